This is an optimization exercise on Yosys and OpenROAD, whose aim is small area and a short achievable clock period, not a production implementation.
Where RTL was checked, it was by simulation tests only, not by an equivalence proof against the original.
Runs are listed by start time; runs that overlapped did not see each other's results, and the first one shown may already differ from the original design.
Not every run is shown, and edits may drop behaviour that the tests do not exercise.
The RTL of runs 2 to 19, 21, 23, 25 to 29, 31 to 36, 38 to 41, 44, 47 and 52 was laid out without a check of its function.
Power and IR drop assume default switching activity.

File: run.sh
#!/bin/bash
# synth_recipe.tcl (not shown) runs the flow's synth.tcl, then flattens the netlist and writes it again
# the make line also repeats each setting of config.mk as NAME=value (left out here)
make -C /OpenROAD-flow-scripts/flow DESIGN_CONFIG=/design/flow/config.mk WORK_HOME=/design/flow/orfs CLKGATE_MAP_FILE= SYNTH_SCRIPT=/design/flow/synth_recipe.tcl finish
File: design.v
module lzsv(
	input wire clk,
	input wire [24:0] v,
	output wire [7:0] num,
	output wire [23:0] res
);
 reg [31:0] cnum;
 assign num = cnum[31:24];
 assign res = cnum[23:0];
always @(posedge clk) begin
	if (v[24]) cnum <= {8'hFF, v[24:1]};
	else if (v[23]) cnum <= {8'd0, v[23:0]};
	else if (v[22]) cnum <= {8'd1, v[22:0],  1'b0};
	else if (v[21]) cnum <= {8'd2, v[21:0],  2'b0};
	else if (v[20]) cnum <= {8'd3, v[20:0],  3'b0};
	else if (v[19]) cnum <= {8'd4, v[19:0],  4'b0};
	else if (v[18]) cnum <= {8'd5, v[18:0],  5'b0};
	else if (v[17]) cnum <= {8'd6, v[17:0],  6'b0};
	else if (v[16]) cnum <= {8'd7, v[16:0],  7'b0};
	else if (v[15]) cnum <= {8'd8, v[15:0],  8'b0};
	else if (v[14]) cnum <= {8'd9, v[14:0],  9'b0};
	else if (v[13]) cnum <= {8'd10, v[13:0], 10'b0};
	else if (v[12]) cnum <= {8'd11, v[12:0], 11'b0};
	else if (v[11]) cnum <= {8'd12, v[11:0], 12'b0};
	else if (v[10]) cnum <= {8'd13, v[10:0], 13'b0};
	else if (v[ 9]) cnum <= {8'd14, v[ 9:0], 14'b0};
	else if (v[ 8]) cnum <= {8'd15, v[ 8:0], 15'b0};
	else if (v[ 7]) cnum <= {8'd16, v[ 7:0], 16'b0};
	else if (v[ 6]) cnum <= {8'd17, v[ 6:0], 17'b0};
	else if (v[ 5]) cnum <= {8'd18, v[ 5:0], 18'b0};
	else if (v[ 4]) cnum <= {8'd19, v[ 4:0], 19'b0};
	else if (v[ 3]) cnum <= {8'd20, v[ 3:0], 20'b0};
	else if (v[ 2]) cnum <= {8'd21, v[ 2:0], 21'b0};
	else if (v[ 1]) cnum <= {8'd22, v[ 1:0], 22'b0};
	else if (v[ 0]) cnum <= {8'd23, 24'h800_000};
	else cnum <= {8'd0, 24'd0};
end
endmodule
module float_addsub(
	input wire clk,
	input wire [31:0] v1,
	input wire [31:0] v2,
	input wire op,
	output wire [31:0] vres
);
	assign vres = res;
	reg [31:0] vb;
	reg [31:0] vs;
	reg [7:0] dexp;
	reg [7:0] eb;
	reg [7:0] es;
	reg [22:0] vb2;
	reg [22:0] vs2;
	reg opb;
	reg ops;
	reg [7:0] eb2;
	reg [7:0] es2;
	reg [24:0] vb3;
	reg [24:0] vs3;
	reg opb2;
	reg ops2;
	reg [7:0] vexp3;
	reg [24:0] r;
	reg op3;
	reg [7:0] vexp4;
	reg [7:0] vexp5;
	reg [23:0] lzr;
	reg op4;
	reg op5;
	wire [7:0] lznum;
	wire [23:0] lzres;
	lzsv lzm(
		.clk(clk),
		.v(r),
		.num(lznum),
		.res(lzres)
	);
	reg [31:0] res;
	always @(posedge clk) begin
		if (v2[30:23] < v1[30:23]) begin
			vb <= v1;
			vs <= {v2[31] ^ op, v2[30:0]};
		end else if (v1[30:23] < v2[30:23]) begin
			vb <= {v2[31] ^ op, v2[30:0]};
			vs <= v1;
		end else if (v2[22:0] < v1[22:0]) begin
			vb <= v1;
			vs <= {v2[31] ^ op, v2[30:0]};
		end else begin
			vb <= {v2[31] ^ op, v2[30:0]};
			vs <= v1;
		end
		opb <= vb[31];
		ops <= vs[31];
		dexp <= vb[30:23] - vs[30:23];
		eb <= vb[30:23];
		es <= vs[30:23];
		vb2 <= vb;
		vs2 <= vs;
		opb2 <= opb;
		ops2 <= ops;
		eb2 <= eb;
		es2 <= es;
		vb3 <= {2'b1, vb2};
		vs3 <= {1'b0, vssf({1'b1, vs2}, dexp)};
		if ((eb2 == es2) && (vb3 == vs3) && (opb2 ^ ops2)) begin
			op3 <= 1'b0;
			vexp3 <= 8'b0;
		end else begin
			op3 <= opb2;
			vexp3 <= eb2;
		end
		if (eb2 == 8'b0) begin
			r <= 25'b0;
		end else if (es2 == 8'b0) begin
			r <= vb3;
		end else if (opb2 ^ ops2) begin
			r <= vb3 - vs3;
		end else begin
			r <= vb3 + vs3;
		end
		op4 <= op3;
		op5 <= op4;
		vexp4 <= vexp3;
		vexp5 <= vexp4 - lznum;
		lzr <= lzres;
		res[31] <= op5;
		res[30:23] <= vexp5;
		res[22:0] <= lzr[22:0];
	end
function [23:0] vssf(input [23:0] v, input [7:0] num);
begin
  case(num)
  8'd0: vssf = v;
  8'd1: vssf = {1'b0, v[23:1]};
  8'd2: vssf = {2'b0, v[23:2]};
  8'd3: vssf = {3'b0, v[23:3]};
  8'd4: vssf = {4'b0, v[23:4]};
  8'd5: vssf = {5'b0, v[23:5]};
  8'd6: vssf = {6'b0, v[23:6]};
  8'd7: vssf = {7'b0, v[23:7]};
  8'd8: vssf = {8'b0, v[23:8]};
  8'd9: vssf = {9'b0, v[23:9]};
  8'd10: vssf = {10'b0, v[23:10]};
  8'd11: vssf = {11'b0, v[23:11]};
  8'd12: vssf = {12'b0, v[23:12]};
  8'd13: vssf = {13'b0, v[23:13]};
  8'd14: vssf = {14'b0, v[23:14]};
  8'd15: vssf = {15'b0, v[23:15]};
  8'd16: vssf = {16'b0, v[23:16]};
  8'd17: vssf = {17'b0, v[23:17]};
  8'd18: vssf = {18'b0, v[23:18]};
  8'd19: vssf = {19'b0, v[23:19]};
  8'd20: vssf = {20'b0, v[23:20]};
  8'd21: vssf = {21'b0, v[23:21]};
  8'd22: vssf = {22'b0, v[23:22]};
  8'd23: vssf = {23'b0, v[23]};
  default: vssf = 24'b0;
  endcase
end
endfunction
endmodule
File: constraint.sdc
create_clock -name core_clock -period 4.0 [get_ports {clk}]
set_input_delay 0.8000 -clock core_clock [delete_from_list [all_inputs] [get_ports {clk}]]
set_output_delay 0.8000 -clock core_clock [all_outputs]
set_load 0.01 [all_outputs]
File: config.mk
export PLATFORM = sky130hd
export DESIGN_NAME = float_addsub
export DESIGN_NICKNAME = float_addsub
export VERILOG_FILES = /design/flow/design.v
export SDC_FILE = /design/flow/constraint.sdc
export NUM_CORES = 4
export LEC_CHECK = 0
export CAP_MARGIN = 20
export CORE_MARGIN = 2
export CORE_UTILIZATION = 40
export SLEW_MARGIN = 20
==> results of run 1 <==
worst max-delay path: stages:
cell and delay, ns:
clkdlybuf4s50_1 0.49, inv_1 0.06, ha_1 0.30, a21o_1 0.16, a21oi_1 0.17, nor2_1 0.08
a2111oi_2 0.31, nor2_1 0.08, o2111ai_1 0.19, o211ai_1 0.22, o21ai_4 0.27, buf_12 0.25
mux2_2 0.38
stage by stage:
step,area (µm²),power (mW)
final,19200,14.6
after global routing,19200,15.5
after CTS,19200,14.6
after detailed placement,17800,10.6
after global placement,17800,10.6
after floorplan,16400,8.83
cell families (layout without fill, tap and decap cells):
| kind of cell | after synthesis | count (layout) |
|---|---|---|
| adder cells (fa/ha/maj) | 94 | 94 |
| XOR/XNOR | 43 | 43 |
| multiplexers | 84 | 84 |
| AND/OR/NAND/NOR | 443 | 443 |
| buffers and inverters | 257 | 313 |
| flip-flops | 337 | 337 |
| AO/OA/AOI/OAI | 605 | 605 |
routing by layer:
| metal | global-route usage, % | vias up | wire, µm |
|---|---|---|---|
| met1 | 27.6 | 6709 | 19600 |
| li1 | - | 6790 | - |
| met2 | 35.8 | 666 | 21900 |
| met5 | 0 | - | 0 |
| met3 | 3.70 | 171 | 3210 |
| met4 | 10.8 | 0 | 2170 |
power groups by stage:
stage                     combinational, mW  sequential (mW)  clock [mW]
after global placement                 5.31             5.27           0
final                                  5.45             5.23        3.91
after detailed placement               5.34             5.29           0
after CTS                              5.37             5.22        4.01
after floorplan                        4.07             4.76           0
after global routing                   5.98             5.34        4.16
layout by cell type (no fill, tap or decap), types with 32 or more instances in the layout:
cell,n
dfxtp_1,337
a21oi_1,161
nor2_1,134
nand2_1,114
inv_1,107
o21ai_0,104
clkdlybuf4s50_1,97
ha_1,90
a22oi_1,49
mux2_2,49
a211oi_1,46
nor2b_1,41
clkbuf_16,39
a221oi_1,35
nand3_1,33
buf_4,32
how the worst max path moves through the flow:
stage | from | slack (ns) | cells past startpoint | endpoint
floorplan | v1[8] | 0.94 | 12 | vs[11]$_DFF_P_
global placement | v1[8] | 0.09 | 13 | vs[3]$_DFF_P_
detailed placement | v1[8] | 0.09 | 13 | vb[2]$_DFF_P_
CTS | v1[8] | 0.67 | 13 | vb[2]$_DFF_P_
global route | v1[8] | 0.51 | 13 | vb[2]$_DFF_P_
finish | v1[8] | 0.67 | 13 | vb[2]$_DFF_P_
final cells by class:
| type | count | area, µm² |
|---|---|---|
| flip-flops and latches | 337 | 6750 |
| clock inverters | 25 | 404 |
| repair buffers | 131 | 1250 |
| inverters | 112 | 420 |
| multi-input cells | 1269 | 8690 |
| clock buffers | 45 | 1050 |
| well taps | 532 | 666 |
| fillers | 3830 | 21400 |
flip-flops by register name, summed over array words and instances, names as in the netlist, 8 cells and up:
register  count
es2           8
dexp          8
vs           32
es            8
r            25
vexp5         8
vexp3         8
vexp4         8
vb3          23
vb2          23
lzr          23
eb2           8
eb            8
vb           32
vs3          24
lzm.cnum     29
res          32
vs2          23
==> results.yml, run 1 <==
floorplanning:
  die_h_um: 207
  die_area_mm2: 0.0427
  die_w_um: 207
  core_region_area_mm2: 0.0406
  io_pins: 98
  floorplan.initialDensity_pct: 40.4
  row_count: 74
setup_path:
  critPathArrivalTime_ns: 3.77
  reg2reg_to: "r[24]$_SDFF_PP0_"
  crit_type: "in -> reg"
  start_kind: "primary input"
  required_ns: 4.44
  endpoint_kind: "register"
  reg2reg_from: "vs3[8]$_DFF_P_"
  cp_max_fo: 38
  r2r_slack_ns: 0.81
  r2r_cells: 11
synth:
  synth.largest_area_cell: "dfxtp_1"
  synth_mux_area_share_pct: 5.70
  synth_cell_type_count: 72
  synth_xor_area_share_pct: 2.29
  synth-async-reset-ratio_pct: 0
  synthTopCellsByCount: "dfxtp_1 (337), a21oi_1 (161), nor2_1 (134)"
  yosys.area.top_type_share_pct: 41.1
  yosysSeqAreaShare_pct: 41.1
  avgSynthCellArea_um2: 8.82
  synth_top_family_by_area: "compound AO/OA/AOI/OAI gates"
  synthAdderAreaFrac_pct: 7.34
  syn_inst: 1863
  synth_fp_nets: 2023
  synthTopCellsByArea: "dfxtp_1 (41%), ha_1 (6.9%), a21oi_1 (4.9%), mux2_2 (3.4%), o21ai_0 (3.2%)"
  synth_area_mm2: 0.0164
  ys_seq_elements: 337
  synth_edf_count: 0
  synth_flop_cell: "dfxtp_1"
  synth-compound-area-share_pct: 24.6
  synthSimpleGateAreaFrac_pct: 12.8
  synth_most_common_cell: "dfxtp_1"
  ys.warnings.count: 2
timing:
  hold-worst-slack_ns: 0.321
  setup_viol_count_final: 0
  timing.final.ws_setup_ns: 0.674
  fin_setup_tns_ns: 0
  period_minus_slack_ns: 3.33
  slew_viol_final: 0
  clock_skew_ns: 0.0156
  slew_headroom_pct: 28.1
  finalCritPeriodShare_pct: 83.2
  hold_viol: 0
  max_freq_mhz: 301
  tightestPinTransition_ns: 1.08
  rsz0062_at_grt: "false"
detailed_routing:
  vias_per_cell: 5.85
  drtPass1Iterations: 7
  wire_per_inst_um: 19.1
  num_vias: 14300
  ant_nets: 0
  drt_iter0_drc: 1775
  finalWirelength_mm: 46.9
  route.detailed.drc: 0
clocking:
  cts_tree: "done"
  clk_pin_slew_ns: 0.06
  clk_latency_ns: 0.56
  cts.htree.levels: 2
  clockBufferDepth: 3
  clockRootBuffer: "clkbuf_16"
  numCtsBuffers: 38
  holdBufCountCts: 0
  post_cts_buffers: 0
  cts-resized-gates: 0
  clock-sinks: 337
finish:
  drive_gt1_share_pct: 8.91
  fin_util_pct: 47.3
  fin_nets: 2049
  fin_cells: 2451
  num_antenna_cells: 0
  areaGrowthSynthToFinish_pct: 17.0
power:
  p_leak_nw: 7.71
  peakVddDrop_mv: 0.334
  p_int_mw: 9.04
  power-per-cell-area_mw_per_mm2: 759
  p_sw_share_pct: 38.0
  clockPowerShare_pct: 26.8
  p_comb_share_pct: 37.3
  p_switching_mw: 5.55
  seqPwrFrac_pct: 35.8
hold_path:
  whs_path_depth: 0
  whs_endpoint: "vb3[10]$_DFF_P_"
  hold_class: "reg -> reg"
  hold_start: "vb2[10]$_DFF_P_"
run_status:
  status: "timing/DRC/antenna clean"
global_route:
  globalRouteTotalUtil_pct: 21.8
  grt_pass1_vias: 13500
  grt_pass1_wl_mm: 74.0
  grt_antenna_before_repair: 1
  grt.overflow.total: 0
  grt_max_degree: 39
placed_design:
  post-dp-hpwl_mm: 33.0
  dpl.cell_count: 2381
  place_ws_ns: 0.0861
  gp_congestion: 0.973
  portBuffers: 97
flow_run:
  drv_cap: 0
==> run 2: changes to the inputs <==
==> design.v (replaced) <==
module lzc25(
	input wire [24:0] v,
	output reg [4:0] n
);
	integer i;
	always @(*) begin
		n = 5'd0;
		for (i = 0; i < 25; i = i + 1)
			if (v[i]) n = 5'd24 - i[4:0];
	end
endmodule
module float_addsub(
	input wire clk,
	input wire [31:0] v1,
	input wire [31:0] v2,
	input wire op,
	output wire [31:0] vres
);
	wire        s1 = v1[31];
	wire        s2 = v2[31] ^ op;
	wire [7:0]  e1 = v1[30:23];
	wire [7:0]  e2 = v2[30:23];
	wire        gt = v1[30:0] > v2[30:0];     
	wire        eq = v1[30:0] == v2[30:0];
	wire        sub = s1 ^ s2;
	wire [8:0]  d12 = {1'b0, e1} - {1'b0, e2};
	wire [7:0]  d21 = e2 - e1;
	wire [7:0]  d = d12[8] ? d21 : d12[7:0];
	wire        ez = (e1 == 8'd0) | (e2 == 8'd0);      
	wire        bz = (e1 == 8'd0) & (e2 == 8'd0);      
	wire        far = ez | (d[7:5] != 3'd0) | (d[4:3] == 2'b11);
	reg         r1_s, r1_sub, r1_kill;
	reg  [7:0]  r1_e;
	reg  [22:0] r1_fb, r1_fs;
	reg  [4:0]  r1_sh;
	always @(posedge clk) begin
		r1_s    <= (gt ? s1 : s2) & ~(eq & sub);
		r1_sub  <= sub;
		r1_kill <= bz | (eq & sub);
		r1_e    <= gt ? e1 : e2;
		r1_fb   <= gt ? v1[22:0] : v2[22:0];
		r1_fs   <= gt ? v2[22:0] : v1[22:0];
		r1_sh   <= far ? 5'd31 : d[4:0];
	end
	wire [23:0] sm = {1'b1, r1_fs} >> r1_sh;
	wire [24:0] sum = r1_sub ? ({2'b01, r1_fb} - {1'b0, sm}) : ({2'b01, r1_fb} + {1'b0, sm});
	reg         r2_s, r2_kill;
	reg  [7:0]  r2_e;
	reg  [24:0] r2_r;
	always @(posedge clk) begin
		r2_s    <= r1_s;
		r2_kill <= r1_kill;
		r2_e    <= r1_e + 8'd1;
		r2_r    <= sum;
	end
	wire [4:0] lz;
	lzc25 lzm(.v(r2_r), .n(lz));
	reg         r3_s, r3_kill;
	reg  [7:0]  r3_e;
	reg  [24:0] r3_r;
	reg  [4:0]  r3_lz;
	always @(posedge clk) begin
		r3_s    <= r2_s;
		r3_kill <= r2_kill;
		r3_e    <= r2_e;
		r3_r    <= r2_r;
		r3_lz   <= lz;
	end
	wire [24:0] nr = r3_r << r3_lz;
	wire [7:0]  ne = r3_e - {3'b0, r3_lz};
	reg  [31:0] r4, r5, r6, r7;
	always @(posedge clk) begin
		r4 <= {r3_s, r3_kill ? 8'd0 : ne, r3_kill ? 23'd0 : nr[23:1]};
		r5 <= r4;
		r6 <= r5;
		r7 <= r6;
	end
	assign vres = r7;
endmodule
==> run 2 against run 1 <==
Now fails the layout checks on negative setup slack. Register-to-register slack worse by 1.4 ns. Core utilization up 6.5 points. First-iteration DRC count down 64%. Synthesized cell count down 21%. Count of clock-buffer cells in the layout down 13. Sequential cell count down 73. Critical path type is now reg -> reg. Largest cell class unchanged.
==> results.yml, run 2 <==
finish:
  drive_gt1_share_pct: 23.0
  seqAreaFraction_pct: 30.2
  ff_latch_area_mm2: 0.00529
  n_all_inverters: 76
  num_antenna_cells: 0
  mostFrequentLayoutCell: "dfxtp_1"
  final_cell_area_mm2: 0.0175
  clockNetworkAreaShare_pct: 4.70
  areaGrowthSynthToFinish_pct: 32.4
  clkbuf_count: 32
  fin_nets: 1886
  mostFrequentLayoutCells: "dfxtp_1 (262), buf_4 (217), nand2_1 (187)"
  multi_input_area_mm2: 0.00764
  n_all_buffers: 331
  fin_cells: 2207
  fillers: 2995
  nFlopsAndLatches: 264
  nonClkBufAreaFrac_pct: 16.6
  multi_input_gates: 1050
  dominant-cell-class: "multi-input combinational cells"
  multi_input_area_share_pct: 43.7
setup_path:
  cp_max_fo: 7
  critPathMaxStageDelay_ns: 0.50
  crit_type: "reg -> reg"
  crit_top_cell: "buf_4"
  path_depth: 21
  crit_end: "r2_r[24]$_DFF_P_"
  start_kind: "register"
  r2r_slack_ns: -0.56
  slowest_stage: "mux4_2"
  required_ns: 4.46
  crit_family: "simple AND/OR/NAND/NOR gates"
  worstPathCellList: "buf_8 -> buf_6 -> mux4_2 -> a22oi_2 -> a31o_2 -> nor4b_4 -> buf_4 -> nand3_4 -> nor3_4 -> and3b_2 -> buf_4 -> a31oi_1 -> xnor2_1 -> ha_1 -> a21o_1 -> or3_4 -> o21ai_4 -> o311ai_2 -> or3_1 -> o221ai_2 -> xor2_1"
  reg2reg_to: "r2_r[24]$_DFF_P_"
  r2r_cells: 21
  critPathBufInv: 4
  critPathArrivalTime_ns: 5.01
  crit_start: "r1_sh[0]$_SDFF_PP1_"
  endpoint_kind: "register"
  reg2reg_from: "r1_sh[0]$_SDFF_PP1_"
floorplanning:
  die_h_um: 186
  core_region_area_mm2: 0.0325
  floorplan.initialDensity_pct: 40.6
  die_area_mm2: 0.0345
  tap_cells: 442
  row_count: 66
  die_w_um: 186
  io_pins: 98
timing:
  slew_headroom_pct: 44.4
  timing.final.ws_setup_ns: -0.558
  clock_skew_ns: 0.00652
  rsz0062_at_grt: "true"
  slew_viol_final: 0
  tightestPinTransition_ns: 0.832
  finalCritPeriodShare_pct: 114
  setup_viol_count_final: 10
  max_freq_mhz: 219
  period_minus_slack_ns: 4.56
  hold_viol: 0
power:
  p_comb_share_pct: 43.3
  clockPowerShare_pct: 20.0
  peakVddDrop_mv: 0.306
  powerSeq_mw: 4.20
  p_switching_mw: 3.83
  clock_power_mw: 2.28
  p_leak_nw: 7.55
  seqPwrFrac_pct: 36.7
  p_sw_share_pct: 33.5
  combinationalPower_mw: 4.95
  power-per-cell-area_mw_per_mm2: 653
  power.group.top: "combinational logic"
  p_int_mw: 7.61
placed_design:
  post-dp-hpwl_mm: 27.4
  place_ws_ns: -0.821
  gp_congestion: 0.912
  portBuffers: 97
  dpl_cell_area_mm2: 0.0163
  dpl.cell_count: 2150
synth:
  synth.largest_area_cell: "dfxtp_1"
  synth_area_mm2: 0.0132
  synth_flop_cell: "dfxtp_1"
  synth_most_common_cell: "dfxtp_1"
  synth_edf_count: 0
  yosysSeqAreaShare_pct: 40.0
  synth-async-reset-ratio_pct: 0
  synth_cell_type_count: 73
  ys_seq_elements: 264
  synthTopCellsByCount: "dfxtp_1 (264), nand2_1 (191), nor2_1 (106)"
  synth_fp_nets: 1610
  syn_inst: 1472
  ys.warnings.count: 2
  avgSynthCellArea_um2: 8.98
  synthTopCellsByArea: "dfxtp_1 (40%), ha_1 (6.4%), nand2_1 (5.4%), mux4_2 (4.4%), a2bb2oi_1 (3.6%)"
  yosys.area.top_type_share_pct: 40.0
clocking:
  cts.htree.levels: 1
  clockRootBuffer: "clkbuf_16"
  clk_latency_ns: 0.53
  numCtsBuffers: 25
  clk_pin_slew_ns: 0.06
  clock-sinks: 264
  cts_tree: "done"
  holdBufCountCts: 0
  clockBufferDepth: 3
global_route:
  grt.overflow.total: 0
  grt_antenna_before_repair: 0
  globalRouteTotalUtil_pct: 20.3
  grt_pass1_vias: 11200
  grt_pass1_wl_mm: 56.4
  grt_max_degree: 69
detailed_routing:
  drt_iter0_drc: 644
  vias_per_cell: 5.29
  ant_nets: 0
  finalWirelength_mm: 34.9
  wire_per_inst_um: 15.8
  num_vias: 11700
  route.detailed.drc: 0
  drtPass1Iterations: 6
flow_run:
  drv_cap: 0
run_status:
  status: "finished with violations"
  so_faults: "negative setup slack"
hold_path:
  hold_class: "reg -> reg"
  hold_start: "r4[2]$_SDFF_PP0_"
## run 2: cell types whose count changed after synthesis, sizes merged, moves of 48 or more
| cell | before | now |
|---|---|---|
| a21oi | 161 | 76 |
| nand2 | 114 | 191 |
| o21ai | 109 | 35 |
| dfxtp | 337 | 264 |
| a2bb2oi | 3 | 54 |
| clkbuf | 112 | 64 |
## run 2: timing repair
| action | CTS | global route |
|---|---|---|
| pin swaps | 19 | 13 |
| gates resized for setup | 38 | 29 |
| hold endpoints to repair | 0 | 0 |
| setup endpoints to repair | 15 | 20 |
| setup buffers | 8 | 5 |
## run 2: how the worst min path moves through the flow
stage / to / slack (ns) / cells after the start
6_report: r5[2]$_DFF_P_ / 0.32 / 0
5_1_grt: r7[23]$_DFF_P_ / 0.33 / 0
4_1_cts: r6[4]$_DFF_P_ / 0.32 / 0
3_5_place_dp: r3_s$_DFF_P_ / 0.31 / 0
3_3_place_gp: r7[11]$_DFF_P_ / 0.31 / 0
2_1_floorplan: r2_kill$_DFF_P_ / 0.31 / 0
## run 2: worst register-to-register path: cells and delay by family (launching register included)
kind / cells / cell delay [ns]
buffers and inverters: 4 / 0.52
xor gates and xnor gates: 2 / 0.32
AOI/OAI and AO/OA: 7 / 1.12
and+or+nand+nor: 6 / 1.31
DFF: 1 / 0.41
adders and majority gates: 1 / 0.32
muxes: 1 / 0.50
## run 2: metal layers
metal | global-route usage (%) | routed length [µm]
met3 | 2.29 | 1680
met2 | 36.6 | 17100
met4 | 5.32 | 852
met5 | 0 | 0
met1 | 25.6 | 15200
## run 2: cells by family after synthesis
group | Yosys count | share of synthesized area (%)
AND/OR/NAND/NOR | 489 | 17.1
multiplexers | 71 | 8.07
adder cells (fa/ha/maj) | 72 | 7.04
flip-flops | 264 | 40.0
AO/OA/AOI/OAI | 365 | 19.5
buffers and inverters | 158 | 4.81
XOR/XNOR | 53 | 3.51
## run 2: through the flow
stage	util, %	power, mW	hold slack (ns)	setup TNS [ns]
4_1_cts	53.3	11.4	0.323	-3.04
5_1_grt	53.8	12.2	0.326	-5.89
3_5_place_dp	50.2	8.95	0.312	-6.39
3_3_place_gp	50.2	8.87	0.310	-5.71
6_report	53.8	11.4	0.324	-2.95
2_1_floorplan	-	6.97	0.310	-1.55
==> run 3: changes to the inputs <==
--- a/design.v
+++ b/design.v
@@ -44,4 +44,15 @@
 	end
-	wire [23:0] sm = {1'b1, r1_fs} >> r1_sh;
-	wire [24:0] sum = r1_sub ? ({2'b01, r1_fb} - {1'b0, sm}) : ({2'b01, r1_fb} + {1'b0, sm});
+	reg         q_s, q_sub, q_kill;
+	reg  [7:0]  q_e;
+	reg  [22:0] q_fb;
+	reg  [23:0] q_sm;
+	always @(posedge clk) begin
+		q_s    <= r1_s;
+		q_sub  <= r1_sub;
+		q_kill <= r1_kill;
+		q_e    <= r1_e + 8'd1;
+		q_fb   <= r1_fb;
+		q_sm   <= {1'b1, r1_fs} >> r1_sh;
+	end
+	wire [24:0] sum = q_sub ? ({2'b01, q_fb} - {1'b0, q_sm}) : ({2'b01, q_fb} + {1'b0, q_sm});
 	reg         r2_s, r2_kill;
@@ -50,5 +61,5 @@
 	always @(posedge clk) begin
-		r2_s    <= r1_s;
-		r2_kill <= r1_kill;
-		r2_e    <= r1_e + 8'd1;
+		r2_s    <= q_s;
+		r2_kill <= q_kill;
+		r2_e    <= q_e;
 		r2_r    <= sum;
@@ -70,3 +81,3 @@
 	wire [7:0]  ne = r3_e - {3'b0, r3_lz};
-	reg  [31:0] r4, r5, r6, r7;
+	reg  [31:0] r4, r5, r6;
 	always @(posedge clk) begin
@@ -75,5 +86,4 @@
 		r6 <= r5;
-		r7 <= r6;
 	end
-	assign vres = r7;
+	assign vres = r6;
 endmodule
==> run 3 against run 2 <==
The run now finishes clean. Hold slack got worse by 0.0062 ns. Critical path depth decreased by 9. Sequential cell count increased by 26. Non-clock buffer count decreased by 221. Clock skew increased by 0.0046 ns. Critical path type unchanged.
==> results.yml, run 3 <==
run_status:
  status: "timing/DRC/antenna clean"
synth:
  synthTopCellsByArea: "dfxtp_1 (47%), ha_1 (6.9%), mux2i_1 (4.5%), mux2_2 (4.2%), nor2_1 (3.1%)"
  synth_flop_cell: "dfxtp_1"
  synth.largest_area_cell: "dfxtp_1"
  synth_mux_area_share_pct: 12.7
  synth_cell_type_count: 69
  synth_xor_area_share_pct: 4.11
  synth-compound-area-share_pct: 13.1
  synth_top_family_by_area: "compound AO/OA/AOI/OAI gates"
  synth-async-reset-ratio_pct: 0
  synthAdderAreaFrac_pct: 7.55
  synth_most_common_cell: "dfxtp_1"
  synth_fp_nets: 1349
  yosys.area.top_type_share_pct: 47.1
  yosysSeqAreaShare_pct: 47.1
  synthTopCellsByCount: "dfxtp_1 (290), nor2_1 (103), inv_1 (74)"
  synth_edf_count: 0
  avgSynthCellArea_um2: 10.2
  ys.warnings.count: 2
  synth_area_mm2: 0.0123
  syn_inst: 1211
  ys_seq_elements: 290
  synthSimpleGateAreaFrac_pct: 11.4
clocking:
  clk_pin_slew_ns: 0.06
  holdBufCountCts: 0
  clk_latency_ns: 0.55
  cts.htree.levels: 1
  cts_tree: "done"
  numCtsBuffers: 29
  post_cts_buffers: 0
  clock-sinks: 290
  cts-resized-gates: 0
  clockBufferDepth: 3
  clockRootBuffer: "clkbuf_16"
finish:
  mostFrequentLayoutCell: "dfxtp_1"
  drive_gt1_share_pct: 10.6
  areaGrowthSynthToFinish_pct: 20.2
  fin_cells: 1723
  final_cell_area_mm2: 0.0148
  mostFrequentLayoutCells: "dfxtp_1 (290), nor2_1 (103), clkdlybuf4s50_1 (97)"
  largest_registers: "r4: 32 flops, r5: 32 flops, r6: 32 flops"
  fin_nets: 1443
  fin_util_pct: 48.6
  num_antenna_cells: 0
  fillers: 2816
detailed_routing:
  ant_nets: 0
  finalWirelength_mm: 24.9
  drtPass1Iterations: 7
  route.detailed.drc: 0
  drt_iter0_drc: 534
  vias_per_cell: 5.01
  wire_per_inst_um: 14.4
  num_vias: 8626
timing:
  max_freq_mhz: 271
  slew_headroom_pct: 39.8
  finalCritPeriodShare_pct: 92.3
  period_minus_slack_ns: 3.69
  fin_setup_tns_ns: 0
  slew_viol_final: 0
  rsz0062_at_grt: "false"
  setup_viol_count_final: 0
  clock_skew_ns: 0.0111
  tightestPinTransition_ns: 0.902
  hold_viol: 0
floorplanning:
  core_region_area_mm2: 0.0305
  die_h_um: 180
  floorplan.initialDensity_pct: 40.4
  io_pins: 98
  die_w_um: 180
  row_count: 64
  die_area_mm2: 0.0323
global_route:
  grt_max_degree: 43
  grt_pass1_vias: 8547
  grt_pass1_wl_mm: 41.0
  grt_antenna_before_repair: 0
  grt.overflow.total: 0
  globalRouteTotalUtil_pct: 15.1
power:
  peakVddDrop_mv: 0.391
  seqPwrFrac_pct: 38.2
  p_int_mw: 7.71
  power-per-cell-area_mw_per_mm2: 759
  p_switching_mw: 3.54
  p_sw_share_pct: 31.5
  p_leak_nw: 6.21
  p_comb_share_pct: 34.3
  clockPowerShare_pct: 27.5
setup_path:
  critPathMaxStageDelay_ns: 0.66
  start_kind: "register"
  worstPathCellList: "or4_1 -> nor3b_4 -> a21oi_1 -> xnor2_1 -> ha_1 -> and4_1 -> nand2_1 -> o211ai_1 -> a31o_2 -> a2111oi_0 -> o21bai_1 -> xor2_1"
  endpoint_kind: "register"
  slowest_stage: "a2111oi_0"
  critPathArrivalTime_ns: 4.13
  cp_max_fo: 5
  crit_type: "reg -> reg"
  required_ns: 4.43
placed_design:
  post-dp-hpwl_mm: 19.5
  gp_congestion: 0.912
  dpl.cell_count: 1670
  dpl_cell_area_mm2: 0.0137
  portBuffers: 97
hold_path:
  hold_class: "reg -> reg"
flow_run:
  drv_cap: 0
==> run 3: worst max-delay path: cells and delay by family (launching register included) <==
kind / cells / cell delay [ns]
xor+xnor: 2 / 0.30
fa+ha+maj: 1 / 0.34
simple gates: 4 / 1.23
compound gates: 5 / 1.37
flops: 1 / 0.34
==> run 3: cell type report <==
| cell class | count | area (µm²) | area share (%) |
|---|---|---|---|
| multi-input cells | 798 | 6020 | 40.6 |
| flip-flops and latches | 290 | 5810 | 39.2 |
| repair buffers | 110 | 1080 | 7.29 |
| clock buffers | 33 | 771 | 5.20 |
| well taps | 396 | 495 | 3.34 |
| clock inverters | 20 | 360 | 2.43 |
| inverters | 76 | 285 | 1.92 |
==> run 3: worst paths after layout <==
kind | startpoint | to | slack (ns) | depth (start not counted)
setup / recovery | q_sm[0]$_DFF_P_ | r2_r[17]$_DFF_P_ | 0.31 | 12
hold / removal | q_e[7]$_DFF_P_ | r2_e[7]$_DFF_P_ | 0.32 | 0
setup reg to reg | q_sm[0]$_DFF_P_ | r2_r[17]$_DFF_P_ | 0.31 | 12
hold reg to reg | q_e[7]$_DFF_P_ | r2_e[7]$_DFF_P_ | 0.32 | 0
==> run 3: logic make-up after synthesis <==
kind of cell	after synthesis
AND/OR/NAND/NOR	292
flip-flops	290
AO/OA/AOI/OAI	246
multiplexers	131
buffers and inverters	123
adder cells (fa/ha/maj)	72
XOR/XNOR	57
==> run 3: metal layers <==
metal	track usage (%)	wire length (µm)
met5	0	0
met1	18.9	11400
met3	2.23	934
met2	26.5	11700
met4	5.01	745
==> run 3: power by group through the flow <==
stage,Combinational [mW],Clock [mW],Sequential [mW]
CTS,3.88,3.17,4.31
finish,3.86,3.09,4.30
floorplan,2.78,0,4.28
global route,4.31,3.29,4.41
detailed placement,3.87,0,4.37
global placement,3.84,0,4.34
==> run 3: per-stage QoR <==
stage	power, mW	setup slack, ns	hold WS [ns]
floorplan	7.06	0.711	0.310
CTS	11.4	0.332	0.307
global placement	8.18	0.279	0.311
detailed placement	8.23	0.202	0.312
global route	12.0	0.155	0.325
finish	11.3	0.306	0.318
==> run 4: changes to the inputs <==
--- a/config.mk
+++ b/config.mk
@@ -10,2 +10,3 @@
 export CORE_UTILIZATION = 40
+export SETUP_SLACK_MARGIN = 1.6
 export SLEW_MARGIN = 20
==> run 4 against run 3 <==
Count of clock-buffer cells in the layout up 3. Clock skew about the same. Final area up 14%. Sequential cell count unchanged. Critical path depth up 3. Critical endpoint is now r2_r[23]$_DFF_P_. Combinational power up 25%. Global-route usage up 1.6 points. Area after synthesis unchanged. Sequential power about the same. Wire length up 13%. Highest routed layer unchanged. Final cell count up 6.3%. Total power up 6.7%.
==> results.yml, run 4 <==
synth:
  synth_cell_type_count: 69
  ys.warnings.count: 2
  synth-async-reset-ratio_pct: 0
  avgSynthCellArea_um2: 10.2
  yosysSeqAreaShare_pct: 47.1
  ys_seq_elements: 290
  synth_flop_cell: "dfxtp_1"
  synth_edf_count: 0
  synthTopCellsByArea: "dfxtp_1 (47%), ha_1 (6.9%), mux2i_1 (4.5%), mux2_2 (4.2%), nor2_1 (3.1%)"
  synth_most_common_cell: "dfxtp_1"
  syn_inst: 1211
  synthTopCellsByCount: "dfxtp_1 (290), nor2_1 (103), inv_1 (74)"
  synth_fp_nets: 1349
  yosys.area.top_type_share_pct: 47.1
  synth_area_mm2: 0.0123
  synth.largest_area_cell: "dfxtp_1"
power:
  clockPowerShare_pct: 24.1
  p_comb_share_pct: 40.1
  p_switching_mw: 3.89
  fin_total_pwr_mw: 12.0
  p_int_mw: 8.12
  power.group.top: "combinational logic"
  peakVddDrop_mv: 0.344
  powerSeq_mw: 4.30
  power-per-cell-area_mw_per_mm2: 709
  combinationalPower_mw: 4.82
  p_sw_share_pct: 32.4
  p_leak_nw: 7.22
  seqPwrFrac_pct: 35.8
  clock_power_mw: 2.90
detailed_routing:
  finalWirelength_mm: 28.1
  num_vias: 9293
  drtPass1Iterations: 5
  wire_per_inst_um: 15.3
  drt_iter0_drc: 507
  vias_per_cell: 5.08
  route.detailed.drc: 0
  ant_nets: 0
clocking:
  cts.htree.levels: 1
  clk_latency_ns: 0.54
  cts_tree: "done"
  clock-sinks: 290
  holdBufCountCts: 0
  clockBufferDepth: 3
  clockRootBuffer: "clkbuf_16"
  clk_pin_slew_ns: 0.06
  numCtsBuffers: 29
timing:
  period_minus_slack_ns: 3.31
  max_freq_mhz: 302
  rsz0062_at_grt: "true"
  clock_skew_ns: 0.0107
  slew_viol_final: 0
  finalCritPeriodShare_pct: 82.8
  fin_setup_tns_ns: 0
  tightestPinTransition_ns: 0.762
  setup_viol_count_final: 0
  slew_headroom_pct: 49.1
  hold_viol: 0
setup_path:
  endpoint_kind: "register"
  reg2reg_from: "q_sm[0]$_DFF_P_"
  cp_max_fo: 4
  r2r_slack_ns: 0.69
  worstPathCellList: "or4_4 -> nor3b_4 -> buf_6 -> and2_4 -> a21oi_2 -> xnor2_1 -> ha_1 -> buf_4 -> buf_4 -> a21o_1 -> a21o_1 -> a21oi_1 -> nand3b_1 -> a21oi_1 -> nor4_2"
  crit_type: "reg -> reg"
  critPathMaxStageDelay_ns: 0.57
  required_ns: 4.42
  crit_family: "simple AND/OR/NAND/NOR gates"
  critPathArrivalTime_ns: 3.73
  reg2reg_to: "r2_r[23]$_DFF_P_"
  r2r_cells: 15
  slowest_stage: "or4_4"
  critPathBufInv: 3
  start_kind: "register"
finish:
  fillers: 2602
  mostFrequentLayoutCell: "dfxtp_1"
  largest_registers: "r4: 32 flops, r5: 32 flops, r6: 32 flops"
  mostFrequentLayoutCells: "dfxtp_1 (286), nor2_1 (93), buf_4 (75)"
  areaGrowthSynthToFinish_pct: 37.4
  fin_nets: 1550
  drive_gt1_share_pct: 30.0
  num_antenna_cells: 0
hold_path:
  whs_path_depth: 0
  hold_start: "r5[25]$_DFF_P_"
  whs_endpoint: "r6[25]$_DFF_P_"
  hold_class: "reg -> reg"
placed_design:
  gp_congestion: 0.898
  portBuffers: 97
  post-dp-hpwl_mm: 19.5
floorplanning:
  floorplan.initialDensity_pct: 40.4
  io_pins: 98
  die_h_um: 180
  row_count: 64
  die_w_um: 180
  die_area_mm2: 0.0323
  core_region_area_mm2: 0.0305
flow_run:
  drv_cap: 0
global_route:
  grt_pass1_wl_mm: 45.4
  grt_pass1_vias: 9208
  grt_max_degree: 31
  globalRouteTotalUtil_pct: 16.7
  grt.overflow.total: 0
  grt_antenna_before_repair: 0
run_status:
  status: "timing/DRC/antenna clean"
-- run 4: cell types whose count changed in the layout (fill, tap and decap cells not counted), moves of 17 or more --
cell | before | now
buf_4 | 12 | 75
clkdlybuf4s50_1 | 97 | 35
mux2_4 | 0 | 48
buf_6 | 0 | 34
mux2_2 | 46 | 13
ha_1 | 68 | 43
ha_4 | 0 | 21
buf_2 | 0 | 17
inv_1 | 74 | 57
-- run 4: how the worst max path moves through the flow --
stage	startpoint	end	slack, ns	cells after the start
global placement	v2[1]	r1_e[7]$_DFF_P_	0.10	11
CTS	q_sm[1]$_DFF_P_	r2_r[24]$_DFF_P_	0.76	14
global route	q_sm[0]$_DFF_P_	r2_r[24]$_DFF_P_	0.55	14
floorplan	v2[1]	r1_fs[10]$_DFF_P_	0.89	10
finish	q_sm[0]$_DFF_P_	r2_r[23]$_DFF_P_	0.69	15
detailed placement	v2[1]	r1_e[7]$_DFF_P_	0.06	11
-- run 4: what timing repair did --
item,4_1_cts,5_1_grt
setup buffers,61,35
setup endpoints to repair,78,91
endpoints found under the hold margin,0,0
cloned,9,0
gates resized for setup,324,101
pin swaps,87,54
-- run 4: stage by stage --
stage / std cells / worst slack, ns / utilization [%] / area, µm² / hold WS (ns)
2_1_floorplan: 1211 / 0.893 / - / 12600 / 0.310
3_3_place_gp: 1672 / 0.101 / 45.9 / 14000 / 0.310
3_5_place_dp: 1672 / 0.0627 / 45.9 / 14000 / 0.312
4_1_cts: 1796 / 0.758 / 53.4 / 16300 / 0.325
5_1_grt: 1831 / 0.547 / 55.5 / 16900 / 0.328
6_report: 1831 / 0.689 / 55.5 / 16900 / 0.324
-- run 4: layer usage --
metal  vias up  track usage [%]  part of all wire [%]
li1       4697                -                     -
met1      4315             20.6                    43
met2       219             30.0                    49
met3        62             2.43                   4.0
met4         0             5.30                   3.1
met5         -                0                     0
-- run 4: final cells by class --
cell class	instances	area, µm²	area share (%)
Clock buffer	36	792	4.67
Inverter	76	320	1.89
Sequential cell	290	5810	34.3
Clock inverter	18	265	1.57
Timing Repair Buffer	215	2180	12.9
Tap cell	396	495	2.92
Timing Repair inverter	1	5.00	0.0295
Multi-Input combinational cell	799	7070	41.7
-- run 4: cell families (layout without fill, tap and decap cells) --
group	Yosys count	count (layout)	synth area share [%]
compound gates	246	247	13.1
mux	131	131	12.7
buf+inv	123	346	4.10
xor+xnor	57	57	4.11
fa+ha+maj	72	72	7.55
flops	290	290	47.1
simple gates	292	292	11.4
==> run 5: changes to the inputs <==
--- a/design.v
+++ b/design.v
@@ -1,11 +1,70 @@
+module ks_add #(parameter N = 25) (
+	input  wire [N-1:0] a,
+	input  wire [N-1:0] b,
+	input  wire         cin,
+	output wire [N-1:0] s,
+	output wire         cout
+);
+	localparam L = $clog2(N);
+	wire [N-1:0] p = a ^ b;
+	wire [N-1:0] g [0:L];
+	wire [N-1:0] q [0:L];
+	assign g[0] = {(a[N-1:1] & b[N-1:1]), (a[0] & b[0]) | (p[0] & cin)};
+	assign q[0] = p;
+	genvar k, i;
+	generate
+		for (k = 0; k < L; k = k + 1) begin : lvl
+			for (i = 0; i < N; i = i + 1) begin : bit_
+				if (i >= (1 << k)) begin : comb
+					assign g[k+1][i] = g[k][i] | (q[k][i] & g[k][i - (1 << k)]);
+					assign q[k+1][i] = q[k][i] & q[k][i - (1 << k)];
+				end else begin : pass
+					assign g[k+1][i] = g[k][i];
+					assign q[k+1][i] = q[k][i];
+				end
+			end
+		end
+	endgenerate
+	assign s = p ^ {g[L][N-2:0], cin};
+	assign cout = g[L][N-1];
+endmodule
 module lzc25(
-	input wire [24:0] v,
-	output reg [4:0] n
+	input  wire [24:0] v,
+	output wire [4:0]  n
 );
-	integer i;
-	always @(*) begin
-		n = 5'd0;
-		for (i = 0; i < 25; i = i + 1)
-			if (v[i]) n = 5'd24 - i[4:0];
-	end
+	wire [31:0] x = {v, 7'h7f};
+	wire [15:0] z1;             
+	wire [15:0] c1;             
+	genvar i;
+	generate
+		for (i = 0; i < 16; i = i + 1) begin : l1
+			assign z1[i] = ~(x[2*i+1] | x[2*i]);
+			assign c1[i] = ~x[2*i+1];
+		end
+	endgenerate
+	wire [7:0] z2;
+	wire [1:0] c2 [0:7];
+	generate
+		for (i = 0; i < 8; i = i + 1) begin : l2
+			assign z2[i] = z1[2*i+1] & z1[2*i];
+			assign c2[i] = z1[2*i+1] ? {1'b1, c1[2*i]} : {1'b0, c1[2*i+1]};
+		end
+	endgenerate
+	wire [3:0] z3;
+	wire [2:0] c3 [0:3];
+	generate
+		for (i = 0; i < 4; i = i + 1) begin : l3
+			assign z3[i] = z2[2*i+1] & z2[2*i];
+			assign c3[i] = z2[2*i+1] ? {1'b1, c2[2*i]} : {1'b0, c2[2*i+1]};
+		end
+	endgenerate
+	wire [1:0] z4;
+	wire [3:0] c4 [0:1];
+	generate
+		for (i = 0; i < 2; i = i + 1) begin : l4
+			assign z4[i] = z3[2*i+1] & z3[2*i];
+			assign c4[i] = z3[2*i+1] ? {1'b1, c3[2*i]} : {1'b0, c3[2*i+1]};
+		end
+	endgenerate
+	assign n = z4[1] ? {1'b1, c4[0]} : {1'b0, c4[1]};
 endmodule
@@ -22,8 +81,32 @@
 	wire [7:0]  e2 = v2[30:23];
-	wire        gt = v1[30:0] > v2[30:0];     
-	wire        eq = v1[30:0] == v2[30:0];
 	wire        sub = s1 ^ s2;
-	wire [8:0]  d12 = {1'b0, e1} - {1'b0, e2};
-	wire [7:0]  d21 = e2 - e1;
-	wire [7:0]  d = d12[8] ? d21 : d12[7:0];
+	wire [30:0] bg = v1[30:0] & ~v2[30:0];
+	wire [30:0] be = ~(v1[30:0] ^ v2[30:0]);
+	function automatic [1:0] cmpc(input [1:0] hi, input [1:0] lo);  
+		cmpc = {hi[1] | (hi[0] & lo[1]), hi[0] & lo[0]};
+	endfunction
+	function automatic [1:0] cmp8(input [7:0] g, input [7:0] e);
+		reg [1:0] a0, a1, a2, a3, b0, b1;
+		begin
+			a0 = cmpc({g[1], e[1]}, {g[0], e[0]});
+			a1 = cmpc({g[3], e[3]}, {g[2], e[2]});
+			a2 = cmpc({g[5], e[5]}, {g[4], e[4]});
+			a3 = cmpc({g[7], e[7]}, {g[6], e[6]});
+			b0 = cmpc(a1, a0);
+			b1 = cmpc(a3, a2);
+			cmp8 = cmpc(b1, b0);
+		end
+	endfunction
+	wire [1:0] ce  = cmp8(bg[30:23], be[30:23]);
+	wire [1:0] cf2 = cmp8(bg[22:15], be[22:15]);
+	wire [1:0] cf1 = cmp8(bg[14:7], be[14:7]);
+	wire [1:0] cf0 = cmp8({bg[6:0], 1'b0}, {be[6:0], 1'b1});
+	wire [1:0] cf  = cmpc(cf2, cmpc(cf1, cf0));
+	wire        gt = ce[1] | (ce[0] & cf[1]);    
+	wire        eq = ce[0] & cf[0];
+	wire [7:0]  d12, d21;
+	wire        c12, c21;
+	ks_add #(8) ad12(.a(e1), .b(~e2), .cin(1'b1), .s(d12), .cout(c12));
+	ks_add #(8) ad21(.a(e2), .b(~e1), .cin(1'b1), .s(d21), .cout(c21));
+	wire [7:0]  d = c12 ? d12 : d21;         
 	wire        ez = (e1 == 8'd0) | (e2 == 8'd0);      
@@ -44,2 +127,7 @@
 	end
+	wire [23:0] t0 = r1_sh[0] ? {1'b0, 1'b1, r1_fs[22:1]} : {1'b1, r1_fs};
+	wire [23:0] t1 = r1_sh[1] ? {2'b0, t0[23:2]} : t0;
+	wire [23:0] t2 = r1_sh[2] ? {4'b0, t1[23:4]} : t1;
+	wire [23:0] t3 = r1_sh[3] ? {8'b0, t2[23:8]} : t2;
+	wire [23:0] t4 = r1_sh[4] ? {16'b0, t3[23:16]} : t3;
 	reg         q_s, q_sub, q_kill;
@@ -54,5 +142,7 @@
 		q_fb   <= r1_fb;
-		q_sm   <= {1'b1, r1_fs} >> r1_sh;
+		q_sm   <= t4 ^ {24{r1_sub}};
 	end
-	wire [24:0] sum = q_sub ? ({2'b01, q_fb} - {1'b0, q_sm}) : ({2'b01, q_fb} + {1'b0, q_sm});
+	wire [24:0] sum;
+	wire        cout_unused;
+	ks_add #(25) addm(.a({2'b01, q_fb}), .b({q_sub, q_sm}), .cin(q_sub), .s(sum), .cout(cout_unused));
 	reg         r2_s, r2_kill;
@@ -79,3 +169,7 @@
 	end
-	wire [24:0] nr = r3_r << r3_lz;
+	wire [24:0] n0 = r3_lz[4] ? {r3_r[8:0], 16'b0} : r3_r;
+	wire [24:0] n1 = r3_lz[3] ? {n0[16:0], 8'b0} : n0;
+	wire [24:0] n2 = r3_lz[2] ? {n1[20:0], 4'b0} : n1;
+	wire [24:0] n3 = r3_lz[1] ? {n2[22:0], 2'b0} : n2;
+	wire [24:0] n4 = r3_lz[0] ? {n3[23:0], 1'b0} : n3;
 	wire [7:0]  ne = r3_e - {3'b0, r3_lz};
@@ -83,3 +177,3 @@
 	always @(posedge clk) begin
-		r4 <= {r3_s, r3_kill ? 8'd0 : ne, r3_kill ? 23'd0 : nr[23:1]};
+		r4 <= {r3_s, r3_kill ? 8'd0 : ne, r3_kill ? 23'd0 : n4[23:1]};
 		r5 <= r4;
--- a/config.mk
+++ b/config.mk
@@ -10,3 +10,3 @@
 export CORE_UTILIZATION = 40
-export SETUP_SLACK_MARGIN = 1.6
+export SETUP_SLACK_MARGIN = 1.5
 export SLEW_MARGIN = 20
==> run 5 against run 4 <==
Still clean. Wire length decreased by 10%. Die area decreased by 2.7%. Worst setup slack improved by 0.62 ns.
==> results.yml, run 5 <==
setup_path:
  reg2reg_from: "q_sub$_DFF_P_"
  required_ns: 4.43
  start_kind: "primary input"
  cp_max_fo: 5
  reg2reg_to: "r2_r[10]$_DFF_P_"
  r2r_cells: 12
  crit_type: "in -> reg"
  critPathArrivalTime_ns: 3.12
  endpoint_kind: "register"
  r2r_slack_ns: 1.61
finish:
  fin_cells: 1743
  largest_registers: "r4: 32 flops, r5: 32 flops, r6: 32 flops"
  num_antenna_cells: 0
  fin_nets: 1468
  final_cell_area_mm2: 0.0157
  mostFrequentLayoutCells: "dfxtp_1 (287), nor2_1 (84), nand2_1 (80)"
  drive_gt1_share_pct: 23.9
  areaGrowthSynthToFinish_pct: 30.7
  fillers: 2634
  mostFrequentLayoutCell: "dfxtp_1"
power:
  powerSeq_mw: 4.38
  combinationalPower_mw: 3.23
  p_switching_mw: 3.19
  p_sw_share_pct: 30.3
  p_int_mw: 7.33
  power.group.top: "sequential cells"
  seqPwrFrac_pct: 41.6
  p_leak_nw: 6.79
  clock_power_mw: 2.91
  p_comb_share_pct: 30.7
  peakVddDrop_mv: 0.433
  clockPowerShare_pct: 27.7
  power-per-cell-area_mw_per_mm2: 671
global_route:
  globalRouteTotalUtil_pct: 15.6
  grt_antenna_before_repair: 1
  grt.overflow.total: 0
  grt_pass1_wl_mm: 40.3
  grt_max_degree: 40
  grt_pass1_vias: 8476
clocking:
  clockRootBuffer: "clkbuf_16"
  clockBufferDepth: 3
  post_cts_buffers: 26
  clk_latency_ns: 0.54
  cts-resized-gates: 202
  holdBufCountCts: 0
  cts_tree: "done"
  cts.htree.levels: 1
  clock-sinks: 290
  clk_pin_slew_ns: 0.06
  numCtsBuffers: 29
timing:
  period_minus_slack_ns: 2.69
  rsz0062_at_grt: "true"
  clock_skew_ns: 0.0139
  slew_viol_final: 0
  tightestPinTransition_ns: 0.880
  setup_viol_count_final: 0
  finalCritPeriodShare_pct: 67.2
  slew_headroom_pct: 41.2
  max_freq_mhz: 372
  timing.final.ws_setup_ns: 1.31
  hold_viol: 0
synth:
  synth_flop_cell: "dfxtp_1"
  ys.warnings.count: 4
  syn_inst: 1194
  synth-async-reset-ratio_pct: 0
  avgSynthCellArea_um2: 10.0
  synthTopCellsByArea: "dfxtp_1 (48%), ha_1 (7.0%), mux2i_1 (4.3%), mux2_2 (3.5%), a21oi_1 (2.9%)"
  synth_edf_count: 0
  yosys.area.top_type_share_pct: 48.4
  synth.largest_area_cell: "dfxtp_1"
  synth_area_mm2: 0.0120
  synth_fp_nets: 1332
  synthTopCellsByCount: "dfxtp_1 (290), nand2_1 (91), nor2_1 (85)"
  yosysSeqAreaShare_pct: 48.4
  ys_seq_elements: 290
  synth_most_common_cell: "dfxtp_1"
  synth_cell_type_count: 58
detailed_routing:
  wire_per_inst_um: 14.5
  num_vias: 8595
  route.detailed.drc: 0
  wl_met3_um: 998
  drt_iter0_drc: 244
  finalWirelength_mm: 25.3
  met2_length_mm: 12.1
  top_layer_used: "met5"
  ant_nets: 0
  drtPass1Iterations: 5
  vias_per_cell: 4.93
  wl_met1_mm: 11.0
placed_design:
  portBuffers: 97
  dpl_cell_area_mm2: 0.0136
  gp_congestion: 0.866
  place_ws_ns: 0.0359
  post-dp-hpwl_mm: 17.9
  dpl.cell_count: 1647
hold_path:
  whs_endpoint: "r5[12]$_DFF_P_"
  hold_class: "reg -> reg"
  hold_start: "r4[12]$_SDFF_PP0_"
  whs_path_depth: 0
floorplanning:
  die_w_um: 177
  floorplan.initialDensity_pct: 40.6
  core_region_area_mm2: 0.0296
  die_h_um: 177
  row_count: 63
  die_area_mm2: 0.0314
  io_pins: 98
run_status:
  status: "timing/DRC/antenna clean"
flow_run:
  drv_cap: 0
==> run 5: changes by cell type after synthesis, moves of 12 or more <==
cell | before | now
xor2_1 | 15 | 33
nand3_1 | 6 | 18
o21ai_0 | 39 | 59
nand2_1 | 72 | 91
mux2_1 | 15 | 0
nor2_1 | 103 | 85
==> run 5: cells by family (layout without fill, tap and decap cells) <==
| group | Yosys count | in the layout | share of synthesized area (%) |
|---|---|---|---|
| adders and majority gates | 72 | 72 | 7.83 |
| buffers and inverters | 124 | 283 | 4.28 |
| and+or+nand+nor | 282 | 282 | 10.8 |
| muxes | 103 | 103 | 10.4 |
| DFF | 290 | 290 | 48.4 |
| xor gates and xnor gates | 64 | 64 | 4.68 |
| AOI/OAI and AO/OA | 259 | 259 | 13.5 |
==> run 5: critical path, stage by stage <==
cell             delay [ns]
clkdlybuf4s50_1        0.50
inv_1                  0.11
ha_4                   0.24
a21oi_4                0.16
a2bb2oi_4              0.19
a21oi_4                0.09
a211oi_4               0.24
buf_4                  0.16
buf_6                  0.11
buf_16                 0.12
buf_8                  0.11
mux2_4                 0.29
==> run 5: final cells by class <==
| class | instances | area, µm² | area share (%) |
|---|---|---|---|
| flip-flops and latches | 290 | 5810 | 37.1 |
| clock inverters | 17 | 246 | 1.57 |
| multi-input cells | 780 | 6450 | 41.2 |
| repair buffers | 161 | 1580 | 10.1 |
| inverters | 68 | 277 | 1.76 |
| clock buffers | 37 | 826 | 5.27 |
| well taps | 390 | 488 | 3.11 |
==> run 5: metal layers <==
metal / GRT usage [%] / vias to the layer above
met4: 8.40 / 2
met3: 2.41 / 69
met1: 18.5 / 3886
li1: - / 4441
met5: 0 / -
met2: 27.2 / 197
==> run 5: worst max-delay path by stage <==
stage	start	to	slack [ns]
2_1_floorplan	v1[8]	r1_e[7]$_DFF_P_	1.35
5_1_grt	v2[2]	r1_fb[13]$_DFF_P_	1.25
4_1_cts	v2[8]	r1_fb[13]$_DFF_P_	1.40
6_report	v2[2]	r1_fb[18]$_DFF_P_	1.31
3_3_place_gp	v1[25]	r1_s$_DFF_P_	-0.14
3_5_place_dp	v1[25]	r1_fb[0]$_DFF_P_	0.04
==> run 5: through the flow <==
step	total power, mW	util [%]	setup TNS [ns]	hold WS, ns
after floorplan	6.44	-	0	0.310
after global placement	7.39	46.0	-0.221	0.310
after detailed placement	7.43	46.0	0	0.312
after CTS	10.5	52.0	0	0.313
after global routing	11.2	53.0	0	0.311
final	10.5	53.0	0	0.311
==> run 6: changes to the inputs <==
--- a/config.mk
+++ b/config.mk
@@ -10,3 +10,2 @@
 export CORE_UTILIZATION = 40
-export SETUP_SLACK_MARGIN = 1.5
 export SLEW_MARGIN = 20
==> run 6 against run 5 <==
Non-clock buffer count is 34 lower. Sequential power is essentially flat. Core utilization down 4.2 points. Clock skew is 0.00097 ns higher. Die area unchanged. Clock power is 5% lower. Register-to-register slack worse by 0.44 ns. Combinational power decreased by 9.0%. Wire length fell by 7.6%. Hold slack gained 0.011 ns. Via count fell by 3.3%. Largest power group unchanged. Highest routed layer is now met4.
==> results.yml, run 6 <==
clocking:
  post_cts_buffers: 0
  clock-sinks: 290
  clk_pin_slew_ns: 0.06
  cts_tree: "done"
  cts-resized-gates: 0
  clk_latency_ns: 0.55
  clockBufferDepth: 3
  holdBufCountCts: 0
  numCtsBuffers: 29
  cts.htree.levels: 1
  clockRootBuffer: "clkbuf_16"
synth:
  synth_area_mm2: 0.0120
  ys.warnings.count: 4
  synth.largest_area_cell: "dfxtp_1"
  syn_inst: 1194
  yosysSeqAreaShare_pct: 48.4
  ys_seq_elements: 290
  synth_edf_count: 0
  yosys.area.top_type_share_pct: 48.4
  synth_cell_type_count: 58
  synth_mux_area_share_pct: 10.4
  synthSimpleGateAreaFrac_pct: 10.8
  synth-async-reset-ratio_pct: 0
  synthTopCellsByArea: "dfxtp_1 (48%), ha_1 (7.0%), mux2i_1 (4.3%), mux2_2 (3.5%), a21oi_1 (2.9%)"
  synth_flop_cell: "dfxtp_1"
  synth_fp_nets: 1332
  synthAdderAreaFrac_pct: 7.83
  synth_top_family_by_area: "compound AO/OA/AOI/OAI gates"
  synthTopCellsByCount: "dfxtp_1 (290), nand2_1 (91), nor2_1 (85)"
  synth_xor_area_share_pct: 4.68
  synth_most_common_cell: "dfxtp_1"
  synth-compound-area-share_pct: 13.5
  avgSynthCellArea_um2: 10.0
detailed_routing:
  vias_per_cell: 4.86
  drt_iter0_drc: 346
  drtPass1Iterations: 4
  num_vias: 8311
  wire_per_inst_um: 13.7
  ant_nets: 0
  route.detailed.drc: 0
  finalWirelength_mm: 23.4
placed_design:
  gp_congestion: 0.863
  post-dp-hpwl_mm: 18.1
  dpl.cell_count: 1655
  portBuffers: 97
setup_path:
  worstPathCellList: "clkdlybuf4s50_1 -> inv_1 -> ha_1 -> a211oi_1 -> o21bai_1 -> a2111oi_0 -> buf_4 -> o21ai_1 -> a211oi_4 -> buf_12 -> mux2_2"
  r2r_slack_ns: 1.17
  endpoint_kind: "register"
  critPathMaxStageDelay_ns: 0.47
  slowest_stage: "clkdlybuf4s50_1"
  crit_family: "compound AO/OA/AOI/OAI gates"
  required_ns: 4.42
  critPathBufInv: 4
  start_kind: "primary input"
  cp_max_fo: 51
  critPathArrivalTime_ns: 3.66
  crit_type: "in -> reg"
finish:
  areaGrowthSynthToFinish_pct: 20.5
  fin_cells: 1709
  fin_nets: 1434
  largest_registers: "r4: 32 flops, r5: 32 flops, r6: 32 flops"
  fillers: 2781
  drive_gt1_share_pct: 10.3
  mostFrequentLayoutCell: "dfxtp_1"
  mostFrequentLayoutCells: "dfxtp_1 (290), clkdlybuf4s50_1 (97), nand2_1 (91)"
  num_antenna_cells: 0
global_route:
  grt_pass1_wl_mm: 38.4
  grt_max_degree: 52
  globalRouteTotalUtil_pct: 14.9
  grt_pass1_vias: 7913
  grt.overflow.total: 0
  grt_antenna_before_repair: 0
floorplanning:
  die_w_um: 177
  row_count: 63
  io_pins: 98
  die_area_mm2: 0.0314
  core_region_area_mm2: 0.0296
  floorplan.initialDensity_pct: 40.6
  die_h_um: 177
timing:
  tightestPinTransition_ns: 0.992
  slew_viol_final: 0
  setup_viol_count_final: 0
  clock_skew_ns: 0.0149
  period_minus_slack_ns: 3.24
  hold_viol: 0
  fin_setup_tns_ns: 0
  rsz0062_at_grt: "false"
  max_freq_mhz: 309
  hold-worst-slack_ns: 0.321
  slew_headroom_pct: 33.8
  finalCritPeriodShare_pct: 81.0
power:
  power-per-cell-area_mw_per_mm2: 698
  peakVddDrop_mv: 0.356
  p_leak_nw: 6.24
flow_run:
  drv_cap: 0
hold_path:
  hold_class: "reg -> reg"
run_status:
  status: "timing/DRC/antenna clean"
==> run 6: cell counts after synthesis <==
No cell type changed its count.
==> run 6: worst register-to-register path, stage by stage, from the launching register on <==
cell and delay, ns:
dfxtp_1 0.29, inv_1 0.12, fa_1 0.22, inv_1 0.07, fa_1 0.48, a211oi_1 0.23
o21bai_1 0.11, a21oi_1 0.30, o31ai_1 0.11, buf_4 0.16, a21oi_1 0.28, o21bai_1 0.19
xnor2_1 0.16
==> run 6: cell families (layout without fill, tap and decap cells) <==
| group | Yosys count | after routing |
|---|---|---|
| flip-flops | 290 | 290 |
| AND/OR/NAND/NOR | 282 | 282 |
| AO/OA/AOI/OAI | 259 | 259 |
| buffers and inverters | 124 | 249 |
| multiplexers | 103 | 103 |
| adder cells (fa/ha/maj) | 72 | 72 |
| XOR/XNOR | 64 | 64 |
==> run 6: power breakdown <==
group,internal (mW),total [mW],switching (mW)
combinational,1.46,2.94,1.47
sequential,3.89,4.38,0.489
clock,1.67,2.77,1.10
==> run 6: layer usage <==
metal,GRT usage (%),part of all wire [%],vias up
li1,-,-,4381
met5,0,0,-
met2,26.1,48,157
met3,2.60,4.3,41
met4,4.61,2.4,0
met1,18.6,46,3732
==> run 6: path summary, 6_finish.rpt <==
check                    start          endpoint  depth (start not counted)
max reg2reg      q_sub$_DFF_P_  r2_r[24]$_DFF_P_                         12
min          r4[12]$_SDFF_PP0_    r5[12]$_DFF_P_                          0
min reg2reg  r4[12]$_SDFF_PP0_    r5[12]$_DFF_P_                          0
max                      v2[8]  r1_fb[1]$_DFF_P_                         11
==> run 6: final cells by class <==
cell class	instances	area (µm²)	share of cell area [%]
clock buffers	36	792	5.48
well taps	390	488	3.38
repair buffers	127	1210	8.37
clock inverters	18	216	1.50
inverters	68	255	1.77
flip-flops and latches	290	5810	40.2
multi-input cells	780	5680	39.3
==> run 6: stage by stage <==
step	utilization [%]	area, µm²	total power [mW]	setup WS (ns)
4_1_cts	48.9	14400	10.2	0.759
5_1_grt	48.9	14400	10.8	0.616
3_3_place_gp	45.5	13400	7.36	0.230
6_report	48.9	14400	10.1	0.760
2_1_floorplan	-	12000	6.40	1.11
3_5_place_dp	45.5	13400	7.40	0.201
==> run 7: changes to the inputs <==
==> flow/run.sh (new file) <==
#!/bin/bash
set -euo pipefail
export BUFFER_PORTS_ARGS="-buffer_cell sky130_fd_sc_hd__buf_2"
bash standard.sh > standard_flow.log 2>&1
==> standard.sh (new file) <==
#!/bin/bash
# synth_recipe.tcl (not shown) runs the flow's synth.tcl, then flattens the netlist and writes it again
# the make line also repeats each setting of config.mk as NAME=value (left out here)
make -C /OpenROAD-flow-scripts/flow DESIGN_CONFIG=/design/flow/config.mk WORK_HOME=/design/flow/orfs CLKGATE_MAP_FILE= SYNTH_SCRIPT=/design/flow/synth_recipe.tcl "${@:-finish}"
--- a/config.mk
+++ b/config.mk
@@ -10,2 +10,3 @@
 export CORE_UTILIZATION = 40
+export SETUP_SLACK_MARGIN = 1.5
 export SLEW_MARGIN = 20
removed: run.sh
==> run 7 against run 6 <==
Register-to-register slack improved by 0.42 ns. Synthesized cell count unchanged. Sequential power barely moved. Global-route usage increased by 0.61 points. Sequential cell count did not move. Hold slack gained 0.0022 ns. Sequential share of layout area shrank 0.73 points. Die area did not move.
==> results.yml, run 7 <==
synth:
  yosysSeqAreaShare_pct: 48.4
  synth_flop_cell: "dfxtp_1"
  avgSynthCellArea_um2: 10.0
  synth_cell_type_count: 58
  synth-async-reset-ratio_pct: 0
  synth_most_common_cell: "dfxtp_1"
  ys.warnings.count: 4
  syn_inst: 1194
  synth.largest_area_cell: "dfxtp_1"
  synth_edf_count: 0
  synthTopCellsByCount: "dfxtp_1 (290), nand2_1 (91), nor2_1 (85)"
  synth_fp_nets: 1332
  synthTopCellsByArea: "dfxtp_1 (48%), ha_1 (7.0%), mux2i_1 (4.3%), mux2_2 (3.5%), a21oi_1 (2.9%)"
  yosys.area.top_type_share_pct: 48.4
  synth_area_mm2: 0.0120
  ys_seq_elements: 290
placed_design:
  gp_congestion: 0.866
  post-dp-hpwl_mm: 18.0
  portBuffers: 97
  dpl.cell_count: 1638
hold_path:
  whs_path_depth: 0
  hold_class: "reg -> reg"
  hold_start: "r5[9]$_DFF_P_"
power:
  peakVddDrop_mv: 0.345
  power-per-cell-area_mw_per_mm2: 688
  p_sw_share_pct: 31.3
  p_comb_share_pct: 29.4
  p_int_mw: 6.96
  p_leak_nw: 6.49
  seqPwrFrac_pct: 43.2
  p_switching_mw: 3.17
  clockPowerShare_pct: 27.4
detailed_routing:
  route.detailed.drc: 0
  finalWirelength_mm: 25.1
  vias_per_cell: 4.91
  num_vias: 8447
  ant_nets: 0
  drt_iter0_drc: 346
  drtPass1Iterations: 5
  wire_per_inst_um: 14.6
clocking:
  holdBufCountCts: 0
  clockRootBuffer: "clkbuf_16"
  clockBufferDepth: 3
  cts_tree: "done"
  clk_latency_ns: 0.55
  cts.htree.levels: 1
  numCtsBuffers: 30
  clock-sinks: 290
  clk_pin_slew_ns: 0.06
setup_path:
  slowest_stage: "a2111oi_2"
  crit_start: "v1[8]"
  critPathArrivalTime_ns: 2.95
  start_kind: "primary input"
  reg2reg_from: "q_fb[0]$_DFF_P_"
  critPathMaxStageDelay_ns: 0.33
  crit_top_cell: "buf_6"
  cp_max_fo: 5
  crit_type: "in -> reg"
  endpoint_kind: "register"
  required_ns: 4.43
  path_depth: 11
  r2r_cells: 12
  critPathBufInv: 4
  crit_family: "compound AO/OA/AOI/OAI gates"
  worstPathCellList: "buf_8 -> ha_4 -> a211oi_2 -> o21bai_1 -> a2111oi_2 -> o21ai_1 -> a211oi_4 -> buf_6 -> buf_6 -> buf_16 -> mux2_4"
timing:
  slew_viol_final: 0
  rsz0062_at_grt: "true"
  tightestPinTransition_ns: 0.891
  max_freq_mhz: 397
  slew_headroom_pct: 40.5
  period_minus_slack_ns: 2.52
  fin_setup_tns_ns: 0
  finalCritPeriodShare_pct: 63.0
  clock_skew_ns: 0.00997
  hold_viol: 0
  setup_viol_count_final: 0
finish:
  drive_gt1_share_pct: 22.6
  ff_latch_area_mm2: 0.00581
  fillers: 2663
  fin_nets: 1446
  multi_input_area_mm2: 0.00613
  num_antenna_cells: 0
  areaGrowthSynthToFinish_pct: 22.8
  largest_registers: "r4: 32 flops, r5: 32 flops, r6: 32 flops"
  mostFrequentLayoutCell: "dfxtp_1"
  mostFrequentLayoutCells: "dfxtp_1 (287), buf_2 (93), nand2_1 (91)"
  fin_cells: 1721
floorplanning:
  io_pins: 98
  die_w_um: 177
  floorplan.initialDensity_pct: 40.6
  die_area_mm2: 0.0314
  core_region_area_mm2: 0.0296
  row_count: 63
  die_h_um: 177
global_route:
  globalRouteTotalUtil_pct: 15.5
  grt_pass1_vias: 8133
  grt.overflow.total: 0
  grt_max_degree: 40
  grt_antenna_before_repair: 0
  grt_pass1_wl_mm: 39.9
flow_run:
  drv_cap: 0
run_status:
  status: "timing/DRC/antenna clean"
-- run 7: cell types whose count changed in the layout (fill, tap and decap cells not counted), sizes merged --
cell | previous run | this run
buf | 30 | 132
clkinvlp | 2 | 9
clkinv | 11 | 9
clkbuf | 36 | 42
bufbuf | 0 | 1
clkdlybuf4s50 | 97 | 0
inv | 69 | 65
bufinv | 4 | 3
-- run 7: repair_timing --
item                                   CTS  global route
buffers inserted                         8            12
pin swaps                                9            17
resized for setup                       27            46
endpoints found under the hold margin    0             0
gates cloned                             3             5
setup endpoints to repair               75            71
-- run 7: cells by family after synthesis --
family | after synthesis | share of synthesized area (%)
buffers and inverters | 124 | 4.28
adder cells (fa/ha/maj) | 72 | 7.83
flip-flops | 290 | 48.4
AO/OA/AOI/OAI | 259 | 13.5
XOR/XNOR | 64 | 4.68
AND/OR/NAND/NOR | 282 | 10.8
multiplexers | 103 | 10.4
-- run 7: worst paths after layout --
kind | endpoint | slack [ns]
max | r1_fb[13]$_DFF_P_ | 1.48
min | r6[9]$_DFF_P_ | 0.32
min reg2reg | r6[9]$_DFF_P_ | 0.32
max reg2reg | r2_r[20]$_DFF_P_ | 1.59
-- run 7: power by group through the flow --
stage | combinational (mW) | sequential [mW] | clock (mW)
after floorplan | 2.11 | 4.33 | 0
after global placement | 2.77 | 4.42 | 0
after detailed placement | 2.79 | 4.44 | 0
after CTS | 2.89 | 4.38 | 2.85
after global routing | 3.36 | 4.49 | 2.97
final | 2.98 | 4.37 | 2.77
-- run 7: stage by stage --
step,instance area (µm²),hold WS (ns),utilization [%],power [mW],worst slack (ns)
after floorplan,12200,0.310,-,6.44,1.35
after global placement,13000,0.310,44.1,7.19,0.320
after detailed placement,13000,0.312,44.1,7.23,0.345
after CTS,14300,0.325,48.4,10.1,1.50
after global routing,14700,0.329,49.8,10.8,1.39
final,14700,0.324,49.8,10.1,1.48
-- run 7: layer usage --
layer  part of all wire (%)  routed length, µm  vias to the layer above  track usage (%)
met4                    2.8                699                        0             4.92
li1                       -                  -                     4397                -
met1                     44              11100                     3857             19.2
met5                      0                  0                        -                0
met2                     50              12500                      143             27.6
met3                    3.2                808                       50             2.17
-- run 7: layout make-up --
type | count | area share, %
inverters | 68 | 1.87
clock inverters | 18 | 1.41
well taps | 390 | 3.31
repair buffers | 138 | 6.74
clock buffers | 37 | 5.55
flip-flops and latches | 290 | 39.5
multi-input cells | 780 | 41.6
==> run 8: changes to the inputs <==
==> run.sh (new file) <==
#!/bin/bash
# synth_recipe.tcl (not shown) runs the flow's synth.tcl, then flattens the netlist and writes it again
# the make line also repeats each setting of config.mk as NAME=value (left out here)
make -C /OpenROAD-flow-scripts/flow DESIGN_CONFIG=/design/flow/config.mk WORK_HOME=/design/flow/orfs CLKGATE_MAP_FILE= SYNTH_SCRIPT=/design/flow/synth_recipe.tcl finish
--- a/config.mk
+++ b/config.mk
@@ -10,3 +10,3 @@
 export CORE_UTILIZATION = 40
-export SETUP_SLACK_MARGIN = 1.5
+export SETUP_SLACK_MARGIN = 2.0
 export SLEW_MARGIN = 20
removed: flow/run.sh
removed: standard.sh
==> run 8 against run 7 <==
Sequential power about the same. Worst setup slack worse by 0.015 ns. Clock power down 3%. Clock skew up 0.0011 ns. Combinational power up 16%. First-iteration DRC count down 2.0%. Final cell count up 3.5%. Critical path type unchanged. Highest routed layer unchanged.
==> results.yml, run 8 <==
run_status:
  status: "timing/DRC/antenna clean"
synth:
  synth_flop_cell: "dfxtp_1"
  synthTopCellsByArea: "dfxtp_1 (48%), ha_1 (7.0%), mux2i_1 (4.3%), mux2_2 (3.5%), a21oi_1 (2.9%)"
  synth_edf_count: 0
  synth_top_family_by_area: "compound AO/OA/AOI/OAI gates"
  syn_inst: 1194
  synth_area_mm2: 0.0120
  synth_mux_area_share_pct: 10.4
  yosysSeqAreaShare_pct: 48.4
  synth_cell_type_count: 58
  synth_most_common_cell: "dfxtp_1"
  synthSimpleGateAreaFrac_pct: 10.8
  synth_fp_nets: 1332
  synthTopCellsByCount: "dfxtp_1 (290), nand2_1 (91), nor2_1 (85)"
  synth-compound-area-share_pct: 13.5
  synth_xor_area_share_pct: 4.68
  synth-async-reset-ratio_pct: 0
  synth.largest_area_cell: "dfxtp_1"
  ys_seq_elements: 290
  yosys.area.top_type_share_pct: 48.4
  avgSynthCellArea_um2: 10.0
  ys.warnings.count: 4
  synthAdderAreaFrac_pct: 7.83
timing:
  tightestPinTransition_ns: 0.860
  hold_viol: 0
  rsz0062_at_grt: "true"
  finalCritPeriodShare_pct: 63.4
  slew_viol_final: 0
  max_freq_mhz: 394
  period_minus_slack_ns: 2.54
  slew_headroom_pct: 42.6
  clock_skew_ns: 0.0111
  fin_setup_tns_ns: 0
  setup_viol_count_final: 0
power:
  p_int_mw: 7.17
  clockPowerShare_pct: 25.5
  p_comb_share_pct: 32.8
  peakVddDrop_mv: 0.331
  fin_total_pwr_mw: 10.5
  p_sw_share_pct: 31.8
  seqPwrFrac_pct: 41.7
  p_switching_mw: 3.34
  power-per-cell-area_mw_per_mm2: 648
  p_leak_nw: 6.99
hold_path:
  hold_class: "reg -> reg"
flow_run:
  drv_cap: 0
floorplanning:
  floorplan.initialDensity_pct: 40.6
  die_w_um: 177
  die_h_um: 177
  core_region_area_mm2: 0.0296
  die_area_mm2: 0.0314
  row_count: 63
  io_pins: 98
global_route:
  globalRouteTotalUtil_pct: 16.3
  grt_antenna_before_repair: 0
  grt_pass1_vias: 8717
  grt_pass1_wl_mm: 42.1
  grt.overflow.total: 0
  grt_max_degree: 40
setup_path:
  r2r_slack_ns: 1.63
  crit_family: "compound AO/OA/AOI/OAI gates"
  crit_type: "in -> reg"
  cp_max_fo: 5
  endpoint_kind: "register"
  critPathArrivalTime_ns: 2.96
  required_ns: 4.43
  critPathMaxStageDelay_ns: 0.32
  start_kind: "primary input"
  critPathBufInv: 5
  slowest_stage: "a211oi_4"
  worstPathCellList: "dlygate4sd2_1 -> inv_2 -> ha_4 -> a21o_1 -> a21o_1 -> a2bb2oi_2 -> a21oi_4 -> a211oi_4 -> buf_6 -> buf_16 -> buf_6 -> mux2_4"
detailed_routing:
  wire_per_inst_um: 14.8
  finalWirelength_mm: 26.4
  route.detailed.drc: 0
  num_vias: 8848
  vias_per_cell: 4.97
  ant_nets: 0
  drtPass1Iterations: 4
  drt_iter0_drc: 339
clocking:
  clk_pin_slew_ns: 0.07
  clockBufferDepth: 3
  clk_latency_ns: 0.54
  cts_tree: "done"
  numCtsBuffers: 29
  cts.htree.levels: 1
  clock-sinks: 290
  clockRootBuffer: "clkbuf_16"
finish:
  areaGrowthSynthToFinish_pct: 35.4
  mostFrequentLayoutCell: "dfxtp_1"
  num_antenna_cells: 0
  largest_registers: "r4: 32 flops, r5: 32 flops, r6: 32 flops"
  mostFrequentLayoutCells: "dfxtp_1 (284), nor2_1 (83), nand2_1 (72)"
  fillers: 2585
  drive_gt1_share_pct: 30.6
  fin_nets: 1508
placed_design:
  portBuffers: 97
  gp_congestion: 0.893
  post-dp-hpwl_mm: 18.3
run 8: cell counts after synthesis:
No cell type changed its count.
run 8: area by class of cell:
class / instances / area [µm²] / share of cell area (%)
Tap cell: 390 / 488 / 3.01
Multi-Input combinational cell: 780 / 6700 / 41.2
Sequential cell: 290 / 5820 / 35.8
Timing Repair Buffer: 201 / 1970 / 12.1
Clock buffer: 36 / 782 / 4.82
Inverter: 68 / 292 / 1.80
Clock inverter: 17 / 190 / 1.17
run 8: kinds of logic after synthesis:
kind of cell / count (synthesis)
AOI/OAI and AO/OA: 259
buffers and inverters: 124
and+or+nand+nor: 282
DFF: 290
xor gates and xnor gates: 64
adders and majority gates: 72
muxes: 103
run 8: timing repair:
item                       4_1_cts  5_1_grt
setup endpoints to repair      144       95
cloned                           3        4
buffers inserted                40       38
hold buffers                     0        0
gates resized for setup        287      190
pin swaps                       57       68
run 8: per-stage QoR:
stage          hold WS (ns)  setup WS [ns]  utilization, %  cells  area (µm²)
2_1_floorplan         0.310           1.35               -   1194       12300
3_3_place_gp          0.310          0.112            46.2   1644       13700
3_5_place_dp          0.312         0.0799            46.2   1644       13700
4_1_cts               0.325           1.42            52.4   1740       15500
5_1_grt               0.326           1.44            54.9   1782       16200
6_report              0.325           1.46            54.9   1782       16200
run 8: layer usage:
layer	global-route usage [%]	vias to the layer above	part of all wire, %
met1	19.5	4061	43
met5	0	-	0
met2	28.8	192	49
li1	-	4529	-
met4	6.65	0	4.0
met3	2.64	66	3.8
run 8: final timing paths:
path | end | start | cells after the start
hold / removal | r6[12]$_DFF_P_ | r5[12]$_DFF_P_ | 0
setup / recovery | r1_fb[22]$_DFF_P_ | v2[4] | 12
setup reg to reg | r2_r[20]$_DFF_P_ | q_sub$_DFF_P_ | 11
hold reg to reg | r6[12]$_DFF_P_ | r5[12]$_DFF_P_ | 0
run 8: worst reg2reg max path: stages (launching register included):
cell	delay, ns
dfxtp_2	0.32
inv_2	0.04
fa_2	0.41
inv_2	0.07
fa_2	0.21
a211oi_2	0.07
o21bai_1	0.20
a21oi_2	0.12
o31ai_4	0.31
a21oi_2	0.14
o31ai_2	0.24
xor2_1	0.16
run 8: power by group through the flow:
stage               clock network [mW]  registers [mW]  logic [mW]
detailed placement                   0            4.46        3.02
floorplan                            0            4.33        2.15
global route                      2.89            4.49        3.84
global placement                     0            4.44        3.00
finish                            2.68            4.38        3.45
CTS                               2.76            4.40        3.18
==> run 9: changes to the inputs <==
==> flow/run.sh (new file) <==
#!/bin/bash
set -euo pipefail
export BUFFER_PORTS_ARGS="-buffer_cell sky130_fd_sc_hd__buf_2"
bash standard.sh > standard_flow.log 2>&1
==> standard.sh (new file) <==
#!/bin/bash
# synth_recipe.tcl (not shown) runs the flow's synth.tcl, then flattens the netlist and writes it again
# the make line also repeats each setting of config.mk as NAME=value (left out here)
make -C /OpenROAD-flow-scripts/flow DESIGN_CONFIG=/design/flow/config.mk WORK_HOME=/design/flow/orfs CLKGATE_MAP_FILE= SYNTH_SCRIPT=/design/flow/synth_recipe.tcl "${@:-finish}"
--- a/config.mk
+++ b/config.mk
@@ -10,3 +10,6 @@
 export CORE_UTILIZATION = 40
-export SETUP_SLACK_MARGIN = 2.0
+export CTS_BUF_LIST = sky130_fd_sc_hd__clkbuf_8
+export CTS_CLUSTER_DIAMETER = 50
+export CTS_CLUSTER_SIZE = 20
+export SETUP_SLACK_MARGIN = 1.5
 export SLEW_MARGIN = 20
removed: run.sh
==> run 9 against run 8 <==
Wire length down 9.5%. Critical path type unchanged. Worst setup slack improved by 0.024 ns. Combinational power decreased by 16%. Sequential cell count unchanged. Final cell count is 4.9% lower. Via count is 7.1% lower.
==> results.yml, run 9 <==
synth:
  synthTopCellsByArea: "dfxtp_1 (48%), ha_1 (7.0%), mux2i_1 (4.3%), mux2_2 (3.5%), a21oi_1 (2.9%)"
  yosys.area.top_type_share_pct: 48.4
  syn_inst: 1194
  ys_seq_elements: 290
  yosysSeqAreaShare_pct: 48.4
  synth_cell_type_count: 58
  synth_most_common_cell: "dfxtp_1"
  synth-async-reset-ratio_pct: 0
  synth.largest_area_cell: "dfxtp_1"
  synth_edf_count: 0
  synth_area_mm2: 0.0120
  avgSynthCellArea_um2: 10.0
  synth_fp_nets: 1332
  ys.warnings.count: 4
  synth_flop_cell: "dfxtp_1"
  synthTopCellsByCount: "dfxtp_1 (290), nand2_1 (91), nor2_1 (85)"
finish:
  drive_gt1_share_pct: 20.9
  num_antenna_cells: 0
  fin_nets: 1426
  areaGrowthSynthToFinish_pct: 17.2
  largest_registers: "r4: 32 flops, r5: 32 flops, r6: 32 flops"
  final_cell_area_mm2: 0.0141
  fin_util_pct: 47.5
  mostFrequentLayoutCell: "dfxtp_1"
  fillers: 2752
  mostFrequentLayoutCells: "dfxtp_1 (287), buf_2 (95), nand2_1 (91)"
floorplanning:
  core_region_area_mm2: 0.0296
  io_pins: 98
  die_h_um: 177
  floorplan.initialDensity_pct: 40.6
  die_w_um: 177
  row_count: 63
  die_area_mm2: 0.0314
timing:
  clock_skew_ns: 0.0264
  rsz0062_at_grt: "true"
  tightestPinTransition_ns: 0.892
  max_freq_mhz: 398
  slew_viol_final: 0
  fin_setup_tns_ns: 0
  slew_headroom_pct: 40.4
  period_minus_slack_ns: 2.51
  finalCritPeriodShare_pct: 62.8
  hold-worst-slack_ns: 0.327
  setup_viol_count_final: 0
  hold_viol: 0
clocking:
  clockBufferDepth: 3
  cts_tree: "done"
  holdBufCountCts: 0
  clock-sinks: 290
  clockRootBuffer: "clkbuf_8"
  numCtsBuffers: 27
  clk_latency_ns: 0.57
  cts.htree.levels: 1
  clk_pin_slew_ns: 0.10
placed_design:
  post-dp-hpwl_mm: 18.0
  gp_congestion: 0.866
  portBuffers: 97
  dpl_cell_area_mm2: 0.0130
global_route:
  grt_max_degree: 40
  grt.overflow.total: 0
  globalRouteTotalUtil_pct: 15.3
  grt_pass1_wl_mm: 39.3
  grt_pass1_vias: 8061
  grt_antenna_before_repair: 0
setup_path:
  required_ns: 4.47
  endpoint_kind: "register"
  critPathArrivalTime_ns: 2.98
  start_kind: "primary input"
  crit_type: "in -> reg"
  r2r_cells: 12
  cp_max_fo: 17
detailed_routing:
  num_vias: 8219
  ant_nets: 0
  wire_per_inst_um: 14.1
  vias_per_cell: 4.85
  drtPass1Iterations: 4
  finalWirelength_mm: 23.9
  route.detailed.drc: 0
  drt_iter0_drc: 324
power:
  p_switching_mw: 3.09
  fin_total_pwr_mw: 9.19
  p_comb_share_pct: 31.5
  p_sw_share_pct: 33.7
  seqPwrFrac_pct: 47.4
  peakVddDrop_mv: 0.230
  p_leak_nw: 6.20
  p_int_mw: 6.10
  clockPowerShare_pct: 21.1
  power-per-cell-area_mw_per_mm2: 654
flow_run:
  drv_cap: 0
run_status:
  status: "timing/DRC/antenna clean"
hold_path:
  whs_path_depth: 0
  hold_class: "reg -> reg"
## run 9: cell counts after synthesis
No cell type changed its count.
## run 9: cell families after synthesis
family / count (synthesis) / share of synthesized area, %
AO/OA/AOI/OAI: 259 / 13.5
XOR/XNOR: 64 / 4.68
adder cells (fa/ha/maj): 72 / 7.83
buffers and inverters: 124 / 4.28
flip-flops: 290 / 48.4
multiplexers: 103 / 10.4
AND/OR/NAND/NOR: 282 / 10.8
## run 9: stage by stage
step | cells | setup slack (ns)
after floorplan | 1194 | 1.35
after global placement | 1638 | 0.320
after detailed placement | 1638 | 0.345
after CTS | 1692 | 1.50
after global routing | 1695 | 1.44
final | 1695 | 1.49
## run 9: worst paths after layout
check                                startpoint               end  slack [ns]
worst max-delay path                     v2[20]  r1_fb[0]$_DFF_P_        1.49
worst min-delay path              r5[8]$_DFF_P_     r6[8]$_DFF_P_        0.33
worst max register to register  q_sm[0]$_DFF_P_  r2_r[20]$_DFF_P_        1.56
worst min register to register    r5[8]$_DFF_P_     r6[8]$_DFF_P_        0.33
## run 9: final cells by class
class | count | area, µm² | share of cell area (%)
inverter | 68 | 273 | 1.94
clock inverter | 18 | 240 | 1.71
clock buffer | 28 | 385 | 2.74
multi-input combinational | 780 | 6040 | 43.0
timing repair buffer | 121 | 815 | 5.80
tap | 390 | 488 | 3.47
sequential | 290 | 5810 | 41.3
## run 9: worst max-delay path, cell delays in order
cell       delay [ns]
buf_2            0.09
inv_1            0.05
ha_1             0.29
a21o_1           0.16
a21o_1           0.17
a21oi_1          0.23
o21ai_1          0.17
a211oi_4         0.35
bufbuf_16        0.37
mux2_4           0.30
## run 9: timing repair
| item | CTS | global route |
|---|---|---|
| gates resized for setup | 22 | 27 |
| cloned | 3 | 2 |
| setup endpoints to repair | 73 | 67 |
| buffers inserted | 5 | 1 |
| pin swaps | 6 | 9 |
## run 9: routing by layer
metal,track usage [%],routed length [µm],share of wire [%],vias to the layer above
met1,19.1,10800,45,3679
met2,26.9,11500,48,147
met4,4.82,735,3.1,0
met3,2.30,855,3.6,46
li1,-,-,-,4347
met5,0,0,0,-
## run 9: power by group through the flow
stage | Sequential [mW] | Clock (mW) | Combinational [mW]
finish | 4.35 | 1.94 | 2.90
floorplan | 4.33 | 0 | 2.11
CTS | 4.36 | 2.01 | 2.88
detailed placement | 4.44 | 0 | 2.79
global route | 4.48 | 2.13 | 3.29
global placement | 4.42 | 0 | 2.77
==> run 10: changes to the inputs <==
--- a/config.mk
+++ b/config.mk
@@ -10,5 +10,5 @@
 export CORE_UTILIZATION = 40
-export CTS_BUF_LIST = sky130_fd_sc_hd__clkbuf_8
-export CTS_CLUSTER_DIAMETER = 50
-export CTS_CLUSTER_SIZE = 20
+export CTS_BUF_LIST = sky130_fd_sc_hd__clkbuf_16
+export CTS_CLUSTER_DIAMETER = 100
+export CTS_CLUSTER_SIZE = 30
 export SETUP_SLACK_MARGIN = 1.5
==> run 10 against run 9 <==
Still clean on timing, DRC and antenna. Wire length up 1.2%. First-iteration DRC count grew 6.2%. Sequential share of layout area shrank 0.061 points. Final cell count is 0.88% lower. Critical path type unchanged. Highest routed layer unchanged.
==> results.yml, run 10 <==
global_route:
  grt_pass1_vias: 7966
  grt_pass1_wl_mm: 39.2
  globalRouteTotalUtil_pct: 15.2
  grt_max_degree: 40
  grt.overflow.total: 0
  grt_antenna_before_repair: 0
power:
  p_leak_nw: 6.19
  peakVddDrop_mv: 0.322
  fin_total_pwr_mw: 8.98
  power-per-cell-area_mw_per_mm2: 638
synth:
  synth_cell_type_count: 58
  synth_fp_nets: 1332
  synth_area_mm2: 0.0120
  synth_xor_area_share_pct: 4.68
  avgSynthCellArea_um2: 10.0
  synth_most_common_cell: "dfxtp_1"
  ys_seq_elements: 290
  synth_edf_count: 0
  synth-async-reset-ratio_pct: 0
  synthTopCellsByCount: "dfxtp_1 (290), nand2_1 (91), nor2_1 (85)"
  yosysSeqAreaShare_pct: 48.4
  synth.largest_area_cell: "dfxtp_1"
  synthAdderAreaFrac_pct: 7.83
  yosys.area.top_type_share_pct: 48.4
  synth-compound-area-share_pct: 13.5
  ys.warnings.count: 4
  synth_mux_area_share_pct: 10.4
  synthTopCellsByArea: "dfxtp_1 (48%), ha_1 (7.0%), mux2i_1 (4.3%), mux2_2 (3.5%), a21oi_1 (2.9%)"
  synthSimpleGateAreaFrac_pct: 10.8
  syn_inst: 1194
  synth_flop_cell: "dfxtp_1"
  synth_top_family_by_area: "compound AO/OA/AOI/OAI gates"
floorplanning:
  core_region_area_mm2: 0.0296
  io_pins: 98
  floorplan.initialDensity_pct: 40.6
  die_area_mm2: 0.0314
  row_count: 63
  die_w_um: 177
  die_h_um: 177
setup_path:
  reg2reg_to: "r2_r[20]$_DFF_P_"
  required_ns: 4.38
  crit_type: "in -> reg"
  critPathArrivalTime_ns: 2.87
  r2r_slack_ns: 1.58
  start_kind: "primary input"
  r2r_cells: 12
  reg2reg_from: "q_fb[0]$_DFF_P_"
  cp_max_fo: 5
  endpoint_kind: "register"
finish:
  fin_cells: 1680
  areaGrowthSynthToFinish_pct: 17.4
  mostFrequentLayoutCells: "dfxtp_1 (286), buf_2 (92), nand2_1 (91)"
  drive_gt1_share_pct: 20.9
  fillers: 2726
  num_antenna_cells: 0
  mostFrequentLayoutCell: "dfxtp_1"
  fin_util_pct: 47.6
  final_cell_area_mm2: 0.0141
  largest_registers: "r4: 32 flops, r5: 32 flops, r6: 32 flops"
  fin_nets: 1425
placed_design:
  place_ws_ns: 0.345
  portBuffers: 97
  post-dp-hpwl_mm: 18.0
  gp_congestion: 0.866
  dpl_cell_area_mm2: 0.0130
  dpl.cell_count: 1638
run_status:
  status: "timing/DRC/antenna clean"
timing:
  hold-worst-slack_ns: 0.313
  hold_viol: 0
  period_minus_slack_ns: 2.49
  rsz0062_at_grt: "true"
  slew_viol_final: 0
  tightestPinTransition_ns: 0.892
  clock_skew_ns: 0.0208
  finalCritPeriodShare_pct: 62.3
  max_freq_mhz: 401
  timing.final.ws_setup_ns: 1.51
  slew_headroom_pct: 40.5
  fin_setup_tns_ns: 0
  setup_viol_count_final: 0
detailed_routing:
  drtPass1Iterations: 6
  finalWirelength_mm: 24.2
  num_vias: 8240
  route.detailed.drc: 0
  drt_iter0_drc: 344
  vias_per_cell: 4.90
  wire_per_inst_um: 14.4
  ant_nets: 0
clocking:
  clk_latency_ns: 0.50
  cts_tree: "done"
  cts.htree.levels: 1
  clk_pin_slew_ns: 0.11
  clockBufferDepth: 3
  numCtsBuffers: 14
  clockRootBuffer: "clkbuf_16"
  holdBufCountCts: 0
  clock-sinks: 290
hold_path:
  hold_class: "reg -> reg"
  hold_start: "r1_fb[15]$_DFF_P_"
  whs_endpoint: "q_fb[15]$_DFF_P_"
  whs_path_depth: 0
flow_run:
  drv_cap: 0
-- run 10: cell counts after synthesis --
Identical to the previous run, type by type.
-- run 10: worst max path at each step --
stage,startpoint,endpoint,slack (ns),depth (start not counted)
after floorplan,v1[8],r1_e[7]$_DFF_P_,1.35,8
after global placement,v1[26],r1_s$_DFF_P_,0.32,9
after detailed placement,v1[26],r1_s$_DFF_P_,0.34,9
after CTS,v2[8],r1_fb[19]$_DFF_P_,1.45,10
after global routing,v2[8],r1_fb[17]$_DFF_P_,1.41,12
final,v1[8],r1_fb[15]$_DFF_P_,1.51,11
-- run 10: power breakdown --
part           leakage (nW)  total [mW]  switching [mW]  internal, mW
Clock                 0.220        1.67           0.899         0.769
Combinational          3.52        2.95            1.56          1.39
Sequential             2.44        4.35           0.470          3.88
-- run 10: kinds of logic (layout without fill, tap and decap cells) --
group	count (synthesis)	count (layout)
adder cells (fa/ha/maj)	72	72
multiplexers	103	103
AND/OR/NAND/NOR	282	282
AO/OA/AOI/OAI	259	259
buffers and inverters	124	220
flip-flops	290	290
XOR/XNOR	64	64
-- run 10: what timing repair did --
| item | 4_1_cts | 5_1_grt |
|---|---|---|
| cloned | 3 | 3 |
| pin swaps | 9 | 17 |
| buffers inserted | 6 | 11 |
| setup endpoints to repair | 78 | 79 |
| resized for setup | 34 | 40 |
-- run 10: layout make-up --
cell class                      instances  area, µm²  area share [%]
Clock buffer                           15        375            2.67
Clock inverter                          4       71.3           0.507
Inverter                               68        275            1.96
Multi-Input combinational cell        780       6110            43.4
Sequential cell                       290       5810            41.3
Tap cell                              390        488            3.47
Timing Repair Buffer                  133        940            6.68
-- run 10: per-layer routing --
| metal | up-vias | track usage, % | part of all wire (%) |
|---|---|---|---|
| li1 | 4327 | - | - |
| met1 | 3731 | 18.9 | 45 |
| met2 | 148 | 27.1 | 49 |
| met3 | 34 | 2.32 | 3.4 |
| met4 | 0 | 4.51 | 2.7 |
| met5 | - | 0 | 0 |
-- run 10: worst max-delay path, stage by stage --
cell	delay, ns
buf_8	0.10
ha_4	0.24
a211oi_2	0.21
o21bai_1	0.12
a2111oi_2	0.31
o21ai_1	0.14
a211oi_4	0.27
buf_6	0.15
buf_6	0.12
buf_16	0.13
mux2_4	0.29
==> run 11: changes to the inputs <==
--- a/design.v
+++ b/design.v
@@ -114,3 +114,3 @@
 	wire        far = ez | (d[7:5] != 3'd0) | (d[4:3] == 2'b11);
-	reg         r1_s, r1_sub, r1_kill;
+	reg         r1_s, r1_sub, r1_bz;
 	reg  [7:0]  r1_e;
@@ -121,4 +121,4 @@
 		r1_sub  <= sub;
-		r1_kill <= bz | (eq & sub);
-		r1_e    <= gt ? e1 : e2;
+		r1_bz   <= bz;
+		r1_e    <= ce[1] ? e1 : e2;
 		r1_fb   <= gt ? v1[22:0] : v2[22:0];
@@ -132,3 +132,3 @@
 	wire [23:0] t4 = r1_sh[4] ? {16'b0, t3[23:16]} : t3;
-	reg         q_s, q_sub, q_kill;
+	reg         q_s, q_sub, q_hb;
 	reg  [7:0]  q_e;
@@ -139,5 +139,5 @@
 		q_sub  <= r1_sub;
-		q_kill <= r1_kill;
+		q_hb   <= ~r1_bz;                       
 		q_e    <= r1_e + 8'd1;
-		q_fb   <= r1_fb;
+		q_fb   <= r1_fb & {23{~r1_bz}};
 		q_sm   <= t4 ^ {24{r1_sub}};
@@ -146,4 +146,4 @@
 	wire        cout_unused;
-	ks_add #(25) addm(.a({2'b01, q_fb}), .b({q_sub, q_sm}), .cin(q_sub), .s(sum), .cout(cout_unused));
-	reg         r2_s, r2_kill;
+	ks_add #(25) addm(.a({1'b0, q_hb, q_fb}), .b({q_sub, q_sm}), .cin(q_sub), .s(sum), .cout(cout_unused));
+	reg         r2_s;
 	reg  [7:0]  r2_e;
@@ -152,3 +152,2 @@
 		r2_s    <= q_s;
-		r2_kill <= q_kill;
 		r2_e    <= q_e;
@@ -158,3 +157,3 @@
 	lzc25 lzm(.v(r2_r), .n(lz));
-	reg         r3_s, r3_kill;
+	reg         r3_s;
 	reg  [7:0]  r3_e;
@@ -164,3 +163,2 @@
 		r3_s    <= r2_s;
-		r3_kill <= r2_kill;
 		r3_e    <= r2_e;
@@ -174,6 +172,6 @@
 	wire [24:0] n4 = r3_lz[0] ? {n3[23:0], 1'b0} : n3;
-	wire [7:0]  ne = r3_e - {3'b0, r3_lz};
+	wire [7:0]  ne = (r3_lz == 5'd25) ? 8'd0 : r3_e - {3'b0, r3_lz};
 	reg  [31:0] r4, r5, r6;
 	always @(posedge clk) begin
-		r4 <= {r3_s, r3_kill ? 8'd0 : ne, r3_kill ? 23'd0 : n4[23:1]};
+		r4 <= {r3_s, ne, n4[23:1]};
 		r5 <= r4;
==> run 11 against run 10 <==
Final area rose by 2.0%. Wire length rose by 1.4%. Clock skew fell by 0.0093 ns. Area after synthesis rose by 0.32%. Worst setup slack got worse by 0.042 ns. Global-route usage fell by 0.34 points. Register-to-register slack got worse by 0.07 ns. Critical endpoint is now r1_fb[3]$_DFF_P_.
==> results.yml, run 11 <==
detailed_routing:
  drt_iter0_drc: 288
  wire_per_inst_um: 14.4
  ant_nets: 0
  finalWirelength_mm: 24.5
  drtPass1Iterations: 4
  vias_per_cell: 4.98
  num_vias: 8479
  route.detailed.drc: 0
floorplanning:
  die_area_mm2: 0.0315
  floorplan.initialDensity_pct: 40.6
  core_region_area_mm2: 0.0296
  row_count: 63
  die_h_um: 177
  io_pins: 98
  die_w_um: 177
synth:
  synth-async-reset-ratio_pct: 0
  avgSynthCellArea_um2: 10.0
  synth_edf_count: 0
  synth_most_common_cell: "dfxtp_1"
  ys_seq_elements: 288
  synth_fp_nets: 1337
  synth_area_mm2: 0.0120
  synthTopCellsByArea: "dfxtp_1 (48%), ha_1 (7.1%), mux2i_1 (4.6%), nand2_1 (3.0%), a21oi_1 (2.9%)"
  synthTopCellsByCount: "dfxtp_1 (288), nand2_1 (96), a21oi_1 (69), nor2_1 (69), ha_1 (68)"
  synth_flop_cell: "dfxtp_1"
  ys.warnings.count: 4
  synth_cell_type_count: 63
  yosys.area.top_type_share_pct: 47.9
  yosysSeqAreaShare_pct: 47.9
  synth.largest_area_cell: "dfxtp_1"
  syn_inst: 1198
clocking:
  clockRootBuffer: "clkbuf_16"
  clk_latency_ns: 0.49
  holdBufCountCts: 0
  cts_tree: "done"
  clk_pin_slew_ns: 0.11
  clockBufferDepth: 3
  cts.htree.levels: 1
  clock-sinks: 288
  numCtsBuffers: 14
placed_design:
  gp_congestion: 0.894
  post-dp-hpwl_mm: 17.4
  portBuffers: 97
  dpl.cell_count: 1635
  dpl_cell_area_mm2: 0.0129
setup_path:
  critPathArrivalTime_ns: 2.93
  critPathMaxStageDelay_ns: 0.30
  worstPathCellList: "buf_8 -> inv_4 -> ha_4 -> a21o_1 -> a21o_1 -> a21oi_4 -> a211oi_2 -> a2111oi_4 -> buf_6 -> buf_6 -> clkbuf_16 -> mux2_4"
  crit_type: "in -> reg"
  endpoint_kind: "register"
  start_kind: "primary input"
  cp_max_fo: 5
  required_ns: 4.39
  slowest_stage: "a2111oi_4"
finish:
  largest_registers: "r4: 32 flops, r5: 32 flops, r6: 32 flops"
  final_cell_area_mm2: 0.0144
  drive_gt1_share_pct: 23.0
  mostFrequentLayoutCells: "dfxtp_1 (283), nand2_1 (95), buf_2 (86)"
  mostFrequentLayoutCell: "dfxtp_1"
  fin_nets: 1447
  num_antenna_cells: 0
  areaGrowthSynthToFinish_pct: 19.4
  fin_cells: 1702
timing:
  tightestPinTransition_ns: 0.926
  max_freq_mhz: 395
  finalCritPeriodShare_pct: 63.4
  period_minus_slack_ns: 2.53
  slew_viol_final: 0
  slew_headroom_pct: 38.2
  rsz0062_at_grt: "true"
  hold-worst-slack_ns: 0.331
  setup_viol_count_final: 0
  fin_setup_tns_ns: 0
  hold_viol: 0
  clock_skew_ns: 0.0115
global_route:
  grt_pass1_vias: 7937
  grt.overflow.total: 0
  globalRouteTotalUtil_pct: 14.9
  grt_max_degree: 37
  grt_pass1_wl_mm: 38.6
  grt_antenna_before_repair: 0
flow_run:
  drv_cap: 0
power:
  peakVddDrop_mv: 0.281
  p_leak_nw: 6.29
  power-per-cell-area_mw_per_mm2: 617
hold_path:
  hold_class: "reg -> reg"
run_status:
  status: "timing/DRC/antenna clean"
==> run 11: changes by cell type after synthesis, sizes merged, moves of 4 or more <==
cell    delta
nor2b     +18
a211oi    -16
nor2      -16
o21ai      +8
nor3       -6
nand2      +5
nand4      +5
o31ai      -5
clkbuf     +4
o21a       -4
==> run 11: cells by family after synthesis <==
kind of cell | after synthesis | share of synthesized area [%]
muxes | 105 | 10.6
AOI/OAI and AO/OA | 251 | 13.0
DFF | 288 | 47.9
adders and majority gates | 73 | 7.91
xor gates and xnor gates | 66 | 4.81
and+or+nand+nor | 287 | 11.5
buffers and inverters | 128 | 4.33
==> run 11: repair_timing <==
action                                  in CTS  in global routing
resized for setup                           32                 85
gates cloned                                 4                  3
buffers inserted                            18                 22
hold endpoints to repair                     0                  0
pin swaps                                   17                 30
endpoints found under the setup margin      70                 69
==> run 11: power by group <==
group / internal [mW] / switching (mW) / leakage, nW
registers: 3.87 / 0.460 / 2.43
logic: 1.38 / 1.55 / 3.65
clock network: 0.707 / 0.894 / 0.208
total: 5.96 / 2.90 / 6.29
==> run 11: area by class of cell <==
type / count / area [µm²]
multi-input combinational: 782 / 6220
clock inverter: 5 / 56.3
sequential: 288 / 5770
timing repair buffer: 154 / 1160
tap: 390 / 488
inverter: 68 / 287
clock buffer: 15 / 375
fill: 2837 / 15300
==> run 11: routing by layer <==
layer / global-route usage, % / vias up / wire length [µm]
met3: 2.21 / 48 / 937
met5: 0 / - / 0
met1: 18.5 / 3892 / 11100
met2: 26.4 / 170 / 11600
li1: - / 4369 / -
met4: 4.78 / 0 / 887
==> run 11: path summary, 6_finish.rpt <==
path | startpoint | to | depth (start not counted) | slack (ns)
hold / removal | r4[11]$_DFF_P_ | r5[11]$_DFF_P_ | 0 | 0.33
hold reg to reg | r4[11]$_DFF_P_ | r5[11]$_DFF_P_ | 0 | 0.33
setup reg to reg | q_sub$_DFF_P_ | r2_r[18]$_DFF_P_ | 12 | 1.51
setup / recovery | v2[20] | r1_fb[3]$_DFF_P_ | 12 | 1.47
==> run 11: worst max-delay path, delay by kind of cell <==
family,cells,cell delay [ns]
buf+inv,5,0.65
mux,1,0.29
fa+ha+maj,1,0.19
compound gates,5,1.00
==> run 11: stage by stage <==
step	power [mW]	util [%]	setup WS (ns)
finish	8.86	48.5	1.47
global route	9.49	48.5	1.39
CTS	8.79	46.5	1.45
detailed placement	7.07	43.7	0.610
global placement	7.02	43.7	0.679
floorplan	6.32	-	1.21
==> run 12: changes to the inputs <==
--- a/design.v
+++ b/design.v
@@ -1,2 +1,29 @@
-module ks_add #(parameter N = 25) (
+module ks_sum #(parameter N = 25) (
+	input  wire [N-1:0] g,
+	input  wire [N-1:0] p,
+	input  wire         cin,
+	output wire [N-1:0] s
+);
+	localparam L = $clog2(N);
+	wire [N-1:0] gg [0:L];
+	wire [N-1:0] pp [0:L];
+	assign gg[0] = g;
+	assign pp[0] = p;
+	genvar k, i;
+	generate
+		for (k = 0; k < L; k = k + 1) begin : lvl
+			for (i = 0; i < N; i = i + 1) begin : bit_
+				if (i >= (1 << k)) begin : comb
+					assign gg[k+1][i] = gg[k][i] | (pp[k][i] & gg[k][i - (1 << k)]);
+					assign pp[k+1][i] = pp[k][i] & pp[k][i - (1 << k)];
+				end else begin : pass
+					assign gg[k+1][i] = gg[k][i];
+					assign pp[k+1][i] = pp[k][i];
+				end
+			end
+		end
+	endgenerate
+	assign s = p ^ {gg[L][N-2:0], cin};
+endmodule
+module ks_add #(parameter N = 8) (
 	input  wire [N-1:0] a,
@@ -114,5 +141,5 @@
 	wire        far = ez | (d[7:5] != 3'd0) | (d[4:3] == 2'b11);
-	reg         r1_s, r1_sub, r1_bz;
+	reg         r1_s, r1_sub, r1_bz, r1_gt;
 	reg  [7:0]  r1_e;
-	reg  [22:0] r1_fb, r1_fs;
+	reg  [22:0] r1_f1, r1_f2;
 	reg  [4:0]  r1_sh;
@@ -122,60 +149,78 @@
 		r1_bz   <= bz;
+		r1_gt   <= gt;
 		r1_e    <= ce[1] ? e1 : e2;
-		r1_fb   <= gt ? v1[22:0] : v2[22:0];
-		r1_fs   <= gt ? v2[22:0] : v1[22:0];
-		r1_sh   <= far ? 5'd31 : d[4:0];
-	end
-	wire [23:0] t0 = r1_sh[0] ? {1'b0, 1'b1, r1_fs[22:1]} : {1'b1, r1_fs};
-	wire [23:0] t1 = r1_sh[1] ? {2'b0, t0[23:2]} : t0;
-	wire [23:0] t2 = r1_sh[2] ? {4'b0, t1[23:4]} : t1;
-	wire [23:0] t3 = r1_sh[3] ? {8'b0, t2[23:8]} : t2;
-	wire [23:0] t4 = r1_sh[4] ? {16'b0, t3[23:16]} : t3;
-	reg         q_s, q_sub, q_hb;
-	reg  [7:0]  q_e;
-	reg  [22:0] q_fb;
-	reg  [23:0] q_sm;
-	always @(posedge clk) begin
-		q_s    <= r1_s;
-		q_sub  <= r1_sub;
-		q_hb   <= ~r1_bz;                       
-		q_e    <= r1_e + 8'd1;
-		q_fb   <= r1_fb & {23{~r1_bz}};
-		q_sm   <= t4 ^ {24{r1_sub}};
+		r1_f1   <= v1[22:0];
+		r1_f2   <= v2[22:0];
+		r1_sh   <= far ? 5'd31 : d[4:0];    
+	end
+	wire [22:0] fb = r1_gt ? r1_f1 : r1_f2;
+	wire [23:0] x0 = {1'b1, r1_gt ? r1_f2 : r1_f1};
+	wire [23:0] x1 = r1_sh[4] ? {16'b0, x0[23:16]} : x0;
+	wire [23:0] x2 = r1_sh[3] ? {8'b0, x1[23:8]} : x1;
+	reg         r2_s, r2_sub, r2_hb;
+	reg  [7:0]  r2_e;
+	reg  [22:0] r2_fb;
+	reg  [23:0] r2_x;
+	reg  [2:0]  r2_sh;
+	always @(posedge clk) begin
+		r2_s    <= r1_s;
+		r2_sub  <= r1_sub;
+		r2_hb   <= ~r1_bz;                       
+		r2_e    <= r1_e + 8'd1;
+		r2_fb   <= fb & {23{~r1_bz}};
+		r2_x    <= x2;
+		r2_sh   <= r1_sh[2:0];
+	end
+	wire [23:0] x3 = r2_sh[2] ? {4'b0, x2_r[23:4]} : x2_r;
+	wire [23:0] x2_r = r2_x;
+	wire [23:0] x4 = r2_sh[1] ? {2'b0, x3[23:2]} : x3;
+	wire [23:0] x5 = r2_sh[0] ? {1'b0, x4[23:1]} : x4;
+	wire [24:0] opa = {1'b0, r2_hb, r2_fb};
+	wire [24:0] opb = {r2_sub, x5 ^ {24{r2_sub}}};
+	wire [24:0] gen = {opa[24:1] & opb[24:1], (opa[0] & opb[0]) | ((opa[0] ^ opb[0]) & r2_sub)};
+	wire [24:0] pro = opa ^ opb;
+	reg         r3_s, r3_cin;
+	reg  [7:0]  r3_e;
+	reg  [24:0] r3_g, r3_p;
+	always @(posedge clk) begin
+		r3_s    <= r2_s;
+		r3_cin  <= r2_sub;
+		r3_e    <= r2_e;
+		r3_g    <= gen;
+		r3_p    <= pro;
 	end
 	wire [24:0] sum;
-	wire        cout_unused;
-	ks_add #(25) addm(.a({1'b0, q_hb, q_fb}), .b({q_sub, q_sm}), .cin(q_sub), .s(sum), .cout(cout_unused));
-	reg         r2_s;
-	reg  [7:0]  r2_e;
-	reg  [24:0] r2_r;
-	always @(posedge clk) begin
-		r2_s    <= q_s;
-		r2_e    <= q_e;
-		r2_r    <= sum;
+	ks_sum #(25) addm(.g(r3_g), .p(r3_p), .cin(r3_cin), .s(sum));
+	reg         r4_s;
+	reg  [7:0]  r4_e;
+	reg  [24:0] r4_r;
+	always @(posedge clk) begin
+		r4_s    <= r3_s;
+		r4_e    <= r3_e;
+		r4_r    <= sum;
 	end
 	wire [4:0] lz;
-	lzc25 lzm(.v(r2_r), .n(lz));
-	reg         r3_s;
-	reg  [7:0]  r3_e;
-	reg  [24:0] r3_r;
-	reg  [4:0]  r3_lz;
-	always @(posedge clk) begin
-		r3_s    <= r2_s;
-		r3_e    <= r2_e;
-		r3_r    <= r2_r;
-		r3_lz   <= lz;
-	end
-	wire [24:0] n0 = r3_lz[4] ? {r3_r[8:0], 16'b0} : r3_r;
-	wire [24:0] n1 = r3_lz[3] ? {n0[16:0], 8'b0} : n0;
-	wire [24:0] n2 = r3_lz[2] ? {n1[20:0], 4'b0} : n1;
-	wire [24:0] n3 = r3_lz[1] ? {n2[22:0], 2'b0} : n2;
-	wire [24:0] n4 = r3_lz[0] ? {n3[23:0], 1'b0} : n3;
-	wire [7:0]  ne = (r3_lz == 5'd25) ? 8'd0 : r3_e - {3'b0, r3_lz};
-	reg  [31:0] r4, r5, r6;
-	always @(posedge clk) begin
-		r4 <= {r3_s, ne, n4[23:1]};
-		r5 <= r4;
-		r6 <= r5;
-	end
-	assign vres = r6;
-endmodule
+	lzc25 lzm(.v(r4_r), .n(lz));
+	reg         r5_s;
+	reg  [7:0]  r5_e;
+	reg  [24:0] r5_r;
+	reg  [4:0]  r5_lz;
+	always @(posedge clk) begin
+		r5_s    <= r4_s;
+		r5_e    <= r4_e;
+		r5_r    <= r4_r;
+		r5_lz   <= lz;
+	end
+	wire [24:0] n0 = r5_lz[4] ? {r5_r[8:0], 16'b0} : r5_r;
+	wire [24:0] n1 = r5_lz[3] ? {n0[16:0], 8'b0} : n0;
+	wire [24:0] n2 = r5_lz[2] ? {n1[20:0], 4'b0} : n1;
+	wire [24:0] n3 = r5_lz[1] ? {n2[22:0], 2'b0} : n2;
+	wire [24:0] n4 = r5_lz[0] ? {n3[23:0], 1'b0} : n3;
+	wire [7:0]  ne = (r5_lz == 5'd25) ? 8'd0 : r5_e - {3'b0, r5_lz};
+	reg  [31:0] r6, r7;
+	always @(posedge clk) begin
+		r6 <= {r5_s, ne, n4[23:1]};
+		r7 <= r6;
+	end
+	assign vres = r7;
+endmodule
--- a/config.mk
+++ b/config.mk
@@ -13,3 +13,3 @@
 export CTS_CLUSTER_SIZE = 30
-export SETUP_SLACK_MARGIN = 1.5
+export SETUP_SLACK_MARGIN = 2.2
 export SLEW_MARGIN = 20
==> run 12 against run 11 <==
First-iteration DRC count rose by 31%. Final cell count grew 2.0%. Critical path type unchanged. Still clean on timing, DRC and antenna. Wire length rose by 9.9%.
==> results.yml, run 12 <==
hold_path:
  hold_class: "reg -> reg"
  hold_start: "r1_sh[2]$_SDFF_PP1_"
global_route:
  grt_pass1_wl_mm: 42.3
  grt_max_degree: 37
  grt-busiest-layer: "met2"
  grt_antenna_before_repair: 1
  met3_usage_pct: 1.70
  use_met2_pct: 28.7
  grt_pass1_vias: 8395
  grt.overflow.total: 0
  grt_util_met1_pct: 19.9
  globalRouteTotalUtil_pct: 15.7
clocking:
  cts.htree.levels: 1
  numCtsBuffers: 14
  clock-sinks: 318
  clk_pin_slew_ns: 0.11
  clockBufferDepth: 3
  cts_tree: "done"
  clk_latency_ns: 0.49
  clockRootBuffer: "clkbuf_16"
  holdBufCountCts: 0
finish:
  num_antenna_cells: 0
  fin_nets: 1471
  areaGrowthSynthToFinish_pct: 23.8
  mostFrequentLayoutCell: "dfxtp_1"
  fin_cells: 1736
  drive_gt1_share_pct: 28.9
  mostFrequentLayoutCells: "dfxtp_1 (298), mux2i_1 (97), nor2_1 (88)"
  fillers: 2848
  largest_registers: "r6: 32 flops, r7: 32 flops, r4_r: 25 flops"
  ff_latch_area_mm2: 0.00642
  multi_input_area_mm2: 0.00682
  final_cell_area_mm2: 0.0157
setup_path:
  critPathMaxStageDelay_ns: 0.42
  cp_max_fo: 5
  slowest_stage: "fa_2"
  endpoint_kind: "register"
  r2r_slack_ns: 2.12
  start_kind: "primary input"
  worstPathCellList: "buf_8 -> inv_4 -> ha_4 -> fa_2 -> o21ai_4 -> a21oi_4 -> mux2_4 -> a211o_1 -> a2111oi_4 -> buf_4 -> o2111ai_2"
  reg2reg_from: "r3_p[9]$_DFF_P_"
  crit_end: "r1_sh[1]$_SDFF_PP1_"
  reg2reg_to: "r4_r[22]$_DFF_P_"
  required_ns: 4.37
  crit_start: "v1[23]"
  crit_type: "in -> reg"
  r2r_cells: 8
  critPathArrivalTime_ns: 2.99
floorplanning:
  floorplan.initialDensity_pct: 40.4
  core_region_area_mm2: 0.0314
  die_w_um: 182
  die_h_um: 182
  die_area_mm2: 0.0332
  row_count: 65
  io_pins: 98
synth:
  synth_most_common_cell: "dfxtp_1"
  yosysSeqAreaShare_pct: 50.2
  ys.warnings.count: 4
  yosys.area.top_type_share_pct: 50.2
  synth_fp_nets: 1334
  ys_seq_elements: 318
  avgSynthCellArea_um2: 10.6
  synth_flop_cell: "dfxtp_1"
  synth-async-reset-ratio_pct: 0
  synth_area_mm2: 0.0127
  synth_cell_type_count: 67
  syn_inst: 1196
  synth_edf_count: 0
  synthTopCellsByCount: "dfxtp_1 (318), mux2i_1 (106), nor2_1 (92)"
  synth.largest_area_cell: "dfxtp_1"
  synthTopCellsByArea: "dfxtp_1 (50%), mux2i_1 (8.4%), ha_1 (6.8%), mux4_2 (4.3%), xnor2_1 (3.5%)"
timing:
  hold_viol: 0
  timing.final.ws_setup_ns: 1.39
  slew_viol_final: 0
  setup_viol_count_final: 0
  finalCritPeriodShare_pct: 65.4
  clock_skew_ns: 0.0132
  tightestPinTransition_ns: 0.940
  fin_setup_tns_ns: 0
  max_freq_mhz: 382
  period_minus_slack_ns: 2.61
  slew_headroom_pct: 37.2
  rsz0062_at_grt: "true"
placed_design:
  post-dp-hpwl_mm: 20.1
  dpl_cell_area_mm2: 0.0140
  dpl.cell_count: 1661
  portBuffers: 97
  gp_congestion: 0.851
  place_ws_ns: 0.616
power:
  p_int_mw: 6.33
  p_leak_nw: 6.51
  seqPwrFrac_pct: 50.6
  p_switching_mw: 3.02
  p_sw_share_pct: 32.3
  power-per-cell-area_mw_per_mm2: 596
  p_comb_share_pct: 32.4
  peakVddDrop_mv: 0.251
  clockPowerShare_pct: 17.0
detailed_routing:
  route.detailed.drc: 0
  finalWirelength_mm: 27.0
  ant_nets: 0
  drt_iter0_drc: 377
  vias_per_cell: 4.99
  drtPass1Iterations: 4
  num_vias: 8670
  wire_per_inst_um: 15.5
run_status:
  status: "timing/DRC/antenna clean"
flow_run:
  drv_cap: 0
-- run 12: per-layer routing --
metal / part of all wire, % / wire length (µm) / vias up
met1: 45 / 12200 / 4064
met4: 2.0 / 548 / 0
li1: - / - / 4413
met2: 50 / 13400 / 159
met3: 3.3 / 879 / 34
met5: 0 / 0 / -
-- run 12: worst min path at each step --
stage | endpoint | slack (ns) | cells after the start
CTS | r2_sh[2]$_DFF_P_ | 0.32 | 0
global route | r2_sh[1]$_DFF_P_ | 0.33 | 0
finish | r2_sh[2]$_DFF_P_ | 0.32 | 0
floorplan | r2_s$_DFF_P_ | 0.31 | 0
detailed placement | r3_e[4]$_DFF_P_ | 0.31 | 0
global placement | r7[3]$_DFF_P_ | 0.31 | 0
-- run 12: power by group through the flow --
stage	Combinational, mW	Sequential [mW]	Clock, mW
floorplan	1.98	4.62	0
global placement	2.53	4.80	0
detailed placement	2.55	4.82	0
CTS	2.78	4.73	1.66
global route	3.39	4.84	1.75
finish	3.03	4.73	1.59
-- run 12: logic make-up (layout without fill, tap and decap cells) --
kind of cell,count (synthesis),after routing,synth area share [%]
adder cells (fa/ha/maj),72,72,7.28
XOR/XNOR,66,66,4.56
multiplexers,141,141,13.7
AND/OR/NAND/NOR,279,279,10.2
AO/OA/AOI/OAI,212,212,10.9
flip-flops,318,318,50.2
buffers and inverters,108,246,3.29
-- run 12: timing repair --
item                                    in CTS  in global routing
pin swaps                                   35                 64
gates cloned                                 2                  3
buffers inserted                            30                 23
endpoints found under the setup margin     114                 67
gates resized for setup                     87                110
endpoints found under the hold margin        0                  0
-- run 12: stage by stage --
step,util (%),hold WS (ns),total power [mW]
final,50.0,0.325,9.35
after global routing,50.0,0.333,9.98
after CTS,47.9,0.324,9.17
after detailed placement,44.7,0.312,7.37
after global placement,44.7,0.310,7.33
after floorplan,-,0.310,6.59
-- run 12: area by class of cell --
| type | instances | area share (%) |
|---|---|---|
| clock buffers | 15 | 2.39 |
| clock inverters | 2 | 0.104 |
| inverters | 62 | 1.83 |
| multi-input cells | 770 | 43.4 |
| flip-flops and latches | 318 | 40.9 |
| well taps | 402 | 3.20 |
| repair buffers | 166 | 8.12 |
| repair inverters | 1 | 0.0478 |
-- run 12: worst max-delay path: cells and delay by family --
kind                     cells  cell delay [ns]
AO/OA/AOI/OAI                5             1.00
buffers and inverters        3             0.30
multiplexers                 1             0.31
adder cells (fa/ha/maj)      2             0.58
==> run 13: changes to the inputs <==
--- a/config.mk
+++ b/config.mk
@@ -13,3 +13,3 @@
 export CTS_CLUSTER_SIZE = 30
-export SETUP_SLACK_MARGIN = 2.2
+export SETUP_SLACK_MARGIN = 1.9
 export SLEW_MARGIN = 20
==> run 13 against run 12 <==
Still clean. Hold slack worse by 0.0053 ns. Synthesized cell count stayed put. Wire length down 9.6%. Worst setup slack got worse by 0.079 ns. Area after synthesis did not move. Non-clock buffer count is 48 lower. Final area down 5.6%. Global-route usage shrank 1.1 points. Register-to-register slack worse by 0.18 ns. Critical endpoint unchanged.
==> results.yml, run 13 <==
run_status:
  status: "timing/DRC/antenna clean"
synth:
  synth_flop_cell: "dfxtp_1"
  synth_edf_count: 0
  synth_area_mm2: 0.0127
  avgSynthCellArea_um2: 10.6
  ys.warnings.count: 4
  synth.largest_area_cell: "dfxtp_1"
  synthTopCellsByCount: "dfxtp_1 (318), mux2i_1 (106), nor2_1 (92)"
  synth-async-reset-ratio_pct: 0
  synth_fp_nets: 1334
  syn_inst: 1196
  ys_seq_elements: 318
  synth_most_common_cell: "dfxtp_1"
  yosysSeqAreaShare_pct: 50.2
  synthTopCellsByArea: "dfxtp_1 (50%), mux2i_1 (8.4%), ha_1 (6.8%), mux4_2 (4.3%), xnor2_1 (3.5%)"
  yosys.area.top_type_share_pct: 50.2
  synth_cell_type_count: 67
setup_path:
  critPathArrivalTime_ns: 3.04
  crit_type: "in -> reg"
  endpoint_kind: "register"
  reg2reg_from: "r1_gt$_DFF_P_"
  r2r_cells: 3
  start_kind: "primary input"
  slowest_stage: "a2111oi_4"
  critPathMaxStageDelay_ns: 0.49
  worstPathCellList: "buf_12 -> inv_6 -> ha_4 -> fa_2 -> o21ai_4 -> a21oi_4 -> mux2_4 -> a211o_1 -> a2111oi_4 -> o2111ai_1"
  crit_family: "compound AO/OA/AOI/OAI gates"
  cp_max_fo: 5
  path_depth: 10
  r2r_slack_ns: 1.94
  reg2reg_to: "r2_x[15]$_DFF_P_"
  required_ns: 4.35
  critPathBufInv: 2
power:
  p_leak_nw: 6.21
  peakVddDrop_mv: 0.294
  power-per-cell-area_mw_per_mm2: 605
timing:
  setup_viol_count_final: 0
  clock_skew_ns: 0.0133
  max_freq_mhz: 371
  timing.final.ws_setup_ns: 1.31
  hold_viol: 0
  slew_headroom_pct: 33.7
  slew_viol_final: 0
  tightestPinTransition_ns: 0.994
  fin_setup_tns_ns: 0
  finalCritPeriodShare_pct: 67.3
  period_minus_slack_ns: 2.69
  rsz0062_at_grt: "true"
clocking:
  cts_tree: "done"
  clk_latency_ns: 0.49
  holdBufCountCts: 0
  numCtsBuffers: 14
  clk_pin_slew_ns: 0.11
  clockRootBuffer: "clkbuf_16"
  clockBufferDepth: 3
  cts.htree.levels: 1
  clock-sinks: 318
floorplanning:
  die_h_um: 182
  io_pins: 98
  die_w_um: 182
  row_count: 65
  die_area_mm2: 0.0332
  floorplan.initialDensity_pct: 40.4
  core_region_area_mm2: 0.0314
global_route:
  globalRouteTotalUtil_pct: 14.6
  grt_pass1_vias: 8032
  grt_pass1_wl_mm: 40.2
  grt.overflow.total: 0
  grt_max_degree: 33
  grt_antenna_before_repair: 0
detailed_routing:
  finalWirelength_mm: 24.4
  route.detailed.drc: 0
  ant_nets: 0
  vias_per_cell: 4.88
  num_vias: 8238
  drt_iter0_drc: 396
  drtPass1Iterations: 4
  wire_per_inst_um: 14.4
finish:
  mostFrequentLayoutCells: "dfxtp_1 (311), mux2i_1 (105), nor2_1 (91)"
  fin_nets: 1423
  areaGrowthSynthToFinish_pct: 16.9
  largest_registers: "r6: 32 flops, r7: 32 flops, r4_r: 25 flops"
  mostFrequentLayoutCell: "dfxtp_1"
  fin_cells: 1689
  drive_gt1_share_pct: 21.4
  num_antenna_cells: 0
hold_path:
  whs_path_depth: 0
  hold_class: "reg -> reg"
  hold_start: "r1_sh[0]$_SDFF_PP1_"
  whs_endpoint: "r2_sh[0]$_DFF_P_"
placed_design:
  dpl.cell_count: 1659
  place_ws_ns: 0.651
  gp_congestion: 0.891
  portBuffers: 97
  post-dp-hpwl_mm: 18.9
flow_run:
  drv_cap: 0
run 13: cell count changes in the layout (fill, tap and decap cells not counted), moves of 8 or more:
cell	previous run	this run
a21oi_1	48	56
dfxtp_1	298	311
mux2i_1	97	105
o21ai_0	27	35
a21oi_2	13	5
dfxtp_4	10	0
buf_4	52	19
buf_6	19	10
run 13: cell families after synthesis:
kind of cell               Yosys count  synth area share [%]
xor gates and xnor gates            66                  4.56
adders and majority gates           72                  7.28
AOI/OAI and AO/OA                  212                  10.9
muxes                              141                  13.7
and+or+nand+nor                    279                  10.2
buffers and inverters              108                  3.29
DFF                                318                  50.2
run 13: area by class of cell:
cell class                 instances  area (µm²)
fill                            2929       16600
multi-input combinational        770        6470
sequential                       318        6370
timing repair buffer             118         776
tap                              402         503
clock buffer                      15         375
inverter                          62         279
clock inverter                     3        42.5
timing repair inverter             1        5.00
run 13: how the worst max path moves through the flow:
stage                               end    from  slack [ns]
finish              r1_sh[1]$_SDFF_PP1_  v1[23]        1.31
global route        r1_sh[1]$_SDFF_PP1_  v1[24]        1.26
CTS                 r1_sh[1]$_SDFF_PP1_  v1[23]        1.32
detailed placement  r1_sh[1]$_SDFF_PP1_  v1[25]        0.65
global placement    r1_sh[1]$_SDFF_PP1_  v1[25]        0.67
floorplan           r1_sh[1]$_SDFF_PP1_  v2[26]        1.06
run 13: metal layers:
| layer | vias up | global-route usage [%] | wire length (µm) |
|---|---|---|---|
| li1 | 4324 | - | - |
| met1 | 3725 | 18.8 | 11300 |
| met4 | 0 | 3.71 | 488 |
| met5 | - | 0 | 0 |
| met2 | 160 | 25.9 | 11700 |
| met3 | 29 | 1.94 | 893 |
run 13: stage by stage:
step           cell area, µm²  utilization [%]  hold WS (ns)  power, mW
2_1_floorplan           13100                -         0.310       6.50
3_5_place_dp            13900             44.4         0.312       7.25
4_1_cts                 14500             46.3         0.331       8.97
5_1_grt                 14800             47.2         0.337       9.61
3_3_place_gp            13900             44.4         0.311       7.22
6_report                14800             47.2         0.320       8.97
run 13: power by group:
| group | switching [mW] | leakage, nW | internal [mW] |
|---|---|---|---|
| clock | 0.912 | 0.205 | 0.748 |
| combinational | 1.35 | 3.34 | 1.28 |
| sequential | 0.585 | 2.67 | 4.09 |
| total | 2.85 | 6.21 | 6.12 |
run 13: timing repair:
action                     4_1_cts  5_1_grt
setup buffers                    6        4
pin swaps                       12       25
resized for setup               31       66
gates cloned                     0        2
setup endpoints to repair       50       35
==> run 14: changes to the inputs <==
--- a/design.v
+++ b/design.v
@@ -140,7 +140,6 @@
 	wire        bz = (e1 == 8'd0) & (e2 == 8'd0);      
-	wire        far = ez | (d[7:5] != 3'd0) | (d[4:3] == 2'b11);
-	reg         r1_s, r1_sub, r1_bz, r1_gt;
+	reg         r1_s, r1_sub, r1_bz, r1_gt, r1_ez;
 	reg  [7:0]  r1_e;
 	reg  [22:0] r1_f1, r1_f2;
-	reg  [4:0]  r1_sh;
+	reg  [7:0]  r1_d;
 	always @(posedge clk) begin
@@ -153,8 +152,11 @@
 		r1_f2   <= v2[22:0];
-		r1_sh   <= far ? 5'd31 : d[4:0];    
-	end
+		r1_ez   <= ez;
+		r1_d    <= d;
+	end
+	wire        far = r1_ez | (r1_d[7:5] != 3'd0) | (r1_d[4:3] == 2'b11);
+	wire [4:0]  sh = far ? 5'd31 : r1_d[4:0];
 	wire [22:0] fb = r1_gt ? r1_f1 : r1_f2;
 	wire [23:0] x0 = {1'b1, r1_gt ? r1_f2 : r1_f1};
-	wire [23:0] x1 = r1_sh[4] ? {16'b0, x0[23:16]} : x0;
-	wire [23:0] x2 = r1_sh[3] ? {8'b0, x1[23:8]} : x1;
+	wire [23:0] x1 = sh[4] ? {16'b0, x0[23:16]} : x0;
+	wire [23:0] x2 = sh[3] ? {8'b0, x1[23:8]} : x1;
 	reg         r2_s, r2_sub, r2_hb;
@@ -171,3 +173,3 @@
 		r2_x    <= x2;
-		r2_sh   <= r1_sh[2:0];
+		r2_sh   <= sh[2:0];
 	end
==> run 14 against run 13 <==
Still clean on timing, DRC and antenna. Final area shrank 2.0%. Synthesized cell count increased by 1.8%. Hold slack improved by 0.013 ns. Sequential cell count up 4. Maximum frequency up 24%. Critical path depth did not move. Combinational power rose by 3%. Core utilization fell by 0.83 points. Register-to-register slack better by 0.08 ns. Global-route usage is 0.11 points lower.
==> results.yml, run 14 <==
run_status:
  status: "timing/DRC/antenna clean"
setup_path:
  r2r_slack_ns: 2.02
  reg2reg_to: "r2_x[7]$_DFF_P_"
  start_kind: "primary input"
  crit_type: "in -> reg"
  endpoint_kind: "register"
  crit_start: "v1[28]"
  required_ns: 4.42
  cp_max_fo: 5
  critPathArrivalTime_ns: 2.60
  r2r_cells: 6
  reg2reg_from: "r1_d[6]$_DFF_P_"
  crit_end: "r1_d[7]$_DFF_P_"
synth:
  synth_most_common_cell: "dfxtp_1"
  synth_area_mm2: 0.0126
  synth_fp_nets: 1355
  synth_flop_cell: "dfxtp_1"
  syn_inst: 1217
  synth-async-reset-ratio_pct: 0
  yosys.area.top_type_share_pct: 51.1
  ys_seq_elements: 322
  synth_edf_count: 0
  synth.largest_area_cell: "dfxtp_1"
  yosysSeqAreaShare_pct: 51.1
  ys.warnings.count: 4
  avgSynthCellArea_um2: 10.4
  synthTopCellsByCount: "dfxtp_1 (322), nor2_1 (114), mux2i_1 (109)"
  synthTopCellsByArea: "dfxtp_1 (51%), mux2i_1 (8.6%), ha_1 (6.8%), nor2_1 (3.4%), xnor2_1 (3.3%)"
  synth_cell_type_count: 59
detailed_routing:
  route.detailed.drc: 0
  wl_met1_mm: 11.3
  drtPass1Iterations: 5
  wire_per_inst_um: 14.0
  met2_length_mm: 11.6
  num_vias: 8420
  vias_per_cell: 4.87
  drt_iter0_drc: 370
  finalWirelength_mm: 24.2
  wl_met3_um: 696
  top_layer_used: "met4"
  ant_nets: 0
clocking:
  cts_tree: "done"
  clk_latency_ns: 0.49
  clockRootBuffer: "clkbuf_16"
  cts.htree.levels: 1
  numCtsBuffers: 14
  holdBufCountCts: 0
  clk_pin_slew_ns: 0.11
  clockBufferDepth: 3
  clock-sinks: 322
timing:
  hold_viol: 0
  tightestPinTransition_ns: 0.939
  slew_viol_final: 0
  timing.final.ws_setup_ns: 1.82
  finalCritPeriodShare_pct: 54.5
  setup_viol_count_final: 0
  rsz0062_at_grt: "true"
  period_minus_slack_ns: 2.18
  hold-worst-slack_ns: 0.333
  slew_headroom_pct: 37.3
  fin_setup_tns_ns: 0
  max_freq_mhz: 459
  clock_skew_ns: 0.0137
finish:
  mostFrequentLayoutCells: "dfxtp_1 (315), nor2_1 (114), mux2i_1 (109)"
  largest_registers: "r6: 32 flops, r7: 32 flops, r4_r: 25 flops"
  final_cell_area_mm2: 0.0145
  num_antenna_cells: 0
  areaGrowthSynthToFinish_pct: 15.1
  fillers: 2987
  mostFrequentLayoutCell: "dfxtp_1"
  fin_nets: 1464
  drive_gt1_share_pct: 18.5
placed_design:
  place_ws_ns: 1.11
  gp_congestion: 0.817
  dpl_cell_area_mm2: 0.0136
  post-dp-hpwl_mm: 18.6
  portBuffers: 97
global_route:
  grt-busiest-layer: "met2"
  grt_pass1_vias: 8148
  grt.overflow.total: 0
  met3_usage_pct: 1.60
  grt_max_degree: 36
  grt_pass1_wl_mm: 39.8
  grt_antenna_before_repair: 0
  use_met2_pct: 25.9
  grt_util_met1_pct: 18.4
  globalRouteTotalUtil_pct: 14.5
floorplanning:
  floorplan.initialDensity_pct: 40.3
  row_count: 65
  die_area_mm2: 0.0330
  die_h_um: 182
  die_w_um: 182
  io_pins: 98
  core_region_area_mm2: 0.0313
power:
  p_leak_nw: 6.34
  power-per-cell-area_mw_per_mm2: 629
  peakVddDrop_mv: 0.275
hold_path:
  hold_class: "reg -> reg"
flow_run:
  drv_cap: 0
run 14: changes by cell type after synthesis, sizes merged, moves of 5 or more:
cell / change
a21o: +8
a21oi: +8
buf: +6
clkbuf: -9
inv: +5
mux4: -11
nand2b: -5
nand4: +5
nor2: +22
nor2b: -10
o22ai: +6
run 14: cell families (layout without fill, tap and decap cells):
| group | Yosys count | after routing | share of synthesized area, % |
|---|---|---|---|
| flops | 322 | 322 | 51.1 |
| simple gates | 292 | 292 | 10.5 |
| compound gates | 218 | 218 | 10.9 |
| mux | 137 | 137 | 12.3 |
| buf+inv | 111 | 222 | 3.42 |
| fa+ha+maj | 72 | 72 | 7.31 |
| xor+xnor | 65 | 65 | 4.51 |
run 14: how the worst min path moves through the flow:
stage | cells past startpoint | startpoint | end | slack [ns]
final | 0 | r4_e[3]$_DFF_P_ | r5_e[3]$_DFF_P_ | 0.33
after global routing | 0 | r6[13]$_DFF_P_ | r7[13]$_DFF_P_ | 0.34
after CTS | 0 | r4_e[3]$_DFF_P_ | r5_e[3]$_DFF_P_ | 0.33
after detailed placement | 0 | r4_e[0]$_DFF_P_ | r5_e[0]$_DFF_P_ | 0.31
after global placement | 0 | r6[14]$_DFF_P_ | r7[14]$_DFF_P_ | 0.31
after floorplan | 0 | r1_s$_DFF_P_ | r2_s$_DFF_P_ | 0.31
run 14: where the power goes:
part	switching (mW)	total, mW	internal, mW
registers	0.606	4.77	4.17
logic	1.42	2.71	1.29
clock network	0.917	1.66	0.746
total	2.94	9.14	6.20
run 14: timing repair:
item | in CTS | in global routing
pin swaps | 11 | 18
buffers inserted | 14 | 12
resized for setup | 36 | 33
gates cloned | 0 | 2
setup endpoints to repair | 57 | 63
run 14: critical path: stages:
cell,delay [ns]
buf_6,0.09
inv_6,0.03
ha_4,0.24
and2_4,0.14
and3_4,0.16
a21oi_4,0.23
mux2_4,0.33
a211o_1,0.25
a31oi_1,0.17
xnor2_1,0.14
run 14: per-stage QoR:
stage               util (%)  total power [mW]  cells
global route            46.4              9.80   1730
finish                  46.4              9.14   1730
floorplan                  -              6.67   1217
CTS                     45.6              9.17   1716
detailed placement      43.6              7.46   1684
global placement        43.6              7.42   1684
run 14: layout make-up:
cell class	instances	area, µm²	share of cell area (%)
sequential	322	6460	44.5
multi-input combinational	784	6000	41.3
timing repair buffer	135	852	5.87
tap	402	503	3.46
clock buffer	15	375	2.58
inverter	68	284	1.96
clock inverter	3	38.8	0.267
timing repair inverter	1	5.00	0.0345
==> run 15: changes to the inputs <==
--- a/config.mk
+++ b/config.mk
@@ -13,3 +13,3 @@
 export CTS_CLUSTER_SIZE = 30
-export SETUP_SLACK_MARGIN = 1.9
+export SETUP_SLACK_MARGIN = 2.1
 export SLEW_MARGIN = 20
==> run 15 against run 14 <==
Still clean on timing, DRC and antenna. Hold slack improved by 0.0029 ns. Synthesized cell count did not move. First-iteration DRC count fell by 11%. Register-to-register slack improved by 0.10 ns. Worst setup slack got worse by 0.0096 ns. Clock power fell by 4%. Total power rose by 2.0%. Core utilization rose by 1.7 points. Combinational power rose by 8.1%. Critical path type unchanged. Critical endpoint unchanged. Largest cell class unchanged.
==> results.yml, run 15 <==
run_status:
  status: "timing/DRC/antenna clean"
finish:
  largest_registers: "r6: 32 flops, r7: 32 flops, r4_r: 25 flops"
  final_cell_area_mm2: 0.0151
  mostFrequentLayoutCells: "dfxtp_1 (309), nor2_1 (113), mux2i_1 (105)"
  areaGrowthSynthToFinish_pct: 19.3
  fillers: 2887
  num_antenna_cells: 0
  fin_nets: 1488
  fin_util_pct: 48.1
  mostFrequentLayoutCell: "dfxtp_1"
  drive_gt1_share_pct: 23.2
setup_path:
  critPathBufInv: 1
  crit_end: "r1_d[7]$_DFF_P_"
  slowest_stage: "mux2_4"
  critPathMaxStageDelay_ns: 0.33
  required_ns: 4.43
  reg2reg_to: "r3_p[13]$_DFF_P_"
  endpoint_kind: "register"
  r2r_cells: 7
  crit_family: "compound AO/OA/AOI/OAI gates"
  crit_type: "in -> reg"
  r2r_slack_ns: 2.12
  cp_max_fo: 4
  crit_start: "v2[28]"
  path_depth: 9
  worstPathCellList: "buf_4 -> ha_4 -> and2_4 -> and3_4 -> a21oi_4 -> mux2_4 -> a211o_1 -> a31oi_1 -> xnor2_1"
  start_kind: "primary input"
  reg2reg_from: "r2_sh[2]$_SDFF_PP1_"
  critPathArrivalTime_ns: 2.62
synth:
  synth_cell_type_count: 59
  synthTopCellsByCount: "dfxtp_1 (322), nor2_1 (114), mux2i_1 (109)"
  yosys.area.top_type_share_pct: 51.1
  synth_flop_cell: "dfxtp_1"
  synth_most_common_cell: "dfxtp_1"
  ys_seq_elements: 322
  yosysSeqAreaShare_pct: 51.1
  synth.largest_area_cell: "dfxtp_1"
  syn_inst: 1217
  avgSynthCellArea_um2: 10.4
  ys.warnings.count: 4
  synthTopCellsByArea: "dfxtp_1 (51%), mux2i_1 (8.6%), ha_1 (6.8%), nor2_1 (3.4%), xnor2_1 (3.3%)"
  synth_area_mm2: 0.0126
  synth-async-reset-ratio_pct: 0
  synth_edf_count: 0
  synth_fp_nets: 1355
power:
  peakVddDrop_mv: 0.252
  p_leak_nw: 6.51
  power-per-cell-area_mw_per_mm2: 619
global_route:
  grt_pass1_vias: 8240
  grt_pass1_wl_mm: 40.6
  grt_max_degree: 33
  globalRouteTotalUtil_pct: 14.9
  grt.overflow.total: 0
  grt_antenna_before_repair: 0
timing:
  tightestPinTransition_ns: 0.927
  slew_headroom_pct: 38.1
  timing.final.ws_setup_ns: 1.81
  clock_skew_ns: 0.0103
  slew_viol_final: 0
  fin_setup_tns_ns: 0
  setup_viol_count_final: 0
  finalCritPeriodShare_pct: 54.7
  max_freq_mhz: 457
  rsz0062_at_grt: "true"
  hold_viol: 0
  period_minus_slack_ns: 2.19
flow_run:
  drv_cap: 0
hold_path:
  hold_class: "reg -> reg"
detailed_routing:
  finalWirelength_mm: 25.3
  vias_per_cell: 4.84
  drtPass1Iterations: 5
  wire_per_inst_um: 14.4
  ant_nets: 0
  num_vias: 8492
  route.detailed.drc: 0
  drt_iter0_drc: 329
floorplanning:
  die_w_um: 182
  die_h_um: 182
  floorplan.initialDensity_pct: 40.3
  io_pins: 98
  die_area_mm2: 0.0330
  core_region_area_mm2: 0.0313
  row_count: 65
clocking:
  cts_tree: "done"
  clk_pin_slew_ns: 0.11
  clock-sinks: 322
  clockBufferDepth: 3
  numCtsBuffers: 14
  clockRootBuffer: "clkbuf_16"
  clk_latency_ns: 0.49
  cts.htree.levels: 1
placed_design:
  gp_congestion: 0.841
  portBuffers: 97
  dpl_cell_area_mm2: 0.0137
  place_ws_ns: 1.09
  post-dp-hpwl_mm: 18.7
==> run 15: where the power goes <==
| group | total (mW) | switching [mW] | internal (mW) |
|---|---|---|---|
| Clock | 1.59 | 0.913 | 0.682 |
| Sequential | 4.80 | 0.630 | 4.17 |
| Combinational | 2.93 | 1.50 | 1.42 |
==> run 15: stage by stage <==
| stage | total power, mW | instances | hold WS, ns |
|---|---|---|---|
| floorplan | 6.69 | 1217 | 0.310 |
| global placement | 7.43 | 1683 | 0.312 |
| detailed placement | 7.48 | 1683 | 0.312 |
| CTS | 9.26 | 1725 | 0.336 |
| global route | 9.95 | 1753 | 0.341 |
| finish | 9.32 | 1753 | 0.336 |
==> run 15: logic make-up (layout without fill, tap and decap cells) <==
kind of cell	Yosys count	count (layout)	synth area share (%)
and+or+nand+nor	292	292	10.5
DFF	322	322	51.1
AOI/OAI and AO/OA	218	218	10.9
muxes	137	137	12.3
xor gates and xnor gates	65	65	4.51
adders and majority gates	72	72	7.31
buffers and inverters	111	245	3.42
==> run 15: repair_timing <==
item                       in CTS  in global routing
buffers inserted               23                 27
setup endpoints to repair      96                 88
hold buffers                    0                  0
resized for setup              92                 56
cloned                          2                  1
pin swaps                      38                 31
==> run 15: final cells by class <==
cell class | count | area, µm² | area share, %
Timing Repair Buffer | 159 | 1150 | 7.65
Clock inverter | 2 | 12.5 | 0.0831
Sequential cell | 322 | 6480 | 43.0
Tap cell | 402 | 503 | 3.34
Timing Repair inverter | 1 | 7.51 | 0.0498
Clock buffer | 15 | 375 | 2.49
Multi-Input combinational cell | 784 | 6240 | 41.4
Inverter | 68 | 294 | 1.95
==> run 15: worst min-delay path by stage <==
| stage | start | end | slack, ns | depth (start not counted) |
|---|---|---|---|---|
| after floorplan | r1_s$_DFF_P_ | r2_s$_DFF_P_ | 0.31 | 0 |
| after global placement | r6[14]$_DFF_P_ | r7[14]$_DFF_P_ | 0.31 | 0 |
| after detailed placement | r4_e[5]$_DFF_P_ | r5_e[5]$_DFF_P_ | 0.31 | 0 |
| after CTS | r3_e[0]$_DFF_P_ | r4_e[0]$_DFF_P_ | 0.34 | 0 |
| after global routing | r6[28]$_SDFF_PN0_ | r7[28]$_DFF_P_ | 0.34 | 0 |
| final | r2_e[5]$_DFF_P_ | r3_e[5]$_DFF_P_ | 0.34 | 0 |
==> run 15: layer usage <==
layer	track usage, %	wire (µm)	up-vias
li1	-	-	4455
met1	18.3	11500	3862
met5	0	0	-
met2	27.7	12600	144
met3	1.85	783	31
met4	3.41	468	0
==> run 16: changes to the inputs <==
--- a/design.v
+++ b/design.v
@@ -137,3 +137,2 @@
 	ks_add #(8) ad21(.a(e2), .b(~e1), .cin(1'b1), .s(d21), .cout(c21));
-	wire [7:0]  d = c12 ? d12 : d21;         
 	wire        ez = (e1 == 8'd0) | (e2 == 8'd0);      
@@ -143,3 +142,4 @@
 	reg  [22:0] r1_f1, r1_f2;
-	reg  [7:0]  r1_d;
+	reg  [7:0]  r1_d12, r1_d21;
+	reg         r1_c12;
 	always @(posedge clk) begin
@@ -153,6 +153,9 @@
 		r1_ez   <= ez;
-		r1_d    <= d;
-	end
-	wire        far = r1_ez | (r1_d[7:5] != 3'd0) | (r1_d[4:3] == 2'b11);
-	wire [4:0]  sh = far ? 5'd31 : r1_d[4:0];
+		r1_d12  <= d12;                     
+		r1_d21  <= d21;                     
+		r1_c12  <= c12;                     
+	end
+	wire [7:0]  d = r1_c12 ? r1_d12 : r1_d21;         
+	wire        far = r1_ez | (d[7:5] != 3'd0) | (d[4:3] == 2'b11);
+	wire [4:0]  sh = far ? 5'd31 : d[4:0];
 	wire [22:0] fb = r1_gt ? r1_f1 : r1_f2;
--- a/config.mk
+++ b/config.mk
@@ -13,3 +13,3 @@
 export CTS_CLUSTER_SIZE = 30
-export SETUP_SLACK_MARGIN = 2.1
+export SETUP_SLACK_MARGIN = 1.9
 export SLEW_MARGIN = 20
==> run 16 against run 15 <==
Hold slack lost 0.011 ns. Critical path depth is 1 lower. Final area fell by 2.9%. Final cell count is 1.2% lower. Core utilization decreased by 1.9 points. Area after synthesis rose by 2.2%. Sequential power rose by 2%. Largest power group unchanged. Highest routed layer unchanged.
==> results.yml, run 16 <==
run_status:
  status: "timing/DRC/antenna clean"
synth:
  synth_most_common_cell: "dfxtp_1"
  synth_area_mm2: 0.0129
  ys_seq_elements: 330
  synth_cell_type_count: 59
  synth_flop_cell: "dfxtp_1"
  synth.largest_area_cell: "dfxtp_1"
  avgSynthCellArea_um2: 10.4
  ys.warnings.count: 4
  synthTopCellsByArea: "dfxtp_1 (51%), mux2i_1 (7.8%), ha_1 (6.7%), nor2_1 (3.3%), xnor2_1 (3.0%)"
  synth-async-reset-ratio_pct: 0
  syn_inst: 1238
  synthTopCellsByCount: "dfxtp_1 (330), nor2_1 (115), mux2i_1 (100)"
  yosysSeqAreaShare_pct: 51.2
  synth_fp_nets: 1376
  yosys.area.top_type_share_pct: 51.2
  synth_edf_count: 0
timing:
  max_freq_mhz: 459
  clock_skew_ns: 0.0234
  setup_viol_count_final: 0
  rsz0062_at_grt: "true"
  tightestPinTransition_ns: 0.971
  finalCritPeriodShare_pct: 54.5
  hold_viol: 0
  period_minus_slack_ns: 2.18
  slew_viol_final: 0
  fin_setup_tns_ns: 0
  slew_headroom_pct: 35.2
detailed_routing:
  ant_nets: 0
  wire_per_inst_um: 14.9
  drtPass1Iterations: 5
  finalWirelength_mm: 25.7
  route.detailed.drc: 0
  drt_iter0_drc: 400
  num_vias: 8551
  vias_per_cell: 4.94
hold_path:
  hold_class: "reg -> reg"
  whs_path_depth: 0
placed_design:
  post-dp-hpwl_mm: 20.2
  gp_congestion: 0.873
  portBuffers: 97
finish:
  fin_nets: 1468
  mostFrequentLayoutCell: "dfxtp_1"
  areaGrowthSynthToFinish_pct: 13.3
  largest_registers: "r6: 32 flops, r7: 32 flops, r4_r: 25 flops"
  fillers: 2987
  mostFrequentLayoutCells: "dfxtp_1 (323), nor2_1 (112), mux2i_1 (100)"
  drive_gt1_share_pct: 17.1
  num_antenna_cells: 0
setup_path:
  r2r_cells: 8
  cp_max_fo: 2
  crit_type: "reg -> reg"
  crit_end: "r2_x[5]$_DFF_P_"
  reg2reg_from: "r1_d21[5]$_DFF_P_"
  crit_start: "r1_d21[5]$_DFF_P_"
  reg2reg_to: "r2_x[5]$_DFF_P_"
  required_ns: 4.39
  r2r_slack_ns: 1.82
  endpoint_kind: "register"
  critPathArrivalTime_ns: 2.57
  start_kind: "register"
global_route:
  globalRouteTotalUtil_pct: 15.3
  grt_pass1_vias: 8484
  grt.overflow.total: 0
  grt_antenna_before_repair: 0
  grt_pass1_wl_mm: 41.9
  grt_max_degree: 37
power:
  p_leak_nw: 6.44
  fin_total_pwr_mw: 9.26
  peakVddDrop_mv: 0.287
  power-per-cell-area_mw_per_mm2: 633
clocking:
  cts-resized-gates: 28
  cts.htree.levels: 1
  holdBufCountCts: 0
  clk_latency_ns: 0.49
  numCtsBuffers: 15
  clock-sinks: 330
  cts_tree: "done"
  clockBufferDepth: 3
  clk_pin_slew_ns: 0.11
  clockRootBuffer: "clkbuf_16"
  post_cts_buffers: 4
floorplanning:
  die_w_um: 184
  floorplan.initialDensity_pct: 40.8
  die_area_mm2: 0.0337
  core_region_area_mm2: 0.0316
  row_count: 65
  io_pins: 98
  die_h_um: 184
flow_run:
  drv_cap: 0
[run 16: how the worst min path moves through the flow]
stage	startpoint	end
detailed placement	r2_e[2]$_DFF_P_	r3_e[2]$_DFF_P_
CTS	r4_e[7]$_DFF_P_	r5_e[7]$_DFF_P_
floorplan	r1_s$_DFF_P_	r2_s$_DFF_P_
global route	r4_e[5]$_DFF_P_	r5_e[5]$_DFF_P_
finish	r4_e[7]$_DFF_P_	r5_e[7]$_DFF_P_
global placement	r6[22]$_DFF_P_	r7[22]$_DFF_P_
[run 16: cell type report]
| cell class | count | area, µm² | share of cell area (%) |
|---|---|---|---|
| sequential | 330 | 6620 | 45.3 |
| multi-input combinational | 796 | 6080 | 41.6 |
| timing repair buffer | 119 | 738 | 5.05 |
| tap | 402 | 503 | 3.44 |
| clock buffer | 15 | 375 | 2.57 |
| inverter | 68 | 280 | 1.92 |
| clock inverter | 2 | 31.3 | 0.214 |
[run 16: stage by stage]
step | area, µm² | instances | hold WS [ns] | worst slack (ns) | util, %
after global routing | 14600 | 1732 | 0.338 | 1.77 | 46.2
after detailed placement | 13900 | 1702 | 0.312 | 1.45 | 44.0
after floorplan | 13100 | 1238 | 0.310 | 1.90 | -
after CTS | 14500 | 1724 | 0.324 | 1.82 | 45.7
after global placement | 13900 | 1702 | 0.312 | 1.49 | 44.0
final | 14600 | 1732 | 0.325 | 1.82 | 46.2
[run 16: worst max-delay path: stages (launching register included)]
cell	delay (ns)
dfxtp_2	0.32
or3_4	0.38
or3_4	0.35
a21oi_4	0.20
buf_12	0.14
buf_16	0.09
mux4_2	0.47
nand2_1	0.08
o21ai_1	0.05
[run 16: routing by layer]
| layer | vias up | share of wire, % | global-route usage [%] |
|---|---|---|---|
| met5 | - | 0 | 0 |
| met4 | 0 | 2.9 | 5.22 |
| met3 | 45 | 3.3 | 1.88 |
| met2 | 164 | 49 | 27.6 |
| met1 | 3918 | 44 | 18.7 |
| li1 | 4424 | - | - |
[run 16: where the power goes]
part           switching, mW  total [mW]  internal [mW]
Combinational           1.42        2.70           1.28
Clock                  0.957        1.66          0.701
Sequential             0.647        4.90           4.25
Total                   3.02        9.26           6.23
[run 16: logic make-up (layout without fill, tap and decap cells)]
kind of cell	Yosys count	count (layout)	share of synthesized area (%)
compound gates	217	217	10.4
xor+xnor	70	70	4.75
fa+ha+maj	72	72	7.15
buf+inv	112	204	3.39
flops	330	330	51.2
mux	136	136	12.6
simple gates	301	301	10.5
==> run 17: changes to the inputs <==
--- a/config.mk
+++ b/config.mk
@@ -13,3 +13,3 @@
 export CTS_CLUSTER_SIZE = 30
-export SETUP_SLACK_MARGIN = 1.9
+export SETUP_SLACK_MARGIN = 2.05
 export SLEW_MARGIN = 20
==> run 17 against run 16 <==
Still clean. Via count rose by 1.5%. Sequential cell count did not move. Area after synthesis did not move. Clock power barely moved. Total power rose by 2.6%. Worst setup slack got worse by 0.028 ns. Largest power group unchanged.
==> results.yml, run 17 <==
clocking:
  clk_latency_ns: 0.50
  numCtsBuffers: 15
  cts_tree: "done"
  clockRootBuffer: "clkbuf_16"
  clock-sinks: 330
  cts.htree.levels: 1
  clk_pin_slew_ns: 0.10
  clockBufferDepth: 3
setup_path:
  endpoint_kind: "register"
  reg2reg_from: "r1_d21[5]$_DFF_P_"
  start_kind: "register"
  required_ns: 4.39
  crit_type: "reg -> reg"
  cp_max_fo: 5
  critPathArrivalTime_ns: 2.60
  crit_start: "r1_d21[5]$_DFF_P_"
detailed_routing:
  drt_iter0_drc: 416
  finalWirelength_mm: 26.1
  vias_per_cell: 4.94
  ant_nets: 0
  num_vias: 8683
  drtPass1Iterations: 5
  route.detailed.drc: 0
  wire_per_inst_um: 14.9
finish:
  areaGrowthSynthToFinish_pct: 17.2
  fin_nets: 1491
  drive_gt1_share_pct: 21.9
  largest_registers: "r6: 32 flops, r7: 32 flops, r4_r: 25 flops"
  mostFrequentLayoutCell: "dfxtp_1"
  num_antenna_cells: 0
  mostFrequentLayoutCells: "dfxtp_1 (303), nor2_1 (112), mux2i_1 (100)"
  fillers: 2928
  fin_cells: 1756
timing:
  tightestPinTransition_ns: 0.940
  clock_skew_ns: 0.0207
  hold_viol: 0
  rsz0062_at_grt: "true"
  finalCritPeriodShare_pct: 55.2
  period_minus_slack_ns: 2.21
  setup_viol_count_final: 0
  max_freq_mhz: 453
  slew_viol_final: 0
  fin_setup_tns_ns: 0
  timing.final.ws_setup_ns: 1.79
  slew_headroom_pct: 37.2
floorplanning:
  core_region_area_mm2: 0.0316
  die_h_um: 184
  die_area_mm2: 0.0337
  io_pins: 98
  die_w_um: 184
  floorplan.initialDensity_pct: 40.8
  row_count: 65
power:
  fin_total_pwr_mw: 9.50
  peakVddDrop_mv: 0.283
  power-per-cell-area_mw_per_mm2: 628
  p_leak_nw: 6.61
hold_path:
  hold_start: "r6[25]$_SDFF_PN0_"
  hold_class: "reg -> reg"
synth:
  synth_fp_nets: 1376
  avgSynthCellArea_um2: 10.4
  syn_inst: 1238
  ys_seq_elements: 330
  ys.warnings.count: 4
  synth_flop_cell: "dfxtp_1"
  synth_edf_count: 0
  synth-async-reset-ratio_pct: 0
  synthTopCellsByCount: "dfxtp_1 (330), nor2_1 (115), mux2i_1 (100)"
  synth_most_common_cell: "dfxtp_1"
  synth_cell_type_count: 59
  synth_area_mm2: 0.0129
  yosys.area.top_type_share_pct: 51.2
  synth.largest_area_cell: "dfxtp_1"
  yosysSeqAreaShare_pct: 51.2
  synthTopCellsByArea: "dfxtp_1 (51%), mux2i_1 (7.8%), ha_1 (6.7%), nor2_1 (3.3%), xnor2_1 (3.0%)"
placed_design:
  place_ws_ns: 1.48
  portBuffers: 97
  dpl.cell_count: 1702
  gp_congestion: 0.851
  post-dp-hpwl_mm: 20.0
run_status:
  status: "timing/DRC/antenna clean"
global_route:
  grt_pass1_wl_mm: 41.5
  grt.overflow.total: 0
  globalRouteTotalUtil_pct: 15.1
  grt_max_degree: 37
  grt_antenna_before_repair: 0
  grt_pass1_vias: 8331
flow_run:
  drv_cap: 0
-- run 17: final timing paths --
check                                        to  slack, ns  cells after the start
worst min register to register   r7[25]$_DFF_P_       0.33                      0
worst min-delay path             r7[25]$_DFF_P_       0.33                      0
worst max-delay path            r2_x[5]$_DFF_P_       1.79                      7
worst max register to register  r2_x[5]$_DFF_P_       1.79                      7
-- run 17: critical path, cell delays in order (launching register included) --
cell     delay, ns
dfxtp_2       0.33
or3_4         0.38
or3_4         0.35
a21oi_4       0.22
buf_12        0.16
mux4_2        0.51
nand2_1       0.10
o21ai_2       0.06
-- run 17: cells by family after synthesis --
family | share of synthesized area, %
flip-flops | 51.2
AND/OR/NAND/NOR | 10.5
XOR/XNOR | 4.75
buffers and inverters | 3.39
multiplexers | 12.6
AO/OA/AOI/OAI | 10.4
adder cells (fa/ha/maj) | 7.15
-- run 17: layout make-up --
cell class	instances	area (µm²)	area share, %
sequential	330	6670	44.1
multi-input combinational	796	6250	41.3
timing repair buffer	142	990	6.54
tap	402	503	3.33
clock buffer	15	375	2.48
inverter	68	312	2.06
clock inverter	3	35.0	0.232
-- run 17: per-stage QoR --
| step | cell area [µm²] | util (%) | hold slack, ns |
|---|---|---|---|
| final | 15100 | 47.8 | 0.335 |
| after global routing | 15100 | 47.8 | 0.342 |
| after CTS | 14600 | 46.3 | 0.337 |
| after detailed placement | 14000 | 44.2 | 0.312 |
| after global placement | 14000 | 44.2 | 0.312 |
| after floorplan | 13200 | - | 0.310 |
-- run 17: where the power goes --
group	internal (mW)	leakage, nW	switching (mW)
sequential	4.28	2.78	0.658
combinational	1.41	3.64	1.48
clock	0.703	0.202	0.980
-- run 17: layer usage --
| layer | share of wire, % | up-vias | global-route usage (%) |
|---|---|---|---|
| li1 | - | 4473 | - |
| met1 | 45 | 3987 | 19.0 |
| met2 | 49 | 179 | 27.1 |
| met3 | 3.3 | 44 | 1.74 |
| met4 | 2.7 | 0 | 4.32 |
| met5 | 0 | - | 0 |
-- run 17: repair_timing --
item                                    in CTS  in global routing
hold buffers                                 0                  0
setup buffers                               14                 19
gates resized for setup                     29                 88
pin swaps                                    9                 25
cloned                                       0                  3
endpoints found under the setup margin      93                 56
endpoints found under the hold margin        0                  0
==> run 18: changes to the inputs <==
--- a/design.v
+++ b/design.v
@@ -159,7 +159,6 @@
 	wire        far = r1_ez | (d[7:5] != 3'd0) | (d[4:3] == 2'b11);
-	wire [4:0]  sh = far ? 5'd31 : d[4:0];
 	wire [22:0] fb = r1_gt ? r1_f1 : r1_f2;
 	wire [23:0] x0 = {1'b1, r1_gt ? r1_f2 : r1_f1};
-	wire [23:0] x1 = sh[4] ? {16'b0, x0[23:16]} : x0;
-	wire [23:0] x2 = sh[3] ? {8'b0, x1[23:8]} : x1;
+	wire [23:0] x1 = d[4] ? {16'b0, x0[23:16]} : x0;
+	wire [23:0] x2 = d[3] ? {8'b0, x1[23:8]} : x1;
 	reg         r2_s, r2_sub, r2_hb;
@@ -175,4 +174,4 @@
 		r2_fb   <= fb & {23{~r1_bz}};
-		r2_x    <= x2;
-		r2_sh   <= sh[2:0];
+		r2_x    <= x2 & {24{~far}};
+		r2_sh   <= d[2:0];
 	end
--- a/config.mk
+++ b/config.mk
@@ -13,3 +13,3 @@
 export CTS_CLUSTER_SIZE = 30
-export SETUP_SLACK_MARGIN = 2.05
+export SETUP_SLACK_MARGIN = 2.0
 export SLEW_MARGIN = 20
==> run 18 against run 17 <==
Still clean on timing, DRC and antenna. Core utilization down 0.96 points. Via count decreased by 1.8%. Combinational power grew 3%. Total power is 2.5% higher. Register-to-register slack better by 0.18 ns. Wire length fell by 2.6%. Clock skew is 0.0058 ns higher. Maximum frequency up 9.0%. Sequential share of layout area up 0.81 points. Global-route usage decreased by 0.12 points. Largest cell class unchanged.
==> results.yml, run 18 <==
detailed_routing:
  ant_nets: 0
  wl_met3_um: 953
  top_layer_used: "met4"
  route.detailed.drc: 0
  finalWirelength_mm: 25.5
  wire_per_inst_um: 14.8
  drtPass1Iterations: 5
  vias_per_cell: 4.94
  num_vias: 8525
  met2_length_mm: 12.5
  wl_met1_mm: 11.3
  drt_iter0_drc: 264
finish:
  largest_registers: "r6: 32 flops, r7: 32 flops, r4_r: 25 flops"
  areaGrowthSynthToFinish_pct: 15.4
  drive_gt1_share_pct: 19.6
  fin_util_pct: 46.9
  num_antenna_cells: 0
  fin_cells: 1726
  mostFrequentLayoutCell: "dfxtp_1"
  fillers: 2975
  mostFrequentLayoutCells: "dfxtp_1 (317), nor2_1 (112), mux2i_1 (91)"
  fin_nets: 1461
  final_cell_area_mm2: 0.0148
setup_path:
  required_ns: 4.38
  slowest_stage: "dfxtp_4"
  cp_max_fo: 2
  worstPathCellList: "ha_4 -> o211ai_1 -> a21oi_2 -> o41ai_2 -> buf_4 -> a31oi_4 -> o21ai_2 -> mux2i_1 -> o21ai_1"
  endpoint_kind: "register"
  critPathMaxStageDelay_ns: 0.37
  start_kind: "register"
  crit_family: "compound AO/OA/AOI/OAI gates"
  critPathBufInv: 1
  critPathArrivalTime_ns: 2.41
  crit_type: "reg -> reg"
timing:
  hold_viol: 0
  max_freq_mhz: 494
  rsz0062_at_grt: "true"
  period_minus_slack_ns: 2.02
  timing.final.ws_setup_ns: 1.98
  slew_viol_final: 0
  tightestPinTransition_ns: 0.945
  slew_headroom_pct: 36.9
  setup_viol_count_final: 0
  clock_skew_ns: 0.0264
  finalCritPeriodShare_pct: 50.6
  fin_setup_tns_ns: 0
  hold-worst-slack_ns: 0.333
synth:
  synth.largest_area_cell: "dfxtp_1"
  yosysSeqAreaShare_pct: 51.5
  synth-async-reset-ratio_pct: 0
  ys_seq_elements: 330
  synth_edf_count: 0
  synthTopCellsByCount: "dfxtp_1 (330), nor2_1 (112), mux2i_1 (93)"
  synthTopCellsByArea: "dfxtp_1 (52%), mux2i_1 (7.3%), ha_1 (6.7%), nor2_1 (3.3%), xnor2_1 (3.1%)"
  syn_inst: 1230
  avgSynthCellArea_um2: 10.4
  ys.warnings.count: 4
  yosys.area.top_type_share_pct: 51.5
  synth_flop_cell: "dfxtp_1"
  synth_area_mm2: 0.0128
  synth_fp_nets: 1368
  synth_most_common_cell: "dfxtp_1"
  synth_cell_type_count: 59
floorplanning:
  core_region_area_mm2: 0.0316
  floorplan.initialDensity_pct: 40.6
  die_h_um: 183
  row_count: 65
  die_area_mm2: 0.0335
  die_w_um: 183
  io_pins: 98
power:
  p_leak_nw: 6.40
  power-per-cell-area_mw_per_mm2: 659
  fin_total_pwr_mw: 9.74
  peakVddDrop_mv: 0.295
global_route:
  grt.overflow.total: 0
  grt_pass1_wl_mm: 40.6
  grt_pass1_vias: 8073
  grt_max_degree: 33
  globalRouteTotalUtil_pct: 14.9
  grt_antenna_before_repair: 0
clocking:
  cts_tree: "done"
  clk_latency_ns: 0.49
  holdBufCountCts: 0
  clockRootBuffer: "clkbuf_16"
  clock-sinks: 330
  cts.htree.levels: 1
  clk_pin_slew_ns: 0.10
  clockBufferDepth: 3
  numCtsBuffers: 15
placed_design:
  post-dp-hpwl_mm: 19.6
  dpl.cell_count: 1688
  place_ws_ns: 1.25
  gp_congestion: 0.904
  portBuffers: 97
  dpl_cell_area_mm2: 0.0137
run_status:
  status: "timing/DRC/antenna clean"
hold_path:
  hold_class: "reg -> reg"
flow_run:
  drv_cap: 0
-- run 18: cells by family after synthesis --
logic type | Yosys count | share of synthesized area (%)
XOR/XNOR | 70 | 4.78
AND/OR/NAND/NOR | 286 | 10.1
AO/OA/AOI/OAI | 225 | 11.1
multiplexers | 130 | 11.5
adder cells (fa/ha/maj) | 72 | 7.20
buffers and inverters | 117 | 3.73
flip-flops | 330 | 51.5
-- run 18: final cells by class --
cell class	count	area, µm²	share of cell area (%)
well taps	402	503	3.40
inverters	68	285	1.93
repair buffers	125	868	5.87
clock buffers	15	375	2.54
flip-flops and latches	330	6640	44.9
clock inverters	3	63.8	0.432
multi-input cells	783	6060	41.0
-- run 18: power by group --
part	leakage [nW]	total, mW	switching, mW	internal [mW]
sequential	2.77	5.03	0.729	4.30
clock	0.212	1.73	0.968	0.763
combinational	3.41	2.98	1.54	1.45
-- run 18: worst reg2reg max path, stage by stage, from the launching register on --
cell      delay [ns]
dfxtp_4         0.37
ha_4            0.15
o211ai_1        0.26
a21oi_2         0.13
o41ai_2         0.21
buf_4           0.19
a31oi_4         0.09
o21ai_2         0.23
mux2i_1         0.20
o21ai_1         0.09
-- run 18: what timing repair did --
item,4_1_cts,5_1_grt
setup endpoints to repair,95,36
setup buffers,12,7
gates resized for setup,35,60
pin swaps,7,32
cloned,1,0
-- run 18: metal layers --
metal / vias up / global-route usage [%]
li1: 4407 / -
met1: 3917 / 18.4
met2: 152 / 26.7
met3: 49 / 2.12
met4: 0 / 5.06
met5: - / 0
-- run 18: final timing paths --
check | start | end | slack [ns] | cells after the start
setup reg to reg | r3_p[1]$_DFF_P_ | r4_r[24]$_DFF_P_ | 1.98 | 9
setup / recovery | r3_p[1]$_DFF_P_ | r4_r[24]$_DFF_P_ | 1.98 | 9
hold reg to reg | r2_e[0]$_DFF_P_ | r3_e[0]$_DFF_P_ | 0.33 | 0
hold / removal | r2_e[0]$_DFF_P_ | r3_e[0]$_DFF_P_ | 0.33 | 0
==> run 19: changes to the inputs <==
--- a/config.mk
+++ b/config.mk
@@ -13,3 +13,3 @@
 export CTS_CLUSTER_SIZE = 30
-export SETUP_SLACK_MARGIN = 2.0
+export SETUP_SLACK_MARGIN = 1.9
 export SLEW_MARGIN = 20
==> run 19 against run 18 <==
Sequential cell count unchanged. Synthesized cell count is the same. Largest power group unchanged. Final cell count shrank 0.17%. Non-clock buffer count is 4 lower. Combinational power down 3%. Still clean. Sequential power about the same. Hold slack worse by 0.011 ns. Clock skew shrank 0.0013 ns. Worst setup slack worse by 0.016 ns. Core utilization fell by 0.98 points.
==> results.yml, run 19 <==
run_status:
  status: "timing/DRC/antenna clean"
finish:
  fin_nets: 1457
  drive_gt1_share_pct: 17.5
  fin_cells: 1723
  areaGrowthSynthToFinish_pct: 13.0
  largest_registers: "r6: 32 flops, r7: 32 flops, r4_r: 25 flops"
  num_antenna_cells: 0
  final_cell_area_mm2: 0.0145
  fin_util_pct: 45.9
  mostFrequentLayoutCell: "dfxtp_1"
  mostFrequentLayoutCells: "dfxtp_1 (319), nor2_1 (112), buf_2 (96)"
setup_path:
  r2r_slack_ns: 2.00
  required_ns: 4.43
  crit_family: "simple AND/OR/NAND/NOR gates"
  slowest_stage: "nor3_4"
  worstPathCellList: "buf_2 -> inv_1 -> ha_1 -> and3_4 -> nand4_1 -> nor3_4 -> o21ai_1 -> nand3_1 -> a211o_1 -> mux2i_1"
  crit_type: "in -> reg"
  cp_max_fo: 2
  start_kind: "primary input"
  critPathMaxStageDelay_ns: 0.29
  critPathArrivalTime_ns: 2.48
  endpoint_kind: "register"
  critPathBufInv: 2
power:
  power-per-cell-area_mw_per_mm2: 661
  fin_total_pwr_mw: 9.57
  peakVddDrop_mv: 0.290
  p_leak_nw: 6.35
detailed_routing:
  ant_nets: 0
  drtPass1Iterations: 4
  route.detailed.drc: 0
  num_vias: 8389
  drt_iter0_drc: 345
  wire_per_inst_um: 14.8
  finalWirelength_mm: 25.5
  vias_per_cell: 4.87
synth:
  ys_seq_elements: 330
  synth_most_common_cell: "dfxtp_1"
  synth_area_mm2: 0.0128
  synth-async-reset-ratio_pct: 0
  synth_cell_type_count: 59
  synth_fp_nets: 1368
  yosys.area.top_type_share_pct: 51.5
  synth_flop_cell: "dfxtp_1"
  avgSynthCellArea_um2: 10.4
  syn_inst: 1230
  synthTopCellsByCount: "dfxtp_1 (330), nor2_1 (112), mux2i_1 (93)"
  synth.largest_area_cell: "dfxtp_1"
  yosysSeqAreaShare_pct: 51.5
  synth_edf_count: 0
  synthTopCellsByArea: "dfxtp_1 (52%), mux2i_1 (7.3%), ha_1 (6.7%), nor2_1 (3.3%), xnor2_1 (3.1%)"
  ys.warnings.count: 4
timing:
  finalCritPeriodShare_pct: 51.0
  timing.final.ws_setup_ns: 1.96
  slew_viol_final: 0
  slew_headroom_pct: 36.2
  hold-worst-slack_ns: 0.323
  clock_skew_ns: 0.0252
  setup_viol_count_final: 0
  period_minus_slack_ns: 2.04
  max_freq_mhz: 490
  rsz0062_at_grt: "true"
  tightestPinTransition_ns: 0.955
  hold_viol: 0
  fin_setup_tns_ns: 0
flow_run:
  drv_cap: 0
floorplanning:
  floorplan.initialDensity_pct: 40.6
  die_w_um: 183
  io_pins: 98
  die_area_mm2: 0.0335
  core_region_area_mm2: 0.0316
  row_count: 65
  die_h_um: 183
clocking:
  clockBufferDepth: 3
  clk_latency_ns: 0.50
  clockRootBuffer: "clkbuf_16"
  cts.htree.levels: 1
  clk_pin_slew_ns: 0.11
  cts_tree: "done"
  clock-sinks: 330
  numCtsBuffers: 15
placed_design:
  dpl.cell_count: 1688
  portBuffers: 97
  post-dp-hpwl_mm: 19.9
  dpl_cell_area_mm2: 0.0137
  gp_congestion: 0.924
  place_ws_ns: 1.19
global_route:
  grt_pass1_wl_mm: 41.7
  grt_max_degree: 33
  grt_antenna_before_repair: 0
  grt_pass1_vias: 8453
  globalRouteTotalUtil_pct: 15.2
  grt.overflow.total: 0
hold_path:
  hold_class: "reg -> reg"
run 19: cell count changes in the layout (fill, tap and decap cells not counted), sizes merged:
cell / delta
buf: -5
bufinv: -1
clkbuf: +1
clkinv: -1
inv: +3
run 19: worst paths after layout:
kind / cells past startpoint / to / from
hold reg to reg: 0 / r7[17]$_DFF_P_ / r6[17]$_DFF_P_
hold / removal: 0 / r7[17]$_DFF_P_ / r6[17]$_DFF_P_
setup reg to reg: 8 / r6[30]$_SDFF_PN0_ / r5_lz[3]$_DFF_P_
setup / recovery: 10 / r1_s$_DFF_P_ / v2[21]
run 19: power breakdown:
group	internal [mW]	leakage [nW]	switching [mW]	total (mW)
sequential	4.29	2.77	0.719	5.01
combinational	1.38	3.37	1.51	2.89
clock	0.700	0.207	0.971	1.67
total	6.37	6.35	3.20	9.57
run 19: kinds of logic (layout without fill, tap and decap cells):
logic type	Yosys count	after routing	synth area share, %
flops	330	330	51.5
simple gates	286	286	10.1
compound gates	225	225	11.1
mux	130	130	11.5
buf+inv	117	208	3.73
fa+ha+maj	72	72	7.20
xor+xnor	70	70	4.78
run 19: final cells by class:
type / instances / area (µm²)
fill: 2983 / 17100
sequential: 330 / 6630
multi-input combinational: 783 / 5940
timing repair buffer: 121 / 718
tap: 402 / 503
clock buffer: 15 / 375
inverter: 68 / 278
clock inverter: 4 / 42.5
run 19: what timing repair did:
item | 4_1_cts | 5_1_grt
hold buffers | 0 | 0
cloned | 1 | 0
endpoints found under the setup margin | 63 | 36
gates resized for setup | 29 | 16
setup buffers | 3 | 12
pin swaps | 7 | 8
run 19: metal layers:
| layer | share of wire (%) | vias to the layer above | global-route usage, % | wire length (µm) |
|---|---|---|---|---|
| li1 | - | 4392 | - | - |
| met1 | 45 | 3816 | 18.3 | 11500 |
| met2 | 50 | 142 | 28.2 | 12600 |
| met3 | 3.0 | 39 | 1.95 | 778 |
| met4 | 2.2 | 0 | 4.45 | 567 |
| met5 | 0 | - | 0 | 0 |
==> run 20: changes to the inputs <==
--- a/design.v
+++ b/design.v
@@ -1,2 +1,2 @@
-module ks_sum #(parameter N = 25) (
+module ks_sum #(parameter N = 25, parameter L = 5) (
 	input  wire [N-1:0] g,
@@ -6,3 +6,2 @@
 );
-	localparam L = $clog2(N);
 	wire [N-1:0] gg [0:L];
@@ -27,3 +26,3 @@
 endmodule
-module ks_add #(parameter N = 8) (
+module ks_add #(parameter N = 8, parameter L = 3) (
 	input  wire [N-1:0] a,
@@ -34,3 +33,2 @@
 );
-	localparam L = $clog2(N);
 	wire [N-1:0] p = a ^ b;
@@ -135,4 +133,4 @@
 	wire        c12, c21;
-	ks_add #(8) ad12(.a(e1), .b(~e2), .cin(1'b1), .s(d12), .cout(c12));
-	ks_add #(8) ad21(.a(e2), .b(~e1), .cin(1'b1), .s(d21), .cout(c21));
+	ks_add #(8, 3) ad12(.a(e1), .b(~e2), .cin(1'b1), .s(d12), .cout(c12));
+	ks_add #(8, 3) ad21(.a(e2), .b(~e1), .cin(1'b1), .s(d21), .cout(c21));
 	wire        ez = (e1 == 8'd0) | (e2 == 8'd0);      
@@ -196,3 +194,3 @@
 	wire [24:0] sum;
-	ks_sum #(25) addm(.g(r3_g), .p(r3_p), .cin(r3_cin), .s(sum));
+	ks_sum #(25, 5) addm(.g(r3_g), .p(r3_p), .cin(r3_cin), .s(sum));
 	reg         r4_s;
==> run 20 against run 19 <==
Sequential share of layout area unchanged. Still clean. Register-to-register slack about the same. Hold slack unchanged. Total power unchanged. Combinational power barely moved. Highest routed layer unchanged. Clock skew unchanged. Largest cell class unchanged. Non-clock buffer count is the same.
==> results.yml, run 20 <==
timing:
  timing.final.ws_setup_ns: 1.96
  slew_headroom_pct: 36.2
  period_minus_slack_ns: 2.04
  tightestPinTransition_ns: 0.955
  clock_skew_ns: 0.0252
  hold_viol: 0
  max_freq_mhz: 490
  rsz0062_at_grt: "true"
  hold-worst-slack_ns: 0.323
  setup_viol_count_final: 0
  finalCritPeriodShare_pct: 51.0
  fin_setup_tns_ns: 0
  slew_viol_final: 0
synth:
  synth_most_common_cell: "dfxtp_1"
  synth_flop_cell: "dfxtp_1"
  synthTopCellsByArea: "dfxtp_1 (52%), mux2i_1 (7.3%), ha_1 (6.7%), nor2_1 (3.3%), xnor2_1 (3.1%)"
  synth_area_mm2: 0.0128
  avgSynthCellArea_um2: 10.4
  synth-async-reset-ratio_pct: 0
  synth_edf_count: 0
  ys_seq_elements: 330
  yosysSeqAreaShare_pct: 51.5
  synth.largest_area_cell: "dfxtp_1"
  yosys.area.top_type_share_pct: 51.5
  syn_inst: 1230
  ys.warnings.count: 4
  synth_cell_type_count: 59
  synthTopCellsByCount: "dfxtp_1 (330), nor2_1 (112), mux2i_1 (93)"
  synth_fp_nets: 1368
finish:
  final_cell_area_mm2: 0.0145
  multi_input_area_mm2: 0.00594
  largest_registers: "r6: 32 flops, r7: 32 flops, r4_r: 25 flops"
  mostFrequentLayoutCell: "dfxtp_1"
  num_antenna_cells: 0
  fillers: 2983
  ff_latch_area_mm2: 0.00663
  mostFrequentLayoutCells: "dfxtp_1 (319), nor2_1 (112), buf_2 (96)"
  fin_nets: 1457
  areaGrowthSynthToFinish_pct: 13.0
  drive_gt1_share_pct: 17.5
clocking:
  clk_pin_slew_ns: 0.11
  clockBufferDepth: 3
  cts.htree.levels: 1
  cts_tree: "done"
  clockRootBuffer: "clkbuf_16"
  clk_latency_ns: 0.50
  clock-sinks: 330
  numCtsBuffers: 15
detailed_routing:
  ant_nets: 0
  num_vias: 8389
  route.detailed.drc: 0
  vias_per_cell: 4.87
  finalWirelength_mm: 25.5
  drt_iter0_drc: 345
  drtPass1Iterations: 4
  wire_per_inst_um: 14.8
floorplanning:
  floorplan.initialDensity_pct: 40.6
  core_region_area_mm2: 0.0316
  die_h_um: 183
  die_w_um: 183
  die_area_mm2: 0.0335
  io_pins: 98
  row_count: 65
global_route:
  grt_pass1_wl_mm: 41.7
  globalRouteTotalUtil_pct: 15.2
  grt_antenna_before_repair: 0
  grt.overflow.total: 0
  grt_pass1_vias: 8453
  grt_max_degree: 33
setup_path:
  required_ns: 4.43
  crit_type: "in -> reg"
  worstPathCellList: "buf_2 -> inv_1 -> ha_1 -> and3_4 -> nand4_1 -> nor3_4 -> o21ai_1 -> nand3_1 -> a211o_1 -> mux2i_1"
  critPathBufInv: 2
  endpoint_kind: "register"
  critPathMaxStageDelay_ns: 0.29
  crit_family: "simple AND/OR/NAND/NOR gates"
  cp_max_fo: 2
  slowest_stage: "nor3_4"
  critPathArrivalTime_ns: 2.48
  start_kind: "primary input"
placed_design:
  portBuffers: 97
  place_ws_ns: 1.19
  gp_congestion: 0.924
  dpl_cell_area_mm2: 0.0137
  post-dp-hpwl_mm: 19.9
hold_path:
  hold_class: "reg -> reg"
power:
  peakVddDrop_mv: 0.290
  p_leak_nw: 6.35
  power-per-cell-area_mw_per_mm2: 661
  fin_total_pwr_mw: 9.57
flow_run:
  drv_cap: 0
run_status:
  status: "timing/DRC/antenna clean"
==> run 20: cell counts after synthesis <==
No cell type changed its count.
==> run 20: worst register-to-register path, cell delays in order, from the launching register on <==
cell and delay (ns):
dfxtp_2 0.59, inv_1 0.24, ha_1 0.34, inv_1 0.07
a21oi_1 0.05, o21ai_1 0.15, nor4b_4 0.23, xnor2_1 0.15
nor2_1 0.05
==> run 20: final cells by class <==
class	count	area share, %
clock buffer	15	2.59
clock inverter	4	0.294
inverter	68	1.92
multi-input combinational	783	41.0
sequential	330	45.8
tap	402	3.47
timing repair buffer	121	4.96
==> run 20: cell families after synthesis <==
family | share of synthesized area [%]
compound gates | 11.1
buf+inv | 3.73
fa+ha+maj | 7.20
xor+xnor | 4.78
flops | 51.5
simple gates | 10.1
mux | 11.5
==> run 20: path summary, 6_finish.rpt <==
path | startpoint | endpoint | slack (ns) | depth (start not counted)
hold / removal | r6[17]$_DFF_P_ | r7[17]$_DFF_P_ | 0.32 | 0
setup reg to reg | r5_lz[3]$_DFF_P_ | r6[30]$_SDFF_PN0_ | 2.00 | 8
setup / recovery | v2[21] | r1_s$_DFF_P_ | 1.96 | 10
hold reg to reg | r6[17]$_DFF_P_ | r7[17]$_DFF_P_ | 0.32 | 0
==> run 20: through the flow <==
stage | util, % | std cells
final | 45.9 | 1723
after global routing | 45.9 | 1723
after CTS | 45.4 | 1711
after detailed placement | 43.5 | 1688
after global placement | 43.5 | 1688
after floorplan | - | 1230
==> run 20: repair_timing <==
item                                   in CTS  in global routing
hold buffers                                0                  0
buffers inserted                            3                 12
pin swaps                                   7                  8
setup endpoints to repair                  63                 36
cloned                                      1                  0
endpoints found under the hold margin       0                  0
gates resized for setup                    29                 16
==> run 20: power breakdown <==
part | total, mW | internal, mW | switching, mW
clock network | 1.67 | 0.700 | 0.971
registers | 5.01 | 4.29 | 0.719
logic | 2.89 | 1.38 | 1.51
==> run 20: per-layer routing <==
metal	vias to the layer above	part of all wire, %	routed length, µm	global-route usage (%)
met2	142	50	12600	28.2
met3	39	3.0	778	1.95
met4	0	2.2	567	4.45
met1	3816	45	11500	18.3
li1	4392	-	-	-
met5	-	0	0	0
==> run 21: changes to the inputs <==
--- a/design.v
+++ b/design.v
@@ -137,3 +137,3 @@
 	wire        bz = (e1 == 8'd0) & (e2 == 8'd0);      
-	reg         r1_s, r1_sub, r1_bz, r1_gt, r1_ez;
+	reg         r1_s1, r1_eqs, r1_sub, r1_bz, r1_gt, r1_ez;
 	reg  [7:0]  r1_e;
@@ -143,3 +143,4 @@
 	always @(posedge clk) begin
-		r1_s    <= (gt ? s1 : s2) & ~(eq & sub);
+		r1_s1   <= s1;
+		r1_eqs  <= eq & sub;                
 		r1_sub  <= sub;
@@ -167,3 +168,3 @@
 	always @(posedge clk) begin
-		r2_s    <= r1_s;
+		r2_s    <= (r1_gt ? r1_s1 : r1_s1 ^ r1_sub) & ~r1_eqs;
 		r2_sub  <= r1_sub;
@@ -220,7 +221,16 @@
 	wire [24:0] n4 = r5_lz[0] ? {n3[23:0], 1'b0} : n3;
-	wire [7:0]  ne = (r5_lz == 5'd25) ? 8'd0 : r5_e - {3'b0, r5_lz};
-	reg  [31:0] r6, r7;
-	always @(posedge clk) begin
-		r6 <= {r5_s, ne, n4[23:1]};
-		r7 <= r6;
+	reg         r6_s;
+	reg  [7:0]  r6_e;
+	reg  [4:0]  r6_lz;
+	reg  [22:0] r6_f;
+	always @(posedge clk) begin
+		r6_s    <= r5_s;
+		r6_e    <= r5_e;
+		r6_lz   <= r5_lz;
+		r6_f    <= n4[23:1];
+	end
+	wire [7:0]  ne = (r6_lz == 5'd25) ? 8'd0 : r6_e - {3'b0, r6_lz};
+	reg  [31:0] r7;
+	always @(posedge clk) begin
+		r7 <= {r6_s, ne, r6_f};
 	end
==> run 21 against run 20 <==
Still clean. Count of clock-buffer cells in the layout unchanged. First-iteration DRC count increased by 22%. Hold slack improved by 0.0098 ns. Sequential power increased by 1%. Core utilization decreased by 0.54 points. Non-clock buffer count decreased by 9. Critical path depth decreased by 1. Highest routed layer unchanged.
==> results.yml, run 21 <==
finish:
  mostFrequentLayoutCells: "dfxtp_1 (328), nor2_1 (114), buf_2 (97)"
  fillers: 3010
  num_antenna_cells: 0
  drive_gt1_share_pct: 15.4
  areaGrowthSynthToFinish_pct: 11.1
  final_cell_area_mm2: 0.0143
  fin_cells: 1710
  largest_registers: "r7: 32 flops, r4_r: 25 flops"
  regMostFlops: "r7"
  largest_register_ffs: 32
  mostFrequentLayoutCell: "dfxtp_1"
  fin_nets: 1446
placed_design:
  place_ws_ns: 1.38
  post-dp-hpwl_mm: 18.7
  dpl.cell_count: 1687
  dpl_cell_area_mm2: 0.0138
  portBuffers: 97
  gp_congestion: 0.889
synth:
  synth_most_common_cell: "dfxtp_1"
  synth-async-reset-ratio_pct: 0
  yosysSeqAreaShare_pct: 52.1
  ys_seq_elements: 336
  synth_cell_type_count: 61
  synth_edf_count: 0
  yosys.area.top_type_share_pct: 52.1
  avgSynthCellArea_um2: 10.5
  synthTopCellsByCount: "dfxtp_1 (336), nor2_1 (116), mux2i_1 (93)"
  synthTopCellsByArea: "dfxtp_1 (52%), mux2i_1 (7.2%), ha_1 (6.7%), nor2_1 (3.4%), xnor2_1 (3.3%)"
  synth.largest_area_cell: "dfxtp_1"
  ys.warnings.count: 4
  synth_fp_nets: 1363
  synth_area_mm2: 0.0129
  syn_inst: 1225
  synth_flop_cell: "dfxtp_1"
setup_path:
  worstPathCellList: "ha_4 -> o211ai_1 -> a21oi_2 -> o211a_1 -> o211ai_1 -> nand3_1 -> a31oi_1 -> o21bai_1 -> xor2_1"
  r2r_cells: 9
  critPathArrivalTime_ns: 2.58
  slowest_stage: "dfxtp_2"
  reg2reg_to: "r4_r[24]$_DFF_P_"
  start_kind: "register"
  crit_type: "reg -> reg"
  cp_max_fo: 3
  critPathMaxStageDelay_ns: 0.36
  endpoint_kind: "register"
  required_ns: 4.36
  r2r_slack_ns: 1.78
  reg2reg_from: "r3_g[0]$_DFF_P_"
  crit_top_cell: "o211ai_1"
clocking:
  clk_pin_slew_ns: 0.11
  cts_tree: "done"
  clockRootBuffer: "clkbuf_16"
  cts.htree.levels: 1
  clk_latency_ns: 0.51
  numCtsBuffers: 15
  clock-sinks: 336
  clockBufferDepth: 3
detailed_routing:
  wire_per_inst_um: 14.0
  finalWirelength_mm: 23.9
  drt_iter0_drc: 422
  route.detailed.drc: 0
  drtPass1Iterations: 5
  ant_nets: 0
  vias_per_cell: 4.81
  num_vias: 8230
floorplanning:
  die_area_mm2: 0.0337
  floorplan.initialDensity_pct: 40.8
  core_region_area_mm2: 0.0316
  die_h_um: 184
  row_count: 65
  io_pins: 98
  die_w_um: 184
hold_path:
  whs_endpoint: "r7[2]$_DFF_P_"
  hold_start: "r6_f[2]$_DFF_P_"
  whs_path_depth: 0
  hold_class: "reg -> reg"
timing:
  slew_headroom_pct: 34.9
  finalCritPeriodShare_pct: 55.5
  hold_viol: 0
  max_freq_mhz: 450
  tightestPinTransition_ns: 0.976
  timing.final.ws_setup_ns: 1.78
  period_minus_slack_ns: 2.22
  clock_skew_ns: 0.0273
  fin_setup_tns_ns: 0
  hold-worst-slack_ns: 0.333
  rsz0062_at_grt: "true"
  slew_viol_final: 0
  setup_viol_count_final: 0
global_route:
  grt.overflow.total: 0
  grt_antenna_before_repair: 0
  grt_pass1_vias: 7917
  globalRouteTotalUtil_pct: 14.0
  grt_max_degree: 36
  grt_pass1_wl_mm: 38.8
power:
  power-per-cell-area_mw_per_mm2: 659
  peakVddDrop_mv: 0.303
  p_leak_nw: 6.28
run_status:
  status: "timing/DRC/antenna clean"
flow_run:
  drv_cap: 0
==> run 21: power by group <==
part           total, mW  internal [mW]  switching, mW  leakage (nW)
Clock               1.68          0.696          0.979         0.199
Sequential          5.06           4.33          0.729          2.82
Combinational       2.71           1.36           1.35          3.26
Total               9.45           6.39           3.06          6.28
==> run 21: layout make-up <==
class                           instances  area (µm²)  share of cell area (%)
Sequential cell                       336        6740                    47.0
Multi-Input combinational cell        770        5820                    40.5
Timing Repair Buffer                  112         602                    4.20
Tap cell                              402         503                    3.51
Clock buffer                           15         375                    2.62
Inverter                               73         274                    1.91
Clock inverter                          2        32.5                   0.227
==> run 21: cells by family (layout without fill, tap and decap cells) <==
kind of cell               count (synthesis)  count (layout)  share of synthesized area, %
buffers and inverters                    119             202                          3.62
muxes                                    129             129                          11.6
DFF                                      336             336                          52.1
AOI/OAI and AO/OA                        225             225                          11.1
and+or+nand+nor                          275             275                          9.77
adders and majority gates                 72              72                          7.15
xor gates and xnor gates                  69              69                          4.68
==> run 21: per-stage QoR <==
stage | util (%) | total power [mW]
CTS | 45.1 | 9.51
global placement | 43.7 | 7.76
floorplan | - | 7.01
global route | 45.3 | 10.1
finish | 45.3 | 9.45
detailed placement | 43.7 | 7.81
==> run 21: how the worst max path moves through the flow <==
stage	startpoint	endpoint	slack [ns]	cells after the start
after floorplan	v1[28]	r1_gt$_DFF_P_	1.86	9
after global placement	v1[27]	r1_e[2]$_DFF_P_	1.46	6
after detailed placement	v1[27]	r1_e[4]$_DFF_P_	1.38	6
after CTS	r3_g[0]$_DFF_P_	r4_r[24]$_DFF_P_	1.74	9
after global routing	r3_g[0]$_DFF_P_	r4_r[24]$_DFF_P_	1.64	9
final	r3_g[0]$_DFF_P_	r4_r[24]$_DFF_P_	1.78	9
==> run 21: critical path, delay by kind of cell (launching register included) <==
family / cells / cell delay, ns
xor+xnor: 1 / 0.17
flops: 1 / 0.36
compound gates: 6 / 1.23
fa+ha+maj: 1 / 0.15
simple gates: 1 / 0.16
==> run 21: layer usage <==
layer  vias up  routed length [µm]  GRT usage (%)
met3        39                 843           1.94
met2       158               11300           24.7
met5         -                   0              0
met4         0                 738           4.64
li1       4351                   -              -
met1      3682               11100           17.7
==> run 21: timing repair <==
action                                  4_1_cts  5_1_grt
resized for setup                            11        8
endpoints found under the setup margin       72       42
hold buffers                                  0        0
buffers inserted                              2        4
pin swaps                                     8       16
==> run 22: changes to the inputs <==
--- a/design.v
+++ b/design.v
@@ -137,3 +137,3 @@
 	wire        bz = (e1 == 8'd0) & (e2 == 8'd0);      
-	reg         r1_s1, r1_eqs, r1_sub, r1_bz, r1_gt, r1_ez;
+	reg         r1_s, r1_sub, r1_bz, r1_gt, r1_ez;
 	reg  [7:0]  r1_e;
@@ -143,4 +143,3 @@
 	always @(posedge clk) begin
-		r1_s1   <= s1;
-		r1_eqs  <= eq & sub;                
+		r1_s    <= (gt ? s1 : s2) & ~(eq & sub);
 		r1_sub  <= sub;
@@ -168,3 +167,3 @@
 	always @(posedge clk) begin
-		r2_s    <= (r1_gt ? r1_s1 : r1_s1 ^ r1_sub) & ~r1_eqs;
+		r2_s    <= r1_s;
 		r2_sub  <= r1_sub;
@@ -221,16 +220,7 @@
 	wire [24:0] n4 = r5_lz[0] ? {n3[23:0], 1'b0} : n3;
-	reg         r6_s;
-	reg  [7:0]  r6_e;
-	reg  [4:0]  r6_lz;
-	reg  [22:0] r6_f;
-	always @(posedge clk) begin
-		r6_s    <= r5_s;
-		r6_e    <= r5_e;
-		r6_lz   <= r5_lz;
-		r6_f    <= n4[23:1];
-	end
-	wire [7:0]  ne = (r6_lz == 5'd25) ? 8'd0 : r6_e - {3'b0, r6_lz};
-	reg  [31:0] r7;
-	always @(posedge clk) begin
-		r7 <= {r6_s, ne, r6_f};
+	wire [7:0]  ne = (r5_lz == 5'd25) ? 8'd0 : r5_e - {3'b0, r5_lz};
+	reg  [31:0] r6, r7;
+	always @(posedge clk) begin
+		r6 <= {r5_s, ne, n4[23:1]};
+		r7 <= r6;
 	end
--- a/config.mk
+++ b/config.mk
@@ -9,3 +9,3 @@
 export CORE_MARGIN = 2
-export CORE_UTILIZATION = 40
+export CORE_UTILIZATION = 60
 export CTS_BUF_LIST = sky130_fd_sc_hd__clkbuf_16
==> run 22 against run 21 <==
Area after synthesis shrank 0.72%. Final area is 1.5% lower. Die area decreased by 33%. Count of clock-buffer cells in the layout unchanged. Highest routed layer unchanged. Core utilization rose by 22 points. Final cell count is 7.4% lower. Combinational power grew 4%. Still clean. Register-to-register slack improved by 0.22 ns. Total power shrank 0.33%. Worst setup slack gained 0.20 ns. Sequential share of layout area shrank 0.13 points.
==> results.yml, run 22 <==
run_status:
  status: "timing/DRC/antenna clean"
clocking:
  cts.htree.levels: 1
  cts_tree: "done"
  clockRootBuffer: "clkbuf_16"
  clk_latency_ns: 0.49
  numCtsBuffers: 14
  clock-sinks: 330
  clockBufferDepth: 3
  clk_pin_slew_ns: 0.11
finish:
  areaGrowthSynthToFinish_pct: 10.2
  drive_gt1_share_pct: 16.4
  final_cell_area_mm2: 0.0141
  mostFrequentLayoutCells: "dfxtp_1 (322), nor2_1 (112), buf_2 (96)"
  largest_registers: "r6: 32 flops, r7: 32 flops, r4_r: 25 flops"
  fin_nets: 1447
  mostFrequentLayoutCell: "dfxtp_1"
  num_antenna_cells: 0
  fin_cells: 1583
floorplanning:
  floorplan.initialDensity_pct: 61.0
  die_h_um: 150
  io_pins: 98
  row_count: 53
  die_w_um: 150
  core_region_area_mm2: 0.0210
  die_area_mm2: 0.0225
placed_design:
  dpl.cell_count: 1563
  gp_congestion: 0.926
  place_ws_ns: 1.29
  portBuffers: 97
  dpl_cell_area_mm2: 0.0136
  post-dp-hpwl_mm: 20.2
global_route:
  grt_antenna_before_repair: 0
  grt.overflow.total: 0
  grt_max_degree: 37
  grt_pass1_wl_mm: 40.8
  grt_pass1_vias: 8019
  globalRouteTotalUtil_pct: 22.7
synth:
  ys.warnings.count: 4
  yosys.area.top_type_share_pct: 51.5
  synth-async-reset-ratio_pct: 0
  avgSynthCellArea_um2: 10.4
  ys_seq_elements: 330
  yosysSeqAreaShare_pct: 51.5
  synth_fp_nets: 1368
  synthTopCellsByCount: "dfxtp_1 (330), nor2_1 (112), mux2i_1 (93)"
  synth_area_mm2: 0.0128
  synth_cell_type_count: 59
  syn_inst: 1230
  synthTopCellsByArea: "dfxtp_1 (52%), mux2i_1 (7.3%), ha_1 (6.7%), nor2_1 (3.3%), xnor2_1 (3.1%)"
  synth.largest_area_cell: "dfxtp_1"
  synth_flop_cell: "dfxtp_1"
  synth_most_common_cell: "dfxtp_1"
  synth_edf_count: 0
detailed_routing:
  wire_per_inst_um: 16.1
  drtPass1Iterations: 5
  finalWirelength_mm: 25.6
  num_vias: 8505
  route.detailed.drc: 0
  drt_iter0_drc: 364
  ant_nets: 0
  vias_per_cell: 5.37
setup_path:
  reg2reg_from: "r1_c12$_DFF_P_"
  slowest_stage: "a211o_1"
  crit_type: "in -> reg"
  critPathArrivalTime_ns: 2.41
  start_kind: "primary input"
  required_ns: 4.39
  endpoint_kind: "register"
  critPathBufInv: 2
  worstPathCellList: "buf_2 -> inv_1 -> ha_1 -> a21o_1 -> a21oi_1 -> o22ai_1 -> o21ai_1 -> nand3_1 -> a211o_1 -> mux2i_1"
  cp_max_fo: 2
  critPathMaxStageDelay_ns: 0.34
  crit_start: "v2[1]"
  crit_family: "compound AO/OA/AOI/OAI gates"
timing:
  finalCritPeriodShare_pct: 50.5
  max_freq_mhz: 495
  hold_viol: 0
  timing.final.ws_setup_ns: 1.98
  period_minus_slack_ns: 2.02
  rsz0062_at_grt: "true"
  slew_headroom_pct: 39.0
  clock_skew_ns: 0.0133
  tightestPinTransition_ns: 0.914
  fin_setup_tns_ns: 0
  setup_viol_count_final: 0
  slew_viol_final: 0
power:
  fin_total_pwr_mw: 9.42
  peakVddDrop_mv: 0.320
  p_leak_nw: 6.27
  power-per-cell-area_mw_per_mm2: 667
hold_path:
  hold_class: "reg -> reg"
  hold_start: "r6[2]$_DFF_P_"
flow_run:
  drv_cap: 0
run 22: cell count changes after synthesis, moves of 6 or more:
cell      change
a21o_1        +6
dfxtp_1       -6
inv_1         -9
nand2_1      +10
nand2b_1      -6
nor2_2        +7
run 22: area by class of cell:
class	count	area [µm²]
clock buffer	15	375
tap	275	344
multi-input combinational	783	5880
inverter	68	279
sequential	330	6620
timing repair buffer	112	626
fill	1707	6890
run 22: per-stage QoR:
step	utilization [%]	hold slack, ns
3_3_place_gp	64.6	0.310
5_1_grt	67.2	0.341
3_5_place_dp	64.6	0.312
2_1_floorplan	-	0.310
6_report	67.2	0.328
4_1_cts	66.7	0.335
run 22: final timing paths:
kind	cells after the start	to	slack [ns]
worst min register to register	0	r7[2]$_DFF_P_	0.33
worst min-delay path	0	r7[2]$_DFF_P_	0.33
worst max-delay path	10	r1_s$_DFF_P_	1.98
worst max register to register	4	r2_x[6]$_DFF_P_	2.00
run 22: repair_timing:
item,4_1_cts,5_1_grt
setup buffers,1,4
pin swaps,2,8
setup endpoints to repair,66,46
hold buffers,0,0
gates resized for setup,13,20
run 22: metal layers:
layer	global-route usage, %	up-vias	wire length, µm
li1	-	4378	-
met1	30.4	3933	11800
met2	39.3	157	12400
met3	2.55	37	850
met4	5.90	0	485
met5	0	-	0
run 22: kinds of logic (layout without fill, tap and decap cells):
| logic type | Yosys count | after routing | synth area share, % |
|---|---|---|---|
| AOI/OAI and AO/OA | 225 | 225 | 11.1 |
| xor gates and xnor gates | 70 | 70 | 4.78 |
| adders and majority gates | 72 | 72 | 7.20 |
| buffers and inverters | 117 | 195 | 3.73 |
| DFF | 330 | 330 | 51.5 |
| muxes | 130 | 130 | 11.5 |
| and+or+nand+nor | 286 | 286 | 10.1 |
run 22: report_power, final:
group	switching (mW)	internal, mW	leakage [nW]
Combinational	1.50	1.31	3.31
Sequential	0.725	4.29	2.77
Clock	0.915	0.677	0.185
==> run 23: changes to the inputs <==
--- a/design.v
+++ b/design.v
@@ -54,2 +54,34 @@
 	assign cout = g[L][N-1];
+endmodule
+module ks_absdiff #(parameter N = 8, parameter L = 3) (
+	input  wire [N-1:0] a,
+	input  wire [N-1:0] b,
+	output wire [N-1:0] amb,
+	output wire [N-1:0] bma,
+	output wire         age
+);
+	wire [N-1:0] p = a ^ ~b;
+	wire [N-1:0] g [0:L];
+	wire [N-1:0] q [0:L];
+	assign g[0] = a & ~b;
+	assign q[0] = p;
+	genvar k, i;
+	generate
+		for (k = 0; k < L; k = k + 1) begin : lvl
+			for (i = 0; i < N; i = i + 1) begin : bit_
+				if (i >= (1 << k)) begin : comb
+					assign g[k+1][i] = g[k][i] | (q[k][i] & g[k][i - (1 << k)]);
+					assign q[k+1][i] = q[k][i] & q[k][i - (1 << k)];
+				end else begin : pass
+					assign g[k+1][i] = g[k][i];
+					assign q[k+1][i] = q[k][i];
+				end
+			end
+		end
+	endgenerate
+	wire [N-1:0] c0 = {g[L][N-2:0], 1'b0};                   
+	wire [N-1:0] c1 = {g[L][N-2:0] | q[L][N-2:0], 1'b1};     
+	assign amb = p ^ c1;
+	assign bma = ~(p ^ c0);
+	assign age = g[L][N-1] | q[L][N-1];
 endmodule
@@ -132,8 +164,6 @@
 	wire [7:0]  d12, d21;
-	wire        c12, c21;
-	ks_add #(8, 3) ad12(.a(e1), .b(~e2), .cin(1'b1), .s(d12), .cout(c12));
-	ks_add #(8, 3) ad21(.a(e2), .b(~e1), .cin(1'b1), .s(d21), .cout(c21));
+	wire        c12;
+	ks_absdiff #(8, 3) adiff(.a(e1), .b(e2), .amb(d12), .bma(d21), .age(c12));
 	wire        ez = (e1 == 8'd0) | (e2 == 8'd0);      
-	wire        bz = (e1 == 8'd0) & (e2 == 8'd0);      
-	reg         r1_s, r1_sub, r1_bz, r1_gt, r1_ez;
+	reg         r1_s1, r1_eqs, r1_sub, r1_gt, r1_ez;
 	reg  [7:0]  r1_e;
@@ -143,5 +173,5 @@
 	always @(posedge clk) begin
-		r1_s    <= (gt ? s1 : s2) & ~(eq & sub);
+		r1_s1   <= s1;
+		r1_eqs  <= eq & sub;                
 		r1_sub  <= sub;
-		r1_bz   <= bz;
 		r1_gt   <= gt;
@@ -155,2 +185,3 @@
 	end
+	wire        bz = (r1_e == 8'd0);                   
 	wire [7:0]  d = r1_c12 ? r1_d12 : r1_d21;         
@@ -167,7 +198,7 @@
 	always @(posedge clk) begin
-		r2_s    <= r1_s;
+		r2_s    <= (r1_gt ? r1_s1 : r1_s1 ^ r1_sub) & ~r1_eqs;
 		r2_sub  <= r1_sub;
-		r2_hb   <= ~r1_bz;                       
-		r2_e    <= r1_e + 8'd1;
-		r2_fb   <= fb & {23{~r1_bz}};
+		r2_hb   <= ~bz;                          
+		r2_e    <= r1_e;
+		r2_fb   <= fb & {23{~bz}};
 		r2_x    <= x2 & {24{~far}};
@@ -220,7 +251,16 @@
 	wire [24:0] n4 = r5_lz[0] ? {n3[23:0], 1'b0} : n3;
-	wire [7:0]  ne = (r5_lz == 5'd25) ? 8'd0 : r5_e - {3'b0, r5_lz};
-	reg  [31:0] r6, r7;
-	always @(posedge clk) begin
-		r6 <= {r5_s, ne, n4[23:1]};
-		r7 <= r6;
+	reg         r6_s;
+	reg  [7:0]  r6_e;
+	reg  [4:0]  r6_lz;
+	reg  [22:0] r6_f;
+	always @(posedge clk) begin
+		r6_s    <= r5_s;
+		r6_e    <= r5_e;
+		r6_lz   <= r5_lz;
+		r6_f    <= n4[23:1];
+	end
+	wire [7:0]  ne = (r6_lz == 5'd25) ? 8'd0 : r6_e + 8'd1 - {3'b0, r6_lz};
+	reg  [31:0] r7;
+	always @(posedge clk) begin
+		r7 <= {r6_s, ne, r6_f};
 	end
==> flow/run.sh (replaced) <==
#!/bin/bash
set -euo pipefail
export BUFFER_PORTS_ARGS="-buffer_cell sky130_fd_sc_hd__buf_1"
bash standard.sh > standard_flow.log 2>&1
==> run 23 against run 22 <==
First-iteration DRC count decreased by 38%. Register-to-register slack got worse by 0.06 ns. Core utilization decreased by 0.22 points. Maximum frequency decreased by 2.4%. Synthesized cell count decreased by 1.5%. Critical path type unchanged. Largest cell class unchanged.
==> results.yml, run 23 <==
timing:
  tightestPinTransition_ns: 0.993
  hold_viol: 0
  rsz0062_at_grt: "true"
  max_freq_mhz: 483
  slew_headroom_pct: 33.8
  setup_viol_count_final: 0
  fin_setup_tns_ns: 0
  finalCritPeriodShare_pct: 51.7
  period_minus_slack_ns: 2.07
  slew_viol_final: 0
  clock_skew_ns: 0.0248
clocking:
  clockBufferDepth: 3
  cts_tree: "done"
  clk_latency_ns: 0.50
  clk_pin_slew_ns: 0.11
  numCtsBuffers: 15
  cts.htree.levels: 1
  clockRootBuffer: "clkbuf_16"
  clock-sinks: 335
synth:
  synthTopCellsByCount: "dfxtp_1 (335), nor2_1 (113), mux2i_1 (112)"
  synth_cell_type_count: 65
  avgSynthCellArea_um2: 10.6
  synth_most_common_cell: "dfxtp_1"
  ys.warnings.count: 4
  synth_fp_nets: 1346
  yosysSeqAreaShare_pct: 52.0
  synth_edf_count: 0
  syn_inst: 1211
  synth-async-reset-ratio_pct: 0
  yosys.area.top_type_share_pct: 52.0
  synth_flop_cell: "dfxtp_1"
  synthTopCellsByArea: "dfxtp_1 (52%), mux2i_1 (8.7%), ha_1 (6.5%), xnor2_1 (3.3%), nor2_1 (3.3%)"
  synth.largest_area_cell: "dfxtp_1"
  synth_area_mm2: 0.0129
  ys_seq_elements: 335
setup_path:
  endpoint_kind: "register"
  r2r_slack_ns: 1.94
  start_kind: "primary input"
  crit_type: "in -> reg"
  cp_max_fo: 7
  required_ns: 4.40
  reg2reg_from: "r6_e[1]$_DFF_P_"
  critPathArrivalTime_ns: 2.47
  reg2reg_to: "r7[30]$_SDFF_PN0_"
  r2r_cells: 13
hold_path:
  hold_class: "reg -> reg"
  whs_endpoint: "r6_e[3]$_DFF_P_"
  whs_path_depth: 0
  hold_start: "r5_e[3]$_DFF_P_"
run_status:
  status: "timing/DRC/antenna clean"
power:
  fin_total_pwr_mw: 9.30
  clockPowerShare_pct: 17.9
  p_comb_share_pct: 29.0
  p_leak_nw: 6.02
  p_sw_share_pct: 32.9
  power-per-cell-area_mw_per_mm2: 660
  seqPwrFrac_pct: 53.1
  clock_power_mw: 1.66
  p_switching_mw: 3.06
  p_int_mw: 6.24
  combinationalPower_mw: 2.70
  powerSeq_mw: 4.94
  power.group.top: "sequential cells"
  peakVddDrop_mv: 0.378
placed_design:
  dpl_cell_area_mm2: 0.0135
  gp_congestion: 0.886
  portBuffers: 97
  post-dp-hpwl_mm: 18.1
detailed_routing:
  wire_per_inst_um: 14.9
  drtPass1Iterations: 4
  ant_nets: 0
  route.detailed.drc: 0
  vias_per_cell: 5.29
  finalWirelength_mm: 23.3
  drt_iter0_drc: 226
  num_vias: 8280
finish:
  multi_input_area_mm2: 0.00582
  mostFrequentLayoutCells: "dfxtp_1 (328), nor2_1 (112), mux2i_1 (111)"
  mostFrequentLayoutCell: "dfxtp_1"
  regMostFlops: "r7"
  fin_nets: 1425
  largest_registers: "r7: 32 flops, r4_r: 25 flops"
  num_antenna_cells: 0
  final_cell_area_mm2: 0.0141
  ff_latch_area_mm2: 0.00672
  fillers: 1710
  largest_register_ffs: 32
  drive_gt1_share_pct: 8.69
  areaGrowthSynthToFinish_pct: 9.25
global_route:
  grt_pass1_vias: 8000
  grt_max_degree: 37
  globalRouteTotalUtil_pct: 21.1
  grt.overflow.total: 0
  grt_pass1_wl_mm: 38.7
  grt_antenna_before_repair: 0
floorplanning:
  die_area_mm2: 0.0227
  core_region_area_mm2: 0.0210
  io_pins: 98
  die_w_um: 151
  row_count: 53
  floorplan.initialDensity_pct: 61.3
  die_h_um: 151
flow_run:
  drv_cap: 0
run 23: cell count changes in the layout (fill, tap and decap cells not counted), moves of 7 or more:
cell     delta
buf_1      +94
buf_2      -96
mux2i_1    +20
nand2_1    -17
nor2_2      -7
nor3_1     +13
run 23: per-layer routing:
layer  global-route usage, %  up-vias  part of all wire, %
li1                        -     4341                    -
met1                    25.1     3738                   43
met2                    39.2      150                   51
met3                    2.58       51                  2.9
met4                    7.15        0                  3.6
met5                       0        -                    0
run 23: worst max-delay path by stage:
stage / cells after the start / to / startpoint
global placement: 12 / r1_e[2]$_DFF_P_ / v2[23]
CTS: 13 / r7[30]$_SDFF_PN0_ / r6_e[1]$_DFF_P_
floorplan: 11 / r1_e[3]$_DFF_P_ / v2[23]
global route: 13 / r7[30]$_SDFF_PN0_ / r6_e[1]$_DFF_P_
detailed placement: 12 / r1_e[2]$_DFF_P_ / v2[23]
finish: 12 / r1_e[5]$_DFF_P_ / v2[23]
run 23: repair_timing:
action / CTS / global route
buffers inserted: 2 / 4
pin swaps: 3 / 10
endpoints found under the setup margin: 62 / 50
gates resized for setup: 13 / 30
hold buffers: 0 / 0
cloned: 0 / 1
run 23: area by class of cell:
cell class / instances / share of cell area [%]
clock buffer: 15 / 2.67
clock inverter: 1 / 0.213
inverter: 64 / 1.84
multi-input combinational: 758 / 41.3
sequential: 335 / 47.7
tap: 275 / 2.44
timing repair buffer: 115 / 3.78
timing repair inverter: 1 / 0.0355
run 23: worst max-delay path: stages:
cell,delay (ns)
buf_12,0.10
inv_12,0.03
ha_4,0.15
inv_4,0.05
fa_2,0.22
inv_2,0.04
a21o_1,0.19
a21oi_4,0.20
o21ai_2,0.08
nor2_2,0.14
buf_6,0.16
mux2_4,0.30
run 23: metrics by stage:
stage / setup WS, ns / utilization, % / std cells / hold slack [ns]
3_3_place_gp: 1.03 / 64.2 / 1541 / 0.310
4_1_cts: 1.90 / 66.4 / 1559 / 0.334
2_1_floorplan: 1.54 / - / 1211 / 0.310
5_1_grt: 1.80 / 67.0 / 1564 / 0.339
6_report: 1.93 / 67.0 / 1564 / 0.329
3_5_place_dp: 0.971 / 64.3 / 1541 / 0.312
run 23: cells by family after synthesis:
kind of cell	count (synthesis)	share of synthesized area, %
DFF	335	52.0
and+or+nand+nor	263	9.16
AOI/OAI and AO/OA	207	10.4
muxes	149	13.0
buffers and inverters	118	3.80
xor gates and xnor gates	70	4.76
adders and majority gates	69	6.81
==> run 24: changes to the inputs <==
==> design.v: back to that of run 20 <==
==> run 24 against run 23 <==
Still clean on timing, DRC and antenna. Maximum frequency decreased by 0.30%. Sequential share of layout area decreased by 0.95 points. First-iteration DRC count increased by 74%. Clock power decreased by 4%. Die area decreased by 0.55%. Count of clock-buffer cells in the layout unchanged. Critical path depth decreased by 3. Non-clock buffer count increased by 4. Final cell count increased by 1.7%. Sequential power increased by 1%. Critical endpoint is now r4_r[22]$_DFF_P_. Largest power group unchanged. Highest routed layer unchanged.
==> results.yml, run 24 <==
placed_design:
  place_ws_ns: 1.12
  post-dp-hpwl_mm: 19.4
  portBuffers: 97
  gp_congestion: 0.964
timing:
  period_minus_slack_ns: 2.08
  rsz0062_at_grt: "true"
  slew_viol_final: 0
  timing.final.ws_setup_ns: 1.92
  clock_skew_ns: 0.0257
  fin_setup_tns_ns: 0
  finalCritPeriodShare_pct: 51.9
  setup_viol_count_final: 0
  slew_headroom_pct: 33.4
  tightestPinTransition_ns: 0.998
  hold_viol: 0
  max_freq_mhz: 482
synth:
  ys_seq_elements: 330
  syn_inst: 1230
  synth_most_common_cell: "dfxtp_1"
  synth_fp_nets: 1368
  synth.largest_area_cell: "dfxtp_1"
  yosysSeqAreaShare_pct: 51.5
  synth_edf_count: 0
  synthTopCellsByCount: "dfxtp_1 (330), nor2_1 (112), mux2i_1 (93)"
  synth_cell_type_count: 59
  synth-async-reset-ratio_pct: 0
  avgSynthCellArea_um2: 10.4
  synth_flop_cell: "dfxtp_1"
  synth_area_mm2: 0.0128
  yosys.area.top_type_share_pct: 51.5
  ys.warnings.count: 4
  synthTopCellsByArea: "dfxtp_1 (52%), mux2i_1 (7.3%), ha_1 (6.7%), nor2_1 (3.3%), xnor2_1 (3.1%)"
setup_path:
  start_kind: "register"
  r2r_cells: 9
  reg2reg_from: "r3_p[1]$_DFF_P_"
  critPathArrivalTime_ns: 2.52
  endpoint_kind: "register"
  required_ns: 4.44
  reg2reg_to: "r4_r[22]$_DFF_P_"
  crit_type: "reg -> reg"
  cp_max_fo: 3
  r2r_slack_ns: 1.92
  crit_start: "r3_p[1]$_DFF_P_"
global_route:
  grt_max_degree: 38
  grt_antenna_before_repair: 0
  globalRouteTotalUtil_pct: 21.7
  grt.overflow.total: 0
  grt_pass1_wl_mm: 39.2
  grt_pass1_vias: 7903
floorplanning:
  row_count: 53
  io_pins: 98
  floorplan.initialDensity_pct: 61.0
  die_area_mm2: 0.0225
  die_h_um: 150
  die_w_um: 150
  core_region_area_mm2: 0.0210
finish:
  fillers: 1685
  areaGrowthSynthToFinish_pct: 10.5
  largest_registers: "r6: 32 flops, r7: 32 flops, r4_r: 25 flops"
  mostFrequentLayoutCell: "dfxtp_1"
  mostFrequentLayoutCells: "dfxtp_1 (321), nor2_1 (112), mux2i_1 (91)"
  fin_util_pct: 67.4
  fin_nets: 1454
  drive_gt1_share_pct: 11.1
  num_antenna_cells: 0
power:
  power-per-cell-area_mw_per_mm2: 662
  peakVddDrop_mv: 0.292
  p_leak_nw: 6.06
detailed_routing:
  drt_iter0_drc: 394
  num_vias: 8526
  route.detailed.drc: 0
  drtPass1Iterations: 5
  wire_per_inst_um: 15.7
  finalWirelength_mm: 24.9
  ant_nets: 0
  vias_per_cell: 5.36
clocking:
  clockBufferDepth: 3
  numCtsBuffers: 14
  clk_latency_ns: 0.50
  cts.htree.levels: 1
  clk_pin_slew_ns: 0.10
  holdBufCountCts: 0
  clock-sinks: 330
  cts_tree: "done"
  clockRootBuffer: "clkbuf_16"
flow_run:
  drv_cap: 0
hold_path:
  hold_start: "r6[13]$_DFF_P_"
  hold_class: "reg -> reg"
  whs_path_depth: 0
  whs_endpoint: "r7[13]$_DFF_P_"
run_status:
  status: "timing/DRC/antenna clean"
## run 24: cell types whose count changed after synthesis, moves of 5 or more
cell      previous run  this run
a21oi_1             59        66
nand2_1             58        75
mux2i_1            112        93
nor2_2               0         8
nor3_1              25        12
dfxtp_1            335       330
a211oi_1            14        21
o211ai_1             2         8
a221oi_1             0         5
## run 24: cell families after synthesis
group,share of synthesized area [%]
XOR/XNOR,4.78
multiplexers,11.5
adder cells (fa/ha/maj),7.20
buffers and inverters,3.73
AND/OR/NAND/NOR,10.1
AO/OA/AOI/OAI,11.1
flip-flops,51.5
## run 24: cell type report
class | instances | area, µm² | area share (%)
inverter | 68 | 284 | 2.01
multi-input combinational | 783 | 5950 | 42.0
clock buffer | 15 | 375 | 2.65
sequential | 330 | 6630 | 46.8
timing repair buffer | 119 | 588 | 4.15
tap | 275 | 344 | 2.43
## run 24: metrics by stage
step / area [µm²] / power, mW / hold slack (ns) / instances
6_report: 14200 / 9.38 / 0.330 / 1590
5_1_grt: 14200 / 10.0 / 0.342 / 1590
4_1_cts: 13900 / 9.39 / 0.335 / 1583
3_5_place_dp: 13500 / 7.78 / 0.312 / 1564
3_3_place_gp: 13500 / 7.74 / 0.310 / 1564
2_1_floorplan: 12900 / 6.95 / 0.310 / 1230
## run 24: report_power, final
group	internal (mW)	total (mW)	switching, mW
clock	0.677	1.59	0.912
sequential	4.29	4.99	0.700
combinational	1.28	2.80	1.51
## run 24: worst max path at each step
stage,end,cells past startpoint
floorplan,r1_s$_DFF_P_,8
global placement,r1_s$_DFF_P_,10
global route,r4_r[24]$_DFF_P_,9
detailed placement,r1_s$_DFF_P_,10
finish,r4_r[22]$_DFF_P_,9
CTS,r1_s$_DFF_P_,10
## run 24: critical path, cell delays in order (launching register included)
cell      delay [ns]
dfxtp_2         0.34
ha_1            0.20
o211ai_1        0.27
a21oi_2         0.12
buf_4           0.14
o31a_1          0.25
o21bai_1        0.19
a21oi_1         0.15
o211ai_1        0.20
o211a_1         0.18
## run 24: metal layers
metal	GRT usage (%)	vias to the layer above	share of wire [%]
met5	0	-	0
met4	5.28	0	1.6
li1	-	4390	-
met2	37.6	169	48
met1	28.7	3935	47
met3	3.27	32	3.9
## run 24: what timing repair did
item                                    in CTS  in global routing
pin swaps                                    5                 13
endpoints found under the hold margin        0                  0
setup buffers                                4                  7
resized for setup                           17                 43
endpoints found under the setup margin      70                 46
==> run 25: changes to the inputs <==
--- a/design.v
+++ b/design.v
@@ -54,2 +54,34 @@
 	assign cout = g[L][N-1];
+endmodule
+module ks_absdiff #(parameter N = 8, parameter L = 3) (
+	input  wire [N-1:0] a,
+	input  wire [N-1:0] b,
+	output wire [N-1:0] amb,
+	output wire [N-1:0] bma,
+	output wire         age
+);
+	wire [N-1:0] p = a ^ ~b;
+	wire [N-1:0] g [0:L];
+	wire [N-1:0] q [0:L];
+	assign g[0] = a & ~b;
+	assign q[0] = p;
+	genvar k, i;
+	generate
+		for (k = 0; k < L; k = k + 1) begin : lvl
+			for (i = 0; i < N; i = i + 1) begin : bit_
+				if (i >= (1 << k)) begin : comb
+					assign g[k+1][i] = g[k][i] | (q[k][i] & g[k][i - (1 << k)]);
+					assign q[k+1][i] = q[k][i] & q[k][i - (1 << k)];
+				end else begin : pass
+					assign g[k+1][i] = g[k][i];
+					assign q[k+1][i] = q[k][i];
+				end
+			end
+		end
+	endgenerate
+	wire [N-1:0] c0 = {g[L][N-2:0], 1'b0};                   
+	wire [N-1:0] c1 = {g[L][N-2:0] | q[L][N-2:0], 1'b1};     
+	assign amb = p ^ c1;
+	assign bma = ~(p ^ c0);
+	assign age = g[L][N-1] | q[L][N-1];
 endmodule
@@ -132,9 +164,7 @@
 	wire [7:0]  d12, d21;
-	wire        c12, c21;
-	ks_add #(8, 3) ad12(.a(e1), .b(~e2), .cin(1'b1), .s(d12), .cout(c12));
-	ks_add #(8, 3) ad21(.a(e2), .b(~e1), .cin(1'b1), .s(d21), .cout(c21));
+	wire        c12;
+	ks_absdiff #(8, 3) adiff(.a(e1), .b(e2), .amb(d12), .bma(d21), .age(c12));
 	wire        ez = (e1 == 8'd0) | (e2 == 8'd0);      
-	wire        bz = (e1 == 8'd0) & (e2 == 8'd0);      
-	reg         r1_s, r1_sub, r1_bz, r1_gt, r1_ez;
-	reg  [7:0]  r1_e;
+	reg         r1_s1, r1_eqs, r1_sub, r1_gt, r1_ez;
+	reg  [7:0]  r1_e2;
 	reg  [22:0] r1_f1, r1_f2;
@@ -143,7 +173,7 @@
 	always @(posedge clk) begin
-		r1_s    <= (gt ? s1 : s2) & ~(eq & sub);
+		r1_s1   <= s1;
+		r1_eqs  <= eq & sub;                
 		r1_sub  <= sub;
-		r1_bz   <= bz;
 		r1_gt   <= gt;
-		r1_e    <= ce[1] ? e1 : e2;
+		r1_e2   <= e2;
 		r1_f1   <= v1[22:0];
@@ -155,2 +185,4 @@
 	end
+	wire        bz = r1_ez & (r1_d12 == 8'd0);         
+	wire [7:0]  eb = r1_c12 ? r1_e2 + r1_d12 : r1_e2;   
 	wire [7:0]  d = r1_c12 ? r1_d12 : r1_d21;         
@@ -167,7 +199,7 @@
 	always @(posedge clk) begin
-		r2_s    <= r1_s;
+		r2_s    <= (r1_gt ? r1_s1 : r1_s1 ^ r1_sub) & ~r1_eqs;
 		r2_sub  <= r1_sub;
-		r2_hb   <= ~r1_bz;                       
-		r2_e    <= r1_e + 8'd1;
-		r2_fb   <= fb & {23{~r1_bz}};
+		r2_hb   <= ~bz;                          
+		r2_e    <= eb;
+		r2_fb   <= fb & {23{~bz}};
 		r2_x    <= x2 & {24{~far}};
@@ -189,3 +221,3 @@
 		r3_cin  <= r2_sub;
-		r3_e    <= r2_e;
+		r3_e    <= r2_e + 8'd1;
 		r3_g    <= gen;
@@ -220,7 +252,16 @@
 	wire [24:0] n4 = r5_lz[0] ? {n3[23:0], 1'b0} : n3;
-	wire [7:0]  ne = (r5_lz == 5'd25) ? 8'd0 : r5_e - {3'b0, r5_lz};
-	reg  [31:0] r6, r7;
-	always @(posedge clk) begin
-		r6 <= {r5_s, ne, n4[23:1]};
-		r7 <= r6;
+	reg         r6_s;
+	reg  [7:0]  r6_e;
+	reg  [4:0]  r6_lz;
+	reg  [22:0] r6_f;
+	always @(posedge clk) begin
+		r6_s    <= r5_s;
+		r6_e    <= r5_e;
+		r6_lz   <= r5_lz;
+		r6_f    <= n4[23:1];
+	end
+	wire [7:0]  ne = (r6_lz == 5'd25) ? 8'd0 : r6_e - {3'b0, r6_lz};
+	reg  [31:0] r7;
+	always @(posedge clk) begin
+		r7 <= {r6_s, ne, r6_f};
 	end
==> run 25 against run 24 <==
Register-to-register slack better by 0.08 ns. Worst setup slack improved by 0.079 ns. Sequential power grew 1%. Die area up 4.2%. Maximum frequency is 3.9% higher. Clock power grew 5%. Hold slack gained 0.0035 ns. Combinational power grew 1%. Sequential share of layout area down 0.32 points. Core utilization fell by 1.1 points. Global-route usage down 1.1 points. Critical endpoint is now r2_e[6]$_DFF_P_. Highest routed layer unchanged.
==> results.yml, run 25 <==
finish:
  areaGrowthSynthToFinish_pct: 8.13
  mostFrequentLayoutCell: "dfxtp_1"
  drive_gt1_share_pct: 7.07
  regMostFlops: "r7"
  fin_util_pct: 66.3
  largest_register_ffs: 32
  fin_nets: 1482
  num_antenna_cells: 0
  largest_registers: "r7: 32 flops, r4_r: 25 flops"
  mostFrequentLayoutCells: "dfxtp_1 (331), mux2i_1 (119), buf_1 (96)"
  final_cell_area_mm2: 0.0145
timing:
  rsz0062_at_grt: "true"
  fin_setup_tns_ns: 0
  hold-worst-slack_ns: 0.334
  slew_headroom_pct: 33.5
  setup_viol_count_final: 0
  clock_skew_ns: 0.0261
  slew_viol_final: 0
  hold_viol: 0
  period_minus_slack_ns: 2.00
  max_freq_mhz: 501
  finalCritPeriodShare_pct: 49.9
  tightestPinTransition_ns: 0.998
detailed_routing:
  num_vias: 8682
  finalWirelength_mm: 24.3
  drtPass1Iterations: 4
  wire_per_inst_um: 14.9
  drt_iter0_drc: 288
  vias_per_cell: 5.35
  route.detailed.drc: 0
  ant_nets: 0
global_route:
  grt.overflow.total: 0
  grt_max_degree: 37
  grt_pass1_wl_mm: 40.2
  grt_antenna_before_repair: 0
  grt_pass1_vias: 8371
  globalRouteTotalUtil_pct: 20.6
setup_path:
  crit_start: "r1_d21[0]$_DFF_P_"
  worstPathCellList: "ha_1 -> inv_1 -> fa_1 -> nor2b_1 -> o21ai_0 -> a21boi_1 -> o21a_1 -> nor3_1 -> o31ai_1"
  reg2reg_to: "r2_e[6]$_DFF_P_"
  critPathArrivalTime_ns: 2.40
  slowest_stage: "fa_1"
  endpoint_kind: "register"
  crit_type: "reg -> reg"
  r2r_slack_ns: 2.00
  critPathMaxStageDelay_ns: 0.40
  reg2reg_from: "r1_d21[0]$_DFF_P_"
  required_ns: 4.40
  r2r_cells: 9
  start_kind: "register"
  cp_max_fo: 3
synth:
  synth-async-reset-ratio_pct: 0
  synth_xor_area_share_pct: 4.85
  synth_top_family_by_area: "multiplexers"
  synthAdderAreaFrac_pct: 6.91
  ys.warnings.count: 4
  synthTopCellsByCount: "dfxtp_1 (335), mux2i_1 (119), nor2_1 (94)"
  synthTopCellsByArea: "dfxtp_1 (50%), mux2i_1 (8.9%), ha_1 (6.5%), xnor2_1 (3.5%), mux4_2 (3.0%)"
  synth_area_mm2: 0.0134
  synth_edf_count: 0
  synthSimpleGateAreaFrac_pct: 9.85
  avgSynthCellArea_um2: 10.6
  yosys.area.top_type_share_pct: 50.2
  synth_flop_cell: "dfxtp_1"
  synth_fp_nets: 1402
  syn_inst: 1264
  synth_most_common_cell: "dfxtp_1"
  ys_seq_elements: 335
  synth-compound-area-share_pct: 10.6
  synth.largest_area_cell: "dfxtp_1"
  synth_cell_type_count: 64
  synth_mux_area_share_pct: 14.0
  yosysSeqAreaShare_pct: 50.2
floorplanning:
  die_w_um: 153
  die_h_um: 153
  row_count: 54
  floorplan.initialDensity_pct: 61.3
  die_area_mm2: 0.0235
  io_pins: 98
  core_region_area_mm2: 0.0218
power:
  p_leak_nw: 6.13
  fin_total_pwr_mw: 9.57
  power-per-cell-area_mw_per_mm2: 662
  peakVddDrop_mv: 0.366
clocking:
  clock-sinks: 335
  numCtsBuffers: 15
  holdBufCountCts: 0
  cts_tree: "done"
  clk_latency_ns: 0.50
  clockRootBuffer: "clkbuf_16"
  cts.htree.levels: 1
  clockBufferDepth: 3
  clk_pin_slew_ns: 0.10
hold_path:
  hold_start: "r3_e[6]$_DFF_P_"
  whs_endpoint: "r4_e[6]$_DFF_P_"
  hold_class: "reg -> reg"
  whs_path_depth: 0
placed_design:
  gp_congestion: 0.936
  portBuffers: 97
  post-dp-hpwl_mm: 19.0
  dpl_cell_area_mm2: 0.0140
flow_run:
  drv_cap: 0
run_status:
  status: "timing/DRC/antenna clean"
## run 25: cell type report
class | count | area, µm²
Sequential cell | 335 | 6720
Multi-Input combinational cell | 810 | 6220
Timing Repair Buffer | 111 | 470
Tap cell | 280 | 350
Clock inverter | 2 | 38.8
Clock buffer | 15 | 375
Fill cell | 1813 | 7360
Inverter | 71 | 283
## run 25: worst max path at each step
stage	endpoint	depth (start not counted)	slack, ns
6_report	r2_e[6]$_DFF_P_	9	2.00
5_1_grt	r2_e[6]$_DFF_P_	9	1.81
4_1_cts	r2_x[7]$_DFF_P_	4	1.90
3_5_place_dp	r1_c12$_DFF_P_	11	1.38
3_3_place_gp	r1_c12$_DFF_P_	11	1.42
2_1_floorplan	r1_c12$_DFF_P_	10	1.88
## run 25: routing by layer
metal / part of all wire, % / vias to the layer above / routed length [µm] / track usage [%]
met1: 45 / 3939 / 10900 / 25.3
li1: - / 4556 / - / -
met4: 2.0 / 0 / 478 / 5.38
met3: 3.1 / 37 / 740 / 2.55
met5: 0 / - / 0 / 0
met2: 50 / 150 / 12100 / 38.2
## run 25: power breakdown
part	leakage (nW)	internal, mW	switching (mW)
sequential	2.81	4.36	0.696
clock	0.201	0.700	0.969
combinational	3.11	1.33	1.51
total	6.13	6.40	3.18
## run 25: cell families (layout without fill, tap and decap cells)
logic type / count (synthesis) / in the layout
xor+xnor: 74 / 74
simple gates: 278 / 278
fa+ha+maj: 72 / 72
compound gates: 228 / 228
flops: 335 / 335
buf+inv: 119 / 199
mux: 158 / 158
## run 25: worst max-delay path: cells and delay by family (launching register included)
kind            cells  cell delay (ns)
compound gates      4             0.73
fa+ha+maj           2             0.58
flops               1             0.37
simple gates        2             0.17
buf+inv             1             0.05
## run 25: what timing repair did
action / CTS / global route
pin swaps: 0 / 1
setup buffers: 0 / 0
resized for setup: 4 / 10
endpoints found under the setup margin: 59 / 39
## run 25: stage by stage
stage	cells	setup WS, ns
final	1624	2.00
after floorplan	1264	1.88
after global placement	1607	1.42
after detailed placement	1607	1.38
after global routing	1624	1.81
after CTS	1624	1.90
==> run 26: changes to the inputs <==
--- a/design.v
+++ b/design.v
@@ -186,3 +186,6 @@
 	wire        bz = r1_ez & (r1_d12 == 8'd0);         
-	wire [7:0]  eb = r1_c12 ? r1_e2 + r1_d12 : r1_e2;   
+	wire [7:0]  e1r;                                   
+	wire        e1c_unused;
+	ks_add #(8, 3) ade1(.a(r1_e2), .b(r1_d12), .cin(1'b0), .s(e1r), .cout(e1c_unused));
+	wire [7:0]  eb = r1_c12 ? e1r : r1_e2;             
 	wire [7:0]  d = r1_c12 ? r1_d12 : r1_d21;         
==> run 26 against run 25 <==
Largest cell class unchanged. Area after synthesis up 0.12%. Synthesized cell count fell by 0.32%. Maximum frequency is 0.74% lower. Worst setup slack got worse by 0.015 ns. Final area rose by 0.86%. Core utilization is 0.36 points higher. First-iteration DRC count decreased by 15%. Register-to-register slack barely moved. Sequential power grew 1%. Non-clock buffer count rose by 7. Critical path type unchanged. Hold slack worse by 0.00079 ns. Clock skew grew 0.0088 ns.
==> results.yml, run 26 <==
synth:
  synth_edf_count: 0
  avgSynthCellArea_um2: 10.6
  synth-async-reset-ratio_pct: 0
  ys.warnings.count: 5
  syn_inst: 1260
  synth_fp_nets: 1398
  ys_seq_elements: 335
  yosysSeqAreaShare_pct: 50.1
  synth_cell_type_count: 63
  yosys.area.top_type_share_pct: 50.1
  synthTopCellsByCount: "dfxtp_1 (335), mux2i_1 (109), nor2_1 (96)"
  synthTopCellsByArea: "dfxtp_1 (50%), mux2i_1 (8.1%), ha_1 (6.4%), mux4_2 (4.2%), xnor2_1 (3.5%)"
  synth_flop_cell: "dfxtp_1"
  synth_most_common_cell: "dfxtp_1"
  synth.largest_area_cell: "dfxtp_1"
  synth_area_mm2: 0.0134
setup_path:
  start_kind: "register"
  r2r_slack_ns: 1.99
  cp_max_fo: 3
  critPathMaxStageDelay_ns: 0.45
  crit_type: "reg -> reg"
  reg2reg_to: "r2_e[6]$_DFF_P_"
  r2r_cells: 9
  crit_start: "r1_d21[0]$_DFF_P_"
  critPathArrivalTime_ns: 2.41
  crit_end: "r2_e[6]$_DFF_P_"
  slowest_stage: "fa_1"
  endpoint_kind: "register"
  reg2reg_from: "r1_d21[0]$_DFF_P_"
  required_ns: 4.40
  worstPathCellList: "ha_1 -> inv_1 -> fa_1 -> nor2b_1 -> o21ai_0 -> a21boi_1 -> o21a_1 -> nor3_1 -> o31ai_1"
detailed_routing:
  drtPass1Iterations: 5
  num_vias: 8707
  drt_iter0_drc: 244
  wire_per_inst_um: 14.9
  route.detailed.drc: 0
  ant_nets: 0
  vias_per_cell: 5.36
  finalWirelength_mm: 24.2
global_route:
  grt_max_degree: 40
  grt.overflow.total: 0
  grt_antenna_before_repair: 0
  grt_pass1_vias: 8406
  globalRouteTotalUtil_pct: 20.3
  grt_pass1_wl_mm: 39.8
finish:
  num_antenna_cells: 0
  fin_cells: 1623
  largest_register_ffs: 32
  fin_nets: 1482
  areaGrowthSynthToFinish_pct: 8.92
  mostFrequentLayoutCells: "dfxtp_1 (325), mux2i_1 (109), nor2_1 (96), buf_1 (96), a21oi_1 (70)"
  largest_registers: "r7: 32 flops, r4_r: 25 flops"
  regMostFlops: "r7"
  drive_gt1_share_pct: 8.49
  mostFrequentLayoutCell: "dfxtp_1"
timing:
  finalCritPeriodShare_pct: 50.3
  clock_skew_ns: 0.0349
  period_minus_slack_ns: 2.01
  setup_viol_count_final: 0
  hold_viol: 0
  tightestPinTransition_ns: 0.906
  slew_headroom_pct: 39.6
  rsz0062_at_grt: "true"
  timing.final.ws_setup_ns: 1.99
  fin_setup_tns_ns: 0
  max_freq_mhz: 497
  slew_viol_final: 0
floorplanning:
  io_pins: 98
  floorplan.initialDensity_pct: 61.2
  die_area_mm2: 0.0235
  row_count: 54
  die_h_um: 153
  die_w_um: 153
  core_region_area_mm2: 0.0219
placed_design:
  place_ws_ns: 1.21
  post-dp-hpwl_mm: 18.9
  dpl.cell_count: 1601
  gp_congestion: 0.858
  portBuffers: 97
power:
  power-per-cell-area_mw_per_mm2: 659
  p_int_mw: 6.43
  seqPwrFrac_pct: 53.2
  peakVddDrop_mv: 0.318
  clockPowerShare_pct: 17.1
  p_comb_share_pct: 29.7
  p_sw_share_pct: 33.2
  p_switching_mw: 3.19
  p_leak_nw: 6.09
clocking:
  clockBufferDepth: 3
  clockRootBuffer: "clkbuf_16"
  holdBufCountCts: 0
  clk_pin_slew_ns: 0.11
  clock-sinks: 335
  clk_latency_ns: 0.49
  cts_tree: "done"
  cts.htree.levels: 1
  numCtsBuffers: 15
flow_run:
  drv_cap: 0
hold_path:
  whs_path_depth: 0
  hold_class: "reg -> reg"
run_status:
  status: "timing/DRC/antenna clean"
[run 26: layout make-up]
class,count,area (µm²)
Sequential cell,335,6730
Tap cell,280,350
Clock inverter,1,30.0
Clock buffer,15,375
Timing Repair Buffer,118,523
Inverter,69,267
Fill cell,1799,7310
Multi-Input combinational cell,805,6310
[run 26: per-stage QoR]
step / instance area (µm²) / utilization (%) / total power [mW] / hold slack, ns
2_1_floorplan: 13400 / - / 7.18 / 0.310
3_3_place_gp: 14100 / 64.2 / 7.94 / 0.310
3_5_place_dp: 14100 / 64.2 / 8.01 / 0.312
4_1_cts: 14500 / 66.4 / 9.69 / 0.334
5_1_grt: 14600 / 66.6 / 10.3 / 0.343
6_report: 14600 / 66.6 / 9.62 / 0.333
[run 26: worst min-delay path by stage]
stage                startpoint               to  slack (ns)
6_report        r5_e[2]$_DFF_P_  r6_e[2]$_DFF_P_        0.33
5_1_grt        r6_f[11]$_DFF_P_   r7[11]$_DFF_P_        0.34
4_1_cts         r5_e[0]$_DFF_P_  r6_e[0]$_DFF_P_        0.33
3_5_place_dp    r5_e[0]$_DFF_P_  r6_e[0]$_DFF_P_        0.31
3_3_place_gp       r3_s$_DFF_P_     r4_s$_DFF_P_        0.31
2_1_floorplan      r2_s$_DFF_P_     r3_s$_DFF_P_        0.31
[run 26: logic make-up after synthesis]
group           synth area share (%)
simple gates                    10.2
compound gates                  10.5
xor+xnor                        4.84
flops                           50.1
buf+inv                         3.49
mux                             14.0
fa+ha+maj                       6.90
[run 26: timing repair]
item | CTS | global route
setup endpoints to repair | 59 | 32
gates resized for setup | 12 | 20
pin swaps | 3 | 3
buffers inserted | 6 | 0
[run 26: worst max-delay path, delay by kind of cell (launching register included)]
kind | cells | cell delay [ns]
compound gates | 4 | 0.69
fa+ha+maj | 2 | 0.63
flops | 1 | 0.38
simple gates | 2 | 0.16
buf+inv | 1 | 0.06
[run 26: power groups by stage]
stage	combinational, mW	sequential, mW	clock [mW]
6_report	2.85	5.12	1.65
2_1_floorplan	2.22	4.96	0
3_5_place_dp	2.82	5.19	0
3_3_place_gp	2.77	5.17	0
5_1_grt	3.25	5.25	1.81
4_1_cts	2.86	5.11	1.71
[run 26: layer usage]
layer  GRT usage (%)  wire [µm]  vias to the layer above
met3            2.01        691                       35
met5               0          0                        -
li1                -          -                     4562
met2            38.7      12300                      143
met4            4.98        452                        0
met1            24.5      10700                     3967
==> run 27: changes to the inputs <==
--- a/design.v
+++ b/design.v
@@ -168,3 +168,3 @@
 	reg         r1_s1, r1_eqs, r1_sub, r1_gt, r1_ez;
-	reg  [7:0]  r1_e2;
+	reg  [7:0]  r1_e;
 	reg  [22:0] r1_f1, r1_f2;
@@ -177,3 +177,3 @@
 		r1_gt   <= gt;
-		r1_e2   <= e2;
+		r1_e    <= ce[1] ? e1 : e2;
 		r1_f1   <= v1[22:0];
@@ -185,7 +185,3 @@
 	end
-	wire        bz = r1_ez & (r1_d12 == 8'd0);         
-	wire [7:0]  e1r;                                   
-	wire        e1c_unused;
-	ks_add #(8, 3) ade1(.a(r1_e2), .b(r1_d12), .cin(1'b0), .s(e1r), .cout(e1c_unused));
-	wire [7:0]  eb = r1_c12 ? e1r : r1_e2;             
+	wire        bz = (r1_e == 8'd0);                   
 	wire [7:0]  d = r1_c12 ? r1_d12 : r1_d21;         
@@ -205,3 +201,3 @@
 		r2_hb   <= ~bz;                          
-		r2_e    <= eb;
+		r2_e    <= r1_e;
 		r2_fb   <= fb & {23{~bz}};
@@ -224,3 +220,3 @@
 		r3_cin  <= r2_sub;
-		r3_e    <= r2_e + 8'd1;
+		r3_e    <= r2_e;
 		r3_g    <= gen;
@@ -265,3 +261,3 @@
 	end
-	wire [7:0]  ne = (r6_lz == 5'd25) ? 8'd0 : r6_e - {3'b0, r6_lz};
+	wire [7:0]  ne = (r6_lz == 5'd25) ? 8'd0 : r6_e + 8'd1 - {3'b0, r6_lz};
 	reg  [31:0] r7;
--- a/config.mk
+++ b/config.mk
@@ -13,2 +13,3 @@
 export CTS_CLUSTER_SIZE = 30
+export PLACE_DENSITY = 0.72
 export SETUP_SLACK_MARGIN = 1.9
==> run 27 against run 26 <==
Core utilization is 0.64 points higher. Hold slack got worse by 0.00091 ns. Final cell count down 3.4%. Clock skew shrank 0.0074 ns. Largest power group unchanged. Clock power barely moved. Global-route usage up 0.20 points. Sequential share of layout area grew 1.4 points. Die area decreased by 3.6%. Non-clock buffer count grew 1. Via count decreased by 3.7%.
==> results.yml, run 27 <==
setup_path:
  start_kind: "primary input"
  crit_end: "r1_e[2]$_DFF_P_"
  endpoint_kind: "register"
  critPathArrivalTime_ns: 2.45
  r2r_slack_ns: 1.98
  reg2reg_from: "r6_lz[1]$_DFF_P_"
  required_ns: 4.40
  cp_max_fo: 7
  crit_start: "v2[29]"
  reg2reg_to: "r7[30]$_SDFF_PN0_"
  crit_type: "in -> reg"
  r2r_cells: 12
timing:
  rsz0062_at_grt: "true"
  fin_setup_tns_ns: 0
  slew_headroom_pct: 53.1
  max_freq_mhz: 489
  finalCritPeriodShare_pct: 51.1
  hold_viol: 0
  period_minus_slack_ns: 2.05
  tightestPinTransition_ns: 0.698
  setup_viol_count_final: 0
  hold-worst-slack_ns: 0.332
  slew_viol_final: 0
  clock_skew_ns: 0.0274
detailed_routing:
  wire_per_inst_um: 14.7
  route.detailed.drc: 0
  vias_per_cell: 5.35
  drtPass1Iterations: 4
  finalWirelength_mm: 23.1
  ant_nets: 0
  num_vias: 8387
  drt_iter0_drc: 288
placed_design:
  post-dp-hpwl_mm: 17.8
  gp_congestion: 0.905
  portBuffers: 97
power:
  p_switching_mw: 3.08
  peakVddDrop_mv: 0.381
  combinationalPower_mw: 2.74
  p_leak_nw: 6.03
  power-per-cell-area_mw_per_mm2: 662
  powerSeq_mw: 4.96
  p_sw_share_pct: 32.9
  clock_power_mw: 1.66
  clockPowerShare_pct: 17.7
  p_int_mw: 6.28
  seqPwrFrac_pct: 53.0
  p_comb_share_pct: 29.3
  power.group.top: "sequential cells"
hold_path:
  whs_path_depth: 0
  hold_class: "reg -> reg"
finish:
  fin_util_pct: 67.3
  fillers: 1667
  fin_nets: 1428
  ff_latch_area_mm2: 0.00673
  mostFrequentLayoutCells: "dfxtp_1 (324), nor2_1 (112), mux2i_1 (111)"
  largest_register_ffs: 32
  drive_gt1_share_pct: 9.44
  regMostFlops: "r7"
  multi_input_area_mm2: 0.00585
  largest_registers: "r7: 32 flops, r4_r: 25 flops"
  mostFrequentLayoutCell: "dfxtp_1"
  areaGrowthSynthToFinish_pct: 9.68
  num_antenna_cells: 0
run_status:
  status: "timing/DRC/antenna clean"
floorplanning:
  die_w_um: 151
  row_count: 53
  core_region_area_mm2: 0.0210
  io_pins: 98
  die_area_mm2: 0.0227
  die_h_um: 151
  floorplan.initialDensity_pct: 61.3
synth:
  synth_top_family_by_area: "multiplexers"
  synth-async-reset-ratio_pct: 0
  synth_flop_cell: "dfxtp_1"
  synth_edf_count: 0
  synth-compound-area-share_pct: 10.4
  synth_mux_area_share_pct: 13.0
  synthAdderAreaFrac_pct: 6.81
  ys.warnings.count: 4
  synthTopCellsByCount: "dfxtp_1 (335), nor2_1 (113), mux2i_1 (112)"
  yosysSeqAreaShare_pct: 52.0
  synthTopCellsByArea: "dfxtp_1 (52%), mux2i_1 (8.7%), ha_1 (6.5%), xnor2_1 (3.3%), nor2_1 (3.3%)"
  synth_fp_nets: 1346
  synth_most_common_cell: "dfxtp_1"
  ys_seq_elements: 335
  avgSynthCellArea_um2: 10.6
  yosys.area.top_type_share_pct: 52.0
  synthSimpleGateAreaFrac_pct: 9.16
  synth.largest_area_cell: "dfxtp_1"
  synth_area_mm2: 0.0129
  synth_cell_type_count: 65
  syn_inst: 1211
  synth_xor_area_share_pct: 4.76
clocking:
  holdBufCountCts: 0
  cts_tree: "done"
  clk_latency_ns: 0.50
  numCtsBuffers: 15
  cts.htree.levels: 1
  clk_pin_slew_ns: 0.11
  clock-sinks: 335
  clockRootBuffer: "clkbuf_16"
  clockBufferDepth: 3
global_route:
  grt_pass1_wl_mm: 37.6
  globalRouteTotalUtil_pct: 20.5
  grt_max_degree: 32
  grt.overflow.total: 0
  grt_antenna_before_repair: 0
  grt_pass1_vias: 8055
flow_run:
  drv_cap: 0
[run 27: cell count changes in the layout (fill, tap and decap cells not counted), sizes merged, moves of 5 or more]
cell,delta
o21a,-6
a31oi,+8
nor2,+17
inv,-5
mux2,+8
a21o,+9
a22oi,+5
a21oi,-11
o2bb2ai,-5
or3,-5
o21ai,-15
and3,-10
mux4,-14
[run 27: critical path: stages]
cell and delay [ns]:
buf_1 0.14, inv_1 0.06, ha_1 0.38, nor2b_1 0.17, o21ai_0 0.15, o21ai_1 0.10
nor2_2 0.16, buf_6 0.16, mux2_2 0.33
[run 27: layout make-up]
| class | count | share of cell area (%) |
|---|---|---|
| clock buffers | 15 | 2.66 |
| well taps | 275 | 2.43 |
| multi-input cells | 758 | 41.4 |
| repair buffers | 119 | 3.86 |
| flip-flops and latches | 335 | 47.6 |
| clock inverters | 2 | 0.274 |
| inverters | 64 | 1.81 |
[run 27: what timing repair did]
item                                    4_1_cts  5_1_grt
pin swaps                                     3       12
endpoints found under the setup margin       67       54
resized for setup                            14       27
buffers inserted                              7        3
[run 27: logic make-up (layout without fill, tap and decap cells)]
kind of cell	count (synthesis)	after routing
buffers and inverters	118	200
AND/OR/NAND/NOR	263	263
XOR/XNOR	70	70
multiplexers	149	149
flip-flops	335	335
adder cells (fa/ha/maj)	69	69
AO/OA/AOI/OAI	207	207
[run 27: how the worst min path moves through the flow]
stage	startpoint	endpoint
after floorplan	r2_e[0]$_DFF_P_	r3_e[0]$_DFF_P_
after global placement	r6_f[3]$_DFF_P_	r7[3]$_DFF_P_
after detailed placement	r4_e[0]$_DFF_P_	r5_e[0]$_DFF_P_
after CTS	r3_e[5]$_DFF_P_	r4_e[5]$_DFF_P_
after global routing	r6_f[14]$_DFF_P_	r7[14]$_DFF_P_
final	r3_e[5]$_DFF_P_	r4_e[5]$_DFF_P_
[run 27: through the flow]
step	setup WS (ns)	power [mW]	instance area, µm²	instances
floorplan	1.54	6.92	13000	1211
global placement	1.03	7.60	13500	1541
detailed placement	0.997	7.66	13500	1541
CTS	1.90	9.36	14000	1565
global route	1.90	10.0	14100	1568
finish	1.95	9.36	14100	1568
[run 27: layer usage]
layer  GRT usage, %  up-vias  share of wire (%)
li1               -     4351                  -
met1           24.2     3831                 43
met2           38.0      156                 51
met3           2.33       49                2.9
met4           8.04        0                3.1
met5              0        -                  0
==> run 28: changes to the inputs <==
--- a/config.mk
+++ b/config.mk
@@ -7,2 +7,3 @@
 export LEC_CHECK = 0
+export ABC_CLOCK_PERIOD_IN_PS = 1500
 export CAP_MARGIN = 20
@@ -13,3 +14,2 @@
 export CTS_CLUSTER_SIZE = 30
-export PLACE_DENSITY = 0.72
 export SETUP_SLACK_MARGIN = 1.9
==> run 28 against run 27 <==
Total power fell by 0.69%. Wire length up 0.92%. Global-route usage rose by 0.60 points. Area after synthesis is the same. Clock skew down 0.0026 ns. Sequential share of layout area rose by 0.15 points. Worst setup slack worse by 0.024 ns. Final cell count decreased by 0.26%. Critical path type unchanged. Critical endpoint is now r1_e[5]$_DFF_P_.
==> results.yml, run 28 <==
synth:
  ys.warnings.count: 4
  synth_cell_type_count: 65
  synth_edf_count: 0
  synth_flop_cell: "dfxtp_1"
  synthTopCellsByArea: "dfxtp_1 (52%), mux2i_1 (8.7%), ha_1 (6.5%), xnor2_1 (3.3%), nor2_1 (3.3%)"
  synth_most_common_cell: "dfxtp_1"
  synth_fp_nets: 1346
  synthTopCellsByCount: "dfxtp_1 (335), nor2_1 (113), mux2i_1 (112)"
  synth_area_mm2: 0.0129
  synth-async-reset-ratio_pct: 0
  synth.largest_area_cell: "dfxtp_1"
  yosys.area.top_type_share_pct: 52.0
  ys_seq_elements: 335
  avgSynthCellArea_um2: 10.6
  syn_inst: 1211
  yosysSeqAreaShare_pct: 52.0
setup_path:
  cp_max_fo: 7
  critPathArrivalTime_ns: 2.47
  slowest_stage: "mux2_4"
  endpoint_kind: "register"
  critPathMaxStageDelay_ns: 0.30
  required_ns: 4.40
  crit_type: "in -> reg"
  start_kind: "primary input"
  worstPathCellList: "buf_12 -> inv_12 -> ha_4 -> inv_4 -> fa_2 -> inv_2 -> a21o_1 -> a21oi_4 -> o21ai_2 -> nor2_2 -> buf_6 -> mux2_4"
  reg2reg_from: "r6_e[1]$_DFF_P_"
  crit_start: "v2[23]"
global_route:
  grt_antenna_before_repair: 0
  grt_pass1_wl_mm: 38.7
  grt.overflow.total: 0
  grt_max_degree: 37
  globalRouteTotalUtil_pct: 21.1
  grt_pass1_vias: 8000
finish:
  areaGrowthSynthToFinish_pct: 9.25
  fin_nets: 1425
  largest_registers: "r7: 32 flops, r4_r: 25 flops"
  num_antenna_cells: 0
  largest_register_ffs: 32
  mostFrequentLayoutCell: "dfxtp_1"
  fin_cells: 1564
  drive_gt1_share_pct: 8.69
  regMostFlops: "r7"
  mostFrequentLayoutCells: "dfxtp_1 (328), nor2_1 (112), mux2i_1 (111)"
detailed_routing:
  drt_iter0_drc: 226
  wire_per_inst_um: 14.9
  finalWirelength_mm: 23.3
  wl_met1_mm: 9.96
  drtPass1Iterations: 4
  top_layer_used: "met4"
  route.detailed.drc: 0
  met2_length_mm: 11.8
  num_vias: 8280
  wl_met3_um: 676
  ant_nets: 0
  vias_per_cell: 5.29
floorplanning:
  core_region_area_mm2: 0.0210
  io_pins: 98
  die_w_um: 151
  die_h_um: 151
  die_area_mm2: 0.0227
  row_count: 53
  floorplan.initialDensity_pct: 61.3
timing:
  setup_viol_count_final: 0
  tightestPinTransition_ns: 0.993
  rsz0062_at_grt: "true"
  hold_viol: 0
  hold-worst-slack_ns: 0.329
  max_freq_mhz: 483
  slew_viol_final: 0
  timing.final.ws_setup_ns: 1.93
  slew_headroom_pct: 33.8
  fin_setup_tns_ns: 0
  clock_skew_ns: 0.0248
  period_minus_slack_ns: 2.07
  finalCritPeriodShare_pct: 51.7
clocking:
  clk_latency_ns: 0.50
  clockRootBuffer: "clkbuf_16"
  cts_tree: "done"
  holdBufCountCts: 0
  numCtsBuffers: 15
  clock-sinks: 335
  clk_pin_slew_ns: 0.11
  cts.htree.levels: 1
  clockBufferDepth: 3
power:
  peakVddDrop_mv: 0.378
  power-per-cell-area_mw_per_mm2: 660
  p_leak_nw: 6.02
hold_path:
  hold_start: "r5_e[3]$_DFF_P_"
  hold_class: "reg -> reg"
placed_design:
  gp_congestion: 0.886
  dpl.cell_count: 1541
  place_ws_ns: 0.971
  post-dp-hpwl_mm: 18.1
  portBuffers: 97
flow_run:
  drv_cap: 0
run_status:
  status: "timing/DRC/antenna clean"
## run 28: cell counts after synthesis
No cell type changed its count.
## run 28: cell families after synthesis
family          count (synthesis)  synth area share (%)
mux                           149                  13.0
xor+xnor                       70                  4.76
fa+ha+maj                      69                  6.81
buf+inv                       118                  3.80
compound gates                207                  10.4
flops                         335                  52.0
simple gates                  263                  9.16
## run 28: layer usage
layer | vias to the layer above | global-route usage (%)
met2 | 150 | 39.2
met4 | 0 | 7.15
li1 | 4341 | -
met3 | 51 | 2.58
met1 | 3738 | 25.1
met5 | - | 0
## run 28: through the flow
stage                     power [mW]  cell area [µm²]  utilization, %
final                           9.30            14100            67.0
after detailed placement        7.67            13500            64.3
after floorplan                 6.92            13000               -
after global routing            9.97            14100            67.0
after CTS                       9.34            14000            66.4
after global placement          7.62            13500            64.2
## run 28: layout make-up
| cell class | instances | area [µm²] |
|---|---|---|
| multi-input cells | 758 | 5820 |
| repair inverters | 1 | 5.00 |
| well taps | 275 | 344 |
| fillers | 1710 | 6940 |
| clock buffers | 15 | 375 |
| repair buffers | 115 | 532 |
| clock inverters | 1 | 30.0 |
| flip-flops and latches | 335 | 6720 |
| inverters | 64 | 259 |
## run 28: power by group
| part | switching, mW | internal, mW | total [mW] |
|---|---|---|---|
| combinational | 1.44 | 1.26 | 2.70 |
| clock | 0.968 | 0.695 | 1.66 |
| sequential | 0.651 | 4.28 | 4.94 |
| total | 3.06 | 6.24 | 9.30 |
## run 28: critical path, delay by kind of cell
kind                     cells  cell delay, ns
buffers and inverters        5            0.38
AND/OR/NAND/NOR              1            0.14
multiplexers                 1            0.30
AO/OA/AOI/OAI                3            0.47
adder cells (fa/ha/maj)      2            0.37
## run 28: what timing repair did
item / in CTS / in global routing
buffers inserted: 2 / 4
pin swaps: 3 / 10
gates cloned: 0 / 1
setup endpoints to repair: 62 / 50
gates resized for setup: 13 / 30
hold endpoints to repair: 0 / 0
## run 28: final timing paths
path	end	slack (ns)	cells past startpoint
setup / recovery	r1_e[5]$_DFF_P_	1.93	12
hold / removal	r6_e[3]$_DFF_P_	0.33	0
setup reg to reg	r7[30]$_SDFF_PN0_	1.94	13
hold reg to reg	r6_e[3]$_DFF_P_	0.33	0
==> run 29: changes to the inputs <==
--- a/config.mk
+++ b/config.mk
@@ -7,3 +7,3 @@
 export LEC_CHECK = 0
-export ABC_CLOCK_PERIOD_IN_PS = 1500
+export ABC_CLOCK_PERIOD_IN_PS = 1800
 export CAP_MARGIN = 20
==> run 29 against run 28 <==
Still clean on timing, DRC and antenna. Combinational power is essentially flat. Worst setup slack is the same. Sequential power is essentially flat. Hold slack is the same. Maximum frequency is the same. Final area is the same. Via count is the same. Core utilization is the same. Count of clock-buffer cells in the layout is the same. Area after synthesis is the same. Sequential share of layout area is the same. Non-clock buffer count is the same. Highest routed layer unchanged.
==> results.yml, run 29 <==
finish:
  mostFrequentLayoutCell: "dfxtp_1"
  drive_gt1_share_pct: 8.69
  regMostFlops: "r7"
  num_antenna_cells: 0
  mostFrequentLayoutCells: "dfxtp_1 (328), nor2_1 (112), mux2i_1 (111)"
  areaGrowthSynthToFinish_pct: 9.25
  fin_nets: 1425
  largest_register_ffs: 32
  largest_registers: "r7: 32 flops, r4_r: 25 flops"
floorplanning:
  core_region_area_mm2: 0.0210
  floorplan.initialDensity_pct: 61.3
  row_count: 53
  die_h_um: 151
  die_w_um: 151
  io_pins: 98
  die_area_mm2: 0.0227
global_route:
  grt_pass1_wl_mm: 38.7
  grt_max_degree: 37
  globalRouteTotalUtil_pct: 21.1
  grt.overflow.total: 0
  grt_antenna_before_repair: 0
  grt_pass1_vias: 8000
timing:
  hold-worst-slack_ns: 0.329
  fin_setup_tns_ns: 0
  max_freq_mhz: 483
  slew_headroom_pct: 33.8
  period_minus_slack_ns: 2.07
  rsz0062_at_grt: "true"
  finalCritPeriodShare_pct: 51.7
  setup_viol_count_final: 0
  tightestPinTransition_ns: 0.993
  hold_viol: 0
  slew_viol_final: 0
  clock_skew_ns: 0.0248
synth:
  yosysSeqAreaShare_pct: 52.0
  synth-async-reset-ratio_pct: 0
  yosys.area.top_type_share_pct: 52.0
  synth_cell_type_count: 65
  synth_fp_nets: 1346
  synth_edf_count: 0
  synthTopCellsByCount: "dfxtp_1 (335), nor2_1 (113), mux2i_1 (112)"
  synth_flop_cell: "dfxtp_1"
  ys_seq_elements: 335
  synth_most_common_cell: "dfxtp_1"
  syn_inst: 1211
  synth.largest_area_cell: "dfxtp_1"
  ys.warnings.count: 4
  synthTopCellsByArea: "dfxtp_1 (52%), mux2i_1 (8.7%), ha_1 (6.5%), xnor2_1 (3.3%), nor2_1 (3.3%)"
  avgSynthCellArea_um2: 10.6
  synth_area_mm2: 0.0129
setup_path:
  required_ns: 4.40
  endpoint_kind: "register"
  slowest_stage: "mux2_4"
  cp_max_fo: 7
  reg2reg_from: "r6_e[1]$_DFF_P_"
  start_kind: "primary input"
  crit_start: "v2[23]"
  critPathMaxStageDelay_ns: 0.30
  critPathArrivalTime_ns: 2.47
  worstPathCellList: "buf_12 -> inv_12 -> ha_4 -> inv_4 -> fa_2 -> inv_2 -> a21o_1 -> a21oi_4 -> o21ai_2 -> nor2_2 -> buf_6 -> mux2_4"
  crit_type: "in -> reg"
detailed_routing:
  drt_iter0_drc: 226
  vias_per_cell: 5.29
  finalWirelength_mm: 23.3
  ant_nets: 0
  num_vias: 8280
  wire_per_inst_um: 14.9
  route.detailed.drc: 0
  drtPass1Iterations: 4
clocking:
  clockRootBuffer: "clkbuf_16"
  clk_latency_ns: 0.50
  clock-sinks: 335
  clk_pin_slew_ns: 0.11
  cts_tree: "done"
  numCtsBuffers: 15
  clockBufferDepth: 3
  cts.htree.levels: 1
  holdBufCountCts: 0
placed_design:
  portBuffers: 97
  post-dp-hpwl_mm: 18.1
  gp_congestion: 0.886
power:
  power-per-cell-area_mw_per_mm2: 660
  peakVddDrop_mv: 0.378
  p_leak_nw: 6.02
hold_path:
  hold_start: "r5_e[3]$_DFF_P_"
  hold_class: "reg -> reg"
flow_run:
  drv_cap: 0
run_status:
  status: "timing/DRC/antenna clean"
## run 29: cell counts after synthesis
No cell type changed its count.
## run 29: layout make-up
cell class	instances	area, µm²
Tap cell	275	344
Timing Repair inverter	1	5.00
Fill cell	1710	6940
Inverter	64	259
Clock buffer	15	375
Sequential cell	335	6720
Timing Repair Buffer	115	532
Multi-Input combinational cell	758	5820
Clock inverter	1	30.0
## run 29: cell families (layout without fill, tap and decap cells)
family / count (synthesis) / in the layout / synth area share (%)
AND/OR/NAND/NOR: 263 / 263 / 9.16
adder cells (fa/ha/maj): 69 / 69 / 6.81
AO/OA/AOI/OAI: 207 / 207 / 10.4
XOR/XNOR: 70 / 70 / 4.76
flip-flops: 335 / 335 / 52.0
buffers and inverters: 118 / 196 / 3.80
multiplexers: 149 / 149 / 13.0
## run 29: metrics by stage
stage               area (µm²)  util, %  setup slack (ns)  cells  power [mW]
detailed placement       13500     64.3             0.971   1541        7.67
global route             14100     67.0              1.80   1564        9.97
floorplan                13000        -              1.54   1211        6.92
global placement         13500     64.2              1.03   1541        7.62
finish                   14100     67.0              1.93   1564        9.30
CTS                      14000     66.4              1.90   1559        9.34
## run 29: worst paths after layout
| kind | endpoint | slack (ns) | cells past startpoint |
|---|---|---|---|
| worst max-delay path | r1_e[5]$_DFF_P_ | 1.93 | 12 |
| worst min-delay path | r6_e[3]$_DFF_P_ | 0.33 | 0 |
| worst min register to register | r6_e[3]$_DFF_P_ | 0.33 | 0 |
| worst max register to register | r7[30]$_SDFF_PN0_ | 1.94 | 13 |
## run 29: critical path, delay by kind of cell
family                     cells  cell delay (ns)
AOI/OAI and AO/OA              3             0.47
and+or+nand+nor                1             0.14
buffers and inverters          5             0.38
adders and majority gates      2             0.37
muxes                          1             0.30
## run 29: layer usage
metal	track usage, %	share of wire (%)	vias up
met5	0	0	-
met4	7.15	3.6	0
met3	2.58	2.9	51
met2	39.2	51	150
met1	25.1	43	3738
li1	-	-	4341
## run 29: timing repair
item	CTS	global route
setup buffers	2	4
endpoints found under the setup margin	62	50
pin swaps	3	10
cloned	0	1
resized for setup	13	30
## run 29: power by group
part	internal, mW	total (mW)	switching, mW	leakage [nW]
clock	0.695	1.66	0.968	0.196
sequential	4.28	4.94	0.651	2.81
combinational	1.26	2.70	1.44	3.01
==> run 30: changes to the inputs <==
==> design.v: back to that of run 20 <==
--- a/config.mk
+++ b/config.mk
@@ -7,6 +7,5 @@
 export LEC_CHECK = 0
-export ABC_CLOCK_PERIOD_IN_PS = 1800
 export CAP_MARGIN = 20
 export CORE_MARGIN = 2
-export CORE_UTILIZATION = 60
+export CORE_UTILIZATION = 40
 export CTS_BUF_LIST = sky130_fd_sc_hd__clkbuf_16
==> run 30 against run 29 <==
Hold slack better by 0.0015 ns. Clock skew rose by 0.018 ns. Sequential share of layout area decreased by 1.8 points. Worst setup slack gained 0.072 ns. Die area rose by 48%. Global-route usage decreased by 6.1 points. First-iteration DRC count up 77%. Critical path type is now reg -> reg. Largest power group unchanged. Highest routed layer unchanged.
==> results.yml, run 30 <==
run_status:
  status: "timing/DRC/antenna clean"
synth:
  yosysSeqAreaShare_pct: 51.5
  synth-compound-area-share_pct: 11.1
  synthSimpleGateAreaFrac_pct: 10.1
  synth_edf_count: 0
  yosys.area.top_type_share_pct: 51.5
  synthTopCellsByArea: "dfxtp_1 (52%), mux2i_1 (7.3%), ha_1 (6.7%), nor2_1 (3.3%), xnor2_1 (3.1%)"
  synth.largest_area_cell: "dfxtp_1"
  synthTopCellsByCount: "dfxtp_1 (330), nor2_1 (112), mux2i_1 (93)"
  synth_mux_area_share_pct: 11.5
  ys_seq_elements: 330
  syn_inst: 1230
  synth_fp_nets: 1368
  synthAdderAreaFrac_pct: 7.20
  synth_cell_type_count: 59
  synth-async-reset-ratio_pct: 0
  synth_top_family_by_area: "multiplexers"
  ys.warnings.count: 4
  synth_most_common_cell: "dfxtp_1"
  synth_flop_cell: "dfxtp_1"
  synth_area_mm2: 0.0128
  synth_xor_area_share_pct: 4.78
  avgSynthCellArea_um2: 10.4
clocking:
  numCtsBuffers: 15
  clockBufferDepth: 3
  clock-sinks: 330
  cts.htree.levels: 1
  clk_latency_ns: 0.51
  clockRootBuffer: "clkbuf_16"
  clk_pin_slew_ns: 0.10
  holdBufCountCts: 0
  cts_tree: "done"
setup_path:
  required_ns: 4.40
  crit_end: "r6[30]$_SDFF_PN0_"
  r2r_slack_ns: 2.00
  r2r_cells: 10
  crit_type: "reg -> reg"
  endpoint_kind: "register"
  cp_max_fo: 19
  start_kind: "register"
  critPathArrivalTime_ns: 2.40
  crit_start: "r5_lz[1]$_DFF_P_"
  reg2reg_to: "r6[30]$_SDFF_PN0_"
  reg2reg_from: "r5_lz[1]$_DFF_P_"
global_route:
  globalRouteTotalUtil_pct: 15.0
  grt.overflow.total: 0
  grt_max_degree: 33
  grt_pass1_wl_mm: 40.8
  grt_antenna_before_repair: 0
  grt_pass1_vias: 8211
floorplanning:
  row_count: 65
  core_region_area_mm2: 0.0316
  io_pins: 98
  die_w_um: 183
  die_h_um: 183
  die_area_mm2: 0.0335
  floorplan.initialDensity_pct: 40.6
power:
  power-per-cell-area_mw_per_mm2: 669
  fin_total_pwr_mw: 9.64
  p_leak_nw: 6.11
  peakVddDrop_mv: 0.329
hold_path:
  whs_path_depth: 0
  hold_class: "reg -> reg"
finish:
  drive_gt1_share_pct: 10.3
  fin_cells: 1721
  mostFrequentLayoutCell: "dfxtp_1"
  areaGrowthSynthToFinish_pct: 12.5
  largest_registers: "r6: 32 flops, r7: 32 flops, r4_r: 25 flops"
  fillers: 3026
  fin_nets: 1456
  num_antenna_cells: 0
  mostFrequentLayoutCells: "dfxtp_1 (320), nor2_1 (112), buf_1 (94)"
placed_design:
  gp_congestion: 0.906
  place_ws_ns: 1.12
  dpl.cell_count: 1689
  portBuffers: 97
  post-dp-hpwl_mm: 19.7
timing:
  timing.final.ws_setup_ns: 2.00
  rsz0062_at_grt: "true"
  fin_setup_tns_ns: 0
  finalCritPeriodShare_pct: 49.9
  hold_viol: 0
  period_minus_slack_ns: 2.00
  slew_viol_final: 0
  hold-worst-slack_ns: 0.331
  tightestPinTransition_ns: 0.916
  clock_skew_ns: 0.0433
  setup_viol_count_final: 0
  max_freq_mhz: 501
  slew_headroom_pct: 38.9
detailed_routing:
  drtPass1Iterations: 4
  vias_per_cell: 4.88
  route.detailed.drc: 0
  wire_per_inst_um: 14.7
  ant_nets: 0
  finalWirelength_mm: 25.3
  drt_iter0_drc: 399
  num_vias: 8397
flow_run:
  drv_cap: 0
run 30: changes by cell type after synthesis, moves of 6 or more:
| cell | previous run | this run |
|---|---|---|
| nor2_2 | 0 | 8 |
| a211oi_1 | 14 | 21 |
| o211ai_1 | 2 | 8 |
| nor3_1 | 25 | 12 |
| nand2_1 | 58 | 75 |
| a21oi_1 | 59 | 66 |
| mux2i_1 | 112 | 93 |
run 30: worst min path at each step:
stage                     from               to  slack [ns]
2_1_floorplan     r1_s$_DFF_P_     r2_s$_DFF_P_        0.31
3_3_place_gp   r3_e[0]$_DFF_P_  r4_e[0]$_DFF_P_        0.31
3_5_place_dp   r2_e[7]$_DFF_P_  r3_e[7]$_DFF_P_        0.31
4_1_cts         r6[18]$_DFF_P_   r7[18]$_DFF_P_        0.33
5_1_grt        r4_e[5]$_DFF_P_  r5_e[5]$_DFF_P_        0.34
6_report       r4_e[1]$_DFF_P_  r5_e[1]$_DFF_P_        0.33
run 30: metal layers:
layer / track usage [%] / share of wire (%)
met4: 5.31 / 2.9
met5: 0 / 0
met1: 18.0 / 44
met3: 1.97 / 3.4
met2: 27.3 / 50
run 30: report_power, final:
group / internal [mW] / leakage (nW) / switching (mW)
clock: 0.767 / 0.215 / 0.986
sequential: 4.29 / 2.77 / 0.704
combinational: 1.35 / 3.12 / 1.54
total: 6.40 / 6.11 / 3.23
run 30: layout make-up:
cell class	count	area, µm²	share of cell area (%)
clock buffers	15	375	2.60
clock inverters	3	68.8	0.477
inverters	68	280	1.94
multi-input cells	783	5950	41.3
flip-flops and latches	330	6620	46.0
well taps	402	503	3.49
repair buffers	120	612	4.24
run 30: repair_timing:
| item | CTS | global route |
|---|---|---|
| buffers inserted | 6 | 6 |
| setup endpoints to repair | 81 | 21 |
| pin swaps | 7 | 9 |
| resized for setup | 37 | 15 |
| cloned | 1 | 1 |
run 30: critical path: stages, from the launching register on:
cell     delay [ns]
dfxtp_2        0.39
buf_12         0.17
inv_4          0.07
ha_1           0.26
nor2b_1        0.13
o21ai_1        0.15
a21oi_1        0.10
o21ai_1        0.18
nor4b_4        0.24
xnor2_1        0.14
nor2_1         0.05
run 30: per-stage QoR:
step | cell area (µm²) | util [%]
after floorplan | 12900 | -
after global routing | 14400 | 45.7
after detailed placement | 13600 | 43.2
after global placement | 13600 | 43.2
final | 14400 | 45.7
after CTS | 14300 | 45.3
==> run 31: changes to the inputs <==
==> design.v: back to that of run 23 <==
--- a/config.mk
+++ b/config.mk
@@ -9,6 +9,6 @@
 export CORE_MARGIN = 2
-export CORE_UTILIZATION = 40
-export CTS_BUF_LIST = sky130_fd_sc_hd__clkbuf_16
-export CTS_CLUSTER_DIAMETER = 100
-export CTS_CLUSTER_SIZE = 30
+export CORE_UTILIZATION = 60
+export CTS_BUF_LIST = sky130_fd_sc_hd__clkbuf_8
+export CTS_CLUSTER_DIAMETER = 60
+export CTS_CLUSTER_SIZE = 22
 export SETUP_SLACK_MARGIN = 1.9
==> run 31 against run 30 <==
Still clean. Register-to-register slack hardly changed. Sequential power is 1% lower. Final cell count is 7.8% lower. Final area is 1.4% lower. Clock skew is 0.025 ns lower. Critical path depth is 2 higher. Maximum frequency is 1.1% lower. Critical path type is now in -> reg.
==> results.yml, run 31 <==
setup_path:
  required_ns: 4.46
  critPathMaxStageDelay_ns: 0.30
  crit_top_cell: "buf_6"
  crit_type: "in -> reg"
  critPathArrivalTime_ns: 2.48
  slowest_stage: "mux2_4"
  cp_max_fo: 8
  worstPathCellList: "buf_6 -> inv_12 -> ha_4 -> inv_2 -> fa_2 -> inv_1 -> a21o_1 -> a21oi_4 -> o21ai_2 -> nor2_2 -> buf_6 -> mux2_4"
  start_kind: "primary input"
  crit_start: "v2[23]"
  reg2reg_from: "r3_p[10]$_DFF_P_"
  endpoint_kind: "register"
synth:
  avgSynthCellArea_um2: 10.6
  ys.warnings.count: 4
  yosys.area.top_type_share_pct: 52.0
  yosysSeqAreaShare_pct: 52.0
  ys_seq_elements: 335
  synth_flop_cell: "dfxtp_1"
  synthTopCellsByCount: "dfxtp_1 (335), nor2_1 (113), mux2i_1 (112)"
  synth_fp_nets: 1346
  synth-async-reset-ratio_pct: 0
  syn_inst: 1211
  synth_most_common_cell: "dfxtp_1"
  synth_cell_type_count: 65
  synth_area_mm2: 0.0129
  synth_edf_count: 0
  synthTopCellsByArea: "dfxtp_1 (52%), mux2i_1 (8.7%), ha_1 (6.5%), xnor2_1 (3.3%), nor2_1 (3.3%)"
  synth.largest_area_cell: "dfxtp_1"
clocking:
  clk_pin_slew_ns: 0.12
  clk_latency_ns: 0.56
  holdBufCountCts: 0
  clockRootBuffer: "clkbuf_8"
  cts_tree: "done"
  numCtsBuffers: 24
  cts.htree.levels: 1
  clock-sinks: 335
  clockBufferDepth: 3
placed_design:
  place_ws_ns: 0.971
  dpl.cell_count: 1541
  post-dp-hpwl_mm: 18.1
  portBuffers: 97
  gp_congestion: 0.886
timing:
  timing.final.ws_setup_ns: 1.98
  tightestPinTransition_ns: 0.995
  rsz0062_at_grt: "false"
  hold-worst-slack_ns: 0.335
  clock_skew_ns: 0.0183
  setup_viol_count_final: 0
  slew_headroom_pct: 33.6
  period_minus_slack_ns: 2.02
  hold_viol: 0
  fin_setup_tns_ns: 0
  finalCritPeriodShare_pct: 50.5
  slew_viol_final: 0
  max_freq_mhz: 495
finish:
  drive_gt1_share_pct: 10.8
  mostFrequentLayoutCells: "dfxtp_1 (326), nor2_1 (112), mux2i_1 (111)"
  num_antenna_cells: 0
  fin_cells: 1586
  largest_register_ffs: 32
  largest_registers: "r7: 32 flops, r4_r: 25 flops"
  areaGrowthSynthToFinish_pct: 10.2
  regMostFlops: "r7"
  fin_nets: 1433
  mostFrequentLayoutCell: "dfxtp_1"
floorplanning:
  die_w_um: 151
  io_pins: 98
  floorplan.initialDensity_pct: 61.3
  row_count: 53
  die_h_um: 151
  die_area_mm2: 0.0227
  core_region_area_mm2: 0.0210
detailed_routing:
  vias_per_cell: 5.27
  ant_nets: 0
  route.detailed.drc: 0
  finalWirelength_mm: 23.6
  wire_per_inst_um: 14.9
  drtPass1Iterations: 5
  num_vias: 8354
  drt_iter0_drc: 201
hold_path:
  hold_start: "r3_e[7]$_DFF_P_"
  hold_class: "reg -> reg"
power:
  p_leak_nw: 6.05
  peakVddDrop_mv: 0.369
  power-per-cell-area_mw_per_mm2: 668
global_route:
  grt_antenna_before_repair: 0
  grt_pass1_wl_mm: 39.0
  grt_max_degree: 37
  grt_pass1_vias: 8211
  grt.overflow.total: 0
  globalRouteTotalUtil_pct: 21.3
flow_run:
  drv_cap: 0
run_status:
  status: "timing/DRC/antenna clean"
-- run 31: cell types whose count changed after synthesis, moves of 6 or more --
cell	change
a21oi_1	-7
nand2_1	-17
nor2_2	-8
o211ai_1	-6
mux2i_1	+19
nor3_1	+13
a211oi_1	-7
-- run 31: area by class of cell --
class / count / area [µm²]
Fill cell: 1702 / 6810
Sequential cell: 335 / 6720
Multi-Input combinational cell: 758 / 5860
Timing Repair Buffer: 114 / 508
Clock buffer: 26 / 358
Tap cell: 275 / 344
Inverter: 64 / 256
Clock inverter: 13 / 150
Timing Repair inverter: 1 / 5.00
-- run 31: final timing paths --
check	depth (start not counted)	end	slack, ns
setup / recovery	12	r1_e[5]$_DFF_P_	1.98
hold / removal	0	r4_e[7]$_DFF_P_	0.33
setup reg to reg	7	r4_r[23]$_DFF_P_	2.00
hold reg to reg	0	r4_e[7]$_DFF_P_	0.33
-- run 31: repair_timing --
item	CTS	global route
gates cloned	0	1
resized for setup	18	24
setup buffers	1	4
pin swaps	7	11
endpoints found under the setup margin	63	51
-- run 31: cell families (layout without fill, tap and decap cells) --
kind of cell | Yosys count | after routing | share of synthesized area [%]
AOI/OAI and AO/OA | 207 | 207 | 10.4
xor gates and xnor gates | 70 | 70 | 4.76
DFF | 335 | 335 | 52.0
and+or+nand+nor | 263 | 263 | 9.16
adders and majority gates | 69 | 69 | 6.81
muxes | 149 | 149 | 13.0
buffers and inverters | 118 | 218 | 3.80
-- run 31: worst max-delay path, delay by kind of cell --
family                     cells  cell delay, ns
AOI/OAI and AO/OA              3            0.47
buffers and inverters          5            0.43
adders and majority gates      2            0.37
muxes                          1            0.30
and+or+nand+nor                1            0.12
-- run 31: layer usage --
layer / GRT usage, % / share of wire, % / vias up
met5: 0 / 0 / -
met4: 9.07 / 3.8 / 0
met3: 3.12 / 3.7 / 58
met2: 39.0 / 50 / 160
met1: 24.9 / 43 / 3765
li1: - / - / 4371
-- run 31: power breakdown --
group          switching, mW  internal [mW]  total, mW
sequential             0.649           4.29       4.93
combinational           1.46           1.27       2.74
clock                   1.14          0.672       1.81
total                   3.26           6.23       9.49
-- run 31: through the flow --
step	util, %	area [µm²]	power [mW]
floorplan	-	13000	6.92
global placement	64.2	13500	7.62
detailed placement	64.3	13500	7.67
CTS	66.9	14100	9.50
global route	67.6	14200	10.2
finish	67.6	14200	9.49
==> run 32: changes to the inputs <==
--- a/config.mk
+++ b/config.mk
@@ -7,2 +7,3 @@
 export LEC_CHECK = 0
+export ABC_AREA = 1
 export CAP_MARGIN = 20
@@ -10,5 +11,5 @@
 export CORE_UTILIZATION = 60
-export CTS_BUF_LIST = sky130_fd_sc_hd__clkbuf_8
-export CTS_CLUSTER_DIAMETER = 60
-export CTS_CLUSTER_SIZE = 22
+export CTS_BUF_LIST = sky130_fd_sc_hd__clkbuf_16
+export CTS_CLUSTER_DIAMETER = 100
+export CTS_CLUSTER_SIZE = 30
 export SETUP_SLACK_MARGIN = 1.9
==> run 32 against run 31 <==
Sequential share of layout area is 1.6 points lower. Final cell count is 33% higher. Critical endpoint is now r3_p[21]$_DFF_P_. Wire length is 17% higher.
==> results.yml, run 32 <==
finish:
  areaGrowthSynthToFinish_pct: 7.15
  mostFrequentLayoutCells: "nand2_1 (522), dfxtp_1 (334), inv_1 (196)"
  ff_latch_area_mm2: 0.00671
  fin_nets: 1955
  fin_util_pct: 65.2
  fillers: 2035
  drive_gt1_share_pct: 3.46
  num_antenna_cells: 0
  multi_input_area_mm2: 0.00595
  mostFrequentLayoutCell: "nand2_1"
  regMostFlops: "r7"
  largest_register_ffs: 32
  fin_cells: 2107
  largest_registers: "r7: 32 flops, r4_r: 25 flops"
setup_path:
  required_ns: 4.39
  endpoint_kind: "register"
  critPathArrivalTime_ns: 2.33
  cp_max_fo: 25
  r2r_cells: 6
  start_kind: "register"
  crit_type: "reg -> reg"
  reg2reg_to: "r3_p[21]$_DFF_P_"
  r2r_slack_ns: 2.06
  reg2reg_from: "r2_sh[0]$_DFF_P_"
detailed_routing:
  ant_nets: 0
  route.detailed.drc: 0
  drtPass1Iterations: 5
  drt_iter0_drc: 523
  num_vias: 10500
  finalWirelength_mm: 27.5
  wire_per_inst_um: 13.1
  vias_per_cell: 4.99
power:
  clockPowerShare_pct: 16.6
  p_leak_nw: 7.19
  p_sw_share_pct: 37.7
  seqPwrFrac_pct: 48.8
  p_int_mw: 6.30
  peakVddDrop_mv: 0.359
  p_switching_mw: 3.81
  p_comb_share_pct: 34.6
  power-per-cell-area_mw_per_mm2: 689
clocking:
  clock-sinks: 335
  cts.htree.levels: 1
  cts_tree: "done"
  clockBufferDepth: 3
  clk_pin_slew_ns: 0.10
  clk_latency_ns: 0.50
  post_cts_buffers: 0
  numCtsBuffers: 15
  clockRootBuffer: "clkbuf_16"
timing:
  setup_viol_count_final: 0
  rsz0062_at_grt: "false"
  clock_skew_ns: 0.0141
  finalCritPeriodShare_pct: 48.6
  max_freq_mhz: 515
  fin_setup_tns_ns: 0
  slew_headroom_pct: 49.3
  hold-worst-slack_ns: 0.335
  slew_viol_final: 0
  hold_viol: 0
  timing.final.ws_setup_ns: 2.06
  period_minus_slack_ns: 1.94
  tightestPinTransition_ns: 0.760
hold_path:
  whs_path_depth: 0
  hold_class: "reg -> reg"
  whs_endpoint: "r6_e[0]$_DFF_P_"
  hold_start: "r5_e[0]$_DFF_P_"
floorplanning:
  floorplan.initialDensity_pct: 60.8
  die_w_um: 155
  io_pins: 98
  core_region_area_mm2: 0.0225
  die_h_um: 155
  row_count: 55
  die_area_mm2: 0.0240
synth:
  ys.warnings.count: 4
  synth_fp_nets: 1887
  synth.largest_area_cell: "dfxtp_1"
  syn_inst: 1752
  yosys.area.top_type_share_pct: 49.0
  avgSynthCellArea_um2: 7.81
  synth-async-reset-ratio_pct: 0
  synth_area_mm2: 0.0137
  synth_flop_cell: "dfxtp_1"
  synth_edf_count: 0
  yosysSeqAreaShare_pct: 49.0
  synth_most_common_cell: "nand2_1"
  synth_cell_type_count: 47
  synthTopCellsByArea: "dfxtp_1 (49%), nand2_1 (14%), ha_1 (6.1%), nand3_1 (5.8%), inv_1 (5.5%)"
  synthTopCellsByCount: "nand2_1 (522), dfxtp_1 (335), inv_1 (199)"
  ys_seq_elements: 335
global_route:
  grt_pass1_wl_mm: 45.6
  grt_max_degree: 62
  met3_usage_pct: 2.40
  grt_util_met1_pct: 29.4
  grt_antenna_before_repair: 0
  globalRouteTotalUtil_pct: 23.1
  use_met2_pct: 41.9
  grt-busiest-layer: "met2"
  grt.overflow.total: 0
  grt_pass1_vias: 9673
placed_design:
  portBuffers: 97
  place_ws_ns: 1.56
  gp_congestion: 0.930
  dpl.cell_count: 2087
  post-dp-hpwl_mm: 22.0
flow_run:
  drv_cap: 0
run_status:
  status: "timing/DRC/antenna clean"
[run 32: kinds of logic (layout without fill, tap and decap cells)]
kind of cell    after synthesis  after routing  share of synthesized area, %
fa+ha+maj                    69             69                          6.42
xor+xnor                     53             53                          3.39
buf+inv                     262            332                          7.61
compound gates              199            199                          8.02
simple gates                828            828                          25.1
mux                           6              6                         0.439
flops                       335            335                          49.0
[run 32: stage by stage]
stage / cell area, µm² / total power, mW
2_1_floorplan: 13700 / 7.47
3_3_place_gp: 14200 / 8.45
3_5_place_dp: 14200 / 8.51
4_1_cts: 14600 / 10.2
5_1_grt: 14700 / 10.9
6_report: 14700 / 10.1
[run 32: power by group through the flow]
stage | sequential [mW] | clock (mW) | combinational (mW)
2_1_floorplan | 4.87 | 0 | 2.60
5_1_grt | 5.04 | 1.85 | 4.06
3_5_place_dp | 5.02 | 0 | 3.49
4_1_cts | 4.94 | 1.75 | 3.52
6_report | 4.93 | 1.68 | 3.50
3_3_place_gp | 5.00 | 0 | 3.44
[run 32: layout make-up]
type / instances / area share (%)
flip-flops and latches: 335 / 45.8
clock buffers: 15 / 2.56
multi-input cells: 1155 / 40.6
repair buffers: 106 / 2.94
clock inverters: 4 / 0.282
repair inverters: 1 / 0.0512
inverters: 206 / 5.38
well taps: 285 / 2.43
[run 32: how the worst max path moves through the flow]
stage / start / endpoint / slack (ns) / depth (start not counted)
after floorplan: v2[23] / r1_e[1]$_DFF_P_ / 1.91 / 9
after global placement: v1[23] / r1_gt$_DFF_P_ / 1.56 / 9
after detailed placement: v1[23] / r1_gt$_DFF_P_ / 1.56 / 9
after CTS: r2_sh[1]$_DFF_P_ / r3_p[21]$_DFF_P_ / 1.95 / 8
after global routing: r5_lz[3]$_DFF_P_ / r6_f[6]$_DFF_P_ / 1.90 / 8
final: r2_sh[0]$_DFF_P_ / r3_p[21]$_DFF_P_ / 2.06 / 6
[run 32: repair_timing]
action | CTS | global route
pin swaps | 0 | 0
setup endpoints to repair | 19 | 23
resized for setup | 2 | 5
hold buffers | 0 | 0
cloned | 0 | 1
[run 32: worst max-delay path, stage by stage (launching register included)]
cell and delay [ns]:
dfxtp_1 0.32, buf_4 0.25, clkinvlp_4 0.41, a31oi_1 0.33, xor2_1 0.19, inv_1 0.06, ha_1 0.26
[run 32: metal layers]
layer  share of wire (%)  vias up
met5                   0        -
met4                 2.7        0
met3                 3.3       40
met2                  49      171
met1                  45     4637
li1                    -     5671
==> run 33: changes to the inputs <==
--- a/design.v
+++ b/design.v
@@ -220,3 +220,3 @@
 		r3_cin  <= r2_sub;
-		r3_e    <= r2_e;
+		r3_e    <= r2_e + 8'd1;
 		r3_g    <= gen;
@@ -261,3 +261,3 @@
 	end
-	wire [7:0]  ne = (r6_lz == 5'd25) ? 8'd0 : r6_e + 8'd1 - {3'b0, r6_lz};
+	wire [7:0]  ne = (r6_lz == 5'd25) ? 8'd0 : r6_e - {3'b0, r6_lz};
 	reg  [31:0] r7;
--- a/config.mk
+++ b/config.mk
@@ -7,3 +7,2 @@
 export LEC_CHECK = 0
-export ABC_AREA = 1
 export CAP_MARGIN = 20
==> run 33 against run 32 <==
Sequential cell count unchanged. Sequential share of layout area increased by 1.5 points. Critical path type is now in -> reg. Worst setup slack got worse by 0.23 ns. Critical endpoint is now r1_e[3]$_DFF_P_. Still clean on timing, DRC and antenna. Hold slack got worse by 0.0047 ns. Sequential power increased by 3%.
==> results.yml, run 33 <==
synth:
  avgSynthCellArea_um2: 10.5
  synthTopCellsByArea: "dfxtp_1 (52%), mux2i_1 (8.5%), ha_1 (6.0%), xnor2_1 (3.7%), nor2_1 (3.3%)"
  synth_flop_cell: "dfxtp_1"
  synth_area_mm2: 0.0129
  yosysSeqAreaShare_pct: 51.9
  syn_inst: 1230
  synthTopCellsByCount: "dfxtp_1 (335), nor2_1 (112), mux2i_1 (110)"
  synth-async-reset-ratio_pct: 0
  synth.largest_area_cell: "dfxtp_1"
  synth_cell_type_count: 60
  ys.warnings.count: 4
  synth_most_common_cell: "dfxtp_1"
  synth_fp_nets: 1360
  yosys.area.top_type_share_pct: 51.9
  synth_edf_count: 0
  ys_seq_elements: 335
detailed_routing:
  wire_per_inst_um: 15.1
  route.detailed.drc: 0
  drtPass1Iterations: 5
  ant_nets: 0
  finalWirelength_mm: 24.1
  drt_iter0_drc: 329
  num_vias: 8567
  vias_per_cell: 5.37
timing:
  slew_headroom_pct: 33.5
  clock_skew_ns: 0.0252
  tightestPinTransition_ns: 0.997
  fin_setup_tns_ns: 0
  hold-worst-slack_ns: 0.330
  max_freq_mhz: 461
  hold_viol: 0
  rsz0062_at_grt: "true"
  period_minus_slack_ns: 2.17
  setup_viol_count_final: 0
  slew_viol_final: 0
  finalCritPeriodShare_pct: 54.3
clocking:
  cts_tree: "done"
  holdBufCountCts: 0
  post_cts_buffers: 9
  clk_pin_slew_ns: 0.10
  clk_latency_ns: 0.50
  cts-resized-gates: 23
  clockRootBuffer: "clkbuf_16"
  numCtsBuffers: 15
  cts.htree.levels: 1
  clockBufferDepth: 3
  clock-sinks: 335
finish:
  fin_nets: 1448
  largest_register_ffs: 32
  largest_registers: "r7: 32 flops, r4_r: 25 flops"
  drive_gt1_share_pct: 8.95
  mostFrequentLayoutCells: "dfxtp_1 (328), nor2_1 (112), mux2i_1 (109)"
  fillers: 1741
  ff_latch_area_mm2: 0.00672
  fin_util_pct: 67.4
  areaGrowthSynthToFinish_pct: 9.96
  multi_input_area_mm2: 0.00590
  regMostFlops: "r7"
  mostFrequentLayoutCell: "dfxtp_1"
  num_antenna_cells: 0
setup_path:
  cp_max_fo: 7
  critPathArrivalTime_ns: 2.56
  critPathMaxStageDelay_ns: 0.34
  start_kind: "primary input"
  crit_type: "in -> reg"
  worstPathCellList: "buf_12 -> inv_12 -> ha_4 -> inv_2 -> fa_2 -> nor2b_2 -> o21ai_2 -> a21oi_2 -> o21ai_2 -> a21oi_4 -> buf_12 -> mux2_4"
  slowest_stage: "fa_2"
  required_ns: 4.39
  endpoint_kind: "register"
global_route:
  globalRouteTotalUtil_pct: 21.2
  grt.overflow.total: 0
  grt_max_degree: 37
  grt_antenna_before_repair: 0
  grt_pass1_wl_mm: 39.0
  grt_pass1_vias: 8172
floorplanning:
  row_count: 53
  core_region_area_mm2: 0.0211
  die_h_um: 151
  io_pins: 98
  die_area_mm2: 0.0227
  floorplan.initialDensity_pct: 61.3
  die_w_um: 151
flow_run:
  drv_cap: 0
hold_path:
  hold_class: "reg -> reg"
power:
  peakVddDrop_mv: 0.343
  p_leak_nw: 5.96
  fin_total_pwr_mw: 9.36
  power-per-cell-area_mw_per_mm2: 659
placed_design:
  portBuffers: 97
  post-dp-hpwl_mm: 18.6
  gp_congestion: 0.925
run_status:
  status: "timing/DRC/antenna clean"
==> run 33: changes by cell type in the layout (fill, tap and decap cells not counted), sizes merged, moves of 15 or more <==
cell and delta:
a211oi +15, a21o +21, inv -141, mux2 +27
mux2i +104, nand2 -465, nand3 -138, o21ai -50
xnor2 +50, xor2 -34
==> run 33: metrics by stage <==
step | worst slack [ns] | instance area [µm²] | instances
after floorplan | 1.44 | 13000 | 1230
after global placement | 1.02 | 13600 | 1562
after detailed placement | 0.992 | 13600 | 1562
after CTS | 1.83 | 14100 | 1589
after global routing | 1.79 | 14200 | 1594
final | 1.83 | 14200 | 1594
==> run 33: where the power goes <==
| group | internal (mW) | leakage, nW | total, mW | switching [mW] |
|---|---|---|---|---|
| Clock | 0.702 | 0.206 | 1.67 | 0.965 |
| Combinational | 1.24 | 2.94 | 2.63 | 1.39 |
| Sequential | 4.31 | 2.81 | 5.07 | 0.759 |
==> run 33: final cells by class <==
cell class,instances,area share (%)
tap,275,2.42
clock inverter,3,0.299
sequential,335,47.3
timing repair inverter,1,0.0528
timing repair buffer,121,4.09
clock buffer,15,2.64
multi-input combinational,782,41.5
inverter,62,1.75
==> run 33: cells by family (layout without fill, tap and decap cells) <==
kind of cell,after synthesis,after routing,share of synthesized area (%)
flops,335,335,51.9
fa+ha+maj,64,64,6.31
mux,149,149,13.0
xor+xnor,69,69,4.67
compound gates,228,228,11.0
buf+inv,113,202,3.37
simple gates,272,272,9.80
==> run 33: worst max-delay path, delay by kind of cell <==
family | cells | cell delay [ns]
AOI/OAI and AO/OA | 4 | 0.55
adders and majority gates | 2 | 0.46
buffers and inverters | 4 | 0.33
muxes | 1 | 0.29
and+or+nand+nor | 1 | 0.13
==> run 33: final timing paths <==
path | start | endpoint | slack (ns) | cells past startpoint
worst max register to register | r4_r[22]$_DFF_P_ | r5_lz[1]$_DFF_P_ | 2.00 | 6
worst min register to register | r4_e[3]$_DFF_P_ | r5_e[3]$_DFF_P_ | 0.33 | 0
worst max-delay path | v2[23] | r1_e[3]$_DFF_P_ | 1.83 | 12
worst min-delay path | r4_e[3]$_DFF_P_ | r5_e[3]$_DFF_P_ | 0.33 | 0
==> run 33: routing by layer <==
| layer | vias up | share of wire [%] | global-route usage (%) |
|---|---|---|---|
| li1 | 4449 | - | - |
| met1 | 3932 | 43 | 25.4 |
| met2 | 142 | 52 | 39.5 |
| met3 | 44 | 2.9 | 2.50 |
| met4 | 0 | 2.6 | 6.59 |
| met5 | - | 0 | 0 |
==> run 34: changes to the inputs <==
--- a/config.mk
+++ b/config.mk
@@ -13,3 +13,3 @@
 export CTS_CLUSTER_SIZE = 30
-export SETUP_SLACK_MARGIN = 1.9
+export SETUP_SLACK_MARGIN = 2.0
 export SLEW_MARGIN = 20
==> run 34 against run 33 <==
Core utilization rose by 0.65 points. Hold slack worse by 0.0071 ns. Clock power barely moved. Maximum frequency shrank 0.82%. Wire length increased by 3.1%. Register-to-register slack better by 0.06 ns. Final cell count grew 0.56%. Combinational power is 5% higher. Critical path type unchanged. Critical endpoint is now r1_e[6]$_DFF_P_. Largest cell class unchanged. Largest power group unchanged. Highest routed layer unchanged.
==> results.yml, run 34 <==
synth:
  avgSynthCellArea_um2: 10.5
  synth_most_common_cell: "dfxtp_1"
  synth_flop_cell: "dfxtp_1"
  synthTopCellsByArea: "dfxtp_1 (52%), mux2i_1 (8.5%), ha_1 (6.0%), xnor2_1 (3.7%), nor2_1 (3.3%)"
  synthTopCellsByCount: "dfxtp_1 (335), nor2_1 (112), mux2i_1 (110)"
  yosysSeqAreaShare_pct: 51.9
  ys.warnings.count: 4
  synth-async-reset-ratio_pct: 0
  ys_seq_elements: 335
  synth_cell_type_count: 60
  synth_fp_nets: 1360
  synth.largest_area_cell: "dfxtp_1"
  syn_inst: 1230
  synth_area_mm2: 0.0129
  synth_edf_count: 0
  yosys.area.top_type_share_pct: 51.9
floorplanning:
  io_pins: 98
  floorplan.initialDensity_pct: 61.3
  row_count: 53
  die_w_um: 151
  die_area_mm2: 0.0227
  core_region_area_mm2: 0.0211
  die_h_um: 151
timing:
  period_minus_slack_ns: 2.19
  setup_viol_count_final: 0
  slew_headroom_pct: 56.7
  max_freq_mhz: 457
  clock_skew_ns: 0.0137
  tightestPinTransition_ns: 0.647
  rsz0062_at_grt: "true"
  finalCritPeriodShare_pct: 54.7
  hold_viol: 0
  fin_setup_tns_ns: 0
  slew_viol_final: 0
finish:
  drive_gt1_share_pct: 10.6
  largest_registers: "r7: 32 flops, r4_r: 25 flops"
  largest_register_ffs: 32
  mostFrequentLayoutCells: "dfxtp_1 (325), nor2_1 (112), mux2i_1 (109)"
  regMostFlops: "r7"
  final_cell_area_mm2: 0.0144
  fin_util_pct: 68.1
  fin_nets: 1457
  mostFrequentLayoutCell: "dfxtp_1"
  areaGrowthSynthToFinish_pct: 11.0
  num_antenna_cells: 0
flow_run:
  drv_cap: 0
run_status:
  status: "timing/DRC/antenna clean"
placed_design:
  post-dp-hpwl_mm: 18.9
  portBuffers: 97
  dpl_cell_area_mm2: 0.0136
  gp_congestion: 0.901
clocking:
  clk_pin_slew_ns: 0.10
  clockBufferDepth: 3
  cts_tree: "done"
  clk_latency_ns: 0.49
  clock-sinks: 335
  clockRootBuffer: "clkbuf_16"
  numCtsBuffers: 15
  cts.htree.levels: 1
global_route:
  grt_pass1_wl_mm: 40.0
  globalRouteTotalUtil_pct: 21.8
  grt_pass1_vias: 8413
  grt_antenna_before_repair: 0
  grt_max_degree: 37
  grt.overflow.total: 0
setup_path:
  slowest_stage: "fa_2"
  crit_type: "in -> reg"
  critPathArrivalTime_ns: 2.57
  start_kind: "primary input"
  endpoint_kind: "register"
  cp_max_fo: 8
  worstPathCellList: "buf_12 -> inv_12 -> ha_4 -> inv_2 -> fa_2 -> nor2b_2 -> o21ai_2 -> a21oi_2 -> o21ai_2 -> a21oi_4 -> buf_12 -> mux2_4"
  required_ns: 4.38
  critPathMaxStageDelay_ns: 0.33
detailed_routing:
  drt_iter0_drc: 298
  num_vias: 8661
  ant_nets: 0
  vias_per_cell: 5.40
  route.detailed.drc: 0
  drtPass1Iterations: 5
  finalWirelength_mm: 24.8
  wire_per_inst_um: 15.5
hold_path:
  hold_class: "reg -> reg"
power:
  peakVddDrop_mv: 0.299
  power-per-cell-area_mw_per_mm2: 660
  fin_total_pwr_mw: 9.47
  p_leak_nw: 6.01
run 34: through the flow:
| stage | setup slack [ns] | hold slack (ns) | instances |
|---|---|---|---|
| 6_report | 1.81 | 0.323 | 1603 |
| 5_1_grt | 1.77 | 0.337 | 1603 |
| 4_1_cts | 1.79 | 0.329 | 1595 |
| 3_5_place_dp | 0.965 | 0.312 | 1562 |
| 3_3_place_gp | 1.01 | 0.309 | 1562 |
| 2_1_floorplan | 1.44 | 0.310 | 1230 |
run 34: area by class of cell:
| type | count | area [µm²] |
|---|---|---|
| Clock buffer | 15 | 375 |
| Clock inverter | 3 | 32.5 |
| Fill cell | 1698 | 6730 |
| Inverter | 62 | 249 |
| Multi-Input combinational cell | 782 | 5960 |
| Sequential cell | 335 | 6720 |
| Tap cell | 275 | 344 |
| Timing Repair Buffer | 130 | 659 |
| Timing Repair inverter | 1 | 7.51 |
run 34: repair_timing:
action,in CTS,in global routing
cloned,1,0
hold buffers,0,0
setup endpoints to repair,80,41
pin swaps,9,13
hold endpoints to repair,0,0
gates resized for setup,32,21
buffers inserted,14,8
run 34: critical path, delay by kind of cell:
family | cells | cell delay, ns
mux | 1 | 0.29
buf+inv | 4 | 0.33
simple gates | 1 | 0.12
fa+ha+maj | 2 | 0.45
compound gates | 4 | 0.55
run 34: logic make-up (layout without fill, tap and decap cells):
logic type | after synthesis | after routing | share of synthesized area, %
AOI/OAI and AO/OA | 228 | 228 | 11.0
xor gates and xnor gates | 69 | 69 | 4.67
adders and majority gates | 64 | 64 | 6.31
buffers and inverters | 113 | 211 | 3.37
DFF | 335 | 335 | 51.9
muxes | 149 | 149 | 13.0
and+or+nand+nor | 272 | 272 | 9.80
run 34: per-layer routing:
layer	global-route usage, %	up-vias	wire (µm)
met5	0	-	0
met4	5.98	0	561
met1	25.3	4018	10500
met2	42.4	136	13200
met3	2.26	45	669
li1	-	4462	-
run 34: final timing paths:
kind | slack (ns) | from | endpoint | depth (start not counted)
setup / recovery | 1.81 | v2[23] | r1_e[6]$_DFF_P_ | 12
hold / removal | 0.32 | r1_d21[0]$_DFF_P_ | r2_sh[0]$_DFF_P_ | 0
setup reg to reg | 2.06 | r3_p[3]$_DFF_P_ | r4_r[23]$_DFF_P_ | 6
hold reg to reg | 0.32 | r1_d21[0]$_DFF_P_ | r2_sh[0]$_DFF_P_ | 0
run 34: power breakdown:
part	internal, mW	total, mW	switching, mW
Sequential	4.31	5.03	0.724
Clock	0.699	1.68	0.980
Combinational	1.28	2.76	1.47
==> run 35: changes to the inputs <==
--- a/design.v
+++ b/design.v
@@ -168,3 +168,3 @@
 	reg         r1_s1, r1_eqs, r1_sub, r1_gt, r1_ez;
-	reg  [7:0]  r1_e;
+	reg  [7:0]  r1_e1, r1_e2;
 	reg  [22:0] r1_f1, r1_f2;
@@ -177,3 +177,4 @@
 		r1_gt   <= gt;
-		r1_e    <= ce[1] ? e1 : e2;
+		r1_e1   <= e1;
+		r1_e2   <= e2;
 		r1_f1   <= v1[22:0];
@@ -185,3 +186,3 @@
 	end
-	wire        bz = (r1_e == 8'd0);                   
+	wire        bz = r1_ez & (r1_d12 == 8'd0);         
 	wire [7:0]  d = r1_c12 ? r1_d12 : r1_d21;         
@@ -201,3 +202,3 @@
 		r2_hb   <= ~bz;                          
-		r2_e    <= r1_e;
+		r2_e    <= r1_c12 ? r1_e1 : r1_e2;     
 		r2_fb   <= fb & {23{~bz}};
--- a/config.mk
+++ b/config.mk
@@ -13,3 +13,3 @@
 export CTS_CLUSTER_SIZE = 30
-export SETUP_SLACK_MARGIN = 2.0
+export SETUP_SLACK_MARGIN = 1.9
 export SLEW_MARGIN = 20
==> run 35 against run 34 <==
Worst setup slack improved by 0.20 ns. Synthesized cell count increased by 0.16%. Maximum frequency increased by 10%. Highest routed layer unchanged.
==> results.yml, run 35 <==
global_route:
  grt_pass1_vias: 8209
  grt.overflow.total: 0
  grt_antenna_before_repair: 0
  globalRouteTotalUtil_pct: 20.3
  grt_max_degree: 35
  grt_pass1_wl_mm: 39.4
timing:
  period_minus_slack_ns: 1.99
  finalCritPeriodShare_pct: 49.8
  rsz0062_at_grt: "true"
  fin_setup_tns_ns: 0
  slew_viol_final: 0
  hold_viol: 0
  max_freq_mhz: 502
  slew_headroom_pct: 37.9
  clock_skew_ns: 0.0178
  setup_viol_count_final: 0
  tightestPinTransition_ns: 0.931
  hold-worst-slack_ns: 0.330
setup_path:
  cp_max_fo: 4
  endpoint_kind: "register"
  crit_type: "reg -> reg"
  start_kind: "register"
  critPathArrivalTime_ns: 2.35
  required_ns: 4.36
synth:
  synth-async-reset-ratio_pct: 0
  yosys.area.top_type_share_pct: 51.8
  synth_fp_nets: 1362
  synthTopCellsByArea: "dfxtp_1 (52%), mux2i_1 (7.9%), ha_1 (5.9%), mux4_2 (4.8%), xnor2_1 (3.4%)"
  synth_edf_count: 0
  synth_flop_cell: "dfxtp_1"
  synth.largest_area_cell: "dfxtp_1"
  synth_cell_type_count: 59
  yosysSeqAreaShare_pct: 51.8
  synth_most_common_cell: "dfxtp_1"
  ys.warnings.count: 4
  ys_seq_elements: 343
  syn_inst: 1232
  synthTopCellsByCount: "dfxtp_1 (343), mux2i_1 (105), nor2_1 (102)"
  synth_area_mm2: 0.0133
  avgSynthCellArea_um2: 10.8
detailed_routing:
  drtPass1Iterations: 4
  finalWirelength_mm: 23.7
  num_vias: 8475
  ant_nets: 0
  drt_iter0_drc: 220
  route.detailed.drc: 0
  wire_per_inst_um: 14.9
  vias_per_cell: 5.33
clocking:
  clockRootBuffer: "clkbuf_16"
  cts.htree.levels: 1
  clockBufferDepth: 3
  cts_tree: "done"
  clk_latency_ns: 0.50
  clock-sinks: 343
  clk_pin_slew_ns: 0.10
  holdBufCountCts: 0
  numCtsBuffers: 15
finish:
  largest_registers: "r7: 32 flops, r4_r: 25 flops"
  areaGrowthSynthToFinish_pct: 8.43
  regMostFlops: "r7"
  largest_register_ffs: 32
  drive_gt1_share_pct: 8.48
  mostFrequentLayoutCell: "dfxtp_1"
  num_antenna_cells: 0
  final_cell_area_mm2: 0.0144
  mostFrequentLayoutCells: "dfxtp_1 (337), mux2i_1 (105), nor2_1 (101)"
  fin_util_pct: 66.1
  fin_nets: 1439
floorplanning:
  floorplan.initialDensity_pct: 60.9
  die_area_mm2: 0.0233
  core_region_area_mm2: 0.0218
  row_count: 54
  die_h_um: 153
  io_pins: 98
  die_w_um: 153
placed_design:
  dpl_cell_area_mm2: 0.0139
  gp_congestion: 0.888
  post-dp-hpwl_mm: 18.3
  portBuffers: 97
power:
  p_switching_mw: 3.10
  p_comb_share_pct: 28.5
  seqPwrFrac_pct: 53.7
  p_int_mw: 6.36
  clockPowerShare_pct: 17.8
  power-per-cell-area_mw_per_mm2: 658
  peakVddDrop_mv: 0.366
  p_leak_nw: 6.03
  p_sw_share_pct: 32.7
flow_run:
  drv_cap: 0
run_status:
  status: "timing/DRC/antenna clean"
hold_path:
  hold_class: "reg -> reg"
-- run 35: path summary, 6_finish.rpt --
kind | from | end | slack [ns] | depth (start not counted)
worst max-delay path | r4_r[24]$_DFF_P_ | r5_lz[2]$_DFF_P_ | 2.01 | 6
worst min-delay path | r6_f[18]$_DFF_P_ | r7[18]$_DFF_P_ | 0.33 | 0
worst max register to register | r4_r[24]$_DFF_P_ | r5_lz[2]$_DFF_P_ | 2.01 | 6
worst min register to register | r6_f[18]$_DFF_P_ | r7[18]$_DFF_P_ | 0.33 | 0
-- run 35: timing repair --
action                     4_1_cts  5_1_grt
setup buffers                    3        0
hold endpoints to repair         0        0
gates resized for setup          9       14
pin swaps                        3        2
setup endpoints to repair       36       26
-- run 35: layer usage --
metal | global-route usage, % | vias up | share of wire [%] | wire length (µm)
met4 | 6.26 | 0 | 2.4 | 580
met3 | 2.36 | 34 | 2.9 | 678
li1 | - | 4443 | - | -
met1 | 24.7 | 3861 | 45 | 10600
met2 | 37.6 | 137 | 50 | 11900
met5 | 0 | - | 0 | 0
-- run 35: layout make-up --
class / instances / area (µm²)
clock inverter: 2 / 28.8
multi-input combinational: 770 / 6000
tap: 280 / 350
sequential: 343 / 6880
clock buffer: 15 / 375
fill: 1790 / 7390
timing repair buffer: 113 / 488
inverter: 66 / 251
-- run 35: cell families (layout without fill, tap and decap cells) --
| group | after synthesis | in the layout | share of synthesized area [%] |
|---|---|---|---|
| compound gates | 215 | 215 | 10.0 |
| xor+xnor | 70 | 70 | 4.63 |
| fa+ha+maj | 64 | 64 | 6.16 |
| buf+inv | 119 | 196 | 3.48 |
| flops | 343 | 343 | 51.8 |
| mux | 151 | 151 | 14.2 |
| simple gates | 270 | 270 | 9.68 |
-- run 35: critical path: stages (launching register included) --
cell	delay (ns)
dfxtp_1	0.34
or4_4	0.55
nand2b_4	0.16
or3_4	0.35
nor4_4	0.21
buf_4	0.17
a221oi_1	0.07
-- run 35: metrics by stage --
stage | setup WS, ns | cells | total power, mW
after floorplan | 1.90 | 1232 | 7.07
after global placement | 1.15 | 1569 | 7.79
after detailed placement | 1.09 | 1569 | 7.84
after CTS | 1.83 | 1589 | 9.53
after global routing | 1.81 | 1589 | 10.1
final | 2.01 | 1589 | 9.46
-- run 35: power groups by stage --
stage	logic, mW	clock network, mW	registers, mW
2_1_floorplan	2.13	0	4.95
3_3_place_gp	2.65	0	5.14
3_5_place_dp	2.68	0	5.16
4_1_cts	2.71	1.74	5.08
5_1_grt	3.04	1.86	5.20
6_report	2.69	1.68	5.08
==> run 36: changes to the inputs <==
--- a/config.mk
+++ b/config.mk
@@ -13,3 +13,3 @@
 export CTS_CLUSTER_SIZE = 30
-export SETUP_SLACK_MARGIN = 1.9
+export SETUP_SLACK_MARGIN = 2.0
 export SLEW_MARGIN = 20
==> run 36 against run 35 <==
Die area stayed put. Critical endpoint is now r5_lz[1]$_DFF_P_. Synthesized cell count stayed put. Non-clock buffer count is 3 higher. Hold slack better by 0.0043 ns. Maximum frequency is 0.57% lower.
==> results.yml, run 36 <==
run_status:
  status: "timing/DRC/antenna clean"
global_route:
  globalRouteTotalUtil_pct: 20.1
  grt_pass1_vias: 8233
  grt_pass1_wl_mm: 39.2
  grt.overflow.total: 0
  grt_antenna_before_repair: 0
  grt_max_degree: 36
floorplanning:
  die_area_mm2: 0.0233
  core_region_area_mm2: 0.0218
  die_h_um: 153
  row_count: 54
  floorplan.initialDensity_pct: 60.9
  die_w_um: 153
  io_pins: 98
timing:
  slew_headroom_pct: 38.0
  hold-worst-slack_ns: 0.334
  setup_viol_count_final: 0
  finalCritPeriodShare_pct: 50.1
  clock_skew_ns: 0.0163
  max_freq_mhz: 499
  hold_viol: 0
  timing.final.ws_setup_ns: 2.00
  slew_viol_final: 0
  tightestPinTransition_ns: 0.931
  rsz0062_at_grt: "true"
  period_minus_slack_ns: 2.00
  fin_setup_tns_ns: 0
clocking:
  clock-sinks: 343
  clockRootBuffer: "clkbuf_16"
  cts.htree.levels: 1
  clk_latency_ns: 0.49
  clockBufferDepth: 3
  clk_pin_slew_ns: 0.10
  holdBufCountCts: 0
  numCtsBuffers: 15
  cts_tree: "done"
setup_path:
  critPathArrivalTime_ns: 2.39
  required_ns: 4.38
  cp_max_fo: 3
  endpoint_kind: "register"
  start_kind: "register"
  r2r_slack_ns: 2.00
  crit_type: "reg -> reg"
detailed_routing:
  wire_per_inst_um: 15.1
  num_vias: 8478
  finalWirelength_mm: 24.0
  vias_per_cell: 5.33
  drt_iter0_drc: 331
  drtPass1Iterations: 4
  ant_nets: 0
  route.detailed.drc: 0
synth:
  synth-async-reset-ratio_pct: 0
  yosysSeqAreaShare_pct: 51.8
  avgSynthCellArea_um2: 10.8
  syn_inst: 1232
  synth.largest_area_cell: "dfxtp_1"
  synth_area_mm2: 0.0133
  synth_flop_cell: "dfxtp_1"
  synth_edf_count: 0
  synth_fp_nets: 1362
  ys_seq_elements: 343
  ys.warnings.count: 4
  synthTopCellsByArea: "dfxtp_1 (52%), mux2i_1 (7.9%), ha_1 (5.9%), mux4_2 (4.8%), xnor2_1 (3.4%)"
  synth_cell_type_count: 59
  yosys.area.top_type_share_pct: 51.8
  synthTopCellsByCount: "dfxtp_1 (343), mux2i_1 (105), nor2_1 (102)"
  synth_most_common_cell: "dfxtp_1"
finish:
  drive_gt1_share_pct: 9.45
  final_cell_area_mm2: 0.0145
  fin_cells: 1592
  fin_nets: 1443
  fillers: 1775
  mostFrequentLayoutCells: "dfxtp_1 (333), mux2i_1 (105), nor2_1 (102)"
  regMostFlops: "r7"
  num_antenna_cells: 0
  largest_register_ffs: 32
  fin_util_pct: 66.6
  mostFrequentLayoutCell: "dfxtp_1"
  largest_registers: "r7: 32 flops, r4_r: 25 flops"
  areaGrowthSynthToFinish_pct: 9.30
placed_design:
  post-dp-hpwl_mm: 18.5
  portBuffers: 97
  gp_congestion: 0.902
  place_ws_ns: 1.08
  dpl_cell_area_mm2: 0.0139
  dpl.cell_count: 1570
flow_run:
  drv_cap: 0
power:
  power-per-cell-area_mw_per_mm2: 655
  fin_total_pwr_mw: 9.49
  peakVddDrop_mv: 0.335
  p_leak_nw: 6.06
hold_path:
  hold_class: "reg -> reg"
[run 36: cell counts after synthesis]
No cell type changed its count.
[run 36: critical path, cell delays in order, from the launching register on]
cell	delay, ns
dfxtp_1	0.35
or4_4	0.53
nand2b_4	0.16
or3_4	0.36
nor4_4	0.19
o31a_1	0.23
nor4_1	0.07
[run 36: worst paths after layout]
check | startpoint | endpoint | depth (start not counted)
setup / recovery | r4_r[24]$_DFF_P_ | r5_lz[1]$_DFF_P_ | 6
hold / removal | r5_e[6]$_DFF_P_ | r6_e[6]$_DFF_P_ | 0
setup reg to reg | r4_r[24]$_DFF_P_ | r5_lz[1]$_DFF_P_ | 6
hold reg to reg | r5_e[6]$_DFF_P_ | r6_e[6]$_DFF_P_ | 0
[run 36: per-layer routing]
metal | global-route usage [%] | wire length [µm] | vias up
met2 | 38.3 | 12400 | 126
met5 | 0 | 0 | -
met4 | 4.59 | 329 | 0
met3 | 2.39 | 728 | 25
met1 | 24.1 | 10500 | 3866
li1 | - | - | 4461
[run 36: cell type report]
type / count / area (µm²) / area share, %
Tap cell: 280 / 350 / 2.42
Timing Repair Buffer: 116 / 523 / 3.61
Clock inverter: 1 / 20.0 / 0.138
Multi-Input combinational cell: 770 / 6060 / 41.8
Sequential cell: 343 / 6890 / 47.5
Timing Repair inverter: 1 / 5.00 / 0.0346
Inverter: 66 / 264 / 1.82
Clock buffer: 15 / 375 / 2.59
[run 36: logic make-up after synthesis]
group                      Yosys count  share of synthesized area (%)
AOI/OAI and AO/OA                  215                           10.0
xor gates and xnor gates            70                           4.63
adders and majority gates           64                           6.16
buffers and inverters              119                           3.48
DFF                                343                           51.8
muxes                              151                           14.2
and+or+nand+nor                    270                           9.68
[run 36: what timing repair did]
| action | 4_1_cts | 5_1_grt |
|---|---|---|
| buffers inserted | 4 | 1 |
| resized for setup | 15 | 24 |
| pin swaps | 3 | 3 |
| setup endpoints to repair | 68 | 63 |
| gates cloned | 0 | 1 |
[run 36: report_power, final]
group / leakage [nW] / total (mW) / switching [mW] / internal (mW)
combinational: 2.99 / 2.74 / 1.44 / 1.30
clock: 0.195 / 1.67 / 0.973 / 0.694
sequential: 2.88 / 5.08 / 0.695 / 4.39
total: 6.06 / 9.49 / 3.11 / 6.38
==> run 37: changes to the inputs <==
==> design.v: back to that of run 20 <==
--- a/config.mk
+++ b/config.mk
@@ -7,5 +7,5 @@
 export LEC_CHECK = 0
-export CAP_MARGIN = 20
+export CAP_MARGIN = 0
 export CORE_MARGIN = 2
-export CORE_UTILIZATION = 60
+export CORE_UTILIZATION = 40
 export CTS_BUF_LIST = sky130_fd_sc_hd__clkbuf_16
@@ -13,3 +13,3 @@
 export CTS_CLUSTER_SIZE = 30
-export SETUP_SLACK_MARGIN = 2.0
-export SLEW_MARGIN = 20
+export SETUP_SLACK_MARGIN = 1.9
+export SLEW_MARGIN = 0
==> run 37 against run 36 <==
Still clean. Sequential cell count down 13. Wire length grew 5.6%. Sequential power decreased by 2%. Maximum frequency is 0.30% higher. Count of clock-buffer cells in the layout did not move. Largest cell class unchanged.
==> results.yml, run 37 <==
clocking:
  clk_pin_slew_ns: 0.10
  clk_latency_ns: 0.51
  cts.htree.levels: 1
  clockRootBuffer: "clkbuf_16"
  numCtsBuffers: 15
  clockBufferDepth: 3
  holdBufCountCts: 0
  clock-sinks: 330
  cts_tree: "done"
power:
  p_comb_share_pct: 30.0
  fin_total_pwr_mw: 9.64
  power-per-cell-area_mw_per_mm2: 669
  peakVddDrop_mv: 0.329
  p_switching_mw: 3.23
  p_leak_nw: 6.11
  seqPwrFrac_pct: 51.8
  clockPowerShare_pct: 18.2
  p_int_mw: 6.40
  p_sw_share_pct: 33.6
global_route:
  grt_pass1_vias: 8211
  globalRouteTotalUtil_pct: 15.0
  grt_pass1_wl_mm: 40.8
  grt_max_degree: 33
  grt_antenna_before_repair: 0
  grt.overflow.total: 0
setup_path:
  start_kind: "register"
  crit_start: "r5_lz[1]$_DFF_P_"
  r2r_cells: 10
  slowest_stage: "dfxtp_2"
  reg2reg_from: "r5_lz[1]$_DFF_P_"
  path_depth: 10
  critPathMaxStageDelay_ns: 0.39
  required_ns: 4.40
  crit_top_cell: "o21ai_1"
  crit_type: "reg -> reg"
  worstPathCellList: "buf_12 -> inv_4 -> ha_1 -> nor2b_1 -> o21ai_1 -> a21oi_1 -> o21ai_1 -> nor4b_4 -> xnor2_1 -> nor2_1"
  critPathBufInv: 2
  cp_max_fo: 19
  critPathArrivalTime_ns: 2.40
  crit_family: "compound AO/OA/AOI/OAI gates"
  endpoint_kind: "register"
placed_design:
  post-dp-hpwl_mm: 19.7
  dpl.cell_count: 1689
  portBuffers: 97
  place_ws_ns: 1.12
  dpl_cell_area_mm2: 0.0136
  gp_congestion: 0.906
synth:
  synthTopCellsByArea: "dfxtp_1 (52%), mux2i_1 (7.3%), ha_1 (6.7%), nor2_1 (3.3%), xnor2_1 (3.1%)"
  synth_mux_area_share_pct: 11.5
  synthAdderAreaFrac_pct: 7.20
  syn_inst: 1230
  synth.largest_area_cell: "dfxtp_1"
  avgSynthCellArea_um2: 10.4
  synth_fp_nets: 1368
  synth_cell_type_count: 59
  ys_seq_elements: 330
  yosys.area.top_type_share_pct: 51.5
  synth_top_family_by_area: "multiplexers"
  synthTopCellsByCount: "dfxtp_1 (330), nor2_1 (112), mux2i_1 (93)"
  synth_area_mm2: 0.0128
  synth_flop_cell: "dfxtp_1"
  synthSimpleGateAreaFrac_pct: 10.1
  synth-async-reset-ratio_pct: 0
  ys.warnings.count: 4
  synth-compound-area-share_pct: 11.1
  synth_most_common_cell: "dfxtp_1"
  yosysSeqAreaShare_pct: 51.5
  synth_xor_area_share_pct: 4.78
  synth_edf_count: 0
detailed_routing:
  drtPass1Iterations: 4
  num_vias: 8397
  vias_per_cell: 4.88
  finalWirelength_mm: 25.3
  drt_iter0_drc: 399
  wire_per_inst_um: 14.7
  ant_nets: 0
  route.detailed.drc: 0
timing:
  tightestPinTransition_ns: 0.916
  finalCritPeriodShare_pct: 49.9
  slew_headroom_pct: 38.9
  fin_setup_tns_ns: 0
  setup_viol_count_final: 0
  rsz0062_at_grt: "true"
  slew_viol_final: 0
  period_minus_slack_ns: 2.00
  max_freq_mhz: 501
  hold-worst-slack_ns: 0.331
  hold_viol: 0
  timing.final.ws_setup_ns: 2.00
  clock_skew_ns: 0.0433
run_status:
  status: "timing/DRC/antenna clean"
floorplanning:
  die_w_um: 183
  floorplan.initialDensity_pct: 40.6
  die_h_um: 183
  io_pins: 98
  die_area_mm2: 0.0335
  row_count: 65
  core_region_area_mm2: 0.0316
finish:
  mostFrequentLayoutCell: "dfxtp_1"
  areaGrowthSynthToFinish_pct: 12.5
  fin_util_pct: 45.7
  fin_nets: 1456
  num_antenna_cells: 0
  fin_cells: 1721
  final_cell_area_mm2: 0.0144
  ff_latch_area_mm2: 0.00662
  multi_input_area_mm2: 0.00595
  fillers: 3026
  mostFrequentLayoutCells: "dfxtp_1 (320), nor2_1 (112), buf_1 (94)"
  largest_registers: "r6: 32 flops, r7: 32 flops, r4_r: 25 flops"
  drive_gt1_share_pct: 10.3
hold_path:
  hold_class: "reg -> reg"
  hold_start: "r4_e[1]$_DFF_P_"
  whs_path_depth: 0
flow_run:
  drv_cap: 0
==> run 37: cell types whose count changed after synthesis, moves of 8 or more <==
cell | previous run | this run
nor2_2 | 0 | 8
mux4_2 | 28 | 11
a22oi_1 | 0 | 8
nor2_1 | 102 | 112
clkbuf_1 | 38 | 27
dfxtp_1 | 343 | 330
mux2i_1 | 105 | 93
nor3_1 | 20 | 12
mux2_2 | 17 | 25
nand2_1 | 58 | 75
o21ai_0 | 52 | 44
==> run 37: layout make-up <==
class                      instances  area share [%]
inverter                          68            1.94
sequential                       330            46.0
timing repair buffer             120            4.24
tap                              402            3.49
clock inverter                     3           0.477
multi-input combinational        783            41.3
clock buffer                      15            2.60
==> run 37: worst reg2reg max path, cell delays in order, from the launching register on <==
cell	delay, ns
dfxtp_2	0.39
buf_12	0.17
inv_4	0.08
ha_1	0.26
nor2b_1	0.13
o21ai_1	0.15
a21oi_1	0.10
o21ai_1	0.18
nor4b_4	0.24
xnor2_1	0.14
nor2_1	0.05
==> run 37: kinds of logic (layout without fill, tap and decap cells) <==
logic type,Yosys count,count (layout)
AND/OR/NAND/NOR,286,286
multiplexers,130,130
XOR/XNOR,70,70
adder cells (fa/ha/maj),72,72
flip-flops,330,330
AO/OA/AOI/OAI,225,225
buffers and inverters,117,206
==> run 37: repair_timing <==
item | in CTS | in global routing
gates cloned | 1 | 1
pin swaps | 7 | 9
buffers inserted | 6 | 6
resized for setup | 37 | 15
setup endpoints to repair | 81 | 21
==> run 37: power by group through the flow <==
stage | registers, mW | clock network [mW] | logic, mW
2_1_floorplan | 4.84 | 0 | 2.11
3_3_place_gp | 5.05 | 0 | 2.69
3_5_place_dp | 5.06 | 0 | 2.71
4_1_cts | 4.99 | 1.81 | 2.84
5_1_grt | 5.12 | 1.94 | 3.26
6_report | 4.99 | 1.75 | 2.89
==> run 37: worst paths after layout <==
kind | end | slack (ns)
worst min-delay path | r5_e[1]$_DFF_P_ | 0.33
worst min register to register | r5_e[1]$_DFF_P_ | 0.33
worst max-delay path | r6[30]$_SDFF_PN0_ | 2.00
worst max register to register | r6[30]$_SDFF_PN0_ | 2.00
==> run 37: layer usage <==
metal	share of wire [%]	wire [µm]	track usage, %	vias up
met1	44	11100	18.0	3792
met4	2.9	740	5.31	0
met3	3.4	862	1.97	44
met2	50	12600	27.3	160
li1	-	-	-	4401
met5	0	0	0	-
==> run 38: changes to the inputs <==
==> design.v: back to that of run 35 <==
--- a/config.mk
+++ b/config.mk
@@ -9,3 +9,3 @@
 export CORE_MARGIN = 2
-export CORE_UTILIZATION = 40
+export CORE_UTILIZATION = 60
 export CTS_BUF_LIST = sky130_fd_sc_hd__clkbuf_16
==> run 38 against run 37 <==
Global-route usage up 5.3 points. Register-to-register slack about the same. Die area down 30%. Final area down 0.30%. Hold slack worse by 0.00070 ns. Core utilization up 20 points. Combinational power down 6.9%. Clock power down 4%. Non-clock buffer count down 7. Synthesized cell count up 0.16%. Maximum frequency up 0.27%. Final cell count down 7.7%.
==> results.yml, run 38 <==
synth:
  yosys.area.top_type_share_pct: 51.8
  synthAdderAreaFrac_pct: 6.16
  synth_flop_cell: "dfxtp_1"
  synthTopCellsByCount: "dfxtp_1 (343), mux2i_1 (105), nor2_1 (102)"
  synth_cell_type_count: 59
  synth_most_common_cell: "dfxtp_1"
  ys.warnings.count: 4
  synth-compound-area-share_pct: 10.0
  synth.largest_area_cell: "dfxtp_1"
  ys_seq_elements: 343
  synth-async-reset-ratio_pct: 0
  synth_mux_area_share_pct: 14.2
  synth_area_mm2: 0.0133
  synth_fp_nets: 1362
  synthTopCellsByArea: "dfxtp_1 (52%), mux2i_1 (7.9%), ha_1 (5.9%), mux4_2 (4.8%), xnor2_1 (3.4%)"
  synth_edf_count: 0
  synthSimpleGateAreaFrac_pct: 9.68
  yosysSeqAreaShare_pct: 51.8
  avgSynthCellArea_um2: 10.8
  syn_inst: 1232
  synth_top_family_by_area: "multiplexers"
  synth_xor_area_share_pct: 4.63
power:
  clockPowerShare_pct: 17.8
  p_comb_share_pct: 28.5
  peakVddDrop_mv: 0.366
  fin_total_pwr_mw: 9.46
  seqPwrFrac_pct: 53.7
  power-per-cell-area_mw_per_mm2: 658
  p_sw_share_pct: 32.7
  p_switching_mw: 3.10
  p_int_mw: 6.36
  p_leak_nw: 6.03
hold_path:
  hold_class: "reg -> reg"
clocking:
  holdBufCountCts: 0
  clockBufferDepth: 3
  numCtsBuffers: 15
  clk_latency_ns: 0.50
  cts.htree.levels: 1
  clockRootBuffer: "clkbuf_16"
  cts_tree: "done"
  clock-sinks: 343
  clk_pin_slew_ns: 0.10
detailed_routing:
  finalWirelength_mm: 23.7
  drt_iter0_drc: 220
  route.detailed.drc: 0
  num_vias: 8475
  vias_per_cell: 5.33
  ant_nets: 0
  wire_per_inst_um: 14.9
  drtPass1Iterations: 4
timing:
  rsz0062_at_grt: "true"
  period_minus_slack_ns: 1.99
  timing.final.ws_setup_ns: 2.01
  finalCritPeriodShare_pct: 49.8
  tightestPinTransition_ns: 0.931
  clock_skew_ns: 0.0178
  slew_headroom_pct: 37.9
  fin_setup_tns_ns: 0
  slew_viol_final: 0
  hold_viol: 0
  setup_viol_count_final: 0
  max_freq_mhz: 502
setup_path:
  critPathArrivalTime_ns: 2.35
  start_kind: "register"
  r2r_slack_ns: 2.01
  critPathBufInv: 1
  slowest_stage: "or4_4"
  crit_family: "simple AND/OR/NAND/NOR gates"
  cp_max_fo: 4
  critPathMaxStageDelay_ns: 0.55
  required_ns: 4.36
  endpoint_kind: "register"
  crit_type: "reg -> reg"
  worstPathCellList: "or4_4 -> nand2b_4 -> or3_4 -> nor4_4 -> buf_4 -> a221oi_1"
flow_run:
  drv_cap: 0
global_route:
  grt_antenna_before_repair: 0
  grt_pass1_wl_mm: 39.4
  grt_util_met1_pct: 24.7
  grt_pass1_vias: 8209
  met3_usage_pct: 2.36
  globalRouteTotalUtil_pct: 20.3
  grt.overflow.total: 0
  use_met2_pct: 37.6
  grt_max_degree: 35
  grt-busiest-layer: "met2"
floorplanning:
  core_region_area_mm2: 0.0218
  io_pins: 98
  floorplan.initialDensity_pct: 60.9
  die_h_um: 153
  row_count: 54
  die_area_mm2: 0.0233
  die_w_um: 153
finish:
  mostFrequentLayoutCell: "dfxtp_1"
  fillers: 1790
  largest_register_ffs: 32
  mostFrequentLayoutCells: "dfxtp_1 (337), mux2i_1 (105), nor2_1 (101)"
  areaGrowthSynthToFinish_pct: 8.43
  regMostFlops: "r7"
  largest_registers: "r7: 32 flops, r4_r: 25 flops"
  drive_gt1_share_pct: 8.48
  fin_nets: 1439
  num_antenna_cells: 0
placed_design:
  gp_congestion: 0.888
  portBuffers: 97
  place_ws_ns: 1.09
  post-dp-hpwl_mm: 18.3
run_status:
  status: "timing/DRC/antenna clean"
[run 38: cell types whose count changed in the layout (fill, tap and decap cells not counted), sizes merged, moves of 8 or more]
cell	change
nand2	-17
a22oi	-8
mux4	+17
dfxtp	+13
mux2i	+13
nor2	-18
mux2	-9
[run 38: final cells by class]
type	instances	area (µm²)	share of cell area (%)
tap	280	350	2.44
multi-input combinational	770	6000	41.7
timing repair buffer	113	488	3.40
clock inverter	2	28.8	0.200
clock buffer	15	375	2.61
inverter	66	251	1.75
sequential	343	6880	47.9
[run 38: cell families (layout without fill, tap and decap cells)]
group	Yosys count	in the layout
buffers and inverters	119	196
xor gates and xnor gates	70	70
DFF	343	343
AOI/OAI and AO/OA	215	215
adders and majority gates	64	64
muxes	151	151
and+or+nand+nor	270	270
[run 38: worst paths after layout]
kind | from | endpoint | depth (start not counted)
max | r4_r[24]$_DFF_P_ | r5_lz[2]$_DFF_P_ | 6
max reg2reg | r4_r[24]$_DFF_P_ | r5_lz[2]$_DFF_P_ | 6
min reg2reg | r6_f[18]$_DFF_P_ | r7[18]$_DFF_P_ | 0
min | r6_f[18]$_DFF_P_ | r7[18]$_DFF_P_ | 0
[run 38: timing repair]
| item | 4_1_cts | 5_1_grt |
|---|---|---|
| gates resized for setup | 9 | 14 |
| pin swaps | 3 | 2 |
| hold endpoints to repair | 0 | 0 |
| setup buffers | 3 | 0 |
| endpoints found under the setup margin | 36 | 26 |
[run 38: through the flow]
stage	instance area, µm²	hold slack, ns	util [%]	instances
global route	14400	0.335	66.1	1589
CTS	14300	0.331	65.9	1589
floorplan	13300	0.310	-	1232
finish	14400	0.330	66.1	1589
global placement	13900	0.310	63.8	1569
detailed placement	13900	0.312	63.8	1569
[run 38: power groups by stage]
stage | clock, mW | combinational [mW] | sequential (mW)
floorplan | 0 | 2.13 | 4.95
global placement | 0 | 2.65 | 5.14
detailed placement | 0 | 2.68 | 5.16
CTS | 1.74 | 2.71 | 5.08
global route | 1.86 | 3.04 | 5.20
finish | 1.68 | 2.69 | 5.08
[run 38: routing by layer]
layer | vias up | wire length (µm)
li1 | 4443 | -
met1 | 3861 | 10600
met2 | 137 | 11900
met3 | 34 | 678
met4 | 0 | 580
met5 | - | 0
==> run 39: changes to the inputs <==
--- a/design.v
+++ b/design.v
@@ -14,5 +14,5 @@
 			for (i = 0; i < N; i = i + 1) begin : bit_
-				if (i >= (1 << k)) begin : comb
-					assign gg[k+1][i] = gg[k][i] | (pp[k][i] & gg[k][i - (1 << k)]);
-					assign pp[k+1][i] = pp[k][i] & pp[k][i - (1 << k)];
+				if ((i >> k) % 2 == 1) begin : comb
+					assign gg[k+1][i] = gg[k][i] | (pp[k][i] & gg[k][((i >> k) << k) - 1]);
+					assign pp[k+1][i] = pp[k][i] & pp[k][((i >> k) << k) - 1];
 				end else begin : pass
--- a/config.mk
+++ b/config.mk
@@ -7,3 +7,3 @@
 export LEC_CHECK = 0
-export CAP_MARGIN = 0
+export CAP_MARGIN = 20
 export CORE_MARGIN = 2
@@ -14,2 +14,2 @@
 export SETUP_SLACK_MARGIN = 1.9
-export SLEW_MARGIN = 0
+export SLEW_MARGIN = 20
==> run 39 against run 38 <==
Largest power group unchanged. Hold slack lost 0.0050 ns. Clock power is essentially flat. Via count shrank 5.2%. Core utilization grew 1.4 points. First-iteration DRC count grew 29%. Still clean on timing, DRC and antenna. Sequential share of layout area grew 0.51 points. Highest routed layer unchanged. Count of clock-buffer cells in the layout is the same. Critical endpoint is now r4_r[24]$_DFF_P_. Final area shrank 1.1%. Global-route usage grew 0.33 points. Largest cell class unchanged. Combinational power shrank 3%. Sequential power is essentially flat. Wire length shrank 2.9%.
==> results.yml, run 39 <==
placed_design:
  post-dp-hpwl_mm: 17.8
  gp_congestion: 0.927
  portBuffers: 97
clocking:
  clockBufferDepth: 3
  clk_pin_slew_ns: 0.10
  cts.htree.levels: 1
  clock-sinks: 343
  clk_latency_ns: 0.50
  cts_tree: "done"
  numCtsBuffers: 15
  clockRootBuffer: "clkbuf_16"
global_route:
  grt.overflow.total: 0
  grt_max_degree: 37
  grt_antenna_before_repair: 0
  grt_pass1_vias: 7665
  globalRouteTotalUtil_pct: 20.6
  grt_pass1_wl_mm: 37.3
synth:
  synth_mux_area_share_pct: 13.9
  synth_fp_nets: 1309
  ys.warnings.count: 4
  yosys.area.top_type_share_pct: 53.2
  synthSimpleGateAreaFrac_pct: 9.51
  ys_seq_elements: 343
  synth_edf_count: 0
  synthTopCellsByArea: "dfxtp_1 (53%), mux2i_1 (8.2%), ha_1 (6.4%), xnor2_1 (3.5%), mux4_2 (3.1%)"
  synth.largest_area_cell: "dfxtp_1"
  syn_inst: 1175
  synth_cell_type_count: 60
  yosysSeqAreaShare_pct: 53.2
  synth_top_family_by_area: "multiplexers"
  synthTopCellsByCount: "dfxtp_1 (343), mux2i_1 (106), nor2_1 (99)"
  synthAdderAreaFrac_pct: 6.71
  synth_most_common_cell: "dfxtp_1"
  synth-async-reset-ratio_pct: 0
  synth_area_mm2: 0.0129
  avgSynthCellArea_um2: 11.0
  synth_flop_cell: "dfxtp_1"
  synth_xor_area_share_pct: 4.54
  synth-compound-area-share_pct: 8.73
hold_path:
  whs_path_depth: 0
  hold_class: "reg -> reg"
finish:
  largest_registers: "r7: 32 flops, r4_r: 25 flops"
  largest_register_ffs: 32
  regMostFlops: "r7"
  num_antenna_cells: 0
  fin_nets: 1399
  fillers: 1709
  mostFrequentLayoutCells: "dfxtp_1 (335), mux2i_1 (106), buf_1 (96)"
  areaGrowthSynthToFinish_pct: 10.1
  drive_gt1_share_pct: 10.5
  mostFrequentLayoutCell: "dfxtp_1"
setup_path:
  critPathMaxStageDelay_ns: 0.37
  worstPathCellList: "ha_1 -> o211ai_1 -> a211oi_2 -> o311ai_4 -> o211ai_4 -> o41ai_4 -> nor3_1 -> or3_1"
  required_ns: 4.38
  crit_type: "reg -> reg"
  crit_family: "compound AO/OA/AOI/OAI gates"
  cp_max_fo: 3
  path_depth: 8
  r2r_cells: 8
  critPathArrivalTime_ns: 2.59
  r2r_slack_ns: 1.79
  start_kind: "register"
  slowest_stage: "o311ai_4"
  critPathBufInv: 0
  endpoint_kind: "register"
timing:
  setup_viol_count_final: 0
  clock_skew_ns: 0.0134
  hold_viol: 0
  fin_setup_tns_ns: 0
  finalCritPeriodShare_pct: 55.1
  max_freq_mhz: 453
  slew_viol_final: 0
  slew_headroom_pct: 33.2
  tightestPinTransition_ns: 1.00
  rsz0062_at_grt: "true"
  period_minus_slack_ns: 2.21
detailed_routing:
  vias_per_cell: 5.22
  route.detailed.drc: 0
  finalWirelength_mm: 23.0
  drtPass1Iterations: 4
  drt_iter0_drc: 284
  ant_nets: 0
  num_vias: 8033
  wire_per_inst_um: 15.0
power:
  fin_total_pwr_mw: 9.39
  p_comb_share_pct: 27.9
  seqPwrFrac_pct: 54.3
  p_sw_share_pct: 32.2
  clockPowerShare_pct: 17.8
  p_switching_mw: 3.02
  p_leak_nw: 6.02
  peakVddDrop_mv: 0.476
  power-per-cell-area_mw_per_mm2: 661
  p_int_mw: 6.37
floorplanning:
  die_h_um: 151
  floorplan.initialDensity_pct: 61.2
  io_pins: 98
  core_region_area_mm2: 0.0211
  die_area_mm2: 0.0227
  die_w_um: 151
  row_count: 53
run_status:
  status: "timing/DRC/antenna clean"
flow_run:
  drv_cap: 0
-- run 39: cell types whose count changed in the layout (fill, tap and decap cells not counted), moves of 7 or more --
cell and change:
a211oi_1 -7, a21oi_1 -22, ha_1 +7, mux2_2 +11, mux4_2 -10, o21ai_0 -11
-- run 39: path summary, 6_finish.rpt --
| kind | from | to |
|---|---|---|
| worst max register to register | r3_p[1]$_DFF_P_ | r4_r[24]$_DFF_P_ |
| worst min-delay path | r5_e[5]$_DFF_P_ | r6_e[5]$_DFF_P_ |
| worst min register to register | r5_e[5]$_DFF_P_ | r6_e[5]$_DFF_P_ |
| worst max-delay path | r3_p[1]$_DFF_P_ | r4_r[24]$_DFF_P_ |
-- run 39: metrics by stage --
| stage | hold slack, ns | worst slack, ns | cells | util [%] | instance area, µm² |
|---|---|---|---|---|---|
| floorplan | 0.310 | 1.86 | 1175 | - | 13000 |
| global placement | 0.310 | 1.12 | 1512 | 64.3 | 13600 |
| detailed placement | 0.312 | 1.10 | 1512 | 64.3 | 13600 |
| CTS | 0.325 | 1.75 | 1532 | 66.5 | 14000 |
| global route | 0.341 | 1.71 | 1539 | 67.4 | 14200 |
| finish | 0.325 | 1.79 | 1539 | 67.4 | 14200 |
-- run 39: per-layer routing --
metal	vias to the layer above	GRT usage [%]	part of all wire, %
li1	4222	-	-
met1	3649	25.4	45
met2	131	38.2	50
met3	31	2.39	2.9
met4	0	5.56	2.7
met5	-	0	0
-- run 39: cell type report --
cell class / instances / area [µm²] / share of cell area (%)
sequential: 343 / 6880 / 48.4
clock buffer: 15 / 375 / 2.64
timing repair buffer: 119 / 556 / 3.91
multi-input combinational: 718 / 5780 / 40.6
inverter: 68 / 268 / 1.88
clock inverter: 1 / 20.0 / 0.141
tap: 275 / 344 / 2.42
-- run 39: power by group through the flow --
stage	Sequential [mW]	Combinational [mW]	Clock (mW)
after floorplan	4.92	2.00	0
after global placement	5.15	2.49	0
after detailed placement	5.17	2.51	0
after CTS	5.09	2.55	1.73
after global routing	5.24	2.97	1.85
final	5.10	2.62	1.67
-- run 39: repair_timing --
| action | CTS | global route |
|---|---|---|
| endpoints found under the setup margin | 71 | 32 |
| hold buffers | 0 | 0 |
| setup buffers | 4 | 6 |
| pin swaps | 4 | 11 |
| cloned | 0 | 0 |
| resized for setup | 10 | 29 |
==> run 40: changes to the inputs <==
--- a/design.v
+++ b/design.v
@@ -14,5 +14,5 @@
 			for (i = 0; i < N; i = i + 1) begin : bit_
-				if ((i >> k) % 2 == 1) begin : comb
-					assign gg[k+1][i] = gg[k][i] | (pp[k][i] & gg[k][((i >> k) << k) - 1]);
-					assign pp[k+1][i] = pp[k][i] & pp[k][((i >> k) << k) - 1];
+				if (i >= (1 << k)) begin : comb
+					assign gg[k+1][i] = gg[k][i] | (pp[k][i] & gg[k][i - (1 << k)]);
+					assign pp[k+1][i] = pp[k][i] & pp[k][i - (1 << k)];
 				end else begin : pass
@@ -162,3 +162,2 @@
 	wire        gt = ce[1] | (ce[0] & cf[1]);    
-	wire        eq = ce[0] & cf[0];
 	wire [7:0]  d12, d21;
@@ -166,4 +165,3 @@
 	ks_absdiff #(8, 3) adiff(.a(e1), .b(e2), .amb(d12), .bma(d21), .age(c12));
-	wire        ez = (e1 == 8'd0) | (e2 == 8'd0);      
-	reg         r1_s1, r1_eqs, r1_sub, r1_gt, r1_ez;
+	reg         r1_s1, r1_sub, r1_gt;
 	reg  [7:0]  r1_e1, r1_e2;
@@ -174,3 +172,2 @@
 		r1_s1   <= s1;
-		r1_eqs  <= eq & sub;                
 		r1_sub  <= sub;
@@ -181,3 +178,2 @@
 		r1_f2   <= v2[22:0];
-		r1_ez   <= ez;
 		r1_d12  <= d12;                     
@@ -186,5 +182,7 @@
 	end
-	wire        bz = r1_ez & (r1_d12 == 8'd0);         
+	wire        ez = (r1_e1 == 8'd0) | (r1_e2 == 8'd0);  
+	wire        bz = (r1_e1 == 8'd0) & (r1_e2 == 8'd0);  
+	wire        eqs = r1_sub & (r1_e1 == r1_e2) & (r1_f1 == r1_f2);
 	wire [7:0]  d = r1_c12 ? r1_d12 : r1_d21;         
-	wire        far = r1_ez | (d[7:5] != 3'd0) | (d[4:3] == 2'b11);
+	wire        far = ez | (d[7:5] != 3'd0) | (d[4:3] == 2'b11);
 	wire [22:0] fb = r1_gt ? r1_f1 : r1_f2;
@@ -199,3 +197,3 @@
 	always @(posedge clk) begin
-		r2_s    <= (r1_gt ? r1_s1 : r1_s1 ^ r1_sub) & ~r1_eqs;
+		r2_s    <= (r1_gt ? r1_s1 : r1_s1 ^ r1_sub) & ~eqs;
 		r2_sub  <= r1_sub;
==> run 40 against run 39 <==
Wire length is 14% higher. Die area increased by 4.8%. Critical path depth is 1 lower. Worst setup slack improved by 0.19 ns. Final area is 3.2% higher. Synthesized cell count up 5.8%. Register-to-register slack gained 0.19 ns. Area after synthesis is 4.9% higher.
==> results.yml, run 40 <==
power:
  seqPwrFrac_pct: 53.4
  p_int_mw: 6.37
  clockPowerShare_pct: 17.7
  power-per-cell-area_mw_per_mm2: 649
  p_switching_mw: 3.15
  p_leak_nw: 6.03
  fin_total_pwr_mw: 9.52
  peakVddDrop_mv: 0.329
  p_comb_share_pct: 28.9
  p_sw_share_pct: 33.1
setup_path:
  crit_start: "r3_g[0]$_DFF_P_"
  reg2reg_to: "r4_r[22]$_DFF_P_"
  endpoint_kind: "register"
  r2r_cells: 7
  r2r_slack_ns: 1.98
  critPathBufInv: 0
  required_ns: 4.41
  start_kind: "register"
  cp_max_fo: 4
  critPathMaxStageDelay_ns: 0.39
  critPathArrivalTime_ns: 2.42
  crit_family: "compound AO/OA/AOI/OAI gates"
  worstPathCellList: "ha_4 -> o211a_1 -> o21a_2 -> and3b_4 -> o311ai_4 -> o21ai_2 -> o311ai_2"
  reg2reg_from: "r3_g[0]$_DFF_P_"
  crit_type: "reg -> reg"
  slowest_stage: "o311ai_4"
timing:
  slew_headroom_pct: 49.9
  hold_viol: 0
  fin_setup_tns_ns: 0
  max_freq_mhz: 496
  setup_viol_count_final: 0
  clock_skew_ns: 0.0297
  hold-worst-slack_ns: 0.330
  period_minus_slack_ns: 2.02
  tightestPinTransition_ns: 0.744
  slew_viol_final: 0
  rsz0062_at_grt: "true"
  finalCritPeriodShare_pct: 50.4
detailed_routing:
  num_vias: 8832
  vias_per_cell: 5.52
  finalWirelength_mm: 26.4
  route.detailed.drc: 0
  drtPass1Iterations: 5
  ant_nets: 0
  wire_per_inst_um: 16.5
  drt_iter0_drc: 470
finish:
  num_antenna_cells: 0
  areaGrowthSynthToFinish_pct: 8.36
  mostFrequentLayoutCell: "dfxtp_1"
  largest_registers: "r7: 32 flops, r4_r: 25 flops"
  largest_register_ffs: 32
  regMostFlops: "r7"
  fin_nets: 1451
  mostFrequentLayoutCells: "dfxtp_1 (333), mux2i_1 (109), buf_1 (96)"
  fin_cells: 1601
  drive_gt1_share_pct: 8.71
  fin_util_pct: 66.8
synth:
  synth_most_common_cell: "dfxtp_1"
  synth_edf_count: 0
  synth_area_mm2: 0.0135
  ys_seq_elements: 341
  synth_flop_cell: "dfxtp_1"
  yosysSeqAreaShare_pct: 50.4
  yosys.area.top_type_share_pct: 50.4
  synth.largest_area_cell: "dfxtp_1"
  synthTopCellsByArea: "dfxtp_1 (50%), mux2i_1 (8.1%), ha_1 (5.6%), xnor2_1 (5.0%), mux4_2 (4.8%)"
  avgSynthCellArea_um2: 10.9
  synth_fp_nets: 1372
  synth-async-reset-ratio_pct: 0
  syn_inst: 1243
  synthTopCellsByCount: "dfxtp_1 (341), mux2i_1 (109), nor2_1 (89)"
  ys.warnings.count: 4
  synth_cell_type_count: 67
floorplanning:
  floorplan.initialDensity_pct: 61.7
  row_count: 54
  die_w_um: 154
  die_h_um: 154
  io_pins: 98
  core_region_area_mm2: 0.0220
  die_area_mm2: 0.0238
placed_design:
  portBuffers: 97
  post-dp-hpwl_mm: 20.3
  dpl.cell_count: 1584
  gp_congestion: 0.912
clocking:
  holdBufCountCts: 0
  numCtsBuffers: 15
  clk_pin_slew_ns: 0.11
  cts.htree.levels: 1
  clock-sinks: 341
  clockBufferDepth: 3
  clk_latency_ns: 0.51
  clockRootBuffer: "clkbuf_16"
  cts_tree: "done"
global_route:
  grt_max_degree: 34
  grt_pass1_wl_mm: 42.5
  globalRouteTotalUtil_pct: 22.3
  grt_antenna_before_repair: 0
  grt.overflow.total: 0
  grt_pass1_vias: 8624
flow_run:
  drv_cap: 0
hold_path:
  whs_path_depth: 0
  whs_endpoint: "r6_e[1]$_DFF_P_"
  hold_start: "r5_e[1]$_DFF_P_"
  hold_class: "reg -> reg"
run_status:
  status: "timing/DRC/antenna clean"
-- run 40: cell count changes in the layout (fill, tap and decap cells not counted), moves of 8 or more --
cell,delta
mux2_2,-8
mux4_2,+11
nor3_1,+8
nand2b_1,+10
a21oi_1,+9
nand4_1,+8
xnor2_1,+27
-- run 40: cell type report --
type	instances	area (µm²)
timing repair buffer	111	477
clock buffer	15	375
multi-input combinational	784	6340
sequential	341	6840
tap	280	350
fill	1748	7280
inverter	69	273
clock inverter	1	20.0
-- run 40: worst register-to-register path, cell delays in order, from the launching register on --
cell and delay (ns):
dfxtp_2 0.36, ha_4 0.16, o211a_1 0.23, o21a_2 0.23, and3b_4 0.21, o311ai_4 0.39, o21ai_2 0.14, o311ai_2 0.21
-- run 40: metal layers --
layer | wire length, µm | vias to the layer above | GRT usage [%]
li1 | - | 4519 | -
met2 | 13400 | 203 | 42.1
met1 | 11100 | 4064 | 25.8
met3 | 1010 | 46 | 2.80
met5 | 0 | - | 0
met4 | 856 | 0 | 7.88
-- run 40: how the worst max path moves through the flow --
stage,endpoint,slack (ns),depth (start not counted)
after floorplan,r1_gt$_DFF_P_,1.86,10
after global placement,r1_gt$_DFF_P_,1.37,11
after detailed placement,r1_gt$_DFF_P_,1.34,11
after CTS,r6_f[21]$_DFF_P_,1.93,5
after global routing,r4_r[22]$_DFF_P_,1.90,7
final,r4_r[22]$_DFF_P_,1.98,7
-- run 40: kinds of logic after synthesis --
group                      Yosys count  share of synthesized area [%]
DFF                                341                           50.4
buffers and inverters              118                           3.51
xor gates and xnor gates            98                           6.34
and+or+nand+nor                    255                           9.11
AOI/OAI and AO/OA                  209                           10.1
muxes                              159                           14.6
adders and majority gates           63                           5.93
-- run 40: power groups by stage --
stage               sequential, mW  combinational (mW)  clock, mW
CTS                           5.08                2.75       1.75
floorplan                     4.93                2.14          0
global route                  5.21                3.10       1.87
finish                        5.08                2.75       1.69
global placement              5.14                2.69          0
detailed placement            5.16                2.73          0
-- run 40: through the flow --
step / setup WS, ns / cell area (µm²)
after floorplan: 1.86 / 13600
after global placement: 1.37 / 14200
after detailed placement: 1.34 / 14200
after CTS: 1.93 / 14600
after global routing: 1.90 / 14700
final: 1.98 / 14700
-- run 40: what timing repair did --
| action | 4_1_cts | 5_1_grt |
|---|---|---|
| buffers inserted | 0 | 1 |
| gates resized for setup | 9 | 13 |
| pin swaps | 1 | 8 |
| endpoints found under the setup margin | 42 | 14 |
==> run 41: changes to the inputs <==
--- a/design.v
+++ b/design.v
@@ -191,3 +191,3 @@
 	wire [23:0] x2 = d[3] ? {8'b0, x1[23:8]} : x1;
-	reg         r2_s, r2_sub, r2_hb;
+	reg         r2_s, r2_sub;
 	reg  [7:0]  r2_e;
@@ -199,5 +199,4 @@
 		r2_sub  <= r1_sub;
-		r2_hb   <= ~bz;                          
-		r2_e    <= r1_c12 ? r1_e1 : r1_e2;     
-		r2_fb   <= fb & {23{~bz}};
+		r2_e    <= bz ? 8'd0 : r1_c12 ? r1_e1 : r1_e2;     
+		r2_fb   <= fb;
 		r2_x    <= x2 & {24{~far}};
@@ -209,3 +208,4 @@
 	wire [23:0] x5 = r2_sh[0] ? {1'b0, x4[23:1]} : x4;
-	wire [24:0] opa = {1'b0, r2_hb, r2_fb};
+	wire        hb = (r2_e != 8'd0);
+	wire [24:0] opa = {1'b0, hb, r2_fb & {23{hb}}};
 	wire [24:0] opb = {r2_sub, x5 ^ {24{r2_sub}}};
==> run 41 against run 40 <==
Count of clock-buffer cells in the layout did not move. Largest power group unchanged. Highest routed layer unchanged. Total power is 0.43% higher. Worst setup slack got worse by 0.11 ns. Still clean on timing, DRC and antenna.
==> results.yml, run 41 <==
timing:
  period_minus_slack_ns: 2.12
  max_freq_mhz: 471
  slew_viol_final: 0
  clock_skew_ns: 0.0232
  tightestPinTransition_ns: 0.960
  setup_viol_count_final: 0
  rsz0062_at_grt: "true"
  finalCritPeriodShare_pct: 53.1
  fin_setup_tns_ns: 0
  hold_viol: 0
  slew_headroom_pct: 35.9
flow_run:
  drv_cap: 0
detailed_routing:
  drt_iter0_drc: 507
  finalWirelength_mm: 26.8
  route.detailed.drc: 0
  num_vias: 8783
  wire_per_inst_um: 16.7
  ant_nets: 0
  vias_per_cell: 5.46
  drtPass1Iterations: 5
setup_path:
  critPathMaxStageDelay_ns: 0.35
  crit_type: "reg -> reg"
  path_depth: 7
  crit_start: "r3_p[1]$_DFF_P_"
  r2r_cells: 7
  crit_family: "compound AO/OA/AOI/OAI gates"
  required_ns: 4.38
  start_kind: "register"
  critPathArrivalTime_ns: 2.50
  critPathBufInv: 0
  reg2reg_from: "r3_p[1]$_DFF_P_"
  endpoint_kind: "register"
  worstPathCellList: "ha_1 -> o211a_1 -> o21a_1 -> and3b_4 -> o311ai_4 -> o21ai_2 -> o311ai_2"
  slowest_stage: "dfxtp_1"
  cp_max_fo: 4
floorplanning:
  core_region_area_mm2: 0.0224
  io_pins: 98
  row_count: 55
  die_h_um: 155
  floorplan.initialDensity_pct: 60.7
  die_area_mm2: 0.0239
  die_w_um: 155
hold_path:
  whs_path_depth: 0
  hold_start: "r3_e[4]$_DFF_P_"
  hold_class: "reg -> reg"
power:
  p_comb_share_pct: 29.0
  seqPwrFrac_pct: 53.6
  power-per-cell-area_mw_per_mm2: 647
  p_switching_mw: 3.17
  peakVddDrop_mv: 0.416
  p_int_mw: 6.40
  clockPowerShare_pct: 17.5
  p_leak_nw: 6.01
  p_sw_share_pct: 33.1
synth:
  synthTopCellsByCount: "dfxtp_1 (340), mux2i_1 (86), xnor2_1 (81)"
  syn_inst: 1246
  synth_area_mm2: 0.0136
  ys_seq_elements: 340
  yosys.area.top_type_share_pct: 49.9
  synth_flop_cell: "dfxtp_1"
  synth_cell_type_count: 66
  synth-async-reset-ratio_pct: 0
  synthTopCellsByArea: "dfxtp_1 (50%), mux2i_1 (6.3%), ha_1 (5.7%), xnor2_1 (5.2%), mux4_2 (4.8%)"
  synth_most_common_cell: "dfxtp_1"
  synth_edf_count: 0
  synth.largest_area_cell: "dfxtp_1"
  yosysSeqAreaShare_pct: 49.9
  ys.warnings.count: 4
  synth_fp_nets: 1376
  avgSynthCellArea_um2: 10.9
global_route:
  globalRouteTotalUtil_pct: 23.0
  grt_antenna_before_repair: 0
  grt_pass1_wl_mm: 44.0
  grt_max_degree: 41
  grt.overflow.total: 0
  grt_pass1_vias: 8692
placed_design:
  post-dp-hpwl_mm: 20.8
  dpl.cell_count: 1593
  gp_congestion: 0.909
  portBuffers: 97
finish:
  largest_register_ffs: 32
  areaGrowthSynthToFinish_pct: 8.44
  mostFrequentLayoutCell: "dfxtp_1"
  drive_gt1_share_pct: 10.1
  regMostFlops: "r7"
  largest_registers: "r7: 32 flops, r4_r: 25 flops"
  mostFrequentLayoutCells: "dfxtp_1 (334), buf_1 (96), mux2i_1 (86)"
  fin_cells: 1610
  fin_nets: 1456
  num_antenna_cells: 0
clocking:
  clockBufferDepth: 3
  cts_tree: "done"
  holdBufCountCts: 0
  clock-sinks: 340
  clk_latency_ns: 0.50
  numCtsBuffers: 15
  clk_pin_slew_ns: 0.10
  cts.htree.levels: 1
  clockRootBuffer: "clkbuf_16"
run_status:
  status: "timing/DRC/antenna clean"
-- run 41: cell count changes after synthesis, moves of 5 or more --
cell / delta
and2_1: +23
nand2_1: +5
clkbuf_1: -6
o21ai_0: +5
mux2_2: +22
nor2_1: -21
and3_1: -7
mux2i_1: -23
-- run 41: what timing repair did --
action,4_1_cts,5_1_grt
buffers inserted,1,0
gates resized for setup,8,14
hold endpoints to repair,0,0
endpoints found under the setup margin,79,29
pin swaps,2,0
-- run 41: cells by family (layout without fill, tap and decap cells) --
family / count (synthesis) / count (layout) / share of synthesized area [%]
fa+ha+maj: 64 / 64 / 5.99
compound gates: 209 / 209 / 9.97
xor+xnor: 98 / 98 / 6.30
buf+inv: 115 / 194 / 3.41
mux: 158 / 158 / 14.7
flops: 340 / 340 / 49.9
simple gates: 262 / 262 / 9.71
-- run 41: layout make-up --
class | instances | area [µm²]
clock buffers | 15 | 375
clock inverters | 1 | 20.0
fillers | 1817 | 7660
inverters | 69 | 274
multi-input cells | 791 | 6470
flip-flops and latches | 340 | 6820
well taps | 285 | 357
repair buffers | 109 | 459
-- run 41: power groups by stage --
stage | Sequential (mW) | Clock (mW) | Combinational [mW]
final | 5.12 | 1.67 | 2.77
after global routing | 5.25 | 1.84 | 3.12
after CTS | 5.11 | 1.73 | 2.76
after detailed placement | 5.20 | 0 | 2.73
after global placement | 5.17 | 0 | 2.70
after floorplan | 4.93 | 0 | 2.18
-- run 41: path summary, 6_finish.rpt --
check                endpoint  slack [ns]
max          r4_r[22]$_DFF_P_        1.88
min           r4_e[4]$_DFF_P_        0.33
max reg2reg  r4_r[22]$_DFF_P_        1.88
min reg2reg   r4_e[4]$_DFF_P_        0.33
-- run 41: stage by stage --
stage                     total power [mW]  setup WS [ns]  area (µm²)  hold WS [ns]  utilization (%)
after floorplan                       7.11           1.82       13700         0.310                -
after global placement                7.86           1.33       14300         0.310             63.7
after detailed placement              7.93           1.26       14300         0.312             63.7
after CTS                             9.60           1.93       14700         0.335             65.6
after global routing                  10.2           1.77       14800         0.335             65.9
final                                 9.56           1.88       14800         0.329             65.9
-- run 41: metal layers --
| metal | routed length, µm | GRT usage, % |
|---|---|---|
| met1 | 11700 | 27.7 |
| met2 | 13400 | 42.3 |
| met4 | 905 | 7.67 |
| met3 | 840 | 2.94 |
| met5 | 0 | 0 |
==> run 42: changes to the inputs <==
==> design.v: back to that of run 20 <==
--- a/config.mk
+++ b/config.mk
@@ -9,3 +9,3 @@
 export CORE_MARGIN = 2
-export CORE_UTILIZATION = 60
+export CORE_UTILIZATION = 40
 export CTS_BUF_LIST = sky130_fd_sc_hd__clkbuf_16
@@ -13,3 +13,3 @@
 export CTS_CLUSTER_SIZE = 30
-export SETUP_SLACK_MARGIN = 1.9
+export SETUP_SLACK_MARGIN = 1.8
 export SLEW_MARGIN = 20
==> run 42 against run 41 <==
Largest power group unchanged. Area after synthesis shrank 5.9%. Highest routed layer unchanged. Via count shrank 4.5%. Non-clock buffer count grew 6. Worst setup slack gained 0.021 ns.
==> results.yml, run 42 <==
detailed_routing:
  route.detailed.drc: 0
  finalWirelength_mm: 25.4
  ant_nets: 0
  drtPass1Iterations: 4
  num_vias: 8390
  vias_per_cell: 4.89
  drt_iter0_drc: 365
  wire_per_inst_um: 14.8
setup_path:
  critPathArrivalTime_ns: 2.51
  start_kind: "primary input"
  r2r_slack_ns: 1.92
  crit_type: "in -> reg"
  reg2reg_from: "r3_p[1]$_DFF_P_"
  endpoint_kind: "register"
  reg2reg_to: "r4_r[24]$_DFF_P_"
  required_ns: 4.41
  r2r_cells: 9
  cp_max_fo: 5
finish:
  largest_registers: "r6: 32 flops, r7: 32 flops, r4_r: 25 flops"
  num_antenna_cells: 0
  mostFrequentLayoutCells: "dfxtp_1 (323), nor2_1 (112), buf_1 (95)"
  final_cell_area_mm2: 0.0142
  drive_gt1_share_pct: 8.98
  fin_util_pct: 44.9
  areaGrowthSynthToFinish_pct: 10.6
  fin_nets: 1451
  mostFrequentLayoutCell: "dfxtp_1"
global_route:
  grt_pass1_wl_mm: 40.3
  grt_antenna_before_repair: 0
  grt_pass1_vias: 8060
  grt_max_degree: 38
  globalRouteTotalUtil_pct: 14.8
  grt.overflow.total: 0
synth:
  yosys.area.top_type_share_pct: 51.5
  synth_cell_type_count: 59
  synthTopCellsByArea: "dfxtp_1 (52%), mux2i_1 (7.3%), ha_1 (6.7%), nor2_1 (3.3%), xnor2_1 (3.1%)"
  synth-compound-area-share_pct: 11.1
  avgSynthCellArea_um2: 10.4
  synthSimpleGateAreaFrac_pct: 10.1
  syn_inst: 1230
  ys.warnings.count: 4
  synth_xor_area_share_pct: 4.78
  synthAdderAreaFrac_pct: 7.20
  synth_flop_cell: "dfxtp_1"
  synthTopCellsByCount: "dfxtp_1 (330), nor2_1 (112), mux2i_1 (93)"
  synth-async-reset-ratio_pct: 0
  synth_area_mm2: 0.0128
  ys_seq_elements: 330
  synth_most_common_cell: "dfxtp_1"
  synth_mux_area_share_pct: 11.5
  synth_fp_nets: 1368
  yosysSeqAreaShare_pct: 51.5
  synth.largest_area_cell: "dfxtp_1"
  synth_top_family_by_area: "multiplexers"
  synth_edf_count: 0
run_status:
  status: "timing/DRC/antenna clean"
floorplanning:
  row_count: 65
  floorplan.initialDensity_pct: 40.6
  die_area_mm2: 0.0335
  core_region_area_mm2: 0.0316
  die_h_um: 183
  die_w_um: 183
  io_pins: 98
clocking:
  clockRootBuffer: "clkbuf_16"
  cts_tree: "done"
  clk_pin_slew_ns: 0.11
  clk_latency_ns: 0.51
  numCtsBuffers: 15
  cts.htree.levels: 1
  clock-sinks: 330
  holdBufCountCts: 0
  clockBufferDepth: 3
power:
  peakVddDrop_mv: 0.325
  fin_total_pwr_mw: 9.44
  p_leak_nw: 6.03
  power-per-cell-area_mw_per_mm2: 666
timing:
  hold-worst-slack_ns: 0.336
  slew_headroom_pct: 39.9
  max_freq_mhz: 476
  setup_viol_count_final: 0
  slew_viol_final: 0
  period_minus_slack_ns: 2.10
  rsz0062_at_grt: "true"
  fin_setup_tns_ns: 0
  clock_skew_ns: 0.0234
  finalCritPeriodShare_pct: 52.6
  hold_viol: 0
  tightestPinTransition_ns: 0.901
placed_design:
  portBuffers: 97
  dpl_cell_area_mm2: 0.0136
  post-dp-hpwl_mm: 19.7
  gp_congestion: 0.892
flow_run:
  drv_cap: 0
hold_path:
  hold_start: "r3_e[5]$_DFF_P_"
  whs_path_depth: 0
  hold_class: "reg -> reg"
  whs_endpoint: "r4_e[5]$_DFF_P_"
run 42: cell types whose count changed after synthesis, sizes merged, moves of 16 or more:
cell / before / now
nor2: 68 / 120
xnor2: 81 / 45
nand2: 54 / 75
and2: 23 / 1
mux4: 29 / 11
mux2: 42 / 26
run 42: where the power goes:
group / internal [mW] / total [mW] / switching [mW] / leakage (nW)
clock network: 0.706 / 1.70 / 0.996 / 0.205
registers: 4.29 / 5.00 / 0.712 / 2.77
logic: 1.26 / 2.74 / 1.49 / 3.05
run 42: cells by family (layout without fill, tap and decap cells):
| group | Yosys count | after routing |
|---|---|---|
| compound gates | 225 | 225 |
| xor+xnor | 70 | 70 |
| fa+ha+maj | 72 | 72 |
| buf+inv | 117 | 201 |
| flops | 330 | 330 |
| mux | 130 | 130 |
| simple gates | 286 | 286 |
run 42: routing by layer:
layer	GRT usage (%)	up-vias	routed length (µm)
met5	0	-	0
met4	4.03	0	561
met3	1.75	32	858
met2	27.1	174	12600
met1	18.3	3793	11400
li1	-	4391	-
run 42: area by class of cell:
type                       count  area (µm²)
clock buffer                  15         375
clock inverter                 3        47.5
fill                        3068       17400
inverter                      68         259
multi-input combinational    783        5850
sequential                   330        6620
tap                          402         503
timing repair buffer         115         522
run 42: worst max path at each step:
stage / end / depth (start not counted) / startpoint / slack (ns)
after global routing: r6[30]$_SDFF_PN0_ / 10 / r5_lz[1]$_DFF_P_ / 1.73
after detailed placement: r1_s$_DFF_P_ / 10 / v2[22] / 0.99
after global placement: r1_s$_DFF_P_ / 10 / v2[21] / 1.05
after CTS: r6[30]$_SDFF_PN0_ / 10 / r5_lz[1]$_DFF_P_ / 1.66
after floorplan: r1_s$_DFF_P_ / 9 / v1[28] / 1.70
final: r1_d12[6]$_DFF_P_ / 10 / v1[23] / 1.90
run 42: through the flow:
stage,setup slack (ns),std cells
2_1_floorplan,1.70,1230
3_3_place_gp,1.05,1689
3_5_place_dp,0.991,1689
4_1_cts,1.66,1710
5_1_grt,1.73,1716
6_report,1.90,1716
run 42: critical path, cell delays in order:
cell	delay, ns
buf_1	0.20
inv_1	0.07
ha_1	0.23
fa_1	0.42
nor2b_1	0.17
o21ai_0	0.11
nand2b_1	0.18
a21o_1	0.14
a21oi_1	0.07
xnor2_1	0.12
run 42: timing repair:
item	CTS	global route
buffers inserted	3	6
pin swaps	3	7
cloned	0	0
gates resized for setup	19	16
endpoints found under the setup margin	51	14
==> run 43: changes to the inputs <==
--- a/config.mk
+++ b/config.mk
@@ -13,3 +13,3 @@
 export CTS_CLUSTER_SIZE = 30
-export SETUP_SLACK_MARGIN = 1.8
+export SETUP_SLACK_MARGIN = 1.95
 export SLEW_MARGIN = 20
==> run 43 against run 42 <==
Still clean on timing, DRC and antenna. Maximum frequency increased by 4.5%. Worst setup slack gained 0.091 ns. Synthesized cell count unchanged. Core utilization grew 0.75 points. Final cell count grew 0.17%. Sequential cell count unchanged. Non-clock buffer count rose by 2. Register-to-register slack improved by 0.07 ns. Critical endpoint is now r4_r[24]$_DFF_P_.
==> results.yml, run 43 <==
run_status:
  status: "timing/DRC/antenna clean"
timing:
  fin_setup_tns_ns: 0
  slew_viol_final: 0
  clock_skew_ns: 0.0318
  setup_viol_count_final: 0
  finalCritPeriodShare_pct: 50.3
  hold-worst-slack_ns: 0.333
  rsz0062_at_grt: "true"
  max_freq_mhz: 497
  tightestPinTransition_ns: 0.946
  hold_viol: 0
  slew_headroom_pct: 36.8
  period_minus_slack_ns: 2.01
power:
  p_int_mw: 6.30
  p_comb_share_pct: 29.6
  fin_total_pwr_mw: 9.53
  p_sw_share_pct: 33.9
  seqPwrFrac_pct: 52.7
  peakVddDrop_mv: 0.349
  power-per-cell-area_mw_per_mm2: 661
  clockPowerShare_pct: 17.6
  p_leak_nw: 6.06
  p_switching_mw: 3.23
global_route:
  grt_pass1_wl_mm: 41.1
  grt.overflow.total: 0
  grt_antenna_before_repair: 0
  globalRouteTotalUtil_pct: 15.1
  grt_pass1_vias: 8352
  grt_max_degree: 37
synth:
  synth_top_family_by_area: "multiplexers"
  ys.warnings.count: 4
  yosys.area.top_type_share_pct: 51.5
  ys_seq_elements: 330
  synthTopCellsByCount: "dfxtp_1 (330), nor2_1 (112), mux2i_1 (93)"
  synth.largest_area_cell: "dfxtp_1"
  avgSynthCellArea_um2: 10.4
  syn_inst: 1230
  synthSimpleGateAreaFrac_pct: 10.1
  synthTopCellsByArea: "dfxtp_1 (52%), mux2i_1 (7.3%), ha_1 (6.7%), nor2_1 (3.3%), xnor2_1 (3.1%)"
  synth_fp_nets: 1368
  synth_most_common_cell: "dfxtp_1"
  synth_flop_cell: "dfxtp_1"
  synthAdderAreaFrac_pct: 7.20
  synth-async-reset-ratio_pct: 0
  synth_cell_type_count: 59
  synth_xor_area_share_pct: 4.78
  synth_edf_count: 0
  synth_area_mm2: 0.0128
  yosysSeqAreaShare_pct: 51.5
  synth_mux_area_share_pct: 11.5
  synth-compound-area-share_pct: 11.1
clocking:
  clk_latency_ns: 0.51
  numCtsBuffers: 15
  clockRootBuffer: "clkbuf_16"
  holdBufCountCts: 0
  clk_pin_slew_ns: 0.10
  cts_tree: "done"
  clockBufferDepth: 3
  cts.htree.levels: 1
  clock-sinks: 330
setup_path:
  critPathArrivalTime_ns: 2.41
  endpoint_kind: "register"
  cp_max_fo: 3
  required_ns: 4.40
  start_kind: "register"
  crit_type: "reg -> reg"
detailed_routing:
  finalWirelength_mm: 25.7
  num_vias: 8496
  ant_nets: 0
  vias_per_cell: 4.94
  drt_iter0_drc: 351
  route.detailed.drc: 0
  drtPass1Iterations: 4
  wire_per_inst_um: 15.0
placed_design:
  post-dp-hpwl_mm: 19.9
  gp_congestion: 0.928
  dpl_cell_area_mm2: 0.0136
  portBuffers: 97
finish:
  ff_latch_area_mm2: 0.00663
  areaGrowthSynthToFinish_pct: 12.5
  final_cell_area_mm2: 0.0144
  largest_registers: "r6: 32 flops, r7: 32 flops, r4_r: 25 flops"
  fin_nets: 1453
  mostFrequentLayoutCells: "dfxtp_1 (318), nor2_1 (112), mux2i_1 (91)"
  mostFrequentLayoutCell: "dfxtp_1"
  fillers: 3018
  drive_gt1_share_pct: 11.8
  fin_util_pct: 45.7
  num_antenna_cells: 0
  multi_input_area_mm2: 0.00599
floorplanning:
  core_region_area_mm2: 0.0316
  die_area_mm2: 0.0335
  die_w_um: 183
  io_pins: 98
  row_count: 65
  die_h_um: 183
  floorplan.initialDensity_pct: 40.6
hold_path:
  hold_class: "reg -> reg"
flow_run:
  drv_cap: 0
[run 43: kinds of logic (layout without fill, tap and decap cells)]
family,count (synthesis),after routing
flops,330,330
simple gates,286,286
compound gates,225,225
mux,130,130
buf+inv,117,204
fa+ha+maj,72,72
xor+xnor,70,70
[run 43: worst paths after layout]
kind | start | endpoint | slack [ns] | cells after the start
max | r3_g[0]$_DFF_P_ | r4_r[24]$_DFF_P_ | 1.99 | 9
min | r2_e[4]$_DFF_P_ | r3_e[4]$_DFF_P_ | 0.33 | 0
max reg2reg | r3_g[0]$_DFF_P_ | r4_r[24]$_DFF_P_ | 1.99 | 9
min reg2reg | r2_e[4]$_DFF_P_ | r3_e[4]$_DFF_P_ | 0.33 | 0
[run 43: critical path, cell delays in order, from the launching register on]
cell	delay, ns
dfxtp_2	0.34
ha_2	0.17
o211ai_1	0.23
a21oi_2	0.12
o41ai_2	0.22
buf_4	0.19
a31oi_4	0.10
o21ai_2	0.23
mux2i_1	0.21
o21ai_1	0.09
[run 43: metrics by stage]
stage	setup slack, ns	std cells
6_report	1.99	1719
5_1_grt	1.85	1719
4_1_cts	1.86	1713
3_5_place_dp	1.16	1688
3_3_place_gp	1.21	1688
2_1_floorplan	1.79	1230
[run 43: timing repair]
action                                  in CTS  in global routing
pin swaps                                    7                 15
buffers inserted                             6                  5
gates cloned                                 0                  1
resized for setup                           26                 43
endpoints found under the setup margin      85                 37
[run 43: area by class of cell]
type | count | area share [%]
timing repair buffer | 117 | 4.03
clock inverter | 4 | 0.347
clock buffer | 15 | 2.60
tap | 402 | 3.49
inverter | 68 | 1.97
sequential | 330 | 46.0
multi-input combinational | 783 | 41.5
[run 43: routing by layer]
layer	track usage (%)	part of all wire [%]	vias to the layer above
li1	-	-	4387
met1	18.3	44	3905
met2	27.6	50	150
met3	1.83	2.9	54
met4	4.96	2.8	0
met5	0	0	-
[run 43: power by group through the flow]
stage | sequential, mW | combinational, mW | clock (mW)
4_1_cts | 5.01 | 2.75 | 1.76
2_1_floorplan | 4.84 | 2.11 | 0
5_1_grt | 5.13 | 3.19 | 1.87
3_3_place_gp | 5.08 | 2.66 | 0
3_5_place_dp | 5.09 | 2.69 | 0
6_report | 5.02 | 2.82 | 1.68
==> run 44: changes to the inputs <==
--- a/design.v
+++ b/design.v
@@ -131,6 +131,5 @@
 	wire        eq = ce[0] & cf[0];
-	wire [7:0]  d12, d21;
-	wire        c12, c21;
+	wire [7:0]  d12;
+	wire        c12;
 	ks_add #(8, 3) ad12(.a(e1), .b(~e2), .cin(1'b1), .s(d12), .cout(c12));
-	ks_add #(8, 3) ad21(.a(e2), .b(~e1), .cin(1'b1), .s(d21), .cout(c21));
 	wire        ez = (e1 == 8'd0) | (e2 == 8'd0);      
@@ -140,3 +139,3 @@
 	reg  [22:0] r1_f1, r1_f2;
-	reg  [7:0]  r1_d12, r1_d21;
+	reg  [7:0]  r1_d12;
 	reg         r1_c12;
@@ -152,6 +151,13 @@
 		r1_d12  <= d12;                     
-		r1_d21  <= d21;                     
 		r1_c12  <= c12;                     
 	end
-	wire [7:0]  d = r1_c12 ? r1_d12 : r1_d21;         
+	wire        neg = ~r1_c12;
+	wire [7:0]  d;
+	genvar k;
+	assign d[0] = r1_d12[0];
+	generate
+		for (k = 1; k < 8; k = k + 1) begin : absd
+			assign d[k] = r1_d12[k] ^ (neg & (r1_d12[k-1:0] != 0));
+		end
+	endgenerate
 	wire        far = r1_ez | (d[7:5] != 3'd0) | (d[4:3] == 2'b11);
@@ -159,4 +165,4 @@
 	wire [23:0] x0 = {1'b1, r1_gt ? r1_f2 : r1_f1};
-	wire [23:0] x1 = d[4] ? {16'b0, x0[23:16]} : x0;
-	wire [23:0] x2 = d[3] ? {8'b0, x1[23:8]} : x1;
+	wire [23:0] x1 = d[0] ? {1'b0, x0[23:1]} : x0;
+	wire [23:0] x2 = d[1] ? {2'b0, x1[23:2]} : x1;
 	reg         r2_s, r2_sub, r2_hb;
@@ -173,8 +179,7 @@
 		r2_x    <= x2 & {24{~far}};
-		r2_sh   <= d[2:0];
-	end
-	wire [23:0] x3 = r2_sh[2] ? {4'b0, x2_r[23:4]} : x2_r;
-	wire [23:0] x2_r = r2_x;
-	wire [23:0] x4 = r2_sh[1] ? {2'b0, x3[23:2]} : x3;
-	wire [23:0] x5 = r2_sh[0] ? {1'b0, x4[23:1]} : x4;
+		r2_sh   <= d[4:2];
+	end
+	wire [23:0] x3 = r2_sh[0] ? {4'b0, r2_x[23:4]} : r2_x;
+	wire [23:0] x4 = r2_sh[1] ? {8'b0, x3[23:8]} : x3;
+	wire [23:0] x5 = r2_sh[2] ? {16'b0, x4[23:16]} : x4;
 	wire [24:0] opa = {1'b0, r2_hb, r2_fb};
==> run 44 against run 43 <==
Still clean on timing, DRC and antenna. First-iteration DRC count increased by 21%. Clock skew decreased by 0.013 ns. Sequential cell count decreased by 7. Worst setup slack improved by 0.0068 ns. Count of clock-buffer cells in the layout unchanged. Synthesized cell count decreased by 2.3%. Area after synthesis decreased by 0.94%. Sequential power decreased by 2%. Critical path depth unchanged. Largest cell class unchanged. Highest routed layer unchanged.
==> results.yml, run 44 <==
run_status:
  status: "timing/DRC/antenna clean"
detailed_routing:
  finalWirelength_mm: 24.1
  wire_per_inst_um: 14.2
  ant_nets: 0
  vias_per_cell: 4.89
  drtPass1Iterations: 5
  drt_iter0_drc: 426
  num_vias: 8305
  route.detailed.drc: 0
setup_path:
  critPathBufInv: 2
  worstPathCellList: "buf_1 -> inv_2 -> ha_4 -> nand3_2 -> nor2_4 -> nand3_2 -> or4_4 -> nand4_1 -> mux2i_1"
  crit_family: "simple AND/OR/NAND/NOR gates"
  slowest_stage: "or4_4"
  crit_type: "in -> reg"
  critPathMaxStageDelay_ns: 0.54
  critPathArrivalTime_ns: 2.43
  crit_top_cell: "nand3_2"
  endpoint_kind: "register"
  required_ns: 4.42
  start_kind: "primary input"
  cp_max_fo: 3
timing:
  fin_setup_tns_ns: 0
  max_freq_mhz: 499
  slew_headroom_pct: 36.0
  tightestPinTransition_ns: 0.958
  finalCritPeriodShare_pct: 50.1
  period_minus_slack_ns: 2.00
  clock_skew_ns: 0.0188
  slew_viol_final: 0
  hold_viol: 0
  setup_viol_count_final: 0
  timing.final.ws_setup_ns: 2.00
  hold-worst-slack_ns: 0.327
  rsz0062_at_grt: "true"
clocking:
  numCtsBuffers: 15
  clk_pin_slew_ns: 0.10
  cts_tree: "done"
  holdBufCountCts: 0
  clockRootBuffer: "clkbuf_16"
  clockBufferDepth: 3
  clk_latency_ns: 0.50
  clock-sinks: 323
  cts.htree.levels: 1
power:
  p_int_mw: 6.21
  p_leak_nw: 5.83
  p_sw_share_pct: 33.9
  clockPowerShare_pct: 17.9
  peakVddDrop_mv: 0.276
  p_comb_share_pct: 29.9
  power-per-cell-area_mw_per_mm2: 652
  p_switching_mw: 3.18
  seqPwrFrac_pct: 52.2
finish:
  largest_registers: "r6: 32 flops, r7: 32 flops, r4_r: 25 flops"
  fillers: 2966
  num_antenna_cells: 0
  final_cell_area_mm2: 0.0144
  drive_gt1_share_pct: 15.5
  areaGrowthSynthToFinish_pct: 13.5
  mostFrequentLayoutCells: "dfxtp_1 (313), nand2_1 (104), nor2_1 (99)"
  mostFrequentLayoutCell: "dfxtp_1"
  fin_util_pct: 45.9
  fin_nets: 1425
synth:
  synth.largest_area_cell: "dfxtp_1"
  synth_flop_cell: "dfxtp_1"
  synthTopCellsByCount: "dfxtp_1 (323), nand2_1 (104), nor2_1 (100)"
  yosysSeqAreaShare_pct: 50.9
  avgSynthCellArea_um2: 10.6
  ys_seq_elements: 323
  synth_edf_count: 0
  synth_area_mm2: 0.0127
  synth_most_common_cell: "dfxtp_1"
  synth_cell_type_count: 61
  syn_inst: 1202
  synthTopCellsByArea: "dfxtp_1 (51%), ha_1 (6.1%), mux4_2 (5.5%), mux2i_1 (5.2%), nand2_1 (3.1%)"
  yosys.area.top_type_share_pct: 50.9
  synth_fp_nets: 1332
  synth-async-reset-ratio_pct: 0
  ys.warnings.count: 4
placed_design:
  place_ws_ns: 1.09
  gp_congestion: 0.875
  dpl_cell_area_mm2: 0.0136
  portBuffers: 97
  post-dp-hpwl_mm: 18.2
floorplanning:
  die_w_um: 182
  die_area_mm2: 0.0332
  die_h_um: 182
  row_count: 65
  core_region_area_mm2: 0.0314
  floorplan.initialDensity_pct: 40.4
  io_pins: 98
global_route:
  grt_pass1_wl_mm: 39.4
  grt_antenna_before_repair: 0
  globalRouteTotalUtil_pct: 14.4
  grt.overflow.total: 0
  grt_max_degree: 48
  grt_pass1_vias: 7991
flow_run:
  drv_cap: 0
hold_path:
  hold_class: "reg -> reg"
run 44: path summary, 6_finish.rpt:
check / startpoint / to / slack, ns / cells past startpoint
worst max-delay path: v2[18] / r1_s$_DFF_P_ / 2.00 / 9
worst min-delay path: r2_e[7]$_DFF_P_ / r3_e[7]$_DFF_P_ / 0.33 / 0
worst max register to register: r2_sh[0]$_DFF_P_ / r3_p[5]$_DFF_P_ / 2.03 / 5
worst min register to register: r2_e[7]$_DFF_P_ / r3_e[7]$_DFF_P_ / 0.33 / 0
run 44: power by group through the flow:
stage                     sequential, mW  clock, mW  combinational (mW)
after floorplan                     4.74          0                2.17
after detailed placement            4.98          0                2.70
after global routing                5.04       1.87                3.18
final                               4.90       1.68                2.81
after CTS                           4.90       1.76                2.78
after global placement              4.97          0                2.66
run 44: worst register-to-register path, cell delays in order, from the launching register on:
cell,delay [ns]
dfxtp_4,0.49
mux4_2,0.52
nor2b_1,0.14
a31oi_1,0.29
xnor2_1,0.17
ha_1,0.25
run 44: per-stage QoR:
stage | power, mW | cells
after floorplan | 6.91 | 1202
after global placement | 7.63 | 1663
after detailed placement | 7.68 | 1664
after CTS | 9.44 | 1693
after global routing | 10.1 | 1699
final | 9.39 | 1699
run 44: cell families after synthesis:
family	Yosys count	synth area share [%]
mux	115	12.3
compound gates	207	10.8
flops	323	50.9
xor+xnor	67	4.68
simple gates	316	11.3
buf+inv	110	3.59
fa+ha+maj	64	6.42
run 44: final cells by class:
cell class                 instances  area [µm²]  share of cell area (%)
multi-input combinational        770        6120                    42.5
clock buffer                      15         375                    2.60
timing repair buffer             123         616                    4.27
inverter                          62         263                    1.82
sequential                       323        6490                    45.0
tap                              402         503                    3.49
clock inverter                     4        50.0                   0.347
run 44: timing repair:
action                     4_1_cts  5_1_grt
cloned                           1        0
resized for setup               43       32
setup buffers                    9        6
pin swaps                       10       12
setup endpoints to repair       75       38
run 44: layer usage:
layer  track usage, %  routed length [µm]  up-vias
met5                0                   0        -
li1                 -                   -     4352
met3             1.74                 693       35
met1             17.7               10900     3776
met2             26.1               11900      142
met4             4.81                 683        0
==> run 45: changes to the inputs <==
--- a/design.v
+++ b/design.v
@@ -135,4 +135,3 @@
 	wire        ez = (e1 == 8'd0) | (e2 == 8'd0);      
-	wire        bz = (e1 == 8'd0) & (e2 == 8'd0);      
-	reg         r1_s, r1_sub, r1_bz, r1_gt, r1_ez;
+	reg         r1_s1, r1_eqs, r1_sub, r1_gt, r1_ez;
 	reg  [7:0]  r1_e;
@@ -142,5 +141,5 @@
 	always @(posedge clk) begin
-		r1_s    <= (gt ? s1 : s2) & ~(eq & sub);
+		r1_s1   <= s1;
+		r1_eqs  <= eq & sub;                
 		r1_sub  <= sub;
-		r1_bz   <= bz;
 		r1_gt   <= gt;
@@ -163,2 +162,3 @@
 	wire        far = r1_ez | (d[7:5] != 3'd0) | (d[4:3] == 2'b11);
+	wire        bz = r1_ez & (r1_d12 == 8'd0);         
 	wire [22:0] fb = r1_gt ? r1_f1 : r1_f2;
@@ -173,7 +173,7 @@
 	always @(posedge clk) begin
-		r2_s    <= r1_s;
+		r2_s    <= (r1_gt ? r1_s1 : r1_s1 ^ r1_sub) & ~r1_eqs;
 		r2_sub  <= r1_sub;
-		r2_hb   <= ~r1_bz;                       
+		r2_hb   <= ~bz;                          
 		r2_e    <= r1_e + 8'd1;
-		r2_fb   <= fb & {23{~r1_bz}};
+		r2_fb   <= fb & {23{~bz}};
 		r2_x    <= x2 & {24{~far}};
==> run 45 against run 44 <==
First-iteration DRC count is 0.70% lower. Combinational power up 6%. Still clean. Largest power group unchanged. Critical path depth is 1 lower. Highest routed layer unchanged. Clock power is 5% higher. Sequential power about the same.
==> results.yml, run 45 <==
placed_design:
  post-dp-hpwl_mm: 18.3
  portBuffers: 97
  gp_congestion: 0.894
synth:
  ys.warnings.count: 4
  synth-async-reset-ratio_pct: 0
  synth_edf_count: 0
  ys_seq_elements: 323
  synth_cell_type_count: 57
  synth_fp_nets: 1356
  synthTopCellsByCount: "dfxtp_1 (323), nand2_1 (112), nor2_1 (93)"
  synthTopCellsByArea: "dfxtp_1 (51%), ha_1 (6.1%), mux4_2 (5.5%), mux2i_1 (5.0%), nand2_1 (3.3%)"
  yosysSeqAreaShare_pct: 50.7
  synth_area_mm2: 0.0128
  synth_flop_cell: "dfxtp_1"
  yosys.area.top_type_share_pct: 50.7
  syn_inst: 1226
  avgSynthCellArea_um2: 10.4
  synth.largest_area_cell: "dfxtp_1"
  synth_most_common_cell: "dfxtp_1"
timing:
  setup_viol_count_final: 0
  hold-worst-slack_ns: 0.327
  slew_viol_final: 0
  slew_headroom_pct: 55.6
  clock_skew_ns: 0.0218
  finalCritPeriodShare_pct: 49.2
  rsz0062_at_grt: "false"
  hold_viol: 0
  period_minus_slack_ns: 1.97
  max_freq_mhz: 508
  fin_setup_tns_ns: 0
  tightestPinTransition_ns: 0.662
setup_path:
  cp_max_fo: 25
  endpoint_kind: "register"
  start_kind: "register"
  crit_type: "reg -> reg"
  required_ns: 4.43
  critPathArrivalTime_ns: 2.40
floorplanning:
  floorplan.initialDensity_pct: 40.5
  die_area_mm2: 0.0333
  io_pins: 98
  die_w_um: 183
  die_h_um: 183
  row_count: 65
  core_region_area_mm2: 0.0315
global_route:
  grt_pass1_vias: 8180
  globalRouteTotalUtil_pct: 14.4
  grt_pass1_wl_mm: 40.1
  grt.overflow.total: 0
  grt_antenna_before_repair: 0
  grt_max_degree: 35
detailed_routing:
  ant_nets: 0
  wire_per_inst_um: 14.1
  drt_iter0_drc: 423
  num_vias: 8455
  drtPass1Iterations: 4
  route.detailed.drc: 0
  finalWirelength_mm: 24.4
  vias_per_cell: 4.90
finish:
  num_antenna_cells: 0
  mostFrequentLayoutCells: "dfxtp_1 (314), nand2_1 (112), buf_1 (97)"
  largest_registers: "r6: 32 flops, r7: 32 flops, r4_r: 25 flops"
  drive_gt1_share_pct: 11.5
  fin_nets: 1453
  mostFrequentLayoutCell: "dfxtp_1"
  areaGrowthSynthToFinish_pct: 13.0
power:
  p_leak_nw: 5.95
  power-per-cell-area_mw_per_mm2: 670
  peakVddDrop_mv: 0.302
  fin_total_pwr_mw: 9.66
clocking:
  clockBufferDepth: 3
  clock-sinks: 323
  holdBufCountCts: 0
  clockRootBuffer: "clkbuf_16"
  cts.htree.levels: 1
  numCtsBuffers: 15
  clk_latency_ns: 0.51
  clk_pin_slew_ns: 0.11
  cts_tree: "done"
flow_run:
  drv_cap: 0
hold_path:
  hold_class: "reg -> reg"
run_status:
  status: "timing/DRC/antenna clean"
==> run 45: path summary, 6_finish.rpt <==
check | start | to | slack (ns) | depth (start not counted)
max | r5_lz[2]$_DFF_P_ | r6[30]$_SDFF_PN0_ | 2.03 | 8
min | r4_e[0]$_DFF_P_ | r5_e[0]$_DFF_P_ | 0.33 | 0
max reg2reg | r5_lz[2]$_DFF_P_ | r6[30]$_SDFF_PN0_ | 2.03 | 8
min reg2reg | r4_e[0]$_DFF_P_ | r5_e[0]$_DFF_P_ | 0.33 | 0
==> run 45: area by class of cell <==
type                       count  area (µm²)
multi-input combinational    790        5970
sequential                   323        6490
clock inverter                 4        73.8
fill                        2988       17100
clock buffer                  15         375
inverter                      64         248
timing repair buffer         129         748
tap                          402         503
==> run 45: per-stage QoR <==
step           area [µm²]  std cells  util, %  worst slack, ns
6_report            14400       1727     45.8             2.03
3_3_place_gp        13600       1689     43.1             1.19
5_1_grt             14400       1727     45.8             1.93
4_1_cts             14200       1714     45.0             1.95
3_5_place_dp        13600       1689     43.1             1.19
2_1_floorplan       12800       1226        -             1.95
==> run 45: worst max-delay path, stage by stage, from the launching register on <==
cell        delay, ns
dfxtp_2          0.35
buf_12           0.16
clkinvlp_4       0.14
ha_1             0.32
o21ai_1          0.11
a21oi_1          0.11
o21a_1           0.21
or3_1            0.35
a21oi_1          0.15
==> run 45: where the power goes <==
group | internal, mW | total, mW | switching (mW)
clock network | 0.770 | 1.76 | 0.995
registers | 4.21 | 4.90 | 0.694
logic | 1.42 | 2.99 | 1.57
==> run 45: kinds of logic (layout without fill, tap and decap cells) <==
| family | count (synthesis) | count (layout) | share of synthesized area [%] |
|---|---|---|---|
| flops | 323 | 323 | 50.7 |
| simple gates | 315 | 315 | 11.3 |
| compound gates | 236 | 236 | 11.7 |
| buf+inv | 113 | 212 | 3.63 |
| mux | 108 | 108 | 11.6 |
| xor+xnor | 67 | 67 | 4.60 |
| fa+ha+maj | 64 | 64 | 6.40 |
==> run 45: what timing repair did <==
action                     4_1_cts  5_1_grt
setup endpoints to repair       84       46
pin swaps                        0        9
buffers inserted                 5       10
gates resized for setup         20       30
gates cloned                     1        3
==> run 45: layer usage <==
metal	part of all wire, %	global-route usage (%)	up-vias
met3	3.4	1.94	48
met2	48	25.5	145
li1	-	-	4430
met5	0	0	-
met4	2.8	4.48	0
met1	46	18.2	3832
==> run 46: changes to the inputs <==
--- a/config.mk
+++ b/config.mk
@@ -9,3 +9,3 @@
 export CORE_MARGIN = 2
-export CORE_UTILIZATION = 40
+export CORE_UTILIZATION = 60
 export CTS_BUF_LIST = sky130_fd_sc_hd__clkbuf_16
==> run 46 against run 45 <==
Critical path depth shrank 2. Final cell count shrank 7.6%. Wire length shrank 2.0%. Maximum frequency shrank 1.2%. Clock skew shrank 0.011 ns. Combinational power is essentially flat. Hold slack gained 0.0017 ns. Sequential share of layout area grew 0.78 points. Sequential cell count is the same. Final area shrank 1.7%. Worst setup slack lost 0.024 ns. Die area shrank 33%. Critical path type unchanged. Largest cell class unchanged.
==> results.yml, run 46 <==
setup_path:
  endpoint_kind: "register"
  r2r_cells: 6
  crit_start: "r1_d12[0]$_DFF_P_"
  cp_max_fo: 9
  slowest_stage: "a211o_4"
  r2r_slack_ns: 2.01
  critPathBufInv: 1
  reg2reg_from: "r1_d12[0]$_DFF_P_"
  worstPathCellList: "buf_12 -> or3_4 -> nor4_4 -> o21ai_4 -> a211o_4 -> a211oi_2"
  reg2reg_to: "r2_x[20]$_DFF_P_"
  critPathArrivalTime_ns: 2.41
  crit_type: "reg -> reg"
  start_kind: "register"
  required_ns: 4.42
  critPathMaxStageDelay_ns: 0.41
  crit_family: "simple AND/OR/NAND/NOR gates"
detailed_routing:
  finalWirelength_mm: 23.9
  route.detailed.drc: 0
  wire_per_inst_um: 15.0
  vias_per_cell: 5.37
  drt_iter0_drc: 363
  drtPass1Iterations: 5
  ant_nets: 0
  num_vias: 8569
floorplanning:
  io_pins: 98
  core_region_area_mm2: 0.0210
  row_count: 53
  die_w_um: 150
  floorplan.initialDensity_pct: 60.9
  die_h_um: 150
  die_area_mm2: 0.0224
placed_design:
  gp_congestion: 0.888
  portBuffers: 97
  post-dp-hpwl_mm: 17.9
global_route:
  grt_antenna_before_repair: 0
  grt_max_degree: 36
  grt.overflow.total: 0
  grt_pass1_vias: 8263
  globalRouteTotalUtil_pct: 21.6
  grt_pass1_wl_mm: 39.3
timing:
  rsz0062_at_grt: "true"
  fin_setup_tns_ns: 0
  tightestPinTransition_ns: 1.09
  slew_viol_final: 0
  period_minus_slack_ns: 1.99
  max_freq_mhz: 502
  setup_viol_count_final: 0
  finalCritPeriodShare_pct: 49.8
  slew_headroom_pct: 27.5
  clock_skew_ns: 0.0109
  hold_viol: 0
clocking:
  clk_latency_ns: 0.49
  cts_tree: "done"
  clk_pin_slew_ns: 0.10
  cts.htree.levels: 1
  holdBufCountCts: 0
  clockRootBuffer: "clkbuf_16"
  clock-sinks: 323
  clockBufferDepth: 3
  numCtsBuffers: 14
power:
  power-per-cell-area_mw_per_mm2: 669
  p_leak_nw: 5.89
  fin_total_pwr_mw: 9.47
  peakVddDrop_mv: 0.248
hold_path:
  whs_endpoint: "r5_e[2]$_DFF_P_"
  hold_class: "reg -> reg"
  hold_start: "r4_e[2]$_DFF_P_"
  whs_path_depth: 0
finish:
  multi_input_area_mm2: 0.00603
  mostFrequentLayoutCells: "dfxtp_1 (316), nand2_1 (112), buf_1 (96)"
  drive_gt1_share_pct: 11.4
  largest_registers: "r6: 32 flops, r7: 32 flops, r4_r: 25 flops"
  areaGrowthSynthToFinish_pct: 11.1
  ff_latch_area_mm2: 0.00649
  fillers: 1675
  fin_nets: 1451
  mostFrequentLayoutCell: "dfxtp_1"
  num_antenna_cells: 0
synth:
  synth_area_mm2: 0.0128
  synth-async-reset-ratio_pct: 0
  synthTopCellsByCount: "dfxtp_1 (323), nand2_1 (112), nor2_1 (93)"
  synth.largest_area_cell: "dfxtp_1"
  ys_seq_elements: 323
  synthTopCellsByArea: "dfxtp_1 (51%), ha_1 (6.1%), mux4_2 (5.5%), mux2i_1 (5.0%), nand2_1 (3.3%)"
  synth_flop_cell: "dfxtp_1"
  synth_edf_count: 0
  synth_cell_type_count: 57
  ys.warnings.count: 4
  synth_most_common_cell: "dfxtp_1"
  yosys.area.top_type_share_pct: 50.7
  syn_inst: 1226
  avgSynthCellArea_um2: 10.4
  yosysSeqAreaShare_pct: 50.7
  synth_fp_nets: 1356
flow_run:
  drv_cap: 0
run_status:
  status: "timing/DRC/antenna clean"
run 46: worst register-to-register path: cells and delay by family, from the launching register on:
| family | cells | cell delay (ns) |
|---|---|---|
| buffers and inverters | 1 | 0.13 |
| and+or+nand+nor | 2 | 0.71 |
| AOI/OAI and AO/OA | 3 | 0.71 |
| DFF | 1 | 0.37 |
run 46: power breakdown:
part	internal (mW)	switching (mW)	total, mW	leakage (nW)
Sequential	4.21	0.693	4.90	2.72
Combinational	1.40	1.58	2.99	2.99
Clock	0.682	0.905	1.59	0.189
Total	6.29	3.18	9.47	5.89
run 46: cell type report:
cell class                      count  share of cell area, %
Clock buffer                       15                   2.65
Multi-Input combinational cell    793                   42.5
Timing Repair Buffer              125                   4.77
Sequential cell                   323                   45.8
Clock inverter                      1                 0.0618
Tap cell                          275                   2.43
Inverter                           64                   1.75
run 46: logic make-up (layout without fill, tap and decap cells):
family          count (synthesis)  in the layout  share of synthesized area [%]
buf+inv                       113            205                           3.63
mux                           108            108                           11.6
flops                         323            323                           50.7
compound gates                236            239                           11.7
fa+ha+maj                      64             64                           6.40
xor+xnor                       67             67                           4.60
simple gates                  315            315                           11.3
run 46: how the worst max path moves through the flow:
stage	to	slack (ns)	cells past startpoint
6_report	r2_x[20]$_DFF_P_	2.01	6
5_1_grt	r6[30]$_SDFF_PN0_	1.86	5
4_1_cts	r2_x[20]$_DFF_P_	1.94	6
3_5_place_dp	r1_eqs$_DFF_P_	1.27	6
3_3_place_gp	r1_eqs$_DFF_P_	1.26	6
2_1_floorplan	r1_gt$_DFF_P_	1.95	7
run 46: metal layers:
| layer | share of wire (%) | GRT usage [%] | vias to the layer above |
|---|---|---|---|
| li1 | - | - | 4451 |
| met2 | 51 | 39.5 | 155 |
| met3 | 2.8 | 2.50 | 49 |
| met1 | 43 | 25.9 | 3914 |
| met4 | 3.5 | 8.73 | 0 |
| met5 | 0 | 0 | - |
run 46: per-stage QoR:
stage	hold WS [ns]	std cells	worst slack, ns	area (µm²)	util (%)
2_1_floorplan	0.310	1226	1.95	12800	-
3_3_place_gp	0.310	1562	1.26	13400	63.9
3_5_place_dp	0.312	1562	1.27	13400	63.9
4_1_cts	0.329	1584	1.94	13900	66.6
5_1_grt	0.340	1596	1.86	14200	67.6
6_report	0.329	1596	2.01	14200	67.6
run 46: repair_timing:
item / 4_1_cts / 5_1_grt
hold endpoints to repair: 0 / 0
gates resized for setup: 27 / 26
setup endpoints to repair: 103 / 49
pin swaps: 1 / 11
gates cloned: 3 / 2
setup buffers: 3 / 10
==> run 47: changes to the inputs <==
--- a/design.v
+++ b/design.v
@@ -225,7 +225,16 @@
 	wire [24:0] n4 = r5_lz[0] ? {n3[23:0], 1'b0} : n3;
-	wire [7:0]  ne = (r5_lz == 5'd25) ? 8'd0 : r5_e - {3'b0, r5_lz};
-	reg  [31:0] r6, r7;
-	always @(posedge clk) begin
-		r6 <= {r5_s, ne, n4[23:1]};
-		r7 <= r6;
+	reg         r6_s;
+	reg  [7:0]  r6_e;
+	reg  [4:0]  r6_lz;
+	reg  [22:0] r6_f;
+	always @(posedge clk) begin
+		r6_s    <= r5_s;
+		r6_e    <= r5_e;
+		r6_lz   <= r5_lz;
+		r6_f    <= n4[23:1];
+	end
+	wire [7:0]  ne = (r6_lz == 5'd25) ? 8'd0 : r6_e - {3'b0, r6_lz};
+	reg  [31:0] r7;
+	always @(posedge clk) begin
+		r7 <= {r6_s, ne, r6_f};
 	end
==> run 47 against run 46 <==
Clock skew up 0.0030 ns. Sequential cell count up 5. Register-to-register slack hardly changed. First-iteration DRC count down 5.2%.
==> results.yml, run 47 <==
timing:
  slew_headroom_pct: 24.4
  period_minus_slack_ns: 2.01
  setup_viol_count_final: 0
  slew_viol_final: 0
  rsz0062_at_grt: "true"
  clock_skew_ns: 0.0140
  max_freq_mhz: 498
  finalCritPeriodShare_pct: 50.2
  timing.final.ws_setup_ns: 1.99
  fin_setup_tns_ns: 0
  hold_viol: 0
  tightestPinTransition_ns: 1.12
global_route:
  grt_antenna_before_repair: 0
  grt_pass1_vias: 8087
  grt.overflow.total: 0
  globalRouteTotalUtil_pct: 21.2
  grt_max_degree: 39
  grt_pass1_wl_mm: 38.7
clocking:
  clk_latency_ns: 0.49
  clockRootBuffer: "clkbuf_16"
  cts_tree: "done"
  holdBufCountCts: 0
  numCtsBuffers: 14
  cts.htree.levels: 1
  clockBufferDepth: 3
  clock-sinks: 328
  clk_pin_slew_ns: 0.10
synth:
  yosys.area.top_type_share_pct: 51.1
  yosysSeqAreaShare_pct: 51.1
  synth-async-reset-ratio_pct: 0
  synth_edf_count: 0
  avgSynthCellArea_um2: 10.5
  synth.largest_area_cell: "dfxtp_1"
  synth_cell_type_count: 57
  synth_top_family_by_area: "multiplexers"
  synth_most_common_cell: "dfxtp_1"
  synth_xor_area_share_pct: 4.84
  synth_mux_area_share_pct: 11.5
  syn_inst: 1228
  synthAdderAreaFrac_pct: 6.35
  synth-compound-area-share_pct: 11.4
  synthTopCellsByArea: "dfxtp_1 (51%), ha_1 (6.0%), mux2i_1 (5.8%), mux4_2 (4.9%), nand2_1 (3.1%)"
  synthTopCellsByCount: "dfxtp_1 (328), nand2_1 (106), nor2_1 (99)"
  synth_flop_cell: "dfxtp_1"
  synth_area_mm2: 0.0129
  synth_fp_nets: 1358
  ys_seq_elements: 328
  ys.warnings.count: 4
  synthSimpleGateAreaFrac_pct: 11.4
detailed_routing:
  drtPass1Iterations: 5
  drt_iter0_drc: 344
  ant_nets: 0
  vias_per_cell: 5.39
  wire_per_inst_um: 15.0
  finalWirelength_mm: 23.7
  route.detailed.drc: 0
  num_vias: 8546
setup_path:
  reg2reg_to: "r3_p[6]$_DFF_P_"
  crit_family: "flip-flops"
  slowest_stage: "dfxtp_4"
  critPathArrivalTime_ns: 2.38
  start_kind: "register"
  required_ns: 4.38
  endpoint_kind: "register"
  r2r_slack_ns: 1.99
  worstPathCellList: "mux4_2 -> nor2b_1 -> a31oi_1 -> xnor2_1 -> ha_1"
  cp_max_fo: 19
  crit_type: "reg -> reg"
  critPathBufInv: 0
  critPathMaxStageDelay_ns: 0.53
  r2r_cells: 5
  reg2reg_from: "r2_sh[0]$_DFF_P_"
finish:
  final_cell_area_mm2: 0.0141
  areaGrowthSynthToFinish_pct: 9.56
  regMostFlops: "r7"
  mostFrequentLayoutCell: "dfxtp_1"
  num_antenna_cells: 0
  fin_nets: 1441
  fillers: 1742
  drive_gt1_share_pct: 10.1
  largest_register_ffs: 32
  mostFrequentLayoutCells: "dfxtp_1 (323), nand2_1 (106), nor2_1 (99)"
  largest_registers: "r7: 32 flops, r4_r: 25 flops"
placed_design:
  dpl_cell_area_mm2: 0.0135
  portBuffers: 97
  post-dp-hpwl_mm: 18.0
  gp_congestion: 0.908
  place_ws_ns: 1.39
power:
  seqPwrFrac_pct: 53.2
  p_leak_nw: 5.87
  power-per-cell-area_mw_per_mm2: 665
  peakVddDrop_mv: 0.296
  clockPowerShare_pct: 17.0
  p_int_mw: 6.20
  p_sw_share_pct: 33.8
  p_switching_mw: 3.17
  p_comb_share_pct: 29.8
hold_path:
  whs_endpoint: "r6_e[3]$_DFF_P_"
  hold_class: "reg -> reg"
  hold_start: "r5_e[3]$_DFF_P_"
  whs_path_depth: 0
floorplanning:
  die_h_um: 150
  core_region_area_mm2: 0.0210
  io_pins: 98
  die_area_mm2: 0.0226
  die_w_um: 150
  row_count: 53
  floorplan.initialDensity_pct: 61.1
run_status:
  status: "timing/DRC/antenna clean"
flow_run:
  drv_cap: 0
==> run 47: kinds of logic (layout without fill, tap and decap cells) <==
logic type / after synthesis / count (layout)
AOI/OAI and AO/OA: 229 / 230
xor gates and xnor gates: 71 / 71
adders and majority gates: 64 / 64
buffers and inverters: 108 / 191
DFF: 328 / 328
muxes: 112 / 112
and+or+nand+nor: 316 / 316
==> run 47: worst max-delay path by stage <==
stage,start,endpoint,slack [ns],cells past startpoint
final,r2_sh[0]$_DFF_P_,r3_p[6]$_DFF_P_,1.99,5
after floorplan,v1[23],r1_d12[6]$_DFF_P_,1.95,9
after global placement,v2[24],r1_e[2]$_DFF_P_,1.43,8
after detailed placement,v2[24],r1_e[2]$_DFF_P_,1.39,8
after CTS,r3_g[0]$_DFF_P_,r4_r[24]$_DFF_P_,1.96,8
after global routing,r3_p[5]$_DFF_P_,r4_r[22]$_DFF_P_,1.90,7
==> run 47: what timing repair did <==
item,4_1_cts,5_1_grt
setup buffers,1,3
setup endpoints to repair,88,63
gates resized for setup,14,16
pin swaps,1,1
gates cloned,1,1
==> run 47: area by class of cell <==
cell class	count	area (µm²)	area share (%)
clock buffer	15	375	2.67
tap	275	344	2.44
clock inverter	2	7.51	0.0533
timing repair buffer	117	557	3.95
sequential	328	6580	46.7
multi-input combinational	793	6000	42.6
inverter	57	218	1.55
==> run 47: worst reg2reg max path: stages, from the launching register on <==
cell	delay, ns
dfxtp_4	0.53
mux4_2	0.54
nor2b_1	0.14
a31oi_1	0.27
xnor2_1	0.16
ha_1	0.25
==> run 47: metrics by stage <==
step	utilization (%)	hold slack, ns	std cells	total power [mW]
after floorplan	-	0.310	1228	6.96
after global placement	64.3	0.310	1564	7.72
after detailed placement	64.3	0.312	1564	7.77
after CTS	66.5	0.330	1583	9.40
after global routing	67.0	0.341	1587	10.0
final	67.0	0.331	1587	9.37
==> run 47: power by group through the flow <==
stage	combinational [mW]	sequential, mW	clock [mW]
6_report	2.79	4.98	1.59
2_1_floorplan	2.14	4.82	0
4_1_cts	2.77	4.97	1.65
5_1_grt	3.15	5.12	1.77
3_3_place_gp	2.70	5.02	0
3_5_place_dp	2.72	5.05	0
==> run 47: per-layer routing <==
| metal | up-vias | share of wire [%] | track usage, % | wire, µm |
|---|---|---|---|---|
| met5 | - | 0 | 0 | 0 |
| met4 | 0 | 2.8 | 6.65 | 669 |
| met3 | 53 | 3.2 | 2.42 | 764 |
| met2 | 171 | 51 | 38.7 | 12100 |
| met1 | 3904 | 43 | 26.1 | 10200 |
| li1 | 4418 | - | - | - |
==> run 48: changes to the inputs <==
--- a/design.v
+++ b/design.v
@@ -135,3 +135,3 @@
 	wire        ez = (e1 == 8'd0) | (e2 == 8'd0);      
-	reg         r1_s1, r1_eqs, r1_sub, r1_gt, r1_ez;
+	reg         r1_s1, r1_eqs, r1_sub, r1_gt, r1_gtn, r1_ez;
 	reg  [7:0]  r1_e;
@@ -144,3 +144,4 @@
 		r1_sub  <= sub;
-		r1_gt   <= gt;
+		r1_gt   <= gt;                      
+		r1_gtn  <= ~gt;                     
 		r1_e    <= ce[1] ? e1 : e2;
@@ -164,3 +165,3 @@
 	wire [22:0] fb = r1_gt ? r1_f1 : r1_f2;
-	wire [23:0] x0 = {1'b1, r1_gt ? r1_f2 : r1_f1};
+	wire [23:0] x0 = {1'b1, r1_gtn ? r1_f1 : r1_f2};
 	wire [23:0] x1 = d[0] ? {1'b0, x0[23:1]} : x0;
==> run 48 against run 47 <==
Clock skew rose by 0.0050 ns. Critical path depth increased by 1. Final area up 0.37%. Sequential cell count increased by 1. Non-clock buffer count grew 2. Area after synthesis up 0.32%. Largest power group unchanged. Largest cell class unchanged. Still clean. Count of clock-buffer cells in the layout unchanged. Sequential power barely moved.
==> results.yml, run 48 <==
run_status:
  status: "timing/DRC/antenna clean"
detailed_routing:
  route.detailed.drc: 0
  drt_iter0_drc: 363
  ant_nets: 0
  finalWirelength_mm: 23.2
  vias_per_cell: 5.33
  drtPass1Iterations: 4
  num_vias: 8499
  wire_per_inst_um: 14.5
placed_design:
  dpl_cell_area_mm2: 0.0136
  post-dp-hpwl_mm: 17.6
  portBuffers: 97
  gp_congestion: 0.902
hold_path:
  whs_endpoint: "r5_e[3]$_DFF_P_"
  hold_class: "reg -> reg"
  whs_path_depth: 0
  hold_start: "r4_e[3]$_DFF_P_"
clocking:
  clockBufferDepth: 3
  clk_latency_ns: 0.49
  numCtsBuffers: 14
  cts_tree: "done"
  cts.htree.levels: 1
  clock-sinks: 329
  clk_pin_slew_ns: 0.11
  clockRootBuffer: "clkbuf_16"
synth:
  synth_cell_type_count: 56
  synth-async-reset-ratio_pct: 0
  synth_fp_nets: 1368
  yosys.area.top_type_share_pct: 51.1
  synth_most_common_cell: "dfxtp_1"
  ys.warnings.count: 4
  syn_inst: 1238
  synth.largest_area_cell: "dfxtp_1"
  synth_area_mm2: 0.0129
  avgSynthCellArea_um2: 10.4
  ys_seq_elements: 329
  yosysSeqAreaShare_pct: 51.1
  synthTopCellsByCount: "dfxtp_1 (329), nand2_1 (106), nor2_1 (103)"
  synth_edf_count: 0
  synth_flop_cell: "dfxtp_1"
  synthTopCellsByArea: "dfxtp_1 (51%), ha_1 (6.0%), mux2i_1 (5.4%), mux4_2 (4.9%), nand2_1 (3.1%)"
timing:
  fin_setup_tns_ns: 0
  hold-worst-slack_ns: 0.331
  max_freq_mhz: 508
  hold_viol: 0
  rsz0062_at_grt: "true"
  period_minus_slack_ns: 1.97
  finalCritPeriodShare_pct: 49.2
  setup_viol_count_final: 0
  tightestPinTransition_ns: 0.901
  clock_skew_ns: 0.0190
  slew_viol_final: 0
  slew_headroom_pct: 39.9
flow_run:
  drv_cap: 0
finish:
  num_antenna_cells: 0
  regMostFlops: "r7"
  mostFrequentLayoutCell: "dfxtp_1"
  drive_gt1_share_pct: 10.0
  mostFrequentLayoutCells: "dfxtp_1 (324), nand2_1 (106), nor2_1 (103)"
  fin_nets: 1449
  largest_registers: "r7: 32 flops, r4_r: 25 flops"
  largest_register_ffs: 32
  areaGrowthSynthToFinish_pct: 9.62
  final_cell_area_mm2: 0.0141
setup_path:
  reg2reg_to: "r3_p[3]$_DFF_P_"
  required_ns: 4.37
  r2r_cells: 6
  reg2reg_from: "r2_sh[0]$_DFF_P_"
  critPathArrivalTime_ns: 2.34
  crit_start: "r2_sh[0]$_DFF_P_"
  cp_max_fo: 11
  r2r_slack_ns: 2.03
  endpoint_kind: "register"
  start_kind: "register"
  crit_type: "reg -> reg"
floorplanning:
  die_area_mm2: 0.0227
  io_pins: 98
  die_h_um: 151
  core_region_area_mm2: 0.0211
  row_count: 53
  floorplan.initialDensity_pct: 61.1
  die_w_um: 151
power:
  power-per-cell-area_mw_per_mm2: 661
  peakVddDrop_mv: 0.344
  p_leak_nw: 5.90
global_route:
  grt.overflow.total: 0
  grt_pass1_wl_mm: 37.9
  globalRouteTotalUtil_pct: 20.6
  grt_pass1_vias: 8000
  grt_max_degree: 35
  grt_antenna_before_repair: 0
-- run 48: what timing repair did --
action,in CTS,in global routing
pin swaps,4,2
setup endpoints to repair,85,44
resized for setup,17,10
gates cloned,2,0
buffers inserted,3,4
hold buffers,0,0
-- run 48: per-stage QoR --
stage,setup slack [ns],total power [mW],instances,utilization [%]
after global placement,1.51,7.70,1569,64.3
final,2.03,9.34,1594,67.0
after floorplan,1.95,6.99,1238,-
after detailed placement,1.48,7.77,1569,64.3
after global routing,1.95,10.0,1594,67.0
after CTS,1.97,9.39,1590,66.7
-- run 48: per-layer routing --
layer	GRT usage [%]	share of wire (%)
met1	24.8	44
met2	37.9	50
met3	2.45	3.4
met4	7.38	3.4
met5	0	0
-- run 48: worst max path at each step --
stage / end / slack (ns)
3_5_place_dp: r2_x[22]$_DFF_P_ / 1.48
2_1_floorplan: r1_d12[6]$_DFF_P_ / 1.95
6_report: r3_p[3]$_DFF_P_ / 2.03
5_1_grt: r6_f[12]$_DFF_P_ / 1.95
4_1_cts: r2_x[6]$_DFF_P_ / 1.97
3_3_place_gp: r2_x[22]$_DFF_P_ / 1.51
-- run 48: critical path: stages, from the launching register on --
cell,delay [ns]
dfxtp_4,0.47
buf_4,0.23
mux2_2,0.35
o21ai_0,0.16
o22ai_1,0.16
xor2_1,0.17
ha_1,0.31
-- run 48: where the power goes --
group	total (mW)	internal (mW)	switching, mW
clock	1.58	0.678	0.902
sequential	4.97	4.25	0.721
combinational	2.79	1.28	1.51
-- run 48: final cells by class --
cell class | count | area, µm²
tap | 275 | 344
clock buffer | 15 | 375
clock inverter | 1 | 3.75
multi-input combinational | 799 | 6020
inverter | 56 | 214
timing repair buffer | 119 | 579
fill | 1722 | 6950
sequential | 329 | 6600
-- run 48: logic make-up (layout without fill, tap and decap cells) --
group / Yosys count / count (layout) / share of synthesized area [%]
AO/OA/AOI/OAI: 232 / 233 / 11.7
buffers and inverters: 111 / 191 / 3.52
multiplexers: 104 / 104 / 10.8
XOR/XNOR: 71 / 71 / 4.82
adder cells (fa/ha/maj): 64 / 64 / 6.33
flip-flops: 329 / 329 / 51.1
AND/OR/NAND/NOR: 327 / 327 / 11.7
==> run 49: changes to the inputs <==
--- a/config.mk
+++ b/config.mk
@@ -13,3 +13,3 @@
 export CTS_CLUSTER_SIZE = 30
-export SETUP_SLACK_MARGIN = 1.95
+export SETUP_SLACK_MARGIN = 2.1
 export SLEW_MARGIN = 20
==> run 49 against run 48 <==
Final area rose by 4.7%. Sequential cell count did not move. Global-route usage rose by 0.54 points. Critical endpoint is now r1_gt$_DFF_P_. Largest power group unchanged.
==> results.yml, run 49 <==
detailed_routing:
  finalWirelength_mm: 24.2
  wire_per_inst_um: 14.9
  drtPass1Iterations: 4
  drt_iter0_drc: 288
  route.detailed.drc: 0
  num_vias: 8770
  vias_per_cell: 5.42
  ant_nets: 0
floorplanning:
  die_h_um: 151
  die_w_um: 151
  row_count: 53
  floorplan.initialDensity_pct: 61.1
  io_pins: 98
  core_region_area_mm2: 0.0211
  die_area_mm2: 0.0227
clocking:
  clockBufferDepth: 3
  cts_tree: "done"
  clock-sinks: 329
  numCtsBuffers: 14
  cts.htree.levels: 1
  clk_latency_ns: 0.49
  clk_pin_slew_ns: 0.10
  clockRootBuffer: "clkbuf_16"
synth:
  synth_edf_count: 0
  synth-async-reset-ratio_pct: 0
  ys.warnings.count: 4
  synth_most_common_cell: "dfxtp_1"
  synth_fp_nets: 1368
  synthTopCellsByArea: "dfxtp_1 (51%), ha_1 (6.0%), mux2i_1 (5.4%), mux4_2 (4.9%), nand2_1 (3.1%)"
  synthTopCellsByCount: "dfxtp_1 (329), nand2_1 (106), nor2_1 (103)"
  ys_seq_elements: 329
  syn_inst: 1238
  synth_cell_type_count: 56
  yosysSeqAreaShare_pct: 51.1
  synth.largest_area_cell: "dfxtp_1"
  avgSynthCellArea_um2: 10.4
  synth_area_mm2: 0.0129
  yosys.area.top_type_share_pct: 51.1
  synth_flop_cell: "dfxtp_1"
finish:
  fillers: 1646
  regMostFlops: "r7"
  ff_latch_area_mm2: 0.00661
  fin_nets: 1473
  mostFrequentLayoutCell: "dfxtp_1"
  final_cell_area_mm2: 0.0148
  largest_register_ffs: 32
  largest_registers: "r7: 32 flops, r4_r: 25 flops"
  mostFrequentLayoutCells: "dfxtp_1 (315), nand2_1 (105), nor2_1 (102)"
  drive_gt1_share_pct: 17.1
  areaGrowthSynthToFinish_pct: 14.7
  multi_input_area_mm2: 0.00643
  num_antenna_cells: 0
timing:
  finalCritPeriodShare_pct: 47.6
  tightestPinTransition_ns: 0.646
  max_freq_mhz: 525
  slew_viol_final: 0
  rsz0062_at_grt: "true"
  fin_setup_tns_ns: 0
  slew_headroom_pct: 56.6
  clock_skew_ns: 0.0107
  hold_viol: 0
  period_minus_slack_ns: 1.90
  setup_viol_count_final: 0
setup_path:
  critPathBufInv: 2
  critPathArrivalTime_ns: 2.29
  start_kind: "primary input"
  crit_family: "compound AO/OA/AOI/OAI gates"
  cp_max_fo: 9
  required_ns: 4.39
  endpoint_kind: "register"
  worstPathCellList: "buf_1 -> inv_1 -> ha_1 -> a21o_1 -> a21o_1 -> a21oi_4 -> o21ai_4 -> a221o_1"
  slowest_stage: "a221o_1"
  crit_type: "in -> reg"
  crit_top_cell: "a21o_1"
  critPathMaxStageDelay_ns: 0.27
placed_design:
  gp_congestion: 0.858
  post-dp-hpwl_mm: 17.3
  portBuffers: 97
  dpl_cell_area_mm2: 0.0137
power:
  clockPowerShare_pct: 16.4
  p_comb_share_pct: 32.4
  p_leak_nw: 6.11
  seqPwrFrac_pct: 51.1
  p_int_mw: 6.40
  power-per-cell-area_mw_per_mm2: 654
  peakVddDrop_mv: 0.430
  p_switching_mw: 3.28
  p_sw_share_pct: 33.9
  fin_total_pwr_mw: 9.68
global_route:
  globalRouteTotalUtil_pct: 21.2
  grt_max_degree: 35
  grt_pass1_vias: 8279
  grt_pass1_wl_mm: 39.1
  grt.overflow.total: 0
  grt_antenna_before_repair: 0
run_status:
  status: "timing/DRC/antenna clean"
hold_path:
  hold_class: "reg -> reg"
flow_run:
  drv_cap: 0
==> run 49: cell counts after synthesis <==
No cell type changed its count.
==> run 49: repair_timing <==
action	in CTS	in global routing
setup endpoints to repair	117	97
buffers inserted	8	17
resized for setup	45	72
pin swaps	16	30
cloned	6	1
hold buffers	0	0
==> run 49: power by group through the flow <==
stage                     registers [mW]  clock network (mW)  logic (mW)
after detailed placement            5.01                   0        2.77
after global routing                5.09                1.75        3.53
final                               4.95                1.59        3.14
after CTS                           4.93                1.64        2.90
after floorplan                     4.83                   0        2.18
after global placement              4.99                   0        2.73
==> run 49: cell type report <==
cell class | count | area share, %
clock inverters | 1 | 0.0254
repair inverters | 1 | 0.0338
repair buffers | 138 | 5.16
multi-input cells | 803 | 43.5
flip-flops and latches | 329 | 44.7
inverters | 56 | 1.73
well taps | 275 | 2.33
clock buffers | 15 | 2.54
==> run 49: stage by stage <==
step	hold WS (ns)	cells	worst slack [ns]	utilization, %
6_report	0.331	1618	2.10	70.2
2_1_floorplan	0.310	1238	1.97	-
4_1_cts	0.333	1600	2.04	68.2
3_3_place_gp	0.310	1570	1.21	64.9
3_5_place_dp	0.312	1570	1.18	64.9
5_1_grt	0.338	1618	2.00	70.2
==> run 49: cells by family (layout without fill, tap and decap cells) <==
logic type               Yosys count  after routing  share of synthesized area [%]
flip-flops                       329            329                           51.1
AND/OR/NAND/NOR                  327            328                           11.7
AO/OA/AOI/OAI                    232            236                           11.7
buffers and inverters            111            211                           3.52
multiplexers                     104            104                           10.8
XOR/XNOR                          71             71                           4.82
adder cells (fa/ha/maj)           64             64                           6.33
==> run 49: final timing paths <==
path	start	cells past startpoint	slack, ns	endpoint
worst max-delay path	v2[23]	8	2.10	r1_gt$_DFF_P_
worst min-delay path	r3_e[2]$_DFF_P_	0	0.33	r4_e[2]$_DFF_P_
worst max register to register	r4_r[15]$_DFF_P_	5	2.11	r5_lz[2]$_DFF_P_
worst min register to register	r3_e[2]$_DFF_P_	0	0.33	r4_e[2]$_DFF_P_
==> run 49: metal layers <==
metal / share of wire (%) / track usage [%] / up-vias / routed length [µm]
met5: 0 / 0 / - / 0
met1: 44 / 26.2 / 4056 / 10600
met4: 2.9 / 8.08 / 0 / 692
li1: - / - / 4508 / -
met2: 50 / 37.8 / 157 / 12100
met3: 3.3 / 2.45 / 49 / 791
==> run 50: changes to the inputs <==
--- a/config.mk
+++ b/config.mk
@@ -13,3 +13,3 @@
 export CTS_CLUSTER_SIZE = 30
-export SETUP_SLACK_MARGIN = 2.1
+export SETUP_SLACK_MARGIN = 2.0
 export SLEW_MARGIN = 20
==> run 50 against run 49 <==
Total power down 2.3%. Die area unchanged. Still clean. Clock skew about the same. Critical path depth up 1. Wire length down 2.6%. Non-clock buffer count down 13. Final cell count down 0.87%. Critical endpoint unchanged.
==> results.yml, run 50 <==
run_status:
  status: "timing/DRC/antenna clean"
timing:
  period_minus_slack_ns: 1.97
  fin_setup_tns_ns: 0
  hold_viol: 0
  hold-worst-slack_ns: 0.331
  tightestPinTransition_ns: 0.686
  max_freq_mhz: 507
  slew_viol_final: 0
  clock_skew_ns: 0.0102
  timing.final.ws_setup_ns: 2.03
  rsz0062_at_grt: "true"
  finalCritPeriodShare_pct: 49.3
  slew_headroom_pct: 53.9
  setup_viol_count_final: 0
detailed_routing:
  wire_per_inst_um: 14.7
  finalWirelength_mm: 23.6
  drtPass1Iterations: 5
  met2_length_mm: 11.9
  wl_met1_mm: 10.4
  wl_met3_um: 763
  top_layer_used: "met4"
  route.detailed.drc: 0
  vias_per_cell: 5.42
  drt_iter0_drc: 266
  ant_nets: 0
  num_vias: 8691
global_route:
  grt_max_degree: 35
  grt_antenna_before_repair: 0
  grt_pass1_wl_mm: 38.5
  grt.overflow.total: 0
  globalRouteTotalUtil_pct: 20.8
  grt_pass1_vias: 8079
clocking:
  clk_latency_ns: 0.49
  clockRootBuffer: "clkbuf_16"
  clock-sinks: 329
  cts_tree: "done"
  clk_pin_slew_ns: 0.11
  clockBufferDepth: 3
  cts.htree.levels: 1
  numCtsBuffers: 14
finish:
  mostFrequentLayoutCells: "dfxtp_1 (324), nand2_1 (106), nor2_1 (103)"
  regMostFlops: "r7"
  drive_gt1_share_pct: 12.5
  areaGrowthSynthToFinish_pct: 11.7
  fin_nets: 1459
  mostFrequentLayoutCell: "dfxtp_1"
  num_antenna_cells: 0
  fin_cells: 1604
  largest_registers: "r7: 32 flops, r4_r: 25 flops"
  largest_register_ffs: 32
setup_path:
  crit_top_cell: "o21ai_1"
  critPathMaxStageDelay_ns: 0.40
  r2r_cells: 6
  required_ns: 4.39
  cp_max_fo: 2
  start_kind: "primary input"
  worstPathCellList: "buf_1 -> inv_2 -> ha_4 -> a21o_1 -> a21oi_1 -> o21ai_1 -> o21ai_1 -> o211ai_1 -> a221o_1"
  critPathBufInv: 2
  crit_family: "compound AO/OA/AOI/OAI gates"
  slowest_stage: "a221o_1"
  endpoint_kind: "register"
  critPathArrivalTime_ns: 2.36
  crit_type: "in -> reg"
  path_depth: 9
power:
  p_leak_nw: 5.97
  peakVddDrop_mv: 0.282
  fin_total_pwr_mw: 9.45
  power-per-cell-area_mw_per_mm2: 656
synth:
  ys_seq_elements: 329
  ys.warnings.count: 4
  synth.largest_area_cell: "dfxtp_1"
  synth_area_mm2: 0.0129
  synth-async-reset-ratio_pct: 0
  synth_flop_cell: "dfxtp_1"
  synth_edf_count: 0
  avgSynthCellArea_um2: 10.4
  synth_fp_nets: 1368
  syn_inst: 1238
  yosysSeqAreaShare_pct: 51.1
  synth_most_common_cell: "dfxtp_1"
  synthTopCellsByCount: "dfxtp_1 (329), nand2_1 (106), nor2_1 (103)"
  yosys.area.top_type_share_pct: 51.1
  synth_cell_type_count: 56
  synthTopCellsByArea: "dfxtp_1 (51%), ha_1 (6.0%), mux2i_1 (5.4%), mux4_2 (4.9%), nand2_1 (3.1%)"
placed_design:
  dpl.cell_count: 1569
  gp_congestion: 0.867
  portBuffers: 97
  place_ws_ns: 1.31
  post-dp-hpwl_mm: 17.7
floorplanning:
  die_h_um: 151
  core_region_area_mm2: 0.0211
  row_count: 53
  floorplan.initialDensity_pct: 61.1
  die_area_mm2: 0.0227
  io_pins: 98
  die_w_um: 151
flow_run:
  drv_cap: 0
hold_path:
  whs_path_depth: 0
  hold_class: "reg -> reg"
-- run 50: kinds of logic after synthesis --
group           after synthesis  synth area share (%)
buf+inv                     111                  3.52
compound gates              232                  11.7
mux                         104                  10.8
fa+ha+maj                    64                  6.33
xor+xnor                     71                  4.82
flops                       329                  51.1
simple gates                327                  11.7
-- run 50: area by class of cell --
type	count	area (µm²)
Clock buffer	15	375
Clock inverter	1	3.75
Fill cell	1705	6680
Inverter	56	250
Multi-Input combinational cell	801	6190
Sequential cell	329	6600
Tap cell	275	344
Timing Repair Buffer	125	636
Timing Repair inverter	2	10.0
-- run 50: power by group --
group / switching (mW) / internal [mW]
Sequential: 0.691 / 4.25
Clock: 0.908 / 0.678
Combinational: 1.60 / 1.33
-- run 50: worst register-to-register path: cells and delay by family (launching register included) --
kind                   cells  cell delay (ns)
DFF                        1             0.37
AOI/OAI and AO/OA          3             0.72
buffers and inverters      1             0.12
and+or+nand+nor            2             0.69
-- run 50: stage by stage --
step / area, µm² / utilization, %
CTS: 14100 / 67.1
floorplan: 13100 / -
finish: 14400 / 68.3
global route: 14400 / 68.3
global placement: 13700 / 64.8
detailed placement: 13700 / 64.8
-- run 50: final timing paths --
path,start,endpoint,slack (ns)
worst max-delay path,v2[1],r1_gt$_DFF_P_,2.03
worst min register to register,r5_e[1]$_DFF_P_,r6_e[1]$_DFF_P_,0.33
worst min-delay path,r5_e[1]$_DFF_P_,r6_e[1]$_DFF_P_,0.33
worst max register to register,r1_d12[0]$_DFF_P_,r2_x[21]$_DFF_P_,2.03
-- run 50: what timing repair did --
action | CTS | global route
hold buffers | 0 | 0
setup buffers | 2 | 11
cloned | 2 | 4
endpoints found under the setup margin | 105 | 82
resized for setup | 17 | 32
pin swaps | 4 | 19
-- run 50: metal layers --
layer / vias up / global-route usage, %
met5: - / 0
li1: 4479 / -
met1: 4013 / 26.2
met3: 42 / 2.48
met2: 157 / 37.8
met4: 0 / 5.56
==> run 51: changes to the inputs <==
--- a/config.mk
+++ b/config.mk
@@ -13,3 +13,3 @@
 export CTS_CLUSTER_SIZE = 30
-export SETUP_SLACK_MARGIN = 2.0
+export SETUP_SLACK_MARGIN = 2.05
 export SLEW_MARGIN = 20
==> run 51 against run 50 <==
Largest cell class unchanged. Wire length grew 0.92%. Synthesized cell count is the same. Clock skew rose by 0.0013 ns. Largest power group unchanged. Still clean on timing, DRC and antenna. Register-to-register slack better by 0.04 ns. Sequential share of layout area fell by 0.36 points. Core utilization rose by 0.59 points. Total power grew 0.56%.
==> results.yml, run 51 <==
timing:
  setup_viol_count_final: 0
  timing.final.ws_setup_ns: 2.07
  finalCritPeriodShare_pct: 48.3
  clock_skew_ns: 0.0115
  slew_viol_final: 0
  rsz0062_at_grt: "true"
  hold_viol: 0
  period_minus_slack_ns: 1.93
  slew_headroom_pct: 54.2
  hold-worst-slack_ns: 0.333
  tightestPinTransition_ns: 0.682
  fin_setup_tns_ns: 0
  max_freq_mhz: 517
setup_path:
  start_kind: "register"
  required_ns: 4.43
  critPathArrivalTime_ns: 2.36
  r2r_slack_ns: 2.07
  endpoint_kind: "register"
  cp_max_fo: 6
  crit_type: "reg -> reg"
clocking:
  numCtsBuffers: 14
  clock-sinks: 329
  cts.htree.levels: 1
  clk_latency_ns: 0.49
  cts_tree: "done"
  clockRootBuffer: "clkbuf_16"
  clk_pin_slew_ns: 0.11
  holdBufCountCts: 0
  clockBufferDepth: 3
finish:
  largest_registers: "r7: 32 flops, r4_r: 25 flops"
  regMostFlops: "r7"
  fin_nets: 1464
  largest_register_ffs: 32
  mostFrequentLayoutCells: "dfxtp_1 (320), nand2_1 (106), nor2_1 (103)"
  final_cell_area_mm2: 0.0145
  mostFrequentLayoutCell: "dfxtp_1"
  areaGrowthSynthToFinish_pct: 12.7
  drive_gt1_share_pct: 13.8
  fin_util_pct: 68.9
  fin_cells: 1610
synth:
  synth-async-reset-ratio_pct: 0
  ys_seq_elements: 329
  synth_area_mm2: 0.0129
  avgSynthCellArea_um2: 10.4
  synth_flop_cell: "dfxtp_1"
  ys.warnings.count: 4
  yosys.area.top_type_share_pct: 51.1
  synth_cell_type_count: 56
  synth.largest_area_cell: "dfxtp_1"
  synth_fp_nets: 1368
  synth_most_common_cell: "dfxtp_1"
  syn_inst: 1238
  yosysSeqAreaShare_pct: 51.1
  synth_edf_count: 0
  synthTopCellsByArea: "dfxtp_1 (51%), ha_1 (6.0%), mux2i_1 (5.4%), mux4_2 (4.9%), nand2_1 (3.1%)"
  synthTopCellsByCount: "dfxtp_1 (329), nand2_1 (106), nor2_1 (103)"
flow_run:
  drv_cap: 0
detailed_routing:
  vias_per_cell: 5.32
  ant_nets: 0
  wire_per_inst_um: 14.8
  drtPass1Iterations: 5
  route.detailed.drc: 0
  drt_iter0_drc: 300
  num_vias: 8570
  finalWirelength_mm: 23.8
global_route:
  grt.overflow.total: 0
  globalRouteTotalUtil_pct: 20.8
  grt_max_degree: 35
  grt_pass1_vias: 8130
  grt_pass1_wl_mm: 38.4
  grt_antenna_before_repair: 1
floorplanning:
  io_pins: 98
  die_w_um: 151
  core_region_area_mm2: 0.0211
  row_count: 53
  die_h_um: 151
  die_area_mm2: 0.0227
  floorplan.initialDensity_pct: 61.1
power:
  fin_total_pwr_mw: 9.51
  power-per-cell-area_mw_per_mm2: 654
  peakVddDrop_mv: 0.377
  p_leak_nw: 6.01
run_status:
  status: "timing/DRC/antenna clean"
placed_design:
  gp_congestion: 0.891
  place_ws_ns: 1.45
  portBuffers: 97
  dpl.cell_count: 1568
  dpl_cell_area_mm2: 0.0137
  post-dp-hpwl_mm: 17.5
hold_path:
  hold_class: "reg -> reg"
==> run 51: final timing paths <==
kind,end,from,cells after the start
min,r7[31]$_DFF_P_,r6_s$_DFF_P_,0
max reg2reg,r2_x[11]$_DFF_P_,r1_d12[0]$_DFF_P_,7
min reg2reg,r7[31]$_DFF_P_,r6_s$_DFF_P_,0
max,r2_x[11]$_DFF_P_,r1_d12[0]$_DFF_P_,7
==> run 51: power breakdown <==
group,leakage [nW],internal (mW),switching [mW]
clock,0.190,0.678,0.905
combinational,3.06,1.35,1.61
sequential,2.76,4.26,0.712
==> run 51: critical path: stages, from the launching register on <==
cell and delay [ns]:
dfxtp_4 0.37, buf_12 0.12, or3_4 0.37, nor4_4 0.26
o21ai_4 0.10, buf_12 0.15, a211o_4 0.38, a21oi_2 0.12
==> run 51: logic make-up (layout without fill, tap and decap cells) <==
group | count (synthesis) | after routing | share of synthesized area [%]
DFF | 329 | 329 | 51.1
and+or+nand+nor | 327 | 327 | 11.7
AOI/OAI and AO/OA | 232 | 236 | 11.7
buffers and inverters | 111 | 203 | 3.52
muxes | 104 | 104 | 10.8
xor gates and xnor gates | 71 | 71 | 4.82
adders and majority gates | 64 | 64 | 6.33
other | 0 | 1 | 0
==> run 51: layout make-up <==
class	instances	area, µm²
timing repair buffer	130	672
inverter	56	253
antenna	1	2.50
multi-input combinational	802	6270
clock inverter	1	3.75
sequential	329	6610
clock buffer	15	375
timing repair inverter	1	5.00
tap	275	344
fill	1675	6560
==> run 51: routing by layer <==
metal  GRT usage, %  share of wire (%)
met5              0                  0
met4           5.75                2.1
met3           2.48                3.3
met2           38.7                 51
met1           25.3                 44
==> run 51: repair_timing <==
action / 4_1_cts / 5_1_grt
gates resized for setup: 27 / 42
endpoints found under the hold margin: 0 / 0
endpoints found under the setup margin: 109 / 82
gates cloned: 3 / 3
pin swaps: 6 / 23
buffers inserted: 3 / 16
==> run 52: changes to the inputs <==
--- a/design.v
+++ b/design.v
@@ -134,4 +134,3 @@
 	ks_add #(8, 3) ad12(.a(e1), .b(~e2), .cin(1'b1), .s(d12), .cout(c12));
-	wire        ez = (e1 == 8'd0) | (e2 == 8'd0);      
-	reg         r1_s1, r1_eqs, r1_sub, r1_gt, r1_gtn, r1_ez;
+	reg         r1_s1, r1_eqs, r1_sub, r1_gt, r1_gtn;
 	reg  [7:0]  r1_e;
@@ -149,3 +148,2 @@
 		r1_f2   <= v2[22:0];
-		r1_ez   <= ez;
 		r1_d12  <= d12;                     
@@ -162,4 +160,4 @@
 	endgenerate
-	wire        far = r1_ez | (d[7:5] != 3'd0) | (d[4:3] == 2'b11);
-	wire        bz = r1_ez & (r1_d12 == 8'd0);         
+	wire        ez = (r1_e == d);
+	wire        far = ez | (d[7:5] != 3'd0) | (d[4:3] == 2'b11);
 	wire [22:0] fb = r1_gt ? r1_f1 : r1_f2;
@@ -168,3 +166,3 @@
 	wire [23:0] x2 = d[1] ? {2'b0, x1[23:2]} : x1;
-	reg         r2_s, r2_sub, r2_hb;
+	reg         r2_s, r2_sub;
 	reg  [7:0]  r2_e;
@@ -176,5 +174,4 @@
 		r2_sub  <= r1_sub;
-		r2_hb   <= ~bz;                          
 		r2_e    <= r1_e + 8'd1;
-		r2_fb   <= fb & {23{~bz}};
+		r2_fb   <= fb;
 		r2_x    <= x2 & {24{~far}};
@@ -185,3 +182,4 @@
 	wire [23:0] x5 = r2_sh[2] ? {16'b0, x4[23:16]} : x4;
-	wire [24:0] opa = {1'b0, r2_hb, r2_fb};
+	wire        hb = (r2_e != 8'd1);
+	wire [24:0] opa = {1'b0, hb, r2_fb & {23{hb}}};
 	wire [24:0] opb = {r2_sub, x5 ^ {24{r2_sub}}};
--- a/config.mk
+++ b/config.mk
@@ -13,3 +13,3 @@
 export CTS_CLUSTER_SIZE = 30
-export SETUP_SLACK_MARGIN = 2.05
+export SETUP_SLACK_MARGIN = 1.95
 export SLEW_MARGIN = 20
==> run 52 against run 51 <==
Still clean. First-iteration DRC count decreased by 20%. Total power decreased by 0.21%. Final area decreased by 1.5%. Clock skew increased by 0.0055 ns. Worst setup slack got worse by 0.16 ns. Critical path depth increased by 3. Die area decreased by 0.64%. Hold slack got worse by 0.0044 ns. Sequential cell count decreased by 2. Area after synthesis decreased by 0.66%. Critical path type unchanged. Critical endpoint is now r2_x[21]$_DFF_P_. Largest cell class unchanged.
==> results.yml, run 52 <==
run_status:
  status: "timing/DRC/antenna clean"
clocking:
  clock-sinks: 327
  clockBufferDepth: 3
  numCtsBuffers: 14
  clockRootBuffer: "clkbuf_16"
  cts_tree: "done"
  cts.htree.levels: 1
  clk_latency_ns: 0.50
  clk_pin_slew_ns: 0.11
power:
  p_sw_share_pct: 33.3
  fin_total_pwr_mw: 9.49
  p_comb_share_pct: 30.4
  p_leak_nw: 5.87
  clockPowerShare_pct: 16.8
  p_switching_mw: 3.16
  seqPwrFrac_pct: 52.8
  peakVddDrop_mv: 0.276
  p_int_mw: 6.33
  power-per-cell-area_mw_per_mm2: 663
detailed_routing:
  ant_nets: 0
  drtPass1Iterations: 5
  met2_length_mm: 12.3
  wire_per_inst_um: 15.5
  finalWirelength_mm: 24.4
  top_layer_used: "met4"
  route.detailed.drc: 0
  drt_iter0_drc: 240
  num_vias: 8419
  wl_met1_mm: 10.5
  vias_per_cell: 5.35
  wl_met3_um: 781
synth:
  synth_cell_type_count: 59
  avgSynthCellArea_um2: 10.6
  synth_area_mm2: 0.0128
  syn_inst: 1207
  synth_flop_cell: "dfxtp_1"
  synth-async-reset-ratio_pct: 0
  synthTopCellsByArea: "dfxtp_1 (51%), ha_1 (6.1%), mux4_2 (5.3%), xnor2_1 (3.8%), mux2i_1 (3.3%)"
  synth.largest_area_cell: "dfxtp_1"
  yosys.area.top_type_share_pct: 51.1
  ys_seq_elements: 327
  synth_edf_count: 0
  synth_most_common_cell: "dfxtp_1"
  synth_fp_nets: 1337
  ys.warnings.count: 4
  yosysSeqAreaShare_pct: 51.1
  synthTopCellsByCount: "dfxtp_1 (327), nand2_1 (111), a21oi_1 (76)"
placed_design:
  portBuffers: 97
  gp_congestion: 0.913
  post-dp-hpwl_mm: 18.1
  dpl.cell_count: 1540
  place_ws_ns: 1.49
hold_path:
  hold_start: "r5_e[3]$_DFF_P_"
  whs_path_depth: 0
  whs_endpoint: "r6_e[3]$_DFF_P_"
  hold_class: "reg -> reg"
global_route:
  grt_antenna_before_repair: 0
  grt_max_degree: 36
  grt.overflow.total: 0
  globalRouteTotalUtil_pct: 21.9
  grt_pass1_wl_mm: 39.6
  grt_pass1_vias: 8283
setup_path:
  crit_type: "reg -> reg"
  reg2reg_to: "r2_x[21]$_DFF_P_"
  r2r_cells: 10
  cp_max_fo: 6
  r2r_slack_ns: 1.90
  reg2reg_from: "r1_d12[0]$_DFF_P_"
  endpoint_kind: "register"
  required_ns: 4.41
  critPathArrivalTime_ns: 2.51
  start_kind: "register"
finish:
  mostFrequentLayoutCell: "dfxtp_1"
  mostFrequentLayoutCells: "dfxtp_1 (317), nand2_1 (111), buf_1 (97)"
  fin_cells: 1574
  areaGrowthSynthToFinish_pct: 11.8
  drive_gt1_share_pct: 13.9
  largest_registers: "r7: 32 flops, r4_r: 25 flops"
  num_antenna_cells: 0
  largest_register_ffs: 32
  fillers: 1696
  fin_nets: 1429
  regMostFlops: "r7"
  fin_util_pct: 68.3
timing:
  finalCritPeriodShare_pct: 52.4
  timing.final.ws_setup_ns: 1.90
  setup_viol_count_final: 0
  slew_viol_final: 0
  clock_skew_ns: 0.0170
  period_minus_slack_ns: 2.10
  slew_headroom_pct: 30.1
  fin_setup_tns_ns: 0
  rsz0062_at_grt: "true"
  max_freq_mhz: 477
  tightestPinTransition_ns: 1.05
  hold_viol: 0
floorplanning:
  floorplan.initialDensity_pct: 61.1
  die_h_um: 150
  io_pins: 98
  die_area_mm2: 0.0225
  die_w_um: 150
  core_region_area_mm2: 0.0210
  row_count: 53
flow_run:
  drv_cap: 0
-- run 52: critical path: stages, from the launching register on --
cell      delay, ns
dfxtp_4        0.37
buf_12         0.12
or3_4          0.36
nor2_4         0.12
nor2_2         0.05
xor2_2         0.21
xor2_2         0.20
buf_6          0.15
o22ai_4        0.10
buf_12         0.18
a211oi_2       0.14
-- run 52: layer usage --
metal  vias to the layer above  GRT usage [%]
met5                         -              0
met4                         0           7.55
met3                        54           2.42
met2                       166           40.9
met1                      3828           26.0
li1                       4371              -
-- run 52: repair_timing --
action	in CTS	in global routing
endpoints found under the hold margin	0	0
pin swaps	11	14
setup endpoints to repair	80	55
setup buffers	8	6
hold buffers	0	0
resized for setup	31	31
gates cloned	3	1
-- run 52: worst max-delay path by stage --
stage | start | end | slack, ns | cells after the start
after floorplan | v2[28] | r1_e[5]$_DFF_P_ | 1.95 | 9
after global placement | r2_sh[0]$_DFF_P_ | r3_p[4]$_DFF_P_ | 1.52 | 5
after detailed placement | v2[30] | r1_e[2]$_DFF_P_ | 1.49 | 6
after CTS | r1_d12[0]$_DFF_P_ | r2_x[22]$_DFF_P_ | 1.92 | 10
after global routing | r1_d12[0]$_DFF_P_ | r2_x[21]$_DFF_P_ | 1.83 | 10
final | r1_d12[0]$_DFF_P_ | r2_x[21]$_DFF_P_ | 1.90 | 10
-- run 52: power groups by stage --
stage	registers (mW)	logic (mW)	clock network, mW
3_5_place_dp	5.07	2.67	0
4_1_cts	5.00	2.81	1.65
6_report	5.01	2.89	1.59
2_1_floorplan	4.81	2.15	0
5_1_grt	5.13	3.24	1.76
3_3_place_gp	5.05	2.63	0
-- run 52: logic make-up after synthesis --
logic type,count (synthesis),share of synthesized area [%]
compound gates,220,10.7
xor+xnor,79,5.52
fa+ha+maj,64,6.37
buf+inv,107,3.36
flops,327,51.1
mux,108,11.7
simple gates,302,11.2
-- run 52: stage by stage --
| step | cell area (µm²) | hold WS (ns) |
|---|---|---|
| after floorplan | 12900 | 0.310 |
| after global placement | 13500 | 0.310 |
| after detailed placement | 13500 | 0.312 |
| after CTS | 14100 | 0.331 |
| after global routing | 14300 | 0.338 |
| final | 14300 | 0.329 |
-- run 52: area by class of cell --
type,count,area [µm²],area share (%)
repair buffers,123,684,4.78
inverters,59,223,1.56
flip-flops and latches,327,6570,45.9
well taps,275,344,2.40
multi-input cells,774,6120,42.8
clock buffers,15,375,2.62
clock inverters,1,5.00,0.0349

-- re-timing with driven ports --
The flow's constraints put no driver on any port. The routed layouts listed below were extracted and timed again, unchanged, in two steps.
Step 1 (the two cells are an assumption about what drives the block):
set clk [get_ports {clk}]
set_driving_cell -lib_cell sky130_fd_sc_hd__clkbuf_16 $clk
set_driving_cell -lib_cell sky130_fd_sc_hd__buf_2 [delete_from_list [all_inputs] $clk]
Step 2 adds t to the input delays and takes it off the output delays; t is the mean of the earliest and latest rising clock arrival at the registers after step 1. Input paths then give back, and output paths get back, about the clock's delay inside the block.
a / b / c = no drivers / after step 1 / after step 2; a / b = the first two.
run	t, ns	slack for setup (ns)	latest minus earliest clock arrival (ns)	pins driven straight from the clock port
run 1	0.607	0.674 / 0.699 / 0.092	0.019 / 0.019	1
run 2	0.573	-0.558 / -0.558 / -0.558	0.007 / 0.007	1
run 3	0.592	0.306 / 0.306 / 0.178	0.014 / 0.014	1
run 4	0.584	0.689 / 0.689 / 0.535	0.012 / 0.012	1
run 5	0.589	1.311 / 1.338 / 0.749	0.016 / 0.016	1
run 6	0.587	0.760 / 0.784 / 0.197	0.018 / 0.018	1
run 7	0.589	1.479 / 1.477 / 0.888	0.012 / 0.011	1
run 8	0.580	1.464 / 1.496 / 0.916	0.016 / 0.016	1
run 9	0.602	1.487 / 1.500 / 0.898	0.030 / 0.030	1
run 10	0.537	1.507 / 1.506 / 0.969	0.022 / 0.022	1
run 11	0.531	1.465 / 1.472 / 0.941	0.018 / 0.018	1
run 12	0.535	1.386 / 1.378 / 0.843	0.014 / 0.014	1
run 13	0.537	1.307 / 1.292 / 0.755	0.014 / 0.014	1
run 14	0.534	1.821 / 1.829 / 1.295	0.016 / 0.016	1
run 15	0.536	1.811 / 1.811 / 1.275	0.012 / 0.013	1
run 16	0.536	1.821 / 1.821 / 1.496	0.025 / 0.025	1
run 17	0.538	1.793 / 1.793 / 1.588	0.023 / 0.022	1
run 18	0.532	1.975 / 1.975 / 1.507	0.028 / 0.028	1
run 19	0.534	1.959 / 1.986 / 1.452	0.026 / 0.026	1
run 20	0.534	1.959 / 1.986 / 1.452	0.026 / 0.026	1
run 21	0.534	1.779 / 1.779 / 1.564	0.034 / 0.035	1
run 22	0.531	1.980 / 2.002 / 1.475	0.013 / 0.014	1
run 23	0.536	1.931 / 1.915 / 1.379	0.030 / 0.029	1
run 24	0.536	1.925 / 1.925 / 1.441	0.026 / 0.026	1
run 25	0.532	2.003 / 2.003 / 1.518	0.027 / 0.028	1
run 26	0.523	1.989 / 1.989 / 1.503	0.036 / 0.036	1
run 27	0.538	1.955 / 1.963 / 1.426	0.028 / 0.029	1
run 28	0.536	1.931 / 1.915 / 1.379	0.030 / 0.029	1
run 29	0.536	1.931 / 1.915 / 1.379	0.030 / 0.029	1
run 30	0.544	2.003 / 2.003 / 1.497	0.045 / 0.045	1
run 31	0.601	1.982 / 1.973 / 1.372	0.022 / 0.021	1
run 32	0.541	2.057 / 2.057 / 1.565	0.014 / 0.014	1
run 33	0.536	1.828 / 1.834 / 1.297	0.025 / 0.025	1
run 34	0.532	1.810 / 1.810 / 1.278	0.015 / 0.015	1
run 35	0.536	2.009 / 2.009 / 1.497	0.022 / 0.023	1
run 36	0.532	1.997 / 1.997 / 1.548	0.020 / 0.019	1
run 37	0.544	2.003 / 2.003 / 1.497	0.045 / 0.045	1
run 38	0.536	2.009 / 2.009 / 1.497	0.022 / 0.023	1
run 39	0.537	1.794 / 1.794 / 1.486	0.021 / 0.020	1
run 40	0.543	1.985 / 1.985 / 1.525	0.033 / 0.034	1
run 41	0.533	1.877 / 1.877 / 1.484	0.024 / 0.024	1
run 42	0.550	1.898 / 1.919 / 1.372	0.026 / 0.025	1
run 43	0.538	1.989 / 1.989 / 1.518	0.033 / 0.033	1
run 44	0.534	1.995 / 2.019 / 1.486	0.021 / 0.021	1
run 45	0.544	2.032 / 2.032 / 1.525	0.021 / 0.022	1
run 46	0.533	2.008 / 2.008 / 1.535	0.012 / 0.012	1
run 47	0.528	1.994 / 1.994 / 1.515	0.016 / 0.016	1
run 48	0.532	2.032 / 2.032 / 1.530	0.021 / 0.021	1
run 49	0.530	2.097 / 2.111 / 1.587	0.013 / 0.013	1
run 50	0.534	2.026 / 2.026 / 1.519	0.012 / 0.013	1
run 51	0.526	2.067 / 2.067 / 1.569	0.014 / 0.015	1
run 52	0.538	1.905 / 1.905 / 1.567	0.018 / 0.017	1
For run 31, which loses most, drivers alone change the setup slack by -0.009 ns; drivers and shift together by -0.610 ns.
